This design comes from an exercise in tuning for small area and a short achievable clock period on the open sky130 flow, not from production work. RTL that was checked went through simulation tests only; none was proved equivalent to the original. The runs stand in the order in which they began. Some may have run side by side, so a run need not build on the results above it, and the first need not be the original design. Not every run is shown, and edits may drop behaviour that the tests do not exercise. The RTL of runs 10, 11, 13 and 22 was laid out without a check of its function.

--- run.sh ---
#!/bin/bash
# synth_recipe.tcl (not shown) runs the flow's synth.tcl, then flattens the netlist and writes it again
# the make line also repeats each setting of config.mk as NAME=value (left out here)
make -C /OpenROAD-flow-scripts/flow DESIGN_CONFIG=/design/flow/config.mk WORK_HOME=/design/flow/orfs CLKGATE_MAP_FILE= SYNTH_SCRIPT=/design/flow/synth_recipe.tcl finish
--- config.mk ---
export PLATFORM = sky130hd
export DESIGN_NAME = fdiv_stream
export DESIGN_NICKNAME = fdiv_stream
export VERILOG_FILES = /design/flow/design.v
export SDC_FILE = /design/flow/constraint.sdc
export NUM_CORES = 4
export LEC_CHECK = 0
export CAP_MARGIN = 20
export CORE_MARGIN = 2
export CORE_UTILIZATION = 40
export SLEW_MARGIN = 20
--- constraint.sdc ---
create_clock -name core_clock -period 170.0 [get_ports {clk}]
set_input_delay 34.0000 -clock core_clock [delete_from_list [all_inputs] [get_ports {clk}]]
set_output_delay 34.0000 -clock core_clock [all_outputs]
set_load 0.01 [all_outputs]
--- design.v ---
`default_nettype none
module fdiv (
  input  wire [31:0] x1,
  input  wire [31:0] x2,
  output wire [31:0]  y
);
  wire        s1 = x1[31:31];
  wire        s2 = x2[31:31];
  wire [ 7:0] e1 = x1[30:23];
  wire [ 7:0] e2 = x2[30:23];
  wire [23:0] m1 =(e1==0) ? {1'b0,x1[22:0]} : {1'b1,x1[22:0]};
  wire [23:0] m2 =(e2==0) ? {1'b0,x2[22:0]} : {1'b1,x2[22:0]};
  wire [47:0] dividend = {m1,24'b0};  
  wire [23:0] divisor  =  m2       ;  
  wire [47:0] q        ;  
  wire [47:0] q_rounded;  
  wire [47:0] r [48]   ;  
  wire signed [ 7:0] e_offset;   
  wire signed [ 8:0] e_crude ;   
  wire               inf;        
  wire               dnm;        
  wire        [ 8:0] dnm_rshift; 
  assign y[31:31] = s1 ^ s2;
  assign y[30:23] =
    (dnm) ?   0 :
    (inf) ? 255 : e_crude[7:0];
  assign y[22: 0] =
    (inf)            ? 0 :
    (dnm)            ? 0 :
    (e_offset == 23) ? q_rounded[46:24]:
    (e_offset == 22) ? q_rounded[45:23]:
    (e_offset == 21) ? q_rounded[44:22]:
    (e_offset == 20) ? q_rounded[43:21]:
    (e_offset == 19) ? q_rounded[42:20]:
    (e_offset == 18) ? q_rounded[41:19]:
    (e_offset == 17) ? q_rounded[40:18]:
    (e_offset == 16) ? q_rounded[39:17]:
    (e_offset == 15) ? q_rounded[38:16]:
    (e_offset == 14) ? q_rounded[37:15]:
    (e_offset == 13) ? q_rounded[36:14]:
    (e_offset == 12) ? q_rounded[35:13]:
    (e_offset == 11) ? q_rounded[34:12]:
    (e_offset == 10) ? q_rounded[33:11]:
    (e_offset ==  9) ? q_rounded[32:10]:
    (e_offset ==  8) ? q_rounded[31: 9]:
    (e_offset ==  7) ? q_rounded[30: 8]:
    (e_offset ==  6) ? q_rounded[29: 7]:
    (e_offset ==  5) ? q_rounded[28: 6]:
    (e_offset ==  4) ? q_rounded[27: 5]:
    (e_offset ==  3) ? q_rounded[26: 4]:
    (e_offset ==  2) ? q_rounded[25: 3]:
    (e_offset ==  1) ? q_rounded[24: 2]:
    (e_offset ==  0) ? q_rounded[23: 1]:
    (e_offset == -1) ? q_rounded[22: 0]:
    (e_offset == -2) ?{q_rounded[21: 0], 1'b0}:
    (e_offset == -3) ?{q_rounded[20: 0], 2'b0}:
    (e_offset == -4) ?{q_rounded[19: 0], 3'b0}:
    (e_offset == -5) ?{q_rounded[18: 0], 4'b0}:
    (e_offset == -6) ?{q_rounded[17: 0], 5'b0}:
    (e_offset == -7) ?{q_rounded[16: 0], 6'b0}:
    (e_offset == -8) ?{q_rounded[15: 0], 7'b0}:
    (e_offset == -9) ?{q_rounded[14: 0], 8'b0}:
    (e_offset ==-10) ?{q_rounded[13: 0], 9'b0}:
    (e_offset ==-11) ?{q_rounded[12: 0],10'b0}:
    (e_offset ==-12) ?{q_rounded[11: 0],11'b0}:
    (e_offset ==-13) ?{q_rounded[10: 0],12'b0}:
    (e_offset ==-14) ?{q_rounded[ 9: 0],13'b0}:
    (e_offset ==-15) ?{q_rounded[ 8: 0],14'b0}:
    (e_offset ==-16) ?{q_rounded[ 7: 0],15'b0}:
    (e_offset ==-17) ?{q_rounded[ 6: 0],16'b0}:
    (e_offset ==-18) ?{q_rounded[ 5: 0],17'b0}:
    (e_offset ==-19) ?{q_rounded[ 4: 0],18'b0}:
    (e_offset ==-20) ?{q_rounded[ 3: 0],19'b0}:
    (e_offset ==-21) ?{q_rounded[ 2: 0],20'b0}:
    (e_offset ==-22) ?{q_rounded[ 1: 0],21'b0}:
    (e_offset ==-23) ?{q_rounded[ 0: 0],22'b0}: 0;
  assign e_offset =
    (q_rounded[47:47])? 23:
    (q_rounded[46:46])? 22:
    (q_rounded[45:45])? 21:
    (q_rounded[44:44])? 20:
    (q_rounded[43:43])? 19:
    (q_rounded[42:42])? 18:
    (q_rounded[41:41])? 17:
    (q_rounded[40:40])? 16:
    (q_rounded[39:39])? 15:
    (q_rounded[38:38])? 14:
    (q_rounded[37:37])? 13:
    (q_rounded[36:36])? 12:
    (q_rounded[35:35])? 11:
    (q_rounded[34:34])? 10:
    (q_rounded[33:33])?  9:
    (q_rounded[32:32])?  8:
    (q_rounded[31:31])?  7:
    (q_rounded[30:30])?  6:
    (q_rounded[29:29])?  5:
    (q_rounded[28:28])?  4:
    (q_rounded[27:27])?  3:
    (q_rounded[26:26])?  2:
    (q_rounded[25:25])?  1:
    (q_rounded[24:24])?  0:
    (q_rounded[23:23])? -1:
    (q_rounded[22:22])? -2:
    (q_rounded[21:21])? -3:
    (q_rounded[20:20])? -4:
    (q_rounded[19:19])? -5:
    (q_rounded[18:18])? -6:
    (q_rounded[17:17])? -7:
    (q_rounded[16:16])? -8:
    (q_rounded[15:15])? -9:
    (q_rounded[14:14])?-10:
    (q_rounded[13:13])?-11:
    (q_rounded[12:12])?-12:
    (q_rounded[11:11])?-13:
    (q_rounded[10:10])?-14:
    (q_rounded[ 9: 9])?-15:
    (q_rounded[ 8: 8])?-16:
    (q_rounded[ 7: 7])?-17:
    (q_rounded[ 6: 6])?-18:
    (q_rounded[ 5: 5])?-19:
    (q_rounded[ 4: 4])?-20:
    (q_rounded[ 3: 3])?-21:
    (q_rounded[ 2: 2])?-22:
    (q_rounded[ 1: 1])?-23: -24;
  assign e_crude    = signed'({1'b0,e1})-signed'({1'b0,e2})+9'(e_offset)+9'(signed'(127));
  assign inf        = (e_crude >= 255);
  assign dnm        = (e_crude <=   0);
  assign dnm_rshift = (dnm) ? ~(e_crude) : 0;  
  assign r[47]    = (71'(dividend) >= {divisor,47'b0}) ? dividend-{divisor[0:0],47'b0}:dividend;
  assign r[46]    = (70'(r[47]) >= {divisor,46'b0}) ? r[47]-{divisor[ 1:0],46'b0}:r[47];
  assign r[45]    = (69'(r[46]) >= {divisor,45'b0}) ? r[46]-{divisor[ 2:0],45'b0}:r[46];
  assign r[44]    = (68'(r[45]) >= {divisor,44'b0}) ? r[45]-{divisor[ 3:0],44'b0}:r[45];
  assign r[43]    = (67'(r[44]) >= {divisor,43'b0}) ? r[44]-{divisor[ 4:0],43'b0}:r[44];
  assign r[42]    = (66'(r[43]) >= {divisor,42'b0}) ? r[43]-{divisor[ 5:0],42'b0}:r[43];
  assign r[41]    = (65'(r[42]) >= {divisor,41'b0}) ? r[42]-{divisor[ 6:0],41'b0}:r[42];
  assign r[40]    = (64'(r[41]) >= {divisor,40'b0}) ? r[41]-{divisor[ 7:0],40'b0}:r[41];
  assign r[39]    = (63'(r[40]) >= {divisor,39'b0}) ? r[40]-{divisor[ 8:0],39'b0}:r[40];
  assign r[38]    = (62'(r[39]) >= {divisor,38'b0}) ? r[39]-{divisor[ 9:0],38'b0}:r[39];
  assign r[37]    = (61'(r[38]) >= {divisor,37'b0}) ? r[38]-{divisor[10:0],37'b0}:r[38];
  assign r[36]    = (60'(r[37]) >= {divisor,36'b0}) ? r[37]-{divisor[11:0],36'b0}:r[37];
  assign r[35]    = (59'(r[36]) >= {divisor,35'b0}) ? r[36]-{divisor[12:0],35'b0}:r[36];
  assign r[34]    = (58'(r[35]) >= {divisor,34'b0}) ? r[35]-{divisor[13:0],34'b0}:r[35];
  assign r[33]    = (57'(r[34]) >= {divisor,33'b0}) ? r[34]-{divisor[14:0],33'b0}:r[34];
  assign r[32]    = (56'(r[33]) >= {divisor,32'b0}) ? r[33]-{divisor[15:0],32'b0}:r[33];
  assign r[31]    = (55'(r[32]) >= {divisor,31'b0}) ? r[32]-{divisor[16:0],31'b0}:r[32];
  assign r[30]    = (54'(r[31]) >= {divisor,30'b0}) ? r[31]-{divisor[17:0],30'b0}:r[31];
  assign r[29]    = (53'(r[30]) >= {divisor,29'b0}) ? r[30]-{divisor[18:0],29'b0}:r[30];
  assign r[28]    = (52'(r[29]) >= {divisor,28'b0}) ? r[29]-{divisor[19:0],28'b0}:r[29];
  assign r[27]    = (51'(r[28]) >= {divisor,27'b0}) ? r[28]-{divisor[20:0],27'b0}:r[28];
  assign r[26]    = (50'(r[27]) >= {divisor,26'b0}) ? r[27]-{divisor[21:0],26'b0}:r[27];
  assign r[25]    = (49'(r[26]) >= {divisor,25'b0}) ? r[26]-{divisor[22:0],25'b0}:r[26];
  assign r[24]    = (    r[25]  >= {divisor,24'b0}) ? r[25]-{divisor[23:0],24'b0}:r[25];
  assign r[23]    = (r[24] >= 48'({divisor,23'b0})) ? r[24]-48'({divisor,23'b0}):r[24];
  assign r[22]    = (r[23] >= 48'({divisor,22'b0})) ? r[23]-48'({divisor,22'b0}):r[23];
  assign r[21]    = (r[22] >= 48'({divisor,21'b0})) ? r[22]-48'({divisor,21'b0}):r[22];
  assign r[20]    = (r[21] >= 48'({divisor,20'b0})) ? r[21]-48'({divisor,20'b0}):r[21];
  assign r[19]    = (r[20] >= 48'({divisor,19'b0})) ? r[20]-48'({divisor,19'b0}):r[20];
  assign r[18]    = (r[19] >= 48'({divisor,18'b0})) ? r[19]-48'({divisor,18'b0}):r[19];
  assign r[17]    = (r[18] >= 48'({divisor,17'b0})) ? r[18]-48'({divisor,17'b0}):r[18];
  assign r[16]    = (r[17] >= 48'({divisor,16'b0})) ? r[17]-48'({divisor,16'b0}):r[17];
  assign r[15]    = (r[16] >= 48'({divisor,15'b0})) ? r[16]-48'({divisor,15'b0}):r[16];
  assign r[14]    = (r[15] >= 48'({divisor,14'b0})) ? r[15]-48'({divisor,14'b0}):r[15];
  assign r[13]    = (r[14] >= 48'({divisor,13'b0})) ? r[14]-48'({divisor,13'b0}):r[14];
  assign r[12]    = (r[13] >= 48'({divisor,12'b0})) ? r[13]-48'({divisor,12'b0}):r[13];
  assign r[11]    = (r[12] >= 48'({divisor,11'b0})) ? r[12]-48'({divisor,11'b0}):r[12];
  assign r[10]    = (r[11] >= 48'({divisor,10'b0})) ? r[11]-48'({divisor,10'b0}):r[11];
  assign r[ 9]    = (r[10] >= 48'({divisor, 9'b0})) ? r[10]-48'({divisor, 9'b0}):r[10];
  assign r[ 8]    = (r[ 9] >= 48'({divisor, 8'b0})) ? r[ 9]-48'({divisor, 8'b0}):r[ 9];
  assign r[ 7]    = (r[ 8] >= 48'({divisor, 7'b0})) ? r[ 8]-48'({divisor, 7'b0}):r[ 8];
  assign r[ 6]    = (r[ 7] >= 48'({divisor, 6'b0})) ? r[ 7]-48'({divisor, 6'b0}):r[ 7];
  assign r[ 5]    = (r[ 6] >= 48'({divisor, 5'b0})) ? r[ 6]-48'({divisor, 5'b0}):r[ 6];
  assign r[ 4]    = (r[ 5] >= 48'({divisor, 4'b0})) ? r[ 5]-48'({divisor, 4'b0}):r[ 5];
  assign r[ 3]    = (r[ 4] >= 48'({divisor, 3'b0})) ? r[ 4]-48'({divisor, 3'b0}):r[ 4];
  assign r[ 2]    = (r[ 3] >= 48'({divisor, 2'b0})) ? r[ 3]-48'({divisor, 2'b0}):r[ 3];
  assign r[ 1]    = (r[ 2] >= 48'({divisor, 1'b0})) ? r[ 2]-48'({divisor, 1'b0}):r[ 2];
  assign r[ 0]    = (r[ 1] >= 48'( divisor       )) ? r[ 1]-48'( divisor       ):r[ 1];
  assign q[47] = (71'(dividend) >= 71'({divisor,47'b0}));
  assign q[46] = (70'(r[47]) >= 70'({divisor,46'b0}));
  assign q[45] = (69'(r[46]) >= 69'({divisor,45'b0}));
  assign q[44] = (68'(r[45]) >= 68'({divisor,44'b0}));
  assign q[43] = (67'(r[44]) >= {divisor,43'b0});
  assign q[42] = (66'(r[43]) >= {divisor,42'b0});
  assign q[41] = (65'(r[42]) >= {divisor,41'b0});
  assign q[40] = (64'(r[41]) >= {divisor,40'b0});
  assign q[39] = (63'(r[40]) >= {divisor,39'b0});
  assign q[38] = (62'(r[39]) >= {divisor,38'b0});
  assign q[37] = (61'(r[38]) >= {divisor,37'b0});
  assign q[36] = (60'(r[37]) >= {divisor,36'b0});
  assign q[35] = (59'(r[36]) >= {divisor,35'b0});
  assign q[34] = (58'(r[35]) >= {divisor,34'b0});
  assign q[33] = (57'(r[34]) >= {divisor,33'b0});
  assign q[32] = (56'(r[33]) >= {divisor,32'b0});
  assign q[31] = (55'(r[32]) >= {divisor,31'b0});
  assign q[30] = (54'(r[31]) >= {divisor,30'b0});
  assign q[29] = (53'(r[30]) >= {divisor,29'b0});
  assign q[28] = (52'(r[29]) >= {divisor,28'b0});
  assign q[27] = (51'(r[28]) >= {divisor,27'b0});
  assign q[26] = (50'(r[27]) >= {divisor,26'b0});
  assign q[25] = (49'(r[26]) >= {divisor,25'b0});
  assign q[24] = (    r[25] >= {divisor,24'b0});
  assign q[23] = (    r[24] >= 48'({divisor,23'b0}));
  assign q[22] = (    r[23] >= 48'({divisor,22'b0}));
  assign q[21] = (    r[22] >= 48'({divisor,21'b0}));
  assign q[20] = (    r[21] >= 48'({divisor,20'b0}));
  assign q[19] = (    r[20] >= 48'({divisor,19'b0}));
  assign q[18] = (    r[19] >= 48'({divisor,18'b0}));
  assign q[17] = (    r[18] >= 48'({divisor,17'b0}));
  assign q[16] = (    r[17] >= 48'({divisor,16'b0}));
  assign q[15] = (    r[16] >= 48'({divisor,15'b0}));
  assign q[14] = (    r[15] >= 48'({divisor,14'b0}));
  assign q[13] = (    r[14] >= 48'({divisor,13'b0}));
  assign q[12] = (    r[13] >= 48'({divisor,12'b0}));
  assign q[11] = (    r[12] >= 48'({divisor,11'b0}));
  assign q[10] = (    r[11] >= 48'({divisor,10'b0}));
  assign q[ 9] = (    r[10] >= 48'({divisor, 9'b0}));
  assign q[ 8] = (    r[ 9] >= 48'({divisor, 8'b0}));
  assign q[ 7] = (    r[ 8] >= 48'({divisor, 7'b0}));
  assign q[ 6] = (    r[ 7] >= 48'({divisor, 6'b0}));
  assign q[ 5] = (    r[ 6] >= 48'({divisor, 5'b0}));
  assign q[ 4] = (    r[ 5] >= 48'({divisor, 4'b0}));
  assign q[ 3] = (    r[ 4] >= 48'({divisor, 3'b0}));
  assign q[ 2] = (    r[ 3] >= 48'({divisor, 2'b0}));
  assign q[ 1] = (    r[ 2] >= 48'({divisor, 1'b0}));
  assign q[ 0] = (    r[ 1] >= 48'( divisor       ));
  assign q_rounded=({r[0],1'b0} >= divisor) ? q+1:q;  
endmodule
`default_nettype wire
module fdiv_stream (
    input wire clk,
    input wire rstn,
    input wire in_valid,
    input wire [31:0] in_x1,
    input wire [31:0] in_x2,
    output reg out_valid,
    output reg [31:0] out_y );
    reg v_q;
    reg [31:0] x1_q;
    reg [31:0] x2_q;
    wire [31:0] y;
    fdiv fdiv0 (
        .x1(x1_q),
        .x2(x2_q),
        .y(y)
    );
    always @(posedge clk) begin
        if (~rstn) begin
            v_q <= 1'b0;
            out_valid <= 1'b0;
        end else begin
            v_q <= in_valid;
            out_valid <= v_q;
        end
        x1_q <= in_x1;
        x2_q <= in_x2;
        out_y <= y;
    end
endmodule
==> results of run 1 <==
## metal layers
metal	part of all wire	vias to the layer above	track usage	wire, um
li1	-	45300	-	-
met5	0.00011	-	0	43
met4	0.040	6	0.115	15200
met2	0.43	4503	0.538	163000
met3	0.086	747	0.0502	32500
met1	0.44	46400	0.476	167000
## area by class of cell
cell class | count | area, sq um
fillers | 20600 | 106000
multi-input cells | 10700 | 77900
repair buffers | 1048 | 8560
well taps | 2656 | 3320
flip-flops and latches | 98 | 1980
inverters | 446 | 1700
clock buffers | 10 | 250
clock inverters | 6 | 70.1
diodes | 7 | 17.5
## cells by family after synthesis
logic type | after synthesis | share of synthesized area
AOI/OAI and AO/OA | 4365 | 0.368
and+or+nand+nor | 4345 | 0.279
DFF | 98 | 0.0243
adders and majority gates | 925 | 0.146
muxes | 243 | 0.0331
xor gates and xnor gates | 801 | 0.0890
buffers and inverters | 969 | 0.0605
## layout by cell type (no fill, tap or decap), types with 357 or more instances in the layout
cell type	Yosys	routed
ha_1	892	816
a21o_1	479	475
nor2_1	1279	1242
nor3_1	393	357
buf_4	15	887
xnor2_1	558	547
a21oi_1	1210	1120
inv_1	437	413
nand2_1	857	836
o21ai_0	748	612
## sequential cells by signal, summed over array words and instances (netlist names)
| signal | flops |
|---|---|
| out_y | 32 |
| x1_q | 32 |
| x2_q | 32 |
| out_valid | 1 |
| v_q | 1 |
## stage by stage
stage / utilization / hold slack (ps) / TNS [ps] / worst slack, ps
global placement: 0.436 / 418 / -59480 / -2410
detailed placement: 0.436 / 420 / -73570 / -2850
CTS: 0.440 / 433 / 0 / 33.0
global route: 0.469 / 437 / -22640 / -1170
finish: 0.469 / 428 / 0 / 8160
floorplan: - / 406 / 0 / 37.6
## repair_timing
item,in CTS,in global routing
hold buffers,0,0
pin swaps,7,288
cloned,0,12
endpoints found under the hold margin,0,0
setup endpoints to repair,31,31
setup buffers,12,273
resized for setup,61,818
==> summary.md, run 1 <==
| Metric | Value |
|---|---|
| DP Wirelength | `295 mm` |
| CTS Buffer Depth | `2` |
| Post-synth ARST share | `0` |
| Post-route design area | `93800 sq um` |
| Placed insts | `~15000` |
| Worst path max stage delay | `around 610 ps` |
| Number of synthesized flops with an enable pin | `0` |
| Final period utilization | `0.952` |
| Number of global-route vias before repair | `89400` |
| Critical Path RT | `~170000 ps` |
| Max Fclk | `6.18 MHz` |
| R2r setup slk | `~8000 ps` |
| Setup-failing EPs final | `0` |
| Gr ovfl total | `0` |
| Dpl cell area | `roughly 87000 sq um` |
| Worst slew pin tran | `1350 ps` |
| Yosys Warn Count | `2` |
| Most used cell, CP | `a21o_1` |
| Critical path startpoint | `x1_q[24]$_DFF_P_` |
| Cells on worst reg2reg path | `between 800 and 900` |
| CTS Root Cell | `clkbuf_16` |
| Nature of the critical path endpoint | `register` |
| Yosys reg bits | `98` |
| Initial Util | `0.403` |
| Worst skew pair latency | `440 ps` |
| Die W | `453 um` |
| Height of the die | `roughly 450 um` |
| Clk slew on worst S/H paths | `80 ps` |
| Final Hold Viols | `0` |
| WL/cell | `25.3 um` |
| GRT Total Usage | `0.343` |
| Status | `no timing/DRC/antenna violations` |
| DR vias/cell | `6.49` |
| Core Area | `200000 sq um` |
| Synth unique cells | `just over 200` |
| Post-synth top cells | `nor2_1 (1279), a21oi_1 (1210), ha_1 (892), nand2_1 (857), o21ai_0 (748)` |
| Worst Path Max Fanout | `25` |
| Fin nets | `about 13000` |
| Worst R2R Start | `x1_q[24]$_DFF_P_` |
| Count leader, synth | `nor2_1` |
| Crit path kind | `register to register` |
| DIE AREA | `a little over 200000 sq um` |
| Drt first pass iters | `8` |
| CP bufs+invs | `57` |
| Routed vias | `around 97000` |
| Largest cells by area after synthesis | `ha_1 (14%), a21oi_1 (7.5%), xnor2_1 (6.1%), nor2_1 (5.9%), o21ai_0 (4.6%)` |
| Post-Syn Nets | `12700` |
| Routed wire length | `around 380 mm` |
| H-tree depth | `3` |
| Number of cells on the critical path | `907` |
| Cell taking the most area after synthesis | `ha_1` |
| IO buf count | `roughly 100` |
| Final Wtd Congestion | `1.06` |
| Fraction of layout cells with a size suffix above 1 | `0.199` |
| Worst path arrival time | `between 150000 and 200000 ps` |
| Register area share after synthesis | `0.0243` |
| Final number of max-transition violations | `0` |
| Total CTS buffers | `9` |
| Worst Hold Path EP | `out_y[31]$_DFF_P_` |
| Reg2reg end | `out_y[6]$_SDFF_PP0_` |
| Post-synth top area share | `0.138` |
| Hold Crit Depth | `1` |
| Critical path's slowest cell | `or4_4` |
| Largest net degree at the start of global routing | `64` |
| First-pass GRT wire length | `between 500 and 600 mm` |
| Hold path startpoint | `x1_q[31]$_DFF_P_` |
| Main synth FF type | `dfxtp_1` |
| Worst setup endpoint | `out_y[6]$_SDFF_PP0_` |
| Final std cells w/o fill | `~15000` |
| Fin crit period | `roughly 160000 ps` |
| # rows | `roughly 160` |
| Unrepaired setup endpoints after global routing | `true` |
| Netlist Area Pre-Place | `a little over 80000 sq um` |
| Crit path launch type | `register` |
| Sink Count | `~100` |
| Area Overhead vs Synth | `16.2%` |
| Synth Instances | `roughly 12000` |
| Hold crit path type | `register to register` |
| Avg Inst Size Synth | `6.87 sq um` |
| Initial antenna violation count | `13` |
| # IOs | `100` |
| Max Cap Violations | `0` |
| Iter 0 DRT Violations | `roughly 9900` |
| DRC viols | `0` |
| Clk_skew | `around 35 ps` |
| Slew margin rel. | `0.0915` |
| DRT antenna net count | `0` |
| CTS tree | `yes` |
| Critical path's top delay family | `compound AO/OA/AOI/OAI gates` |
Power of run 1 is not shown: the default activity estimate is doubtful for this run.
==> run 2, diff against run 1 <==
==> design.v (replaced) <==
`default_nettype none
module fdiv_norm (
  input  wire [31:0] x1,
  input  wire [31:0] x2,
  output wire        s,     
  output wire        z,     
  output wire [22:0] a,     
  output wire [22:0] b,     
  output wire signed [5:0] g,  
  output wire [ 8:0] e      
);
  wire [7:0] e1 = x1[30:23];
  wire [7:0] e2 = x2[30:23];
  wire [23:0] m1 = {|e1, x1[22:0]};
  wire [23:0] m2 = {|e2, x2[22:0]};
  function automatic [4:0] lzc24(input [23:0] m);
    integer i;
    begin
      lzc24 = 5'd24;
      for (i = 0; i < 24; i = i + 1)
        if (m[i]) lzc24 = 5'd23 - i[4:0];
    end
  endfunction
  wire [4:0] lz1 = lzc24(m1);
  wire [4:0] lz2 = lzc24(m2);
  wire [23:0] a1 = m1 << lz1;
  wire [23:0] b1 = m2 << lz2;
  assign s = x1[31] ^ x2[31];
  assign z = ~(|m1) | ~(|m2);
  assign a = a1[22:0];
  assign b = b1[22:0];
  assign g = {1'b0, lz2} - {1'b0, lz1};
  assign e = {1'b0, e1} - {1'b0, e2} + (z ? 9'd103 : 9'd126 + {{3{g[5]}}, g});
endmodule
module fdiv_row (
  input  wire [23:0] r,     
  input  wire        bin,   
  input  wire [22:0] b,     
  output wire [23:0] r_o,
  output wire        q_o
);
  wire [24:0] t = {r, bin};
  wire [25:0] d = {1'b0, t} - {2'b01, b};
  assign q_o = ~d[25];
  assign r_o = q_o ? d[23:0] : t[23:0];
endmodule
module fdiv_post (
  input  wire [24:0] p,
  input  wire [23:0] rem,
  input  wire [22:0] b,
  input  wire signed [5:0] g,
  input  wire [ 8:0] e,
  input  wire        z,
  input  wire        s,
  output wire [31:0] y
);
  wire [23:0] bf  = {1'b1, b};
  wire        neg = g[5];
  wire [4:0]  sh  = neg ? 5'd0 - g[4:0] : 5'd0;
  wire [4:0]  n   = g[4:0] + 5'd1;
  wire [23:0] bs  = bf >> n;
  wire [23:0] dr  = bf - rem;
  wire        c   = ~neg & (dr <= bs);
  wire [24:0] inc = neg ? (25'd1 << (sh - 5'd1)) : {24'd0, c};
  wire [25:0] v   = {1'b0, p} + {1'b0, inc};
  wire [25:0] vm  = v & ~((26'd1 << sh) - 26'd1);
  wire [1:0]  ea  = v[25] ? 2'd2 : v[24] ? 2'd1 : 2'd0;
  wire [22:0] m   = v[25] ? vm[24:2] : v[24] ? vm[23:1] : vm[22:0];
  wire [8:0]  ec  = e + (z ? 9'd0 : {7'd0, ea});
  wire        inf = (ec == 9'd255);
  wire        dnm = ec[8] | (ec == 9'd0);
  assign y = {s, dnm ? 8'd0 : inf ? 8'd255 : ec[7:0], (inf | dnm | z) ? 23'd0 : m};
endmodule
`default_nettype wire
module fdiv_stream (
    input wire clk,
    input wire rstn,
    input wire in_valid,
    input wire [31:0] in_x1,
    input wire [31:0] in_x2,
    output reg out_valid,
    output reg [31:0] out_y );
    reg v_q;
    reg [31:0] x1_q;
    reg [31:0] x2_q;
    always @(posedge clk) begin
        if (~rstn) v_q <= 1'b0; else v_q <= in_valid;
        x1_q <= in_x1;
        x2_q <= in_x2;
    end
    wire        n_s;
    wire        n_z;
    wire [22:0] n_a;    
    wire [22:0] n_b;    
    wire signed [5:0] n_g;   
    wire [8:0]  n_e;    
    fdiv_norm norm0 (.x1(x1_q), .x2(x2_q), .s(n_s), .z(n_z), .a(n_a), .b(n_b), .g(n_g), .e(n_e));
    wire [23:0] r24_r; wire r24_q;
    fdiv_row r24 (.r({2'b01, n_a[22:1]}), .bin(n_a[0]), .b(n_b), .r_o(r24_r), .q_o(r24_q));
    wire [23:0] r23_r; wire r23_q;
    fdiv_row r23 (.r(r24_r), .bin(1'b0), .b(n_b), .r_o(r23_r), .q_o(r23_q));
    wire [23:0] r22_r; wire r22_q;
    fdiv_row r22 (.r(r23_r), .bin(1'b0), .b(n_b), .r_o(r22_r), .q_o(r22_q));
    wire [23:0] r21_r; wire r21_q;
    fdiv_row r21 (.r(r22_r), .bin(1'b0), .b(n_b), .r_o(r21_r), .q_o(r21_q));
    wire [23:0] r20_r; wire r20_q;
    fdiv_row r20 (.r(r21_r), .bin(1'b0), .b(n_b), .r_o(r20_r), .q_o(r20_q));
    wire [23:0] r19_r; wire r19_q;
    fdiv_row r19 (.r(r20_r), .bin(1'b0), .b(n_b), .r_o(r19_r), .q_o(r19_q));
    reg v_1, s_1, z_1;
    reg [22:0] b_1;
    reg signed [5:0] g_1;
    reg [8:0] e_1;
    reg [23:0] r_1;
    reg [5:0] q_1;
    always @(posedge clk) begin
        if (~rstn) v_1 <= 1'b0; else v_1 <= v_q;
        s_1 <= n_s;
        z_1 <= n_z;
        b_1 <= n_b;
        g_1 <= n_g;
        e_1 <= n_e;
        r_1 <= r19_r;
        q_1 <= {{{{{r24_q, r23_q}, r22_q}, r21_q}, r20_q}, r19_q};
    end
    wire [23:0] r18_r; wire r18_q;
    fdiv_row r18 (.r(r_1), .bin(1'b0), .b(b_1), .r_o(r18_r), .q_o(r18_q));
    wire [23:0] r17_r; wire r17_q;
    fdiv_row r17 (.r(r18_r), .bin(1'b0), .b(b_1), .r_o(r17_r), .q_o(r17_q));
    wire [23:0] r16_r; wire r16_q;
    fdiv_row r16 (.r(r17_r), .bin(1'b0), .b(b_1), .r_o(r16_r), .q_o(r16_q));
    wire [23:0] r15_r; wire r15_q;
    fdiv_row r15 (.r(r16_r), .bin(1'b0), .b(b_1), .r_o(r15_r), .q_o(r15_q));
    wire [23:0] r14_r; wire r14_q;
    fdiv_row r14 (.r(r15_r), .bin(1'b0), .b(b_1), .r_o(r14_r), .q_o(r14_q));
    wire [23:0] r13_r; wire r13_q;
    fdiv_row r13 (.r(r14_r), .bin(1'b0), .b(b_1), .r_o(r13_r), .q_o(r13_q));
    wire [23:0] r12_r; wire r12_q;
    fdiv_row r12 (.r(r13_r), .bin(1'b0), .b(b_1), .r_o(r12_r), .q_o(r12_q));
    reg v_2, s_2, z_2;
    reg [22:0] b_2;
    reg signed [5:0] g_2;
    reg [8:0] e_2;
    reg [23:0] r_2;
    reg [12:0] q_2;
    always @(posedge clk) begin
        if (~rstn) v_2 <= 1'b0; else v_2 <= v_1;
        s_2 <= s_1;
        z_2 <= z_1;
        b_2 <= b_1;
        g_2 <= g_1;
        e_2 <= e_1;
        r_2 <= r12_r;
        q_2 <= {{{{{{{q_1, r18_q}, r17_q}, r16_q}, r15_q}, r14_q}, r13_q}, r12_q};
    end
    wire [23:0] r11_r; wire r11_q;
    fdiv_row r11 (.r(r_2), .bin(1'b0), .b(b_2), .r_o(r11_r), .q_o(r11_q));
    wire [23:0] r10_r; wire r10_q;
    fdiv_row r10 (.r(r11_r), .bin(1'b0), .b(b_2), .r_o(r10_r), .q_o(r10_q));
    wire [23:0] r9_r; wire r9_q;
    fdiv_row r9 (.r(r10_r), .bin(1'b0), .b(b_2), .r_o(r9_r), .q_o(r9_q));
    wire [23:0] r8_r; wire r8_q;
    fdiv_row r8 (.r(r9_r), .bin(1'b0), .b(b_2), .r_o(r8_r), .q_o(r8_q));
    wire [23:0] r7_r; wire r7_q;
    fdiv_row r7 (.r(r8_r), .bin(1'b0), .b(b_2), .r_o(r7_r), .q_o(r7_q));
    wire [23:0] r6_r; wire r6_q;
    fdiv_row r6 (.r(r7_r), .bin(1'b0), .b(b_2), .r_o(r6_r), .q_o(r6_q));
    wire [23:0] r5_r; wire r5_q;
    fdiv_row r5 (.r(r6_r), .bin(1'b0), .b(b_2), .r_o(r5_r), .q_o(r5_q));
    reg v_3, s_3, z_3;
    reg [22:0] b_3;
    reg signed [5:0] g_3;
    reg [8:0] e_3;
    reg [23:0] r_3;
    reg [19:0] q_3;
    always @(posedge clk) begin
        if (~rstn) v_3 <= 1'b0; else v_3 <= v_2;
        s_3 <= s_2;
        z_3 <= z_2;
        b_3 <= b_2;
        g_3 <= g_2;
        e_3 <= e_2;
        r_3 <= r5_r;
        q_3 <= {{{{{{{q_2, r11_q}, r10_q}, r9_q}, r8_q}, r7_q}, r6_q}, r5_q};
    end
    wire [23:0] r4_r; wire r4_q;
    fdiv_row r4 (.r(r_3), .bin(1'b0), .b(b_3), .r_o(r4_r), .q_o(r4_q));
    wire [23:0] r3_r; wire r3_q;
    fdiv_row r3 (.r(r4_r), .bin(1'b0), .b(b_3), .r_o(r3_r), .q_o(r3_q));
    wire [23:0] r2_r; wire r2_q;
    fdiv_row r2 (.r(r3_r), .bin(1'b0), .b(b_3), .r_o(r2_r), .q_o(r2_q));
    wire [23:0] r1_r; wire r1_q;
    fdiv_row r1 (.r(r2_r), .bin(1'b0), .b(b_3), .r_o(r1_r), .q_o(r1_q));
    wire [23:0] r0_r; wire r0_q;
    fdiv_row r0 (.r(r1_r), .bin(1'b0), .b(b_3), .r_o(r0_r), .q_o(r0_q));
    wire [31:0] y;
    fdiv_post post0 (.p({{{{{q_3, r4_q}, r3_q}, r2_q}, r1_q}, r0_q}), .rem(r0_r), .b(b_3), .g(g_3), .e(e_3), .z(z_3), .s(s_3), .y(y));
    always @(posedge clk) begin
        if (~rstn) out_valid <= 1'b0; else out_valid <= v_3;
        out_y <= y;
    end
endmodule
==> summary.md, run 2 <==
| Metric | Value |
|---|---|
| Clk slew on worst S/H paths | `roughly 70 ps` |
| Sink Count | `332` |
| Die W | `about 350 um` |
| Commonest non-fill, non-tap cell in the layout | `ha_1` |
| Worst path arrival time | `between 1000 and 1500 ps` |
| CP bufs+invs | `1` |
| GRT Total Usage | `0.217` |
| CTS tree | `yes` |
| Reg2reg end | `out_y[22]$_SDFF_PP0_` |
| Setup_tns | `0 ps` |
| Avg Inst Size Synth | `7.79 sq um` |
| Fin nets | `about 7000` |
| Final Wtd Congestion | `around 0.92` |
| Yosys Warn Count | `2` |
| Crit path kind | `register to output pin` |
| Worst-path cell chain | `clkdlybuf4s50_1` |
| DRC viols | `0` |
| Post-cts resize count | `0` |
| H-tree depth | `2` |
| Final Hold Viols | `0` |
| R2r setup slk | `around 140000 ps` |
| Setup-failing EPs final | `0` |
| Worst slew pin tran | `approximately 1100 ps` |
| Area Overhead vs Synth | `8.29%` |
| WL/cell | `17.6 um` |
| Nature of the critical path endpoint | `output pin` |
| Hold path startpoint | `q_1[1]$_DFF_P_` |
| CTS Buffer Depth | `3` |
| Clk_skew | `a little under 50 ps` |
| Initial antenna violation count | `6` |
| Post-synth top cells | `ha_1 (643), nor2_1 (556), a21oi_1 (499), nand2_1 (489), xnor2_1 (358)` |
| Gr ovfl total | `0` |
| Unrepaired setup endpoints after global routing | `false` |
| Footprint of the multi-input gates | `between 30000 and 40000 sq um` |
| Post-synth ARST share | `0` |
| DP Wirelength | `about 110 mm` |
| Max Cap Violations | `0` |
| CTS Root Cell | `clkbuf_16` |
| DR vias/cell | `roughly 5.7` |
| Post-synth top area share | `0.170` |
| Critical Path RT | `between 100000 and 150000 ps` |
| Fillers | `11800` |
| Drt first pass iters | `6` |
| Largest cells by area after synthesis | `ha_1 (17%), dfxtp_1 (14%), xnor2_1 (6.6%), mux2_2 (6.5%), a21oi_1 (5.3%)` |
| Most frequent cells in the layout | `ha_1 (643), nor2_1 (556), a21oi_1 (499)` |
| Routed vias | `43600` |
| Routed wire length | `roughly 140 mm` |
| Largest regs | `out_y x32, x1_q x32, x2_q x32` |
| Largest net degree at the start of global routing | `39` |
| Main synth FF type | `dfxtp_1` |
| Worst skew pair latency | `roughly 630 ps` |
| Critical path's slowest cell | `clkdlybuf4s50_1` |
| Worst Path Max Fanout | `1` |
| Number of global-route vias before repair | `between 40000 and 50000` |
| Final number of max-transition violations | `0` |
| Height of the die | `348 um` |
| Post-Syn Nets | `6802` |
| Netlist Area Pre-Place | `about 47000 sq um` |
| Max Fclk | `about 28 MHz` |
| Slew margin rel. | `0.250` |
| Worst path max stage delay | `~530 ps` |
| Total CTS buffers | `39` |
| Core Area | `approximately 120000 sq um` |
| Cells on worst reg2reg path | `~130` |
| Initial Util | `0.402` |
| # rows | `126` |
| Synth Instances | `approximately 6000` |
| Cell taking the most area after synthesis | `ha_1` |
| Fin crit period | `approximately 35000 ps` |
| First-pass GRT wire length | `217 mm` |
| Count leader, synth | `ha_1` |
| Iter 0 DRT Violations | `roughly 2800` |
| Hold Buf Count CTS | `0` |
| Synth unique cells | `~110` |
| Status | `no timing/DRC/antenna violations` |
| Worst Hold Path EP | `q_2[8]$_DFF_P_` |
| Worst R2R Start | `b_3[1]$_DFF_P_` |
| Hold Crit Depth | `0` |
| Yosys reg bits | `332` |
| Fraction of layout cells with a size suffix above 1 | `0.0886` |
| DIE AREA | `121000 sq um` |
| Final period utilization | `0.209` |
| Number of synthesized flops with an enable pin | `0` |
| Register area share after synthesis | `0.140` |
| Critical path's top delay family | `buffers and inverters` |
| IO buf count | `99` |
| Crit path launch type | `register` |
| Hold crit path type | `register to register` |
| Sequential cell area | `approximately 6600 sq um` |
| DRT antenna net count | `0` |
| # IOs | `100` |
| Post-CTS setup buffer count | `0` |
run 2: logic make-up after synthesis:
| group | share of synthesized area |
|---|---|
| AO/OA/AOI/OAI | 0.248 |
| XOR/XNOR | 0.0985 |
| adder cells (fa/ha/maj) | 0.177 |
| buffers and inverters | 0.0376 |
| flip-flops | 0.140 |
| multiplexers | 0.113 |
| other | 0.0000792 |
| AND/OR/NAND/NOR | 0.185 |
run 2: area by class of cell:
cell class,count,share of cell area
multi-input combinational,5294,0.760
sequential,332,0.130
tap,1536,0.0375
timing repair buffer,139,0.0252
inverter,303,0.0222
clock buffer,45,0.0201
clock inverter,24,0.00500
antenna,1,0.0000488
run 2: worst max path at each step:
stage / from / end / slack [ps] / cells past startpoint
3_5_place_dp: out_y[11]$_SDFF_PP0_ / out_y[11] / 135160 / 1
2_1_floorplan: out_valid$_SDFF_PN0_ / out_valid / 135670 / 0
5_1_grt: out_y[1]$_SDFF_PP0_ / out_y[1] / 134470 / 1
6_report: out_y[6]$_SDFF_PP0_ / out_y[6] / 134530 / 1
3_3_place_gp: out_y[10]$_SDFF_PP0_ / out_y[10] / 135160 / 1
4_1_cts: out_y[6]$_SDFF_PP0_ / out_y[6] / 134490 / 1
run 2: metrics by stage:
stage | cells | worst slack (ps) | utilization | area, sq um | hold WS (ps)
final | 7674 | 134530 | 0.435 | 51200 | 304
after global placement | 7604 | 135160 | 0.424 | 50000 | 310
after detailed placement | 7604 | 135160 | 0.424 | 50000 | 312
after CTS | 7673 | 134490 | 0.435 | 51200 | 312
after global routing | 7673 | 134470 | 0.435 | 51200 | 316
after floorplan | 6075 | 135670 | - | 47300 | 310
run 2: per-layer routing:
layer  GRT usage  wire, um
met1       0.284     62800
met2       0.380     63500
met4      0.0626      3890
met3      0.0169      4830
met5           0         0
Power of run 2 is not shown: default switching activity piles up to over one toggle a cycle in this logic, so the estimate is an artifact.
==> run 3, diff against run 2 <==
==> design.v (replaced) <==
`default_nettype none
module fdiv_norm (
  input  wire [31:0] x1,
  input  wire [31:0] x2,
  output wire        s,     
  output wire        z,     
  output wire [22:0] a,     
  output wire [22:0] b,     
  output wire signed [5:0] g,  
  output wire [ 8:0] e      
);
  wire [7:0] e1 = x1[30:23];
  wire [7:0] e2 = x2[30:23];
  wire [23:0] m1 = {|e1, x1[22:0]};
  wire [23:0] m2 = {|e2, x2[22:0]};
  function automatic [4:0] lzc24(input [23:0] m);
    integer i;
    begin
      lzc24 = 5'd24;
      for (i = 0; i < 24; i = i + 1)
        if (m[i]) lzc24 = 5'd23 - i[4:0];
    end
  endfunction
  wire [4:0] lz1 = lzc24(m1);
  wire [4:0] lz2 = lzc24(m2);
  wire [23:0] a1 = m1 << lz1;
  wire [23:0] b1 = m2 << lz2;
  assign s = x1[31] ^ x2[31];
  assign z = ~(|m1) | ~(|m2);
  assign a = a1[22:0];
  assign b = b1[22:0];
  assign g = {1'b0, lz2} - {1'b0, lz1};
  assign e = {1'b0, e1} - {1'b0, e2} + (z ? 9'd103 : 9'd126 + {{3{g[5]}}, g});
endmodule
module fdiv_srt0 (
  input  wire [22:0] a,
  input  wire [22:0] b,
  output wire [26:0] s_o,
  output wire [26:0] c_o
);
  wire [26:0] y = {4'b0001, a};
  wire [26:0] d = {4'b1110, ~b};
  assign s_o = y ^ d;
  assign c_o = {y[25:0] & d[25:0], 1'b1};
endmodule
module fdiv_srt (
  input  wire [26:0] s,
  input  wire [26:0] c,
  input  wire [22:0] b,
  output wire [26:0] s_o,
  output wire [26:0] c_o,
  output wire        qp,    
  output wire        qn     
);
  wire [26:0] ys = {s[25:0], 1'b0};
  wire [26:0] yc = {c[25:0], 1'b0};
  wire [3:0] est = s[25:22] + c[25:22];
  assign qp = ~est[3];
  assign qn = est[3] & ~(&est);
  wire [22:0] sel = qp ? ~b : qn ? b : 23'd0;
  wire [26:0] d = {qp, qp, qp, qn, sel};
  assign s_o = ys ^ yc ^ d;
  assign c_o = {(ys[25:0] & yc[25:0]) | (ys[25:0] & d[25:0]) | (yc[25:0] & d[25:0]), qp};
endmodule
module fdiv_rca #(parameter W = 8) (
  input  wire [W-1:0] x,
  input  wire [W-1:0] y,
  input  wire         ci,
  output wire [W-1:0] s
);
  wire [W:0] c;
  assign c[0] = ci;
  genvar i;
  generate
    for (i = 0; i < W; i = i + 1) begin : bit_
      assign s[i]   = x[i] ^ y[i] ^ c[i];
      assign c[i+1] = (x[i] & y[i]) | (x[i] & c[i]) | (y[i] & c[i]);
    end
  endgenerate
endmodule
module fdiv_post (
  input  wire [26:0] s,
  input  wire [26:0] c,
  input  wire [23:0] qp,    
  input  wire [23:0] qn,
  input  wire [22:0] b,
  input  wire signed [5:0] g,
  input  wire [ 8:0] e,
  input  wire        z,
  input  wire        sg,
  output wire [31:0] y
);
  wire [23:0] bf  = {1'b1, b};
  wire        neg = g[5];
  wire [4:0]  gi  = ~g[4:0];              
  wire [23:0] bs  = neg ? 24'd0 : {1'b0, bf[23:1]} >> g[4:0];
  wire [24:0] oh  = neg ? (25'd1 << gi) : 25'd0;
  wire [25:0] keep = neg ? ~((26'd2 << gi) - 26'd1) : {26{1'b1}};
  wire [26:0] k_s = s ^ c ^ {3'd0, bs};
  wire [26:0] k_c = {(s[25:0] & c[25:0]) | (s[25:0] & {2'd0, bs}) | (c[25:0] & {2'd0, bs}), 1'b0};
  wire [26:0] t;
  fdiv_rca #(27) add_t (.x(k_s), .y(k_c), .ci(1'b0), .s(t));
  wire        c_lo = ~t[26];
  wire [26:0] u;
  fdiv_rca #(27) add_u (.x(t), .y(~{3'd0, bf}), .ci(1'b1), .s(u));
  wire        c_hi = ~u[26];
  wire [25:0] xa = {2'b01, qp};
  wire [25:0] xb = {2'b01, ~qn};
  wire [25:0] xo = {1'b0, oh};
  wire [25:0] x_s = xa ^ xb ^ xo;
  wire [25:0] x_c = {(xa[24:0] & xb[24:0]) | (xa[24:0] & xo[24:0]) | (xb[24:0] & xo[24:0]), 1'b0};
  wire [25:0] x;
  fdiv_rca #(26) add_x (.x(x_s), .y(x_c), .ci(1'b0), .s(x));
  wire [25:0] x0 = {~x[25], x[24:0]};
  wire [25:0] x1 = x0 + 26'd1;
  wire [25:0] x2 = x0 + 26'd2;
  wire [25:0] v  = c_hi ? x2 : c_lo ? x1 : x0;
  wire [25:0] vm  = v & keep;
  wire [22:0] m   = v[25] ? vm[24:2] : v[24] ? vm[23:1] : vm[22:0];
  wire [8:0]  e1  = e + 9'd1;
  wire [8:0]  e2  = e + 9'd2;
  wire [8:0]  ec  = z ? e : v[25] ? e2 : v[24] ? e1 : e;
  wire        inf = (ec == 9'd255);
  wire        dnm = ec[8] | (ec == 9'd0);
  assign y = {sg, dnm ? 8'd0 : inf ? 8'd255 : ec[7:0], (inf | dnm | z) ? 23'd0 : m};
endmodule
`default_nettype wire
module fdiv_stream (
    input wire clk,
    input wire rstn,
    input wire in_valid,
    input wire [31:0] in_x1,
    input wire [31:0] in_x2,
    output reg out_valid,
    output reg [31:0] out_y );
    reg v_q;
    reg [31:0] x1_q;
    reg [31:0] x2_q;
    always @(posedge clk) begin
        if (~rstn) v_q <= 1'b0; else v_q <= in_valid;
        x1_q <= in_x1;
        x2_q <= in_x2;
    end
    wire n_s, n_z;
    wire [22:0] n_a, n_b;
    wire signed [5:0] n_g;
    wire [8:0] n_e;
    fdiv_norm norm0 (.x1(x1_q), .x2(x2_q), .s(n_s), .z(n_z), .a(n_a), .b(n_b), .g(n_g), .e(n_e));
    wire [26:0] d1_s, d1_c;
    fdiv_srt0 d1 (.a(n_a), .b(n_b), .s_o(d1_s), .c_o(d1_c));
    wire [26:0] d2_s, d2_c; wire d2_p, d2_n;
    fdiv_srt d2 (.s(d1_s), .c(d1_c), .b(n_b), .s_o(d2_s), .c_o(d2_c), .qp(d2_p), .qn(d2_n));
    wire [26:0] d3_s, d3_c; wire d3_p, d3_n;
    fdiv_srt d3 (.s(d2_s), .c(d2_c), .b(n_b), .s_o(d3_s), .c_o(d3_c), .qp(d3_p), .qn(d3_n));
    wire [26:0] d4_s, d4_c; wire d4_p, d4_n;
    fdiv_srt d4 (.s(d3_s), .c(d3_c), .b(n_b), .s_o(d4_s), .c_o(d4_c), .qp(d4_p), .qn(d4_n));
    wire [26:0] d5_s, d5_c; wire d5_p, d5_n;
    fdiv_srt d5 (.s(d4_s), .c(d4_c), .b(n_b), .s_o(d5_s), .c_o(d5_c), .qp(d5_p), .qn(d5_n));
    wire [26:0] d6_s, d6_c; wire d6_p, d6_n;
    fdiv_srt d6 (.s(d5_s), .c(d5_c), .b(n_b), .s_o(d6_s), .c_o(d6_c), .qp(d6_p), .qn(d6_n));
    wire [26:0] d7_s, d7_c; wire d7_p, d7_n;
    fdiv_srt d7 (.s(d6_s), .c(d6_c), .b(n_b), .s_o(d7_s), .c_o(d7_c), .qp(d7_p), .qn(d7_n));
    wire [26:0] d8_s, d8_c; wire d8_p, d8_n;
    fdiv_srt d8 (.s(d7_s), .c(d7_c), .b(n_b), .s_o(d8_s), .c_o(d8_c), .qp(d8_p), .qn(d8_n));
    wire [26:0] d9_s, d9_c; wire d9_p, d9_n;
    fdiv_srt d9 (.s(d8_s), .c(d8_c), .b(n_b), .s_o(d9_s), .c_o(d9_c), .qp(d9_p), .qn(d9_n));
    wire [26:0] d10_s, d10_c; wire d10_p, d10_n;
    fdiv_srt d10 (.s(d9_s), .c(d9_c), .b(n_b), .s_o(d10_s), .c_o(d10_c), .qp(d10_p), .qn(d10_n));
    wire [26:0] d11_s, d11_c; wire d11_p, d11_n;
    fdiv_srt d11 (.s(d10_s), .c(d10_c), .b(n_b), .s_o(d11_s), .c_o(d11_c), .qp(d11_p), .qn(d11_n));
    reg v_1;
    reg s_1;
    reg z_1;
    reg [22:0] b_1;
    reg signed [5:0] g_1;
    reg [8:0] e_1;
    reg [26:0] ws_1;
    reg [26:0] wc_1;
    reg [9:0] qp_1;
    reg [9:0] qn_1;
    always @(posedge clk) begin
        if (~rstn) v_1 <= 1'b0; else v_1 <= v_q;
        s_1 <= n_s;
        z_1 <= n_z;
        b_1 <= n_b;
        g_1 <= n_g;
        e_1 <= n_e;
        ws_1 <= d11_s;
        wc_1 <= d11_c;
        qp_1 <= {{{{{{{{{d2_p, d3_p}, d4_p}, d5_p}, d6_p}, d7_p}, d8_p}, d9_p}, d10_p}, d11_p};
        qn_1 <= {{{{{{{{{d2_n, d3_n}, d4_n}, d5_n}, d6_n}, d7_n}, d8_n}, d9_n}, d10_n}, d11_n};
    end
    wire [26:0] d12_s, d12_c; wire d12_p, d12_n;
    fdiv_srt d12 (.s(ws_1), .c(wc_1), .b(b_1), .s_o(d12_s), .c_o(d12_c), .qp(d12_p), .qn(d12_n));
    wire [26:0] d13_s, d13_c; wire d13_p, d13_n;
    fdiv_srt d13 (.s(d12_s), .c(d12_c), .b(b_1), .s_o(d13_s), .c_o(d13_c), .qp(d13_p), .qn(d13_n));
    wire [26:0] d14_s, d14_c; wire d14_p, d14_n;
    fdiv_srt d14 (.s(d13_s), .c(d13_c), .b(b_1), .s_o(d14_s), .c_o(d14_c), .qp(d14_p), .qn(d14_n));
    wire [26:0] d15_s, d15_c; wire d15_p, d15_n;
    fdiv_srt d15 (.s(d14_s), .c(d14_c), .b(b_1), .s_o(d15_s), .c_o(d15_c), .qp(d15_p), .qn(d15_n));
    wire [26:0] d16_s, d16_c; wire d16_p, d16_n;
    fdiv_srt d16 (.s(d15_s), .c(d15_c), .b(b_1), .s_o(d16_s), .c_o(d16_c), .qp(d16_p), .qn(d16_n));
    wire [26:0] d17_s, d17_c; wire d17_p, d17_n;
    fdiv_srt d17 (.s(d16_s), .c(d16_c), .b(b_1), .s_o(d17_s), .c_o(d17_c), .qp(d17_p), .qn(d17_n));
    wire [26:0] d18_s, d18_c; wire d18_p, d18_n;
    fdiv_srt d18 (.s(d17_s), .c(d17_c), .b(b_1), .s_o(d18_s), .c_o(d18_c), .qp(d18_p), .qn(d18_n));
    wire [26:0] d19_s, d19_c; wire d19_p, d19_n;
    fdiv_srt d19 (.s(d18_s), .c(d18_c), .b(b_1), .s_o(d19_s), .c_o(d19_c), .qp(d19_p), .qn(d19_n));
    wire [26:0] d20_s, d20_c; wire d20_p, d20_n;
    fdiv_srt d20 (.s(d19_s), .c(d19_c), .b(b_1), .s_o(d20_s), .c_o(d20_c), .qp(d20_p), .qn(d20_n));
    wire [26:0] d21_s, d21_c; wire d21_p, d21_n;
    fdiv_srt d21 (.s(d20_s), .c(d20_c), .b(b_1), .s_o(d21_s), .c_o(d21_c), .qp(d21_p), .qn(d21_n));
    reg v_2;
    reg s_2;
    reg z_2;
    reg [22:0] b_2;
    reg signed [5:0] g_2;
    reg [8:0] e_2;
    reg [26:0] ws_2;
    reg [26:0] wc_2;
    reg [19:0] qp_2;
    reg [19:0] qn_2;
    always @(posedge clk) begin
        if (~rstn) v_2 <= 1'b0; else v_2 <= v_1;
        s_2 <= s_1;
        z_2 <= z_1;
        b_2 <= b_1;
        g_2 <= g_1;
        e_2 <= e_1;
        ws_2 <= d21_s;
        wc_2 <= d21_c;
        qp_2 <= {{{{{{{{{{qp_1, d12_p}, d13_p}, d14_p}, d15_p}, d16_p}, d17_p}, d18_p}, d19_p}, d20_p}, d21_p};
        qn_2 <= {{{{{{{{{{qn_1, d12_n}, d13_n}, d14_n}, d15_n}, d16_n}, d17_n}, d18_n}, d19_n}, d20_n}, d21_n};
    end
    wire [26:0] d22_s, d22_c; wire d22_p, d22_n;
    fdiv_srt d22 (.s(ws_2), .c(wc_2), .b(b_2), .s_o(d22_s), .c_o(d22_c), .qp(d22_p), .qn(d22_n));
    wire [26:0] d23_s, d23_c; wire d23_p, d23_n;
    fdiv_srt d23 (.s(d22_s), .c(d22_c), .b(b_2), .s_o(d23_s), .c_o(d23_c), .qp(d23_p), .qn(d23_n));
    wire [26:0] d24_s, d24_c; wire d24_p, d24_n;
    fdiv_srt d24 (.s(d23_s), .c(d23_c), .b(b_2), .s_o(d24_s), .c_o(d24_c), .qp(d24_p), .qn(d24_n));
    wire [26:0] d25_s, d25_c; wire d25_p, d25_n;
    fdiv_srt d25 (.s(d24_s), .c(d24_c), .b(b_2), .s_o(d25_s), .c_o(d25_c), .qp(d25_p), .qn(d25_n));
    wire [31:0] y;
    fdiv_post post0 (.s(d25_s), .c(d25_c), .qp({{{{qp_2, d22_p}, d23_p}, d24_p}, d25_p}), .qn({{{{qn_2, d22_n}, d23_n}, d24_n}, d25_n}), .b(b_2), .g(g_2), .e(e_2), .z(z_2), .sg(s_2), .y(y));
    always @(posedge clk) begin
        if (~rstn) out_valid <= 1'b0; else out_valid <= v_2;
        out_y <= y;
    end
endmodule
==> summary.md, run 3 <==
| Metric | Value |
|---|---|
| Status | `no timing/DRC/antenna violations` |
| Worst slew pin tran | `1090 ps` |
| Yosys Warn Count | `2` |
| Commonest non-fill, non-tap cell in the layout | `fa_1` |
| Unrepaired setup endpoints after global routing | `false` |
| WL/cell | `roughly 18 um` |
| Largest net degree at the start of global routing | `48` |
| Final period utilization | `0.208` |
| DP Wirelength | `roughly 80 mm` |
| Worst skew pair latency | `roughly 570 ps` |
| Drt first pass iters | `6` |
| Placed insts | `5511` |
| Routed vias | `29400` |
| Worst-path cell chain | `clkdlybuf4s50_1` |
| Synth Area in Simple Gates | `0.118` |
| GRT Total Usage | `0.205` |
| CTS Root Cell | `clkbuf_16` |
| Count leader, synth | `fa_1` |
| Post-cts resize count | `0` |
| Post-CTS setup buffer count | `0` |
| Critical Path RT | `136000 ps` |
| Initial Util | `0.402` |
| Final Hold Viols | `0` |
| Clk_skew | `roughly 20 ps` |
| Largest cells by area after synthesis | `fa_1 (33%), dfxtp_1 (17%), mux2i_1 (6.5%), inv_1 (5.6%), ha_1 (4.6%)` |
| CTS Buffer Depth | `3` |
| Final number of max-transition violations | `0` |
| DR vias/cell | `between 5 and 6` |
| Synth Instances | `about 4400` |
| Main synth FF type | `dfxtp_1` |
| Adder-Cell Fraction of Synth Area | `0.377` |
| Synth Area in XOR/XNOR | `0.0412` |
| Compound-Gate Fraction of Synth Area | `0.123` |
| Slew margin rel. | `0.264` |
| Post-Syn Nets | `roughly 5200` |
| Max Fclk | `about 28 MHz` |
| DRC viols | `0` |
| Nature of the critical path endpoint | `output pin` |
| DIE AREA | `101000 sq um` |
| Routed wire length | `102 mm` |
| Register area share after synthesis | `0.172` |
| Most frequent cells in the layout | `fa_1 (652), inv_1 (593), nor2_1 (372)` |
| Worst Path Max Fanout | `1` |
| Total CTS buffers | `37` |
| Final Wtd Congestion | `0.954` |
| DRT antenna net count | `0` |
| Iter 0 DRT Violations | `around 2100` |
| Crit path kind | `register to output pin` |
| Netlist Area Pre-Place | `between 30000 and 40000 sq um` |
| Fin nets | `5126` |
| Cell taking the most area after synthesis | `fa_1` |
| Height of the die | `318 um` |
| CP bufs+invs | `1` |
| Post-synthesis mux area share | `0.0808` |
| Setup-failing EPs final | `0` |
| Initial antenna violation count | `1` |
| Sink Count | `between 300 and 400` |
| Post-synth ARST share | `0` |
| Critical path's slowest cell | `clkdlybuf4s50_1` |
| Die W | `318 um` |
| CTS tree | `yes` |
| Worst path arrival time | `about 1400 ps` |
| # rows | `115` |
| Number of synthesized flops with an enable pin | `0` |
| Hold Slack | `roughly 310 ps` |
| Number of global-route vias before repair | `just over 30000` |
| Max Cap Violations | `0` |
| H-tree depth | `2` |
| IO buf count | `99` |
| Fin crit period | `35420 ps` |
| Fraction of layout cells with a size suffix above 1 | `0.0566` |
| Critical path's top delay family | `buffers and inverters` |
| First-pass GRT wire length | `168 mm` |
| Combinational family with the most area after synthesis | `adder cells` |
| Setup_tns | `0 ps` |
| Core Area | `between 90000 and 100000 sq um` |
| Crit path launch type | `register` |
| Post-synth top area share | `0.330` |
| Clk slew on worst S/H paths | `60 ps` |
| Final std cells w/o fill | `about 5600` |
| Diode count | `0` |
| Hold Buf Count CTS | `0` |
| Yosys reg bits | `340` |
| Fillers | `9619` |
| Post-layout util | `0.437` |
| Hold crit path type | `register to register` |
| Synth unique cells | `~90` |
| Post-synth top cells | `fa_1 (652), inv_1 (593), nor2_1 (372), nand2_1 (350), a21oi_1 (346)` |
| Largest regs | `out_y x32, x1_q x32, x2_q x32` |
| Area Overhead vs Synth | `8.47%` |
| Worst path max stage delay | `~540 ps` |
| Avg Inst Size Synth | `just over 9 sq um` |
| # IOs | `100` |
| Gr ovfl total | `0` |
[run 3: cell types whose count changed after synthesis, sizes merged, moves of 186 or more]
| cell | change |
|---|---|
| nor2 | -186 |
| fa | +635 |
| xnor2 | -267 |
| inv | +297 |
| ha | -499 |
| mux2 | -280 |
[run 3: cell type report]
| cell class | count | area (sq um) | area share |
|---|---|---|---|
| multi-input combinational | 3118 | 29400 | 0.686 |
| sequential | 340 | 6810 | 0.159 |
| inverter | 601 | 2260 | 0.0527 |
| tap | 1287 | 1610 | 0.0376 |
| timing repair buffer | 165 | 1490 | 0.0347 |
| clock buffer | 44 | 982 | 0.0229 |
| clock inverter | 24 | 330 | 0.00771 |
[run 3: worst paths after layout]
kind / start / endpoint / slack (ps) / cells past startpoint
worst max-delay path: out_y[22]$_SDFF_PP0_ / out_y[22] / 134580 / 1
worst min-delay path: qp_1[3]$_DFF_P_ / qp_2[13]$_DFF_P_ / 310 / 0
worst max register to register: x2_q[1]$_DFF_P_ / ws_1[19]$_DFF_P_ / 140470 / 108
worst min register to register: qp_1[3]$_DFF_P_ / qp_2[13]$_DFF_P_ / 310 / 0
[run 3: metal layers]
| layer | part of all wire | GRT usage | vias to the layer above | wire [um] |
|---|---|---|---|---|
| li1 | - | - | 14000 | - |
| met4 | 0.026 | 0.0575 | 0 | 2690 |
| met1 | 0.45 | 0.280 | 14600 | 45600 |
| met5 | 0 | 0 | - | 0 |
| met3 | 0.042 | 0.0171 | 117 | 4320 |
| met2 | 0.48 | 0.347 | 689 | 49300 |
[run 3: cell families (layout without fill, tap and decap cells)]
group	Yosys count	after routing
AO/OA/AOI/OAI	830	830
XOR/XNOR	159	159
adder cells (fa/ha/maj)	801	801
buffers and inverters	899	834
flip-flops	340	340
multiplexers	298	298
AND/OR/NAND/NOR	1030	1030
[run 3: metrics by stage]
step / setup WS, ps / cell area, sq um
after floorplan: 135670 / 39500
after global placement: 135170 / 41500
after detailed placement: 135160 / 41500
after CTS: 134530 / 42800
after global routing: 134520 / 42800
final: 134580 / 42800
Power of run 3 is left out for the same reason.
==> run 4, diff against run 3 <==
==> design.v (replaced) <==
`default_nettype none
module fdiv_norm (
  input  wire [31:0] x1,
  input  wire [31:0] x2,
  output wire        s,     
  output wire        z,     
  output wire [22:0] a,     
  output wire [22:0] b,     
  output wire signed [5:0] g,  
  output wire [ 8:0] e      
);
  wire [7:0] e1 = x1[30:23];
  wire [7:0] e2 = x2[30:23];
  wire [23:0] m1 = {|e1, x1[22:0]};
  wire [23:0] m2 = {|e2, x2[22:0]};
  function automatic [28:0] norm24(input [23:0] m);
    reg [23:0] t;
    reg [4:0] k;
    begin
      t = m;
      k[4] = ~|t[23:8];  if (k[4]) t = {t[7:0], 16'd0};
      k[3] = ~|t[23:16]; if (k[3]) t = {t[15:0], 8'd0};
      k[2] = ~|t[23:20]; if (k[2]) t = {t[19:0], 4'd0};
      k[1] = ~|t[23:22]; if (k[1]) t = {t[21:0], 2'd0};
      k[0] = ~t[23];     if (k[0]) t = {t[22:0], 1'd0};
      norm24 = {k, t};
    end
  endfunction
  wire [4:0] lz1, lz2;
  wire [23:0] a1, b1;
  assign {lz1, a1} = norm24(m1);
  assign {lz2, b1} = norm24(m2);
  assign s = x1[31] ^ x2[31];
  assign z = ~(|m1) | ~(|m2);
  assign a = a1[22:0];
  assign b = b1[22:0];
  assign g = {1'b0, lz2} - {1'b0, lz1};
  assign e = {1'b0, e1} - {1'b0, e2} + (z ? 9'd103 : 9'd126 + {{3{g[5]}}, g});
endmodule
module fdiv_srt0 (
  input  wire [22:0] a,
  input  wire [22:0] b,
  output wire [25:0] s_o,
  output wire [25:0] c_o
);
  wire [25:0] y = {3'b001, a};
  wire [25:0] d = {3'b110, ~b};
  assign s_o = y ^ d;
  assign c_o = {y[24:0] & d[24:0], 1'b1};
endmodule
module fdiv_srt (
  input  wire [25:0] s,
  input  wire [25:0] c,
  input  wire [22:0] b,
  output wire [25:0] s_o,
  output wire [25:0] c_o,
  output wire        qp,    
  output wire        qn     
);
  wire [25:0] ys = {s[24:0], 1'b0};
  wire [25:0] yc = {c[24:0], 1'b0};
  wire [3:0] est = s[25:22] + c[25:22];
  assign qp = ~est[3];
  assign qn = est[3] & ~(&est);
  wire [22:0] sel = qp ? ~b : qn ? b : 23'd0;
  wire [25:0] d = {qp, qp, qn, sel};
  assign s_o = ys ^ yc ^ d;
  assign c_o = {(ys[24:0] & yc[24:0]) | (ys[24:0] & d[24:0]) | (yc[24:0] & d[24:0]), qp};
endmodule
module fdiv_rca #(parameter W = 8) (
  input  wire [W-1:0] x,
  input  wire [W-1:0] y,
  input  wire         ci,
  output wire [W-1:0] s
);
  wire [W:0] c;
  assign c[0] = ci;
  genvar i;
  generate
    for (i = 0; i < W; i = i + 1) begin : bit_
      assign s[i]   = x[i] ^ y[i] ^ c[i];
      assign c[i+1] = (x[i] & y[i]) | (x[i] & c[i]) | (y[i] & c[i]);
    end
  endgenerate
endmodule
module fdiv_post (
  input  wire [25:0] s,
  input  wire [25:0] c,
  input  wire [23:0] qp,    
  input  wire [23:0] qn,
  input  wire [22:0] b,
  input  wire signed [5:0] g,
  input  wire [ 8:0] e,
  input  wire        z,
  input  wire        sg,
  output wire [31:0] y
);
  wire [23:0] bf  = {1'b1, b};
  wire        neg = g[5];
  wire [4:0]  gi  = ~g[4:0];              
  wire [23:0] bs  = neg ? 24'd0 : {1'b0, bf[23:1]} >> g[4:0];
  wire [24:0] oh  = neg ? (25'd1 << gi) : 25'd0;
  wire [25:0] keep = neg ? ~((26'd2 << gi) - 26'd1) : {26{1'b1}};
  wire [25:0] k_s = s ^ c ^ {2'd0, bs};
  wire [25:0] k_c = {(s[24:0] & c[24:0]) | (s[24:0] & {1'd0, bs}) | (c[24:0] & {1'd0, bs}), 1'b0};
  wire [25:0] t;
  fdiv_rca #(26) add_t (.x(k_s), .y(k_c), .ci(1'b0), .s(t));
  wire        c_lo = ~t[25];
  wire [25:0] u;
  fdiv_rca #(26) add_u (.x(t), .y(~{2'd0, bf}), .ci(1'b1), .s(u));
  wire        c_hi = ~u[25];
  wire [25:0] xa = {2'b01, qp};
  wire [25:0] xb = {2'b01, ~qn};
  wire [25:0] xo = {1'b0, oh};
  wire [25:0] x_s = xa ^ xb ^ xo;
  wire [25:0] x_c = {(xa[24:0] & xb[24:0]) | (xa[24:0] & xo[24:0]) | (xb[24:0] & xo[24:0]), 1'b0};
  wire [25:0] x;
  fdiv_rca #(26) add_x (.x(x_s), .y(x_c), .ci(1'b0), .s(x));
  wire [25:0] x0 = {~x[25], x[24:0]};
  wire [25:0] x1 = x0 + 26'd1;
  wire [25:0] x2 = x0 + 26'd2;
  wire [25:0] v  = c_hi ? x2 : c_lo ? x1 : x0;
  wire [25:0] vm  = v & keep;
  wire [22:0] m   = v[25] ? vm[24:2] : v[24] ? vm[23:1] : vm[22:0];
  wire [8:0]  e1  = e + 9'd1;
  wire [8:0]  e2  = e + 9'd2;
  wire [8:0]  ec  = z ? e : v[25] ? e2 : v[24] ? e1 : e;
  wire        inf = (ec == 9'd255);
  wire        dnm = ec[8] | (ec == 9'd0);
  assign y = {sg, dnm ? 8'd0 : inf ? 8'd255 : ec[7:0], (inf | dnm | z) ? 23'd0 : m};
endmodule
`default_nettype wire
module fdiv_stream (
    input wire clk,
    input wire rstn,
    input wire in_valid,
    input wire [31:0] in_x1,
    input wire [31:0] in_x2,
    output reg out_valid,
    output reg [31:0] out_y );
    reg v_q;
    reg [31:0] x1_q;
    reg [31:0] x2_q;
    always @(posedge clk) begin
        if (~rstn) v_q <= 1'b0; else v_q <= in_valid;
        x1_q <= in_x1;
        x2_q <= in_x2;
    end
    wire n_s, n_z;
    wire [22:0] n_a, n_b;
    wire signed [5:0] n_g;
    wire [8:0] n_e;
    fdiv_norm norm0 (.x1(x1_q), .x2(x2_q), .s(n_s), .z(n_z), .a(n_a), .b(n_b), .g(n_g), .e(n_e));
    wire [25:0] d1_s, d1_c;
    fdiv_srt0 d1 (.a(n_a), .b(n_b), .s_o(d1_s), .c_o(d1_c));
    wire [25:0] d2_s, d2_c; wire d2_p, d2_n;
    fdiv_srt d2 (.s(d1_s), .c(d1_c), .b(n_b), .s_o(d2_s), .c_o(d2_c), .qp(d2_p), .qn(d2_n));
    wire [25:0] d3_s, d3_c; wire d3_p, d3_n;
    fdiv_srt d3 (.s(d2_s), .c(d2_c), .b(n_b), .s_o(d3_s), .c_o(d3_c), .qp(d3_p), .qn(d3_n));
    wire [25:0] d4_s, d4_c; wire d4_p, d4_n;
    fdiv_srt d4 (.s(d3_s), .c(d3_c), .b(n_b), .s_o(d4_s), .c_o(d4_c), .qp(d4_p), .qn(d4_n));
    wire [25:0] d5_s, d5_c; wire d5_p, d5_n;
    fdiv_srt d5 (.s(d4_s), .c(d4_c), .b(n_b), .s_o(d5_s), .c_o(d5_c), .qp(d5_p), .qn(d5_n));
    wire [25:0] d6_s, d6_c; wire d6_p, d6_n;
    fdiv_srt d6 (.s(d5_s), .c(d5_c), .b(n_b), .s_o(d6_s), .c_o(d6_c), .qp(d6_p), .qn(d6_n));
    wire [25:0] d7_s, d7_c; wire d7_p, d7_n;
    fdiv_srt d7 (.s(d6_s), .c(d6_c), .b(n_b), .s_o(d7_s), .c_o(d7_c), .qp(d7_p), .qn(d7_n));
    wire [25:0] d8_s, d8_c; wire d8_p, d8_n;
    fdiv_srt d8 (.s(d7_s), .c(d7_c), .b(n_b), .s_o(d8_s), .c_o(d8_c), .qp(d8_p), .qn(d8_n));
    wire [25:0] d9_s, d9_c; wire d9_p, d9_n;
    fdiv_srt d9 (.s(d8_s), .c(d8_c), .b(n_b), .s_o(d9_s), .c_o(d9_c), .qp(d9_p), .qn(d9_n));
    wire [25:0] d10_s, d10_c; wire d10_p, d10_n;
    fdiv_srt d10 (.s(d9_s), .c(d9_c), .b(n_b), .s_o(d10_s), .c_o(d10_c), .qp(d10_p), .qn(d10_n));
    wire [25:0] d11_s, d11_c; wire d11_p, d11_n;
    fdiv_srt d11 (.s(d10_s), .c(d10_c), .b(n_b), .s_o(d11_s), .c_o(d11_c), .qp(d11_p), .qn(d11_n));
    reg v_1;
    reg s_1;
    reg z_1;
    reg [22:0] b_1;
    reg signed [5:0] g_1;
    reg [8:0] e_1;
    reg [25:0] ws_1;
    reg [25:0] wc_1;
    reg [9:0] qp_1;
    reg [9:0] qn_1;
    always @(posedge clk) begin
        if (~rstn) v_1 <= 1'b0; else v_1 <= v_q;
        s_1 <= n_s;
        z_1 <= n_z;
        b_1 <= n_b;
        g_1 <= n_g;
        e_1 <= n_e;
        ws_1 <= d11_s;
        wc_1 <= d11_c;
        qp_1 <= {{{{{{{{{d2_p, d3_p}, d4_p}, d5_p}, d6_p}, d7_p}, d8_p}, d9_p}, d10_p}, d11_p};
        qn_1 <= {{{{{{{{{d2_n, d3_n}, d4_n}, d5_n}, d6_n}, d7_n}, d8_n}, d9_n}, d10_n}, d11_n};
    end
    wire [25:0] d12_s, d12_c; wire d12_p, d12_n;
    fdiv_srt d12 (.s(ws_1), .c(wc_1), .b(b_1), .s_o(d12_s), .c_o(d12_c), .qp(d12_p), .qn(d12_n));
    wire [25:0] d13_s, d13_c; wire d13_p, d13_n;
    fdiv_srt d13 (.s(d12_s), .c(d12_c), .b(b_1), .s_o(d13_s), .c_o(d13_c), .qp(d13_p), .qn(d13_n));
    wire [25:0] d14_s, d14_c; wire d14_p, d14_n;
    fdiv_srt d14 (.s(d13_s), .c(d13_c), .b(b_1), .s_o(d14_s), .c_o(d14_c), .qp(d14_p), .qn(d14_n));
    wire [25:0] d15_s, d15_c; wire d15_p, d15_n;
    fdiv_srt d15 (.s(d14_s), .c(d14_c), .b(b_1), .s_o(d15_s), .c_o(d15_c), .qp(d15_p), .qn(d15_n));
    wire [25:0] d16_s, d16_c; wire d16_p, d16_n;
    fdiv_srt d16 (.s(d15_s), .c(d15_c), .b(b_1), .s_o(d16_s), .c_o(d16_c), .qp(d16_p), .qn(d16_n));
    wire [25:0] d17_s, d17_c; wire d17_p, d17_n;
    fdiv_srt d17 (.s(d16_s), .c(d16_c), .b(b_1), .s_o(d17_s), .c_o(d17_c), .qp(d17_p), .qn(d17_n));
    wire [25:0] d18_s, d18_c; wire d18_p, d18_n;
    fdiv_srt d18 (.s(d17_s), .c(d17_c), .b(b_1), .s_o(d18_s), .c_o(d18_c), .qp(d18_p), .qn(d18_n));
    wire [25:0] d19_s, d19_c; wire d19_p, d19_n;
    fdiv_srt d19 (.s(d18_s), .c(d18_c), .b(b_1), .s_o(d19_s), .c_o(d19_c), .qp(d19_p), .qn(d19_n));
    wire [25:0] d20_s, d20_c; wire d20_p, d20_n;
    fdiv_srt d20 (.s(d19_s), .c(d19_c), .b(b_1), .s_o(d20_s), .c_o(d20_c), .qp(d20_p), .qn(d20_n));
    wire [25:0] d21_s, d21_c; wire d21_p, d21_n;
    fdiv_srt d21 (.s(d20_s), .c(d20_c), .b(b_1), .s_o(d21_s), .c_o(d21_c), .qp(d21_p), .qn(d21_n));
    reg v_2;
    reg s_2;
    reg z_2;
    reg [22:0] b_2;
    reg signed [5:0] g_2;
    reg [8:0] e_2;
    reg [25:0] ws_2;
    reg [25:0] wc_2;
    reg [19:0] qp_2;
    reg [19:0] qn_2;
    always @(posedge clk) begin
        if (~rstn) v_2 <= 1'b0; else v_2 <= v_1;
        s_2 <= s_1;
        z_2 <= z_1;
        b_2 <= b_1;
        g_2 <= g_1;
        e_2 <= e_1;
        ws_2 <= d21_s;
        wc_2 <= d21_c;
        qp_2 <= {{{{{{{{{{qp_1, d12_p}, d13_p}, d14_p}, d15_p}, d16_p}, d17_p}, d18_p}, d19_p}, d20_p}, d21_p};
        qn_2 <= {{{{{{{{{{qn_1, d12_n}, d13_n}, d14_n}, d15_n}, d16_n}, d17_n}, d18_n}, d19_n}, d20_n}, d21_n};
    end
    wire [25:0] d22_s, d22_c; wire d22_p, d22_n;
    fdiv_srt d22 (.s(ws_2), .c(wc_2), .b(b_2), .s_o(d22_s), .c_o(d22_c), .qp(d22_p), .qn(d22_n));
    wire [25:0] d23_s, d23_c; wire d23_p, d23_n;
    fdiv_srt d23 (.s(d22_s), .c(d22_c), .b(b_2), .s_o(d23_s), .c_o(d23_c), .qp(d23_p), .qn(d23_n));
    wire [25:0] d24_s, d24_c; wire d24_p, d24_n;
    fdiv_srt d24 (.s(d23_s), .c(d23_c), .b(b_2), .s_o(d24_s), .c_o(d24_c), .qp(d24_p), .qn(d24_n));
    wire [25:0] d25_s, d25_c; wire d25_p, d25_n;
    fdiv_srt d25 (.s(d24_s), .c(d24_c), .b(b_2), .s_o(d25_s), .c_o(d25_c), .qp(d25_p), .qn(d25_n));
    wire [31:0] y;
    fdiv_post post0 (.s(d25_s), .c(d25_c), .qp({{{{qp_2, d22_p}, d23_p}, d24_p}, d25_p}), .qn({{{{qn_2, d22_n}, d23_n}, d24_n}, d25_n}), .b(b_2), .g(g_2), .e(e_2), .z(z_2), .sg(s_2), .y(y));
    always @(posedge clk) begin
        if (~rstn) out_valid <= 1'b0; else out_valid <= v_2;
        out_y <= y;
    end
endmodule
==> flow/run.sh (new file) <==
#!/bin/bash
# Layout: the standard flow (standard.sh), with one change to synthesis:
# Yosys's synth runs with -noabc, which skips only its generic pre-mapping
# ABC pass. The adder extraction then sees the full adders with the polarity
# the RTL writes them in, instead of wrapped in inverters; the final ABC
# mapping to the library, the registers and everything else stay standard.
set -euo pipefail
sed 's/yosys synth -nofsm -noshare /yosys synth -nofsm -noshare -noabc /' synth_recipe.tcl > synth_recipe_noabc.tcl
grep -q -- '-noabc' synth_recipe_noabc.tcl
bash standard.sh SYNTH_SCRIPT="$PWD/synth_recipe_noabc.tcl" finish > standard.log 2>&1
==> standard.sh (new file) <==
#!/bin/bash
# synth_recipe.tcl (not shown) runs the flow's synth.tcl, then flattens the netlist and writes it again
# the make line also repeats each setting of config.mk as NAME=value (left out here)
make -C /OpenROAD-flow-scripts/flow DESIGN_CONFIG=/design/flow/config.mk WORK_HOME=/design/flow/orfs CLKGATE_MAP_FILE= SYNTH_SCRIPT=/design/flow/synth_recipe.tcl "${@:-finish}"
removed: run.sh
==> summary.md, run 4 <==
| Metric | Value |
|---|---|
| Status | `no timing/DRC/antenna violations` |
| DRC viols | `0` |
| Worst-path cell chain | `clkdlybuf4s50_1` |
| First-pass GRT wire length | `around 150 mm` |
| CTS tree | `yes` |
| Critical path's top delay family | `buffers and inverters` |
| Hold crit path type | `register to register` |
| Total CTS buffers | `38` |
| Met2 GRT Util | `0.334` |
| Main synth FF type | `dfxtp_1` |
| GR met3 Demand/Resource | `0.0274` |
| GR peak layer | `met2` |
| Height of the die | `around 310 um` |
| Post-cts resize count | `0` |
| Number of synthesized flops with an enable pin | `0` |
| Fillers | `about 9000` |
| GRT Total Usage | `0.198` |
| Setup-failing EPs final | `0` |
| CTS Root Cell | `clkbuf_16` |
| WL/cell | `18.5 um` |
| Most frequent cells in the layout | `fa_1 (676), nand2_1 (351), dfxtp_1 (340)` |
| DR vias/cell | `5.33` |
| CP bufs+invs | `1` |
| Crit path kind | `register to output pin` |
| Yosys reg bits | `between 300 and 400` |
| Fraction of layout cells with a size suffix above 1 | `0.0611` |
| CTS Buffer Depth | `3` |
| Fin nets | `4623` |
| DIE AREA | `approximately 95000 sq um` |
| Post-synth ARST share | `0` |
| Netlist Area Pre-Place | `approximately 37000 sq um` |
| Final Wtd Congestion | `0.909` |
| Largest net degree at the start of global routing | `between 40 and 50` |
| # rows | `between 100 and 150` |
| Yosys Warn Count | `2` |
| Post-CTS setup buffer count | `0` |
| Max Fclk | `between 20 and 30 MHz` |
| Routed vias | `26400` |
| Final Hold Viols | `0` |
| Final period utilization | `0.208` |
| Area Overhead vs Synth | `8.64%` |
| Final number of max-transition violations | `0` |
| Unrepaired setup endpoints after global routing | `false` |
| # IOs | `100` |
| Critical Path RT | `136000 ps` |
| Initial Util | `0.404` |
| Post-Syn Nets | `4691` |
| Largest regs | `out_y x32, x1_q x32, x2_q x32` |
| Avg Inst Size Synth | `9.74 sq um` |
| Setup_tns | `0 ps` |
| Register area share after synthesis | `0.184` |
| DRT antenna net count | `0` |
| Synth Instances | `~3800` |
| Worst skew pair latency | `about 570 ps` |
| Die W | `308 um` |
| Fin crit period | `35390 ps` |
| Count leader, synth | `fa_1` |
| Slew margin rel. | `0.224` |
| Gr ovfl total | `0` |
| Routed wire length | `a little over 90 mm` |
| Iter 0 DRT Violations | `between 1500 and 2000` |
| Met1 Track Usage GR | `0.270` |
| Clk_skew | `29.7 ps` |
| Diode count | `0` |
| Largest cells by area after synthesis | `fa_1 (37%), dfxtp_1 (18%), mux2i_1 (6.0%), ha_1 (4.9%), a21oi_1 (4.3%)` |
| Cell taking the most area after synthesis | `fa_1` |
| Sink Count | `340` |
| Critical path's slowest cell | `clkdlybuf4s50_1` |
| Worst path arrival time | `approximately 1400 ps` |
| Commonest non-fill, non-tap cell in the layout | `fa_1` |
| IO buf count | `99` |
| Worst Path Max Fanout | `1` |
| Nature of the critical path endpoint | `output pin` |
| Number of global-route vias before repair | `about 28000` |
| Post-synth top cells | `fa_1 (676), nand2_1 (351), dfxtp_1 (340), nor2_1 (332), a21oi_1 (317)` |
| Worst path max stage delay | `about 530 ps` |
| Max Cap Violations | `0` |
| Synth unique cells | `85` |
| Post-synth top area share | `0.365` |
| Core Area | `about 90000 sq um` |
| Clk slew on worst S/H paths | `approximately 60 ps` |
| Worst slew pin tran | `~1200 ps` |
| H-tree depth | `2` |
| DP Wirelength | `around 75 mm` |
| Initial antenna violation count | `0` |
| Hold Buf Count CTS | `0` |
| Drt first pass iters | `7` |
| Crit path launch type | `register` |
==> run 4: cell types whose count changed after synthesis, sizes merged, moves of 25 or more <==
cell    change
inv       -306
a21oi      -30
mux2i      -35
nor4       -25
clkbuf     -45
nor2       -40
==> run 4: path summary, 6_finish.rpt <==
| check | startpoint | to | slack [ps] | cells after the start |
|---|---|---|---|---|
| min | qn_1[3]$_DFF_P_ | qn_2[13]$_DFF_P_ | 320 | 0 |
| min reg2reg | qn_1[3]$_DFF_P_ | qn_2[13]$_DFF_P_ | 320 | 0 |
| max | out_y[29]$_SDFF_PP0_ | out_y[29] | 134610 | 1 |
| max reg2reg | x1_q[30]$_DFF_P_ | ws_1[1]$_DFF_P_ | 137730 | 98 |
==> run 4: layout make-up <==
class | instances | area, sq um | area share
Clock inverter | 20 | 196 | 0.00488
Multi-Input combinational cell | 2905 | 28200 | 0.700
Sequential cell | 340 | 6810 | 0.169
Tap cell | 1186 | 1480 | 0.0369
Inverter | 292 | 1100 | 0.0272
Timing Repair Buffer | 159 | 1450 | 0.0360
Clock buffer | 48 | 1030 | 0.0256
==> run 4: cells by family after synthesis <==
logic type	after synthesis	share of synthesized area
xor+xnor	139	0.0402
buf+inv	559	0.0599
simple gates	914	0.106
compound gates	763	0.120
flops	340	0.184
fa+ha+maj	826	0.416
mux	263	0.0749
==> run 4: per-stage QoR <==
step / area, sq um / util / worst slack, ps / hold slack (ps) / instances
floorplan: 37000 / - / 135670 / 310 / 3804
CTS: 40200 / 0.438 / 134570 / 318 / 4947
global placement: 38900 / 0.425 / 135170 / 310 / 4879
detailed placement: 38900 / 0.425 / 135160 / 312 / 4879
global route: 40200 / 0.439 / 134540 / 331 / 4950
finish: 40200 / 0.439 / 134610 / 320 / 4950
==> run 4: per-layer routing <==
layer	vias to the layer above	wire (um)	share of wire
met3	120	4460	0.049
met1	13200	40300	0.44
met2	581	44800	0.49
met4	0	2190	0.024
li1	12400	-	-
met5	-	0	0
Power of run 4 is left out for the same reason.
==> run 5, diff against run 4 <==
==> run.sh (new file) <==
#!/bin/bash
# synth_recipe.tcl (not shown) runs the flow's synth.tcl, then flattens the netlist and writes it again
# the make line also repeats each setting of config.mk as NAME=value (left out here)
make -C /OpenROAD-flow-scripts/flow DESIGN_CONFIG=/design/flow/config.mk WORK_HOME=/design/flow/orfs CLKGATE_MAP_FILE= SYNTH_SCRIPT=/design/flow/synth_recipe.tcl finish
removed: flow/run.sh
removed: standard.sh
==> summary.md, run 5 <==
| Metric | Value |
|---|---|
| H-tree depth | `2` |
| Critical Path RT | `136000 ps` |
| Cell taking the most area after synthesis | `fa_1` |
| WL/cell | `18.1 um` |
| Post-synth ARST share | `0` |
| Crit path kind | `register to output pin` |
| CTS Buffer Depth | `3` |
| Netlist Area Pre-Place | `between 30000 and 40000 sq um` |
| DR vias/cell | `5.24` |
| Setup_tns | `0 ps` |
| R2r setup slk | `140480 ps` |
| # IOs | `100` |
| Avg Inst Size Synth | `a little under 9 sq um` |
| Largest net degree at the start of global routing | `a little over 50` |
| Core Area | `~96000 sq um` |
| Main synth FF type | `dfxtp_1` |
| Final period utilization | `0.208` |
| Worst path arrival time | `around 1400 ps` |
| Post-CTS setup buffer count | `0` |
| Largest regs | `out_y x32, x1_q x32, x2_q x32` |
| Hold Buf Count CTS | `0` |
| Iter 0 DRT Violations | `about 1900` |
| Number of synthesized flops with an enable pin | `0` |
| Max Fclk | `28.2 MHz` |
| Worst skew pair latency | `approximately 570 ps` |
| Clk slew on worst S/H paths | `60 ps` |
| DRT antenna net count | `0` |
| Commonest non-fill, non-tap cell in the layout | `inv_1` |
| Height of the die | `between 300 and 400 um` |
| Routed wire length | `about 100 mm` |
| Post-cts resize count | `0` |
| Post-synth top area share | `0.335` |
| Final Wtd Congestion | `approximately 0.90` |
| Fraction of layout cells with a size suffix above 1 | `0.0525` |
| Fin crit period | `35430 ps` |
| Max Cap Violations | `0` |
| Nature of the critical path endpoint | `output pin` |
| Worst Path Max Fanout | `1` |
| Critical path's slowest cell | `clkdlybuf4s50_1` |
| DRC viols | `0` |
| IO buf count | `99` |
| First-pass GRT wire length | `~160 mm` |
| Slew margin rel. | `0.267` |
| Final number of max-transition violations | `0` |
| Sink Count | `340` |
| Unrepaired setup endpoints after global routing | `false` |
| Initial Util | `0.403` |
| DIE AREA | `~100000 sq um` |
| Number of global-route vias before repair | `30200` |
| GRT Total Usage | `0.208` |
| Register area share after synthesis | `0.175` |
| CTS tree | `yes` |
| Crit path launch type | `register` |
| Fin nets | `between 5000 and 6000` |
| Yosys reg bits | `340` |
| Post-synth top cells | `inv_1 (652), fa_1 (650), a21oi_1 (418), nor2_1 (379), dfxtp_1 (340)` |
| Gr ovfl total | `0` |
| Worst slew pin tran | `around 1100 ps` |
| Worst-path cell chain | `clkdlybuf4s50_1` |
| Routed vias | `29400` |
| Most frequent cells in the layout | `inv_1 (652), fa_1 (650), a21oi_1 (416)` |
| Critical path's top delay family | `buffers and inverters` |
| Area Overhead vs Synth | `8.82%` |
| Synth Instances | `4367` |
| Status | `no timing/DRC/antenna violations` |
| Drt first pass iters | `9` |
| Post-Syn Nets | `between 5000 and 6000` |
| Clk_skew | `between 15 and 20 ps` |
| Hold crit path type | `register to register` |
| Synth unique cells | `90` |
| Count leader, synth | `inv_1` |
| Largest cells by area after synthesis | `fa_1 (33%), dfxtp_1 (18%), inv_1 (6.3%), a21oi_1 (5.4%), mux2i_1 (5.3%)` |
| Initial antenna violation count | `2` |
| Total CTS buffers | `37` |
| Setup-failing EPs final | `0` |
| Yosys Warn Count | `2` |
| CTS Root Cell | `clkbuf_16` |
| Fillers | `~9600` |
| Final Hold Viols | `0` |
| DP Wirelength | `just over 80 mm` |
| CP bufs+invs | `1` |
| # rows | `114` |
| Worst path max stage delay | `540 ps` |
| Die W | `316 um` |
run 5: path summary, 6_finish.rpt:
kind,startpoint,endpoint,depth (start not counted)
min,e_1[4]$_DFF_P_,e_2[4]$_DFF_P_,0
max reg2reg,wc_1[23]$_DFF_P_,ws_2[3]$_DFF_P_,104
max,out_valid$_SDFF_PN0_,out_valid,1
min reg2reg,e_1[4]$_DFF_P_,e_2[4]$_DFF_P_,0
run 5: cell type report:
class	instances	area, sq um	area share
Clock inverter	19	214	0.00506
Inverter	664	2490	0.0589
Tap cell	1276	1600	0.0378
Antenna cell	2	5.00	0.000118
Sequential cell	340	6810	0.161
Clock buffer	48	1020	0.0241
Multi-Input combinational cell	3085	28600	0.677
Timing Repair Buffer	168	1510	0.0358
run 5: per-layer routing:
metal / global-route usage / wire length (um)
met2: 0.351 / 48600
met1: 0.284 / 45300
met4: 0.0522 / 2410
met5: 0 / 0
met3: 0.0233 / 5030
run 5: stage by stage:
stage          cell area (sq um)  hold slack [ps]   util  worst slack [ps]  cells
3_3_place_gp               41000              311  0.425            135170   5532
5_1_grt                    42300              324  0.439            134530   5600
2_1_floorplan              38900              310      -            135670   4367
6_report                   42300              319  0.439            134580   5602
4_1_cts                    42200              320  0.438            134540   5600
3_5_place_dp               41000              312  0.425            135160   5533
run 5: kinds of logic after synthesis:
logic type                 share of synthesized area
and+or+nand+nor                                0.114
buffers and inverters                         0.0923
AOI/OAI and AO/OA                              0.132
adders and majority gates                      0.382
DFF                                            0.175
muxes                                         0.0675
xor gates and xnor gates                      0.0377
Power of run 5 is left out for the same reason.
==> run 6, diff against run 5 <==
--- a/design.v
+++ b/design.v
@@ -4,7 +4,7 @@
   input  wire [31:0] x2,
   output wire        s,     
   output wire        z,     
-  output wire [22:0] a,     
+  output wire [24:0] a,     
   output wire [22:0] b,     
   output wire signed [5:0] g,  
   output wire [ 8:0] e      
@@ -30,20 +30,22 @@
   wire [23:0] a1, b1;
   assign {lz1, a1} = norm24(m1);
   assign {lz2, b1} = norm24(m2);
+  wire lt = a1[22:0] < b1[22:0];    
+  wire [5:0] g0 = {1'b0, lz2} - {1'b0, lz1};
   assign s = x1[31] ^ x2[31];
   assign z = ~(|m1) | ~(|m2);
-  assign a = a1[22:0];
+  assign a = lt ? {a1, 1'b0} : {1'b0, a1};
   assign b = b1[22:0];
-  assign g = {1'b0, lz2} - {1'b0, lz1};
+  assign g = g0 + {5'd0, ~lt};
   assign e = {1'b0, e1} - {1'b0, e2} + (z ? 9'd103 : 9'd126 + {{3{g[5]}}, g});
 endmodule
 module fdiv_srt0 (
-  input  wire [22:0] a,
+  input  wire [24:0] a,
   input  wire [22:0] b,
   output wire [25:0] s_o,
   output wire [25:0] c_o
 );
-  wire [25:0] y = {3'b001, a};
+  wire [25:0] y = {1'b0, a};
   wire [25:0] d = {3'b110, ~b};
   assign s_o = y ^ d;
   assign c_o = {y[24:0] & d[24:0], 1'b1};
@@ -86,8 +88,8 @@
 module fdiv_post (
   input  wire [25:0] s,
   input  wire [25:0] c,
-  input  wire [23:0] qp,    
-  input  wire [23:0] qn,
+  input  wire [22:0] qp,    
+  input  wire [22:0] qn,
   input  wire [22:0] b,
   input  wire signed [5:0] g,
   input  wire [ 8:0] e,
@@ -99,8 +101,8 @@
   wire        neg = g[5];
   wire [4:0]  gi  = ~g[4:0];              
   wire [23:0] bs  = neg ? 24'd0 : {1'b0, bf[23:1]} >> g[4:0];
-  wire [24:0] oh  = neg ? (25'd1 << gi) : 25'd0;
-  wire [25:0] keep = neg ? ~((26'd2 << gi) - 26'd1) : {26{1'b1}};
+  wire [23:0] oh  = neg ? (24'd1 << gi) : 24'd0;
+  wire [24:0] keep = neg ? ~((25'd2 << gi) - 25'd1) : {25{1'b1}};
   wire [25:0] k_s = s ^ c ^ {2'd0, bs};
   wire [25:0] k_c = {(s[24:0] & c[24:0]) | (s[24:0] & {1'd0, bs}) | (c[24:0] & {1'd0, bs}), 1'b0};
   wire [25:0] t;
@@ -109,22 +111,20 @@
   wire [25:0] u;
   fdiv_rca #(26) add_u (.x(t), .y(~{2'd0, bf}), .ci(1'b1), .s(u));
   wire        c_hi = ~u[25];
-  wire [25:0] xa = {2'b01, qp};
-  wire [25:0] xb = {2'b01, ~qn};
-  wire [25:0] xo = {1'b0, oh};
-  wire [25:0] x_s = xa ^ xb ^ xo;
-  wire [25:0] x_c = {(xa[24:0] & xb[24:0]) | (xa[24:0] & xo[24:0]) | (xb[24:0] & xo[24:0]), 1'b0};
-  wire [25:0] x;
-  fdiv_rca #(26) add_x (.x(x_s), .y(x_c), .ci(1'b0), .s(x));
-  wire [25:0] x0 = {~x[25], x[24:0]};
-  wire [25:0] x1 = x0 + 26'd1;
-  wire [25:0] x2 = x0 + 26'd2;
-  wire [25:0] v  = c_hi ? x2 : c_lo ? x1 : x0;
-  wire [25:0] vm  = v & keep;
-  wire [22:0] m   = v[25] ? vm[24:2] : v[24] ? vm[23:1] : vm[22:0];
-  wire [8:0]  e1  = e + 9'd1;
-  wire [8:0]  e2  = e + 9'd2;
-  wire [8:0]  ec  = z ? e : v[25] ? e2 : v[24] ? e1 : e;
+  wire [24:0] xa = {2'b01, qp};
+  wire [24:0] xb = {2'b01, ~qn};
+  wire [24:0] xo = {1'b0, oh};
+  wire [24:0] x_s = xa ^ xb ^ xo;
+  wire [24:0] x_c = {(xa[23:0] & xb[23:0]) | (xa[23:0] & xo[23:0]) | (xb[23:0] & xo[23:0]), 1'b0};
+  wire [24:0] x;
+  fdiv_rca #(25) add_x (.x(x_s), .y(x_c), .ci(1'b0), .s(x));
+  wire [24:0] x0 = {~x[24], x[23:0]};
+  wire [24:0] x1 = x0 + 25'd1;
+  wire [24:0] x2 = x0 + 25'd2;
+  wire [24:0] v  = c_hi ? x2 : c_lo ? x1 : x0;
+  wire [24:0] vm  = v & keep;
+  wire [22:0] m   = v[24] ? vm[23:1] : vm[22:0];
+  wire [8:0]  ec  = (z | ~v[24]) ? e : e + 9'd1;
   wire        inf = (ec == 9'd255);
   wire        dnm = ec[8] | (ec == 9'd0);
   assign y = {sg, dnm ? 8'd0 : inf ? 8'd255 : ec[7:0], (inf | dnm | z) ? 23'd0 : m};
@@ -147,7 +147,7 @@
         x2_q <= in_x2;
     end
     wire n_s, n_z;
-    wire [22:0] n_a, n_b;
+    wire [24:0] n_a; wire [22:0] n_b;
     wire signed [5:0] n_g;
     wire [8:0] n_e;
     fdiv_norm norm0 (.x1(x1_q), .x2(x2_q), .s(n_s), .z(n_z), .a(n_a), .b(n_b), .g(n_g), .e(n_e));
@@ -171,8 +171,6 @@
     fdiv_srt d9 (.s(d8_s), .c(d8_c), .b(n_b), .s_o(d9_s), .c_o(d9_c), .qp(d9_p), .qn(d9_n));
     wire [25:0] d10_s, d10_c; wire d10_p, d10_n;
     fdiv_srt d10 (.s(d9_s), .c(d9_c), .b(n_b), .s_o(d10_s), .c_o(d10_c), .qp(d10_p), .qn(d10_n));
-    wire [25:0] d11_s, d11_c; wire d11_p, d11_n;
-    fdiv_srt d11 (.s(d10_s), .c(d10_c), .b(n_b), .s_o(d11_s), .c_o(d11_c), .qp(d11_p), .qn(d11_n));
     reg v_1;
     reg s_1;
     reg z_1;
@@ -181,8 +179,8 @@
     reg [8:0] e_1;
     reg [25:0] ws_1;
     reg [25:0] wc_1;
-    reg [9:0] qp_1;
-    reg [9:0] qn_1;
+    reg [8:0] qp_1;
+    reg [8:0] qn_1;
     always @(posedge clk) begin
         if (~rstn) v_1 <= 1'b0; else v_1 <= v_q;
         s_1 <= n_s;
@@ -190,13 +188,15 @@
         b_1 <= n_b;
         g_1 <= n_g;
         e_1 <= n_e;
-        ws_1 <= d11_s;
-        wc_1 <= d11_c;
-        qp_1 <= {{{{{{{{{d2_p, d3_p}, d4_p}, d5_p}, d6_p}, d7_p}, d8_p}, d9_p}, d10_p}, d11_p};
-        qn_1 <= {{{{{{{{{d2_n, d3_n}, d4_n}, d5_n}, d6_n}, d7_n}, d8_n}, d9_n}, d10_n}, d11_n};
-    end
+        ws_1 <= d10_s;
+        wc_1 <= d10_c;
+        qp_1 <= {{{{{{{{d2_p, d3_p}, d4_p}, d5_p}, d6_p}, d7_p}, d8_p}, d9_p}, d10_p};
+        qn_1 <= {{{{{{{{d2_n, d3_n}, d4_n}, d5_n}, d6_n}, d7_n}, d8_n}, d9_n}, d10_n};
+    end
+    wire [25:0] d11_s, d11_c; wire d11_p, d11_n;
+    fdiv_srt d11 (.s(ws_1), .c(wc_1), .b(b_1), .s_o(d11_s), .c_o(d11_c), .qp(d11_p), .qn(d11_n));
     wire [25:0] d12_s, d12_c; wire d12_p, d12_n;
-    fdiv_srt d12 (.s(ws_1), .c(wc_1), .b(b_1), .s_o(d12_s), .c_o(d12_c), .qp(d12_p), .qn(d12_n));
+    fdiv_srt d12 (.s(d11_s), .c(d11_c), .b(b_1), .s_o(d12_s), .c_o(d12_c), .qp(d12_p), .qn(d12_n));
     wire [25:0] d13_s, d13_c; wire d13_p, d13_n;
     fdiv_srt d13 (.s(d12_s), .c(d12_c), .b(b_1), .s_o(d13_s), .c_o(d13_c), .qp(d13_p), .qn(d13_n));
     wire [25:0] d14_s, d14_c; wire d14_p, d14_n;
@@ -213,8 +213,6 @@
     fdiv_srt d19 (.s(d18_s), .c(d18_c), .b(b_1), .s_o(d19_s), .c_o(d19_c), .qp(d19_p), .qn(d19_n));
     wire [25:0] d20_s, d20_c; wire d20_p, d20_n;
     fdiv_srt d20 (.s(d19_s), .c(d19_c), .b(b_1), .s_o(d20_s), .c_o(d20_c), .qp(d20_p), .qn(d20_n));
-    wire [25:0] d21_s, d21_c; wire d21_p, d21_n;
-    fdiv_srt d21 (.s(d20_s), .c(d20_c), .b(b_1), .s_o(d21_s), .c_o(d21_c), .qp(d21_p), .qn(d21_n));
     reg v_2;
     reg s_2;
     reg z_2;
@@ -223,8 +221,8 @@
     reg [8:0] e_2;
     reg [25:0] ws_2;
     reg [25:0] wc_2;
-    reg [19:0] qp_2;
-    reg [19:0] qn_2;
+    reg [18:0] qp_2;
+    reg [18:0] qn_2;
     always @(posedge clk) begin
         if (~rstn) v_2 <= 1'b0; else v_2 <= v_1;
         s_2 <= s_1;
@@ -232,21 +230,21 @@
         b_2 <= b_1;
         g_2 <= g_1;
         e_2 <= e_1;
-        ws_2 <= d21_s;
-        wc_2 <= d21_c;
-        qp_2 <= {{{{{{{{{{qp_1, d12_p}, d13_p}, d14_p}, d15_p}, d16_p}, d17_p}, d18_p}, d19_p}, d20_p}, d21_p};
-        qn_2 <= {{{{{{{{{{qn_1, d12_n}, d13_n}, d14_n}, d15_n}, d16_n}, d17_n}, d18_n}, d19_n}, d20_n}, d21_n};
-    end
+        ws_2 <= d20_s;
+        wc_2 <= d20_c;
+        qp_2 <= {{{{{{{{{{qp_1, d11_p}, d12_p}, d13_p}, d14_p}, d15_p}, d16_p}, d17_p}, d18_p}, d19_p}, d20_p};
+        qn_2 <= {{{{{{{{{{qn_1, d11_n}, d12_n}, d13_n}, d14_n}, d15_n}, d16_n}, d17_n}, d18_n}, d19_n}, d20_n};
+    end
+    wire [25:0] d21_s, d21_c; wire d21_p, d21_n;
+    fdiv_srt d21 (.s(ws_2), .c(wc_2), .b(b_2), .s_o(d21_s), .c_o(d21_c), .qp(d21_p), .qn(d21_n));
     wire [25:0] d22_s, d22_c; wire d22_p, d22_n;
-    fdiv_srt d22 (.s(ws_2), .c(wc_2), .b(b_2), .s_o(d22_s), .c_o(d22_c), .qp(d22_p), .qn(d22_n));
+    fdiv_srt d22 (.s(d21_s), .c(d21_c), .b(b_2), .s_o(d22_s), .c_o(d22_c), .qp(d22_p), .qn(d22_n));
     wire [25:0] d23_s, d23_c; wire d23_p, d23_n;
     fdiv_srt d23 (.s(d22_s), .c(d22_c), .b(b_2), .s_o(d23_s), .c_o(d23_c), .qp(d23_p), .qn(d23_n));
     wire [25:0] d24_s, d24_c; wire d24_p, d24_n;
     fdiv_srt d24 (.s(d23_s), .c(d23_c), .b(b_2), .s_o(d24_s), .c_o(d24_c), .qp(d24_p), .qn(d24_n));
-    wire [25:0] d25_s, d25_c; wire d25_p, d25_n;
-    fdiv_srt d25 (.s(d24_s), .c(d24_c), .b(b_2), .s_o(d25_s), .c_o(d25_c), .qp(d25_p), .qn(d25_n));
     wire [31:0] y;
-    fdiv_post post0 (.s(d25_s), .c(d25_c), .qp({{{{qp_2, d22_p}, d23_p}, d24_p}, d25_p}), .qn({{{{qn_2, d22_n}, d23_n}, d24_n}, d25_n}), .b(b_2), .g(g_2), .e(e_2), .z(z_2), .sg(s_2), .y(y));
+    fdiv_post post0 (.s(d24_s), .c(d24_c), .qp({{{{qp_2, d21_p}, d22_p}, d23_p}, d24_p}), .qn({{{{qn_2, d21_n}, d22_n}, d23_n}, d24_n}), .b(b_2), .g(g_2), .e(e_2), .z(z_2), .sg(s_2), .y(y));
     always @(posedge clk) begin
         if (~rstn) out_valid <= 1'b0; else out_valid <= v_2;
         out_y <= y;
==> flow/run.sh (new file) <==
#!/bin/bash
# Layout: the standard flow (standard.sh) with three changes.
# 1. Synthesis: Yosys's synth runs with -noabc, which skips only its generic
#    pre-mapping ABC pass, so the adder extraction sees the full adders with
#    the polarity the RTL writes them in instead of wrapped in inverters. The
#    final ABC mapping, the registers and the rest of synthesis are standard.
# 2. Port buffers: buffer_ports still buffers every input and output, with
#    sky130_fd_sc_hd__buf_1 instead of the delay cell it picks by default.
# 3. Clock tree: smaller buffers and no dummy loads.
set -euo pipefail
sed 's/yosys synth -nofsm -noshare /yosys synth -nofsm -noshare -noabc /' synth_recipe.tcl > synth_recipe_noabc.tcl
grep -q -- '-noabc' synth_recipe_noabc.tcl
bash standard.sh SYNTH_SCRIPT="$PWD/synth_recipe_noabc.tcl" \
  "BUFFER_PORTS_ARGS=-buffer_cell sky130_fd_sc_hd__buf_1" \
  "CTS_ARGS=-sink_clustering_enable -repair_clock_nets -buf_list sky130_fd_sc_hd__clkbuf_8 -dont_use_dummy_load" \
  finish > standard.log 2>&1
==> standard.sh (new file) <==
#!/bin/bash
# synth_recipe.tcl (not shown) runs the flow's synth.tcl, then flattens the netlist and writes it again
# the make line also repeats each setting of config.mk as NAME=value (left out here)
make -C /OpenROAD-flow-scripts/flow DESIGN_CONFIG=/design/flow/config.mk WORK_HOME=/design/flow/orfs CLKGATE_MAP_FILE= SYNTH_SCRIPT=/design/flow/synth_recipe.tcl "${@:-finish}"
removed: run.sh
==> summary.md, run 6 <==
| Metric | Value |
|---|---|
| Status | `no timing/DRC/antenna violations` |
| Placed insts | `~5000` |
| DRT antenna net count | `0` |
| DR vias/cell | `about 5.5` |
| Sequential cell area | `between 6000 and 7000 sq um` |
| Worst path max stage delay | `320 ps` |
| Hold Buf Count CTS | `0` |
| Hold Slack | `about 280 ps` |
| Area Overhead vs Synth | `6.14%` |
| Commonest non-fill, non-tap cell in the layout | `fa_1` |
| Final number of max-transition violations | `0` |
| Nature of the critical path endpoint | `output pin` |
| Most frequent cells in the layout | `fa_1 (651), o21ai_0 (374), dfxtp_1 (334)` |
| IO buf count | `99` |
| CP bufs+invs | `1` |
| Slew margin rel. | `0.318` |
| Setup_tns | `0 ps` |
| Met1 Track Usage GR | `0.280` |
| Fillers | `roughly 9000` |
| # IOs | `100` |
| Register area share after synthesis | `0.183` |
| Routed wire length | `approximately 96 mm` |
| DIE AREA | `roughly 94000 sq um` |
| Post-synth top cells | `fa_1 (651), o21ai_0 (375), dfxtp_1 (336), nor2_1 (324), nand2_1 (322)` |
| # rows | `111` |
| Number of global-route vias before repair | `about 29000` |
| Footprint of the multi-input gates | `approximately 28000 sq um` |
| First-pass GRT wire length | `157 mm` |
| Final Hold Viols | `0` |
| Max Fclk | `28.4 MHz` |
| Largest cells by area after synthesis | `fa_1 (35%), dfxtp_1 (18%), ha_1 (5.7%), o21ai_0 (5.1%), a21oi_1 (4.3%)` |
| Setup-failing EPs final | `0` |
| Worst-path cell chain | `buf_1` |
| Worst skew pair latency | `720 ps` |
| GRT Total Usage | `0.209` |
| Critical path's slowest cell | `dfxtp_1` |
| Count leader, synth | `fa_1` |
| Yosys reg bits | `between 300 and 400` |
| Worst slew pin tran | `between 1000 and 1500 ps` |
| CTS tree | `yes` |
| Hold crit path type | `register to register` |
| Main synth FF type | `dfxtp_1` |
| Routed vias | `27500` |
| Die W | `approximately 300 um` |
| Post-Syn Nets | `around 4800` |
| Synth unique cells | `85` |
| Largest net degree at the start of global routing | `49` |
| GR met3 Demand/Resource | `0.0305` |
| H-tree depth | `2` |
| Fin nets | `~4700` |
| Post-CTS setup buffer count | `0` |
| Post-synth ARST share | `0` |
| Core Area | `between 90000 and 100000 sq um` |
| Final std cells w/o fill | `~5000` |
| Max Cap Violations | `0` |
| Final period utilization | `0.207` |
| Gr ovfl total | `0` |
| WL/cell | `roughly 19 um` |
| Largest regs | `out_y x32, x1_q x32, x2_q x32` |
| Worst path arrival time | `approximately 1200 ps` |
| Initial Util | `0.402` |
| Sink Count | `about 340` |
| Met2 GRT Util | `0.356` |
| DRC viols | `0` |
| Crit path kind | `register to output pin` |
| Worst Path Max Fanout | `1` |
| Cell taking the most area after synthesis | `fa_1` |
| Synth Instances | `3913` |
| GR peak layer | `met2` |
| CTS Root Cell | `clkbuf_8` |
| CTS Buffer Depth | `3` |
| Height of the die | `just over 300 um` |
| Yosys Warn Count | `2` |
| Unrepaired setup endpoints after global routing | `false` |
| Post-synth top area share | `0.355` |
| Critical Path RT | `136000 ps` |
| Total CTS buffers | `just under 60` |
| Fraction of layout cells with a size suffix above 1 | `0.0612` |
| Fin crit period | `between 30000 and 40000 ps` |
| Drt first pass iters | `5` |
| Clk_skew | `135 ps` |
| Critical path's top delay family | `flip-flops` |
| Avg Inst Size Synth | `approximately 9.4 sq um` |
| Clk slew on worst S/H paths | `~60 ps` |
| Initial antenna violation count | `2` |
| Crit path launch type | `register` |
| Final Wtd Congestion | `about 0.9` |
| Netlist Area Pre-Place | `~37000 sq um` |
| Number of synthesized flops with an enable pin | `0` |
| DP Wirelength | `75.7 mm` |
| Post-cts resize count | `0` |
| Iter 0 DRT Violations | `2096` |
-- run 6: final cells by class --
cell class	count	area share
antenna	1	0.0000641
clock buffer	58	0.0205
multi-input combinational	3014	0.720
tap	1186	0.0380
inverter	289	0.0278
sequential	336	0.172
timing repair buffer	161	0.0213
-- run 6: cells by family after synthesis --
family          Yosys count  share of synthesized area
xor+xnor                147                     0.0403
flops                   336                      0.183
compound gates          906                      0.143
mux                     144                     0.0425
simple gates            995                      0.120
fa+ha+maj               822                      0.412
buf+inv                 563                     0.0589
-- run 6: layer usage --
layer	wire, um	share of wire
met5	0	0
met4	1860	0.019
met3	5200	0.054
met2	47400	0.49
met1	41300	0.43
-- run 6: final timing paths --
kind | from | to | slack (ps) | cells after the start
setup reg to reg | x2_q[25]$_DFF_P_ | ws_1[23]$_DFF_P_ | 138150 | 105
hold / removal | qp_1[4]$_DFF_P_ | qp_2[14]$_DFF_P_ | 280 | 0
setup / recovery | out_y[22]$_SDFF_PP0_ | out_y[22] | 134810 | 1
hold reg to reg | qp_1[4]$_DFF_P_ | qp_2[14]$_DFF_P_ | 280 | 0
-- run 6: through the flow --
stage                     instance area, sq um  setup WS, ps  utilization
final                                    39000        134810        0.427
after global routing                     39000        134730        0.427
after CTS                                39000        134730        0.427
after detailed placement                 38200        135540        0.418
after global placement                   38200        135560        0.418
after floorplan                          36800        135670            -
Power of run 6 is left out for the same reason.
==> run 7, diff against run 6 <==
==> design.v (replaced) <==
`default_nettype none
module fdiv_norm (
  input  wire [31:0] x1,
  input  wire [31:0] x2,
  output wire        s,     
  output wire        z,     
  output wire [24:0] a,     
  output wire [22:0] b,     
  output wire signed [5:0] g,  
  output wire [ 8:0] e      
);
  wire [7:0] e1 = x1[30:23];
  wire [7:0] e2 = x2[30:23];
  wire [23:0] m1 = {|e1, x1[22:0]};
  wire [23:0] m2 = {|e2, x2[22:0]};
  function automatic [28:0] norm24(input [23:0] m);
    reg [23:0] t;
    reg [4:0] k;
    begin
      t = m;
      k[4] = ~|t[23:8];  if (k[4]) t = {t[7:0], 16'd0};
      k[3] = ~|t[23:16]; if (k[3]) t = {t[15:0], 8'd0};
      k[2] = ~|t[23:20]; if (k[2]) t = {t[19:0], 4'd0};
      k[1] = ~|t[23:22]; if (k[1]) t = {t[21:0], 2'd0};
      k[0] = ~t[23];     if (k[0]) t = {t[22:0], 1'd0};
      norm24 = {k, t};
    end
  endfunction
  wire [4:0] lz1, lz2;
  wire [23:0] a1, b1;
  assign {lz1, a1} = norm24(m1);
  assign {lz2, b1} = norm24(m2);
  wire lt = a1[22:0] < b1[22:0];    
  wire [5:0] g0 = {1'b0, lz2} - {1'b0, lz1};
  assign s = x1[31] ^ x2[31];
  assign z = ~(|m1) | ~(|m2);
  assign a = lt ? {a1, 1'b0} : {1'b0, a1};
  assign b = b1[22:0];
  assign g = g0 + {5'd0, ~lt};
  assign e = {1'b0, e1} - {1'b0, e2} + (z ? 9'd103 : 9'd126 + {{3{g[5]}}, g});
endmodule
module fdiv_qsl4 (
  input  wire [6:0] yh,
  input  wire [2:0] i,
  output wire       neg,   
  output wire       pos,   
  output wire       q1,    
  output wire       q2     
);
  reg signed [6:0] m2, m1, m0, mm1;
  always @* begin
    case (i)
      3'd0: begin m2 = 7'sd12; m1 = 7'sd4; m0 = -7'sd4; mm1 = -7'sd13; end
      3'd1: begin m2 = 7'sd14; m1 = 7'sd4; m0 = -7'sd6; mm1 = -7'sd15; end
      3'd2: begin m2 = 7'sd15; m1 = 7'sd4; m0 = -7'sd6; mm1 = -7'sd16; end
      3'd3: begin m2 = 7'sd16; m1 = 7'sd4; m0 = -7'sd6; mm1 = -7'sd18; end
      3'd4: begin m2 = 7'sd18; m1 = 7'sd6; m0 = -7'sd8; mm1 = -7'sd20; end
      3'd5: begin m2 = 7'sd20; m1 = 7'sd6; m0 = -7'sd8; mm1 = -7'sd20; end
      3'd6: begin m2 = 7'sd20; m1 = 7'sd8; m0 = -7'sd8; mm1 = -7'sd22; end
      default: begin m2 = 7'sd24; m1 = 7'sd8; m0 = -7'sd8; mm1 = -7'sd24; end
    endcase
  end
  wire signed [6:0] y = yh;
  wire ge2 = y >= m2;
  wire ge1 = y >= m1;
  wire ge0 = y >= m0;
  wire gem = y >= mm1;
  assign pos = ge1;
  assign neg = ~ge0;
  assign q2  = ge2 | ~gem;
  assign q1  = (ge1 & ~ge2) | (gem & ~ge0);
endmodule
module fdiv_r4 (
  input  wire [26:0] s,     
  input  wire [26:0] c,
  input  wire        first,  
  input  wire [22:0] b,
  output wire [26:0] s_o,
  output wire [26:0] c_o,
  output wire        qneg,
  output wire        q1,
  output wire        q2
);
  wire [26:0] ys = first ? s : {s[24:0], 2'b00};
  wire [26:0] yc = first ? c : {c[24:0], 2'b00};
  wire [6:0] yh = ys[26:20] + yc[26:20];
  wire pos;
  fdiv_qsl4 sel0 (.yh(yh), .i(b[22:20]), .neg(qneg), .pos(pos), .q1(q1), .q2(q2));
  wire [26:0] bb = {4'b0001, b};
  wire [26:0] mult = ({27{q1}} & bb) | ({27{q2}} & {bb[25:0], 1'b0});
  wire [26:0] d = mult ^ {27{pos}};
  assign s_o = ys ^ yc ^ d;
  assign c_o = {(ys[25:0] & yc[25:0]) | (ys[25:0] & d[25:0]) | (yc[25:0] & d[25:0]), pos};
endmodule
module fdiv_r2 (
  input  wire [26:0] s,
  input  wire [26:0] c,
  input  wire [22:0] b,
  output wire [26:0] s_o,
  output wire [26:0] c_o,
  output wire        qp,    
  output wire        qn     
);
  wire [26:0] ys = {s[25:0], 1'b0};
  wire [26:0] yc = {c[25:0], 1'b0};
  wire [3:0] est = s[25:22] + c[25:22];
  assign qp = ~est[3];
  assign qn = est[3] & ~(&est);
  wire [22:0] sel = qp ? ~b : qn ? b : 23'd0;
  wire [26:0] d = {qp, qp, qp, qn, sel};
  assign s_o = ys ^ yc ^ d;
  assign c_o = {(ys[25:0] & yc[25:0]) | (ys[25:0] & d[25:0]) | (yc[25:0] & d[25:0]), qp};
endmodule
module fdiv_rca #(parameter W = 8) (
  input  wire [W-1:0] x,
  input  wire [W-1:0] y,
  input  wire         ci,
  output wire [W-1:0] s
);
  wire [W:0] c;
  assign c[0] = ci;
  genvar i;
  generate
    for (i = 0; i < W; i = i + 1) begin : bit_
      assign s[i]   = x[i] ^ y[i] ^ c[i];
      assign c[i+1] = (x[i] & y[i]) | (x[i] & c[i]) | (y[i] & c[i]);
    end
  endgenerate
endmodule
module fdiv_post (
  input  wire [25:0] s,
  input  wire [25:0] c,
  input  wire [24:0] qp,    
  input  wire [24:0] qn,
  input  wire [22:0] b,
  input  wire signed [5:0] g,
  input  wire [ 8:0] e,
  input  wire        z,
  input  wire        sg,
  output wire [31:0] y
);
  wire [23:0] bf  = {1'b1, b};
  wire        neg = g[5];
  wire [4:0]  gi  = ~g[4:0];              
  wire [23:0] bs  = neg ? 24'd0 : {1'b0, bf[23:1]} >> g[4:0];
  wire [23:0] oh  = neg ? (24'd1 << gi) : 24'd0;
  wire [24:0] keep = neg ? ~((25'd2 << gi) - 25'd1) : {25{1'b1}};
  wire [25:0] k_s = s ^ c ^ {2'd0, bs};
  wire [25:0] k_c = {(s[24:0] & c[24:0]) | (s[24:0] & {1'd0, bs}) | (c[24:0] & {1'd0, bs}), 1'b0};
  wire [25:0] t;
  fdiv_rca #(26) add_t (.x(k_s), .y(k_c), .ci(1'b0), .s(t));
  wire        c_lo = ~t[25];
  wire [25:0] u;
  fdiv_rca #(26) add_u (.x(t), .y(~{2'd0, bf}), .ci(1'b1), .s(u));
  wire        c_hi = ~u[25];
  wire [24:0] xb = ~qn;
  wire [24:0] xo = {1'b0, oh};
  wire [24:0] x_s = qp ^ xb ^ xo;
  wire [24:0] x_c = {(qp[23:0] & xb[23:0]) | (qp[23:0] & xo[23:0]) | (xb[23:0] & xo[23:0]), 1'b0};
  wire [24:0] x0;
  fdiv_rca #(25) add_x (.x(x_s), .y(x_c), .ci(1'b0), .s(x0));
  wire [24:0] x1 = x0 + 25'd1;
  wire [24:0] x2 = x0 + 25'd2;
  wire [24:0] v  = c_hi ? x2 : c_lo ? x1 : x0;
  wire [24:0] vm  = v & keep;
  wire [22:0] m   = v[24] ? vm[23:1] : vm[22:0];
  wire [8:0]  ec  = (z | ~v[24]) ? e : e + 9'd1;
  wire        inf = (ec == 9'd255);
  wire        dnm = ec[8] | (ec == 9'd0);
  assign y = {sg, dnm ? 8'd0 : inf ? 8'd255 : ec[7:0], (inf | dnm | z) ? 23'd0 : m};
endmodule
`default_nettype wire
module fdiv_stream (
    input wire clk,
    input wire rstn,
    input wire in_valid,
    input wire [31:0] in_x1,
    input wire [31:0] in_x2,
    output reg out_valid,
    output reg [31:0] out_y );
    reg v_q;
    reg [31:0] x1_q;
    reg [31:0] x2_q;
    always @(posedge clk) begin
        if (~rstn) v_q <= 1'b0; else v_q <= in_valid;
        x1_q <= in_x1;
        x2_q <= in_x2;
    end
    wire n_s, n_z;
    wire [24:0] n_a; wire [22:0] n_b;
    wire signed [5:0] n_g;
    wire [8:0] n_e;
    fdiv_norm norm0 (.x1(x1_q), .x2(x2_q), .s(n_s), .z(n_z), .a(n_a), .b(n_b), .g(n_g), .e(n_e));
    wire [26:0] d1_s, d1_c; wire d1_n, d1_1, d1_2;
    fdiv_r4 d1 (.s({2'b00, n_a}), .c(27'd0), .first(1'b1), .b(n_b), .s_o(d1_s), .c_o(d1_c), .qneg(d1_n), .q1(d1_1), .q2(d1_2));
    wire [26:0] d2_s, d2_c; wire d2_n, d2_1, d2_2;
    fdiv_r4 d2 (.s(d1_s), .c(d1_c), .first(1'b0), .b(n_b), .s_o(d2_s), .c_o(d2_c), .qneg(d2_n), .q1(d2_1), .q2(d2_2));
    wire [26:0] d3_s, d3_c; wire d3_n, d3_1, d3_2;
    fdiv_r4 d3 (.s(d2_s), .c(d2_c), .first(1'b0), .b(n_b), .s_o(d3_s), .c_o(d3_c), .qneg(d3_n), .q1(d3_1), .q2(d3_2));
    wire [26:0] d4_s, d4_c; wire d4_n, d4_1, d4_2;
    fdiv_r4 d4 (.s(d3_s), .c(d3_c), .first(1'b0), .b(n_b), .s_o(d4_s), .c_o(d4_c), .qneg(d4_n), .q1(d4_1), .q2(d4_2));
    wire [26:0] d5_s, d5_c; wire d5_n, d5_1, d5_2;
    fdiv_r4 d5 (.s(d4_s), .c(d4_c), .first(1'b0), .b(n_b), .s_o(d5_s), .c_o(d5_c), .qneg(d5_n), .q1(d5_1), .q2(d5_2));
    reg v_1;
    reg s_1;
    reg z_1;
    reg [22:0] b_1;
    reg signed [5:0] g_1;
    reg [8:0] e_1;
    reg [26:0] ws_1;
    reg [26:0] wc_1;
    reg [14:0] qd_1;
    always @(posedge clk) begin
        if (~rstn) v_1 <= 1'b0; else v_1 <= v_q;
        s_1 <= n_s;
        z_1 <= n_z;
        b_1 <= n_b;
        g_1 <= n_g;
        e_1 <= n_e;
        ws_1 <= d5_s;
        wc_1 <= d5_c;
        qd_1 <= {{{{{d1_n, d1_1, d1_2}, d2_n, d2_1, d2_2}, d3_n, d3_1, d3_2}, d4_n, d4_1, d4_2}, d5_n, d5_1, d5_2};
    end
    wire [26:0] d6_s, d6_c; wire d6_n, d6_1, d6_2;
    fdiv_r4 d6 (.s(ws_1), .c(wc_1), .first(1'b0), .b(b_1), .s_o(d6_s), .c_o(d6_c), .qneg(d6_n), .q1(d6_1), .q2(d6_2));
    wire [26:0] d7_s, d7_c; wire d7_n, d7_1, d7_2;
    fdiv_r4 d7 (.s(d6_s), .c(d6_c), .first(1'b0), .b(b_1), .s_o(d7_s), .c_o(d7_c), .qneg(d7_n), .q1(d7_1), .q2(d7_2));
    wire [26:0] d8_s, d8_c; wire d8_n, d8_1, d8_2;
    fdiv_r4 d8 (.s(d7_s), .c(d7_c), .first(1'b0), .b(b_1), .s_o(d8_s), .c_o(d8_c), .qneg(d8_n), .q1(d8_1), .q2(d8_2));
    wire [26:0] d9_s, d9_c; wire d9_n, d9_1, d9_2;
    fdiv_r4 d9 (.s(d8_s), .c(d8_c), .first(1'b0), .b(b_1), .s_o(d9_s), .c_o(d9_c), .qneg(d9_n), .q1(d9_1), .q2(d9_2));
    wire [26:0] d10_s, d10_c; wire d10_n, d10_1, d10_2;
    fdiv_r4 d10 (.s(d9_s), .c(d9_c), .first(1'b0), .b(b_1), .s_o(d10_s), .c_o(d10_c), .qneg(d10_n), .q1(d10_1), .q2(d10_2));
    wire [26:0] d11_s, d11_c; wire d11_n, d11_1, d11_2;
    fdiv_r4 d11 (.s(d10_s), .c(d10_c), .first(1'b0), .b(b_1), .s_o(d11_s), .c_o(d11_c), .qneg(d11_n), .q1(d11_1), .q2(d11_2));
    reg v_2;
    reg s_2;
    reg z_2;
    reg [22:0] b_2;
    reg signed [5:0] g_2;
    reg [8:0] e_2;
    reg [26:0] ws_2;
    reg [26:0] wc_2;
    reg [32:0] qd_2;
    always @(posedge clk) begin
        if (~rstn) v_2 <= 1'b0; else v_2 <= v_1;
        s_2 <= s_1;
        z_2 <= z_1;
        b_2 <= b_1;
        g_2 <= g_1;
        e_2 <= e_1;
        ws_2 <= d11_s;
        wc_2 <= d11_c;
        qd_2 <= {{{{{{qd_1, d6_n, d6_1, d6_2}, d7_n, d7_1, d7_2}, d8_n, d8_1, d8_2}, d9_n, d9_1, d9_2}, d10_n, d10_1, d10_2}, d11_n, d11_1, d11_2};
    end
    wire [26:0] d12_s, d12_c; wire d12_n, d12_1, d12_2;
    fdiv_r4 d12 (.s(ws_2), .c(wc_2), .first(1'b0), .b(b_2), .s_o(d12_s), .c_o(d12_c), .qneg(d12_n), .q1(d12_1), .q2(d12_2));
    wire [26:0] d13_s, d13_c; wire d13_p, d13_n;
    fdiv_r2 d13 (.s(d12_s), .c(d12_c), .b(b_2), .s_o(d13_s), .c_o(d13_c), .qp(d13_p), .qn(d13_n));
    wire [35:0] qd = {qd_2, d12_n, d12_1, d12_2};
    wire [24:0] qp, qn;
    genvar gj;
    generate for (gj = 0; gj < 12; gj = gj + 1) begin : dig
        assign qp[2*gj+2] = qd[3*gj+0] & ~qd[3*gj+2];
        assign qp[2*gj+1] = qd[3*gj+1] & ~qd[3*gj+2];
        assign qn[2*gj+2] = qd[3*gj+0] & qd[3*gj+2];
        assign qn[2*gj+1] = qd[3*gj+1] & qd[3*gj+2];
    end endgenerate
    assign qp[0] = d13_p;
    assign qn[0] = d13_n;
    wire [31:0] y;
    fdiv_post post0 (.s(d13_s[25:0]), .c(d13_c[25:0]), .qp(qp), .qn(qn), .b(b_2), .g(g_2), .e(e_2), .z(z_2), .sg(s_2), .y(y));
    always @(posedge clk) begin
        if (~rstn) out_valid <= 1'b0; else out_valid <= v_2;
        out_y <= y;
    end
endmodule
--- a/flow/run.sh
+++ b/flow/run.sh
@@ -12,5 +12,5 @@
 grep -q -- '-noabc' synth_recipe_noabc.tcl
 bash standard.sh SYNTH_SCRIPT="$PWD/synth_recipe_noabc.tcl" \
   "BUFFER_PORTS_ARGS=-buffer_cell sky130_fd_sc_hd__buf_1" \
-  "CTS_ARGS=-sink_clustering_enable -repair_clock_nets -buf_list sky130_fd_sc_hd__clkbuf_8 -dont_use_dummy_load" \
+  "CTS_ARGS=-sink_clustering_enable -repair_clock_nets -buf_list {sky130_fd_sc_hd__clkbuf_4 sky130_fd_sc_hd__clkbuf_8 sky130_fd_sc_hd__clkbuf_16} -dont_use_dummy_load" \
   finish > standard.log 2>&1
==> summary.md, run 7 <==
| Metric | Value |
|---|---|
| DRC viols | `0` |
| Largest net degree at the start of global routing | `53` |
| WL/cell | `about 18 um` |
| Cell taking the most area after synthesis | `fa_1` |
| IO buf count | `99` |
| Main synth FF type | `dfxtp_1` |
| DR vias/cell | `5.50` |
| Hold Buf Count CTS | `0` |
| Unrepaired setup endpoints after global routing | `false` |
| Worst path max stage delay | `roughly 310 ps` |
| Yosys Warn Count | `3` |
| Critical Path RT | `about 140000 ps` |
| Height of the die | `302 um` |
| Final period utilization | `0.206` |
| Worst skew pair latency | `between 500 and 600 ps` |
| CTS tree | `yes` |
| Max Fclk | `~29 MHz` |
| # IOs | `100` |
| CP bufs+invs | `1` |
| CTS Buffer Depth | `3` |
| Count leader, synth | `ha_1` |
| Post-cts resize count | `0` |
| Total CTS buffers | `37` |
| Initial Util | `0.403` |
| Fin crit period | `around 35000 ps` |
| Iter 0 DRT Violations | `between 1500 and 2000` |
| Routed vias | `~28000` |
| Core Area | `88400 sq um` |
| Synth unique cells | `slightly below 90` |
| Area Overhead vs Synth | `6.81%` |
| Avg Inst Size Synth | `between 9 and 10 sq um` |
| Final Hold Viols | `0` |
| Most frequent cells in the layout | `ha_1 (381), fa_1 (356), dfxtp_1 (321)` |
| First-pass GRT wire length | `between 150 and 200 mm` |
| Setup-failing EPs final | `0` |
| Initial antenna violation count | `1` |
| Final Wtd Congestion | `between 0.9 and 1` |
| Number of synthesized flops with an enable pin | `0` |
| Fillers | `roughly 8800` |
| DRT antenna net count | `0` |
| Register area share after synthesis | `0.181` |
| Die W | `a little over 300 um` |
| Nature of the critical path endpoint | `output pin` |
| Diode count | `0` |
| H-tree depth | `2` |
| DP Wirelength | `75.7 mm` |
| Max Cap Violations | `0` |
| Crit path kind | `register to output pin` |
| Post-Syn Nets | `4688` |
| Drt first pass iters | `8` |
| Netlist Area Pre-Place | `about 36000 sq um` |
| Worst slew pin tran | `about 1000 ps` |
| Hold crit path type | `register to register` |
| DIE AREA | `roughly 90000 sq um` |
| Largest cells by area after synthesis | `fa_1 (20%), dfxtp_1 (18%), ha_1 (13%), xnor2_1 (6.4%), a22oi_1 (3.8%)` |
| GRT Total Usage | `0.204` |
| Slew margin rel. | `0.302` |
| Fraction of layout cells with a size suffix above 1 | `0.0484` |
| # rows | `109` |
| Critical path's slowest cell | `dfxtp_1` |
| Status | `no timing/DRC/antenna violations` |
| Clk slew on worst S/H paths | `about 60 ps` |
| Yosys reg bits | `around 320` |
| Worst Path Max Fanout | `1` |
| Commonest non-fill, non-tap cell in the layout | `ha_1` |
| Worst path arrival time | `approximately 1000 ps` |
| Post-synth ARST share | `0` |
| Setup_tns | `0 ps` |
| Fin nets | `4666` |
| Final number of max-transition violations | `0` |
| Synth Instances | `approximately 4000` |
| Worst-path cell chain | `buf_1` |
| Gr ovfl total | `0` |
| Clk_skew | `approximately 80 ps` |
| Routed wire length | `approximately 92 mm` |
| Number of global-route vias before repair | `27300` |
| Sink Count | `322` |
| Post-synth top cells | `ha_1 (381), fa_1 (356), dfxtp_1 (322), inv_1 (271), xnor2_1 (262)` |
| Post-CTS setup buffer count | `0` |
| Crit path launch type | `register` |
| Critical path's top delay family | `flip-flops` |
| CTS Root Cell | `clkbuf_16` |
| Post-synth top area share | `0.200` |
-- run 7: changes by cell type after synthesis, moves of 64 or more --
| cell | previous run | this run |
|---|---|---|
| fa_1 | 651 | 356 |
| o21ai_0 | 375 | 116 |
| ha_1 | 166 | 381 |
| xnor2_1 | 76 | 262 |
| a22oi_1 | 8 | 181 |
| nand3_1 | 183 | 42 |
| nand2_1 | 322 | 223 |
| a21oi_1 | 314 | 245 |
| nor2_1 | 324 | 260 |
-- run 7: final timing paths --
| check | endpoint | startpoint | slack, ps | cells after the start |
|---|---|---|---|---|
| max | out_y[14] | out_y[14]$_SDFF_PP0_ | 134960 | 1 |
| min | g_2[3]$_DFF_P_ | g_1[3]$_DFF_P_ | 290 | 0 |
| max reg2reg | ws_1[7]$_DFF_P_ | x2_q[14]$_DFF_P_ | 142730 | 95 |
| min reg2reg | g_2[3]$_DFF_P_ | g_1[3]$_DFF_P_ | 290 | 0 |
-- run 7: final cells by class --
type,instances,area [sq um],area share
sequential,322,6450,0.169
clock buffer,37,926,0.0243
multi-input combinational,3066,27400,0.719
tap,1165,1460,0.0383
timing repair buffer,154,785,0.0206
inverter,281,1060,0.0279
-- run 7: logic make-up (layout without fill, tap and decap cells) --
group,count (synthesis),in the layout,share of synthesized area
adders and majority gates,741,741,0.335
muxes,148,148,0.0439
AOI/OAI and AO/OA,923,923,0.172
xor gates and xnor gates,384,384,0.0952
and+or+nand+nor,870,870,0.120
buffers and inverters,496,472,0.0533
DFF,322,322,0.181
-- run 7: metal layers --
metal | wire, um | track usage | part of all wire | vias to the layer above
met5 | 0 | 0 | 0 | -
met4 | 2360 | 0.0544 | 0.026 | 0
met3 | 4020 | 0.0218 | 0.044 | 125
met2 | 44100 | 0.346 | 0.48 | 667
met1 | 41800 | 0.277 | 0.45 | 13400
li1 | - | - | - | 13400
-- run 7: stage by stage --
step | util | area (sq um) | hold WS (ps) | instances | setup WS, ps
floorplan | - | 35600 | 310 | 3884 | 135670
global placement | 0.420 | 37100 | 311 | 4988 | 135570
detailed placement | 0.420 | 37100 | 312 | 4988 | 135560
CTS | 0.430 | 38000 | 297 | 5025 | 134910
global route | 0.431 | 38100 | 305 | 5025 | 134880
finish | 0.431 | 38100 | 292 | 5025 | 134960
Power of run 7 is left out for the same reason.
==> run 8, diff against run 7 <==
--- a/flow/run.sh
+++ b/flow/run.sh
@@ -12,5 +12,5 @@
 grep -q -- '-noabc' synth_recipe_noabc.tcl
 bash standard.sh SYNTH_SCRIPT="$PWD/synth_recipe_noabc.tcl" \
   "BUFFER_PORTS_ARGS=-buffer_cell sky130_fd_sc_hd__buf_1" \
-  "CTS_ARGS=-sink_clustering_enable -repair_clock_nets -buf_list {sky130_fd_sc_hd__clkbuf_4 sky130_fd_sc_hd__clkbuf_8 sky130_fd_sc_hd__clkbuf_16} -dont_use_dummy_load" \
+  "CTS_ARGS=-sink_clustering_enable -repair_clock_nets -buf_list sky130_fd_sc_hd__clkbuf_8 -dont_use_dummy_load" \
   finish > standard.log 2>&1
==> summary.md, run 8 <==
| Metric | Value |
|---|---|
| Status | `no timing/DRC/antenna violations` |
| Area Overhead vs Synth | `6.28%` |
| Final number of max-transition violations | `0` |
| Routed vias | `approximately 28000` |
| DR vias/cell | `~5.5` |
| Critical path startpoint | `out_y[14]$_SDFF_PP0_` |
| Fraction of layout cells with a size suffix above 1 | `0.0524` |
| Post-synth ARST share | `0` |
| Yosys reg bits | `between 300 and 400` |
| CP bufs+invs | `1` |
| Final Hold Viols | `0` |
| Hold crit path type | `register to register` |
| Synth unique cells | `87` |
| Cells on worst reg2reg path | `96` |
| Iter 0 DRT Violations | `1820` |
| Most frequent cells in the layout | `ha_1 (381), fa_1 (356), dfxtp_1 (321)` |
| R2r setup slk | `142780 ps` |
| Worst skew pair latency | `around 700 ps` |
| Post-synth top cells | `ha_1 (381), fa_1 (356), dfxtp_1 (322), inv_1 (271), xnor2_1 (262)` |
| Post-synth top area share | `0.200` |
| First-pass GRT wire length | `151 mm` |
| Initial antenna violation count | `2` |
| Clk slew on worst S/H paths | `around 60 ps` |
| Max Fclk | `~28 MHz` |
| Post-CTS setup buffer count | `0` |
| Footprint of the multi-input gates | `approximately 27000 sq um` |
| Number of synthesized flops with an enable pin | `0` |
| Register area share after synthesis | `0.181` |
| # rows | `approximately 110` |
| DIE AREA | `around 91000 sq um` |
| Crit path launch type | `register` |
| Final Wtd Congestion | `0.912` |
| Max Cap Violations | `0` |
| Largest cells by area after synthesis | `fa_1 (20%), dfxtp_1 (18%), ha_1 (13%), xnor2_1 (6.4%), a22oi_1 (3.8%)` |
| Yosys Warn Count | `3` |
| Fin nets | `around 4700` |
| Gr ovfl total | `0` |
| Main synth FF type | `dfxtp_1` |
| Reg2reg end | `ws_1[13]$_DFF_P_` |
| Worst setup endpoint | `out_y[14]` |
| Clk_skew | `126 ps` |
| DRT antenna net count | `0` |
| Routed wire length | `92.2 mm` |
| Height of the die | `302 um` |
| Sequential cell area | `approximately 6400 sq um` |
| Critical path's slowest cell | `dfxtp_1` |
| Number of global-route vias before repair | `27500` |
| Critical Path RT | `136000 ps` |
| Drt first pass iters | `7` |
| Nature of the critical path endpoint | `output pin` |
| Setup-failing EPs final | `0` |
| Number of cells on the critical path | `1` |
| Worst R2R Start | `x2_q[14]$_DFF_P_` |
| Final period utilization | `0.207` |
| Count leader, synth | `ha_1` |
| Largest net degree at the start of global routing | `53` |
| Worst Path Max Fanout | `1` |
| # IOs | `100` |
| DP Wirelength | `roughly 76 mm` |
| GRT Total Usage | `0.204` |
| Worst path arrival time | `around 1100 ps` |
| Cell taking the most area after synthesis | `fa_1` |
| DRC viols | `0` |
| Fillers | `roughly 9000` |
| Worst path max stage delay | `slightly above 300 ps` |
| Total CTS buffers | `53` |
| CTS Root Cell | `clkbuf_8` |
| Critical path's top delay family | `flip-flops` |
| IO buf count | `between 90 and 100` |
| Worst slew pin tran | `1050 ps` |
| Avg Inst Size Synth | `slightly above 9 sq um` |
| Post-Syn Nets | `between 4000 and 5000` |
| H-tree depth | `2` |
| Sink Count | `around 320` |
| Worst-path cell chain | `buf_1` |
| Unrepaired setup endpoints after global routing | `false` |
| Netlist Area Pre-Place | `approximately 36000 sq um` |
| WL/cell | `18.3 um` |
| Fin crit period | `~35000 ps` |
| CTS Buffer Depth | `3` |
| Die W | `~300 um` |
| CTS tree | `yes` |
| Post-cts resize count | `0` |
| Core Area | `just under 90000 sq um` |
| Synth Instances | `between 3000 and 4000` |
| Commonest non-fill, non-tap cell in the layout | `ha_1` |
| Setup_tns | `0 ps` |
| Initial Util | `0.403` |
| Crit path kind | `register to output pin` |
| Slew margin rel. | `0.297` |
| Hold Buf Count CTS | `0` |
## run 8: cells by family after synthesis
logic type / synth area share
compound gates: 0.172
simple gates: 0.120
fa+ha+maj: 0.335
buf+inv: 0.0533
xor+xnor: 0.0952
flops: 0.181
mux: 0.0439
## run 8: worst min-delay path by stage
| stage | endpoint | start | slack (ps) | cells past startpoint |
|---|---|---|---|---|
| CTS | g_2[3]$_DFF_P_ | g_1[3]$_DFF_P_ | 270 | 0 |
| detailed placement | e_2[4]$_DFF_P_ | e_1[4]$_DFF_P_ | 310 | 0 |
| finish | g_2[3]$_DFF_P_ | g_1[3]$_DFF_P_ | 260 | 0 |
| global placement | out_y[31]$_DFF_P_ | s_2$_DFF_P_ | 310 | 0 |
| floorplan | e_2[0]$_DFF_P_ | e_1[0]$_DFF_P_ | 310 | 0 |
| global route | g_2[3]$_DFF_P_ | g_1[3]$_DFF_P_ | 270 | 0 |
## run 8: routing by layer
metal | part of all wire | global-route usage | vias to the layer above
li1 | - | - | 13400
met1 | 0.46 | 0.276 | 13500
met2 | 0.48 | 0.346 | 655
met3 | 0.043 | 0.0212 | 126
met4 | 0.026 | 0.0577 | 0
met5 | 0 | 0 | -
## run 8: area by class of cell
type                       count  area share
clock buffer                  53      0.0193
antenna                        2    0.000132
tap                         1165      0.0385
inverter                     281      0.0280
sequential                   322       0.170
multi-input combinational   3066       0.723
timing repair buffer         154      0.0207
## run 8: through the flow
step                cells  worst slack [ps]  utilization  cell area [sq um]  hold WS, ps
global route         5042            134770        0.428              37900          272
global placement     4988            135570        0.420              37100          311
finish               5043            134860        0.428              37900          257
floorplan            3884            135670            -              35600          310
CTS                  5041            134800        0.428              37800          269
detailed placement   4988            135560        0.420              37100          312
Power of run 8 is left out for the same reason.
==> run 9, diff against run 8 <==
--- a/flow/run.sh
+++ b/flow/run.sh
@@ -12,5 +12,5 @@
 grep -q -- '-noabc' synth_recipe_noabc.tcl
 bash standard.sh SYNTH_SCRIPT="$PWD/synth_recipe_noabc.tcl" \
   "BUFFER_PORTS_ARGS=-buffer_cell sky130_fd_sc_hd__buf_1" \
-  "CTS_ARGS=-sink_clustering_enable -repair_clock_nets -buf_list sky130_fd_sc_hd__clkbuf_8 -dont_use_dummy_load" \
+  "CTS_ARGS=-sink_clustering_enable -repair_clock_nets -buf_list sky130_fd_sc_hd__clkbuf_16 -sink_clustering_size 18 -sink_clustering_max_diameter 80 -dont_use_dummy_load" \
   finish > standard.log 2>&1
==> summary.md, run 9 <==
| Metric | Value |
|---|---|
| Post-synth top area share | `0.200` |
| Crit path launch type | `register` |
| Worst setup margin | `134900 ps` |
| Number of synthesized flops with an enable pin | `0` |
| Largest cells by area after synthesis | `fa_1 (20%), dfxtp_1 (18%), ha_1 (13%), xnor2_1 (6.4%), a22oi_1 (3.8%)` |
| Hold Crit Depth | `0` |
| Worst skew pair latency | `640 ps` |
| Number of global-route vias before repair | `around 27000` |
| Reg2reg end | `ws_1[8]$_DFF_P_` |
| Worst slew pin tran | `between 1000 and 1500 ps` |
| Final number of max-transition violations | `0` |
| Worst-path cell chain | `buf_1` |
| Post-synth top cells | `ha_1 (381), fa_1 (356), dfxtp_1 (322), inv_1 (271), xnor2_1 (262)` |
| Synth Area in XOR/XNOR | `0.0952` |
| Die W | `about 300 um` |
| Clk slew on worst S/H paths | `80 ps` |
| Hold crit path type | `register to register` |
| Pre-CTS WS | `between 100000 and 150000 ps` |
| Clk_skew | `about 120 ps` |
| Combinational family with the most area after synthesis | `adder cells` |
| Cells on worst reg2reg path | `between 90 and 100` |
| Critical path startpoint | `out_y[26]$_SDFF_PP0_` |
| Largest net degree at the start of global routing | `53` |
| Netlist Area Pre-Place | `35600 sq um` |
| Gr ovfl total | `0` |
| Area Overhead vs Synth | `6.19%` |
| Critical Path RT | `136000 ps` |
| Fin crit period | `about 35000 ps` |
| Post-synth ARST share | `0` |
| Slew margin rel. | `0.289` |
| Commonest non-fill, non-tap cell in the layout | `ha_1` |
| CP bufs+invs | `1` |
| Core Area | `just under 90000 sq um` |
| Synth Area in Simple Gates | `0.120` |
| Worst R2R Start | `x2_q[14]$_DFF_P_` |
| Cell taking the most area after synthesis | `fa_1` |
| Final Wtd Congestion | `0.912` |
| Height of the die | `between 300 and 400 um` |
| H-tree depth | `1` |
| Max Cap Violations | `0` |
| Post-CTS setup buffer count | `0` |
| DP Wirelength | `75.7 mm` |
| CTS tree | `yes` |
| Fin nets | `~4700` |
| Critical path's slowest cell | `dfxtp_1` |
| Nature of the critical path endpoint | `output pin` |
| Adder-Cell Fraction of Synth Area | `0.335` |
| Final period utilization | `0.206` |
| Routed wire length | `approximately 90 mm` |
| Post-cts resize count | `0` |
| DRT antenna net count | `0` |
| WL/cell | `18.3 um` |
| IO buf count | `99` |
| Status | `no timing/DRC/antenna violations` |
| Synth Instances | `3884` |
| DRC viols | `0` |
| Post-route design area | `about 38000 sq um` |
| Setup-failing EPs final | `0` |
| Register area share after synthesis | `0.181` |
| Post-Syn Nets | `4688` |
| Worst path arrival time | `about 1100 ps` |
| Most frequent cells in the layout | `ha_1 (381), fa_1 (356), dfxtp_1 (321)` |
| Worst Hold Path EP | `e_2[4]$_DFF_P_` |
| Total CTS buffers | `28` |
| Setup_tns | `0 ps` |
| Avg Inst Size Synth | `between 9 and 10 sq um` |
| Fraction of layout cells with a size suffix above 1 | `0.0462` |
| First-pass GRT wire length | `roughly 150 mm` |
| Count leader, synth | `ha_1` |
| Yosys Warn Count | `3` |
| Dpl cell area | `approximately 37000 sq um` |
| Final Hold Viols | `0` |
| CTS Buffer Depth | `3` |
| Iter 0 DRT Violations | `roughly 1800` |
| Crit path kind | `register to output pin` |
| Main synth FF type | `dfxtp_1` |
| # rows | `109` |
| CTS Root Cell | `clkbuf_16` |
| Compound-Gate Fraction of Synth Area | `0.172` |
| Synth unique cells | `between 80 and 90` |
| DIE AREA | `~90000 sq um` |
| DR vias/cell | `roughly 5.5` |
| R2r setup slk | `roughly 140000 ps` |
| Sink Count | `between 300 and 400` |
| Worst path max stage delay | `approximately 320 ps` |
| Unrepaired setup endpoints after global routing | `false` |
| Post-synthesis mux area share | `0.0439` |
| GRT Total Usage | `0.203` |
| Worst Path Max Fanout | `1` |
| Initial Util | `0.403` |
| Drt first pass iters | `6` |
| Yosys reg bits | `roughly 320` |
| # IOs | `100` |
| Max Fclk | `around 28 MHz` |
| Initial antenna violation count | `1` |
| Critical path's top delay family | `flip-flops` |
| Hold Buf Count CTS | `0` |
| Hold path startpoint | `e_1[4]$_DFF_P_` |
| Routed vias | `around 28000` |
[run 9: layout make-up]
| cell class | instances | area [sq um] |
|---|---|---|
| Antenna cell | 1 | 2.50 |
| Fill cell | 8772 | 50500 |
| Multi-Input combinational cell | 3066 | 27400 |
| Tap cell | 1165 | 1460 |
| Sequential cell | 322 | 6450 |
| Clock buffer | 28 | 701 |
| Timing Repair Buffer | 154 | 785 |
| Inverter | 281 | 1060 |
[run 9: logic make-up after synthesis]
kind of cell    Yosys count
xor+xnor                384
flops                   322
mux                     148
simple gates            870
buf+inv                 496
compound gates          923
fa+ha+maj               741
[run 9: metrics by stage]
stage                     hold WS, ps   util  instances
after floorplan                   310      -       3884
after global placement            311  0.420       4988
after detailed placement          312  0.420       4988
after CTS                         322  0.428       5016
after global routing              330  0.428       5016
final                             320  0.428       5017
[run 9: layer usage]
metal,up-vias,GRT usage,share of wire
met1,13400,0.276,0.45
met4,0,0.0545,0.026
li1,13400,-,-
met2,661,0.345,0.48
met5,-,0,0
met3,117,0.0183,0.044
[run 9: worst max path at each step]
stage	cells past startpoint	end	slack [ps]
floorplan	0	out_valid	135670
global placement	1	out_valid	135570
detailed placement	1	out_y[23]	135560
CTS	1	out_y[26]	134860
global route	1	out_y[2]	134840
finish	1	out_y[26]	134900
Power of run 9 is left out for the same reason.
==> run 10, diff against run 9 <==
--- a/design.v
+++ b/design.v
@@ -30,45 +30,1066 @@
   wire [23:0] a1, b1;
   assign {lz1, a1} = norm24(m1);
   assign {lz2, b1} = norm24(m2);
-  wire lt = a1[22:0] < b1[22:0];    
-  wire [5:0] g0 = {1'b0, lz2} - {1'b0, lz1};
+  function automatic borrow23(input [22:0] x, input [22:0] y);
+    integer i;
+    begin
+      borrow23 = 1'b0;
+      for (i = 0; i < 23; i = i + 1)
+        borrow23 = (~x[i] & y[i]) | (~x[i] & borrow23) | (y[i] & borrow23);
+    end
+  endfunction
+  wire lt = borrow23(a1[22:0], b1[22:0]);
   assign s = x1[31] ^ x2[31];
   assign z = ~(|m1) | ~(|m2);
   assign a = lt ? {a1, 1'b0} : {1'b0, a1};
   assign b = b1[22:0];
+  wire [5:0] g0;
+  fdiv_rca #(6) add_g0 (.x({1'b0, lz2}), .y(~{1'b0, lz1}), .ci(1'b1), .s(g0));
   assign g = g0 + {5'd0, ~lt};
-  assign e = {1'b0, e1} - {1'b0, e2} + (z ? 9'd103 : 9'd126 + {{3{g[5]}}, g});
+  wire [8:0] k;
+  fdiv_rca #(9) add_k (.x({4'd0, lz2}), .y(~{4'd0, lz1}), .ci(~lt), .s(k));
+  wire [8:0] kz = z ? 9'd104 : k + 9'd128;
+  wire [8:0] e_s = {1'b0, e1} ^ ~{1'b0, e2} ^ kz;
+  wire [8:0] e_c = {({1'b0, e1[7:0]} & ~{1'b0, e2[7:0]}) | ({1'b0, e1[7:0]} & kz[7:0]) | (~{1'b0, e2[7:0]} & kz[7:0]), 1'b0};
+  fdiv_rca #(9) add_e (.x(e_s), .y(e_c), .ci(1'b0), .s(e));
 endmodule
 module fdiv_qsl4 (
   input  wire [6:0] yh,
   input  wire [2:0] i,
-  output wire       neg,   
-  output wire       pos,   
-  output wire       q1,    
-  output wire       q2     
+  output reg        neg,   
+  output reg        pos,   
+  output reg        q1,    
+  output reg        q2     
 );
-  reg signed [6:0] m2, m1, m0, mm1;
   always @* begin
-    case (i)
-      3'd0: begin m2 = 7'sd12; m1 = 7'sd4; m0 = -7'sd4; mm1 = -7'sd13; end
-      3'd1: begin m2 = 7'sd14; m1 = 7'sd4; m0 = -7'sd6; mm1 = -7'sd15; end
-      3'd2: begin m2 = 7'sd15; m1 = 7'sd4; m0 = -7'sd6; mm1 = -7'sd16; end
-      3'd3: begin m2 = 7'sd16; m1 = 7'sd4; m0 = -7'sd6; mm1 = -7'sd18; end
-      3'd4: begin m2 = 7'sd18; m1 = 7'sd6; m0 = -7'sd8; mm1 = -7'sd20; end
-      3'd5: begin m2 = 7'sd20; m1 = 7'sd6; m0 = -7'sd8; mm1 = -7'sd20; end
-      3'd6: begin m2 = 7'sd20; m1 = 7'sd8; m0 = -7'sd8; mm1 = -7'sd22; end
-      default: begin m2 = 7'sd24; m1 = 7'sd8; m0 = -7'sd8; mm1 = -7'sd24; end
+    case ({i, yh})
+      10'd0: {neg, pos, q1, q2} = 4'b0000;
+      10'd1: {neg, pos, q1, q2} = 4'b0000;
+      10'd2: {neg, pos, q1, q2} = 4'b0000;
+      10'd3: {neg, pos, q1, q2} = 4'b0000;
+      10'd4: {neg, pos, q1, q2} = 4'b0110;
+      10'd5: {neg, pos, q1, q2} = 4'b0110;
+      10'd6: {neg, pos, q1, q2} = 4'b0110;
+      10'd7: {neg, pos, q1, q2} = 4'b0110;
+      10'd8: {neg, pos, q1, q2} = 4'b0110;
+      10'd9: {neg, pos, q1, q2} = 4'b0110;
+      10'd10: {neg, pos, q1, q2} = 4'b0110;
+      10'd11: {neg, pos, q1, q2} = 4'b0110;
+      10'd12: {neg, pos, q1, q2} = 4'b0101;
+      10'd13: {neg, pos, q1, q2} = 4'b0101;
+      10'd14: {neg, pos, q1, q2} = 4'b0101;
+      10'd15: {neg, pos, q1, q2} = 4'b0101;
+      10'd16: {neg, pos, q1, q2} = 4'b0101;
+      10'd17: {neg, pos, q1, q2} = 4'b0101;
+      10'd18: {neg, pos, q1, q2} = 4'b0101;
+      10'd19: {neg, pos, q1, q2} = 4'b0101;
+      10'd20: {neg, pos, q1, q2} = 4'b0101;
+      10'd21: {neg, pos, q1, q2} = 4'b0101;
+      10'd22: {neg, pos, q1, q2} = 4'b0101;
+      10'd23: {neg, pos, q1, q2} = 4'b0101;
+      10'd24: {neg, pos, q1, q2} = 4'b0101;
+      10'd25: {neg, pos, q1, q2} = 4'b0101;
+      10'd26: {neg, pos, q1, q2} = 4'b0101;
+      10'd27: {neg, pos, q1, q2} = 4'b0101;
+      10'd28: {neg, pos, q1, q2} = 4'b0101;
+      10'd29: {neg, pos, q1, q2} = 4'b0101;
+      10'd30: {neg, pos, q1, q2} = 4'b0101;
+      10'd31: {neg, pos, q1, q2} = 4'b0101;
+      10'd32: {neg, pos, q1, q2} = 4'b0101;
+      10'd33: {neg, pos, q1, q2} = 4'b0101;
+      10'd34: {neg, pos, q1, q2} = 4'b0101;
+      10'd35: {neg, pos, q1, q2} = 4'b0101;
+      10'd36: {neg, pos, q1, q2} = 4'b0101;
+      10'd37: {neg, pos, q1, q2} = 4'b0101;
+      10'd38: {neg, pos, q1, q2} = 4'b0101;
+      10'd39: {neg, pos, q1, q2} = 4'b0101;
+      10'd40: {neg, pos, q1, q2} = 4'b0101;
+      10'd41: {neg, pos, q1, q2} = 4'b0101;
+      10'd42: {neg, pos, q1, q2} = 4'b0101;
+      10'd43: {neg, pos, q1, q2} = 4'b0101;
+      10'd44: {neg, pos, q1, q2} = 4'b0101;
+      10'd45: {neg, pos, q1, q2} = 4'b0101;
+      10'd46: {neg, pos, q1, q2} = 4'b0101;
+      10'd47: {neg, pos, q1, q2} = 4'b0101;
+      10'd48: {neg, pos, q1, q2} = 4'b0101;
+      10'd49: {neg, pos, q1, q2} = 4'b0101;
+      10'd50: {neg, pos, q1, q2} = 4'b0101;
+      10'd51: {neg, pos, q1, q2} = 4'b0101;
+      10'd52: {neg, pos, q1, q2} = 4'b0101;
+      10'd53: {neg, pos, q1, q2} = 4'b0101;
+      10'd54: {neg, pos, q1, q2} = 4'b0101;
+      10'd55: {neg, pos, q1, q2} = 4'b0101;
+      10'd56: {neg, pos, q1, q2} = 4'b0101;
+      10'd57: {neg, pos, q1, q2} = 4'b0101;
+      10'd58: {neg, pos, q1, q2} = 4'b0101;
+      10'd59: {neg, pos, q1, q2} = 4'b0101;
+      10'd60: {neg, pos, q1, q2} = 4'b0101;
+      10'd61: {neg, pos, q1, q2} = 4'b0101;
+      10'd62: {neg, pos, q1, q2} = 4'b0101;
+      10'd63: {neg, pos, q1, q2} = 4'b0101;
+      10'd64: {neg, pos, q1, q2} = 4'b1001;
+      10'd65: {neg, pos, q1, q2} = 4'b1001;
+      10'd66: {neg, pos, q1, q2} = 4'b1001;
+      10'd67: {neg, pos, q1, q2} = 4'b1001;
+      10'd68: {neg, pos, q1, q2} = 4'b1001;
+      10'd69: {neg, pos, q1, q2} = 4'b1001;
+      10'd70: {neg, pos, q1, q2} = 4'b1001;
+      10'd71: {neg, pos, q1, q2} = 4'b1001;
+      10'd72: {neg, pos, q1, q2} = 4'b1001;
+      10'd73: {neg, pos, q1, q2} = 4'b1001;
+      10'd74: {neg, pos, q1, q2} = 4'b1001;
+      10'd75: {neg, pos, q1, q2} = 4'b1001;
+      10'd76: {neg, pos, q1, q2} = 4'b1001;
+      10'd77: {neg, pos, q1, q2} = 4'b1001;
+      10'd78: {neg, pos, q1, q2} = 4'b1001;
+      10'd79: {neg, pos, q1, q2} = 4'b1001;
+      10'd80: {neg, pos, q1, q2} = 4'b1001;
+      10'd81: {neg, pos, q1, q2} = 4'b1001;
+      10'd82: {neg, pos, q1, q2} = 4'b1001;
+      10'd83: {neg, pos, q1, q2} = 4'b1001;
+      10'd84: {neg, pos, q1, q2} = 4'b1001;
+      10'd85: {neg, pos, q1, q2} = 4'b1001;
+      10'd86: {neg, pos, q1, q2} = 4'b1001;
+      10'd87: {neg, pos, q1, q2} = 4'b1001;
+      10'd88: {neg, pos, q1, q2} = 4'b1001;
+      10'd89: {neg, pos, q1, q2} = 4'b1001;
+      10'd90: {neg, pos, q1, q2} = 4'b1001;
+      10'd91: {neg, pos, q1, q2} = 4'b1001;
+      10'd92: {neg, pos, q1, q2} = 4'b1001;
+      10'd93: {neg, pos, q1, q2} = 4'b1001;
+      10'd94: {neg, pos, q1, q2} = 4'b1001;
+      10'd95: {neg, pos, q1, q2} = 4'b1001;
+      10'd96: {neg, pos, q1, q2} = 4'b1001;
+      10'd97: {neg, pos, q1, q2} = 4'b1001;
+      10'd98: {neg, pos, q1, q2} = 4'b1001;
+      10'd99: {neg, pos, q1, q2} = 4'b1001;
+      10'd100: {neg, pos, q1, q2} = 4'b1001;
+      10'd101: {neg, pos, q1, q2} = 4'b1001;
+      10'd102: {neg, pos, q1, q2} = 4'b1001;
+      10'd103: {neg, pos, q1, q2} = 4'b1001;
+      10'd104: {neg, pos, q1, q2} = 4'b1001;
+      10'd105: {neg, pos, q1, q2} = 4'b1001;
+      10'd106: {neg, pos, q1, q2} = 4'b1001;
+      10'd107: {neg, pos, q1, q2} = 4'b1001;
+      10'd108: {neg, pos, q1, q2} = 4'b1001;
+      10'd109: {neg, pos, q1, q2} = 4'b1001;
+      10'd110: {neg, pos, q1, q2} = 4'b1001;
+      10'd111: {neg, pos, q1, q2} = 4'b1001;
+      10'd112: {neg, pos, q1, q2} = 4'b1001;
+      10'd113: {neg, pos, q1, q2} = 4'b1001;
+      10'd114: {neg, pos, q1, q2} = 4'b1001;
+      10'd115: {neg, pos, q1, q2} = 4'b1010;
+      10'd116: {neg, pos, q1, q2} = 4'b1010;
+      10'd117: {neg, pos, q1, q2} = 4'b1010;
+      10'd118: {neg, pos, q1, q2} = 4'b1010;
+      10'd119: {neg, pos, q1, q2} = 4'b1010;
+      10'd120: {neg, pos, q1, q2} = 4'b1010;
+      10'd121: {neg, pos, q1, q2} = 4'b1010;
+      10'd122: {neg, pos, q1, q2} = 4'b1010;
+      10'd123: {neg, pos, q1, q2} = 4'b1010;
+      10'd124: {neg, pos, q1, q2} = 4'b0000;
+      10'd125: {neg, pos, q1, q2} = 4'b0000;
+      10'd126: {neg, pos, q1, q2} = 4'b0000;
+      10'd127: {neg, pos, q1, q2} = 4'b0000;
+      10'd128: {neg, pos, q1, q2} = 4'b0000;
+      10'd129: {neg, pos, q1, q2} = 4'b0000;
+      10'd130: {neg, pos, q1, q2} = 4'b0000;
+      10'd131: {neg, pos, q1, q2} = 4'b0000;
+      10'd132: {neg, pos, q1, q2} = 4'b0110;
+      10'd133: {neg, pos, q1, q2} = 4'b0110;
+      10'd134: {neg, pos, q1, q2} = 4'b0110;
+      10'd135: {neg, pos, q1, q2} = 4'b0110;
+      10'd136: {neg, pos, q1, q2} = 4'b0110;
+      10'd137: {neg, pos, q1, q2} = 4'b0110;
+      10'd138: {neg, pos, q1, q2} = 4'b0110;
+      10'd139: {neg, pos, q1, q2} = 4'b0110;
+      10'd140: {neg, pos, q1, q2} = 4'b0110;
+      10'd141: {neg, pos, q1, q2} = 4'b0110;
+      10'd142: {neg, pos, q1, q2} = 4'b0101;
+      10'd143: {neg, pos, q1, q2} = 4'b0101;
+      10'd144: {neg, pos, q1, q2} = 4'b0101;
+      10'd145: {neg, pos, q1, q2} = 4'b0101;
+      10'd146: {neg, pos, q1, q2} = 4'b0101;
+      10'd147: {neg, pos, q1, q2} = 4'b0101;
+      10'd148: {neg, pos, q1, q2} = 4'b0101;
+      10'd149: {neg, pos, q1, q2} = 4'b0101;
+      10'd150: {neg, pos, q1, q2} = 4'b0101;
+      10'd151: {neg, pos, q1, q2} = 4'b0101;
+      10'd152: {neg, pos, q1, q2} = 4'b0101;
+      10'd153: {neg, pos, q1, q2} = 4'b0101;
+      10'd154: {neg, pos, q1, q2} = 4'b0101;
+      10'd155: {neg, pos, q1, q2} = 4'b0101;
+      10'd156: {neg, pos, q1, q2} = 4'b0101;
+      10'd157: {neg, pos, q1, q2} = 4'b0101;
+      10'd158: {neg, pos, q1, q2} = 4'b0101;
+      10'd159: {neg, pos, q1, q2} = 4'b0101;
+      10'd160: {neg, pos, q1, q2} = 4'b0101;
+      10'd161: {neg, pos, q1, q2} = 4'b0101;
+      10'd162: {neg, pos, q1, q2} = 4'b0101;
+      10'd163: {neg, pos, q1, q2} = 4'b0101;
+      10'd164: {neg, pos, q1, q2} = 4'b0101;
+      10'd165: {neg, pos, q1, q2} = 4'b0101;
+      10'd166: {neg, pos, q1, q2} = 4'b0101;
+      10'd167: {neg, pos, q1, q2} = 4'b0101;
+      10'd168: {neg, pos, q1, q2} = 4'b0101;
+      10'd169: {neg, pos, q1, q2} = 4'b0101;
+      10'd170: {neg, pos, q1, q2} = 4'b0101;
+      10'd171: {neg, pos, q1, q2} = 4'b0101;
+      10'd172: {neg, pos, q1, q2} = 4'b0101;
+      10'd173: {neg, pos, q1, q2} = 4'b0101;
+      10'd174: {neg, pos, q1, q2} = 4'b0101;
+      10'd175: {neg, pos, q1, q2} = 4'b0101;
+      10'd176: {neg, pos, q1, q2} = 4'b0101;
+      10'd177: {neg, pos, q1, q2} = 4'b0101;
+      10'd178: {neg, pos, q1, q2} = 4'b0101;
+      10'd179: {neg, pos, q1, q2} = 4'b0101;
+      10'd180: {neg, pos, q1, q2} = 4'b0101;
+      10'd181: {neg, pos, q1, q2} = 4'b0101;
+      10'd182: {neg, pos, q1, q2} = 4'b0101;
+      10'd183: {neg, pos, q1, q2} = 4'b0101;
+      10'd184: {neg, pos, q1, q2} = 4'b0101;
+      10'd185: {neg, pos, q1, q2} = 4'b0101;
+      10'd186: {neg, pos, q1, q2} = 4'b0101;
+      10'd187: {neg, pos, q1, q2} = 4'b0101;
+      10'd188: {neg, pos, q1, q2} = 4'b0101;
+      10'd189: {neg, pos, q1, q2} = 4'b0101;
+      10'd190: {neg, pos, q1, q2} = 4'b0101;
+      10'd191: {neg, pos, q1, q2} = 4'b0101;
+      10'd192: {neg, pos, q1, q2} = 4'b1001;
+      10'd193: {neg, pos, q1, q2} = 4'b1001;
+      10'd194: {neg, pos, q1, q2} = 4'b1001;
+      10'd195: {neg, pos, q1, q2} = 4'b1001;
+      10'd196: {neg, pos, q1, q2} = 4'b1001;
+      10'd197: {neg, pos, q1, q2} = 4'b1001;
+      10'd198: {neg, pos, q1, q2} = 4'b1001;
+      10'd199: {neg, pos, q1, q2} = 4'b1001;
+      10'd200: {neg, pos, q1, q2} = 4'b1001;
+      10'd201: {neg, pos, q1, q2} = 4'b1001;
+      10'd202: {neg, pos, q1, q2} = 4'b1001;
+      10'd203: {neg, pos, q1, q2} = 4'b1001;
+      10'd204: {neg, pos, q1, q2} = 4'b1001;
+      10'd205: {neg, pos, q1, q2} = 4'b1001;
+      10'd206: {neg, pos, q1, q2} = 4'b1001;
+      10'd207: {neg, pos, q1, q2} = 4'b1001;
+      10'd208: {neg, pos, q1, q2} = 4'b1001;
+      10'd209: {neg, pos, q1, q2} = 4'b1001;
+      10'd210: {neg, pos, q1, q2} = 4'b1001;
+      10'd211: {neg, pos, q1, q2} = 4'b1001;
+      10'd212: {neg, pos, q1, q2} = 4'b1001;
+      10'd213: {neg, pos, q1, q2} = 4'b1001;
+      10'd214: {neg, pos, q1, q2} = 4'b1001;
+      10'd215: {neg, pos, q1, q2} = 4'b1001;
+      10'd216: {neg, pos, q1, q2} = 4'b1001;
+      10'd217: {neg, pos, q1, q2} = 4'b1001;
+      10'd218: {neg, pos, q1, q2} = 4'b1001;
+      10'd219: {neg, pos, q1, q2} = 4'b1001;
+      10'd220: {neg, pos, q1, q2} = 4'b1001;
+      10'd221: {neg, pos, q1, q2} = 4'b1001;
+      10'd222: {neg, pos, q1, q2} = 4'b1001;
+      10'd223: {neg, pos, q1, q2} = 4'b1001;
+      10'd224: {neg, pos, q1, q2} = 4'b1001;
+      10'd225: {neg, pos, q1, q2} = 4'b1001;
+      10'd226: {neg, pos, q1, q2} = 4'b1001;
+      10'd227: {neg, pos, q1, q2} = 4'b1001;
+      10'd228: {neg, pos, q1, q2} = 4'b1001;
+      10'd229: {neg, pos, q1, q2} = 4'b1001;
+      10'd230: {neg, pos, q1, q2} = 4'b1001;
+      10'd231: {neg, pos, q1, q2} = 4'b1001;
+      10'd232: {neg, pos, q1, q2} = 4'b1001;
+      10'd233: {neg, pos, q1, q2} = 4'b1001;
+      10'd234: {neg, pos, q1, q2} = 4'b1001;
+      10'd235: {neg, pos, q1, q2} = 4'b1001;
+      10'd236: {neg, pos, q1, q2} = 4'b1001;
+      10'd237: {neg, pos, q1, q2} = 4'b1001;
+      10'd238: {neg, pos, q1, q2} = 4'b1001;
+      10'd239: {neg, pos, q1, q2} = 4'b1001;
+      10'd240: {neg, pos, q1, q2} = 4'b1001;
+      10'd241: {neg, pos, q1, q2} = 4'b1010;
+      10'd242: {neg, pos, q1, q2} = 4'b1010;
+      10'd243: {neg, pos, q1, q2} = 4'b1010;
+      10'd244: {neg, pos, q1, q2} = 4'b1010;
+      10'd245: {neg, pos, q1, q2} = 4'b1010;
+      10'd246: {neg, pos, q1, q2} = 4'b1010;
+      10'd247: {neg, pos, q1, q2} = 4'b1010;
+      10'd248: {neg, pos, q1, q2} = 4'b1010;
+      10'd249: {neg, pos, q1, q2} = 4'b1010;
+      10'd250: {neg, pos, q1, q2} = 4'b0000;
+      10'd251: {neg, pos, q1, q2} = 4'b0000;
+      10'd252: {neg, pos, q1, q2} = 4'b0000;
+      10'd253: {neg, pos, q1, q2} = 4'b0000;
+      10'd254: {neg, pos, q1, q2} = 4'b0000;
+      10'd255: {neg, pos, q1, q2} = 4'b0000;
+      10'd256: {neg, pos, q1, q2} = 4'b0000;
+      10'd257: {neg, pos, q1, q2} = 4'b0000;
+      10'd258: {neg, pos, q1, q2} = 4'b0000;
+      10'd259: {neg, pos, q1, q2} = 4'b0000;
+      10'd260: {neg, pos, q1, q2} = 4'b0110;
+      10'd261: {neg, pos, q1, q2} = 4'b0110;
+      10'd262: {neg, pos, q1, q2} = 4'b0110;
+      10'd263: {neg, pos, q1, q2} = 4'b0110;
+      10'd264: {neg, pos, q1, q2} = 4'b0110;
+      10'd265: {neg, pos, q1, q2} = 4'b0110;
+      10'd266: {neg, pos, q1, q2} = 4'b0110;
+      10'd267: {neg, pos, q1, q2} = 4'b0110;
+      10'd268: {neg, pos, q1, q2} = 4'b0110;
+      10'd269: {neg, pos, q1, q2} = 4'b0110;
+      10'd270: {neg, pos, q1, q2} = 4'b0110;
+      10'd271: {neg, pos, q1, q2} = 4'b0101;
+      10'd272: {neg, pos, q1, q2} = 4'b0101;
+      10'd273: {neg, pos, q1, q2} = 4'b0101;
+      10'd274: {neg, pos, q1, q2} = 4'b0101;
+      10'd275: {neg, pos, q1, q2} = 4'b0101;
+      10'd276: {neg, pos, q1, q2} = 4'b0101;
+      10'd277: {neg, pos, q1, q2} = 4'b0101;
+      10'd278: {neg, pos, q1, q2} = 4'b0101;
+      10'd279: {neg, pos, q1, q2} = 4'b0101;
+      10'd280: {neg, pos, q1, q2} = 4'b0101;
+      10'd281: {neg, pos, q1, q2} = 4'b0101;
+      10'd282: {neg, pos, q1, q2} = 4'b0101;
+      10'd283: {neg, pos, q1, q2} = 4'b0101;
+      10'd284: {neg, pos, q1, q2} = 4'b0101;
+      10'd285: {neg, pos, q1, q2} = 4'b0101;
+      10'd286: {neg, pos, q1, q2} = 4'b0101;
+      10'd287: {neg, pos, q1, q2} = 4'b0101;
+      10'd288: {neg, pos, q1, q2} = 4'b0101;
+      10'd289: {neg, pos, q1, q2} = 4'b0101;
+      10'd290: {neg, pos, q1, q2} = 4'b0101;
+      10'd291: {neg, pos, q1, q2} = 4'b0101;
+      10'd292: {neg, pos, q1, q2} = 4'b0101;
+      10'd293: {neg, pos, q1, q2} = 4'b0101;
+      10'd294: {neg, pos, q1, q2} = 4'b0101;
+      10'd295: {neg, pos, q1, q2} = 4'b0101;
+      10'd296: {neg, pos, q1, q2} = 4'b0101;
+      10'd297: {neg, pos, q1, q2} = 4'b0101;
+      10'd298: {neg, pos, q1, q2} = 4'b0101;
+      10'd299: {neg, pos, q1, q2} = 4'b0101;
+      10'd300: {neg, pos, q1, q2} = 4'b0101;
+      10'd301: {neg, pos, q1, q2} = 4'b0101;
+      10'd302: {neg, pos, q1, q2} = 4'b0101;
+      10'd303: {neg, pos, q1, q2} = 4'b0101;
+      10'd304: {neg, pos, q1, q2} = 4'b0101;
+      10'd305: {neg, pos, q1, q2} = 4'b0101;
+      10'd306: {neg, pos, q1, q2} = 4'b0101;
+      10'd307: {neg, pos, q1, q2} = 4'b0101;
+      10'd308: {neg, pos, q1, q2} = 4'b0101;
+      10'd309: {neg, pos, q1, q2} = 4'b0101;
+      10'd310: {neg, pos, q1, q2} = 4'b0101;
+      10'd311: {neg, pos, q1, q2} = 4'b0101;
+      10'd312: {neg, pos, q1, q2} = 4'b0101;
+      10'd313: {neg, pos, q1, q2} = 4'b0101;
+      10'd314: {neg, pos, q1, q2} = 4'b0101;
+      10'd315: {neg, pos, q1, q2} = 4'b0101;
+      10'd316: {neg, pos, q1, q2} = 4'b0101;
+      10'd317: {neg, pos, q1, q2} = 4'b0101;
+      10'd318: {neg, pos, q1, q2} = 4'b0101;
+      10'd319: {neg, pos, q1, q2} = 4'b0101;
+      10'd320: {neg, pos, q1, q2} = 4'b1001;
+      10'd321: {neg, pos, q1, q2} = 4'b1001;
+      10'd322: {neg, pos, q1, q2} = 4'b1001;
+      10'd323: {neg, pos, q1, q2} = 4'b1001;
+      10'd324: {neg, pos, q1, q2} = 4'b1001;
+      10'd325: {neg, pos, q1, q2} = 4'b1001;
+      10'd326: {neg, pos, q1, q2} = 4'b1001;
+      10'd327: {neg, pos, q1, q2} = 4'b1001;
+      10'd328: {neg, pos, q1, q2} = 4'b1001;
+      10'd329: {neg, pos, q1, q2} = 4'b1001;
+      10'd330: {neg, pos, q1, q2} = 4'b1001;
+      10'd331: {neg, pos, q1, q2} = 4'b1001;
+      10'd332: {neg, pos, q1, q2} = 4'b1001;
+      10'd333: {neg, pos, q1, q2} = 4'b1001;
+      10'd334: {neg, pos, q1, q2} = 4'b1001;
+      10'd335: {neg, pos, q1, q2} = 4'b1001;
+      10'd336: {neg, pos, q1, q2} = 4'b1001;
+      10'd337: {neg, pos, q1, q2} = 4'b1001;
+      10'd338: {neg, pos, q1, q2} = 4'b1001;
+      10'd339: {neg, pos, q1, q2} = 4'b1001;
+      10'd340: {neg, pos, q1, q2} = 4'b1001;
+      10'd341: {neg, pos, q1, q2} = 4'b1001;
+      10'd342: {neg, pos, q1, q2} = 4'b1001;
+      10'd343: {neg, pos, q1, q2} = 4'b1001;
+      10'd344: {neg, pos, q1, q2} = 4'b1001;
+      10'd345: {neg, pos, q1, q2} = 4'b1001;
+      10'd346: {neg, pos, q1, q2} = 4'b1001;
+      10'd347: {neg, pos, q1, q2} = 4'b1001;
+      10'd348: {neg, pos, q1, q2} = 4'b1001;
+      10'd349: {neg, pos, q1, q2} = 4'b1001;
+      10'd350: {neg, pos, q1, q2} = 4'b1001;
+      10'd351: {neg, pos, q1, q2} = 4'b1001;
+      10'd352: {neg, pos, q1, q2} = 4'b1001;
+      10'd353: {neg, pos, q1, q2} = 4'b1001;
+      10'd354: {neg, pos, q1, q2} = 4'b1001;
+      10'd355: {neg, pos, q1, q2} = 4'b1001;
+      10'd356: {neg, pos, q1, q2} = 4'b1001;
+      10'd357: {neg, pos, q1, q2} = 4'b1001;
+      10'd358: {neg, pos, q1, q2} = 4'b1001;
+      10'd359: {neg, pos, q1, q2} = 4'b1001;
+      10'd360: {neg, pos, q1, q2} = 4'b1001;
+      10'd361: {neg, pos, q1, q2} = 4'b1001;
+      10'd362: {neg, pos, q1, q2} = 4'b1001;
+      10'd363: {neg, pos, q1, q2} = 4'b1001;
+      10'd364: {neg, pos, q1, q2} = 4'b1001;
+      10'd365: {neg, pos, q1, q2} = 4'b1001;
+      10'd366: {neg, pos, q1, q2} = 4'b1001;
+      10'd367: {neg, pos, q1, q2} = 4'b1001;
+      10'd368: {neg, pos, q1, q2} = 4'b1010;
+      10'd369: {neg, pos, q1, q2} = 4'b1010;
+      10'd370: {neg, pos, q1, q2} = 4'b1010;
+      10'd371: {neg, pos, q1, q2} = 4'b1010;
+      10'd372: {neg, pos, q1, q2} = 4'b1010;
+      10'd373: {neg, pos, q1, q2} = 4'b1010;
+      10'd374: {neg, pos, q1, q2} = 4'b1010;
+      10'd375: {neg, pos, q1, q2} = 4'b1010;
+      10'd376: {neg, pos, q1, q2} = 4'b1010;
+      10'd377: {neg, pos, q1, q2} = 4'b1010;
+      10'd378: {neg, pos, q1, q2} = 4'b0000;
+      10'd379: {neg, pos, q1, q2} = 4'b0000;
+      10'd380: {neg, pos, q1, q2} = 4'b0000;
+      10'd381: {neg, pos, q1, q2} = 4'b0000;
+      10'd382: {neg, pos, q1, q2} = 4'b0000;
+      10'd383: {neg, pos, q1, q2} = 4'b0000;
+      10'd384: {neg, pos, q1, q2} = 4'b0000;
+      10'd385: {neg, pos, q1, q2} = 4'b0000;
+      10'd386: {neg, pos, q1, q2} = 4'b0000;
+      10'd387: {neg, pos, q1, q2} = 4'b0000;
+      10'd388: {neg, pos, q1, q2} = 4'b0110;
+      10'd389: {neg, pos, q1, q2} = 4'b0110;
+      10'd390: {neg, pos, q1, q2} = 4'b0110;
+      10'd391: {neg, pos, q1, q2} = 4'b0110;
+      10'd392: {neg, pos, q1, q2} = 4'b0110;
+      10'd393: {neg, pos, q1, q2} = 4'b0110;
+      10'd394: {neg, pos, q1, q2} = 4'b0110;
+      10'd395: {neg, pos, q1, q2} = 4'b0110;
+      10'd396: {neg, pos, q1, q2} = 4'b0110;
+      10'd397: {neg, pos, q1, q2} = 4'b0110;
+      10'd398: {neg, pos, q1, q2} = 4'b0110;
+      10'd399: {neg, pos, q1, q2} = 4'b0110;
+      10'd400: {neg, pos, q1, q2} = 4'b0101;
+      10'd401: {neg, pos, q1, q2} = 4'b0101;
+      10'd402: {neg, pos, q1, q2} = 4'b0101;
+      10'd403: {neg, pos, q1, q2} = 4'b0101;
+      10'd404: {neg, pos, q1, q2} = 4'b0101;
+      10'd405: {neg, pos, q1, q2} = 4'b0101;
+      10'd406: {neg, pos, q1, q2} = 4'b0101;
+      10'd407: {neg, pos, q1, q2} = 4'b0101;
+      10'd408: {neg, pos, q1, q2} = 4'b0101;
+      10'd409: {neg, pos, q1, q2} = 4'b0101;
+      10'd410: {neg, pos, q1, q2} = 4'b0101;
+      10'd411: {neg, pos, q1, q2} = 4'b0101;
+      10'd412: {neg, pos, q1, q2} = 4'b0101;
+      10'd413: {neg, pos, q1, q2} = 4'b0101;
+      10'd414: {neg, pos, q1, q2} = 4'b0101;
+      10'd415: {neg, pos, q1, q2} = 4'b0101;
+      10'd416: {neg, pos, q1, q2} = 4'b0101;
+      10'd417: {neg, pos, q1, q2} = 4'b0101;
+      10'd418: {neg, pos, q1, q2} = 4'b0101;
+      10'd419: {neg, pos, q1, q2} = 4'b0101;
+      10'd420: {neg, pos, q1, q2} = 4'b0101;
+      10'd421: {neg, pos, q1, q2} = 4'b0101;
+      10'd422: {neg, pos, q1, q2} = 4'b0101;
+      10'd423: {neg, pos, q1, q2} = 4'b0101;
+      10'd424: {neg, pos, q1, q2} = 4'b0101;
+      10'd425: {neg, pos, q1, q2} = 4'b0101;
+      10'd426: {neg, pos, q1, q2} = 4'b0101;
+      10'd427: {neg, pos, q1, q2} = 4'b0101;
+      10'd428: {neg, pos, q1, q2} = 4'b0101;
+      10'd429: {neg, pos, q1, q2} = 4'b0101;
+      10'd430: {neg, pos, q1, q2} = 4'b0101;
+      10'd431: {neg, pos, q1, q2} = 4'b0101;
+      10'd432: {neg, pos, q1, q2} = 4'b0101;
+      10'd433: {neg, pos, q1, q2} = 4'b0101;
+      10'd434: {neg, pos, q1, q2} = 4'b0101;
+      10'd435: {neg, pos, q1, q2} = 4'b0101;
+      10'd436: {neg, pos, q1, q2} = 4'b0101;
+      10'd437: {neg, pos, q1, q2} = 4'b0101;
+      10'd438: {neg, pos, q1, q2} = 4'b0101;
+      10'd439: {neg, pos, q1, q2} = 4'b0101;
+      10'd440: {neg, pos, q1, q2} = 4'b0101;
+      10'd441: {neg, pos, q1, q2} = 4'b0101;
+      10'd442: {neg, pos, q1, q2} = 4'b0101;
+      10'd443: {neg, pos, q1, q2} = 4'b0101;
+      10'd444: {neg, pos, q1, q2} = 4'b0101;
+      10'd445: {neg, pos, q1, q2} = 4'b0101;
+      10'd446: {neg, pos, q1, q2} = 4'b0101;
+      10'd447: {neg, pos, q1, q2} = 4'b0101;
+      10'd448: {neg, pos, q1, q2} = 4'b1001;
+      10'd449: {neg, pos, q1, q2} = 4'b1001;
+      10'd450: {neg, pos, q1, q2} = 4'b1001;
+      10'd451: {neg, pos, q1, q2} = 4'b1001;
+      10'd452: {neg, pos, q1, q2} = 4'b1001;
+      10'd453: {neg, pos, q1, q2} = 4'b1001;
+      10'd454: {neg, pos, q1, q2} = 4'b1001;
+      10'd455: {neg, pos, q1, q2} = 4'b1001;
+      10'd456: {neg, pos, q1, q2} = 4'b1001;
+      10'd457: {neg, pos, q1, q2} = 4'b1001;
+      10'd458: {neg, pos, q1, q2} = 4'b1001;
+      10'd459: {neg, pos, q1, q2} = 4'b1001;
+      10'd460: {neg, pos, q1, q2} = 4'b1001;
+      10'd461: {neg, pos, q1, q2} = 4'b1001;
+      10'd462: {neg, pos, q1, q2} = 4'b1001;
+      10'd463: {neg, pos, q1, q2} = 4'b1001;
+      10'd464: {neg, pos, q1, q2} = 4'b1001;
+      10'd465: {neg, pos, q1, q2} = 4'b1001;
+      10'd466: {neg, pos, q1, q2} = 4'b1001;
+      10'd467: {neg, pos, q1, q2} = 4'b1001;
+      10'd468: {neg, pos, q1, q2} = 4'b1001;
+      10'd469: {neg, pos, q1, q2} = 4'b1001;
+      10'd470: {neg, pos, q1, q2} = 4'b1001;
+      10'd471: {neg, pos, q1, q2} = 4'b1001;
+      10'd472: {neg, pos, q1, q2} = 4'b1001;
+      10'd473: {neg, pos, q1, q2} = 4'b1001;
+      10'd474: {neg, pos, q1, q2} = 4'b1001;
+      10'd475: {neg, pos, q1, q2} = 4'b1001;
+      10'd476: {neg, pos, q1, q2} = 4'b1001;
+      10'd477: {neg, pos, q1, q2} = 4'b1001;
+      10'd478: {neg, pos, q1, q2} = 4'b1001;
+      10'd479: {neg, pos, q1, q2} = 4'b1001;
+      10'd480: {neg, pos, q1, q2} = 4'b1001;
+      10'd481: {neg, pos, q1, q2} = 4'b1001;
+      10'd482: {neg, pos, q1, q2} = 4'b1001;
+      10'd483: {neg, pos, q1, q2} = 4'b1001;
+      10'd484: {neg, pos, q1, q2} = 4'b1001;
+      10'd485: {neg, pos, q1, q2} = 4'b1001;
+      10'd486: {neg, pos, q1, q2} = 4'b1001;
+      10'd487: {neg, pos, q1, q2} = 4'b1001;
+      10'd488: {neg, pos, q1, q2} = 4'b1001;
+      10'd489: {neg, pos, q1, q2} = 4'b1001;
+      10'd490: {neg, pos, q1, q2} = 4'b1001;
+      10'd491: {neg, pos, q1, q2} = 4'b1001;
+      10'd492: {neg, pos, q1, q2} = 4'b1001;
+      10'd493: {neg, pos, q1, q2} = 4'b1001;
+      10'd494: {neg, pos, q1, q2} = 4'b1010;
+      10'd495: {neg, pos, q1, q2} = 4'b1010;
+      10'd496: {neg, pos, q1, q2} = 4'b1010;
+      10'd497: {neg, pos, q1, q2} = 4'b1010;
+      10'd498: {neg, pos, q1, q2} = 4'b1010;
+      10'd499: {neg, pos, q1, q2} = 4'b1010;
+      10'd500: {neg, pos, q1, q2} = 4'b1010;
+      10'd501: {neg, pos, q1, q2} = 4'b1010;
+      10'd502: {neg, pos, q1, q2} = 4'b1010;
+      10'd503: {neg, pos, q1, q2} = 4'b1010;
+      10'd504: {neg, pos, q1, q2} = 4'b1010;
+      10'd505: {neg, pos, q1, q2} = 4'b1010;
+      10'd506: {neg, pos, q1, q2} = 4'b0000;
+      10'd507: {neg, pos, q1, q2} = 4'b0000;
+      10'd508: {neg, pos, q1, q2} = 4'b0000;
+      10'd509: {neg, pos, q1, q2} = 4'b0000;
+      10'd510: {neg, pos, q1, q2} = 4'b0000;
+      10'd511: {neg, pos, q1, q2} = 4'b0000;
+      10'd512: {neg, pos, q1, q2} = 4'b0000;
+      10'd513: {neg, pos, q1, q2} = 4'b0000;
+      10'd514: {neg, pos, q1, q2} = 4'b0000;
+      10'd515: {neg, pos, q1, q2} = 4'b0000;
+      10'd516: {neg, pos, q1, q2} = 4'b0000;
+      10'd517: {neg, pos, q1, q2} = 4'b0000;
+      10'd518: {neg, pos, q1, q2} = 4'b0110;
+      10'd519: {neg, pos, q1, q2} = 4'b0110;
+      10'd520: {neg, pos, q1, q2} = 4'b0110;
+      10'd521: {neg, pos, q1, q2} = 4'b0110;
+      10'd522: {neg, pos, q1, q2} = 4'b0110;
+      10'd523: {neg, pos, q1, q2} = 4'b0110;
+      10'd524: {neg, pos, q1, q2} = 4'b0110;
+      10'd525: {neg, pos, q1, q2} = 4'b0110;
+      10'd526: {neg, pos, q1, q2} = 4'b0110;
+      10'd527: {neg, pos, q1, q2} = 4'b0110;
+      10'd528: {neg, pos, q1, q2} = 4'b0110;
+      10'd529: {neg, pos, q1, q2} = 4'b0110;
+      10'd530: {neg, pos, q1, q2} = 4'b0101;
+      10'd531: {neg, pos, q1, q2} = 4'b0101;
+      10'd532: {neg, pos, q1, q2} = 4'b0101;
+      10'd533: {neg, pos, q1, q2} = 4'b0101;
+      10'd534: {neg, pos, q1, q2} = 4'b0101;
+      10'd535: {neg, pos, q1, q2} = 4'b0101;
+      10'd536: {neg, pos, q1, q2} = 4'b0101;
+      10'd537: {neg, pos, q1, q2} = 4'b0101;
+      10'd538: {neg, pos, q1, q2} = 4'b0101;
+      10'd539: {neg, pos, q1, q2} = 4'b0101;
+      10'd540: {neg, pos, q1, q2} = 4'b0101;
+      10'd541: {neg, pos, q1, q2} = 4'b0101;
+      10'd542: {neg, pos, q1, q2} = 4'b0101;
+      10'd543: {neg, pos, q1, q2} = 4'b0101;
+      10'd544: {neg, pos, q1, q2} = 4'b0101;
+      10'd545: {neg, pos, q1, q2} = 4'b0101;
+      10'd546: {neg, pos, q1, q2} = 4'b0101;
+      10'd547: {neg, pos, q1, q2} = 4'b0101;
+      10'd548: {neg, pos, q1, q2} = 4'b0101;
+      10'd549: {neg, pos, q1, q2} = 4'b0101;
+      10'd550: {neg, pos, q1, q2} = 4'b0101;
+      10'd551: {neg, pos, q1, q2} = 4'b0101;
+      10'd552: {neg, pos, q1, q2} = 4'b0101;
+      10'd553: {neg, pos, q1, q2} = 4'b0101;
+      10'd554: {neg, pos, q1, q2} = 4'b0101;
+      10'd555: {neg, pos, q1, q2} = 4'b0101;
+      10'd556: {neg, pos, q1, q2} = 4'b0101;
+      10'd557: {neg, pos, q1, q2} = 4'b0101;
+      10'd558: {neg, pos, q1, q2} = 4'b0101;
+      10'd559: {neg, pos, q1, q2} = 4'b0101;
+      10'd560: {neg, pos, q1, q2} = 4'b0101;
+      10'd561: {neg, pos, q1, q2} = 4'b0101;
+      10'd562: {neg, pos, q1, q2} = 4'b0101;
+      10'd563: {neg, pos, q1, q2} = 4'b0101;
+      10'd564: {neg, pos, q1, q2} = 4'b0101;
+      10'd565: {neg, pos, q1, q2} = 4'b0101;
+      10'd566: {neg, pos, q1, q2} = 4'b0101;
+      10'd567: {neg, pos, q1, q2} = 4'b0101;
+      10'd568: {neg, pos, q1, q2} = 4'b0101;
+      10'd569: {neg, pos, q1, q2} = 4'b0101;
+      10'd570: {neg, pos, q1, q2} = 4'b0101;
+      10'd571: {neg, pos, q1, q2} = 4'b0101;
+      10'd572: {neg, pos, q1, q2} = 4'b0101;
+      10'd573: {neg, pos, q1, q2} = 4'b0101;
+      10'd574: {neg, pos, q1, q2} = 4'b0101;
+      10'd575: {neg, pos, q1, q2} = 4'b0101;
+      10'd576: {neg, pos, q1, q2} = 4'b1001;
+      10'd577: {neg, pos, q1, q2} = 4'b1001;
+      10'd578: {neg, pos, q1, q2} = 4'b1001;
+      10'd579: {neg, pos, q1, q2} = 4'b1001;
+      10'd580: {neg, pos, q1, q2} = 4'b1001;
+      10'd581: {neg, pos, q1, q2} = 4'b1001;
+      10'd582: {neg, pos, q1, q2} = 4'b1001;
+      10'd583: {neg, pos, q1, q2} = 4'b1001;
+      10'd584: {neg, pos, q1, q2} = 4'b1001;
+      10'd585: {neg, pos, q1, q2} = 4'b1001;
+      10'd586: {neg, pos, q1, q2} = 4'b1001;
+      10'd587: {neg, pos, q1, q2} = 4'b1001;
+      10'd588: {neg, pos, q1, q2} = 4'b1001;
+      10'd589: {neg, pos, q1, q2} = 4'b1001;
+      10'd590: {neg, pos, q1, q2} = 4'b1001;
+      10'd591: {neg, pos, q1, q2} = 4'b1001;
+      10'd592: {neg, pos, q1, q2} = 4'b1001;
+      10'd593: {neg, pos, q1, q2} = 4'b1001;
+      10'd594: {neg, pos, q1, q2} = 4'b1001;
+      10'd595: {neg, pos, q1, q2} = 4'b1001;
+      10'd596: {neg, pos, q1, q2} = 4'b1001;
+      10'd597: {neg, pos, q1, q2} = 4'b1001;
+      10'd598: {neg, pos, q1, q2} = 4'b1001;
+      10'd599: {neg, pos, q1, q2} = 4'b1001;
+      10'd600: {neg, pos, q1, q2} = 4'b1001;
+      10'd601: {neg, pos, q1, q2} = 4'b1001;
+      10'd602: {neg, pos, q1, q2} = 4'b1001;
+      10'd603: {neg, pos, q1, q2} = 4'b1001;
+      10'd604: {neg, pos, q1, q2} = 4'b1001;
+      10'd605: {neg, pos, q1, q2} = 4'b1001;
+      10'd606: {neg, pos, q1, q2} = 4'b1001;
+      10'd607: {neg, pos, q1, q2} = 4'b1001;
+      10'd608: {neg, pos, q1, q2} = 4'b1001;
+      10'd609: {neg, pos, q1, q2} = 4'b1001;
+      10'd610: {neg, pos, q1, q2} = 4'b1001;
+      10'd611: {neg, pos, q1, q2} = 4'b1001;
+      10'd612: {neg, pos, q1, q2} = 4'b1001;
+      10'd613: {neg, pos, q1, q2} = 4'b1001;
+      10'd614: {neg, pos, q1, q2} = 4'b1001;
+      10'd615: {neg, pos, q1, q2} = 4'b1001;
+      10'd616: {neg, pos, q1, q2} = 4'b1001;
+      10'd617: {neg, pos, q1, q2} = 4'b1001;
+      10'd618: {neg, pos, q1, q2} = 4'b1001;
+      10'd619: {neg, pos, q1, q2} = 4'b1001;
+      10'd620: {neg, pos, q1, q2} = 4'b1010;
+      10'd621: {neg, pos, q1, q2} = 4'b1010;
+      10'd622: {neg, pos, q1, q2} = 4'b1010;
+      10'd623: {neg, pos, q1, q2} = 4'b1010;
+      10'd624: {neg, pos, q1, q2} = 4'b1010;
+      10'd625: {neg, pos, q1, q2} = 4'b1010;
+      10'd626: {neg, pos, q1, q2} = 4'b1010;
+      10'd627: {neg, pos, q1, q2} = 4'b1010;
+      10'd628: {neg, pos, q1, q2} = 4'b1010;
+      10'd629: {neg, pos, q1, q2} = 4'b1010;
+      10'd630: {neg, pos, q1, q2} = 4'b1010;
+      10'd631: {neg, pos, q1, q2} = 4'b1010;
+      10'd632: {neg, pos, q1, q2} = 4'b0000;
+      10'd633: {neg, pos, q1, q2} = 4'b0000;
+      10'd634: {neg, pos, q1, q2} = 4'b0000;
+      10'd635: {neg, pos, q1, q2} = 4'b0000;
+      10'd636: {neg, pos, q1, q2} = 4'b0000;
+      10'd637: {neg, pos, q1, q2} = 4'b0000;
+      10'd638: {neg, pos, q1, q2} = 4'b0000;
+      10'd639: {neg, pos, q1, q2} = 4'b0000;
+      10'd640: {neg, pos, q1, q2} = 4'b0000;
+      10'd641: {neg, pos, q1, q2} = 4'b0000;
+      10'd642: {neg, pos, q1, q2} = 4'b0000;
+      10'd643: {neg, pos, q1, q2} = 4'b0000;
+      10'd644: {neg, pos, q1, q2} = 4'b0000;
+      10'd645: {neg, pos, q1, q2} = 4'b0000;
+      10'd646: {neg, pos, q1, q2} = 4'b0110;
+      10'd647: {neg, pos, q1, q2} = 4'b0110;
+      10'd648: {neg, pos, q1, q2} = 4'b0110;
+      10'd649: {neg, pos, q1, q2} = 4'b0110;
+      10'd650: {neg, pos, q1, q2} = 4'b0110;
+      10'd651: {neg, pos, q1, q2} = 4'b0110;
+      10'd652: {neg, pos, q1, q2} = 4'b0110;
+      10'd653: {neg, pos, q1, q2} = 4'b0110;
+      10'd654: {neg, pos, q1, q2} = 4'b0110;
+      10'd655: {neg, pos, q1, q2} = 4'b0110;
+      10'd656: {neg, pos, q1, q2} = 4'b0110;
+      10'd657: {neg, pos, q1, q2} = 4'b0110;
+      10'd658: {neg, pos, q1, q2} = 4'b0110;
+      10'd659: {neg, pos, q1, q2} = 4'b0110;
+      10'd660: {neg, pos, q1, q2} = 4'b0101;
+      10'd661: {neg, pos, q1, q2} = 4'b0101;
+      10'd662: {neg, pos, q1, q2} = 4'b0101;
+      10'd663: {neg, pos, q1, q2} = 4'b0101;
+      10'd664: {neg, pos, q1, q2} = 4'b0101;
+      10'd665: {neg, pos, q1, q2} = 4'b0101;
+      10'd666: {neg, pos, q1, q2} = 4'b0101;
+      10'd667: {neg, pos, q1, q2} = 4'b0101;
+      10'd668: {neg, pos, q1, q2} = 4'b0101;
+      10'd669: {neg, pos, q1, q2} = 4'b0101;
+      10'd670: {neg, pos, q1, q2} = 4'b0101;
+      10'd671: {neg, pos, q1, q2} = 4'b0101;
+      10'd672: {neg, pos, q1, q2} = 4'b0101;
+      10'd673: {neg, pos, q1, q2} = 4'b0101;
+      10'd674: {neg, pos, q1, q2} = 4'b0101;
+      10'd675: {neg, pos, q1, q2} = 4'b0101;
+      10'd676: {neg, pos, q1, q2} = 4'b0101;
+      10'd677: {neg, pos, q1, q2} = 4'b0101;
+      10'd678: {neg, pos, q1, q2} = 4'b0101;
+      10'd679: {neg, pos, q1, q2} = 4'b0101;
+      10'd680: {neg, pos, q1, q2} = 4'b0101;
+      10'd681: {neg, pos, q1, q2} = 4'b0101;
+      10'd682: {neg, pos, q1, q2} = 4'b0101;
+      10'd683: {neg, pos, q1, q2} = 4'b0101;
+      10'd684: {neg, pos, q1, q2} = 4'b0101;
+      10'd685: {neg, pos, q1, q2} = 4'b0101;
+      10'd686: {neg, pos, q1, q2} = 4'b0101;
+      10'd687: {neg, pos, q1, q2} = 4'b0101;
+      10'd688: {neg, pos, q1, q2} = 4'b0101;
+      10'd689: {neg, pos, q1, q2} = 4'b0101;
+      10'd690: {neg, pos, q1, q2} = 4'b0101;
+      10'd691: {neg, pos, q1, q2} = 4'b0101;
+      10'd692: {neg, pos, q1, q2} = 4'b0101;
+      10'd693: {neg, pos, q1, q2} = 4'b0101;
+      10'd694: {neg, pos, q1, q2} = 4'b0101;
+      10'd695: {neg, pos, q1, q2} = 4'b0101;
+      10'd696: {neg, pos, q1, q2} = 4'b0101;
+      10'd697: {neg, pos, q1, q2} = 4'b0101;
+      10'd698: {neg, pos, q1, q2} = 4'b0101;
+      10'd699: {neg, pos, q1, q2} = 4'b0101;
+      10'd700: {neg, pos, q1, q2} = 4'b0101;
+      10'd701: {neg, pos, q1, q2} = 4'b0101;
+      10'd702: {neg, pos, q1, q2} = 4'b0101;
+      10'd703: {neg, pos, q1, q2} = 4'b0101;
+      10'd704: {neg, pos, q1, q2} = 4'b1001;
+      10'd705: {neg, pos, q1, q2} = 4'b1001;
+      10'd706: {neg, pos, q1, q2} = 4'b1001;
+      10'd707: {neg, pos, q1, q2} = 4'b1001;
+      10'd708: {neg, pos, q1, q2} = 4'b1001;
+      10'd709: {neg, pos, q1, q2} = 4'b1001;
+      10'd710: {neg, pos, q1, q2} = 4'b1001;
+      10'd711: {neg, pos, q1, q2} = 4'b1001;
+      10'd712: {neg, pos, q1, q2} = 4'b1001;
+      10'd713: {neg, pos, q1, q2} = 4'b1001;
+      10'd714: {neg, pos, q1, q2} = 4'b1001;
+      10'd715: {neg, pos, q1, q2} = 4'b1001;
+      10'd716: {neg, pos, q1, q2} = 4'b1001;
+      10'd717: {neg, pos, q1, q2} = 4'b1001;
+      10'd718: {neg, pos, q1, q2} = 4'b1001;
+      10'd719: {neg, pos, q1, q2} = 4'b1001;
+      10'd720: {neg, pos, q1, q2} = 4'b1001;
+      10'd721: {neg, pos, q1, q2} = 4'b1001;
+      10'd722: {neg, pos, q1, q2} = 4'b1001;
+      10'd723: {neg, pos, q1, q2} = 4'b1001;
+      10'd724: {neg, pos, q1, q2} = 4'b1001;
+      10'd725: {neg, pos, q1, q2} = 4'b1001;
+      10'd726: {neg, pos, q1, q2} = 4'b1001;
+      10'd727: {neg, pos, q1, q2} = 4'b1001;
+      10'd728: {neg, pos, q1, q2} = 4'b1001;
+      10'd729: {neg, pos, q1, q2} = 4'b1001;
+      10'd730: {neg, pos, q1, q2} = 4'b1001;
+      10'd731: {neg, pos, q1, q2} = 4'b1001;
+      10'd732: {neg, pos, q1, q2} = 4'b1001;
+      10'd733: {neg, pos, q1, q2} = 4'b1001;
+      10'd734: {neg, pos, q1, q2} = 4'b1001;
+      10'd735: {neg, pos, q1, q2} = 4'b1001;
+      10'd736: {neg, pos, q1, q2} = 4'b1001;
+      10'd737: {neg, pos, q1, q2} = 4'b1001;
+      10'd738: {neg, pos, q1, q2} = 4'b1001;
+      10'd739: {neg, pos, q1, q2} = 4'b1001;
+      10'd740: {neg, pos, q1, q2} = 4'b1001;
+      10'd741: {neg, pos, q1, q2} = 4'b1001;
+      10'd742: {neg, pos, q1, q2} = 4'b1001;
+      10'd743: {neg, pos, q1, q2} = 4'b1001;
+      10'd744: {neg, pos, q1, q2} = 4'b1001;
+      10'd745: {neg, pos, q1, q2} = 4'b1001;
+      10'd746: {neg, pos, q1, q2} = 4'b1001;
+      10'd747: {neg, pos, q1, q2} = 4'b1001;
+      10'd748: {neg, pos, q1, q2} = 4'b1010;
+      10'd749: {neg, pos, q1, q2} = 4'b1010;
+      10'd750: {neg, pos, q1, q2} = 4'b1010;
+      10'd751: {neg, pos, q1, q2} = 4'b1010;
+      10'd752: {neg, pos, q1, q2} = 4'b1010;
+      10'd753: {neg, pos, q1, q2} = 4'b1010;
+      10'd754: {neg, pos, q1, q2} = 4'b1010;
+      10'd755: {neg, pos, q1, q2} = 4'b1010;
+      10'd756: {neg, pos, q1, q2} = 4'b1010;
+      10'd757: {neg, pos, q1, q2} = 4'b1010;
+      10'd758: {neg, pos, q1, q2} = 4'b1010;
+      10'd759: {neg, pos, q1, q2} = 4'b1010;
+      10'd760: {neg, pos, q1, q2} = 4'b0000;
+      10'd761: {neg, pos, q1, q2} = 4'b0000;
+      10'd762: {neg, pos, q1, q2} = 4'b0000;
+      10'd763: {neg, pos, q1, q2} = 4'b0000;
+      10'd764: {neg, pos, q1, q2} = 4'b0000;
+      10'd765: {neg, pos, q1, q2} = 4'b0000;
+      10'd766: {neg, pos, q1, q2} = 4'b0000;
+      10'd767: {neg, pos, q1, q2} = 4'b0000;
+      10'd768: {neg, pos, q1, q2} = 4'b0000;
+      10'd769: {neg, pos, q1, q2} = 4'b0000;
+      10'd770: {neg, pos, q1, q2} = 4'b0000;
+      10'd771: {neg, pos, q1, q2} = 4'b0000;
+      10'd772: {neg, pos, q1, q2} = 4'b0000;
+      10'd773: {neg, pos, q1, q2} = 4'b0000;
+      10'd774: {neg, pos, q1, q2} = 4'b0000;
+      10'd775: {neg, pos, q1, q2} = 4'b0000;
+      10'd776: {neg, pos, q1, q2} = 4'b0110;
+      10'd777: {neg, pos, q1, q2} = 4'b0110;
+      10'd778: {neg, pos, q1, q2} = 4'b0110;
+      10'd779: {neg, pos, q1, q2} = 4'b0110;
+      10'd780: {neg, pos, q1, q2} = 4'b0110;
+      10'd781: {neg, pos, q1, q2} = 4'b0110;
+      10'd782: {neg, pos, q1, q2} = 4'b0110;
+      10'd783: {neg, pos, q1, q2} = 4'b0110;
+      10'd784: {neg, pos, q1, q2} = 4'b0110;
+      10'd785: {neg, pos, q1, q2} = 4'b0110;
+      10'd786: {neg, pos, q1, q2} = 4'b0110;
+      10'd787: {neg, pos, q1, q2} = 4'b0110;
+      10'd788: {neg, pos, q1, q2} = 4'b0101;
+      10'd789: {neg, pos, q1, q2} = 4'b0101;
+      10'd790: {neg, pos, q1, q2} = 4'b0101;
+      10'd791: {neg, pos, q1, q2} = 4'b0101;
+      10'd792: {neg, pos, q1, q2} = 4'b0101;
+      10'd793: {neg, pos, q1, q2} = 4'b0101;
+      10'd794: {neg, pos, q1, q2} = 4'b0101;
+      10'd795: {neg, pos, q1, q2} = 4'b0101;
+      10'd796: {neg, pos, q1, q2} = 4'b0101;
+      10'd797: {neg, pos, q1, q2} = 4'b0101;
+      10'd798: {neg, pos, q1, q2} = 4'b0101;
+      10'd799: {neg, pos, q1, q2} = 4'b0101;
+      10'd800: {neg, pos, q1, q2} = 4'b0101;
+      10'd801: {neg, pos, q1, q2} = 4'b0101;
+      10'd802: {neg, pos, q1, q2} = 4'b0101;
+      10'd803: {neg, pos, q1, q2} = 4'b0101;
+      10'd804: {neg, pos, q1, q2} = 4'b0101;
+      10'd805: {neg, pos, q1, q2} = 4'b0101;
+      10'd806: {neg, pos, q1, q2} = 4'b0101;
+      10'd807: {neg, pos, q1, q2} = 4'b0101;
+      10'd808: {neg, pos, q1, q2} = 4'b0101;
+      10'd809: {neg, pos, q1, q2} = 4'b0101;
+      10'd810: {neg, pos, q1, q2} = 4'b0101;
+      10'd811: {neg, pos, q1, q2} = 4'b0101;
+      10'd812: {neg, pos, q1, q2} = 4'b0101;
+      10'd813: {neg, pos, q1, q2} = 4'b0101;
+      10'd814: {neg, pos, q1, q2} = 4'b0101;
+      10'd815: {neg, pos, q1, q2} = 4'b0101;
+      10'd816: {neg, pos, q1, q2} = 4'b0101;
+      10'd817: {neg, pos, q1, q2} = 4'b0101;
+      10'd818: {neg, pos, q1, q2} = 4'b0101;
+      10'd819: {neg, pos, q1, q2} = 4'b0101;
+      10'd820: {neg, pos, q1, q2} = 4'b0101;
+      10'd821: {neg, pos, q1, q2} = 4'b0101;
+      10'd822: {neg, pos, q1, q2} = 4'b0101;
+      10'd823: {neg, pos, q1, q2} = 4'b0101;
+      10'd824: {neg, pos, q1, q2} = 4'b0101;
+      10'd825: {neg, pos, q1, q2} = 4'b0101;
+      10'd826: {neg, pos, q1, q2} = 4'b0101;
+      10'd827: {neg, pos, q1, q2} = 4'b0101;
+      10'd828: {neg, pos, q1, q2} = 4'b0101;
+      10'd829: {neg, pos, q1, q2} = 4'b0101;
+      10'd830: {neg, pos, q1, q2} = 4'b0101;
+      10'd831: {neg, pos, q1, q2} = 4'b0101;
+      10'd832: {neg, pos, q1, q2} = 4'b1001;
+      10'd833: {neg, pos, q1, q2} = 4'b1001;
+      10'd834: {neg, pos, q1, q2} = 4'b1001;
+      10'd835: {neg, pos, q1, q2} = 4'b1001;
+      10'd836: {neg, pos, q1, q2} = 4'b1001;
+      10'd837: {neg, pos, q1, q2} = 4'b1001;
+      10'd838: {neg, pos, q1, q2} = 4'b1001;
+      10'd839: {neg, pos, q1, q2} = 4'b1001;
+      10'd840: {neg, pos, q1, q2} = 4'b1001;
+      10'd841: {neg, pos, q1, q2} = 4'b1001;
+      10'd842: {neg, pos, q1, q2} = 4'b1001;
+      10'd843: {neg, pos, q1, q2} = 4'b1001;
+      10'd844: {neg, pos, q1, q2} = 4'b1001;
+      10'd845: {neg, pos, q1, q2} = 4'b1001;
+      10'd846: {neg, pos, q1, q2} = 4'b1001;
+      10'd847: {neg, pos, q1, q2} = 4'b1001;
+      10'd848: {neg, pos, q1, q2} = 4'b1001;
+      10'd849: {neg, pos, q1, q2} = 4'b1001;
+      10'd850: {neg, pos, q1, q2} = 4'b1001;
+      10'd851: {neg, pos, q1, q2} = 4'b1001;
+      10'd852: {neg, pos, q1, q2} = 4'b1001;
+      10'd853: {neg, pos, q1, q2} = 4'b1001;
+      10'd854: {neg, pos, q1, q2} = 4'b1001;
+      10'd855: {neg, pos, q1, q2} = 4'b1001;
+      10'd856: {neg, pos, q1, q2} = 4'b1001;
+      10'd857: {neg, pos, q1, q2} = 4'b1001;
+      10'd858: {neg, pos, q1, q2} = 4'b1001;
+      10'd859: {neg, pos, q1, q2} = 4'b1001;
+      10'd860: {neg, pos, q1, q2} = 4'b1001;
+      10'd861: {neg, pos, q1, q2} = 4'b1001;
+      10'd862: {neg, pos, q1, q2} = 4'b1001;
+      10'd863: {neg, pos, q1, q2} = 4'b1001;
+      10'd864: {neg, pos, q1, q2} = 4'b1001;
+      10'd865: {neg, pos, q1, q2} = 4'b1001;
+      10'd866: {neg, pos, q1, q2} = 4'b1001;
+      10'd867: {neg, pos, q1, q2} = 4'b1001;
+      10'd868: {neg, pos, q1, q2} = 4'b1001;
+      10'd869: {neg, pos, q1, q2} = 4'b1001;
+      10'd870: {neg, pos, q1, q2} = 4'b1001;
+      10'd871: {neg, pos, q1, q2} = 4'b1001;
+      10'd872: {neg, pos, q1, q2} = 4'b1001;
+      10'd873: {neg, pos, q1, q2} = 4'b1001;
+      10'd874: {neg, pos, q1, q2} = 4'b1010;
+      10'd875: {neg, pos, q1, q2} = 4'b1010;
+      10'd876: {neg, pos, q1, q2} = 4'b1010;
+      10'd877: {neg, pos, q1, q2} = 4'b1010;
+      10'd878: {neg, pos, q1, q2} = 4'b1010;
+      10'd879: {neg, pos, q1, q2} = 4'b1010;
+      10'd880: {neg, pos, q1, q2} = 4'b1010;
+      10'd881: {neg, pos, q1, q2} = 4'b1010;
+      10'd882: {neg, pos, q1, q2} = 4'b1010;
+      10'd883: {neg, pos, q1, q2} = 4'b1010;
+      10'd884: {neg, pos, q1, q2} = 4'b1010;
+      10'd885: {neg, pos, q1, q2} = 4'b1010;
+      10'd886: {neg, pos, q1, q2} = 4'b1010;
+      10'd887: {neg, pos, q1, q2} = 4'b1010;
+      10'd888: {neg, pos, q1, q2} = 4'b0000;
+      10'd889: {neg, pos, q1, q2} = 4'b0000;
+      10'd890: {neg, pos, q1, q2} = 4'b0000;
+      10'd891: {neg, pos, q1, q2} = 4'b0000;
+      10'd892: {neg, pos, q1, q2} = 4'b0000;
+      10'd893: {neg, pos, q1, q2} = 4'b0000;
+      10'd894: {neg, pos, q1, q2} = 4'b0000;
+      10'd895: {neg, pos, q1, q2} = 4'b0000;
+      10'd896: {neg, pos, q1, q2} = 4'b0000;
+      10'd897: {neg, pos, q1, q2} = 4'b0000;
+      10'd898: {neg, pos, q1, q2} = 4'b0000;
+      10'd899: {neg, pos, q1, q2} = 4'b0000;
+      10'd900: {neg, pos, q1, q2} = 4'b0000;
+      10'd901: {neg, pos, q1, q2} = 4'b0000;
+      10'd902: {neg, pos, q1, q2} = 4'b0000;
+      10'd903: {neg, pos, q1, q2} = 4'b0000;
+      10'd904: {neg, pos, q1, q2} = 4'b0110;
+      10'd905: {neg, pos, q1, q2} = 4'b0110;
+      10'd906: {neg, pos, q1, q2} = 4'b0110;
+      10'd907: {neg, pos, q1, q2} = 4'b0110;
+      10'd908: {neg, pos, q1, q2} = 4'b0110;
+      10'd909: {neg, pos, q1, q2} = 4'b0110;
+      10'd910: {neg, pos, q1, q2} = 4'b0110;
+      10'd911: {neg, pos, q1, q2} = 4'b0110;
+      10'd912: {neg, pos, q1, q2} = 4'b0110;
+      10'd913: {neg, pos, q1, q2} = 4'b0110;
+      10'd914: {neg, pos, q1, q2} = 4'b0110;
+      10'd915: {neg, pos, q1, q2} = 4'b0110;
+      10'd916: {neg, pos, q1, q2} = 4'b0110;
+      10'd917: {neg, pos, q1, q2} = 4'b0110;
+      10'd918: {neg, pos, q1, q2} = 4'b0110;
+      10'd919: {neg, pos, q1, q2} = 4'b0110;
+      10'd920: {neg, pos, q1, q2} = 4'b0101;
+      10'd921: {neg, pos, q1, q2} = 4'b0101;
+      10'd922: {neg, pos, q1, q2} = 4'b0101;
+      10'd923: {neg, pos, q1, q2} = 4'b0101;
+      10'd924: {neg, pos, q1, q2} = 4'b0101;
+      10'd925: {neg, pos, q1, q2} = 4'b0101;
+      10'd926: {neg, pos, q1, q2} = 4'b0101;
+      10'd927: {neg, pos, q1, q2} = 4'b0101;
+      10'd928: {neg, pos, q1, q2} = 4'b0101;
+      10'd929: {neg, pos, q1, q2} = 4'b0101;
+      10'd930: {neg, pos, q1, q2} = 4'b0101;
+      10'd931: {neg, pos, q1, q2} = 4'b0101;
+      10'd932: {neg, pos, q1, q2} = 4'b0101;
+      10'd933: {neg, pos, q1, q2} = 4'b0101;
+      10'd934: {neg, pos, q1, q2} = 4'b0101;
+      10'd935: {neg, pos, q1, q2} = 4'b0101;
+      10'd936: {neg, pos, q1, q2} = 4'b0101;
+      10'd937: {neg, pos, q1, q2} = 4'b0101;
+      10'd938: {neg, pos, q1, q2} = 4'b0101;
+      10'd939: {neg, pos, q1, q2} = 4'b0101;
+      10'd940: {neg, pos, q1, q2} = 4'b0101;
+      10'd941: {neg, pos, q1, q2} = 4'b0101;
+      10'd942: {neg, pos, q1, q2} = 4'b0101;
+      10'd943: {neg, pos, q1, q2} = 4'b0101;
+      10'd944: {neg, pos, q1, q2} = 4'b0101;
+      10'd945: {neg, pos, q1, q2} = 4'b0101;
+      10'd946: {neg, pos, q1, q2} = 4'b0101;
+      10'd947: {neg, pos, q1, q2} = 4'b0101;
+      10'd948: {neg, pos, q1, q2} = 4'b0101;
+      10'd949: {neg, pos, q1, q2} = 4'b0101;
+      10'd950: {neg, pos, q1, q2} = 4'b0101;
+      10'd951: {neg, pos, q1, q2} = 4'b0101;
+      10'd952: {neg, pos, q1, q2} = 4'b0101;
+      10'd953: {neg, pos, q1, q2} = 4'b0101;
+      10'd954: {neg, pos, q1, q2} = 4'b0101;
+      10'd955: {neg, pos, q1, q2} = 4'b0101;
+      10'd956: {neg, pos, q1, q2} = 4'b0101;
+      10'd957: {neg, pos, q1, q2} = 4'b0101;
+      10'd958: {neg, pos, q1, q2} = 4'b0101;
+      10'd959: {neg, pos, q1, q2} = 4'b0101;
+      10'd960: {neg, pos, q1, q2} = 4'b1001;
+      10'd961: {neg, pos, q1, q2} = 4'b1001;
+      10'd962: {neg, pos, q1, q2} = 4'b1001;
+      10'd963: {neg, pos, q1, q2} = 4'b1001;
+      10'd964: {neg, pos, q1, q2} = 4'b1001;
+      10'd965: {neg, pos, q1, q2} = 4'b1001;
+      10'd966: {neg, pos, q1, q2} = 4'b1001;
+      10'd967: {neg, pos, q1, q2} = 4'b1001;
+      10'd968: {neg, pos, q1, q2} = 4'b1001;
+      10'd969: {neg, pos, q1, q2} = 4'b1001;
+      10'd970: {neg, pos, q1, q2} = 4'b1001;
+      10'd971: {neg, pos, q1, q2} = 4'b1001;
+      10'd972: {neg, pos, q1, q2} = 4'b1001;
+      10'd973: {neg, pos, q1, q2} = 4'b1001;
+      10'd974: {neg, pos, q1, q2} = 4'b1001;
+      10'd975: {neg, pos, q1, q2} = 4'b1001;
+      10'd976: {neg, pos, q1, q2} = 4'b1001;
+      10'd977: {neg, pos, q1, q2} = 4'b1001;
+      10'd978: {neg, pos, q1, q2} = 4'b1001;
+      10'd979: {neg, pos, q1, q2} = 4'b1001;
+      10'd980: {neg, pos, q1, q2} = 4'b1001;
+      10'd981: {neg, pos, q1, q2} = 4'b1001;
+      10'd982: {neg, pos, q1, q2} = 4'b1001;
+      10'd983: {neg, pos, q1, q2} = 4'b1001;
+      10'd984: {neg, pos, q1, q2} = 4'b1001;
+      10'd985: {neg, pos, q1, q2} = 4'b1001;
+      10'd986: {neg, pos, q1, q2} = 4'b1001;
+      10'd987: {neg, pos, q1, q2} = 4'b1001;
+      10'd988: {neg, pos, q1, q2} = 4'b1001;
+      10'd989: {neg, pos, q1, q2} = 4'b1001;
+      10'd990: {neg, pos, q1, q2} = 4'b1001;
+      10'd991: {neg, pos, q1, q2} = 4'b1001;
+      10'd992: {neg, pos, q1, q2} = 4'b1001;
+      10'd993: {neg, pos, q1, q2} = 4'b1001;
+      10'd994: {neg, pos, q1, q2} = 4'b1001;
+      10'd995: {neg, pos, q1, q2} = 4'b1001;
+      10'd996: {neg, pos, q1, q2} = 4'b1001;
+      10'd997: {neg, pos, q1, q2} = 4'b1001;
+      10'd998: {neg, pos, q1, q2} = 4'b1001;
+      10'd999: {neg, pos, q1, q2} = 4'b1001;
+      10'd1000: {neg, pos, q1, q2} = 4'b1010;
+      10'd1001: {neg, pos, q1, q2} = 4'b1010;
+      10'd1002: {neg, pos, q1, q2} = 4'b1010;
+      10'd1003: {neg, pos, q1, q2} = 4'b1010;
+      10'd1004: {neg, pos, q1, q2} = 4'b1010;
+      10'd1005: {neg, pos, q1, q2} = 4'b1010;
+      10'd1006: {neg, pos, q1, q2} = 4'b1010;
+      10'd1007: {neg, pos, q1, q2} = 4'b1010;
+      10'd1008: {neg, pos, q1, q2} = 4'b1010;
+      10'd1009: {neg, pos, q1, q2} = 4'b1010;
+      10'd1010: {neg, pos, q1, q2} = 4'b1010;
+      10'd1011: {neg, pos, q1, q2} = 4'b1010;
+      10'd1012: {neg, pos, q1, q2} = 4'b1010;
+      10'd1013: {neg, pos, q1, q2} = 4'b1010;
+      10'd1014: {neg, pos, q1, q2} = 4'b1010;
+      10'd1015: {neg, pos, q1, q2} = 4'b1010;
+      10'd1016: {neg, pos, q1, q2} = 4'b0000;
+      10'd1017: {neg, pos, q1, q2} = 4'b0000;
+      10'd1018: {neg, pos, q1, q2} = 4'b0000;
+      10'd1019: {neg, pos, q1, q2} = 4'b0000;
+      10'd1020: {neg, pos, q1, q2} = 4'b0000;
+      10'd1021: {neg, pos, q1, q2} = 4'b0000;
+      10'd1022: {neg, pos, q1, q2} = 4'b0000;
+      10'd1023: {neg, pos, q1, q2} = 4'b0000;
+      default: {neg, pos, q1, q2} = 4'b0000;
     endcase
   end
-  wire signed [6:0] y = yh;
-  wire ge2 = y >= m2;
-  wire ge1 = y >= m1;
-  wire ge0 = y >= m0;
-  wire gem = y >= mm1;
-  assign pos = ge1;
-  assign neg = ~ge0;
-  assign q2  = ge2 | ~gem;
-  assign q1  = (ge1 & ~ge2) | (gem & ~ge0);
 endmodule
 module fdiv_r4 (
   input  wire [26:0] s,     
@@ -83,7 +1104,8 @@
 );
   wire [26:0] ys = first ? s : {s[24:0], 2'b00};
   wire [26:0] yc = first ? c : {c[24:0], 2'b00};
-  wire [6:0] yh = ys[26:20] + yc[26:20];
+  wire [6:0] yh;
+  fdiv_rca #(7) add_yh (.x(ys[26:20]), .y(yc[26:20]), .ci(1'b0), .s(yh));
   wire pos;
   fdiv_qsl4 sel0 (.yh(yh), .i(b[22:20]), .neg(qneg), .pos(pos), .q1(q1), .q2(q2));
   wire [26:0] bb = {4'b0001, b};
@@ -143,16 +1165,22 @@
   wire        neg = g[5];
   wire [4:0]  gi  = ~g[4:0];              
   wire [23:0] bs  = neg ? 24'd0 : {1'b0, bf[23:1]} >> g[4:0];
-  wire [23:0] oh  = neg ? (24'd1 << gi) : 24'd0;
   wire [24:0] keep = neg ? ~((25'd2 << gi) - 25'd1) : {25{1'b1}};
+  wire [23:0] oh  = keep[24:1] & ~keep[23:0];    
   wire [25:0] k_s = s ^ c ^ {2'd0, bs};
   wire [25:0] k_c = {(s[24:0] & c[24:0]) | (s[24:0] & {1'd0, bs}) | (c[24:0] & {1'd0, bs}), 1'b0};
   wire [25:0] t;
   fdiv_rca #(26) add_t (.x(k_s), .y(k_c), .ci(1'b0), .s(t));
   wire        c_lo = ~t[25];
-  wire [25:0] u;
-  fdiv_rca #(26) add_u (.x(t), .y(~{2'd0, bf}), .ci(1'b1), .s(u));
-  wire        c_hi = ~u[25];
+  function automatic carry25(input [24:0] x, input [24:0] y);
+    integer i;
+    begin
+      carry25 = 1'b1;
+      for (i = 0; i < 25; i = i + 1)
+        carry25 = (x[i] & y[i]) | (x[i] & carry25) | (y[i] & carry25);
+    end
+  endfunction
+  wire        c_hi = t[25] ^ carry25(t[24:0], ~{1'd0, bf});
   wire [24:0] xb = ~qn;
   wire [24:0] xo = {1'b0, oh};
   wire [24:0] x_s = qp ^ xb ^ xo;
@@ -231,8 +1259,6 @@
     fdiv_r4 d9 (.s(d8_s), .c(d8_c), .first(1'b0), .b(b_1), .s_o(d9_s), .c_o(d9_c), .qneg(d9_n), .q1(d9_1), .q2(d9_2));
     wire [26:0] d10_s, d10_c; wire d10_n, d10_1, d10_2;
     fdiv_r4 d10 (.s(d9_s), .c(d9_c), .first(1'b0), .b(b_1), .s_o(d10_s), .c_o(d10_c), .qneg(d10_n), .q1(d10_1), .q2(d10_2));
-    wire [26:0] d11_s, d11_c; wire d11_n, d11_1, d11_2;
-    fdiv_r4 d11 (.s(d10_s), .c(d10_c), .first(1'b0), .b(b_1), .s_o(d11_s), .c_o(d11_c), .qneg(d11_n), .q1(d11_1), .q2(d11_2));
     reg v_2;
     reg s_2;
     reg z_2;
@@ -241,7 +1267,7 @@
     reg [8:0] e_2;
     reg [26:0] ws_2;
     reg [26:0] wc_2;
-    reg [32:0] qd_2;
+    reg [29:0] qd_2;
     always @(posedge clk) begin
         if (~rstn) v_2 <= 1'b0; else v_2 <= v_1;
         s_2 <= s_1;
@@ -249,15 +1275,17 @@
         b_2 <= b_1;
         g_2 <= g_1;
         e_2 <= e_1;
-        ws_2 <= d11_s;
-        wc_2 <= d11_c;
-        qd_2 <= {{{{{{qd_1, d6_n, d6_1, d6_2}, d7_n, d7_1, d7_2}, d8_n, d8_1, d8_2}, d9_n, d9_1, d9_2}, d10_n, d10_1, d10_2}, d11_n, d11_1, d11_2};
+        ws_2 <= d10_s;
+        wc_2 <= d10_c;
+        qd_2 <= {{{{{qd_1, d6_n, d6_1, d6_2}, d7_n, d7_1, d7_2}, d8_n, d8_1, d8_2}, d9_n, d9_1, d9_2}, d10_n, d10_1, d10_2};
     end
+    wire [26:0] d11_s, d11_c; wire d11_n, d11_1, d11_2;
+    fdiv_r4 d11 (.s(ws_2), .c(wc_2), .first(1'b0), .b(b_2), .s_o(d11_s), .c_o(d11_c), .qneg(d11_n), .q1(d11_1), .q2(d11_2));
     wire [26:0] d12_s, d12_c; wire d12_n, d12_1, d12_2;
-    fdiv_r4 d12 (.s(ws_2), .c(wc_2), .first(1'b0), .b(b_2), .s_o(d12_s), .c_o(d12_c), .qneg(d12_n), .q1(d12_1), .q2(d12_2));
+    fdiv_r4 d12 (.s(d11_s), .c(d11_c), .first(1'b0), .b(b_2), .s_o(d12_s), .c_o(d12_c), .qneg(d12_n), .q1(d12_1), .q2(d12_2));
     wire [26:0] d13_s, d13_c; wire d13_p, d13_n;
     fdiv_r2 d13 (.s(d12_s), .c(d12_c), .b(b_2), .s_o(d13_s), .c_o(d13_c), .qp(d13_p), .qn(d13_n));
-    wire [35:0] qd = {qd_2, d12_n, d12_1, d12_2};
+    wire [35:0] qd = {{qd_2, d11_n, d11_1, d11_2}, d12_n, d12_1, d12_2};
     wire [24:0] qp, qn;
     genvar gj;
     generate for (gj = 0; gj < 12; gj = gj + 1) begin : dig
==> summary.md, run 10 <==
| Metric | Value |
|---|---|
| Status | `no timing/DRC/antenna violations` |
| Fillers | `between 8000 and 9000` |
| Register area share after synthesis | `0.186` |
| Fraction of layout cells with a size suffix above 1 | `0.0587` |
| Total CTS buffers | `28` |
| Post-synth top area share | `0.241` |
| DRT antenna net count | `0` |
| First-pass GRT wire length | `about 160 mm` |
| Number of global-route vias before repair | `between 20000 and 30000` |
| Worst Path Max Fanout | `1` |
| DR vias/cell | `5.83` |
| Crit path kind | `register to output pin` |
| Setup-failing EPs final | `0` |
| Sink Count | `319` |
| Iter 0 DRT Violations | `approximately 2300` |
| Post-cts resize count | `0` |
| Synth Instances | `between 3000 and 4000` |
| Slew margin rel. | `0.296` |
| Met1 WL | `between 40 and 50 mm` |
| Main synth FF type | `dfxtp_1` |
| Worst slew pin tran | `about 1100 ps` |
| Reg2reg end | `ws_1[9]$_DFF_P_` |
| Post-Syn Nets | `about 4400` |
| CP bufs+invs | `1` |
| # rows | `between 100 and 150` |
| Largest regs | `out_y x32, x1_q x32, x2_q x32` |
| Post-synth top cells | `fa_1 (414), dfxtp_1 (319), nand2_1 (304), xnor2_1 (281), nor2_1 (266)` |
| Fin crit period | `around 35000 ps` |
| Gr ovfl total | `0` |
| Drt first pass iters | `7` |
| # IOs | `100` |
| Final period utilization | `0.207` |
| Count leader, synth | `fa_1` |
| Routed vias | `around 28000` |
| H-tree depth | `1` |
| Die W | `approximately 300 um` |
| Hold Buf Count CTS | `0` |
| Largest net degree at the start of global routing | `47` |
| DR top layer | `met5` |
| Hold crit path type | `register to register` |
| Crit path launch type | `register` |
| Clk slew on worst S/H paths | `about 80 ps` |
| Critical Path RT | `136000 ps` |
| Routed wire length | `96.1 mm` |
| Worst R2R Start | `x1_q[17]$_DFF_P_` |
| Final Wtd Congestion | `just over 0.9` |
| IO buf count | `a little under 100` |
| Worst path arrival time | `between 1000 and 1500 ps` |
| Cells on worst reg2reg path | `95` |
| Diode count | `0` |
| Critical path's slowest cell | `dfxtp_1` |
| Max Cap Violations | `0` |
| Final Hold Viols | `0` |
| WL/cell | `just under 20 um` |
| Final number of max-transition violations | `0` |
| Nature of the critical path endpoint | `output pin` |
| Worst path max stage delay | `~320 ps` |
| Critical path's top delay family | `flip-flops` |
| Avg Inst Size Synth | `~8.9 sq um` |
| Setup_tns | `0 ps` |
| CTS Buffer Depth | `3` |
| Area Overhead vs Synth | `5.47%` |
| Post-CTS setup buffer count | `0` |
| Netlist Area Pre-Place | `roughly 34000 sq um` |
| Hold path startpoint | `qd_1[2]$_DFF_P_` |
| Yosys Warn Count | `4` |
| Metal3 WL | `5.22 mm` |
| Worst skew pair latency | `roughly 660 ps` |
| Commonest non-fill, non-tap cell in the layout | `fa_1` |
| Met2 WL | `46.2 mm` |
| Number of synthesized flops with an enable pin | `0` |
| CTS tree | `yes` |
| Worst-path cell chain | `buf_1` |
| DP Wirelength | `between 70 and 80 mm` |
| Most frequent cells in the layout | `fa_1 (414), dfxtp_1 (319), nand2_1 (304)` |
| Fin nets | `about 4300` |
| Clk_skew | `between 100 and 150 ps` |
| Unrepaired setup endpoints after global routing | `false` |
| Core Area | `roughly 85000 sq um` |
| Largest cells by area after synthesis | `fa_1 (24%), dfxtp_1 (19%), xnor2_1 (7.2%), a22oi_1 (4.0%), ha_1 (3.4%)` |
| Initial Util | `0.404` |
| Worst Hold Path EP | `qd_2[17]$_DFF_P_` |
| DRC viols | `0` |
| Cell taking the most area after synthesis | `fa_1` |
| Post-synth ARST share | `0` |
| Max Fclk | `between 20 and 30 MHz` |
| CTS Root Cell | `clkbuf_16` |
| Hold Crit Depth | `0` |
| R2r setup slk | `139630 ps` |
| Yosys reg bits | `319` |
| DIE AREA | `just under 90000 sq um` |
| Height of the die | `around 300 um` |
| Synth unique cells | `105` |
| GRT Total Usage | `0.215` |
| Initial antenna violation count | `3` |
run 10: cell count changes after synthesis, sizes merged, moves of 50 or more:
cell	change
clkbuf	+56
fa	+58
inv	-87
ha	-287
o21ai	+78
nand2	+81
a21o	-50
run 10: logic make-up after synthesis:
group	share of synthesized area
AOI/OAI and AO/OA	0.202
and+or+nand+nor	0.140
adders and majority gates	0.278
buffers and inverters	0.0567
xor gates and xnor gates	0.0901
DFF	0.186
muxes	0.0485
run 10: how the worst max path moves through the flow:
stage	cells after the start	end	startpoint	slack [ps]
finish	1	out_valid	out_valid$_SDFF_PN0_	134880
detailed placement	1	out_valid	out_valid$_SDFF_PN0_	135550
CTS	1	out_valid	out_valid$_SDFF_PN0_	134830
floorplan	0	out_valid	out_valid$_SDFF_PN0_	135670
global placement	1	out_y[23]	out_y[23]$_SDFF_PP0_	135570
global route	1	out_y[28]	out_y[28]$_SDFF_PP0_	134820
run 10: stage by stage:
step / hold WS, ps / util / cells / setup slack (ps) / area (sq um)
after global placement: 310 / 0.418 / 4863 / 135570 / 35600
after CTS: 323 / 0.426 / 4891 / 134830 / 36300
after global routing: 332 / 0.426 / 4891 / 134820 / 36300
final: 321 / 0.426 / 4891 / 134880 / 36300
after floorplan: 310 / - / 3866 / 135670 / 34400
after detailed placement: 312 / 0.418 / 4863 / 135550 / 35600
run 10: worst reg2reg max path: cells and delay by family, from the launching register on:
| kind | cells | cell delay [ps] |
|---|---|---|
| AO/OA/AOI/OAI | 24 | 7180 |
| XOR/XNOR | 16 | 3790 |
| adder cells (fa/ha/maj) | 31 | 11640 |
| buffers and inverters | 8 | 2480 |
| flip-flops | 1 | 370 |
| multiplexers | 2 | 620 |
| AND/OR/NAND/NOR | 14 | 4070 |
run 10: area by class of cell:
type                    instances  area (sq um)  share of cell area
inverters                     197           739              0.0204
repair buffers                157           807              0.0223
well taps                    1144          1430              0.0395
flip-flops and latches        319          6390               0.176
clock buffers                  28           701              0.0193
multi-input cells            3046         26200               0.722
run 10: metal layers:
metal / vias up / GRT usage
met5: - / 0
met4: 4 / 0.0590
met3: 160 / 0.0177
met2: 882 / 0.366
met1: 14100 / 0.292
li1: 13400 / -
Power of run 10 is left out for the same reason.
==> run 11, diff against run 10 <==
--- a/design.v
+++ b/design.v
@@ -1091,7 +1091,7 @@
     endcase
   end
 endmodule
-module fdiv_r4 (
+module fdiv_r4 #(parameter FAST = 0) (
   input  wire [26:0] s,     
   input  wire [26:0] c,
   input  wire        first,  
@@ -1105,7 +1105,13 @@
   wire [26:0] ys = first ? s : {s[24:0], 2'b00};
   wire [26:0] yc = first ? c : {c[24:0], 2'b00};
   wire [6:0] yh;
-  fdiv_rca #(7) add_yh (.x(ys[26:20]), .y(yc[26:20]), .ci(1'b0), .s(yh));
+  generate
+    if (FAST) begin : est_fast
+      assign yh = ys[26:20] + yc[26:20];
+    end else begin : est_ripple
+      fdiv_rca #(7) add_yh (.x(ys[26:20]), .y(yc[26:20]), .ci(1'b0), .s(yh));
+    end
+  endgenerate
   wire pos;
   fdiv_qsl4 sel0 (.yh(yh), .i(b[22:20]), .neg(qneg), .pos(pos), .q1(q1), .q2(q2));
   wire [26:0] bb = {4'b0001, b};
@@ -1220,15 +1226,15 @@
     wire [8:0] n_e;
     fdiv_norm norm0 (.x1(x1_q), .x2(x2_q), .s(n_s), .z(n_z), .a(n_a), .b(n_b), .g(n_g), .e(n_e));
     wire [26:0] d1_s, d1_c; wire d1_n, d1_1, d1_2;
-    fdiv_r4 d1 (.s({2'b00, n_a}), .c(27'd0), .first(1'b1), .b(n_b), .s_o(d1_s), .c_o(d1_c), .qneg(d1_n), .q1(d1_1), .q2(d1_2));
+    fdiv_r4 #(.FAST(0)) d1 (.s({2'b00, n_a}), .c(27'd0), .first(1'b1), .b(n_b), .s_o(d1_s), .c_o(d1_c), .qneg(d1_n), .q1(d1_1), .q2(d1_2));
     wire [26:0] d2_s, d2_c; wire d2_n, d2_1, d2_2;
-    fdiv_r4 d2 (.s(d1_s), .c(d1_c), .first(1'b0), .b(n_b), .s_o(d2_s), .c_o(d2_c), .qneg(d2_n), .q1(d2_1), .q2(d2_2));
+    fdiv_r4 #(.FAST(0)) d2 (.s(d1_s), .c(d1_c), .first(1'b0), .b(n_b), .s_o(d2_s), .c_o(d2_c), .qneg(d2_n), .q1(d2_1), .q2(d2_2));
     wire [26:0] d3_s, d3_c; wire d3_n, d3_1, d3_2;
-    fdiv_r4 d3 (.s(d2_s), .c(d2_c), .first(1'b0), .b(n_b), .s_o(d3_s), .c_o(d3_c), .qneg(d3_n), .q1(d3_1), .q2(d3_2));
+    fdiv_r4 #(.FAST(0)) d3 (.s(d2_s), .c(d2_c), .first(1'b0), .b(n_b), .s_o(d3_s), .c_o(d3_c), .qneg(d3_n), .q1(d3_1), .q2(d3_2));
     wire [26:0] d4_s, d4_c; wire d4_n, d4_1, d4_2;
-    fdiv_r4 d4 (.s(d3_s), .c(d3_c), .first(1'b0), .b(n_b), .s_o(d4_s), .c_o(d4_c), .qneg(d4_n), .q1(d4_1), .q2(d4_2));
+    fdiv_r4 #(.FAST(0)) d4 (.s(d3_s), .c(d3_c), .first(1'b0), .b(n_b), .s_o(d4_s), .c_o(d4_c), .qneg(d4_n), .q1(d4_1), .q2(d4_2));
     wire [26:0] d5_s, d5_c; wire d5_n, d5_1, d5_2;
-    fdiv_r4 d5 (.s(d4_s), .c(d4_c), .first(1'b0), .b(n_b), .s_o(d5_s), .c_o(d5_c), .qneg(d5_n), .q1(d5_1), .q2(d5_2));
+    fdiv_r4 #(.FAST(0)) d5 (.s(d4_s), .c(d4_c), .first(1'b0), .b(n_b), .s_o(d5_s), .c_o(d5_c), .qneg(d5_n), .q1(d5_1), .q2(d5_2));
     reg v_1;
     reg s_1;
     reg z_1;
@@ -1250,15 +1256,15 @@
         qd_1 <= {{{{{d1_n, d1_1, d1_2}, d2_n, d2_1, d2_2}, d3_n, d3_1, d3_2}, d4_n, d4_1, d4_2}, d5_n, d5_1, d5_2};
     end
     wire [26:0] d6_s, d6_c; wire d6_n, d6_1, d6_2;
-    fdiv_r4 d6 (.s(ws_1), .c(wc_1), .first(1'b0), .b(b_1), .s_o(d6_s), .c_o(d6_c), .qneg(d6_n), .q1(d6_1), .q2(d6_2));
+    fdiv_r4 #(.FAST(0)) d6 (.s(ws_1), .c(wc_1), .first(1'b0), .b(b_1), .s_o(d6_s), .c_o(d6_c), .qneg(d6_n), .q1(d6_1), .q2(d6_2));
     wire [26:0] d7_s, d7_c; wire d7_n, d7_1, d7_2;
-    fdiv_r4 d7 (.s(d6_s), .c(d6_c), .first(1'b0), .b(b_1), .s_o(d7_s), .c_o(d7_c), .qneg(d7_n), .q1(d7_1), .q2(d7_2));
+    fdiv_r4 #(.FAST(0)) d7 (.s(d6_s), .c(d6_c), .first(1'b0), .b(b_1), .s_o(d7_s), .c_o(d7_c), .qneg(d7_n), .q1(d7_1), .q2(d7_2));
     wire [26:0] d8_s, d8_c; wire d8_n, d8_1, d8_2;
-    fdiv_r4 d8 (.s(d7_s), .c(d7_c), .first(1'b0), .b(b_1), .s_o(d8_s), .c_o(d8_c), .qneg(d8_n), .q1(d8_1), .q2(d8_2));
+    fdiv_r4 #(.FAST(1)) d8 (.s(d7_s), .c(d7_c), .first(1'b0), .b(b_1), .s_o(d8_s), .c_o(d8_c), .qneg(d8_n), .q1(d8_1), .q2(d8_2));
     wire [26:0] d9_s, d9_c; wire d9_n, d9_1, d9_2;
-    fdiv_r4 d9 (.s(d8_s), .c(d8_c), .first(1'b0), .b(b_1), .s_o(d9_s), .c_o(d9_c), .qneg(d9_n), .q1(d9_1), .q2(d9_2));
+    fdiv_r4 #(.FAST(0)) d9 (.s(d8_s), .c(d8_c), .first(1'b0), .b(b_1), .s_o(d9_s), .c_o(d9_c), .qneg(d9_n), .q1(d9_1), .q2(d9_2));
     wire [26:0] d10_s, d10_c; wire d10_n, d10_1, d10_2;
-    fdiv_r4 d10 (.s(d9_s), .c(d9_c), .first(1'b0), .b(b_1), .s_o(d10_s), .c_o(d10_c), .qneg(d10_n), .q1(d10_1), .q2(d10_2));
+    fdiv_r4 #(.FAST(0)) d10 (.s(d9_s), .c(d9_c), .first(1'b0), .b(b_1), .s_o(d10_s), .c_o(d10_c), .qneg(d10_n), .q1(d10_1), .q2(d10_2));
     reg v_2;
     reg s_2;
     reg z_2;
@@ -1280,9 +1286,9 @@
         qd_2 <= {{{{{qd_1, d6_n, d6_1, d6_2}, d7_n, d7_1, d7_2}, d8_n, d8_1, d8_2}, d9_n, d9_1, d9_2}, d10_n, d10_1, d10_2};
     end
     wire [26:0] d11_s, d11_c; wire d11_n, d11_1, d11_2;
-    fdiv_r4 d11 (.s(ws_2), .c(wc_2), .first(1'b0), .b(b_2), .s_o(d11_s), .c_o(d11_c), .qneg(d11_n), .q1(d11_1), .q2(d11_2));
+    fdiv_r4 #(.FAST(1)) d11 (.s(ws_2), .c(wc_2), .first(1'b0), .b(b_2), .s_o(d11_s), .c_o(d11_c), .qneg(d11_n), .q1(d11_1), .q2(d11_2));
     wire [26:0] d12_s, d12_c; wire d12_n, d12_1, d12_2;
-    fdiv_r4 d12 (.s(d11_s), .c(d11_c), .first(1'b0), .b(b_2), .s_o(d12_s), .c_o(d12_c), .qneg(d12_n), .q1(d12_1), .q2(d12_2));
+    fdiv_r4 #(.FAST(0)) d12 (.s(d11_s), .c(d11_c), .first(1'b0), .b(b_2), .s_o(d12_s), .c_o(d12_c), .qneg(d12_n), .q1(d12_1), .q2(d12_2));
     wire [26:0] d13_s, d13_c; wire d13_p, d13_n;
     fdiv_r2 d13 (.s(d12_s), .c(d12_c), .b(b_2), .s_o(d13_s), .c_o(d13_c), .qp(d13_p), .qn(d13_n));
     wire [35:0] qd = {{qd_2, d11_n, d11_1, d11_2}, d12_n, d12_1, d12_2};
==> summary.md, run 11 <==
| Metric | Value |
|---|---|
| Routed vias | `a little under 30000` |
| Final Hold Viols | `0` |
| Sink Count | `319` |
| Iter 0 DRT Violations | `~2300` |
| Initial antenna violation count | `5` |
| Critical Path RT | `~140000 ps` |
| Largest cells by area after synthesis | `fa_1 (23%), dfxtp_1 (18%), xnor2_1 (7.9%), a22oi_1 (3.9%), ha_1 (3.7%)` |
| # IOs | `100` |
| Post-Syn Nets | `4525` |
| Hold Buf Count CTS | `0` |
| Yosys reg bits | `around 320` |
| Unrepaired setup endpoints after global routing | `false` |
| Crit path launch type | `register` |
| Number of synthesized flops with an enable pin | `0` |
| Yosys Warn Count | `4` |
| DP Wirelength | `between 70 and 80 mm` |
| Fin crit period | `about 35000 ps` |
| Gr ovfl total | `0` |
| Worst R2R Start | `x1_q[12]$_DFF_P_` |
| Initial Util | `0.403` |
| DR vias/cell | `5.88` |
| WL/cell | `between 15 and 20 um` |
| Nature of the critical path endpoint | `output pin` |
| Number of global-route vias before repair | `~29000` |
| Post-cts resize count | `0` |
| Most frequent cells in the layout | `fa_1 (406), dfxtp_1 (318), xnor2_1 (315)` |
| DRC viols | `0` |
| Fin nets | `4403` |
| Register area share after synthesis | `0.183` |
| Clk_skew | `approximately 66 ps` |
| CTS Root Cell | `clkbuf_16` |
| Final number of max-transition violations | `0` |
| Count leader, synth | `fa_1` |
| Max Fclk | `~29 MHz` |
| Setup-failing EPs final | `0` |
| H-tree depth | `1` |
| Hold path startpoint | `s_2$_DFF_P_` |
| Core Area | `86800 sq um` |
| Clk slew on worst S/H paths | `~70 ps` |
| Slew margin rel. | `0.288` |
| DIE AREA | `around 90000 sq um` |
| CP bufs+invs | `1` |
| Worst path arrival time | `between 1000 and 1500 ps` |
| Critical path's top delay family | `flip-flops` |
| Worst slew pin tran | `between 1000 and 1500 ps` |
| First-pass GRT wire length | `around 160 mm` |
| Avg Inst Size Synth | `around 8.8 sq um` |
| Cell taking the most area after synthesis | `fa_1` |
| Fraction of layout cells with a size suffix above 1 | `0.0606` |
| Post-synth top area share | `0.233` |
| Drt first pass iters | `7` |
| Synth Instances | `~4000` |
| Height of the die | `approximately 300 um` |
| Largest regs | `out_y x32, x1_q x32, x2_q x32` |
| Post-synth top cells | `fa_1 (406), dfxtp_1 (319), xnor2_1 (316), nor2_1 (296), nand2_1 (280)` |
| Die W | `roughly 300 um` |
| DRT antenna net count | `0` |
| Setup_tns | `0 ps` |
| Hold crit path type | `register to register` |
| Worst skew pair latency | `slightly above 600 ps` |
| Largest net degree at the start of global routing | `46` |
| Post-CTS setup buffer count | `0` |
| Commonest non-fill, non-tap cell in the layout | `fa_1` |
| Critical path's slowest cell | `dfxtp_1` |
| Worst path max stage delay | `between 300 and 400 ps` |
| Status | `no timing/DRC/antenna violations` |
| Fillers | `roughly 8700` |
| Diode count | `0` |
| # rows | `roughly 110` |
| CTS Buffer Depth | `3` |
| Post-synth ARST share | `0` |
| Max Cap Violations | `0` |
| Final Wtd Congestion | `about 0.9` |
| CTS tree | `yes` |
| Worst-path cell chain | `buf_1` |
| Netlist Area Pre-Place | `about 35000 sq um` |
| Area Overhead vs Synth | `5.29%` |
| IO buf count | `~100` |
| Main synth FF type | `dfxtp_1` |
| Critical path startpoint | `out_y[26]$_SDFF_PP0_` |
| Total CTS buffers | `28` |
| Final period utilization | `0.206` |
| Synth unique cells | `~110` |
| Crit path kind | `register to output pin` |
| Worst Path Max Fanout | `1` |
| Routed wire length | `about 97 mm` |
| GRT Total Usage | `0.215` |
[run 11: kinds of logic after synthesis]
logic type      synth area share
compound gates             0.219
xor+xnor                  0.0911
fa+ha+maj                  0.273
mux                       0.0403
simple gates               0.140
flops                      0.183
buf+inv                   0.0549
[run 11: layout make-up]
| type | count | area (sq um) | share of cell area |
|---|---|---|---|
| tap | 1155 | 1450 | 0.0393 |
| timing repair buffer | 152 | 773 | 0.0210 |
| clock buffer | 28 | 701 | 0.0190 |
| inverter | 187 | 704 | 0.0191 |
| sequential | 319 | 6390 | 0.174 |
| multi-input combinational | 3140 | 26800 | 0.728 |
[run 11: stage by stage]
| step | hold WS (ps) | area, sq um | setup WS [ps] | utilization | instances |
|---|---|---|---|---|---|
| 3_5_place_dp | 312 | 36100 | 135560 | 0.416 | 4953 |
| 6_report | 320 | 36800 | 134950 | 0.424 | 4981 |
| 4_1_cts | 317 | 36800 | 134910 | 0.424 | 4981 |
| 5_1_grt | 315 | 36800 | 134890 | 0.424 | 4981 |
| 2_1_floorplan | 310 | 35000 | 135670 | - | 3950 |
| 3_3_place_gp | 310 | 36100 | 135570 | 0.416 | 4952 |
[run 11: routing by layer]
metal	track usage	up-vias	share of wire	wire [um]
li1	-	13700	-	-
met1	0.302	14400	0.45	44100
met2	0.359	987	0.47	45700
met3	0.0198	145	0.056	5410
met4	0.0448	4	0.021	2020
met5	0	-	0.00029	28
[run 11: final timing paths]
kind,endpoint,slack (ps),cells past startpoint
min reg2reg,out_y[31]$_DFF_P_,320,0
min,out_y[31]$_DFF_P_,320,0
max reg2reg,ws_1[7]$_DFF_P_,139820,98
max,out_y[26],134950,1
Power of run 11 is left out for the same reason.
==> run 12, diff against run 11 <==
--- a/design.v
+++ b/design.v
@@ -1091,7 +1091,7 @@
     endcase
   end
 endmodule
-module fdiv_r4 #(parameter FAST = 0) (
+module fdiv_r4 (
   input  wire [26:0] s,     
   input  wire [26:0] c,
   input  wire        first,  
@@ -1105,13 +1105,7 @@
   wire [26:0] ys = first ? s : {s[24:0], 2'b00};
   wire [26:0] yc = first ? c : {c[24:0], 2'b00};
   wire [6:0] yh;
-  generate
-    if (FAST) begin : est_fast
-      assign yh = ys[26:20] + yc[26:20];
-    end else begin : est_ripple
-      fdiv_rca #(7) add_yh (.x(ys[26:20]), .y(yc[26:20]), .ci(1'b0), .s(yh));
-    end
-  endgenerate
+  fdiv_rca #(7) add_yh (.x(ys[26:20]), .y(yc[26:20]), .ci(1'b0), .s(yh));
   wire pos;
   fdiv_qsl4 sel0 (.yh(yh), .i(b[22:20]), .neg(qneg), .pos(pos), .q1(q1), .q2(q2));
   wire [26:0] bb = {4'b0001, b};
@@ -1193,9 +1187,8 @@
   wire [24:0] x_c = {(qp[23:0] & xb[23:0]) | (qp[23:0] & xo[23:0]) | (xb[23:0] & xo[23:0]), 1'b0};
   wire [24:0] x0;
   fdiv_rca #(25) add_x (.x(x_s), .y(x_c), .ci(1'b0), .s(x0));
-  wire [24:0] x1 = x0 + 25'd1;
-  wire [24:0] x2 = x0 + 25'd2;
-  wire [24:0] v  = c_hi ? x2 : c_lo ? x1 : x0;
+  wire [24:0] v;
+  fdiv_rca #(25) add_v (.x(x0), .y({24'd0, c_hi}), .ci(c_lo), .s(v));
   wire [24:0] vm  = v & keep;
   wire [22:0] m   = v[24] ? vm[23:1] : vm[22:0];
   wire [8:0]  ec  = (z | ~v[24]) ? e : e + 9'd1;
@@ -1226,15 +1219,15 @@
     wire [8:0] n_e;
     fdiv_norm norm0 (.x1(x1_q), .x2(x2_q), .s(n_s), .z(n_z), .a(n_a), .b(n_b), .g(n_g), .e(n_e));
     wire [26:0] d1_s, d1_c; wire d1_n, d1_1, d1_2;
-    fdiv_r4 #(.FAST(0)) d1 (.s({2'b00, n_a}), .c(27'd0), .first(1'b1), .b(n_b), .s_o(d1_s), .c_o(d1_c), .qneg(d1_n), .q1(d1_1), .q2(d1_2));
+    fdiv_r4 d1 (.s({2'b00, n_a}), .c(27'd0), .first(1'b1), .b(n_b), .s_o(d1_s), .c_o(d1_c), .qneg(d1_n), .q1(d1_1), .q2(d1_2));
     wire [26:0] d2_s, d2_c; wire d2_n, d2_1, d2_2;
-    fdiv_r4 #(.FAST(0)) d2 (.s(d1_s), .c(d1_c), .first(1'b0), .b(n_b), .s_o(d2_s), .c_o(d2_c), .qneg(d2_n), .q1(d2_1), .q2(d2_2));
+    fdiv_r4 d2 (.s(d1_s), .c(d1_c), .first(1'b0), .b(n_b), .s_o(d2_s), .c_o(d2_c), .qneg(d2_n), .q1(d2_1), .q2(d2_2));
     wire [26:0] d3_s, d3_c; wire d3_n, d3_1, d3_2;
-    fdiv_r4 #(.FAST(0)) d3 (.s(d2_s), .c(d2_c), .first(1'b0), .b(n_b), .s_o(d3_s), .c_o(d3_c), .qneg(d3_n), .q1(d3_1), .q2(d3_2));
+    fdiv_r4 d3 (.s(d2_s), .c(d2_c), .first(1'b0), .b(n_b), .s_o(d3_s), .c_o(d3_c), .qneg(d3_n), .q1(d3_1), .q2(d3_2));
     wire [26:0] d4_s, d4_c; wire d4_n, d4_1, d4_2;
-    fdiv_r4 #(.FAST(0)) d4 (.s(d3_s), .c(d3_c), .first(1'b0), .b(n_b), .s_o(d4_s), .c_o(d4_c), .qneg(d4_n), .q1(d4_1), .q2(d4_2));
+    fdiv_r4 d4 (.s(d3_s), .c(d3_c), .first(1'b0), .b(n_b), .s_o(d4_s), .c_o(d4_c), .qneg(d4_n), .q1(d4_1), .q2(d4_2));
     wire [26:0] d5_s, d5_c; wire d5_n, d5_1, d5_2;
-    fdiv_r4 #(.FAST(0)) d5 (.s(d4_s), .c(d4_c), .first(1'b0), .b(n_b), .s_o(d5_s), .c_o(d5_c), .qneg(d5_n), .q1(d5_1), .q2(d5_2));
+    fdiv_r4 d5 (.s(d4_s), .c(d4_c), .first(1'b0), .b(n_b), .s_o(d5_s), .c_o(d5_c), .qneg(d5_n), .q1(d5_1), .q2(d5_2));
     reg v_1;
     reg s_1;
     reg z_1;
@@ -1256,15 +1249,15 @@
         qd_1 <= {{{{{d1_n, d1_1, d1_2}, d2_n, d2_1, d2_2}, d3_n, d3_1, d3_2}, d4_n, d4_1, d4_2}, d5_n, d5_1, d5_2};
     end
     wire [26:0] d6_s, d6_c; wire d6_n, d6_1, d6_2;
-    fdiv_r4 #(.FAST(0)) d6 (.s(ws_1), .c(wc_1), .first(1'b0), .b(b_1), .s_o(d6_s), .c_o(d6_c), .qneg(d6_n), .q1(d6_1), .q2(d6_2));
+    fdiv_r4 d6 (.s(ws_1), .c(wc_1), .first(1'b0), .b(b_1), .s_o(d6_s), .c_o(d6_c), .qneg(d6_n), .q1(d6_1), .q2(d6_2));
     wire [26:0] d7_s, d7_c; wire d7_n, d7_1, d7_2;
-    fdiv_r4 #(.FAST(0)) d7 (.s(d6_s), .c(d6_c), .first(1'b0), .b(b_1), .s_o(d7_s), .c_o(d7_c), .qneg(d7_n), .q1(d7_1), .q2(d7_2));
+    fdiv_r4 d7 (.s(d6_s), .c(d6_c), .first(1'b0), .b(b_1), .s_o(d7_s), .c_o(d7_c), .qneg(d7_n), .q1(d7_1), .q2(d7_2));
     wire [26:0] d8_s, d8_c; wire d8_n, d8_1, d8_2;
-    fdiv_r4 #(.FAST(1)) d8 (.s(d7_s), .c(d7_c), .first(1'b0), .b(b_1), .s_o(d8_s), .c_o(d8_c), .qneg(d8_n), .q1(d8_1), .q2(d8_2));
+    fdiv_r4 d8 (.s(d7_s), .c(d7_c), .first(1'b0), .b(b_1), .s_o(d8_s), .c_o(d8_c), .qneg(d8_n), .q1(d8_1), .q2(d8_2));
     wire [26:0] d9_s, d9_c; wire d9_n, d9_1, d9_2;
-    fdiv_r4 #(.FAST(0)) d9 (.s(d8_s), .c(d8_c), .first(1'b0), .b(b_1), .s_o(d9_s), .c_o(d9_c), .qneg(d9_n), .q1(d9_1), .q2(d9_2));
+    fdiv_r4 d9 (.s(d8_s), .c(d8_c), .first(1'b0), .b(b_1), .s_o(d9_s), .c_o(d9_c), .qneg(d9_n), .q1(d9_1), .q2(d9_2));
     wire [26:0] d10_s, d10_c; wire d10_n, d10_1, d10_2;
-    fdiv_r4 #(.FAST(0)) d10 (.s(d9_s), .c(d9_c), .first(1'b0), .b(b_1), .s_o(d10_s), .c_o(d10_c), .qneg(d10_n), .q1(d10_1), .q2(d10_2));
+    fdiv_r4 d10 (.s(d9_s), .c(d9_c), .first(1'b0), .b(b_1), .s_o(d10_s), .c_o(d10_c), .qneg(d10_n), .q1(d10_1), .q2(d10_2));
     reg v_2;
     reg s_2;
     reg z_2;
@@ -1286,9 +1279,9 @@
         qd_2 <= {{{{{qd_1, d6_n, d6_1, d6_2}, d7_n, d7_1, d7_2}, d8_n, d8_1, d8_2}, d9_n, d9_1, d9_2}, d10_n, d10_1, d10_2};
     end
     wire [26:0] d11_s, d11_c; wire d11_n, d11_1, d11_2;
-    fdiv_r4 #(.FAST(1)) d11 (.s(ws_2), .c(wc_2), .first(1'b0), .b(b_2), .s_o(d11_s), .c_o(d11_c), .qneg(d11_n), .q1(d11_1), .q2(d11_2));
+    fdiv_r4 d11 (.s(ws_2), .c(wc_2), .first(1'b0), .b(b_2), .s_o(d11_s), .c_o(d11_c), .qneg(d11_n), .q1(d11_1), .q2(d11_2));
     wire [26:0] d12_s, d12_c; wire d12_n, d12_1, d12_2;
-    fdiv_r4 #(.FAST(0)) d12 (.s(d11_s), .c(d11_c), .first(1'b0), .b(b_2), .s_o(d12_s), .c_o(d12_c), .qneg(d12_n), .q1(d12_1), .q2(d12_2));
+    fdiv_r4 d12 (.s(d11_s), .c(d11_c), .first(1'b0), .b(b_2), .s_o(d12_s), .c_o(d12_c), .qneg(d12_n), .q1(d12_1), .q2(d12_2));
     wire [26:0] d13_s, d13_c; wire d13_p, d13_n;
     fdiv_r2 d13 (.s(d12_s), .c(d12_c), .b(b_2), .s_o(d13_s), .c_o(d13_c), .qp(d13_p), .qn(d13_n));
     wire [35:0] qd = {{qd_2, d11_n, d11_1, d11_2}, d12_n, d12_1, d12_2};
==> summary.md, run 12 <==
| Metric | Value |
|---|---|
| Status | `no timing/DRC/antenna violations` |
| Critical path's top delay family | `flip-flops` |
| Fin crit period | `between 30000 and 40000 ps` |
| Unrepaired setup endpoints after global routing | `false` |
| Critical Path RT | `between 100000 and 150000 ps` |
| Worst-path cell chain | `buf_1` |
| Final number of max-transition violations | `0` |
| Number of synthesized flops with an enable pin | `0` |
| CTS tree | `yes` |
| Synth Instances | `3860` |
| Worst setup margin | `134950 ps` |
| Drt first pass iters | `6` |
| Worst slew pin tran | `between 1000 and 1500 ps` |
| Fraction of layout cells with a size suffix above 1 | `0.0633` |
| Hold Slack | `approximately 330 ps` |
| Hold crit path type | `register to register` |
| Hold Buf Count CTS | `0` |
| Placed insts | `4828` |
| Yosys Warn Count | `4` |
| Post-Syn Nets | `about 4500` |
| Critical path's slowest cell | `dfxtp_1` |
| Hold Crit Depth | `0` |
| Final Wtd Congestion | `between 0.9 and 1` |
| Die W | `roughly 300 um` |
| Clk_skew | `just under 70 ps` |
| Largest net degree at the start of global routing | `51` |
| Height of the die | `about 300 um` |
| Setup_tns | `0 ps` |
| Final Hold Viols | `0` |
| Total CTS buffers | `27` |
| Worst path max stage delay | `between 300 and 400 ps` |
| Largest regs | `out_y x32, x1_q x32, x2_q x32` |
| Area Overhead vs Synth | `4.92%` |
| Final period utilization | `0.206` |
| Post-synthesis mux area share | `0.0465` |
| Initial Util | `0.405` |
| DR vias/cell | `5.91` |
| Routed vias | `28700` |
| Register area share after synthesis | `0.185` |
| Worst skew pair latency | `about 600 ps` |
| Cell taking the most area after synthesis | `fa_1` |
| DRT antenna net count | `0` |
| Commonest non-fill, non-tap cell in the layout | `fa_1` |
| Main synth FF type | `dfxtp_1` |
| Combinational family with the most area after synthesis | `adder cells` |
| Pre-CTS WS | `about 140000 ps` |
| Avg Inst Size Synth | `~9.0 sq um` |
| Diode count | `0` |
| CTS Buffer Depth | `3` |
| Setup-failing EPs final | `0` |
| Sink Count | `between 300 and 400` |
| GRT Total Usage | `0.216` |
| DIE AREA | `about 89000 sq um` |
| Yosys reg bits | `approximately 320` |
| Crit path launch type | `register` |
| Max Cap Violations | `0` |
| Number of cells on the critical path | `1` |
| Initial antenna violation count | `1` |
| H-tree depth | `1` |
| Cells on worst reg2reg path | `120` |
| Post-CTS setup buffer count | `0` |
| DRC viols | `0` |
| Post-cts resize count | `0` |
| Compound-Gate Fraction of Synth Area | `0.215` |
| Clk slew on worst S/H paths | `approximately 80 ps` |
| Worst Path Max Fanout | `1` |
| Gr ovfl total | `0` |
| CTS Root Cell | `clkbuf_16` |
| Number of global-route vias before repair | `around 28000` |
| WL/cell | `approximately 20 um` |
| Core Area | `roughly 85000 sq um` |
| Largest cells by area after synthesis | `fa_1 (24%), dfxtp_1 (18%), xnor2_1 (6.5%), a22oi_1 (4.7%), ha_1 (4.2%)` |
| Slew margin rel. | `0.232` |
| Count leader, synth | `fa_1` |
| CP bufs+invs | `1` |
| Post-synth top cells | `fa_1 (415), dfxtp_1 (319), nand2_1 (290), clkbuf_1 (275), nor2_1 (261)` |
| Synth Area in Simple Gates | `0.132` |
| Netlist Area Pre-Place | `34600 sq um` |
| Most frequent cells in the layout | `fa_1 (415), dfxtp_1 (319), nand2_1 (290)` |
| Max Fclk | `roughly 29 MHz` |
| Adder-Cell Fraction of Synth Area | `0.289` |
| DP Wirelength | `approximately 73 mm` |
| # IOs | `100` |
| IO buf count | `99` |
| Fin nets | `approximately 4300` |
| Routed wire length | `97.4 mm` |
| Worst path arrival time | `1050 ps` |
| Post-synth ARST share | `0` |
| Crit path kind | `register to output pin` |
| # rows | `about 110` |
| First-pass GRT wire length | `about 160 mm` |
| Iter 0 DRT Violations | `between 2000 and 2500` |
| Final std cells w/o fill | `4855` |
| Synth Area in XOR/XNOR | `0.0761` |
| Nature of the critical path endpoint | `output pin` |
| Post-synth top area share | `0.240` |
| Synth unique cells | `about 100` |
==> run 12: cells by family (layout without fill, tap and decap cells) <==
kind of cell	count (synthesis)	in the layout
and+or+nand+nor	957	957
adders and majority gates	556	556
DFF	319	319
AOI/OAI and AO/OA	1081	1081
muxes	138	138
xor gates and xnor gates	298	298
buffers and inverters	511	362
==> run 12: final timing paths <==
kind | start | end | slack [ps]
setup reg to reg | ws_2[18]$_DFF_P_ | out_y[7]$_SDFF_PP0_ | 138390
hold / removal | e_1[5]$_DFF_P_ | e_2[5]$_DFF_P_ | 330
setup / recovery | out_y[25]$_SDFF_PP0_ | out_y[25] | 134950
hold reg to reg | e_1[5]$_DFF_P_ | e_2[5]$_DFF_P_ | 330
==> run 12: through the flow <==
stage / cell area [sq um] / util
after floorplan: 34600 / -
after global placement: 35600 / 0.417
after detailed placement: 35600 / 0.417
after CTS: 36300 / 0.425
after global routing: 36300 / 0.425
final: 36300 / 0.425
==> run 12: layout make-up <==
| class | count | area (sq um) |
|---|---|---|
| timing repair buffer | 154 | 785 |
| fill | 8583 | 49100 |
| multi-input combinational | 3030 | 26300 |
| tap | 1144 | 1430 |
| clock buffer | 27 | 676 |
| inverter | 181 | 679 |
| sequential | 319 | 6390 |
==> run 12: metal layers <==
metal	share of wire	up-vias	global-route usage	wire, um
met5	0.00011	-	0	11
met4	0.023	2	0.0522	2280
met3	0.062	149	0.0246	6000
met2	0.47	1089	0.354	45300
met1	0.45	14100	0.306	43800
li1	-	13300	-	-
Power of run 12 is left out for the same reason.
==> run 13, diff against run 12 <==
--- a/design.v
+++ b/design.v
@@ -1187,8 +1187,9 @@
   wire [24:0] x_c = {(qp[23:0] & xb[23:0]) | (qp[23:0] & xo[23:0]) | (xb[23:0] & xo[23:0]), 1'b0};
   wire [24:0] x0;
   fdiv_rca #(25) add_x (.x(x_s), .y(x_c), .ci(1'b0), .s(x0));
-  wire [24:0] v;
-  fdiv_rca #(25) add_v (.x(x0), .y({24'd0, c_hi}), .ci(c_lo), .s(v));
+  wire [24:0] x1 = x0 + 25'd1;
+  wire [24:0] x2 = x0 + 25'd2;
+  wire [24:0] v  = c_hi ? x2 : c_lo ? x1 : x0;
   wire [24:0] vm  = v & keep;
   wire [22:0] m   = v[24] ? vm[23:1] : vm[22:0];
   wire [8:0]  ec  = (z | ~v[24]) ? e : e + 9'd1;
==> flow/run.sh (replaced) <==
#!/bin/bash
# Layout: the standard flow (standard.sh) with these changes.
# 1. Synthesis: Yosys's synth runs with -noabc, which skips only its generic
#    pre-mapping ABC pass, so the adder extraction sees the full adders with
#    the polarity the RTL writes them in instead of wrapped in inverters.
#    The final ABC mapping runs ORFS's own abc_speed.script with its &nf
#    mapper allowed to relax delay for area (-R 1000 -p). The registers and
#    the rest of synthesis are standard.
# 2. Port buffers: buffer_ports still buffers every input and output, with
#    sky130_fd_sc_hd__buf_1 instead of the delay cell it picks by default.
# 3. Clock tree: clkbuf_16 buffers, larger sink clusters, no dummy loads.
set -euo pipefail
sed 's/^&nf$/\&nf -R 1000 -p/' "$FLOW_HOME/scripts/abc_speed.script" > abc_area_relaxed.script
grep -q -- '&nf -R 1000 -p' abc_area_relaxed.script
{
  echo 'proc synth {args} { yosys synth -nofsm -noshare -noabc {*}$args }'
  echo 'proc abc {args} {'
  echo '  set i [lsearch -exact $args -script]'
  echo "  if {\$i >= 0} { lset args [expr {\$i + 1}] $PWD/abc_area_relaxed.script }"
  echo '  yosys abc {*}$args'
  echo '}'
  tail -n +2 synth_recipe.tcl
} > synth_recipe_custom.tcl
head -1 synth_recipe.tcl | grep -q 'proc synth'
bash standard.sh SYNTH_SCRIPT="$PWD/synth_recipe_custom.tcl" \
  "BUFFER_PORTS_ARGS=-buffer_cell sky130_fd_sc_hd__buf_1" \
  "CTS_ARGS=-sink_clustering_enable -repair_clock_nets -buf_list sky130_fd_sc_hd__clkbuf_16 -sink_clustering_size 18 -sink_clustering_max_diameter 80 -dont_use_dummy_load" \
  finish > standard.log 2>&1
==> summary.md, run 13 <==
| Metric | Value |
|---|---|
| Final period utilization | `0.206` |
| DRC viols | `0` |
| Commonest non-fill, non-tap cell in the layout | `fa_1` |
| Routed wire length | `88.8 mm` |
| Unrepaired setup endpoints after global routing | `false` |
| Status | `no timing/DRC/antenna violations` |
| Area Overhead vs Synth | `5.06%` |
| Iter 0 DRT Violations | `~2000` |
| Crit path launch type | `register` |
| Setup_tns | `0 ps` |
| Post-Syn Nets | `4300` |
| CTS Buffer Depth | `3` |
| CP bufs+invs | `1` |
| CTS tree | `yes` |
| Post-CTS setup buffer count | `0` |
| Hold path startpoint | `qd_1[8]$_DFF_P_` |
| DRT antenna net count | `0` |
| Drt first pass iters | `6` |
| H-tree depth | `1` |
| Fillers | `8170` |
| Worst slew pin tran | `approximately 1000 ps` |
| # rows | `~110` |
| Worst path arrival time | `1080 ps` |
| Nature of the critical path endpoint | `output pin` |
| Yosys Warn Count | `4` |
| Netlist Area Pre-Place | `roughly 33000 sq um` |
| CTS Root Cell | `clkbuf_16` |
| Worst-path cell chain | `buf_1` |
| Clk slew on worst S/H paths | `approximately 70 ps` |
| Diode count | `0` |
| Number of global-route vias before repair | `about 27000` |
| Register area share after synthesis | `0.191` |
| DP Wirelength | `around 68 mm` |
| IO buf count | `99` |
| Largest net degree at the start of global routing | `56` |
| Hold crit path type | `register to register` |
| Avg Inst Size Synth | `8.97 sq um` |
| Fin nets | `around 4200` |
| Critical Path RT | `136000 ps` |
| Routed vias | `26900` |
| Most frequent cells in the layout | `fa_1 (414), nand2_1 (320), dfxtp_1 (317)` |
| Post-cts resize count | `0` |
| Critical path's top delay family | `flip-flops` |
| Worst Path Max Fanout | `1` |
| DIE AREA | `roughly 86000 sq um` |
| Height of the die | `roughly 290 um` |
| Clk_skew | `around 80 ps` |
| DR vias/cell | `between 5 and 6` |
| GRT Total Usage | `0.207` |
| # IOs | `100` |
| Fin crit period | `35080 ps` |
| Main synth FF type | `dfxtp_1` |
| First-pass GRT wire length | `146 mm` |
| Total CTS buffers | `27` |
| Post-synth ARST share | `0` |
| Die W | `about 290 um` |
| Critical path startpoint | `out_y[27]$_SDFF_PP0_` |
| Final number of max-transition violations | `0` |
| Final Wtd Congestion | `between 0.8 and 0.9` |
| Synth Instances | `roughly 3700` |
| Number of synthesized flops with an enable pin | `0` |
| Max Cap Violations | `0` |
| Worst R2R Start | `x2_q[12]$_DFF_P_` |
| Yosys reg bits | `319` |
| Largest cells by area after synthesis | `fa_1 (25%), dfxtp_1 (19%), xnor2_1 (7.4%), a22oi_1 (4.1%), nand2_1 (3.6%)` |
| WL/cell | `approximately 19 um` |
| Worst skew pair latency | `approximately 600 ps` |
| Fraction of layout cells with a size suffix above 1 | `0.0618` |
| Cell taking the most area after synthesis | `fa_1` |
| Setup-failing EPs final | `0` |
| Post-synth top area share | `0.248` |
| Count leader, synth | `fa_1` |
| Sink Count | `approximately 320` |
| Worst path max stage delay | `330 ps` |
| Post-synth top cells | `fa_1 (414), nand2_1 (320), dfxtp_1 (319), xnor2_1 (282), nor2_1 (256)` |
| Max Fclk | `about 29 MHz` |
| Gr ovfl total | `0` |
| Final Hold Viols | `0` |
| Synth unique cells | `around 110` |
| Initial antenna violation count | `1` |
| Largest regs | `out_y x32, x1_q x32, x2_q x32` |
| Crit path kind | `register to output pin` |
| Critical path's slowest cell | `dfxtp_1` |
| Initial Util | `0.406` |
| Hold Buf Count CTS | `0` |
| Slew margin rel. | `0.327` |
| Core Area | `82400 sq um` |
[run 13: final cells by class]
type | instances | area [sq um] | share of cell area
Clock buffer | 27 | 676 | 0.0193
Sequential cell | 319 | 6390 | 0.182
Inverter | 180 | 676 | 0.0193
Tap cell | 1070 | 1340 | 0.0381
Timing Repair Buffer | 148 | 739 | 0.0211
Multi-Input combinational cell | 2932 | 25300 | 0.720
[run 13: cell families (layout without fill, tap and decap cells)]
group / after synthesis / count (layout) / synth area share
AOI/OAI and AO/OA: 980 / 980 / 0.197
adders and majority gates: 528 / 528 / 0.289
and+or+nand+nor: 959 / 959 / 0.134
buffers and inverters: 474 / 355 / 0.0560
muxes: 110 / 110 / 0.0372
DFF: 319 / 319 / 0.191
xor gates and xnor gates: 355 / 355 / 0.0953
[run 13: worst paths after layout]
path,cells past startpoint,slack (ps),end
setup / recovery,1,134920,out_y[27]
hold / removal,0,320,qd_2[23]$_DFF_P_
setup reg to reg,103,140040,ws_1[8]$_DFF_P_
hold reg to reg,0,320,qd_2[23]$_DFF_P_
[run 13: through the flow]
stage | hold WS (ps) | cells | util | setup slack, ps | cell area, sq um
floorplan | 310 | 3725 | - | 135670 | 33400
detailed placement | 312 | 4649 | 0.418 | 135540 | 34400
finish | 317 | 4676 | 0.426 | 134920 | 35100
CTS | 315 | 4676 | 0.426 | 134880 | 35100
global route | 314 | 4676 | 0.426 | 134880 | 35100
global placement | 310 | 4649 | 0.418 | 135560 | 34400
[run 13: routing by layer]
| layer | global-route usage | up-vias | share of wire |
|---|---|---|---|
| met5 | 0 | - | 0 |
| met4 | 0.0478 | 0 | 0.021 |
| met3 | 0.0196 | 134 | 0.054 |
| met2 | 0.343 | 821 | 0.47 |
| met1 | 0.291 | 13200 | 0.46 |
| li1 | - | 12700 | - |
Power of run 13 is left out for the same reason.
==> run 14, diff against run 13 <==
--- a/design.v
+++ b/design.v
@@ -1187,9 +1187,8 @@
   wire [24:0] x_c = {(qp[23:0] & xb[23:0]) | (qp[23:0] & xo[23:0]) | (xb[23:0] & xo[23:0]), 1'b0};
   wire [24:0] x0;
   fdiv_rca #(25) add_x (.x(x_s), .y(x_c), .ci(1'b0), .s(x0));
-  wire [24:0] x1 = x0 + 25'd1;
-  wire [24:0] x2 = x0 + 25'd2;
-  wire [24:0] v  = c_hi ? x2 : c_lo ? x1 : x0;
+  wire [24:0] v;
+  fdiv_rca #(25) add_v (.x(x0), .y({24'd0, c_hi}), .ci(c_lo), .s(v));
   wire [24:0] vm  = v & keep;
   wire [22:0] m   = v[24] ? vm[23:1] : vm[22:0];
   wire [8:0]  ec  = (z | ~v[24]) ? e : e + 9'd1;
==> flow/run.sh (replaced) <==
#!/bin/bash
# Layout: the standard flow (standard.sh) with these changes.
# 1. Synthesis: Yosys's synth runs with -noabc, which skips only its generic
#    pre-mapping ABC pass, so the adder extraction sees the full adders with
#    the polarity the RTL writes them in instead of wrapped in inverters.
#    The final ABC mapping to the library uses an area-oriented script
#    (abc_area_map.script below: AIG rewriting with dc2/dch and the amap
#    area mapper, then ORFS's usual buffering and sizing steps) instead of
#    ORFS's delay-oriented abc_speed.script; every stage still has slack at
#    the clock period. The registers and the rest of synthesis are standard.
# 2. Port buffers: buffer_ports still buffers every input and output, with
#    sky130_fd_sc_hd__buf_1 instead of the delay cell it picks by default.
# 3. Clock tree: clkbuf_16 buffers, larger sink clusters, no dummy loads.
set -euo pipefail
cat > abc_area_map.script <<'ABC'
strash
dch -f
amap -m -F 2 -A 8
strash
dc2
dch -f
amap -m -F 2 -A 8
strash
dc2
dch -f
amap -m -F 2 -A 8
strash
dc2
dch -f
amap -m -F 2 -A 8
buffer -c
topo
stime -c
upsize -c
dnsize -c
ABC
{
  echo 'proc synth {args} { yosys synth -nofsm -noshare -noabc {*}$args }'
  echo 'proc abc {args} {'
  echo '  set i [lsearch -exact $args -script]'
  echo "  if {\$i >= 0} { lset args [expr {\$i + 1}] $PWD/abc_area_map.script }"
  echo '  yosys abc {*}$args'
  echo '}'
  tail -n +2 synth_recipe.tcl
} > synth_recipe_custom.tcl
head -1 synth_recipe.tcl | grep -q 'proc synth'
bash standard.sh SYNTH_SCRIPT="$PWD/synth_recipe_custom.tcl" \
  "BUFFER_PORTS_ARGS=-buffer_cell sky130_fd_sc_hd__buf_1" \
  "CTS_ARGS=-sink_clustering_enable -repair_clock_nets -buf_list sky130_fd_sc_hd__clkbuf_16 -sink_clustering_size 18 -sink_clustering_max_diameter 80 -dont_use_dummy_load" \
  finish > standard.log 2>&1
==> summary.md, run 14 <==
| Metric | Value |
|---|---|
| Status | `no timing/DRC/antenna violations` |
| Routed wire length | `around 93 mm` |
| Most frequent cells in the layout | `nor2_1 (577), fa_1 (415), o22ai_1 (406)` |
| Hold Buf Count CTS | `0` |
| DIE AREA | `about 79000 sq um` |
| WL/cell | `19.5 um` |
| Post-synth ARST share | `0` |
| Fin nets | `approximately 4300` |
| CP bufs+invs | `1` |
| Total CTS buffers | `27` |
| Clk slew on worst S/H paths | `~70 ps` |
| Worst-path cell chain | `buf_1` |
| Commonest non-fill, non-tap cell in the layout | `nor2_1` |
| Number of synthesized flops with an enable pin | `0` |
| Critical Path RT | `~140000 ps` |
| Critical path's top delay family | `flip-flops` |
| Register area share after synthesis | `0.207` |
| Fin crit period | `35080 ps` |
| Worst Path Max Fanout | `1` |
| Largest net degree at the start of global routing | `55` |
| DR vias/cell | `5.70` |
| Count leader, synth | `nor2_1` |
| CTS tree | `yes` |
| Setup_tns | `0 ps` |
| Clk_skew | `just under 90 ps` |
| Iter 0 DRT Violations | `2500` |
| CTS Buffer Depth | `3` |
| Gr ovfl total | `0` |
| Hold crit path type | `register to register` |
| Sink Count | `about 320` |
| IO buf count | `99` |
| DP Wirelength | `74.5 mm` |
| H-tree depth | `1` |
| DRC viols | `0` |
| Unrepaired setup endpoints after global routing | `false` |
| Largest regs | `out_y x32, x1_q x32, x2_q x32` |
| Worst slew pin tran | `about 1100 ps` |
| Setup-failing EPs final | `0` |
| Avg Inst Size Synth | `roughly 8 sq um` |
| # IOs | `100` |
| Cell taking the most area after synthesis | `fa_1` |
| Initial antenna violation count | `1` |
| Main synth FF type | `dfxtp_1` |
| Netlist Area Pre-Place | `between 30000 and 40000 sq um` |
| Post-CTS setup buffer count | `0` |
| Routed vias | `27200` |
| Yosys reg bits | `319` |
| Nature of the critical path endpoint | `output pin` |
| Final period utilization | `0.206` |
| Area Overhead vs Synth | `6.63%` |
| Largest cells by area after synthesis | `fa_1 (27%), dfxtp_1 (21%), o22ai_1 (8.3%), nor2_1 (7.0%), a21oi_1 (5.7%)` |
| Final number of max-transition violations | `0` |
| Slew margin rel. | `0.252` |
| Critical path's slowest cell | `dfxtp_1` |
| Max Cap Violations | `0` |
| Final Wtd Congestion | `around 0.95` |
| Drt first pass iters | `14` |
| Post-cts resize count | `0` |
| GRT Total Usage | `0.233` |
| Synth Instances | `around 3800` |
| Initial Util | `0.405` |
| First-pass GRT wire length | `148 mm` |
| Fraction of layout cells with a size suffix above 1 | `0.0425` |
| # rows | `just over 100` |
| DRT antenna net count | `0` |
| Height of the die | `between 200 and 300 um` |
| Post-Syn Nets | `about 4400` |
| Yosys Warn Count | `4` |
| CTS Root Cell | `clkbuf_16` |
| Post-synth top cells | `nor2_1 (580), fa_1 (415), o22ai_1 (408), a21oi_1 (353), dfxtp_1 (319)` |
| Max Fclk | `between 20 and 30 MHz` |
| Post-synth top area share | `0.269` |
| Diode count | `0` |
| Number of global-route vias before repair | `26400` |
| Synth unique cells | `between 70 and 80` |
| Worst path max stage delay | `around 320 ps` |
| Fillers | `approximately 7600` |
| Crit path kind | `register to output pin` |
| Core Area | `roughly 76000 sq um` |
| Final Hold Viols | `0` |
| Worst path arrival time | `1080 ps` |
| Crit path launch type | `register` |
| Die W | `between 200 and 300 um` |
| Worst skew pair latency | `around 610 ps` |
## run 14: through the flow
step	cell area (sq um)	hold slack, ps	worst slack, ps	std cells	utilization
after global placement	32200	310	135540	4740	0.423
final	32900	268	134920	4768	0.432
after CTS	32900	261	134880	4767	0.432
after global routing	32900	267	133170	4768	0.432
after detailed placement	32200	313	135540	4740	0.423
after floorplan	30900	310	135670	3769	-
## run 14: cells by family (layout without fill, tap and decap cells)
group | after synthesis | count (layout) | synth area share
adders and majority gates | 531 | 531 | 0.316
and+or+nand+nor | 1008 | 1008 | 0.137
xor gates and xnor gates | 8 | 8 | 0.00227
buffers and inverters | 573 | 542 | 0.0704
DFF | 319 | 319 | 0.207
AOI/OAI and AO/OA | 1330 | 1330 | 0.267
## run 14: per-layer routing
metal | share of wire | vias to the layer above | routed length, um | track usage
met3 | 0.049 | 129 | 4590 | 0.0233
met2 | 0.47 | 825 | 43400 | 0.385
met1 | 0.45 | 13100 | 42000 | 0.322
li1 | - | 13200 | - | -
met4 | 0.031 | 0 | 2890 | 0.0742
met5 | 0 | - | 0 | 0
## run 14: path summary, 6_finish.rpt
kind,startpoint,endpoint,slack (ps),cells after the start
hold / removal,qd_1[9]$_DFF_P_,qd_2[24]$_DFF_P_,270,0
setup reg to reg,ws_2[18]$_DFF_P_,out_y[22]$_SDFF_PP0_,135530,127
hold reg to reg,qd_1[9]$_DFF_P_,qd_2[24]$_DFF_P_,270,0
setup / recovery,out_y[29]$_SDFF_PP0_,out_y[29],134920,1
## run 14: layout make-up
class                   instances  area (sq um)  share of cell area
clock buffers                  27           676              0.0205
inverters                     372          1400              0.0425
multi-input cells            2877         22500               0.682
flip-flops and latches        319          6390               0.194
well taps                    1030          1290              0.0391
repair buffers                143           722              0.0219
Power of run 14 is left out for the same reason.
==> run 15, diff against run 14 <==
==> flow/run.sh (replaced) <==
#!/bin/bash
# Layout: the standard flow (standard.sh) with these changes.
# 1. Synthesis: Yosys's synth runs with -noabc, which skips only its generic
#    pre-mapping ABC pass, so the adder extraction sees the full adders with
#    the polarity the RTL writes them in instead of wrapped in inverters.
#    The final ABC mapping runs ORFS's own abc_speed.script with its &nf
#    mapper allowed to relax delay for area (-R 1000 -p). The registers and
#    the rest of synthesis are standard.
# 2. Port buffers: buffer_ports still buffers every input and output, with
#    sky130_fd_sc_hd__buf_1 instead of the delay cell it picks by default.
# 3. Clock tree: clkbuf_16 buffers, larger sink clusters, no dummy loads.
set -euo pipefail
sed 's/^&nf$/\&nf -R 1000 -p/' "$FLOW_HOME/scripts/abc_speed.script" > abc_area_relaxed.script
grep -q -- '&nf -R 1000 -p' abc_area_relaxed.script
{
  echo 'proc synth {args} { yosys synth -nofsm -noshare -noabc {*}$args }'
  echo 'proc abc {args} {'
  echo '  set i [lsearch -exact $args -script]'
  echo "  if {\$i >= 0} { lset args [expr {\$i + 1}] $PWD/abc_area_relaxed.script }"
  echo '  yosys abc {*}$args'
  echo '}'
  tail -n +2 synth_recipe.tcl
} > synth_recipe_custom.tcl
head -1 synth_recipe.tcl | grep -q 'proc synth'
bash standard.sh SYNTH_SCRIPT="$PWD/synth_recipe_custom.tcl" \
  "BUFFER_PORTS_ARGS=-buffer_cell sky130_fd_sc_hd__buf_1" \
  "CTS_ARGS=-sink_clustering_enable -repair_clock_nets -buf_list sky130_fd_sc_hd__clkbuf_16 -sink_clustering_size 18 -sink_clustering_max_diameter 80 -dont_use_dummy_load" \
  finish > standard.log 2>&1
==> summary.md, run 15 <==
| Metric | Value |
|---|---|
| Gr ovfl total | `0` |
| Most frequent cells in the layout | `fa_1 (415), dfxtp_1 (317), nand2_1 (305)` |
| Largest regs | `out_y x32, x1_q x32, x2_q x32` |
| Largest cells by area after synthesis | `fa_1 (25%), dfxtp_1 (19%), xnor2_1 (7.8%), a22oi_1 (5.4%), ha_1 (4.4%)` |
| Fin nets | `just over 4000` |
| Core Area | `82200 sq um` |
| Worst skew pair latency | `approximately 600 ps` |
| Post-Syn Nets | `4256` |
| Final period utilization | `0.206` |
| Drt first pass iters | `6` |
| Crit path launch type | `register` |
| Post-layout util | `0.426` |
| Hold Crit Depth | `0` |
| Worst R2R Start | `ws_2[18]$_DFF_P_` |
| Area Overhead vs Synth | `5.37%` |
| DRC viols | `0` |
| Iter 0 DRT Violations | `2100` |
| Worst path arrival time | `1060 ps` |
| Number of global-route vias before repair | `about 27000` |
| Critical Path RT | `136000 ps` |
| R2r setup slk | `approximately 140000 ps` |
| Critical path's slowest cell | `dfxtp_1` |
| Final Wtd Congestion | `0.927` |
| Initial Util | `0.404` |
| Post-synth ARST share | `0` |
| Critical path's top delay family | `flip-flops` |
| Register area share after synthesis | `0.192` |
| Routed wire length | `about 89 mm` |
| Worst slew pin tran | `between 900 and 1000 ps` |
| Commonest non-fill, non-tap cell in the layout | `fa_1` |
| WL/cell | `19.4 um` |
| Avg Inst Size Synth | `slightly above 9 sq um` |
| First-pass GRT wire length | `about 150 mm` |
| DRT antenna net count | `0` |
| Total CTS buffers | `28` |
| Post-cts resize count | `0` |
| Largest net degree at the start of global routing | `53` |
| Sink Count | `319` |
| Fin crit period | `approximately 35000 ps` |
| CTS Root Cell | `clkbuf_16` |
| Yosys reg bits | `about 320` |
| GRT Total Usage | `0.208` |
| Status | `no timing/DRC/antenna violations` |
| Setup_tns | `0 ps` |
| Die W | `between 200 and 300 um` |
| Max Cap Violations | `0` |
| Number of synthesized flops with an enable pin | `0` |
| Worst path max stage delay | `between 300 and 400 ps` |
| Setup-failing EPs final | `0` |
| Synth Instances | `about 3700` |
| Reg2reg end | `out_y[22]$_SDFF_PP0_` |
| Count leader, synth | `fa_1` |
| DP Wirelength | `between 60 and 70 mm` |
| Final number of max-transition violations | `0` |
| CTS tree | `yes` |
| Clk slew on worst S/H paths | `approximately 80 ps` |
| Slew margin rel. | `0.339` |
| Clk_skew | `59.8 ps` |
| Hold crit path type | `register to register` |
| Fraction of layout cells with a size suffix above 1 | `0.0669` |
| Worst-path cell chain | `buf_1` |
| Synth unique cells | `slightly below 100` |
| H-tree depth | `1` |
| Crit path kind | `register to output pin` |
| Worst Path Max Fanout | `1` |
| Met2 WL | `around 42 mm` |
| DR top layer | `met4` |
| CTS Buffer Depth | `3` |
| Main synth FF type | `dfxtp_1` |
| Post-synth top cells | `fa_1 (415), dfxtp_1 (319), nand2_1 (305), xnor2_1 (298), nor2_1 (244)` |
| Unrepaired setup endpoints after global routing | `false` |
| Hold path startpoint | `qd_1[13]$_DFF_P_` |
| Yosys Warn Count | `4` |
| DR vias/cell | `5.75` |
| Worst Hold Path EP | `qd_2[28]$_DFF_P_` |
| Post-CTS setup buffer count | `0` |
| Cell taking the most area after synthesis | `fa_1` |
| Cells on worst reg2reg path | `around 120` |
| Max Fclk | `roughly 29 MHz` |
| Final Hold Viols | `0` |
| Post-synth top area share | `0.250` |
| Nature of the critical path endpoint | `output pin` |
| Hold Buf Count CTS | `0` |
| CP bufs+invs | `1` |
| # rows | `around 110` |
| Metal3 WL | `4.91 mm` |
| Diode count | `0` |
| IO buf count | `99` |
| Met1 WL | `about 41 mm` |
| Height of the die | `around 290 um` |
| # IOs | `100` |
| Initial antenna violation count | `0` |
| Routed vias | `26500` |
| Netlist Area Pre-Place | `about 33000 sq um` |
| DIE AREA | `between 80000 and 90000 sq um` |
run 15: cell types whose count changed after synthesis, moves of 35 or more:
| cell | change |
|---|---|
| o22ai_1 | -384 |
| nor2_1 | -336 |
| xnor2_1 | +298 |
| a22oi_1 | +229 |
| a21oi_1 | -172 |
| inv_1 | -162 |
| mux2i_1 | +76 |
| clkbuf_1 | +68 |
| o22a_1 | -68 |
| nand2_1 | +67 |
| nand2b_1 | +52 |
| clkinv_1 | -43 |
| nand3_1 | +37 |
| and2_1 | +35 |
run 15: cells by family after synthesis:
family / synth area share
adder cells (fa/ha/maj): 0.299
AO/OA/AOI/OAI: 0.205
AND/OR/NAND/NOR: 0.123
buffers and inverters: 0.0548
XOR/XNOR: 0.0860
multiplexers: 0.0405
flip-flops: 0.192
run 15: through the flow:
| step | setup slack, ps | hold WS, ps | instances | area, sq um |
|---|---|---|---|---|
| finish | 134940 | 305 | 4611 | 35000 |
| global route | 134870 | 324 | 4611 | 35000 |
| CTS | 134880 | 308 | 4611 | 35000 |
| detailed placement | 135540 | 312 | 4583 | 34300 |
| global placement | 135560 | 311 | 4583 | 34300 |
| floorplan | 135670 | 310 | 3658 | 33200 |
run 15: worst max-delay path by stage:
stage | start | slack, ps | cells after the start | endpoint
after floorplan | out_valid$_SDFF_PN0_ | 135670 | 0 | out_valid
after global placement | out_y[27]$_SDFF_PP0_ | 135560 | 1 | out_y[27]
after detailed placement | out_y[12]$_SDFF_PP0_ | 135540 | 1 | out_y[12]
after CTS | out_y[30]$_SDFF_PP0_ | 134880 | 1 | out_y[30]
after global routing | out_y[28]$_SDFF_PP0_ | 134870 | 1 | out_y[28]
final | out_y[30]$_SDFF_PP0_ | 134940 | 1 | out_y[30]
run 15: cell type report:
type	instances	area, sq um
fill	8127	47200
clock buffer	28	701
sequential	319	6390
inverter	161	604
timing repair buffer	162	845
multi-input combinational	2871	25200
tap	1070	1340
run 15: layer usage:
metal | GRT usage | up-vias
met4 | 0.0512 | 0
li1 | - | 12500
met5 | 0 | -
met3 | 0.0275 | 120
met2 | 0.347 | 778
met1 | 0.286 | 13100
Power of run 15 is left out for the same reason.
==> run 16, diff against run 15 <==
==> flow/run.sh (replaced) <==
#!/bin/bash
# Layout: the standard flow (standard.sh) with these changes.
# 1. Synthesis: Yosys's synth runs with -noabc, which skips only its generic
#    pre-mapping ABC pass, so the adder extraction sees the full adders with
#    the polarity the RTL writes them in instead of wrapped in inverters.
#    The final ABC mapping to the library uses an area-oriented script
#    (abc_area_map.script below: AIG rewriting with dc2/dch and the amap
#    area mapper, then ORFS's usual buffering and sizing steps) instead of
#    ORFS's delay-oriented abc_speed.script; every stage still has slack at
#    the clock period. The registers and the rest of synthesis are standard.
# 2. Port buffers: buffer_ports still buffers every input and output, with
#    sky130_fd_sc_hd__buf_1 instead of the delay cell it picks by default.
# 3. Clock tree: clkbuf_16 buffers, larger sink clusters, no dummy loads.
set -euo pipefail
cat > abc_area_map.script <<'ABC'
strash
dch -f
amap -m -F 4 -A 16 -C 1000
strash
dc2
dch -f
amap -m -F 4 -A 16 -C 1000
strash
dc2
dch -f
amap -m -F 4 -A 16 -C 1000
strash
dc2
dch -f
amap -m -F 4 -A 16 -C 1000
buffer -c
topo
stime -c
upsize -c
dnsize -c
ABC
{
  echo 'proc synth {args} { yosys synth -nofsm -noshare -noabc {*}$args }'
  echo 'proc abc {args} {'
  echo '  set i [lsearch -exact $args -script]'
  echo "  if {\$i >= 0} { lset args [expr {\$i + 1}] $PWD/abc_area_map.script }"
  echo '  yosys abc {*}$args'
  echo '}'
  tail -n +2 synth_recipe.tcl
} > synth_recipe_custom.tcl
head -1 synth_recipe.tcl | grep -q 'proc synth'
bash standard.sh SYNTH_SCRIPT="$PWD/synth_recipe_custom.tcl" \
  "BUFFER_PORTS_ARGS=-buffer_cell sky130_fd_sc_hd__buf_1" \
  "CTS_ARGS=-sink_clustering_enable -repair_clock_nets -buf_list sky130_fd_sc_hd__clkbuf_16 -sink_clustering_size 30 -sink_clustering_max_diameter 120 -dont_use_dummy_load" \
  finish > standard.log 2>&1
==> summary.md, run 16 <==
| Metric | Value |
|---|---|
| Number of synthesized flops with an enable pin | `0` |
| Setup_tns | `0 ps` |
| Clk slew on worst S/H paths | `110 ps` |
| Area Overhead vs Synth | `5.93%` |
| Critical path's slowest cell | `dfxtp_1` |
| Worst path arrival time | `~1000 ps` |
| Commonest non-fill, non-tap cell in the layout | `nor2_1` |
| Max Fclk | `between 20 and 30 MHz` |
| Diode count | `0` |
| IO buf count | `99` |
| Routed vias | `26900` |
| GRT Total Usage | `0.225` |
| Clk_skew | `about 64 ps` |
| Critical Path RT | `136000 ps` |
| DP Wirelength | `~72 mm` |
| Synth unique cells | `71` |
| Nature of the critical path endpoint | `output pin` |
| Cell taking the most area after synthesis | `fa_1` |
| Post-CTS setup buffer count | `0` |
| Final Hold Viols | `0` |
| # rows | `around 100` |
| Largest cells by area after synthesis | `fa_1 (27%), dfxtp_1 (21%), o22ai_1 (8.1%), nor2_1 (6.2%), a21oi_1 (5.9%)` |
| Largest net degree at the start of global routing | `55` |
| Final Wtd Congestion | `0.955` |
| Netlist Area Pre-Place | `slightly above 30000 sq um` |
| WL/cell | `about 19 um` |
| Worst Path Max Fanout | `1` |
| Crit path kind | `register to output pin` |
| Hold crit path type | `register to register` |
| First-pass GRT wire length | `143 mm` |
| Most frequent cells in the layout | `nor2_1 (509), fa_1 (415), o22ai_1 (396)` |
| Synth Instances | `approximately 3700` |
| Slew margin rel. | `0.220` |
| Worst path max stage delay | `about 320 ps` |
| Max Cap Violations | `0` |
| DRT antenna net count | `0` |
| Fin crit period | `~35000 ps` |
| Avg Inst Size Synth | `roughly 8.3 sq um` |
| Drt first pass iters | `7` |
| Worst skew pair latency | `540 ps` |
| Yosys reg bits | `approximately 320` |
| Unrepaired setup endpoints after global routing | `false` |
| Largest regs | `out_y x32, x1_q x32, x2_q x32` |
| CP bufs+invs | `1` |
| CTS tree | `yes` |
| Setup-failing EPs final | `0` |
| Iter 0 DRT Violations | `approximately 2400` |
| Height of the die | `281 um` |
| Post-cts resize count | `0` |
| Post-synth top area share | `0.270` |
| Final number of max-transition violations | `0` |
| Number of global-route vias before repair | `around 26000` |
| Main synth FF type | `dfxtp_1` |
| Post-synth ARST share | `0` |
| DR vias/cell | `~5.7` |
| Sink Count | `319` |
| Post-Syn Nets | `between 4000 and 5000` |
| Worst-path cell chain | `buf_1` |
| Fraction of layout cells with a size suffix above 1 | `0.0471` |
| Status | `no timing/DRC/antenna violations` |
| Die W | `around 280 um` |
| Yosys Warn Count | `4` |
| Critical path's top delay family | `flip-flops` |
| Initial antenna violation count | `0` |
| H-tree depth | `1` |
| CTS Root Cell | `clkbuf_16` |
| Initial Util | `0.405` |
| # IOs | `100` |
| Routed wire length | `between 80 and 90 mm` |
| CTS Buffer Depth | `3` |
| Crit path launch type | `register` |
| Register area share after synthesis | `0.208` |
| Final period utilization | `0.206` |
| Gr ovfl total | `0` |
| Core Area | `around 76000 sq um` |
| Total CTS buffers | `16` |
| Count leader, synth | `nor2_1` |
| Hold Buf Count CTS | `0` |
| Fin nets | `~4300` |
| Worst slew pin tran | `between 1000 and 1500 ps` |
| DRC viols | `0` |
| Post-synth top cells | `nor2_1 (510), fa_1 (415), o22ai_1 (399), a21oi_1 (363), dfxtp_1 (319)` |
| DIE AREA | `about 79000 sq um` |
==> run 16: cell types whose count changed after synthesis, moves of 60 or more <==
cell      previous run  this run
mux2i_1             76         0
a21oi_1            181       363
clkbuf_1           243       170
nor2_1             244       510
inv_1              142       308
o22a_1              11        71
nand2_1            305       219
a22oi_1            239         6
xnor2_1            298         0
o22ai_1             24       399
==> run 16: kinds of logic after synthesis <==
| logic type | after synthesis | share of synthesized area |
|---|---|---|
| adders and majority gates | 531 | 0.318 |
| and+or+nand+nor | 949 | 0.132 |
| xor gates and xnor gates | 9 | 0.00281 |
| AOI/OAI and AO/OA | 1320 | 0.269 |
| DFF | 319 | 0.208 |
| buffers and inverters | 576 | 0.0710 |
==> run 16: per-stage QoR <==
stage / cells / hold WS (ps) / utilization / worst slack (ps) / instance area [sq um]
finish: 4701 / 331 / 0.429 / 134970 / 32500
global route: 4701 / 314 / 0.429 / 132250 / 32500
CTS: 4699 / 325 / 0.428 / 134940 / 32500
detailed placement: 4683 / 312 / 0.423 / 135540 / 32100
global placement: 4683 / 310 / 0.423 / 135540 / 32100
floorplan: 3704 / 310 / - / 135670 / 30700
==> run 16: final timing paths <==
path / startpoint / end / slack, ps / cells after the start
worst max register to register: x1_q[28]$_DFF_P_ / ws_1[12]$_DFF_P_ / 135090 / 144
worst min-delay path: z_1$_DFF_P_ / z_2$_DFF_P_ / 330 / 0
worst min register to register: z_1$_DFF_P_ / z_2$_DFF_P_ / 330 / 0
worst max-delay path: out_y[7]$_SDFF_PP0_ / out_y[7] / 134970 / 1
==> run 16: final cells by class <==
class                           count  area [sq um]
Clock buffer                       16           400
Fill cell                        7642         43400
Inverter                          379          1430
Multi-Input combinational cell   2809         22300
Sequential cell                   319          6390
Tap cell                         1030          1290
Timing Repair Buffer              148           752
==> run 16: routing by layer <==
layer / vias to the layer above / track usage / share of wire
met4: 0 / 0.0694 / 0.033
met3: 145 / 0.0205 / 0.052
met1: 12900 / 0.309 / 0.45
met2: 898 / 0.373 / 0.46
li1: 13000 / - / -
met5: - / 0 / 0
Power of run 16 is left out for the same reason.
==> run 17, diff against run 16 <==
--- a/flow/run.sh
+++ b/flow/run.sh
@@ -15,19 +15,19 @@
 cat > abc_area_map.script <<'ABC'
 strash
 dch -f
-amap -m -F 4 -A 16 -C 1000
+amap -m -F 2 -A 8
 strash
 dc2
 dch -f
-amap -m -F 4 -A 16 -C 1000
+amap -m -F 2 -A 8
 strash
 dc2
 dch -f
-amap -m -F 4 -A 16 -C 1000
+amap -m -F 2 -A 8
 strash
 dc2
 dch -f
-amap -m -F 4 -A 16 -C 1000
+amap -m -F 2 -A 8
 buffer -c
 topo
 stime -c
--- a/config.mk
+++ b/config.mk
@@ -7,5 +7,5 @@
 export LEC_CHECK = 0
 export CAP_MARGIN = 20
 export CORE_MARGIN = 2
-export CORE_UTILIZATION = 40
+export CORE_UTILIZATION = 60
 export SLEW_MARGIN = 20
==> summary.md, run 17 <==
| Metric | Value |
|---|---|
| Largest net degree at the start of global routing | `55` |
| Adder-Cell Fraction of Synth Area | `0.316` |
| Unrepaired setup endpoints after global routing | `false` |
| Yosys reg bits | `319` |
| Die W | `about 230 um` |
| GRT Total Usage | `0.343` |
| Hold path startpoint | `b_1[10]$_DFF_P_` |
| Total CTS buffers | `16` |
| # rows | `83` |
| # IOs | `100` |
| Final Hold Viols | `0` |
| Worst-path cell chain | `buf_1` |
| Area Overhead vs Synth | `4.19%` |
| Number of global-route vias before repair | `~27000` |
| Post-synth top cells | `nor2_1 (580), fa_1 (415), o22ai_1 (408), a21oi_1 (353), dfxtp_1 (319)` |
| Crit path launch type | `register` |
| Post-synth ARST share | `0` |
| Clk slew on worst S/H paths | `approximately 110 ps` |
| Final number of max-transition violations | `0` |
| DP Wirelength | `73.7 mm` |
| Hold Buf Count CTS | `0` |
| Worst R2R Start | `ws_2[18]$_DFF_P_` |
| IO buf count | `99` |
| Critical Path RT | `approximately 140000 ps` |
| Critical path's top delay family | `flip-flops` |
| First-pass GRT wire length | `about 150 mm` |
| WL/cell | `around 21 um` |
| CTS Root Cell | `clkbuf_16` |
| Sink Count | `around 320` |
| Critical path startpoint | `out_y[24]$_SDFF_PP0_` |
| Setup_tns | `0 ps` |
| DRT antenna net count | `0` |
| Nature of the critical path endpoint | `output pin` |
| Core Area | `51100 sq um` |
| Post-CTS setup buffer count | `0` |
| Routed wire length | `~92 mm` |
| Cell taking the most area after synthesis | `fa_1` |
| Fin nets | `roughly 4300` |
| Synth Area in XOR/XNOR | `0.00227` |
| Routed vias | `between 20000 and 30000` |
| Final period utilization | `0.206` |
| Commonest non-fill, non-tap cell in the layout | `nor2_1` |
| Largest cells by area after synthesis | `fa_1 (27%), dfxtp_1 (21%), o22ai_1 (8.3%), nor2_1 (7.0%), a21oi_1 (5.7%)` |
| Combinational family with the most area after synthesis | `adder cells` |
| Gr ovfl total | `0` |
| Status | `no timing/DRC/antenna violations` |
| Compound-Gate Fraction of Synth Area | `0.267` |
| Yosys Warn Count | `4` |
| Count leader, synth | `nor2_1` |
| Clk_skew | `94.3 ps` |
| Avg Inst Size Synth | `between 8 and 9 sq um` |
| Height of the die | `approximately 230 um` |
| Most frequent cells in the layout | `nor2_1 (577), fa_1 (415), o22ai_1 (406)` |
| CP bufs+invs | `1` |
| Initial antenna violation count | `5` |
| Post-synthesis mux area share | `0` |
| DR vias/cell | `6.43` |
| Synth Area in Simple Gates | `0.137` |
| Hold crit path type | `register to register` |
| Synth unique cells | `75` |
| Worst skew pair latency | `approximately 540 ps` |
| CTS Buffer Depth | `3` |
| Initial Util | `0.605` |
| Post-Syn Nets | `~4400` |
| Setup-failing EPs final | `0` |
| Crit path kind | `register to output pin` |
| Netlist Area Pre-Place | `slightly above 30000 sq um` |
| Post-synth top area share | `0.269` |
| Worst path max stage delay | `between 300 and 400 ps` |
| Post-layout util | `0.630` |
| Worst path arrival time | `a little over 1000 ps` |
| Number of synthesized flops with an enable pin | `0` |
| Max Fclk | `between 20 and 30 MHz` |
| Largest regs | `out_y x32, x1_q x32, x2_q x32` |
| Worst slew pin tran | `approximately 1200 ps` |
| Final Wtd Congestion | `between 0.9 and 1` |
| Critical path's slowest cell | `dfxtp_1` |
| DIE AREA | `about 53000 sq um` |
| Worst Path Max Fanout | `1` |
| Drt first pass iters | `6` |
| Pre-CTS WS | `135540 ps` |
| Fraction of layout cells with a size suffix above 1 | `0.0392` |
| Max Cap Violations | `0` |
| Slew margin rel. | `0.216` |
| DRC viols | `0` |
| H-tree depth | `1` |
| CTS tree | `yes` |
| Fin crit period | `~35000 ps` |
| Synth Instances | `~3800` |
| Main synth FF type | `dfxtp_1` |
| Post-cts resize count | `0` |
| Iter 0 DRT Violations | `~3000` |
| Register area share after synthesis | `0.207` |
| Worst setup margin | `134970 ps` |
==> run 17: path summary, 6_finish.rpt <==
check | to | slack [ps] | cells after the start
setup / recovery | out_y[24] | 134970 | 1
hold / removal | b_2[10]$_DFF_P_ | 250 | 0
setup reg to reg | out_y[8]$_SDFF_PP0_ | 135550 | 129
hold reg to reg | b_2[10]$_DFF_P_ | 250 | 0
==> run 17: metal layers <==
layer | global-route usage | wire length, um
met2 | 0.563 | 43200
met4 | 0.153 | 4470
met1 | 0.456 | 37700
met3 | 0.0425 | 6780
met5 | 0 | 31
==> run 17: kinds of logic (layout without fill, tap and decap cells) <==
group,after synthesis,count (layout)
other,0,3
buffers and inverters,573,530
adders and majority gates,531,531
DFF,319,319
AOI/OAI and AO/OA,1330,1330
xor gates and xnor gates,8,8
and+or+nand+nor,1008,1008
==> run 17: area by class of cell <==
cell class                      instances  area [sq um]
Antenna cell                            3          7.51
Clock buffer                           16           400
Fill cell                            4519         18900
Inverter                              372          1400
Multi-Input combinational cell       2877         22400
Sequential cell                       319          6390
Tap cell                              680           851
Timing Repair Buffer                  142           694
==> run 17: metrics by stage <==
stage,cells,area [sq um],hold WS [ps]
floorplan,3769,30900,310
global placement,4390,31800,311
finish,4409,32200,248
global route,4406,32200,246
CTS,4406,32200,246
detailed placement,4390,31800,312
Power of run 17 is left out for the same reason.
==> run 18, diff against run 17 <==
--- a/config.mk
+++ b/config.mk
@@ -8,4 +8,5 @@
 export CAP_MARGIN = 20
 export CORE_MARGIN = 2
 export CORE_UTILIZATION = 60
+export PLACE_DENSITY = 0.75
 export SLEW_MARGIN = 20
==> summary.md, run 18 <==
| Metric | Value |
|---|---|
| Status | `no timing/DRC/antenna violations` |
| Setup_tns | `0 ps` |
| R2r setup slk | `135350 ps` |
| Height of the die | `between 200 and 250 um` |
| Post-CTS setup buffer count | `0` |
| Iter 0 DRT Violations | `between 2000 and 3000` |
| DRT antenna net count | `0` |
| Yosys Warn Count | `4` |
| Number of global-route vias before repair | `26500` |
| Sink Count | `approximately 320` |
| Crit path kind | `register to output pin` |
| Largest regs | `out_y x32, x1_q x32, x2_q x32` |
| Slew margin rel. | `0.286` |
| Yosys reg bits | `between 300 and 400` |
| Final period utilization | `0.206` |
| Clk slew on worst S/H paths | `about 100 ps` |
| Number of cells on the critical path | `1` |
| Routed wire length | `87.6 mm` |
| Critical path startpoint | `out_y[29]$_SDFF_PP0_` |
| CTS Buffer Depth | `3` |
| Setup-failing EPs final | `0` |
| Worst slew pin tran | `~1100 ps` |
| Synth unique cells | `75` |
| GRT Total Usage | `0.329` |
| CTS tree | `yes` |
| Cell taking the most area after synthesis | `fa_1` |
| Fin crit period | `between 30000 and 40000 ps` |
| WL/cell | `19.9 um` |
| Largest cells by area after synthesis | `fa_1 (27%), dfxtp_1 (21%), o22ai_1 (8.3%), nor2_1 (7.0%), a21oi_1 (5.7%)` |
| IO buf count | `99` |
| Initial Util | `0.605` |
| DR vias/cell | `about 6.3` |
| Gr ovfl total | `0` |
| Post-Syn Nets | `between 4000 and 5000` |
| H-tree depth | `1` |
| Fin nets | `~4300` |
| Worst setup endpoint | `out_y[29]` |
| CTS Root Cell | `clkbuf_16` |
| Largest net degree at the start of global routing | `55` |
| Synth Instances | `between 3000 and 4000` |
| Worst Path Max Fanout | `1` |
| Worst R2R Start | `ws_2[18]$_DFF_P_` |
| Drt first pass iters | `9` |
| Register area share after synthesis | `0.207` |
| Reg2reg end | `out_y[9]$_SDFF_PP0_` |
| Clk_skew | `between 60 and 70 ps` |
| Core Area | `just over 50000 sq um` |
| Final Wtd Congestion | `slightly above 1` |
| Total CTS buffers | `16` |
| Netlist Area Pre-Place | `30900 sq um` |
| Hold Buf Count CTS | `0` |
| Count leader, synth | `nor2_1` |
| DRC viols | `0` |
| Max Cap Violations | `0` |
| Hold Crit Depth | `0` |
| Worst-path cell chain | `buf_1` |
| Initial antenna violation count | `1` |
| CP bufs+invs | `1` |
| Die W | `between 200 and 250 um` |
| DIE AREA | `around 53000 sq um` |
| Post-cts resize count | `0` |
| Critical path's top delay family | `flip-flops` |
| Avg Inst Size Synth | `~8.2 sq um` |
| Worst path max stage delay | `approximately 340 ps` |
| Post-synth top cells | `nor2_1 (580), fa_1 (415), o22ai_1 (408), a21oi_1 (353), dfxtp_1 (319)` |
| Post-synth top area share | `0.269` |
| Hold crit path type | `register to register` |
| Nature of the critical path endpoint | `output pin` |
| Number of synthesized flops with an enable pin | `0` |
| Footprint of the multi-input gates | `22500 sq um` |
| Worst path arrival time | `roughly 1000 ps` |
| Fraction of layout cells with a size suffix above 1 | `0.0381` |
| Area Overhead vs Synth | `4.19%` |
| DP Wirelength | `between 60 and 70 mm` |
| Diode count | `0` |
| Critical Path RT | `136000 ps` |
| Cells on worst reg2reg path | `~130` |
| First-pass GRT wire length | `142 mm` |
| Commonest non-fill, non-tap cell in the layout | `nor2_1` |
| Fillers | `4556` |
| Sequential cell area | `6390 sq um` |
| Final Hold Viols | `0` |
| Worst skew pair latency | `around 530 ps` |
| Routed vias | `~28000` |
| Main synth FF type | `dfxtp_1` |
| Most frequent cells in the layout | `nor2_1 (577), fa_1 (415), o22ai_1 (406)` |
| Critical path's slowest cell | `dfxtp_1` |
| Crit path launch type | `register` |
| Final number of max-transition violations | `0` |
| Unrepaired setup endpoints after global routing | `false` |
| Post-synth ARST share | `0` |
| Max Fclk | `28.5 MHz` |
| # rows | `83` |
| # IOs | `100` |
run 18: cell counts after synthesis:
No cell type changed its count.
run 18: worst min path at each step:
stage,start,slack (ps),to
floorplan,e_1[0]$_DFF_P_,310,e_2[0]$_DFF_P_
global placement,e_1[2]$_DFF_P_,310,e_2[2]$_DFF_P_
detailed placement,e_1[6]$_DFF_P_,310,e_2[6]$_DFF_P_
CTS,qd_1[9]$_DFF_P_,340,qd_2[24]$_DFF_P_
global route,qd_1[3]$_DFF_P_,340,qd_2[18]$_DFF_P_
finish,qd_1[9]$_DFF_P_,330,qd_2[24]$_DFF_P_
run 18: routing by layer:
layer | track usage | routed length (um) | up-vias
met4 | 0.130 | 3710 | 2
met3 | 0.0359 | 6220 | 210
met5 | 0 | 13 | -
li1 | - | - | 13200
met1 | 0.442 | 36400 | 13100
met2 | 0.545 | 41200 | 1188
run 18: cells by family after synthesis:
kind of cell             after synthesis  share of synthesized area
AO/OA/AOI/OAI                       1330                      0.267
flip-flops                           319                      0.207
AND/OR/NAND/NOR                     1008                      0.137
buffers and inverters                573                     0.0704
adder cells (fa/ha/maj)              531                      0.316
XOR/XNOR                               8                    0.00227
run 18: area by class of cell:
type,count,area share
multi-input cells,2877,0.698
well taps,680,0.0264
clock buffers,16,0.0124
repair buffers,139,0.0216
flip-flops and latches,319,0.198
inverters,372,0.0435
run 18: metrics by stage:
stage                     utilization  hold slack [ps]  instances  cell area [sq um]  worst slack, ps
after floorplan                     -              310       3769              30900           135670
after global placement          0.621              310       4384              31700           135550
after detailed placement        0.621              312       4384              31700           135540
after CTS                       0.629              337       4400              32100           134950
after global routing            0.630              342       4403              32200           133140
final                           0.630              333       4403              32200           134970
Power of run 18 is left out for the same reason.
==> run 19, diff against run 18 <==
--- a/config.mk
+++ b/config.mk
@@ -7,6 +7,5 @@
 export LEC_CHECK = 0
 export CAP_MARGIN = 20
 export CORE_MARGIN = 2
-export CORE_UTILIZATION = 60
-export PLACE_DENSITY = 0.75
+export CORE_UTILIZATION = 40
 export SLEW_MARGIN = 20
==> summary.md, run 19 <==
| Metric | Value |
|---|---|
| Worst path arrival time | `between 1000 and 1500 ps` |
| Post-CTS setup buffer count | `0` |
| Slew margin rel. | `0.254` |
| Fillers | `roughly 7600` |
| Iter 0 DRT Violations | `approximately 2500` |
| Routed wire length | `approximately 93 mm` |
| Final period utilization | `0.206` |
| CP bufs+invs | `1` |
| Setup_tns | `0 ps` |
| # IOs | `100` |
| Gr ovfl total | `0` |
| CTS Buffer Depth | `3` |
| Synth unique cells | `75` |
| Netlist Area Pre-Place | `~31000 sq um` |
| Post-cts resize count | `0` |
| Number of synthesized flops with an enable pin | `0` |
| Main synth FF type | `dfxtp_1` |
| CTS Root Cell | `clkbuf_16` |
| Yosys Warn Count | `4` |
| Worst Path Max Fanout | `1` |
| Worst path max stage delay | `between 300 and 400 ps` |
| DP Wirelength | `between 70 and 80 mm` |
| Core Area | `76200 sq um` |
| GRT Total Usage | `0.233` |
| Initial antenna violation count | `0` |
| Height of the die | `between 200 and 300 um` |
| Register area share after synthesis | `0.207` |
| Post-synth top cells | `nor2_1 (580), fa_1 (415), o22ai_1 (408), a21oi_1 (353), dfxtp_1 (319)` |
| First-pass GRT wire length | `148 mm` |
| Worst-path cell chain | `buf_1` |
| Fin crit period | `around 35000 ps` |
| DRT antenna net count | `0` |
| Met1 Track Usage GR | `0.322` |
| Sequential cell area | `6390 sq um` |
| Setup-failing EPs final | `0` |
| Routed vias | `about 27000` |
| Post-synth ARST share | `0` |
| # rows | `between 100 and 150` |
| Area Overhead vs Synth | `5.74%` |
| IO buf count | `between 90 and 100` |
| Number of global-route vias before repair | `around 26000` |
| Final Hold Viols | `0` |
| DRC viols | `0` |
| Nature of the critical path endpoint | `output pin` |
| CTS tree | `yes` |
| Fraction of layout cells with a size suffix above 1 | `0.0397` |
| Hold Buf Count CTS | `0` |
| Clk slew on worst S/H paths | `approximately 110 ps` |
| Clk_skew | `between 80 and 90 ps` |
| Diode count | `0` |
| Worst slew pin tran | `between 1000 and 1500 ps` |
| GR peak layer | `met2` |
| Most frequent cells in the layout | `nor2_1 (577), fa_1 (415), o22ai_1 (406)` |
| Largest cells by area after synthesis | `fa_1 (27%), dfxtp_1 (21%), o22ai_1 (8.3%), nor2_1 (7.0%), a21oi_1 (5.7%)` |
| Met2 GRT Util | `0.385` |
| Yosys reg bits | `319` |
| WL/cell | `between 15 and 20 um` |
| Synth Instances | `approximately 3800` |
| Status | `no timing/DRC/antenna violations` |
| Largest regs | `out_y x32, x1_q x32, x2_q x32` |
| Crit path kind | `register to output pin` |
| Total CTS buffers | `16` |
| Max Cap Violations | `0` |
| GR met3 Demand/Resource | `0.0199` |
| Cell taking the most area after synthesis | `fa_1` |
| Largest net degree at the start of global routing | `55` |
| Final number of max-transition violations | `0` |
| Post-synth top area share | `0.269` |
| Commonest non-fill, non-tap cell in the layout | `nor2_1` |
| Post-Syn Nets | `roughly 4400` |
| Die W | `282 um` |
| Drt first pass iters | `5` |
| Fin nets | `around 4300` |
| H-tree depth | `1` |
| Initial Util | `0.405` |
| DR vias/cell | `5.70` |
| Worst skew pair latency | `roughly 550 ps` |
| Footprint of the multi-input gates | `between 20000 and 25000 sq um` |
| Count leader, synth | `nor2_1` |
| DIE AREA | `around 80000 sq um` |
| Max Fclk | `~29 MHz` |
| Final Wtd Congestion | `0.949` |
| Sink Count | `319` |
| Critical path's top delay family | `flip-flops` |
| Critical Path RT | `136000 ps` |
| Critical path's slowest cell | `dfxtp_1` |
| Crit path launch type | `register` |
| Avg Inst Size Synth | `roughly 8.2 sq um` |
| Hold crit path type | `register to register` |
| Unrepaired setup endpoints after global routing | `false` |
run 19: final timing paths:
kind,start,end,slack [ps],cells after the start
setup / recovery,out_y[27]$_SDFF_PP0_,out_y[27],134950,1
hold reg to reg,s_2$_DFF_P_,out_y[31]$_DFF_P_,330,0
hold / removal,s_2$_DFF_P_,out_y[31]$_DFF_P_,330,0
setup reg to reg,ws_2[18]$_DFF_P_,out_y[22]$_SDFF_PP0_,135460,127
run 19: area by class of cell:
type | instances | share of cell area
multi-input cells | 2877 | 0.688
flip-flops and latches | 319 | 0.196
inverters | 372 | 0.0429
well taps | 1030 | 0.0395
repair buffers | 143 | 0.0221
clock buffers | 16 | 0.0123
run 19: through the flow:
stage          worst slack [ps]  std cells  cell area (sq um)  hold slack, ps  utilization
3_3_place_gp             135540       4740              32200             310        0.423
3_5_place_dp             135540       4740              32200             313        0.423
2_1_floorplan            135670       3769              30900             310            -
5_1_grt                  133140       4757              32700             322        0.429
4_1_cts                  134920       4756              32600             321        0.428
6_report                 134950       4757              32700             326        0.429
run 19: kinds of logic after synthesis:
logic type      count (synthesis)  synth area share
flops                         319             0.207
compound gates               1330             0.267
buf+inv                       573            0.0704
simple gates                 1008             0.137
xor+xnor                        8           0.00227
fa+ha+maj                     531             0.316
run 19: layer usage:
layer  part of all wire  up-vias  routed length [um]
met3              0.048      129                4490
met2               0.47      890               43500
li1                   -    13100                   -
met1               0.45    13000               42100
met4              0.030        0                2790
met5                  0        -                   0
Power of run 19 is left out for the same reason.
==> run 20, diff against run 19 <==
--- a/flow/run.sh
+++ b/flow/run.sh
@@ -46,5 +46,5 @@
 head -1 synth_recipe.tcl | grep -q 'proc synth'
 bash standard.sh SYNTH_SCRIPT="$PWD/synth_recipe_custom.tcl" \
   "BUFFER_PORTS_ARGS=-buffer_cell sky130_fd_sc_hd__buf_1" \
-  "CTS_ARGS=-sink_clustering_enable -repair_clock_nets -buf_list sky130_fd_sc_hd__clkbuf_16 -sink_clustering_size 30 -sink_clustering_max_diameter 120 -dont_use_dummy_load" \
+  "CTS_ARGS=-sink_clustering_enable -repair_clock_nets -buf_list sky130_fd_sc_hd__clkbuf_16 -sink_clustering_size 30 -sink_clustering_max_diameter 120 -sink_clustering_levels 1 -dont_use_dummy_load" \
   finish > standard.log 2>&1
==> summary.md, run 20 <==
| Metric | Value |
|---|---|
| Initial antenna violation count | `0` |
| DR vias/cell | `roughly 5.7` |
| Netlist Area Pre-Place | `just over 30000 sq um` |
| Diode count | `0` |
| Placed insts | `around 4700` |
| Most frequent cells in the layout | `nor2_1 (577), fa_1 (415), o22ai_1 (406)` |
| Worst Path Max Fanout | `1` |
| Slew margin rel. | `0.254` |
| Dpl cell area | `about 32000 sq um` |
| Synth unique cells | `75` |
| Worst setup endpoint | `out_y[27]` |
| Fraction of layout cells with a size suffix above 1 | `0.0397` |
| WL/cell | `~20 um` |
| Largest net degree at the start of global routing | `55` |
| Number of synthesized flops with an enable pin | `0` |
| Cell taking the most area after synthesis | `fa_1` |
| Fillers | `approximately 7600` |
| Hold crit path type | `register to register` |
| Avg Inst Size Synth | `between 8 and 9 sq um` |
| Post-synth top cells | `nor2_1 (580), fa_1 (415), o22ai_1 (408), a21oi_1 (353), dfxtp_1 (319)` |
| Setup-failing EPs final | `0` |
| Setup_tns | `0 ps` |
| First-pass GRT wire length | `148 mm` |
| Final number of max-transition violations | `0` |
| Post-synth top area share | `0.269` |
| CTS Root Cell | `clkbuf_16` |
| Core Area | `roughly 76000 sq um` |
| Critical Path RT | `~140000 ps` |
| DIE AREA | `a little under 80000 sq um` |
| Die W | `~280 um` |
| DP Wirelength | `~75 mm` |
| Routed wire length | `around 93 mm` |
| Fin crit period | `35050 ps` |
| Clk slew on worst S/H paths | `110 ps` |
| CTS tree | `yes` |
| Post-synth ARST share | `0` |
| Largest regs | `out_y x32, x1_q x32, x2_q x32` |
| Worst path arrival time | `between 1000 and 1500 ps` |
| Worst R2R Start | `ws_2[18]$_DFF_P_` |
| Worst path max stage delay | `320 ps` |
| Hold Crit Depth | `0` |
| Critical path's top delay family | `flip-flops` |
| Worst skew pair latency | `between 500 and 600 ps` |
| Critical path startpoint | `out_y[27]$_SDFF_PP0_` |
| Final period utilization | `0.206` |
| # IOs | `100` |
| CP bufs+invs | `1` |
| Area Overhead vs Synth | `5.74%` |
| Crit path kind | `register to output pin` |
| H-tree depth | `1` |
| Fin nets | `4327` |
| Final Hold Viols | `0` |
| Gr ovfl total | `0` |
| Crit path launch type | `register` |
| Hold Buf Count CTS | `0` |
| Post-cts resize count | `0` |
| Drt first pass iters | `5` |
| IO buf count | `between 90 and 100` |
| Iter 0 DRT Violations | `between 2000 and 3000` |
| Status | `no timing/DRC/antenna violations` |
| Reg2reg end | `out_y[22]$_SDFF_PP0_` |
| Final std cells w/o fill | `between 4000 and 5000` |
| R2r setup slk | `135460 ps` |
| Sink Count | `about 320` |
| Max Fclk | `28.5 MHz` |
| Clk_skew | `between 80 and 90 ps` |
| Initial Util | `0.405` |
| Main synth FF type | `dfxtp_1` |
| Post-CTS setup buffer count | `0` |
| GRT Total Usage | `0.233` |
| Critical path's slowest cell | `dfxtp_1` |
| Nature of the critical path endpoint | `output pin` |
| Register area share after synthesis | `0.207` |
| Worst-path cell chain | `buf_1` |
| Synth Instances | `roughly 3800` |
| Largest cells by area after synthesis | `fa_1 (27%), dfxtp_1 (21%), o22ai_1 (8.3%), nor2_1 (7.0%), a21oi_1 (5.7%)` |
| # rows | `a little over 100` |
| Final Wtd Congestion | `0.949` |
| Commonest non-fill, non-tap cell in the layout | `nor2_1` |
| DRT antenna net count | `0` |
| Worst slew pin tran | `about 1100 ps` |
| Post-route design area | `32700 sq um` |
| Yosys Warn Count | `4` |
| Unrepaired setup endpoints after global routing | `false` |
| Cells on worst reg2reg path | `between 100 and 150` |
| Post-Syn Nets | `4367` |
| Count leader, synth | `nor2_1` |
| Max Cap Violations | `0` |
| Number of cells on the critical path | `1` |
| Routed vias | `27100` |
| Yosys reg bits | `roughly 320` |
| Hold Slack | `between 300 and 400 ps` |
| CTS Buffer Depth | `3` |
| Number of global-route vias before repair | `around 26000` |
| DRC viols | `0` |
| Total CTS buffers | `16` |
| Height of the die | `between 200 and 300 um` |
run 20: cell counts after synthesis:
No cell type changed its count.
run 20: worst min path at each step:
stage                        endpoint            from
floorplan              e_2[0]$_DFF_P_  e_1[0]$_DFF_P_
global placement          s_2$_DFF_P_     s_1$_DFF_P_
detailed placement     g_2[4]$_DFF_P_  g_1[4]$_DFF_P_
CTS                    b_2[7]$_DFF_P_  b_1[7]$_DFF_P_
global route           b_2[7]$_DFF_P_  b_1[7]$_DFF_P_
finish              out_y[31]$_DFF_P_     s_2$_DFF_P_
run 20: logic make-up after synthesis:
group	after synthesis	synth area share
XOR/XNOR	8	0.00227
AO/OA/AOI/OAI	1330	0.267
adder cells (fa/ha/maj)	531	0.316
AND/OR/NAND/NOR	1008	0.137
flip-flops	319	0.207
buffers and inverters	573	0.0704
run 20: stage by stage:
stage / worst slack, ps / util
after floorplan: 135670 / -
after global placement: 135540 / 0.423
after detailed placement: 135540 / 0.423
after CTS: 134920 / 0.428
after global routing: 133140 / 0.429
final: 134950 / 0.429
run 20: area by class of cell:
type / count / area (sq um) / area share
timing repair buffer: 143 / 722 / 0.0221
clock buffer: 16 / 400 / 0.0123
tap: 1030 / 1290 / 0.0395
multi-input combinational: 2877 / 22500 / 0.688
inverter: 372 / 1400 / 0.0429
sequential: 319 / 6390 / 0.196
run 20: per-layer routing:
layer / vias to the layer above / routed length, um / GRT usage
met1: 13000 / 42100 / 0.322
met4: 0 / 2790 / 0.0701
met5: - / 0 / 0
met2: 890 / 43500 / 0.385
li1: 13100 / - / -
met3: 129 / 4490 / 0.0199
run 20: worst reg2reg max path: cells and delay by family (launching register included):
| kind | cells | cell delay [ps] |
|---|---|---|
| simple gates | 23 | 3870 |
| flops | 1 | 350 |
| buf+inv | 12 | 3150 |
| fa+ha+maj | 66 | 20660 |
| xor+xnor | 1 | 200 |
| compound gates | 25 | 6130 |
Power of run 20 is left out for the same reason.
==> run 21, diff against run 20 <==
--- a/flow/run.sh
+++ b/flow/run.sh
@@ -46,5 +46,5 @@
 head -1 synth_recipe.tcl | grep -q 'proc synth'
 bash standard.sh SYNTH_SCRIPT="$PWD/synth_recipe_custom.tcl" \
   "BUFFER_PORTS_ARGS=-buffer_cell sky130_fd_sc_hd__buf_1" \
-  "CTS_ARGS=-sink_clustering_enable -repair_clock_nets -buf_list sky130_fd_sc_hd__clkbuf_16 -sink_clustering_size 30 -sink_clustering_max_diameter 120 -sink_clustering_levels 1 -dont_use_dummy_load" \
+  "CTS_ARGS=-sink_clustering_enable -repair_clock_nets -buf_list sky130_fd_sc_hd__clkbuf_16 -sink_clustering_size 36 -sink_clustering_max_diameter 150 -dont_use_dummy_load" \
   finish > standard.log 2>&1
==> summary.md, run 21 <==
| Metric | Value |
|---|---|
| # IOs | `100` |
| Post-layout util | `0.428` |
| Cell taking the most area after synthesis | `fa_1` |
| CTS Buffer Depth | `3` |
| Synth Area in XOR/XNOR | `0.00227` |
| Reg2reg end | `out_y[22]$_SDFF_PP0_` |
| Sequential cell area | `around 6400 sq um` |
| Synth Area in Simple Gates | `0.137` |
| Worst-path cell chain | `buf_1` |
| Crit path launch type | `register` |
| Fillers | `around 7600` |
| Post-synth top cells | `nor2_1 (580), fa_1 (415), o22ai_1 (408), a21oi_1 (353), dfxtp_1 (319)` |
| Hold Buf Count CTS | `0` |
| Number of synthesized flops with an enable pin | `0` |
| Sink Count | `about 320` |
| Final number of max-transition violations | `0` |
| Most frequent cells in the layout | `nor2_1 (577), fa_1 (415), o22ai_1 (406)` |
| Largest regs | `out_y x32, x1_q x32, x2_q x32` |
| Largest net degree at the start of global routing | `55` |
| Initial antenna violation count | `1` |
| Hold crit path type | `register to register` |
| Worst path max stage delay | `between 300 and 400 ps` |
| H-tree depth | `1` |
| Yosys Warn Count | `4` |
| Yosys reg bits | `319` |
| Adder-Cell Fraction of Synth Area | `0.316` |
| Synth unique cells | `between 70 and 80` |
| R2r setup slk | `135500 ps` |
| Commonest non-fill, non-tap cell in the layout | `nor2_1` |
| Total CTS buffers | `14` |
| Fraction of layout cells with a size suffix above 1 | `0.0392` |
| Routed vias | `27100` |
| Critical path's slowest cell | `dfxtp_1` |
| WL/cell | `around 19 um` |
| CTS tree | `yes` |
| Worst slew pin tran | `between 1000 and 1500 ps` |
| CTS Root Cell | `clkbuf_16` |
| Slew margin rel. | `0.216` |
| Placed insts | `between 4000 and 5000` |
| Worst skew pair latency | `~550 ps` |
| Worst R2R Start | `ws_2[18]$_DFF_P_` |
| Diode count | `0` |
| Register area share after synthesis | `0.207` |
| Clk slew on worst S/H paths | `roughly 120 ps` |
| Post-CTS setup buffer count | `0` |
| Avg Inst Size Synth | `8.20 sq um` |
| Die W | `between 200 and 300 um` |
| Max Fclk | `about 29 MHz` |
| Routed wire length | `between 90 and 100 mm` |
| Critical Path RT | `136000 ps` |
| Fin crit period | `35050 ps` |
| Critical path startpoint | `out_y[27]$_SDFF_PP0_` |
| GRT Total Usage | `0.232` |
| Height of the die | `282 um` |
| Number of global-route vias before repair | `around 26000` |
| Post-synth top area share | `0.269` |
| # rows | `about 100` |
| Clk_skew | `between 90 and 100 ps` |
| Footprint of the multi-input gates | `22500 sq um` |
| Worst Path Max Fanout | `1` |
| Max Cap Violations | `0` |
| Setup_tns | `0 ps` |
| Worst path arrival time | `1050 ps` |
| Largest cells by area after synthesis | `fa_1 (27%), dfxtp_1 (21%), o22ai_1 (8.3%), nor2_1 (7.0%), a21oi_1 (5.7%)` |
| Post-synthesis mux area share | `0` |
| Final Hold Viols | `0` |
| Unrepaired setup endpoints after global routing | `false` |
| Nature of the critical path endpoint | `output pin` |
| Synth Instances | `between 3000 and 4000` |
| Fin nets | `around 4300` |
| Status | `no timing/DRC/antenna violations` |
| Worst setup endpoint | `out_y[27]` |
| Cells on worst reg2reg path | `~130` |
| Compound-Gate Fraction of Synth Area | `0.267` |
| First-pass GRT wire length | `approximately 150 mm` |
| IO buf count | `just under 100` |
| DRT antenna net count | `0` |
| Gr ovfl total | `0` |
| Setup-failing EPs final | `0` |
| Count leader, synth | `nor2_1` |
| Core Area | `approximately 76000 sq um` |
| Final std cells w/o fill | `roughly 4800` |
| Area Overhead vs Synth | `5.58%` |
| Combinational family with the most area after synthesis | `adder cells` |
| Crit path kind | `register to output pin` |
| Final Wtd Congestion | `0.949` |
| Number of cells on the critical path | `1` |
| Critical path's top delay family | `flip-flops` |
| DP Wirelength | `between 70 and 80 mm` |
| DRC viols | `0` |
| Drt first pass iters | `6` |
| Post-Syn Nets | `around 4400` |
| CP bufs+invs | `1` |
| Initial Util | `0.405` |
| Post-cts resize count | `0` |
| DIE AREA | `~80000 sq um` |
| Post-synth ARST share | `0` |
| Final period utilization | `0.206` |
| Netlist Area Pre-Place | `~30000 sq um` |
| DR vias/cell | `5.70` |
| Iter 0 DRT Violations | `2464` |
| Main synth FF type | `dfxtp_1` |
-- run 21: through the flow --
stage	instance area (sq um)	hold WS, ps	worst slack, ps
2_1_floorplan	30900	310	135670
3_3_place_gp	32200	310	135540
3_5_place_dp	32200	313	135540
4_1_cts	32600	284	134910
5_1_grt	32600	287	133150
6_report	32600	293	134950
-- run 21: worst min-delay path by stage --
stage	startpoint	end	slack (ps)	depth (start not counted)
6_report	b_1[7]$_DFF_P_	b_2[7]$_DFF_P_	290	0
5_1_grt	b_1[7]$_DFF_P_	b_2[7]$_DFF_P_	290	0
4_1_cts	b_1[7]$_DFF_P_	b_2[7]$_DFF_P_	280	0
3_5_place_dp	g_1[4]$_DFF_P_	g_2[4]$_DFF_P_	310	0
3_3_place_gp	s_1$_DFF_P_	s_2$_DFF_P_	310	0
2_1_floorplan	e_1[0]$_DFF_P_	e_2[0]$_DFF_P_	310	0
-- run 21: cells by family (layout without fill, tap and decap cells) --
group                    Yosys count  after routing
flip-flops                       319            319
AO/OA/AOI/OAI                   1330           1330
adder cells (fa/ha/maj)          531            531
AND/OR/NAND/NOR                 1008           1008
buffers and inverters            573            529
XOR/XNOR                           8              8
-- run 21: area by class of cell --
type                       instances  share of cell area
multi-input combinational       2877               0.689
sequential                       319               0.196
inverter                         372              0.0429
tap                             1030              0.0395
timing repair buffer             143              0.0221
clock buffer                      14              0.0107
-- run 21: metal layers --
metal | GRT usage | vias to the layer above | share of wire
met3 | 0.0194 | 115 | 0.049
li1 | - | 13100 | -
met2 | 0.385 | 892 | 0.47
met4 | 0.0674 | 0 | 0.029
met5 | 0 | - | 0
met1 | 0.322 | 13000 | 0.45
Power of run 21 is left out for the same reason.
==> run 22, diff against run 21 <==
--- a/design.v
+++ b/design.v
@@ -1181,14 +1181,11 @@
     end
   endfunction
   wire        c_hi = t[25] ^ carry25(t[24:0], ~{1'd0, bf});
-  wire [24:0] xb = ~qn;
-  wire [24:0] xo = {1'b0, oh};
-  wire [24:0] x_s = qp ^ xb ^ xo;
-  wire [24:0] x_c = {(qp[23:0] & xb[23:0]) | (qp[23:0] & xo[23:0]) | (xb[23:0] & xo[23:0]), 1'b0};
-  wire [24:0] x0;
-  fdiv_rca #(25) add_x (.x(x_s), .y(x_c), .ci(1'b0), .s(x0));
+  wire [24:0] a;
+  fdiv_rca #(25) add_a (.x(qp), .y(~qn), .ci(1'b0), .s(a));
+  wire [24:0] inc = {1'b0, oh[23:1], oh[0] | c_hi};
   wire [24:0] v;
-  fdiv_rca #(25) add_v (.x(x0), .y({24'd0, c_hi}), .ci(c_lo), .s(v));
+  fdiv_rca #(25) add_v (.x(a), .y(inc), .ci(c_lo), .s(v));
   wire [24:0] vm  = v & keep;
   wire [22:0] m   = v[24] ? vm[23:1] : vm[22:0];
   wire [8:0]  ec  = (z | ~v[24]) ? e : e + 9'd1;
@@ -1258,6 +1255,8 @@
     fdiv_r4 d9 (.s(d8_s), .c(d8_c), .first(1'b0), .b(b_1), .s_o(d9_s), .c_o(d9_c), .qneg(d9_n), .q1(d9_1), .q2(d9_2));
     wire [26:0] d10_s, d10_c; wire d10_n, d10_1, d10_2;
     fdiv_r4 d10 (.s(d9_s), .c(d9_c), .first(1'b0), .b(b_1), .s_o(d10_s), .c_o(d10_c), .qneg(d10_n), .q1(d10_1), .q2(d10_2));
+    wire [26:0] d11_s, d11_c; wire d11_n, d11_1, d11_2;
+    fdiv_r4 d11 (.s(d10_s), .c(d10_c), .first(1'b0), .b(b_1), .s_o(d11_s), .c_o(d11_c), .qneg(d11_n), .q1(d11_1), .q2(d11_2));
     reg v_2;
     reg s_2;
     reg z_2;
@@ -1266,7 +1265,7 @@
     reg [8:0] e_2;
     reg [26:0] ws_2;
     reg [26:0] wc_2;
-    reg [29:0] qd_2;
+    reg [32:0] qd_2;
     always @(posedge clk) begin
         if (~rstn) v_2 <= 1'b0; else v_2 <= v_1;
         s_2 <= s_1;
@@ -1274,17 +1273,15 @@
         b_2 <= b_1;
         g_2 <= g_1;
         e_2 <= e_1;
-        ws_2 <= d10_s;
-        wc_2 <= d10_c;
-        qd_2 <= {{{{{qd_1, d6_n, d6_1, d6_2}, d7_n, d7_1, d7_2}, d8_n, d8_1, d8_2}, d9_n, d9_1, d9_2}, d10_n, d10_1, d10_2};
+        ws_2 <= d11_s;
+        wc_2 <= d11_c;
+        qd_2 <= {{{{{{qd_1, d6_n, d6_1, d6_2}, d7_n, d7_1, d7_2}, d8_n, d8_1, d8_2}, d9_n, d9_1, d9_2}, d10_n, d10_1, d10_2}, d11_n, d11_1, d11_2};
     end
-    wire [26:0] d11_s, d11_c; wire d11_n, d11_1, d11_2;
-    fdiv_r4 d11 (.s(ws_2), .c(wc_2), .first(1'b0), .b(b_2), .s_o(d11_s), .c_o(d11_c), .qneg(d11_n), .q1(d11_1), .q2(d11_2));
     wire [26:0] d12_s, d12_c; wire d12_n, d12_1, d12_2;
-    fdiv_r4 d12 (.s(d11_s), .c(d11_c), .first(1'b0), .b(b_2), .s_o(d12_s), .c_o(d12_c), .qneg(d12_n), .q1(d12_1), .q2(d12_2));
+    fdiv_r4 d12 (.s(ws_2), .c(wc_2), .first(1'b0), .b(b_2), .s_o(d12_s), .c_o(d12_c), .qneg(d12_n), .q1(d12_1), .q2(d12_2));
     wire [26:0] d13_s, d13_c; wire d13_p, d13_n;
     fdiv_r2 d13 (.s(d12_s), .c(d12_c), .b(b_2), .s_o(d13_s), .c_o(d13_c), .qp(d13_p), .qn(d13_n));
-    wire [35:0] qd = {{qd_2, d11_n, d11_1, d11_2}, d12_n, d12_1, d12_2};
+    wire [35:0] qd = {qd_2, d12_n, d12_1, d12_2};
     wire [24:0] qp, qn;
     genvar gj;
     generate for (gj = 0; gj < 12; gj = gj + 1) begin : dig
--- a/flow/run.sh
+++ b/flow/run.sh
@@ -46,5 +46,5 @@
 head -1 synth_recipe.tcl | grep -q 'proc synth'
 bash standard.sh SYNTH_SCRIPT="$PWD/synth_recipe_custom.tcl" \
   "BUFFER_PORTS_ARGS=-buffer_cell sky130_fd_sc_hd__buf_1" \
-  "CTS_ARGS=-sink_clustering_enable -repair_clock_nets -buf_list sky130_fd_sc_hd__clkbuf_16 -sink_clustering_size 36 -sink_clustering_max_diameter 150 -dont_use_dummy_load" \
+  "CTS_ARGS=-sink_clustering_enable -repair_clock_nets -buf_list sky130_fd_sc_hd__clkbuf_16 -sink_clustering_size 30 -sink_clustering_max_diameter 120 -dont_use_dummy_load" \
   finish > standard.log 2>&1
==> summary.md, run 22 <==
| Metric | Value |
|---|---|
| Max Cap Violations | `0` |
| Commonest non-fill, non-tap cell in the layout | `nor2_1` |
| Fraction of layout cells with a size suffix above 1 | `0.0394` |
| Worst path arrival time | `around 36000 ps` |
| Fin crit period | `~35000 ps` |
| DRC viols | `0` |
| Post-Syn Nets | `4293` |
| Netlist Area Pre-Place | `~31000 sq um` |
| Main synth FF type | `dfxtp_1` |
| Final number of max-transition violations | `0` |
| Post-synth ARST share | `0` |
| Setup-failing EPs final | `0` |
| Critical Path RT | `170410 ps` |
| Sink Count | `between 300 and 400` |
| DIE AREA | `78900 sq um` |
| DP Wirelength | `about 72 mm` |
| Core Area | `75900 sq um` |
| GRT Total Usage | `0.227` |
| Synth unique cells | `80` |
| Routed vias | `between 20000 and 30000` |
| Status | `no timing/DRC/antenna violations` |
| Post-cts resize count | `0` |
| Initial Util | `0.404` |
| IO buf count | `99` |
| H-tree depth | `1` |
| Nature of the critical path endpoint | `register` |
| CP bufs+invs | `13` |
| Pre-CTS WS | `~140000 ps` |
| Final Hold Viols | `0` |
| Count leader, synth | `nor2_1` |
| Yosys Warn Count | `4` |
| Register area share after synthesis | `0.210` |
| # rows | `101` |
| Clk_skew | `51.7 ps` |
| Die W | `between 200 and 300 um` |
| Largest cells by area after synthesis | `fa_1 (27%), dfxtp_1 (21%), o22ai_1 (8.8%), nor2_1 (7.1%), a21oi_1 (5.9%)` |
| Setup_tns | `0 ps` |
| Most frequent cells in the layout | `nor2_1 (573), o22ai_1 (432), fa_1 (415)` |
| Area Overhead vs Synth | `5.51%` |
| Crit path kind | `register to register` |
| CTS Buffer Depth | `3` |
| DRT antenna net count | `0` |
| Post-CTS setup buffer count | `0` |
| Total CTS buffers | `16` |
| Synth Instances | `between 3000 and 4000` |
| Critical path's slowest cell | `nor2_2` |
| Worst slew pin tran | `around 1100 ps` |
| Clk slew on worst S/H paths | `110 ps` |
| Yosys reg bits | `about 320` |
| Worst skew pair latency | `between 500 and 600 ps` |
| Hold Buf Count CTS | `0` |
| Slew margin rel. | `0.282` |
| Post-synth top cells | `nor2_1 (577), o22ai_1 (433), fa_1 (415), a21oi_1 (359)` |
| DR vias/cell | `5.69` |
| Drt first pass iters | `6` |
| Cell taking the most area after synthesis | `fa_1` |
| Final Wtd Congestion | `about 0.94` |
| Final std cells w/o fill | `around 4700` |
| # IOs | `100` |
| Sequential cell area | `6450 sq um` |
| Unrepaired setup endpoints after global routing | `false` |
| Footprint of the multi-input gates | `22100 sq um` |
| Worst Path Max Fanout | `29` |
| Hold crit path type | `register to register` |
| Number of synthesized flops with an enable pin | `0` |
| CTS tree | `yes` |
| Crit path launch type | `register` |
| Placed insts | `around 4700` |
| Post-synth top area share | `0.271` |
| Critical path's top delay family | `compound AO/OA/AOI/OAI gates` |
| Fin nets | `approximately 4200` |
| Avg Inst Size Synth | `a little over 8 sq um` |
| Worst setup margin | `134880 ps` |
| Initial antenna violation count | `4` |
| Most used cell, CP | `fa_1` |
| Fillers | `7632` |
| Final period utilization | `0.207` |
| Largest net degree at the start of global routing | `between 50 and 60` |
| CTS Root Cell | `clkbuf_16` |
| Gr ovfl total | `0` |
| Routed wire length | `89.9 mm` |
| First-pass GRT wire length | `145 mm` |
| Post-layout util | `0.426` |
| WL/cell | `about 19 um` |
| Number of global-route vias before repair | `around 26000` |
| Max Fclk | `between 20 and 30 MHz` |
| Iter 0 DRT Violations | `about 2300` |
| Worst path max stage delay | `between 800 and 900 ps` |
| Height of the die | `~280 um` |
-- run 22: changes by cell type after synthesis, sizes merged, moves of 8 or more --
cell and delta:
a21oi +8, buf +12, clkinv -35, ha -24, inv +19, nand2 -36, nor2b +9, nor3 +40
o211ai -9, o21ai -51, o221ai -8, o22ai +23
-- run 22: through the flow --
stage                     hold slack, ps  instance area (sq um)
after floorplan                      310                  30700
final                                316                  32300
after global placement               310                  31800
after global routing                 320                  32300
after CTS                            321                  32300
after detailed placement             312                  31900
-- run 22: final cells by class --
type                            instances  area share
Multi-Input combinational cell       2821       0.684
Sequential cell                       322       0.199
Inverter                              356      0.0415
Tap cell                             1030      0.0398
Timing Repair Buffer                  139      0.0226
Clock buffer                           16      0.0124
Antenna cell                            2    0.000155
-- run 22: final timing paths --
path,from,to,slack [ps],cells past startpoint
worst max-delay path,x2_q[23]$_DFF_P_,ws_1[10]$_DFF_P_,134880,148
worst min-delay path,qd_1[4]$_DFF_P_,qd_2[22]$_DFF_P_,320,0
worst max register to register,x2_q[23]$_DFF_P_,ws_1[10]$_DFF_P_,134880,148
worst min register to register,qd_1[4]$_DFF_P_,qd_2[22]$_DFF_P_,320,0
-- run 22: per-layer routing --
layer | up-vias | track usage | routed length [um]
met4 | 4 | 0.0686 | 2820
met1 | 12700 | 0.310 | 39600
met2 | 915 | 0.377 | 42100
met3 | 134 | 0.0278 | 5420
li1 | 12900 | - | -
met5 | - | 0 | 28
-- run 22: cells by family after synthesis --
family          count (synthesis)  share of synthesized area
fa+ha+maj                     507                      0.309
flops                         322                      0.210
xor+xnor                       10                    0.00286
simple gates                 1007                      0.141
buf+inv                       576                     0.0718
compound gates               1297                      0.265
Power of run 22 is left out for the same reason.
==> run 23, diff against run 22 <==
==> design.v: back to that of run 12 <==
--- a/flow/run.sh
+++ b/flow/run.sh
@@ -5,7 +5,7 @@
 #    the polarity the RTL writes them in instead of wrapped in inverters.
 #    The final ABC mapping to the library uses an area-oriented script
 #    (abc_area_map.script below: AIG rewriting with dc2/dch and the amap
-#    area mapper, then ORFS's usual buffering and sizing steps) instead of
+#    area mapper, then ORFS's buffering and down-sizing steps) instead of
 #    ORFS's delay-oriented abc_speed.script; every stage still has slack at
 #    the clock period. The registers and the rest of synthesis are standard.
 # 2. Port buffers: buffer_ports still buffers every input and output, with
@@ -31,7 +31,6 @@
 buffer -c
 topo
 stime -c
-upsize -c
 dnsize -c
 ABC
 {
==> summary.md, run 23 <==
| Metric | Value |
|---|---|
| Critical Path RT | `~170000 ps` |
| Final period utilization | `0.207` |
| Largest regs | `out_y x32, x1_q x32, x2_q x32` |
| DP Wirelength | `between 70 and 80 mm` |
| Largest net degree at the start of global routing | `55` |
| Synth unique cells | `slightly below 60` |
| Register area share after synthesis | `0.208` |
| WL/cell | `approximately 20 um` |
| Largest cells by area after synthesis | `fa_1 (27%), dfxtp_1 (21%), o22ai_1 (8.6%), nor2_1 (7.2%), a21oi_1 (5.8%)` |
| Fillers | `7665` |
| Fin crit period | `about 35000 ps` |
| Netlist Area Pre-Place | `roughly 31000 sq um` |
| Count leader, synth | `nor2_1` |
| Initial antenna violation count | `1` |
| Most frequent cells in the layout | `nor2_1 (585), o22ai_1 (418), fa_1 (415)` |
| Crit path kind | `register to register` |
| Slew margin rel. | `0.206` |
| Commonest non-fill, non-tap cell in the layout | `nor2_1` |
| Number of global-route vias before repair | `between 20000 and 30000` |
| Worst slew pin tran | `roughly 1200 ps` |
| Yosys Warn Count | `4` |
| Worst path arrival time | `35590 ps` |
| Final Hold Viols | `0` |
| Clk_skew | `about 47 ps` |
| Fraction of layout cells with a size suffix above 1 | `0.0278` |
| IO buf count | `99` |
| Worst path max stage delay | `roughly 860 ps` |
| Post-Syn Nets | `4367` |
| Setup_tns | `0 ps` |
| Unrepaired setup endpoints after global routing | `false` |
| CTS Buffer Depth | `3` |
| Initial Util | `0.404` |
| GRT Total Usage | `0.234` |
| DRC viols | `0` |
| First-pass GRT wire length | `~150 mm` |
| H-tree depth | `1` |
| Max Fclk | `between 20 and 30 MHz` |
| CTS Root Cell | `clkbuf_16` |
| Core Area | `75900 sq um` |
| Critical path's slowest cell | `o22ai_1` |
| Clk slew on worst S/H paths | `110 ps` |
| Post-synth top area share | `0.271` |
| DIE AREA | `~79000 sq um` |
| Post-synth top cells | `nor2_1 (588), o22ai_1 (420), fa_1 (415), a21oi_1 (355), inv_1 (323)` |
| Max Cap Violations | `0` |
| Most used cell, CP | `o21ai_0` |
| Setup-failing EPs final | `0` |
| Total CTS buffers | `17` |
| Avg Inst Size Synth | `~8.1 sq um` |
| DRT antenna net count | `0` |
| Hold Buf Count CTS | `0` |
| Final Wtd Congestion | `about 0.98` |
| Gr ovfl total | `0` |
| Worst Path Max Fanout | `25` |
| # IOs | `100` |
| Number of synthesized flops with an enable pin | `0` |
| Sink Count | `roughly 320` |
| Fin nets | `between 4000 and 5000` |
| Post-cts resize count | `0` |
| Drt first pass iters | `6` |
| Worst skew pair latency | `roughly 560 ps` |
| DR vias/cell | `between 5 and 6` |
| Area Overhead vs Synth | `6.14%` |
| Routed vias | `~27000` |
| Status | `no timing/DRC/antenna violations` |
| Height of the die | `between 200 and 300 um` |
| Crit path launch type | `register` |
| Synth Instances | `3769` |
| Routed wire length | `slightly above 90 mm` |
| Cell taking the most area after synthesis | `fa_1` |
| Final number of max-transition violations | `0` |
| Iter 0 DRT Violations | `between 2000 and 3000` |
| Yosys reg bits | `between 300 and 400` |
| Nature of the critical path endpoint | `register` |
| Hold crit path type | `register to register` |
| # rows | `101` |
| Critical path's top delay family | `compound AO/OA/AOI/OAI gates` |
| Die W | `281 um` |
| CP bufs+invs | `16` |
| CTS tree | `yes` |
| Main synth FF type | `dfxtp_1` |
| Post-CTS setup buffer count | `0` |
| Post-synth ARST share | `0` |
==> run 23: cell count changes in the layout (fill, tap and decap cells not counted), sizes merged, moves of 8 or more <==
cell | previous run | this run
inv | 345 | 323
ha | 92 | 116
a21oi | 363 | 355
o211ai | 2 | 11
nor3 | 87 | 47
clkinv | 11 | 49
o221ai | 12 | 20
nand2 | 203 | 239
o21ai | 206 | 257
o22ai | 443 | 420
buf | 139 | 152
nor2b | 49 | 41
==> run 23: cell families (layout without fill, tap and decap cells) <==
family | count (synthesis) | count (layout) | synth area share
AO/OA/AOI/OAI | 1330 | 1330 | 0.266
adder cells (fa/ha/maj) | 531 | 531 | 0.318
XOR/XNOR | 8 | 8 | 0.00228
buffers and inverters | 573 | 541 | 0.0702
AND/OR/NAND/NOR | 1008 | 1008 | 0.136
flip-flops | 319 | 319 | 0.208
other | 0 | 1 | 0
==> run 23: layout make-up <==
class / instances / area (sq um) / share of cell area
clock buffer: 17 / 425 / 0.0131
multi-input combinational: 2877 / 22300 / 0.684
timing repair buffer: 152 / 782 / 0.0240
sequential: 319 / 6390 / 0.196
tap: 1030 / 1290 / 0.0396
inverter: 372 / 1400 / 0.0429
antenna: 1 / 2.50 / 0.0000769
==> run 23: worst register-to-register path: cells and delay by family (launching register included) <==
kind	cells	cell delay [ps]
compound gates	70	13470
buf+inv	16	6100
simple gates	23	3590
flops	1	340
fa+ha+maj	29	10920
xor+xnor	3	580
==> run 23: worst paths after layout <==
| path | from | end | slack, ps | depth (start not counted) |
|---|---|---|---|---|
| max reg2reg | x2_q[25]$_DFF_P_ | ws_1[2]$_DFF_P_ | 134820 | 141 |
| max | x2_q[25]$_DFF_P_ | ws_1[2]$_DFF_P_ | 134820 | 141 |
| min reg2reg | qd_1[12]$_DFF_P_ | qd_2[27]$_DFF_P_ | 320 | 0 |
| min | qd_1[12]$_DFF_P_ | qd_2[27]$_DFF_P_ | 320 | 0 |
==> run 23: layer usage <==
layer	wire [um]	track usage	share of wire
met1	41000	0.321	0.44
met2	43200	0.386	0.46
met3	5720	0.0277	0.062
met4	3050	0.0728	0.033
met5	13	0	0.00014
==> run 23: stage by stage <==
stage | cells | hold WS (ps) | setup WS (ps) | utilization | instance area (sq um)
after detailed placement | 4749 | 312 | 135260 | 0.423 | 32100
after floorplan | 3769 | 310 | 135670 | - | 30700
final | 4768 | 317 | 134820 | 0.429 | 32600
after CTS | 4766 | 321 | 134910 | 0.428 | 32500
after global placement | 4749 | 310 | 135330 | 0.423 | 32100
after global routing | 4767 | 319 | 131500 | 0.429 | 32600
Power of run 23 is left out for the same reason.

-- re-timing with driven ports --
The results above use ideal ports. As a check the final layouts listed here were re-extracted and re-timed, cells and wires unchanged.
Step 1, drivers: a clkbuf_16 drives clk and a buf_2 each remaining input, both assumed.
Step 2 also shifts input and output timing later by t, the mid clock arrival at the registers, as if the neighbouring blocks saw the same clock.
Slacks: no drivers / after step 1 / after step 2; pairs: no drivers / after step 1.
| run | shift t [ns] | setup WS [ns] | worst register clock-pin slew, ns |
|---|---|---|---|
| run 1 | 0.492 | 8.163 / 8.163 / 8.163 | 0.11 / 0.11 |
| run 2 | 0.670 | 134.529 / 134.458 / 135.129 | 0.08 / 0.08 |
| run 3 | 0.633 | 134.577 / 134.509 / 135.142 | 0.07 / 0.07 |
| run 4 | 0.614 | 134.607 / 134.546 / 135.160 | 0.06 / 0.06 |
| run 5 | 0.619 | 134.575 / 134.519 / 135.137 | 0.07 / 0.07 |
| run 6 | 0.709 | 134.812 / 134.751 / 135.459 | 0.06 / 0.06 |
| run 7 | 0.605 | 134.964 / 134.903 / 135.508 | 0.07 / 0.07 |
| run 8 | 0.680 | 134.856 / 134.797 / 135.478 | 0.06 / 0.06 |
| run 9 | 0.638 | 134.900 / 134.836 / 135.474 | 0.08 / 0.08 |
| run 10 | 0.653 | 134.884 / 134.818 / 135.471 | 0.08 / 0.08 |
| run 11 | 0.647 | 134.952 / 134.894 / 135.540 | 0.08 / 0.08 |
| run 12 | 0.645 | 134.952 / 134.883 / 135.528 | 0.08 / 0.08 |
| run 13 | 0.627 | 134.924 / 134.861 / 135.488 | 0.08 / 0.08 |
| run 14 | 0.621 | 134.917 / 134.857 / 135.478 | 0.08 / 0.08 |
| run 15 | 0.631 | 134.938 / 134.878 / 135.509 | 0.08 / 0.08 |
| run 16 | 0.558 | 134.971 / 134.917 / 135.086 | 0.11 / 0.11 |
| run 17 | 0.555 | 134.971 / 134.908 / 135.463 | 0.11 / 0.11 |
| run 18 | 0.559 | 134.966 / 134.908 / 135.346 | 0.11 / 0.11 |
| run 19 | 0.564 | 134.952 / 134.894 / 135.457 | 0.11 / 0.11 |
| run 20 | 0.564 | 134.952 / 134.894 / 135.457 | 0.11 / 0.11 |
| run 21 | 0.555 | 134.947 / 134.893 / 135.448 | 0.12 / 0.12 |
| run 22 | 0.562 | 134.879 / 134.879 / 134.879 | 0.12 / 0.12 |
| run 23 | 0.575 | 134.816 / 134.816 / 134.816 | 0.11 / 0.11 |
After both steps setup and hold are still met in every run listed.
